Context: an optimization exercise on an open-source flow, tuned for small area and a short achievable clock period. The choices shown serve that exercise and are no tape-out recipe.
RTL that was checked went through simulation tests only; none was proved equivalent to the original.
Order is by start time. A run may have started before the one above it ended, and the first run may already hold edits.
Not every run is shown, and edits may drop behaviour that the tests do not exercise.
Function not checked in runs 3 to 5, 7, 8, 11 and 12: the RTL went through the layout flow alone.
Power is estimated from default activity; no workload was simulated.

==> flow/constraint.sdc <==
create_clock -name core_clock -period 28.0 [get_ports {clk}]
set_input_delay 5.6000 -clock core_clock [delete_from_list [all_inputs] [get_ports {clk}]]
set_output_delay 5.6000 -clock core_clock [all_outputs]
set_load 0.01 [all_outputs]
==> flow/run.sh <==
#!/bin/bash
# synth_recipe.tcl (not shown) runs the flow's synth.tcl, then flattens the netlist and writes it again
# the make line also repeats each setting of config.mk as NAME=value (left out here)
make -C /OpenROAD-flow-scripts/flow DESIGN_CONFIG=/design/flow/config.mk WORK_HOME=/design/flow/orfs CLKGATE_MAP_FILE= SYNTH_SCRIPT=/design/flow/synth_recipe.tcl finish
==> flow/design.v <==
`timescale 1ns / 1ps
module judge(
	input [63:0]num,
	output [15:0] judge
    );
assign judge[0] = (num[3:0]==4'b0000)?1'b0:1'b1;	
assign judge[1] = (num[7:4]==4'b0000)?1'b0:1'b1;
assign judge[2] = (num[11:8]==4'b0000)?1'b0:1'b1;
assign judge[3] = (num[15:12]==4'b0000)?1'b0:1'b1;
assign judge[4] = (num[19:16]==4'b0000)?1'b0:1'b1;
assign judge[5] = (num[23:20]==4'b0000)?1'b0:1'b1;
assign judge[6] = (num[27:24]==4'b0000)?1'b0:1'b1;
assign judge[7] = (num[31:28]==4'b0000)?1'b0:1'b1;
assign judge[8] = (num[35:32]==4'b0000)?1'b0:1'b1;
assign judge[9] = (num[39:36]==4'b0000)?1'b0:1'b1;
assign judge[10] = (num[43:40]==4'b0000)?1'b0:1'b1;
assign judge[11] = (num[47:44]==4'b0000)?1'b0:1'b1;
assign judge[12] = (num[51:48]==4'b0000)?1'b0:1'b1;
assign judge[13] = (num[55:52]==4'b0000)?1'b0:1'b1;
assign judge[14] = (num[59:56]==4'b0000)?1'b0:1'b1;
assign judge[15] = (num[63:60]==4'b0000)?1'b0:1'b1;
endmodule
`timescale 1ns / 1ps
module GameModeEazy(
input wire clk,
input wire rst,
input wire load,
input wire [63:0] load_board,
input wire [3:0]btn,
input wire [3:0]mode,
output wire [63:0] num,
output wire [15:0] judge
    );
reg [63:0] num_reg; 
reg [63:0] num_reg_last;
reg [3:0]position_reg;
reg [1:0]count;
assign num = num_reg;
judge m0(.num(num),.judge(judge));
always @ (posedge clk)
if (rst) begin
	num_reg = 64'b0001000000000000000000000000000000000000000000000000000000010000;
	count = 2'b00;
end
else if (load) begin
	num_reg = load_board;
end
else if (mode==4'b0011) begin
	if (count==2'b11) count=2'b00; else count=count+1'b1;
	num_reg_last=num_reg;
		if (btn[0]==1)
		begin		
			if (num_reg[3:0]==4'b0000)
				begin
					num_reg[3:0]=num_reg[19:16];
					num_reg[19:16]=4'b0000;
				end
			if (num_reg[7:4]==4'b0000)
				begin
					num_reg[7:4]=num_reg[23:20];
					num_reg[23:20]=4'b0000;
				end	
			if (num_reg[11:8]==4'b0000)
				begin
					num_reg[11:8]=num_reg[27:24];
					num_reg[27:24]=4'b0000;
				end	
			if (num_reg[15:12]==4'b0000)
				begin
					num_reg[15:12]=num_reg[31:28];
					num_reg[31:28]=4'b0000;
				end	
			if (num_reg[19:16]==4'b0000)
				begin
					num_reg[19:16]=num_reg[35:32];
					num_reg[35:32]=4'b0000;
				end
			if (num_reg[23:20]==4'b0000)
				begin
					num_reg[23:20]=num_reg[39:36];
					num_reg[39:36]=4'b0000;
				end	
			if (num_reg[27:24]==4'b0000)
				begin
					num_reg[27:24]=num_reg[43:40];
					num_reg[43:40]=4'b0000;
				end	
			if (num_reg[31:28]==4'b0000)
				begin
					num_reg[31:28]=num_reg[47:44];
					num_reg[47:44]=4'b0000;
				end	
			if (num_reg[3:0]==4'b0000)
				begin
					num_reg[3:0]=num_reg[19:16];
					num_reg[19:16]=4'b0000;
				end
			if (num_reg[7:4]==4'b0000)
				begin
					num_reg[7:4]=num_reg[23:20];
					num_reg[23:20]=4'b0000;
				end	
			if (num_reg[11:8]==4'b0000)
				begin
					num_reg[11:8]=num_reg[27:24];
					num_reg[27:24]=4'b0000;
				end	
			if (num_reg[15:12]==4'b0000)
				begin
					num_reg[15:12]=num_reg[31:28];
					num_reg[31:28]=4'b0000;
				end	
			if (num_reg[35:32]==4'b0000)
				begin
					num_reg[35:32]=num_reg[51:48];
					num_reg[51:48]=4'b0000;
				end
			if (num_reg[39:36]==4'b0000)
				begin
					num_reg[39:36]=num_reg[55:52];
					num_reg[55:52]=4'b0000;
				end	
			if (num_reg[43:40]==4'b0000)
				begin
					num_reg[43:40]=num_reg[59:56];
					num_reg[59:56]=4'b0000;
				end	
			if (num_reg[47:44]==4'b0000)
				begin
					num_reg[47:44]=num_reg[63:60];
					num_reg[63:60]=4'b0000;
				end		
			if (num_reg[19:16]==4'b0000)
				begin
					num_reg[19:16]=num_reg[35:32];
					num_reg[35:32]=4'b0000;
				end
			if (num_reg[23:20]==4'b0000)
				begin
					num_reg[23:20]=num_reg[39:36];
					num_reg[39:36]=4'b0000;
				end	
			if (num_reg[27:24]==4'b0000)
				begin
					num_reg[27:24]=num_reg[43:40];
					num_reg[43:40]=4'b0000;
				end	
			if (num_reg[31:28]==4'b0000)
				begin
					num_reg[31:28]=num_reg[47:44];
					num_reg[47:44]=4'b0000;
				end	
			if (num_reg[3:0]==4'b0000)
				begin
					num_reg[3:0]=num_reg[19:16];
					num_reg[19:16]=4'b0000;
				end
			if (num_reg[7:4]==4'b0000)
				begin
					num_reg[7:4]=num_reg[23:20];
					num_reg[23:20]=4'b0000;
				end	
			if (num_reg[11:8]==4'b0000)
				begin
					num_reg[11:8]=num_reg[27:24];
					num_reg[27:24]=4'b0000;
				end	
			if (num_reg[15:12]==4'b0000)
				begin
					num_reg[15:12]=num_reg[31:28];
					num_reg[31:28]=4'b0000;
				end	
			if (num_reg[3:0]==num_reg[19:16] && num_reg[3:0]!=4'b0000)
				begin
					num_reg[3:0]=num_reg[3:0]+1'b1;
					num_reg[19:16]=4'b0000;
				end
			if (num_reg[7:4]==num_reg[23:20] && num_reg[7:4]!=4'b0000)
				begin
					num_reg[7:4]=num_reg[7:4]+1'b1;
					num_reg[23:20]=4'b0000;
				end	
			if (num_reg[11:8]==num_reg[27:24] && num_reg[11:8]!=4'b0000)
				begin
					num_reg[11:8]=num_reg[11:8]+1'b1;
					num_reg[27:24]=4'b0000;
				end	
			if (num_reg[15:12]==num_reg[31:28] && num_reg[15:12]!=4'b0000)
				begin
					num_reg[15:12]=num_reg[15:12]+1'b1;
					num_reg[31:28]=4'b0000;
				end	
			if (num_reg[35:32]==num_reg[19:16] && num_reg[35:32]!=4'b0000)
				begin
					num_reg[19:16]=num_reg[19:16]+1'b1;
					num_reg[35:32]=4'b0000;
				end
			if (num_reg[23:20]==num_reg[39:36] && num_reg[23:20]!=4'b000)
				begin
					num_reg[23:20]=num_reg[23:20]+1'b1;
					num_reg[39:36]=4'b0000;
				end	
			if (num_reg[43:40]==num_reg[27:24] && num_reg[43:40]!=4'b0000)
				begin
					num_reg[27:24]=num_reg[27:24]+1'b1;
					num_reg[43:40]=4'b0000;
				end	
			if (num_reg[47:44]==num_reg[31:28] && num_reg[47:44]!=4'b0000)
				begin
					num_reg[31:28]=num_reg[31:28]+1'b1;
					num_reg[47:44]=4'b0000;
				end	
			if (num_reg[35:32]==num_reg[51:48] && num_reg[35:32]!=4'b0000)
				begin
					num_reg[35:32]=num_reg[35:32]+1'b1;
					num_reg[51:48]=4'b0000;
				end
			if (num_reg[55:52]==num_reg[39:36] && num_reg[55:52]!=4'b0000) 
				begin
					num_reg[39:36]=num_reg[39:36]+1'b1;
					num_reg[55:52]=4'b0000;
				end	
			if (num_reg[43:40]==num_reg[59:56] && num_reg[43:40]!=4'b0000)
				begin
					num_reg[43:40]=num_reg[43:40]+1'b1;
					num_reg[59:56]=4'b0000;
				end	
			if (num_reg[47:44]==num_reg[63:60] && num_reg[47:44]!=4'b0000)
				begin
					num_reg[47:44]=num_reg[47:44]+1'b1;
					num_reg[63:60]=4'b0000;
				end		
			if (num_reg[3:0]==4'b0000)
				begin
					num_reg[3:0]=num_reg[19:16];
					num_reg[19:16]=4'b0000;
				end
			if (num_reg[7:4]==4'b0000)
				begin
					num_reg[7:4]=num_reg[23:20];
					num_reg[23:20]=4'b0000;
				end	
			if (num_reg[11:8]==4'b0000)
				begin
					num_reg[11:8]=num_reg[27:24];
					num_reg[27:24]=4'b0000;
				end	
			if (num_reg[15:12]==4'b0000)
				begin
					num_reg[15:12]=num_reg[31:28];
					num_reg[31:28]=4'b0000;
				end	
			if (num_reg[19:16]==4'b0000)
				begin
					num_reg[19:16]=num_reg[35:32];
					num_reg[35:32]=4'b0000;
				end
			if (num_reg[23:20]==4'b0000)
				begin
					num_reg[23:20]=num_reg[39:36];
					num_reg[39:36]=4'b0000;
				end	
			if (num_reg[27:24]==4'b0000)
				begin
					num_reg[27:24]=num_reg[43:40];
					num_reg[43:40]=4'b0000;
				end	
			if (num_reg[31:28]==4'b0000)
				begin
					num_reg[31:28]=num_reg[47:44];
					num_reg[47:44]=4'b0000;
				end	
			if (num_reg[3:0]==4'b0000)
				begin
					num_reg[3:0]=num_reg[19:16];
					num_reg[19:16]=4'b0000;
				end
			if (num_reg[7:4]==4'b0000)
				begin
					num_reg[7:4]=num_reg[23:20];
					num_reg[23:20]=4'b0000;
				end	
			if (num_reg[11:8]==4'b0000)
				begin
					num_reg[11:8]=num_reg[27:24];
					num_reg[27:24]=4'b0000;
				end	
			if (num_reg[15:12]==4'b0000)
				begin
					num_reg[15:12]=num_reg[31:28];
					num_reg[31:28]=4'b0000;
				end	
			if (num_reg[35:32]==4'b0000)
				begin
					num_reg[35:32]=num_reg[51:48];
					num_reg[51:48]=4'b0000;
				end
			if (num_reg[39:36]==4'b0000)
				begin
					num_reg[39:36]=num_reg[55:52];
					num_reg[55:52]=4'b0000;
				end	
			if (num_reg[43:40]==4'b0000)
				begin
					num_reg[43:40]=num_reg[59:56];
					num_reg[59:56]=4'b0000;
				end	
			if (num_reg[47:44]==4'b0000)
				begin
					num_reg[47:44]=num_reg[63:60];
					num_reg[63:60]=4'b0000;
				end		
			if (num_reg[19:16]==4'b0000)
				begin
					num_reg[19:16]=num_reg[35:32];
					num_reg[35:32]=4'b0000;
				end
			if (num_reg[23:20]==4'b0000)
				begin
					num_reg[23:20]=num_reg[39:36];
					num_reg[39:36]=4'b0000;
				end	
			if (num_reg[27:24]==4'b0000)
				begin
					num_reg[27:24]=num_reg[43:40];
					num_reg[43:40]=4'b0000;
				end	
			if (num_reg[31:28]==4'b0000)
				begin
					num_reg[31:28]=num_reg[47:44];
					num_reg[47:44]=4'b0000;
				end	
			if (num_reg[3:0]==4'b0000)
				begin
					num_reg[3:0]=num_reg[19:16];
					num_reg[19:16]=4'b0000;
				end
			if (num_reg[7:4]==4'b0000)
				begin
					num_reg[7:4]=num_reg[23:20];
					num_reg[23:20]=4'b0000;
				end	
			if (num_reg[11:8]==4'b0000)
				begin
					num_reg[11:8]=num_reg[27:24];
					num_reg[27:24]=4'b0000;
				end	
			if (num_reg[15:12]==4'b0000)
				begin
					num_reg[15:12]=num_reg[31:28];
					num_reg[31:28]=4'b0000;
				end	
			end		
	else if (btn[1]==1)
		begin	
			if (num_reg[51:48]==4'b0000)
				begin
					num_reg[51:48]=num_reg[35:32];
					num_reg[35:32]=4'b0000;
				end
			if (num_reg[55:52]==4'b0000)
				begin
					num_reg[55:52]=num_reg[39:36];
					num_reg[39:36]=4'b0000;
				end	
			if (num_reg[59:56]==4'b0000)
				begin
					num_reg[59:56]=num_reg[43:40];
					num_reg[43:40]=4'b0000;
				end	
			if (num_reg[63:60]==4'b0000)
				begin
					num_reg[63:60]=num_reg[47:44];
					num_reg[47:44]=4'b0000;
				end	
			if (num_reg[35:32]==4'b0000)
				begin
					num_reg[35:32]=num_reg[19:16];
					num_reg[19:16]=4'b0000;
				end
			if (num_reg[39:36]==4'b0000)
				begin
					num_reg[39:36]=num_reg[23:20];
					num_reg[23:20]=4'b0000;
				end	
			if (num_reg[43:40]==4'b0000)
				begin
					num_reg[43:40]=num_reg[27:24];
					num_reg[27:24]=4'b0000;
				end	
			if (num_reg[47:44]==4'b0000)
				begin
					num_reg[47:44]=num_reg[31:28];
					num_reg[31:28]=4'b0000;
				end	
			if (num_reg[51:48]==4'b0000)
				begin
					num_reg[51:48]=num_reg[35:32];
					num_reg[35:32]=4'b0000;
				end
			if (num_reg[55:52]==4'b0000)
				begin
					num_reg[55:52]=num_reg[39:36];
					num_reg[39:36]=4'b0000;
				end	
			if (num_reg[59:56]==4'b0000)
				begin
					num_reg[59:56]=num_reg[43:40];
					num_reg[43:40]=4'b0000;
				end	
			if (num_reg[63:60]==4'b0000)
				begin
					num_reg[63:60]=num_reg[47:44];
					num_reg[47:44]=4'b0000;
				end	
			if (num_reg[19:16]==4'b0000)
				begin
					num_reg[19:16]=num_reg[3:0];
					num_reg[3:0]=4'b0000;
				end
			if (num_reg[23:20]==4'b0000)
				begin
					num_reg[23:20]=num_reg[7:4];
					num_reg[7:4]=4'b0000;
				end	
			if (num_reg[27:24]==4'b0000)
				begin
					num_reg[27:24]=num_reg[11:8];
					num_reg[11:8]=4'b0000;
				end	
			if (num_reg[31:28]==4'b0000)
				begin
					num_reg[31:28]=num_reg[15:12];
					num_reg[15:12]=4'b0000;
				end		
			if (num_reg[35:32]==4'b0000)
				begin
					num_reg[35:32]=num_reg[19:16];
					num_reg[19:16]=4'b0000;
				end
			if (num_reg[39:36]==4'b0000)
				begin
					num_reg[39:36]=num_reg[23:20];
					num_reg[23:20]=4'b0000;
				end	
			if (num_reg[43:40]==4'b0000)
				begin
					num_reg[43:40]=num_reg[27:24];
					num_reg[27:24]=4'b0000;
				end	
			if (num_reg[47:44]==4'b0000)
				begin
					num_reg[47:44]=num_reg[31:28];
					num_reg[31:28]=4'b0000;
				end	
			if (num_reg[51:48]==4'b0000)
				begin
					num_reg[51:48]=num_reg[35:32];
					num_reg[35:32]=4'b0000;
				end
			if (num_reg[55:52]==4'b0000)
				begin
					num_reg[55:52]=num_reg[39:36];
					num_reg[39:36]=4'b0000;
				end	
			if (num_reg[59:56]==4'b0000)
				begin
					num_reg[59:56]=num_reg[43:40];
					num_reg[43:40]=4'b0000;
				end	
			if (num_reg[63:60]==4'b0000)
				begin
					num_reg[63:60]=num_reg[47:44];
					num_reg[47:44]=4'b0000;
				end	
			if (num_reg[51:48]==num_reg[35:32] && num_reg[51:48]!=4'b0000)
				begin
					num_reg[51:48]=num_reg[51:48]+1'b1;
					num_reg[35:32]=4'b0000;
				end
			if (num_reg[55:52]==num_reg[39:36] && num_reg[55:52]!=4'b0000)
				begin
					num_reg[55:52]=num_reg[55:52]+1'b1;
					num_reg[39:36]=4'b0000;
				end	
			if (num_reg[59:56]==num_reg[43:40] && num_reg[59:56]!=4'b0000)
				begin
					num_reg[59:56]=num_reg[59:56]+1'b1;
					num_reg[43:40]=4'b0000;
				end	
			if (num_reg[63:60]==num_reg[47:44] && num_reg[63:60]!=4'b0000)
				begin
					num_reg[63:60]=num_reg[63:60]+1'b1;
					num_reg[47:44]=4'b0000;
				end	
			if (num_reg[35:32]==num_reg[19:16] && num_reg[35:32]!=4'b0000)
				begin
					num_reg[35:32]=num_reg[35:32]+1'b1;
					num_reg[19:16]=4'b0000;
				end
			if (num_reg[39:36]==num_reg[23:20] && num_reg[39:36]!=4'b0000)
				begin
					num_reg[39:36]=num_reg[39:36]+1'b1;
					num_reg[23:20]=4'b0000;
				end	
			if (num_reg[43:40]==num_reg[27:24] && num_reg[43:40]!=4'b0000)
				begin
					num_reg[43:40]=num_reg[43:40]+1'b1;
					num_reg[27:24]=4'b0000;
				end	
			if (num_reg[47:44]==num_reg[31:28] && num_reg[47:44]!=4'b0000)
				begin
					num_reg[47:44]=num_reg[47:44]+1'b1;
					num_reg[31:28]=4'b0000;
				end	
			if (num_reg[19:16]==num_reg[3:0] && num_reg[19:16]!=4'b0000)
				begin
					num_reg[19:16]=num_reg[19:16]+1'b1;
					num_reg[3:0]=4'b0000;
				end
			if (num_reg[23:20]==num_reg[7:4] && num_reg[23:20]!=4'b0000)
				begin
					num_reg[23:20]=num_reg[23:20]+1'b1;
					num_reg[7:4]=4'b0000;
				end	
			if (num_reg[27:24]==num_reg[11:8] && num_reg[27:24]!=4'b0000)
				begin
					num_reg[27:24]=num_reg[27:24]+1'b1;
					num_reg[11:8]=4'b0000;
				end	
			if (num_reg[31:28]==num_reg[15:12] && num_reg[31:28]!=4'b0000)
				begin
					num_reg[31:28]=num_reg[31:28]+1'b1;
					num_reg[15:12]=4'b0000;
				end		
			if (num_reg[51:48]==4'b0000)
				begin
					num_reg[51:48]=num_reg[35:32];
					num_reg[35:32]=4'b0000;
				end
			if (num_reg[55:52]==4'b0000)
				begin
					num_reg[55:52]=num_reg[39:36];
					num_reg[39:36]=4'b0000;
				end	
			if (num_reg[59:56]==4'b0000)
				begin
					num_reg[59:56]=num_reg[43:40];
					num_reg[43:40]=4'b0000;
				end	
			if (num_reg[63:60]==4'b0000)
				begin
					num_reg[63:60]=num_reg[47:44];
					num_reg[47:44]=4'b0000;
				end	
			if (num_reg[35:32]==4'b0000)
				begin
					num_reg[35:32]=num_reg[19:16];
					num_reg[19:16]=4'b0000;
				end
			if (num_reg[39:36]==4'b0000)
				begin
					num_reg[39:36]=num_reg[23:20];
					num_reg[23:20]=4'b0000;
				end	
			if (num_reg[43:40]==4'b0000)
				begin
					num_reg[43:40]=num_reg[27:24];
					num_reg[27:24]=4'b0000;
				end	
			if (num_reg[47:44]==4'b0000)
				begin
					num_reg[47:44]=num_reg[31:28];
					num_reg[31:28]=4'b0000;
				end	
			if (num_reg[51:48]==4'b0000)
				begin
					num_reg[51:48]=num_reg[35:32];
					num_reg[35:32]=4'b0000;
				end
			if (num_reg[55:52]==4'b0000)
				begin
					num_reg[55:52]=num_reg[39:36];
					num_reg[39:36]=4'b0000;
				end	
			if (num_reg[59:56]==4'b0000)
				begin
					num_reg[59:56]=num_reg[43:40];
					num_reg[43:40]=4'b0000;
				end	
			if (num_reg[63:60]==4'b0000)
				begin
					num_reg[63:60]=num_reg[47:44];
					num_reg[47:44]=4'b0000;
				end	
			if (num_reg[19:16]==4'b0000)
				begin
					num_reg[19:16]=num_reg[3:0];
					num_reg[3:0]=4'b0000;
				end
			if (num_reg[23:20]==4'b0000)
				begin
					num_reg[23:20]=num_reg[7:4];
					num_reg[7:4]=4'b0000;
				end	
			if (num_reg[27:24]==4'b0000)
				begin
					num_reg[27:24]=num_reg[11:8];
					num_reg[11:8]=4'b0000;
				end	
			if (num_reg[31:28]==4'b0000)
				begin
					num_reg[31:28]=num_reg[15:12];
					num_reg[15:12]=4'b0000;
				end		
			if (num_reg[35:32]==4'b0000)
				begin
					num_reg[35:32]=num_reg[19:16];
					num_reg[19:16]=4'b0000;
				end
			if (num_reg[39:36]==4'b0000)
				begin
					num_reg[39:36]=num_reg[23:20];
					num_reg[23:20]=4'b0000;
				end	
			if (num_reg[43:40]==4'b0000)
				begin
					num_reg[43:40]=num_reg[27:24];
					num_reg[27:24]=4'b0000;
				end	
			if (num_reg[47:44]==4'b0000)
				begin
					num_reg[47:44]=num_reg[31:28];
					num_reg[31:28]=4'b0000;
				end	
			if (num_reg[51:48]==4'b0000)
				begin
					num_reg[51:48]=num_reg[35:32];
					num_reg[35:32]=4'b0000;
				end
			if (num_reg[55:52]==4'b0000)
				begin
					num_reg[55:52]=num_reg[39:36];
					num_reg[39:36]=4'b0000;
				end	
			if (num_reg[59:56]==4'b0000)
				begin
					num_reg[59:56]=num_reg[43:40];
					num_reg[43:40]=4'b0000;
				end	
			if (num_reg[63:60]==4'b0000)
				begin
					num_reg[63:60]=num_reg[47:44];
					num_reg[47:44]=4'b0000;
				end	
			end	
	else if(btn[2]==1)
	begin
			if (num_reg[3:0]==4'b0000)
				begin
					num_reg[3:0]=num_reg[7:4];
					num_reg[7:4]=4'b0000;
				end
			if (num_reg[19:16]==4'b0000)
				begin
					num_reg[19:16]=num_reg[23:20];
					num_reg[23:20]=4'b0000;
				end	
			if (num_reg[35:32]==4'b0000)
				begin
					num_reg[35:32]=num_reg[39:36];
					num_reg[39:36]=4'b0000;
				end	
			if (num_reg[51:48]==4'b0000)
				begin
					num_reg[51:48]=num_reg[55:52];
					num_reg[55:52]=4'b0000;
				end	
			if (num_reg[7:4]==4'b0000)
				begin
					num_reg[7:4]=num_reg[11:8];
					num_reg[11:8]=4'b0000;
				end
			if (num_reg[23:20]==4'b0000)
				begin
					num_reg[23:20]=num_reg[27:24];
					num_reg[27:24]=4'b0000;
				end	
			if (num_reg[39:36]==4'b0000)
				begin
					num_reg[39:36]=num_reg[43:40];
					num_reg[43:40]=4'b0000;
				end	
			if (num_reg[55:52]==4'b0000)
				begin
					num_reg[55:52]=num_reg[59:56];
					num_reg[59:56]=4'b0000;
				end	
			if (num_reg[3:0]==4'b0000)
				begin
					num_reg[3:0]=num_reg[7:4];
					num_reg[7:4]=4'b0000;
				end
			if (num_reg[19:16]==4'b0000)
				begin
					num_reg[19:16]=num_reg[23:20];
					num_reg[23:20]=4'b0000;
				end	
			if (num_reg[35:32]==4'b0000)
				begin
					num_reg[35:32]=num_reg[39:36];
					num_reg[39:36]=4'b0000;
				end	
			if (num_reg[51:48]==4'b0000)
				begin
					num_reg[51:48]=num_reg[55:52];
					num_reg[55:52]=4'b0000;
				end	
			if (num_reg[11:8]==4'b0000)
				begin
					num_reg[11:8]=num_reg[15:12];
					num_reg[15:12]=4'b0000;
				end
			if (num_reg[27:24]==4'b0000)
				begin
					num_reg[27:24]=num_reg[31:28];
					num_reg[31:28]=4'b0000;
				end	
			if (num_reg[43:40]==4'b0000)
				begin
					num_reg[43:40]=num_reg[47:44];
					num_reg[47:44]=4'b0000;
				end	
			if (num_reg[59:56]==4'b0000)
				begin
					num_reg[59:56]=num_reg[63:60];
					num_reg[63:60]=4'b0000;
				end		
			if (num_reg[7:4]==4'b0000)
				begin
					num_reg[7:4]=num_reg[11:8];
					num_reg[11:8]=4'b0000;
				end
			if (num_reg[23:20]==4'b0000)
				begin
					num_reg[23:20]=num_reg[27:24];
					num_reg[27:24]=4'b0000;
				end	
			if (num_reg[39:36]==4'b0000)
				begin
					num_reg[39:36]=num_reg[43:40];
					num_reg[43:40]=4'b0000;
				end	
			if (num_reg[55:52]==4'b0000)
				begin
					num_reg[55:52]=num_reg[59:56];
					num_reg[59:56]=4'b0000;
				end	
			if (num_reg[3:0]==4'b0000)
				begin
					num_reg[3:0]=num_reg[7:4];
					num_reg[7:4]=4'b0000;
				end
			if (num_reg[19:16]==4'b0000)
				begin
					num_reg[19:16]=num_reg[23:20];
					num_reg[23:20]=4'b0000;
				end	
			if (num_reg[35:32]==4'b0000)
				begin
					num_reg[35:32]=num_reg[39:36];
					num_reg[39:36]=4'b0000;
				end	
			if (num_reg[51:48]==4'b0000)
				begin
					num_reg[51:48]=num_reg[55:52];
					num_reg[55:52]=4'b0000;
				end	
			if (num_reg[3:0]==num_reg[7:4] && num_reg[3:0]!=4'b0000)
				begin
					num_reg[3:0]=num_reg[3:0]+1'b1;
					num_reg[7:4]=4'b0000;
				end
			if (num_reg[19:16]==num_reg[23:20] && num_reg[19:16]!=4'b0000)
				begin
					num_reg[19:16]=num_reg[19:16]+1'b1;
					num_reg[23:20]=4'b0000;
				end	
			if (num_reg[35:32]==num_reg[39:36] && num_reg[35:32]!=4'b0000)
				begin
					num_reg[35:32]=num_reg[35:32]+1'b1;
					num_reg[39:36]=4'b0000;
				end	
			if (num_reg[51:48]==num_reg[55:52] && num_reg[51:48]!=4'b0000)
				begin
					num_reg[51:48]=num_reg[51:48]+1'b1;
					num_reg[55:52]=4'b0000;
				end	
			if (num_reg[7:4]==num_reg[11:8] && num_reg[7:4]!=4'b0000)
				begin
					num_reg[7:4]=num_reg[7:4]+1'b1;
					num_reg[11:8]=4'b0000;
				end
			if (num_reg[23:20]==num_reg[27:24] && num_reg[23:20]!=4'b0000)
				begin
					num_reg[23:20]=num_reg[23:20]+1'b1;
					num_reg[27:24]=4'b0000;
				end	
			if (num_reg[39:36]==num_reg[43:40] && num_reg[39:36]!=4'b0000)
				begin
					num_reg[39:36]=num_reg[39:36]+1'b1;
					num_reg[43:40]=4'b0000;
				end	
			if (num_reg[55:52]==num_reg[59:56] && num_reg[55:52]!=4'b0000)
				begin
					num_reg[55:52]=num_reg[55:52]+1'b1;
					num_reg[59:56]=4'b0000;
				end	
			if (num_reg[11:8]==num_reg[15:12] && num_reg[11:8]!=4'b0000)
				begin
					num_reg[11:8]=num_reg[11:8]+1'b1;
					num_reg[15:12]=4'b0000;
				end
			if (num_reg[27:24]==num_reg[31:28] && num_reg[27:24]!=4'b0000)
				begin
					num_reg[27:24]=num_reg[27:24]+1'b1;
					num_reg[31:28]=4'b0000;
				end	
			if (num_reg[43:40]==num_reg[47:44] && num_reg[43:40]!=4'b0000)
				begin
					num_reg[43:40]=num_reg[43:40]+1'b1;
					num_reg[47:44]=4'b0000;
				end	
			if (num_reg[59:56]==num_reg[63:60] && num_reg[59:56]!=4'b0000)
				begin
					num_reg[59:56]=num_reg[59:56]+1'b1;
					num_reg[63:60]=4'b0000;
				end		
			if (num_reg[3:0]==4'b0000)
				begin
					num_reg[3:0]=num_reg[7:4];
					num_reg[7:4]=4'b0000;
				end
			if (num_reg[19:16]==4'b0000)
				begin
					num_reg[19:16]=num_reg[23:20];
					num_reg[23:20]=4'b0000;
				end	
			if (num_reg[35:32]==4'b0000)
				begin
					num_reg[35:32]=num_reg[39:36];
					num_reg[39:36]=4'b0000;
				end	
			if (num_reg[51:48]==4'b0000)
				begin
					num_reg[51:48]=num_reg[55:52];
					num_reg[55:52]=4'b0000;
				end	
			if (num_reg[7:4]==4'b0000)
				begin
					num_reg[7:4]=num_reg[11:8];
					num_reg[11:8]=4'b0000;
				end
			if (num_reg[23:20]==4'b0000)
				begin
					num_reg[23:20]=num_reg[27:24];
					num_reg[27:24]=4'b0000;
				end	
			if (num_reg[39:36]==4'b0000)
				begin
					num_reg[39:36]=num_reg[43:40];
					num_reg[43:40]=4'b0000;
				end	
			if (num_reg[55:52]==4'b0000)
				begin
					num_reg[55:52]=num_reg[59:56];
					num_reg[59:56]=4'b0000;
				end	
			if (num_reg[3:0]==4'b0000)
				begin
					num_reg[3:0]=num_reg[7:4];
					num_reg[7:4]=4'b0000;
				end
			if (num_reg[19:16]==4'b0000)
				begin
					num_reg[19:16]=num_reg[23:20];
					num_reg[23:20]=4'b0000;
				end	
			if (num_reg[35:32]==4'b0000)
				begin
					num_reg[35:32]=num_reg[39:36];
					num_reg[39:36]=4'b0000;
				end	
			if (num_reg[51:48]==4'b0000)
				begin
					num_reg[51:48]=num_reg[55:52];
					num_reg[55:52]=4'b0000;
				end	
			if (num_reg[11:8]==4'b0000)
				begin
					num_reg[11:8]=num_reg[15:12];
					num_reg[15:12]=4'b0000;
				end
			if (num_reg[27:24]==4'b0000)
				begin
					num_reg[27:24]=num_reg[31:28];
					num_reg[31:28]=4'b0000;
				end	
			if (num_reg[43:40]==4'b0000)
				begin
					num_reg[43:40]=num_reg[47:44];
					num_reg[47:44]=4'b0000;
				end	
			if (num_reg[59:56]==4'b0000)
				begin
					num_reg[59:56]=num_reg[63:60];
					num_reg[63:60]=4'b0000;
				end		
			if (num_reg[7:4]==4'b0000)
				begin
					num_reg[7:4]=num_reg[11:8];
					num_reg[11:8]=4'b0000;
				end
			if (num_reg[23:20]==4'b0000)
				begin
					num_reg[23:20]=num_reg[27:24];
					num_reg[27:24]=4'b0000;
				end	
			if (num_reg[39:36]==4'b0000)
				begin
					num_reg[39:36]=num_reg[43:40];
					num_reg[43:40]=4'b0000;
				end	
			if (num_reg[55:52]==4'b0000)
				begin
					num_reg[55:52]=num_reg[59:56];
					num_reg[59:56]=4'b0000;
				end	
			if (num_reg[3:0]==4'b0000)
				begin
					num_reg[3:0]=num_reg[7:4];
					num_reg[7:4]=4'b0000;
				end
			if (num_reg[19:16]==4'b0000)
				begin
					num_reg[19:16]=num_reg[23:20];
					num_reg[23:20]=4'b0000;
				end	
			if (num_reg[35:32]==4'b0000)
				begin
					num_reg[35:32]=num_reg[39:36];
					num_reg[39:36]=4'b0000;
				end	
			if (num_reg[51:48]==4'b0000)
				begin
					num_reg[51:48]=num_reg[55:52];
					num_reg[55:52]=4'b0000;
				end	
		end	
	else if(btn[3]==1)
	begin		
			if (num_reg[15:12]==4'b0000)
				begin
					num_reg[15:12]=num_reg[11:8];
					num_reg[11:8]=4'b0000;
				end
			if (num_reg[31:28]==4'b0000)
				begin
					num_reg[31:28]=num_reg[27:24];
					num_reg[27:24]=4'b0000;
				end	
			if (num_reg[47:44]==4'b0000)
				begin
					num_reg[47:44]=num_reg[43:40];
					num_reg[43:40]=4'b0000;
				end	
			if (num_reg[63:60]==4'b0000)
				begin
					num_reg[63:60]=num_reg[59:56];
					num_reg[59:56]=4'b0000;
				end	
			if (num_reg[11:8]==4'b0000)
				begin
					num_reg[11:8]=num_reg[7:4];
					num_reg[7:4]=4'b0000;
				end
			if (num_reg[27:24]==4'b0000)
				begin
					num_reg[27:24]=num_reg[23:20];
					num_reg[23:20]=4'b0000;
				end	
			if (num_reg[43:40]==4'b0000)
				begin
					num_reg[43:40]=num_reg[39:36];
					num_reg[39:36]=4'b0000;
				end	
			if (num_reg[59:56]==4'b0000)
				begin
					num_reg[59:56]=num_reg[55:52];
					num_reg[55:52]=4'b0000;
				end	
			if (num_reg[15:12]==4'b0000)
				begin
					num_reg[15:12]=num_reg[11:8];
					num_reg[11:8]=4'b0000;
				end
			if (num_reg[31:28]==4'b0000)
				begin
					num_reg[31:28]=num_reg[27:24];
					num_reg[27:24]=4'b0000;
				end	
			if (num_reg[47:44]==4'b0000)
				begin
					num_reg[47:44]=num_reg[43:40];
					num_reg[43:40]=4'b0000;
				end	
			if (num_reg[63:60]==4'b0000)
				begin
					num_reg[63:60]=num_reg[59:56];
					num_reg[59:56]=4'b0000;
				end	
			if (num_reg[7:4]==4'b0000)
				begin
					num_reg[7:4]=num_reg[3:0];
					num_reg[3:0]=4'b0000;
				end
			if (num_reg[23:20]==4'b0000)
				begin
					num_reg[23:20]=num_reg[19:16];
					num_reg[19:16]=4'b0000;
				end	
			if (num_reg[39:36]==4'b0000)
				begin
					num_reg[39:36]=num_reg[35:32];
					num_reg[35:32]=4'b0000;
				end	
			if (num_reg[55:52]==4'b0000)
				begin
					num_reg[55:52]=num_reg[51:48];
					num_reg[51:48]=4'b0000;
				end		
			if (num_reg[11:8]==4'b0000)
				begin
					num_reg[11:8]=num_reg[7:4];
					num_reg[7:4]=4'b0000;
				end
			if (num_reg[27:24]==4'b0000)
				begin
					num_reg[27:24]=num_reg[23:20];
					num_reg[23:20]=4'b0000;
				end	
			if (num_reg[43:40]==4'b0000)
				begin
					num_reg[43:40]=num_reg[39:36];
					num_reg[39:36]=4'b0000;
				end	
			if (num_reg[59:56]==4'b0000)
				begin
					num_reg[59:56]=num_reg[55:52];
					num_reg[55:52]=4'b0000;
				end	
			if (num_reg[15:12]==4'b0000)
				begin
					num_reg[15:12]=num_reg[11:8];
					num_reg[11:8]=4'b0000;
				end
			if (num_reg[31:28]==4'b0000)
				begin
					num_reg[31:28]=num_reg[27:24];
					num_reg[27:24]=4'b0000;
				end	
			if (num_reg[47:44]==4'b0000)
				begin
					num_reg[47:44]=num_reg[43:40];
					num_reg[43:40]=4'b0000;
				end	
			if (num_reg[63:60]==4'b0000)
				begin
					num_reg[63:60]=num_reg[59:56];
					num_reg[59:56]=4'b0000;
				end	
			if (num_reg[15:12]==num_reg[11:8] && num_reg[15:12]!=4'b0000)
				begin
					num_reg[15:12]=num_reg[15:12]+1'b1;
					num_reg[11:8]=4'b0000;
				end
			if (num_reg[31:28]==num_reg[27:24] && num_reg[31:28]!=4'b0000)
				begin
					num_reg[31:28]=num_reg[31:28]+1'b1;
					num_reg[27:24]=4'b0000;
				end	
			if (num_reg[47:44]==num_reg[43:40] && num_reg[47:44]!=4'b0000)
				begin
					num_reg[47:44]=num_reg[47:44]+1'b1;
					num_reg[43:40]=4'b0000;
				end	
			if (num_reg[63:60]==num_reg[59:56] && num_reg[63:60]!=4'b0000)
				begin
					num_reg[63:60]=num_reg[63:60]+1'b1;
					num_reg[59:56]=4'b0000;
				end	
			if (num_reg[11:8]==num_reg[7:4] && num_reg[11:8]!=4'b0000)
				begin
					num_reg[11:8]=num_reg[11:8]+1'b1;
					num_reg[7:4]=4'b0000;
				end
			if (num_reg[27:24]==num_reg[23:20] && num_reg[27:24]!=4'b0000)
				begin
					num_reg[27:24]=num_reg[27:24]+1'b1;
					num_reg[23:20]=4'b0000;
				end	
			if (num_reg[43:40]==num_reg[39:36] && num_reg[43:40]!=4'b0000)
				begin
					num_reg[43:40]=num_reg[43:40]+1'b1;
					num_reg[39:36]=4'b0000;
				end	
			if (num_reg[59:56]==num_reg[55:52] && num_reg[59:56]!=4'b0000)
				begin
					num_reg[59:56]=num_reg[59:56]+1'b1;
					num_reg[55:52]=4'b0000;
				end	
			if (num_reg[7:4]==num_reg[3:0] && num_reg[7:4]!=4'b0000)
				begin
					num_reg[7:4]=num_reg[7:4]+1'b1;
					num_reg[3:0]=4'b0000;
				end
			if (num_reg[23:20]==num_reg[19:16] && num_reg[23:20]!=4'b0000)
				begin
					num_reg[23:20]=num_reg[23:20]+1'b1;
					num_reg[19:16]=4'b0000;
				end	
			if (num_reg[39:36]==num_reg[35:32] && num_reg[39:36]!=4'b0000)
				begin
					num_reg[39:36]=num_reg[39:36]+1'b1;
					num_reg[35:32]=4'b0000;
				end	
			if (num_reg[55:52]==num_reg[51:48] && num_reg[55:52]!=4'b0000)
				begin
					num_reg[55:52]=num_reg[55:52]+1'b1;
					num_reg[51:48]=4'b0000;
				end		
			if (num_reg[15:12]==4'b0000)
				begin
					num_reg[15:12]=num_reg[11:8];
					num_reg[11:8]=4'b0000;
				end
			if (num_reg[31:28]==4'b0000)
				begin
					num_reg[31:28]=num_reg[27:24];
					num_reg[27:24]=4'b0000;
				end	
			if (num_reg[47:44]==4'b0000)
				begin
					num_reg[47:44]=num_reg[43:40];
					num_reg[43:40]=4'b0000;
				end	
			if (num_reg[63:60]==4'b0000)
				begin
					num_reg[63:60]=num_reg[59:56];
					num_reg[59:56]=4'b0000;
				end	
			if (num_reg[11:8]==4'b0000)
				begin
					num_reg[11:8]=num_reg[7:4];
					num_reg[7:4]=4'b0000;
				end
			if (num_reg[27:24]==4'b0000)
				begin
					num_reg[27:24]=num_reg[23:20];
					num_reg[23:20]=4'b0000;
				end	
			if (num_reg[43:40]==4'b0000)
				begin
					num_reg[43:40]=num_reg[39:36];
					num_reg[39:36]=4'b0000;
				end	
			if (num_reg[59:56]==4'b0000)
				begin
					num_reg[59:56]=num_reg[55:52];
					num_reg[55:52]=4'b0000;
				end	
			if (num_reg[15:12]==4'b0000)
				begin
					num_reg[15:12]=num_reg[11:8];
					num_reg[11:8]=4'b0000;
				end
			if (num_reg[31:28]==4'b0000)
				begin
					num_reg[31:28]=num_reg[27:24];
					num_reg[27:24]=4'b0000;
				end	
			if (num_reg[47:44]==4'b0000)
				begin
					num_reg[47:44]=num_reg[43:40];
					num_reg[43:40]=4'b0000;
				end	
			if (num_reg[63:60]==4'b0000)
				begin
					num_reg[63:60]=num_reg[59:56];
					num_reg[59:56]=4'b0000;
				end	
			if (num_reg[7:4]==4'b0000)
				begin
					num_reg[7:4]=num_reg[3:0];
					num_reg[3:0]=4'b0000;
				end
			if (num_reg[23:20]==4'b0000)
				begin
					num_reg[23:20]=num_reg[19:16];
					num_reg[19:16]=4'b0000;
				end	
			if (num_reg[39:36]==4'b0000)
				begin
					num_reg[39:36]=num_reg[35:32];
					num_reg[35:32]=4'b0000;
				end	
			if (num_reg[55:52]==4'b0000)
				begin
					num_reg[55:52]=num_reg[51:48];
					num_reg[51:48]=4'b0000;
				end		
			if (num_reg[11:8]==4'b0000)
				begin
					num_reg[11:8]=num_reg[7:4];
					num_reg[7:4]=4'b0000;
				end
			if (num_reg[27:24]==4'b0000)
				begin
					num_reg[27:24]=num_reg[23:20];
					num_reg[23:20]=4'b0000;
				end	
			if (num_reg[43:40]==4'b0000)
				begin
					num_reg[43:40]=num_reg[39:36];
					num_reg[39:36]=4'b0000;
				end	
			if (num_reg[59:56]==4'b0000)
				begin
					num_reg[59:56]=num_reg[55:52];
					num_reg[55:52]=4'b0000;
				end	
			if (num_reg[15:12]==4'b0000)
				begin
					num_reg[15:12]=num_reg[11:8];
					num_reg[11:8]=4'b0000;
				end
			if (num_reg[31:28]==4'b0000)
				begin
					num_reg[31:28]=num_reg[27:24];
					num_reg[27:24]=4'b0000;
				end	
			if (num_reg[47:44]==4'b0000)
				begin
					num_reg[47:44]=num_reg[43:40];
					num_reg[43:40]=4'b0000;
				end	
			if (num_reg[63:60]==4'b0000)
				begin
					num_reg[63:60]=num_reg[59:56];
					num_reg[59:56]=4'b0000;
				end	
		end	
		if (num_reg !=num_reg_last) begin
		if (count==2'b00) position_reg=4'b0000;
		if (count==2'b01) position_reg=4'b0101;
		if (count==2'b10) position_reg=4'b1010;
		if (count==2'b11) position_reg=4'b1111;
		if (num_reg[4*position_reg+3]!=0 || num_reg[4*position_reg+2]!=0 || num_reg[4*position_reg+1]!=0 ||num_reg[4*position_reg]!=0) position_reg=(position_reg==4'b1111)?4'b0000:position_reg+1'b1;
		if (num_reg[4*position_reg+3]!=0 || num_reg[4*position_reg+2]!=0 || num_reg[4*position_reg+1]!=0 ||num_reg[4*position_reg]!=0) position_reg=(position_reg==4'b1111)?4'b0000:position_reg+1'b1;
		if (num_reg[4*position_reg+3]!=0 || num_reg[4*position_reg+2]!=0 || num_reg[4*position_reg+1]!=0 ||num_reg[4*position_reg]!=0) position_reg=(position_reg==4'b1111)?4'b0000:position_reg+1'b1;
		if (num_reg[4*position_reg+3]!=0 || num_reg[4*position_reg+2]!=0 || num_reg[4*position_reg+1]!=0 ||num_reg[4*position_reg]!=0) position_reg=(position_reg==4'b1111)?4'b0000:position_reg+1'b1;
		if (num_reg[4*position_reg+3]!=0 || num_reg[4*position_reg+2]!=0 || num_reg[4*position_reg+1]!=0 ||num_reg[4*position_reg]!=0) position_reg=(position_reg==4'b1111)?4'b0000:position_reg+1'b1;
		if (num_reg[4*position_reg+3]!=0 || num_reg[4*position_reg+2]!=0 || num_reg[4*position_reg+1]!=0 ||num_reg[4*position_reg]!=0) position_reg=(position_reg==4'b1111)?4'b0000:position_reg+1'b1;
		if (num_reg[4*position_reg+3]!=0 || num_reg[4*position_reg+2]!=0 || num_reg[4*position_reg+1]!=0 ||num_reg[4*position_reg]!=0) position_reg=(position_reg==4'b1111)?4'b0000:position_reg+1'b1;
		if (num_reg[4*position_reg+3]!=0 || num_reg[4*position_reg+2]!=0 || num_reg[4*position_reg+1]!=0 ||num_reg[4*position_reg]!=0) position_reg=(position_reg==4'b1111)?4'b0000:position_reg+1'b1;
		if (num_reg[4*position_reg+3]!=0 || num_reg[4*position_reg+2]!=0 || num_reg[4*position_reg+1]!=0 ||num_reg[4*position_reg]!=0) position_reg=(position_reg==4'b1111)?4'b0000:position_reg+1'b1;
		if (num_reg[4*position_reg+3]!=0 || num_reg[4*position_reg+2]!=0 || num_reg[4*position_reg+1]!=0 ||num_reg[4*position_reg]!=0) position_reg=(position_reg==4'b1111)?4'b0000:position_reg+1'b1;
		if (num_reg[4*position_reg+3]!=0 || num_reg[4*position_reg+2]!=0 || num_reg[4*position_reg+1]!=0 ||num_reg[4*position_reg]!=0) position_reg=(position_reg==4'b1111)?4'b0000:position_reg+1'b1;
		if (num_reg[4*position_reg+3]!=0 || num_reg[4*position_reg+2]!=0 || num_reg[4*position_reg+1]!=0 ||num_reg[4*position_reg]!=0) position_reg=(position_reg==4'b1111)?4'b0000:position_reg+1'b1;
		if (num_reg[4*position_reg+3]!=0 || num_reg[4*position_reg+2]!=0 || num_reg[4*position_reg+1]!=0 ||num_reg[4*position_reg]!=0) position_reg=(position_reg==4'b1111)?4'b0000:position_reg+1'b1;
		if (num_reg[4*position_reg+3]!=0 || num_reg[4*position_reg+2]!=0 || num_reg[4*position_reg+1]!=0 ||num_reg[4*position_reg]!=0) position_reg=(position_reg==4'b1111)?4'b0000:position_reg+1'b1;
		if (num_reg[4*position_reg+3]!=0 || num_reg[4*position_reg+2]!=0 || num_reg[4*position_reg+1]!=0 ||num_reg[4*position_reg]!=0) position_reg=(position_reg==4'b1111)?4'b0000:position_reg+1'b1;
		if (num_reg[4*position_reg+3]!=0 || num_reg[4*position_reg+2]!=0 || num_reg[4*position_reg+1]!=0 ||num_reg[4*position_reg]!=0) position_reg=(position_reg==4'b1111)?4'b0000:position_reg+1'b1;
		if (num_reg[3:0]>4'b0111 || num_reg[7:4]>4'b0111 || num_reg[11:8]>4'b0111 || num_reg[15:12]>4'b0111 || 
			 num_reg[19:16]>4'b0111 || num_reg[23:20]>4'b0111 || num_reg[27:24]>4'b0111 || num_reg[31:28]>4'b0111 ||
			 num_reg[35:32]>4'b0111 || num_reg[39:36]>4'b0111 || num_reg[43:40]>4'b0111 || num_reg[47:44]>4'b0111 ||
			 num_reg[51:48]>4'b0111 || num_reg[55:52]>4'b0111 || num_reg[59:56]>4'b0111 || num_reg[63:60]>4'b0111)
		num_reg[4*position_reg +: 4]=4'b0010;
		else
		num_reg[4*position_reg +: 4]=4'b0001;
	end	
end	
endmodule
==> flow/config.mk <==
export PLATFORM = sky130hd
export DESIGN_NAME = GameModeEazy
export DESIGN_NICKNAME = GameModeEazy
export VERILOG_FILES = /design/flow/design.v
export SDC_FILE = /design/flow/constraint.sdc
export NUM_CORES = 4
export LEC_CHECK = 0
export CAP_MARGIN = 20
export CORE_MARGIN = 2
export CORE_UTILIZATION = 30
export GPL_ROUTABILITY_DRIVEN = 1
export SLEW_MARGIN = 20
==> reports/results.md, run 1 <==
| Metric | Value | Unit |
|:---|:---|:---|
| Outcome | no timing/DRC/antenna violations | - |
| Core outline area | 0.1494 | mm² |
| Gate count of the mapped netlist | 6829 | - |
| Post-synthesis sequential area ratio | 3.137 | % |
| Critical Path Most Common Cell | buf_4 | - |
| I/O pin total | 155 | - |
| Die H | 391.3 | µm |
| Arrival time reported for the critical path endpoint | 27.26 | ns |
| Reg2reg setup slack | 1.04 | ns |
| Global-route wire length before repair | 409.6 | mm |
| Fraction of the mapped netlist area in compound gates | 44.26 | % |
| Share of flip-flops with an asynchronous set or reset after synthesis | 0 | % |
| Detailed-router iteration count before antenna repair | 8 | - |
| Count of pins over their slew limit | 0 | - |
| CP bufs+invs | 24 | - |
| Count of antenna-violating nets left after detailed routing | 0 | - |
| Mux share of post-synthesis cell area | 8.139 | % |
| Finished Core Util | 35.77 | % |
| H-tree Lvls | 3 | - |
| Synthesized cell area | 0.04500 | mm² |
| Antenna violations before repair | 23 | - |
| Flop and latch count out of synthesis | 69 | - |
| Largest net degree at the start of global routing | 68 | - |
| Final setup violating endpoints | 0 | - |
| Clock latency on the worst-skew pair | 0.42 | ns |
| Final worst-path cycle share | 96.27 | % |
| Share of final-layout standard cells stronger than drive strength 1 | 17.17 | % |
| Number of flops mapped to enable cells by yosys | 3 | - |
| Accumulated negative setup slack | 0 | ns |
| Core Rows | 142 | - |
| Clock tree from TritonCTS | done | - |
| Post-synthesis to final-layout area growth | 18.77 | % |
| Min Tclk post-route | 26.96 | ns |
| Vias in the first global route | 57452 | - |
| Most common flop cell mapped by yosys | dfxtp_1 | - |
| Filler cells | 16193 | - |
| Setup Crit Path Kind | reg2reg | - |
| Mean cell area of the mapped netlist | 6.589 | µm² |
| Nets@finish | 7383 | - |
| Number of violations reported at the end of detailed-routing iteration 0 | 9609 | - |
| Clock tree root driver cell | clkbuf_16 | - |
| Start point of the worst min-delay path | count[1]$_SDFFE_PP0P_ | - |
| Slowest cell on crit path | mux4_2 | - |
| Worst hold path stage count | 2 | - |
| Port Buf Inserts | 154 | - |
| Detailed-route DRC error count | 0 | - |
| Post-DR wirelength/cell | 31.33 | µm |
| Skew final | 0.02213 | ns |
| Mean number of vias per cell | 6.834 | - |
| Effective utilization at floorplan | 30.11 | % |
| CTS sink cnt | 69 | - |
| Final weighted congestion of routability-driven global placement | 1.105 | - |
| Remaining max-slew budget at the tightest pin | 13.27 | % |
| Max cap viols | 0 | - |
| Type of destination of the critical path | register | - |
| Global routing usage summed across all routing layers | 35.78 | % |
| Critical path data required time | 28.31 | ns |
| Clock edge transition at the registers on the reported setup and hold paths | 0.08 | ns |
| Netlist cell types | 149 | - |
| Kind of cell adding the most delay to the critical path | compound AO/OA/AOI/OAI gates | - |
| Critical Path Fanout Max | 17 | - |
| Flip-flop count of the largest register after layout | 64 | - |
| GRT overflow | 0 | - |
| Hold Crit Class | reg2reg | - |
| Post-Synth XOR/XNOR Area | 6.206 | % |
| Simple-gate share of the synthesized area | 28.18 | % |
| Worst setup SP type | register | - |
| Die area | 0.1531 | mm² |
| Reg-to-reg startpoint | num_reg[21]$_SDFFE_PP0P_ | - |
| Warnings from Yosys | 1 | - |
| Hold Violations, Final | 0 | - |
| Half-perimeter wire length of the detailed placement result | 228.8 | mm |
| Die X-Extent | 391.3 | µm |
| Least-Margin Pin Slew | 1.298 | ns |
| Sink of the worst hold path | count[1]$_SDFFE_PP0P_ | - |
| FF-to-FF End | num_reg[44]$_SDFFE_PP0P_ | - |
| Bufs on Longest Clock Path | 2 | - |
| Biggest cell delay along the critical path | 0.58 | ns |
| Adder-Cell Fraction of Synth Area | 3.203 | % |
| Worst R2R Path Depth | 115 | - |
| Num CTS Buffers | 9 | - |
| Highest clock rate | 37.10 | MHz |
| Via total after detailed routing | 63072 | - |
| Aggregate routed wire length | 289.2 | mm |
| Main combinational cell family by area after synthesis | compound AO/OA/AOI/OAI gates | - |
## stage by stage
stage	instances	instance area [µm²]	hold WS (ns)	setup slack [ns]
floorplan	6829	45000	0.5268	0.1379
global placement	9170	51900	0.5477	0.3410
detailed placement	9171	51930	0.5576	0.2924
CTS	9186	52220	0.5682	0.1403
global route	9219	53420	0.5901	-0.1105
finish	9229	53440	0.5714	1.045
## kinds of logic after synthesis
group,after synthesis
AO/OA/AOI/OAI,2807
adder cells (fa/ha/maj),116
buffers and inverters,740
AND/OR/NAND/NOR,2504
flip-flops,69
multiplexers,287
XOR/XNOR,306
## layout by cell type (no fill, tap or decap), types with 95 or more instances in the layout
cell / n
o31ai_1: 106
nand3_1: 262
o21ai_0: 360
ha_1: 111
a211oi_1: 106
a21o_1: 102
nor2_1: 591
nor3_1: 272
a21oi_1: 608
a31oi_1: 112
nand2_1: 589
o211ai_1: 103
xnor2_1: 228
mux2i_1: 156
buf_4: 648
clkdlybuf4s50_1: 148
o21ai_1: 101
inv_1: 230
and2_1: 95
## area by class of cell
type / instances / area, µm² / share of cell area (%)
antenna: 13 / 32.53 / 0.06087
clock buffer: 11 / 242.7 / 0.4542
clock inverter: 4 / 50.05 / 0.09365
inverter: 277 / 1050 / 1.964
multi-input combinational: 6020 / 41520 / 77.69
sequential: 69 / 1423 / 2.662
tap: 2016 / 2522 / 4.720
timing repair buffer: 819 / 6601 / 12.35
## routing by layer
layer / wire length [µm] / GRT usage, % / share of wire (%) / up-vias
met5: 110 / 0 / 0.038 / -
met4: 17810 / 17.57 / 6.2 / 14
met3: 36590 / 9.971 / 13 / 872
met2: 117300 / 52.51 / 41 / 4408
met1: 117300 / 47.67 / 41 / 30408
li1: - / - / - / 27370
## Yosys cell counts (102+ instances only)
master,n,area (µm²)
o21ai_0,368,1842
a31oi_1,119,744.5
xnor2_1,236,2067
o31ai_1,109,818.3
mux2i_1,164,1642
inv_1,231,867.1
nor2_1,602,2260
nand3_1,267,1336
nor3_1,287,1436
a21oi_1,620,3103
a21o_1,102,765.7
o211ai_1,103,773.2
nand2_1,592,2222
a211oi_1,120,900.9
ha_1,112,1401
clkbuf_1,288,1081
## repair_timing
action | in CTS | in global routing
setup endpoints to repair | 0 | 66
setup buffers | 0 | 29
hold buffers | 0 | 0
hold endpoints to repair | 0 | 0
gates resized for setup | 0 | 195
## tightest hold or removal path, stage by stage, from the launching register on
cell and delay [ns]:
dfxtp_1 0.36, nor2_1 0.12, a211oi_1 0.05
## worst max-delay path by stage
stage,startpoint,end,slack (ns),cells after the start
floorplan,num_reg[2]$_SDFFE_PP0P_,num_reg[1]$_SDFFE_PP0P_,0.14,118
global placement,num_reg[36]$_SDFFE_PP0P_,num_reg[1]$_SDFFE_PP0P_,0.34,108
detailed placement,num_reg[36]$_SDFFE_PP0P_,num_reg[1]$_SDFFE_PP0P_,0.29,106
CTS,num_reg[36]$_SDFFE_PP0P_,num_reg[1]$_SDFFE_PP0P_,0.14,106
global route,num_reg[21]$_SDFFE_PP0P_,num_reg[1]$_SDFFE_PP0P_,-0.11,117
finish,num_reg[21]$_SDFFE_PP0P_,num_reg[44]$_SDFFE_PP0P_,1.04,115
Power of run 1 is left out: the tool's default activity adds up to more than one toggle a clock period on the data nets, which glitch-free logic cannot reach.
==> run 2, diff against run 1 <==
==> flow/design.v (replaced) <==
`timescale 1ns / 1ps
module judge(
	input [63:0]num,
	output [15:0] judge
    );
assign judge[0] = (num[3:0]==4'b0000)?1'b0:1'b1;	
assign judge[1] = (num[7:4]==4'b0000)?1'b0:1'b1;
assign judge[2] = (num[11:8]==4'b0000)?1'b0:1'b1;
assign judge[3] = (num[15:12]==4'b0000)?1'b0:1'b1;
assign judge[4] = (num[19:16]==4'b0000)?1'b0:1'b1;
assign judge[5] = (num[23:20]==4'b0000)?1'b0:1'b1;
assign judge[6] = (num[27:24]==4'b0000)?1'b0:1'b1;
assign judge[7] = (num[31:28]==4'b0000)?1'b0:1'b1;
assign judge[8] = (num[35:32]==4'b0000)?1'b0:1'b1;
assign judge[9] = (num[39:36]==4'b0000)?1'b0:1'b1;
assign judge[10] = (num[43:40]==4'b0000)?1'b0:1'b1;
assign judge[11] = (num[47:44]==4'b0000)?1'b0:1'b1;
assign judge[12] = (num[51:48]==4'b0000)?1'b0:1'b1;
assign judge[13] = (num[55:52]==4'b0000)?1'b0:1'b1;
assign judge[14] = (num[59:56]==4'b0000)?1'b0:1'b1;
assign judge[15] = (num[63:60]==4'b0000)?1'b0:1'b1;
endmodule
module line4(
	input  wire [15:0] in,    
	input  wire        hold,
	output wire [15:0] out,
	output wire        chg
);
	wire [3:0] e0 = in[3:0], e1 = in[7:4], e2 = in[11:8], e3 = in[15:12];
	wire n0 = |e0, n1 = |e1, n2 = |e2, n3 = |e3;
	wire [3:0] x0 = e1 | (e2 & {4{~n1}}) | (e3 & {4{~n1 & ~n2}});
	wire [3:0] x1 = e2 | (e3 & {4{~n2}});
	wire q0 = n0 & (e0 == x0);
	wire q1 = n1 & (e1 == x1);
	wire q2 = n2 & (e2 == e3);
	wire h0 = q0;
	wire t1 = h0;
	wire h1 = q1 & ~t1;
	wire t2 = n1 ? h1 : t1;
	wire h2 = q2 & ~t2;
	wire t3 = n2 ? h2 : t2;
	wire s0 = hold | (n0 & ~(h0 & (&e0)));
	wire s1 = hold | (n1 & ~t1 & ~(h1 & (&e1)));
	wire s2 = hold | (n2 & ~t2 & ~(h2 & (&e2)));
	wire s3 = hold | (n3 & ~t3);
	wire i0 = h0 & ~hold, i1 = h1 & ~hold, i2 = h2 & ~hold;
	wire p00 = s0, p01 = ~s0 & s1, p02 = ~s0 & ~s1 & s2, p03 = ~s0 & ~s1 & ~s2 & s3;
	wire p11 = s0 & s1, p12 = (s0 ^ s1) & s2, p13 = ((s0 ^ s1) ^ s2) & ~(s0 & s1 & s2) & s3;
	wire p22 = s0 & s1 & s2, p23 = ((s0 & s1 & ~s2) | (s0 & ~s1 & s2) | (~s0 & s1 & s2)) & s3;
	wire p33 = s0 & s1 & s2 & s3;
	wire [3:0] v0 = (e0 & {4{p00}}) | (e1 & {4{p01}}) | (e2 & {4{p02}}) | (e3 & {4{p03}});
	wire [3:0] v1 = (e1 & {4{p11}}) | (e2 & {4{p12}}) | (e3 & {4{p13}});
	wire [3:0] v2 = (e2 & {4{p22}}) | (e3 & {4{p23}});
	wire [3:0] v3 = e3 & {4{p33}};
	wire c0 = (p00 & i0) | (p01 & i1) | (p02 & i2);
	wire c1 = (p11 & i1) | (p12 & i2);
	wire c2 = p22 & i2;
	assign out[3:0]   = v0 + {3'b000, c0};
	assign out[7:4]   = v1 + {3'b000, c1};
	assign out[11:8]  = v2 + {3'b000, c2};
	assign out[15:12] = v3;
	wire gap = (~n0 & (n1 | n2 | n3)) | (~n1 & (n2 | n3)) | (~n2 & n3);
	assign chg = gap | h0 | h1 | h2;
endmodule
module GameModeEazy(
input wire clk,
input wire rst,
input wire load,
input wire [63:0] load_board,
input wire [3:0]btn,
input wire [3:0]mode,
output wire [63:0] num,
output wire [15:0] judge
    );
reg [63:0] num_reg;
reg [1:0] count;
assign num = num_reg;
judge m0(.num(num),.judge(judge));
wire move = (mode == 4'b0011) & (|btn);
wire d0 = btn[0] | ~(|btn);
wire d1 = ~btn[0] & btn[1];
wire d2 = ~btn[0] & ~btn[1] & btn[2];
wire d3 = ~btn[0] & ~btn[1] & ~btn[2] & btn[3];
wire [63:0] moved;
wire [3:0] ch;
genvar l, p;
generate
for (l = 0; l < 4; l = l + 1) begin : ln
	wire [15:0] lin, lout;
	for (p = 0; p < 4; p = p + 1) begin : pos
		localparam integer C0 = l + 4*p;
		localparam integer C1 = l + 4*(3-p);
		localparam integer C2 = 4*l + p;
		localparam integer C3 = 4*l + 3 - p;
		assign lin[4*p +: 4] = (num_reg[4*C0 +: 4] & {4{d0}}) | (num_reg[4*C1 +: 4] & {4{d1}}) |
		                       (num_reg[4*C2 +: 4] & {4{d2}}) | (num_reg[4*C3 +: 4] & {4{d3}});
	end
	line4 u(.in(lin), .hold(~move), .out(lout), .chg(ch[l]));
end
endgenerate
genvar i;
generate
for (i = 0; i < 16; i = i + 1) begin : sc
	assign moved[4*i +: 4] = (ln[i%4].lout[4*(i/4) +: 4] & {4{d0}}) |
	                         (ln[i%4].lout[4*(3-i/4) +: 4] & {4{d1}}) |
	                         (ln[i/4].lout[4*(i%4) +: 4] & {4{d2}}) |
	                         (ln[i/4].lout[4*(3-i%4) +: 4] & {4{d3}});
end
endgenerate
wire changed = move & (|ch);
wire [1:0] cnt_n = count + 2'd1;
wire [15:0] em;
generate
for (i = 0; i < 16; i = i + 1) begin : emp
	assign em[i] = ~(|moved[4*i +: 4]);
end
endgenerate
wire big = moved[3] | moved[7] | moved[11] | moved[15] | moved[19] | moved[23] | moved[27] | moved[31] |
           moved[35] | moved[39] | moved[43] | moved[47] | moved[51] | moved[55] | moved[59] | moved[63];
wire f0 = ~(|em[4:0]);
wire f1 = ~(|em[9:5]);
wire f2 = ~(|em[14:10]);
wire f3 = ~em[15];
wire c0 = cnt_n == 2'd0, c1 = cnt_n == 2'd1, c2 = cnt_n == 2'd2, c3 = cnt_n == 2'd3;
wire g0 = changed & (c0 | (c1 & f1 & f2 & f3) | (c2 & f2 & f3) | (c3 & f3));
wire g1 = changed & (c1 | (c2 & f2 & f3 & f0) | (c3 & f3 & f0) | (c0 & f0));
wire g2 = changed & (c2 | (c3 & f3 & f0 & f1) | (c0 & f0 & f1) | (c1 & f1));
wire g3 = changed & (c3 | (c0 & f0 & f1 & f2) | (c1 & f1 & f2) | (c2 & f2));
wire [15:0] sel;
assign sel[0]  = g0 & em[0];
assign sel[1]  = g0 & ~em[0] & em[1];
assign sel[2]  = g0 & ~em[0] & ~em[1] & em[2];
assign sel[3]  = g0 & ~em[0] & ~em[1] & ~em[2] & em[3];
assign sel[4]  = g0 & ~em[0] & ~em[1] & ~em[2] & ~em[3] & em[4];
assign sel[5]  = g1 & em[5];
assign sel[6]  = g1 & ~em[5] & em[6];
assign sel[7]  = g1 & ~em[5] & ~em[6] & em[7];
assign sel[8]  = g1 & ~em[5] & ~em[6] & ~em[7] & em[8];
assign sel[9]  = g1 & ~em[5] & ~em[6] & ~em[7] & ~em[8] & em[9];
assign sel[10] = g2 & em[10];
assign sel[11] = g2 & ~em[10] & em[11];
assign sel[12] = g2 & ~em[10] & ~em[11] & em[12];
assign sel[13] = g2 & ~em[10] & ~em[11] & ~em[12] & em[13];
assign sel[14] = g2 & ~em[10] & ~em[11] & ~em[12] & ~em[13] & em[14];
assign sel[15] = g3 & em[15];
wire [63:0] spawned;
generate
for (i = 0; i < 16; i = i + 1) begin : sp
	assign spawned[4*i +: 4] = moved[4*i +: 4] | {2'b00, sel[i] & big, sel[i] & ~big};
end
endgenerate
always @(posedge clk)
	if (rst) begin
		num_reg <= 64'h1000_0000_0000_0010;
		count <= 2'b00;
	end
	else if (load) begin
		num_reg <= load_board;
	end
	else begin
		if (mode == 4'b0011) count <= cnt_n;
		num_reg <= spawned;
	end
endmodule
==> run 2 against run 1 <==
Highest routed layer is now met4. Final area decreased by 72%. Global-route usage is 5.8 points lower. Worst hold slack lost 0.018 ns.
==> reports/results.md, run 2 <==
| Metric | Value | Unit |
|:---|:---|:---|
| Outcome | no timing/DRC/antenna violations | - |
| Maximum ir drop on the vdd rail | 0.00003659 | V |
| Mean cell area of the mapped netlist | 7.090 | µm² |
| Synth top area cells | dfxtp_1, nand2_1, a21oi_1 | - |
| Biggest cell delay along the critical path | 1.18 | ns |
| Critical path data required time | 28.28 | ns |
| # resized after CTS | 0 | - |
| Hold Violations, Final | 0 | - |
| Post-Place Worst Slack | 12.44 | ns |
| GRT overflow | 0 | - |
| CTS sink cnt | 66 | - |
| Clock latency on the worst-skew pair | 0.37 | ns |
| FF-to-FF End | num_reg[12]$_SDFF_PP0_ | - |
| Final Non-Filler Cells | 2392 | - |
| Flop and latch count out of synthesis | 66 | - |
| Die X-Extent | 209.7 | µm |
| Skew final | 0.01867 | ns |
| Gate count of the mapped netlist | 1791 | - |
| Core outline area | 0.04185 | mm² |
| Total power density per cell area | 43.88 | mW/mm² |
| Worst hold path stage count | 2 | - |
| Leakage | 5.161 | nW |
| Count of hold-fix buffers inserted at cts | 0 | - |
| Max cap viols | 0 | - |
| Most instantiated cells after synthesis | nand2_1, nor2_1, a21oi_1 | - |
| Detailed-route DRC error count | 0 | - |
| Number of cells after detailed placement | 2375 | - |
| Flip-flop count of the largest register after layout | 64 | - |
| Critical Path Fanout Max | 40 | - |
| Num CTS Buffers | 9 | - |
| Clock edge transition at the registers on the reported setup and hold paths | 0.06 | ns |
| Global-route wire length before repair | 100.2 | mm |
| I/O pin total | 155 | - |
| Final setup violating endpoints | 0 | - |
| Min Tclk post-route | 15.62 | ns |
| Netlist cell types | 118 | - |
| Least-Margin Pin Slew | 1.145 | ns |
| Antenna violations before repair | 0 | - |
| Count of pins over their slew limit | 0 | - |
| Final weighted congestion of routability-driven global placement | 1.085 | - |
| Sink of the worst hold path | count[1]$_SDFFE_PP0P_ | - |
| Number of antenna cells inserted | 0 | - |
| Port Buf Inserts | 154 | - |
| Type of destination of the critical path | register | - |
| Arrival time reported for the critical path endpoint | 15.90 | ns |
| Half-perimeter wire length of the detailed placement result | 53.39 | mm |
| Synthesized cell area | 0.01270 | mm² |
| Most common cell after layout, fill and taps aside | nand2_1 | - |
| Setup Crit Path Kind | in2reg | - |
| Aggregate routed wire length | 69.20 | mm |
| Most frequently used cell type in the post-synthesis netlist | nand2_1 | - |
| Share of flip-flops with an asynchronous set or reset after synthesis | 0 | % |
| Post-DR wirelength/cell | 28.93 | µm |
| Remaining max-slew budget at the tightest pin | 23.50 | % |
| Vias in the first global route | 15228 | - |
| RSZ-0062 raised after global routing | false | - |
| Bufs on Longest Clock Path | 2 | - |
| Post-synthesis sequential area ratio | 10.40 | % |
| Number of flops mapped to enable cells by yosys | 0 | - |
| Global routing usage summed across all routing layers | 30.02 | % |
| Effective utilization at floorplan | 30.34 | % |
| Worst-case hold slack | 0.5539 | ns |
| Warnings from Yosys | 1 | - |
| Final worst-path cycle share | 55.80 | % |
| Reg2reg setup slack | 19.19 | ns |
| Hold Crit Class | reg2reg | - |
| Share of the synthesized area in the top cell type | 10.40 | % |
| Via total after detailed routing | 16686 | - |
| Accumulated negative setup slack | 0 | ns |
| Worst setup SP type | input port | - |
| Placed cell area | 0.01438 | mm² |
| Core Rows | 75 | - |
| Clock tree from TritonCTS | done | - |
| Share of final-layout standard cells stronger than drive strength 1 | 7.609 | % |
| Start point of the worst min-delay path | count[1]$_SDFFE_PP0P_ | - |
| Most frequent cells in the layout | nand2_1, nor2_1, clkdlybuf4s50_1, a21oi_1, nand3_1 | - |
| Clock tree root driver cell | clkbuf_16 | - |
| Slowest cell on crit path | clkdlybuf4s50_1 | - |
| Nets@finish | 1971 | - |
| Detailed-router iteration count before antenna repair | 8 | - |
| Number of violations reported at the end of detailed-routing iteration 0 | 2794 | - |
| Die H | 209.7 | µm |
| Reg-to-reg startpoint | num_reg[12]$_SDFF_PP0_ | - |
| Most common flop cell mapped by yosys | dfxtp_1 | - |
| Post-synth top area cell | dfxtp_1 | - |
| Mean number of vias per cell | 6.976 | - |
| Post-synthesis to final-layout area growth | 16.18 | % |
| H-tree Lvls | 3 | - |
| Count of antenna-violating nets left after detailed routing | 0 | - |
| Setup repair bufs after CTS | 0 | - |
| Die area | 0.04399 | mm² |
| Slack of the critical path | 12.38 | ns |
| Filler cells | 4474 | - |
| Worst R2R Path Depth | 27 | - |
| Largest net degree at the start of global routing | 79 | - |
| Post-route standard cell area excluding fillers | 0.01475 | mm² |
| Highest clock rate | 64.01 | MHz |
==> run 2: cell types whose count changed after synthesis, sizes merged, moves of 148 or more <==
cell,before,now
inv,265,40
nor3,293,50
xnor2,244,39
nor2,609,159
o21ai,475,78
a21oi,624,147
nand2,594,198
mux2i,169,21
clkbuf,289,60
nand3,268,80
==> run 2: how the worst max path moves through the flow <==
| stage | startpoint | endpoint | depth (start not counted) |
|---|---|---|---|
| after floorplan | btn[2] | num_reg[12]$_SDFF_PP0_ | 31 |
| after global placement | btn[3] | num_reg[12]$_SDFF_PP0_ | 30 |
| after detailed placement | btn[3] | num_reg[12]$_SDFF_PP0_ | 30 |
| after CTS | btn[3] | num_reg[12]$_SDFF_PP0_ | 30 |
| after global routing | btn[3] | num_reg[12]$_SDFF_PP0_ | 31 |
| final | btn[3] | num_reg[12]$_SDFF_PP0_ | 30 |
==> run 2: logic make-up after synthesis <==
logic type                 Yosys count  share of synthesized area, %
AOI/OAI and AO/OA                  680                         41.73
DFF                                 66                         10.40
adders and majority gates           48                         4.730
buffers and inverters              173                         6.838
and+or+nand+nor                    749                         30.76
xor gates and xnor gates            52                         3.705
muxes                               23                         1.833
==> run 2: layout make-up <==
type                    instances  area [µm²]  share of cell area, %
multi-input cells            1552       10540                  71.47
repair buffers                177        1712                  11.60
clock inverters                 6       115.1                 0.7803
inverters                      42       157.7                  1.069
clock buffers                  10       229.0                  1.552
well taps                     539       674.4                  4.571
flip-flops and latches         66        1321                  8.956
==> run 2: metrics by stage <==
| step | util [%] | total power [mW] |
|---|---|---|
| 3_5_place_dp | 34.36 | 0.4891 |
| 2_1_floorplan | - | 0.3535 |
| 3_3_place_gp | 34.35 | 0.4888 |
| 4_1_cts | 35.18 | 0.6298 |
| 5_1_grt | 35.25 | 0.6691 |
| 6_report | 35.25 | 0.6474 |
==> run 2: power by group <==
group,internal (mW),total [mW],switching (mW)
logic,0.133,0.376,0.243
registers,0.101,0.131,0.0296
clock network,0.0874,0.141,0.0534
==> run 2: metal layers <==
| metal | track usage [%] | wire length [µm] | share of wire (%) | vias to the layer above |
|---|---|---|---|---|
| li1 | - | - | - | 7251 |
| met1 | 40.79 | 28190 | 41 | 7920 |
| met2 | 43.24 | 27640 | 40 | 1301 |
| met3 | 9.217 | 10030 | 14 | 214 |
| met4 | 13.52 | 3338 | 4.8 | 0 |
| met5 | 0 | 0 | 0 | - |
==> run 2: critical path: cells and delay by family <==
kind | cells | cell delay, ns
buffers and inverters | 3 | 1.86
multiplexers | 1 | 0.48
adder cells (fa/ha/maj) | 3 | 0.80
AO/OA/AOI/OAI | 13 | 3.71
AND/OR/NAND/NOR | 9 | 3.33
XOR/XNOR | 1 | 0.09
==> run 3, diff against run 2 <==
==> flow/design.v (replaced) <==
`timescale 1ns / 1ps
module judge(
	input [63:0]num,
	output [15:0] judge
    );
assign judge[0] = (num[3:0]==4'b0000)?1'b0:1'b1;	
assign judge[1] = (num[7:4]==4'b0000)?1'b0:1'b1;
assign judge[2] = (num[11:8]==4'b0000)?1'b0:1'b1;
assign judge[3] = (num[15:12]==4'b0000)?1'b0:1'b1;
assign judge[4] = (num[19:16]==4'b0000)?1'b0:1'b1;
assign judge[5] = (num[23:20]==4'b0000)?1'b0:1'b1;
assign judge[6] = (num[27:24]==4'b0000)?1'b0:1'b1;
assign judge[7] = (num[31:28]==4'b0000)?1'b0:1'b1;
assign judge[8] = (num[35:32]==4'b0000)?1'b0:1'b1;
assign judge[9] = (num[39:36]==4'b0000)?1'b0:1'b1;
assign judge[10] = (num[43:40]==4'b0000)?1'b0:1'b1;
assign judge[11] = (num[47:44]==4'b0000)?1'b0:1'b1;
assign judge[12] = (num[51:48]==4'b0000)?1'b0:1'b1;
assign judge[13] = (num[55:52]==4'b0000)?1'b0:1'b1;
assign judge[14] = (num[59:56]==4'b0000)?1'b0:1'b1;
assign judge[15] = (num[63:60]==4'b0000)?1'b0:1'b1;
endmodule
module dline(
	input  wire [15:0] e,      
	input  wire [11:0] ei,     
	input  wire [3:0]  n,      
	input  wire [2:0]  q,      
	input  wire [2:0]  f,      
	output wire [15:0] out,
	output wire [3:0]  occ,    
	output wire        chg
);
	wire h0 = q[0];
	wire t1 = h0;
	wire h1 = q[1] & ~t1;
	wire t2 = n[1] ? h1 : t1;
	wire h2 = q[2] & ~t2;
	wire t3 = n[2] ? h2 : t2;
	wire s0 = n[0] & ~(h0 & f[0]);
	wire s1 = n[1] & ~t1 & ~(h1 & f[1]);
	wire s2 = n[2] & ~t2 & ~(h2 & f[2]);
	wire s3 = n[3] & ~t3;
	wire p00 = s0, p01 = ~s0 & s1, p02 = ~s0 & ~s1 & s2, p03 = ~s0 & ~s1 & ~s2 & s3;
	wire p11 = s0 & s1, p12 = (s0 ^ s1) & s2, p13 = ((s0 ^ s1) ^ s2) & ~(s0 & s1 & s2) & s3;
	wire p22 = s0 & s1 & s2, p23 = ((s0 & s1 & ~s2) | (s0 & ~s1 & s2) | (~s0 & s1 & s2)) & s3;
	wire p33 = s0 & s1 & s2 & s3;
	wire [3:0] e0 = e[3:0], e1 = e[7:4], e2 = e[11:8], e3 = e[15:12];
	wire [3:0] i0 = ei[3:0], i1 = ei[7:4], i2 = ei[11:8];
	assign out[3:0]   = (e0 & {4{p00 & ~h0}}) | (i0 & {4{p00 & h0}}) |
	                    (e1 & {4{p01 & ~h1}}) | (i1 & {4{p01 & h1}}) |
	                    (e2 & {4{p02 & ~h2}}) | (i2 & {4{p02 & h2}}) |
	                    (e3 & {4{p03}});
	assign out[7:4]   = (e1 & {4{p11 & ~h1}}) | (i1 & {4{p11 & h1}}) |
	                    (e2 & {4{p12 & ~h2}}) | (i2 & {4{p12 & h2}}) |
	                    (e3 & {4{p13}});
	assign out[11:8]  = (e2 & {4{p22 & ~h2}}) | (i2 & {4{p22 & h2}}) |
	                    (e3 & {4{p23}});
	assign out[15:12] = e3 & {4{p33}};
	assign occ = {p33, p22 | p23, p11 | p12 | p13, s0 | s1 | s2 | s3};
	wire gap = (~n[0] & (n[1] | n[2] | n[3])) | (~n[1] & (n[2] | n[3])) | (~n[2] & n[3]);
	assign chg = gap | h0 | h1 | h2;
endmodule
module spawn(
	input  wire [15:0] em,
	input  wire [3:0]  c,       
	input  wire        changed,
	output wire [15:0] sel
);
	wire f0 = ~(|em[4:0]);
	wire f1 = ~(|em[9:5]);
	wire f2 = ~(|em[14:10]);
	wire f3 = ~em[15];
	wire g0 = changed & (c[0] | (c[1] & f1 & f2 & f3) | (c[2] & f2 & f3) | (c[3] & f3));
	wire g1 = changed & (c[1] | (c[2] & f2 & f3 & f0) | (c[3] & f3 & f0) | (c[0] & f0));
	wire g2 = changed & (c[2] | (c[3] & f3 & f0 & f1) | (c[0] & f0 & f1) | (c[1] & f1));
	wire g3 = changed & (c[3] | (c[0] & f0 & f1 & f2) | (c[1] & f1 & f2) | (c[2] & f2));
	assign sel[0]  = g0 & em[0];
	assign sel[1]  = g0 & ~em[0] & em[1];
	assign sel[2]  = g0 & ~em[0] & ~em[1] & em[2];
	assign sel[3]  = g0 & ~em[0] & ~em[1] & ~em[2] & em[3];
	assign sel[4]  = g0 & ~em[0] & ~em[1] & ~em[2] & ~em[3] & em[4];
	assign sel[5]  = g1 & em[5];
	assign sel[6]  = g1 & ~em[5] & em[6];
	assign sel[7]  = g1 & ~em[5] & ~em[6] & em[7];
	assign sel[8]  = g1 & ~em[5] & ~em[6] & ~em[7] & em[8];
	assign sel[9]  = g1 & ~em[5] & ~em[6] & ~em[7] & ~em[8] & em[9];
	assign sel[10] = g2 & em[10];
	assign sel[11] = g2 & ~em[10] & em[11];
	assign sel[12] = g2 & ~em[10] & ~em[11] & em[12];
	assign sel[13] = g2 & ~em[10] & ~em[11] & ~em[12] & em[13];
	assign sel[14] = g2 & ~em[10] & ~em[11] & ~em[12] & ~em[13] & em[14];
	assign sel[15] = g3 & em[15];
endmodule
module GameModeEazy(
input wire clk,
input wire rst,
input wire load,
input wire [63:0] load_board,
input wire [3:0]btn,
input wire [3:0]mode,
output wire [63:0] num,
output wire [15:0] judge
    );
reg [63:0] num_reg;
reg [1:0] count;
assign num = num_reg;
judge m0(.num(num),.judge(judge));
wire [1:0] cnt_n = count + 2'd1;
wire [3:0] c1h = {cnt_n == 2'd3, cnt_n == 2'd2, cnt_n == 2'd1, cnt_n == 2'd0};
wire [15:0] nz, f15;
wire [63:0] inc;
genvar i, l, p, d;
generate
for (i = 0; i < 16; i = i + 1) begin : cl
	assign nz[i]  = |num_reg[4*i +: 4];
	assign f15[i] = &num_reg[4*i +: 4];
	assign inc[4*i +: 4] = num_reg[4*i +: 4] + 4'd1;
end
endgenerate
wire [63:0] mv [0:3];
wire [15:0] oc [0:3];
wire [3:0]  ch [0:3];
generate
for (l = 0; l < 8; l = l + 1) begin : pl
	localparam integer B = (l < 4) ? l : 4*(l-4);
	localparam integer S = (l < 4) ? 4 : 1;
	wire [3:0] c0 = num_reg[4*(B)     +: 4];
	wire [3:0] c1 = num_reg[4*(B+S)   +: 4];
	wire [3:0] c2 = num_reg[4*(B+2*S) +: 4];
	wire [3:0] c3 = num_reg[4*(B+3*S) +: 4];
	wire [3:0] n = {nz[B+3*S], nz[B+2*S], nz[B+S], nz[B]};
	wire [3:0] fl = {f15[B+3*S], f15[B+2*S], f15[B+S], f15[B]};
	wire [3:0] x0 = c1 | (c2 & {4{~n[1]}}) | (c3 & {4{~n[1] & ~n[2]}});
	wire [3:0] x1 = c2 | (c3 & {4{~n[2]}});
	wire E0 = n[0] & (c0 == x0);
	wire E1 = n[1] & (c1 == x1);
	wire E2 = n[2] & (c2 == c3);
	wire [2:0] qf = {E2, E1, E0};
	wire [2:0] qb = {n[1] & E0, n[2] & (n[1] ? E1 : E0), n[2] ? E2 : (n[1] ? E1 : E0)};
	wire [15:0] fo, bo;
	wire [3:0] fc, bc;
	wire fch, bch;
	dline fw(.e({c3, c2, c1, c0}),
	         .ei({inc[4*(B+2*S) +: 4], inc[4*(B+S) +: 4], inc[4*B +: 4]}),
	         .n(n), .q(qf), .f(fl[2:0]), .out(fo), .occ(fc), .chg(fch));
	dline bw(.e({c0, c1, c2, c3}),
	         .ei({inc[4*(B+S) +: 4], inc[4*(B+2*S) +: 4], inc[4*(B+3*S) +: 4]}),
	         .n({n[0], n[1], n[2], n[3]}), .q(qb), .f({fl[1], fl[2], fl[3]}),
	         .out(bo), .occ(bc), .chg(bch));
	localparam integer DF = (l < 4) ? 0 : 2;
	localparam integer LI = (l < 4) ? l : l - 4;
	for (p = 0; p < 4; p = p + 1) begin : pos
		assign mv[DF][4*(B+p*S) +: 4]     = fo[4*p +: 4];
		assign mv[DF+1][4*(B+p*S) +: 4]   = bo[4*(3-p) +: 4];
		assign oc[DF][B+p*S]   = fc[p];
		assign oc[DF+1][B+p*S] = bc[3-p];
	end
	assign ch[DF][LI]   = fch;
	assign ch[DF+1][LI] = bch;
end
endgenerate
wire [63:0] nb [0:3];
generate
for (d = 0; d < 4; d = d + 1) begin : dir
	wire changed = |ch[d];
	wire [15:0] sel;
	wire big = mv[d][3] | mv[d][7] | mv[d][11] | mv[d][15] | mv[d][19] | mv[d][23] | mv[d][27] | mv[d][31] |
	           mv[d][35] | mv[d][39] | mv[d][43] | mv[d][47] | mv[d][51] | mv[d][55] | mv[d][59] | mv[d][63];
	spawn sp(.em(~oc[d]), .c(c1h), .changed(changed), .sel(sel));
	for (i = 0; i < 16; i = i + 1) begin : c
		assign nb[d][4*i +: 4] = mv[d][4*i +: 4] | {2'b00, sel[i] & big, sel[i] & ~big};
	end
end
endgenerate
wire m3 = (mode == 4'b0011);
wire s0 = m3 & btn[0];
wire s1 = m3 & ~btn[0] & btn[1];
wire s2 = m3 & ~btn[0] & ~btn[1] & btn[2];
wire s3 = m3 & ~btn[0] & ~btn[1] & ~btn[2] & btn[3];
wire sh = ~(m3 & (|btn));
wire [63:0] nxt = (nb[0] & {64{s0}}) | (nb[1] & {64{s1}}) | (nb[2] & {64{s2}}) |
                  (nb[3] & {64{s3}}) | (num_reg & {64{sh}});
always @(posedge clk)
	if (rst) begin
		num_reg <= 64'h1000_0000_0000_0010;
		count <= 2'b00;
	end
	else if (load) begin
		num_reg <= load_board;
	end
	else begin
		if (m3) count <= cnt_n;
		num_reg <= nxt;
	end
endmodule
==> run 3 against run 2 <==
Final area is 68% higher. Critical path type is now reg2out. Largest cell class unchanged. Register-to-register slack improved by 0.33 ns. Combinational power rose to 2.6 times the previous value. Sequential share of layout area down 3.6 points. Area after synthesis grew 70%. Clock-buffer cell count grew 1.
==> reports/results.md, run 3 <==
| Metric | Value | Unit |
|:---|:---|:---|
| Warnings from Yosys | 1 | - |
| Count of pins over their slew limit | 0 | - |
| Nets@finish | 3585 | - |
| Count of antenna-violating nets left after detailed routing | 0 | - |
| Final weighted congestion of routability-driven global placement | 1.077 | - |
| Leakage | 8.952 | nW |
| Most frequently used cell type in the post-synthesis netlist | nand2_1 | - |
| H-tree Lvls | 3 | - |
| Post-DR wirelength/cell | 38.79 | µm |
| Number of flops mapped to enable cells by yosys | 0 | - |
| I/O pin total | 155 | - |
| Outcome | no timing/DRC/antenna violations | - |
| Critical Path Most Common Cell | buf_4 | - |
| Post-synthesis to final-layout area growth | 15.07 | % |
| Clock tree root driver cell | clkbuf_16 | - |
| Global routing usage summed across all routing layers | 43.73 | % |
| Least-Margin Pin Slew | 1.248 | ns |
| Kind of cell adding the most delay to the critical path | buffers and inverters | - |
| Number of violations reported at the end of detailed-routing iteration 0 | 4988 | - |
| Via total after detailed routing | 30306 | - |
| Detailed-router iteration count before antenna repair | 9 | - |
| Max cap viols | 0 | - |
| Hold Crit Class | reg2reg | - |
| Half-perimeter wire length of the detailed placement result | 133.3 | mm |
| Largest net degree at the start of global routing | 67 | - |
| Clock tree from TritonCTS | done | - |
| Mean number of vias per cell | 6.965 | - |
| CTS sink cnt | 66 | - |
| Most common flop cell mapped by yosys | dfxtp_1 | - |
| Clock edge transition at the registers on the reported setup and hold paths | 0.09 | ns |
| Setup repair bufs after CTS | 0 | - |
| Most frequent cells in the layout | nand2_1, nor2_1, a21oi_1, o21ai_0, inv_1 | - |
| # resized after CTS | 0 | - |
| Flop and latch count out of synthesis | 66 | - |
| Die area | 0.07404 | mm² |
| Most instantiated cells after synthesis | nand2_1, nor2_1, a21oi_1 | - |
| Bufs on Longest Clock Path | 2 | - |
| Port Buf Inserts | 154 | - |
| Share of final-layout standard cells stronger than drive strength 1 | 9.573 | % |
| Detailed-route DRC error count | 0 | - |
| Antenna violations before repair | 16 | - |
| Flip-flop count of the largest register after layout | 64 | - |
| Core Rows | 98 | - |
| Min Tclk post-route | 8.968 | ns |
| Num CTS Buffers | 9 | - |
| Number of cells after detailed placement | 4329 | - |
| Type of destination of the critical path | primary output | - |
| Final Non-Filler Cells | 4351 | - |
| Mean cell area of the mapped netlist | 6.495 | µm² |
| Global-route wire length before repair | 228.0 | mm |
| Skew final | 0.02366 | ns |
| Synthesized cell area | 0.02156 | mm² |
| Post-synth top area cell | xnor2_1 | - |
| Netlist cell types | 110 | - |
| Slowest cell on crit path | clkdlybuf4s50_1 | - |
| Clock latency on the worst-skew pair | 0.42 | ns |
| Biggest cell delay along the critical path | 0.67 | ns |
| Aggregate routed wire length | 168.8 | mm |
| Vias in the first global route | 27395 | - |
| Final setup violating endpoints | 0 | - |
| Post-synthesis sequential area ratio | 6.127 | % |
| Accumulated negative setup slack | 0 | ns |
| Die X-Extent | 272.1 | µm |
| Count of hold-fix buffers inserted at cts | 0 | - |
| Critical path data required time | 22.40 | ns |
| Highest clock rate | 111.5 | MHz |
| Effective utilization at floorplan | 30.22 | % |
| Gate count of the mapped netlist | 3320 | - |
| Cell breakdown of the critical path | buf_4 > clkinv_1 > ha_1 > nor3b_2 > buf_4 > inv_1 > clkdlybuf4s50_1 | - |
| Die H | 272.1 | µm |
| Maximum ir drop on the vdd rail | 0.00003335 | V |
| Remaining max-slew budget at the tightest pin | 16.51 | % |
| GRT overflow | 0 | - |
| Setup Crit Path Kind | reg2out | - |
| Share of flip-flops with an asynchronous set or reset after synthesis | 0 | % |
| Worst setup SP type | register | - |
| Arrival time reported for the critical path endpoint | 3.37 | ns |
| Hold Violations, Final | 0 | - |
| Most common cell after layout, fill and taps aside | nand2_1 | - |
| RSZ-0062 raised after global routing | false | - |
| CP bufs+invs | 5 | - |
| Synth top area cells | xnor2_1, ha_1, nand2_1 | - |
| Critical Path Fanout Max | 16 | - |
| Core outline area | 0.07136 | mm² |
| Share of the synthesized area in the top cell type | 6.214 | % |
| Final worst-path cycle share | 32.03 | % |
| Total power density per cell area | 48.47 | mW/mm² |
run 3: final timing paths:
kind	from	to	slack (ns)	cells after the start
max	num_reg[24]$_SDFF_PP0_	judge[6]	19.03	7
min reg2reg	count[1]$_SDFFE_PP0P_	count[1]$_SDFFE_PP0P_	0.56	2
max reg2reg	num_reg[41]$_SDFF_PP0_	num_reg[8]$_SDFF_PP0_	19.52	23
min	count[1]$_SDFFE_PP0P_	count[1]$_SDFFE_PP0P_	0.56	2
run 3: routing by layer:
layer,vias to the layer above,GRT usage [%],part of all wire [%]
li1,12597,-,-
met1,14734,56.95,40
met2,2383,63.60,41
met3,582,10.48,11
met4,10,29.57,8.2
met5,-,0,0.044
run 3: cell type report:
| cell class | count | area, µm² |
|---|---|---|
| diodes | 6 | 15.01 |
| clock buffers | 11 | 252.7 |
| clock inverters | 4 | 27.53 |
| fillers | 7941 | 46550 |
| inverters | 189 | 709.4 |
| multi-input cells | 2814 | 18590 |
| flip-flops and latches | 66 | 1321 |
| well taps | 950 | 1189 |
| repair buffers | 311 | 2705 |
run 3: stage by stage:
step	utilization, %	power [mW]	hold WS (ns)	worst slack, ns	instance area, µm²
after floorplan	-	0.6202	0.5136	20.32	21560
after global placement	34.33	1.025	0.5438	19.20	24500
after detailed placement	34.35	1.012	0.5565	19.23	24510
after CTS	34.74	1.148	0.5650	19.09	24790
after global routing	34.75	1.218	0.6157	19.00	24800
final	34.77	1.203	0.5582	19.03	24810
run 3: report_power, final:
part	internal, mW	switching, mW
Clock	0.0647	0.0722
Combinational	0.275	0.684
Sequential	0.101	0.00591
run 3: kinds of logic (layout without fill, tap and decap cells):
kind of cell             Yosys count  in the layout  synth area share [%]
adder cells (fa/ha/maj)          119            119                 7.323
XOR/XNOR                         190            190                 7.717
other                              0              6                     0
flip-flops                        66             66                 6.127
multiplexers                      67             67                 3.302
AO/OA/AOI/OAI                   1107           1107                 35.75
buffers and inverters            440            515                 8.002
AND/OR/NAND/NOR                 1331           1331                 31.78
run 3: worst reg2reg max path: cells and delay by family (launching register included):
| family | cells | cell delay (ns) |
|---|---|---|
| and+or+nand+nor | 11 | 3.84 |
| AOI/OAI and AO/OA | 8 | 2.90 |
| adders and majority gates | 2 | 1.00 |
| buffers and inverters | 2 | 0.37 |
| DFF | 1 | 0.30 |
==> run 4, diff against run 3 <==
--- a/flow/design.v
+++ b/flow/design.v
@@ -1,24 +1,8 @@
-`timescale 1ns / 1ps
 module judge(
-	input [63:0]num,
-	output [15:0] judge
+	input  wire [15:0] nzr,
+	output wire [15:0] judge
     );
-assign judge[0] = (num[3:0]==4'b0000)?1'b0:1'b1;	
-assign judge[1] = (num[7:4]==4'b0000)?1'b0:1'b1;
-assign judge[2] = (num[11:8]==4'b0000)?1'b0:1'b1;
-assign judge[3] = (num[15:12]==4'b0000)?1'b0:1'b1;
-assign judge[4] = (num[19:16]==4'b0000)?1'b0:1'b1;
-assign judge[5] = (num[23:20]==4'b0000)?1'b0:1'b1;
-assign judge[6] = (num[27:24]==4'b0000)?1'b0:1'b1;
-assign judge[7] = (num[31:28]==4'b0000)?1'b0:1'b1;
-assign judge[8] = (num[35:32]==4'b0000)?1'b0:1'b1;
-assign judge[9] = (num[39:36]==4'b0000)?1'b0:1'b1;
-assign judge[10] = (num[43:40]==4'b0000)?1'b0:1'b1;
-assign judge[11] = (num[47:44]==4'b0000)?1'b0:1'b1;
-assign judge[12] = (num[51:48]==4'b0000)?1'b0:1'b1;
-assign judge[13] = (num[55:52]==4'b0000)?1'b0:1'b1;
-assign judge[14] = (num[59:56]==4'b0000)?1'b0:1'b1;
-assign judge[15] = (num[63:60]==4'b0000)?1'b0:1'b1;
+assign judge = nzr;
 endmodule
 module dline(
 	input  wire [15:0] e,      
@@ -27,7 +11,10 @@
 	input  wire [2:0]  q,      
 	input  wire [2:0]  f,      
 	output wire [15:0] out,
+	input  wire [3:0]  b3,     
+	input  wire [2:0]  f7,     
 	output wire [3:0]  occ,    
+	output wire        big,    
 	output wire        chg
 );
 	wire h0 = q[0];
@@ -56,6 +43,8 @@
 	assign out[11:8]  = (e2 & {4{p22 & ~h2}}) | (i2 & {4{p22 & h2}}) |
 	                    (e3 & {4{p23}});
 	assign out[15:12] = e3 & {4{p33}};
+	assign big = (s0 & (b3[0] | (h0 & f7[0]))) | (s1 & (b3[1] | (h1 & f7[1]))) |
+	             (s2 & (b3[2] | (h2 & f7[2]))) | (s3 & b3[3]);
 	assign occ = {p33, p22 | p23, p11 | p12 | p13, s0 | s1 | s2 | s3};
 	wire gap = (~n[0] & (n[1] | n[2] | n[3])) | (~n[1] & (n[2] | n[3])) | (~n[2] & n[3]);
 	assign chg = gap | h0 | h1 | h2;
@@ -102,17 +91,19 @@
 output wire [15:0] judge
     );
 reg [63:0] num_reg;
+reg [15:0] nz;       
 reg [1:0] count;
 assign num = num_reg;
-judge m0(.num(num),.judge(judge));
+judge m0(.nzr(nz),.judge(judge));
 wire [1:0] cnt_n = count + 2'd1;
 wire [3:0] c1h = {cnt_n == 2'd3, cnt_n == 2'd2, cnt_n == 2'd1, cnt_n == 2'd0};
-wire [15:0] nz, f15;
+wire [15:0] f15, f7, b3;
 wire [63:0] inc;
 genvar i, l, p, d;
 generate
 for (i = 0; i < 16; i = i + 1) begin : cl
-	assign nz[i]  = |num_reg[4*i +: 4];
+	assign f7[i]  = num_reg[4*i +: 4] == 4'd7;
+	assign b3[i]  = num_reg[4*i + 3];
 	assign f15[i] = &num_reg[4*i +: 4];
 	assign inc[4*i +: 4] = num_reg[4*i +: 4] + 4'd1;
 end
@@ -120,6 +111,7 @@
 wire [63:0] mv [0:3];
 wire [15:0] oc [0:3];
 wire [3:0]  ch [0:3];
+wire [3:0]  bg [0:3];
 generate
 for (l = 0; l < 8; l = l + 1) begin : pl
 	localparam integer B = (l < 4) ? l : 4*(l-4);
@@ -130,6 +122,8 @@
 	wire [3:0] c3 = num_reg[4*(B+3*S) +: 4];
 	wire [3:0] n = {nz[B+3*S], nz[B+2*S], nz[B+S], nz[B]};
 	wire [3:0] fl = {f15[B+3*S], f15[B+2*S], f15[B+S], f15[B]};
+	wire [3:0] f7l = {f7[B+3*S], f7[B+2*S], f7[B+S], f7[B]};
+	wire [3:0] b3l = {b3[B+3*S], b3[B+2*S], b3[B+S], b3[B]};
 	wire [3:0] x0 = c1 | (c2 & {4{~n[1]}}) | (c3 & {4{~n[1] & ~n[2]}});
 	wire [3:0] x1 = c2 | (c3 & {4{~n[2]}});
 	wire E0 = n[0] & (c0 == x0);
@@ -139,14 +133,16 @@
 	wire [2:0] qb = {n[1] & E0, n[2] & (n[1] ? E1 : E0), n[2] ? E2 : (n[1] ? E1 : E0)};
 	wire [15:0] fo, bo;
 	wire [3:0] fc, bc;
-	wire fch, bch;
+	wire fch, bch, fbig, bbig;
 	dline fw(.e({c3, c2, c1, c0}),
 	         .ei({inc[4*(B+2*S) +: 4], inc[4*(B+S) +: 4], inc[4*B +: 4]}),
-	         .n(n), .q(qf), .f(fl[2:0]), .out(fo), .occ(fc), .chg(fch));
+	         .n(n), .q(qf), .f(fl[2:0]), .b3(b3l), .f7(f7l[2:0]),
+	         .out(fo), .occ(fc), .big(fbig), .chg(fch));
 	dline bw(.e({c0, c1, c2, c3}),
 	         .ei({inc[4*(B+S) +: 4], inc[4*(B+2*S) +: 4], inc[4*(B+3*S) +: 4]}),
 	         .n({n[0], n[1], n[2], n[3]}), .q(qb), .f({fl[1], fl[2], fl[3]}),
-	         .out(bo), .occ(bc), .chg(bch));
+	         .b3({b3l[0], b3l[1], b3l[2], b3l[3]}), .f7({f7l[1], f7l[2], f7l[3]}),
+	         .out(bo), .occ(bc), .big(bbig), .chg(bch));
 	localparam integer DF = (l < 4) ? 0 : 2;
 	localparam integer LI = (l < 4) ? l : l - 4;
 	for (p = 0; p < 4; p = p + 1) begin : pos
@@ -157,15 +153,18 @@
 	end
 	assign ch[DF][LI]   = fch;
 	assign ch[DF+1][LI] = bch;
+	assign bg[DF][LI]   = fbig;
+	assign bg[DF+1][LI] = bbig;
 end
 endgenerate
 wire [63:0] nb [0:3];
+wire [15:0] nn [0:3];
 generate
 for (d = 0; d < 4; d = d + 1) begin : dir
 	wire changed = |ch[d];
 	wire [15:0] sel;
-	wire big = mv[d][3] | mv[d][7] | mv[d][11] | mv[d][15] | mv[d][19] | mv[d][23] | mv[d][27] | mv[d][31] |
-	           mv[d][35] | mv[d][39] | mv[d][43] | mv[d][47] | mv[d][51] | mv[d][55] | mv[d][59] | mv[d][63];
+	wire big = |bg[d];
+	assign nn[d] = oc[d] | sel;
 	spawn sp(.em(~oc[d]), .c(c1h), .changed(changed), .sel(sel));
 	for (i = 0; i < 16; i = i + 1) begin : c
 		assign nb[d][4*i +: 4] = mv[d][4*i +: 4] | {2'b00, sel[i] & big, sel[i] & ~big};
@@ -180,16 +179,27 @@
 wire sh = ~(m3 & (|btn));
 wire [63:0] nxt = (nb[0] & {64{s0}}) | (nb[1] & {64{s1}}) | (nb[2] & {64{s2}}) |
                   (nb[3] & {64{s3}}) | (num_reg & {64{sh}});
+wire [15:0] nzn = (nn[0] & {16{s0}}) | (nn[1] & {16{s1}}) | (nn[2] & {16{s2}}) |
+                  (nn[3] & {16{s3}}) | (nz & {16{sh}});
+wire [15:0] nzl;
+generate
+for (i = 0; i < 16; i = i + 1) begin : ldz
+	assign nzl[i] = |load_board[4*i +: 4];
+end
+endgenerate
 always @(posedge clk)
 	if (rst) begin
 		num_reg <= 64'h1000_0000_0000_0010;
+		nz <= 16'h8002;
 		count <= 2'b00;
 	end
 	else if (load) begin
 		num_reg <= load_board;
+		nz <= nzl;
 	end
 	else begin
 		if (m3) count <= cnt_n;
 		num_reg <= nxt;
-	end
-endmodule
+		nz <= nzn;
+	end
+endmodule
==> flow/flow/run.sh (new file) <==
#!/bin/bash
# The standard layout, with the timing repair steps aiming for a
# setup slack margin well above zero, so that the design is laid out for
# speed rather than only for the (loose) clock period.
set -uo pipefail
bash standard.sh SETUP_SLACK_MARGIN=20 finish > standard.log 2>&1
==> flow/standard.sh (new file) <==
#!/bin/bash
# synth_recipe.tcl (not shown) runs the flow's synth.tcl, then flattens the netlist and writes it again
# the make line also repeats each setting of config.mk as NAME=value (left out here)
make -C /OpenROAD-flow-scripts/flow DESIGN_CONFIG=/design/flow/config.mk WORK_HOME=/design/flow/orfs CLKGATE_MAP_FILE= SYNTH_SCRIPT=/design/flow/synth_recipe.tcl "${@:-finish}"
removed: flow/run.sh
==> run 4 against run 3 <==
Cell count is 3.9% higher. Sequential share of layout area is 0.94 points higher. Largest cell class unchanged. Worst hold slack worse by 0.0019 ns. Largest power group unchanged. Still clean. Critical path depth is 3 higher.
==> reports/results.md, run 4 <==
| Metric | Value | Unit |
|:---|:---|:---|
| Final Non-Filler Cells | 4522 | - |
| Synthesized cell area | 0.02274 | mm² |
| Clock tree root driver cell | clkbuf_16 | - |
| Min Tclk post-route | 8.109 | ns |
| Setup Crit Path Kind | in2reg | - |
| Highest clock rate | 123.3 | MHz |
| Vias in the first global route | 30045 | - |
| Count of pins over their slew limit | 0 | - |
| Most common cell after layout, fill and taps aside | nand2_1 | - |
| Final worst-path cycle share | 28.96 | % |
| Post-synth top area cell | dfxtp_1 | - |
| Share of the synthesized area in the top cell type | 7.218 | % |
| Worst setup SP type | input port | - |
| Worst Setup SP | mode[1] | - |
| Port Buf Inserts | 154 | - |
| Reg-to-reg startpoint | num_reg[1]$_SDFF_PP0_ | - |
| H-tree Lvls | 3 | - |
| Clock tree from TritonCTS | done | - |
| Gate count of the mapped netlist | 3498 | - |
| Most instantiated cells after synthesis | nand2_1, nor2_1, a21oi_1 | - |
| Aggregate routed wire length | 179.1 | mm |
| Remaining max-slew budget at the tightest pin | 17.15 | % |
| Warnings from Yosys | 1 | - |
| Filler cells | 8270 | - |
| Most frequently used cell type in the post-synthesis netlist | nand2_1 | - |
| Number of flops mapped to enable cells by yosys | 0 | - |
| Count of antenna-violating nets left after detailed routing | 0 | - |
| Post-DR wirelength/cell | 39.60 | µm |
| Final weighted congestion of routability-driven global placement | 1.102 | - |
| Count of hold-fix buffers inserted at cts | 0 | - |
| Core Rows | 100 | - |
| Bufs on Longest Clock Path | 2 | - |
| Multi-input combinational cell area | 0.01952 | mm² |
| Kind of cell adding the most delay to the critical path | simple AND/OR/NAND/NOR gates | - |
| Mean number of vias per cell | 7.305 | - |
| Outcome | no timing/DRC/antenna violations | - |
| Post-synthesis sequential area ratio | 7.218 | % |
| Critical Path Fanout Max | 11 | - |
| Total power density per cell area | 33.26 | mW/mm² |
| CP bufs+invs | 3 | - |
| Global routing usage summed across all routing layers | 43.81 | % |
| Leakage | 8.892 | nW |
| Mean cell area of the mapped netlist | 6.502 | µm² |
| Hold Violations, Final | 0 | - |
| Accumulated negative setup slack | 0 | ns |
| Num CTS Buffers | 9 | - |
| GRT overflow | 0 | - |
| Arrival time reported for the critical path endpoint | 8.41 | ns |
| Share of flip-flops with an asynchronous set or reset after synthesis | 0 | % |
| Via total after detailed routing | 33034 | - |
| Biggest cell delay along the critical path | 0.46 | ns |
| Skew final | 0.01847 | ns |
| Critical path data required time | 28.30 | ns |
| RSZ-0062 raised after global routing | true | - |
| Final setup violating endpoints | 0 | - |
| Most common flop cell mapped by yosys | dfxtp_1 | - |
| Effective utilization at floorplan | 30.45 | % |
| Most frequent cells in the layout | nand2_1, nor2_1, a21oi_1, o21ai_0, buf_4 | - |
| Antenna violations before repair | 11 | - |
| Maximum ir drop on the vdd rail | 0.00002437 | V |
| Combined flip-flop and latch cell area | 0.001642 | mm² |
| Detailed-router iteration count before antenna repair | 9 | - |
| Die H | 279.3 | µm |
| Post-synthesis to final-layout area growth | 15.25 | % |
| Type of destination of the critical path | register | - |
| Synth top area cells | dfxtp_1, xnor2_1, nand2_1 | - |
| Max cap viols | 0 | - |
| Largest net degree at the start of global routing | 58 | - |
| Core outline area | 0.07470 | mm² |
| Number of violations reported at the end of detailed-routing iteration 0 | 6028 | - |
| Start point of the worst min-delay path | count[1]$_SDFFE_PP0P_ | - |
| Flip-flop count of the largest register after layout | 64 | - |
| Share of final-layout standard cells stronger than drive strength 1 | 8.794 | % |
| CTS sink cnt | 82 | - |
| Hold Crit Class | reg2reg | - |
| Number of cells after detailed placement | 4492 | - |
| Detailed-route DRC error count | 0 | - |
| Slowest cell on crit path | clkdlybuf4s50_1 | - |
| Half-perimeter wire length of the detailed placement result | 139.0 | mm |
| Netlist cell types | 107 | - |
| Clock latency on the worst-skew pair | 0.41 | ns |
| I/O pin total | 155 | - |
| Least-Margin Pin Slew | 1.238 | ns |
| Nets@finish | 3720 | - |
| Cell breakdown of the critical path | clkdlybuf4s50_1 > nand2_1 > nor3_2 > buf_4 > and3b_1 > buf_4 > nand2_1 > and2b_1 > nand4b_1 > a311oi_1 | - |
| Die X-Extent | 279.3 | µm |
| Clock edge transition at the registers on the reported setup and hold paths | 0.09 | ns |
| Flop and latch count out of synthesis | 82 | - |
| Global-route wire length before repair | 242.7 | mm |
| Die area | 0.07803 | mm² |
run 4: cell count changes after synthesis, sizes merged, moves of 26 or more:
cell	change
clkbuf	+26
inv	-31
nor2b	+31
nor3	+41
o21ai	-43
o22ai	-33
o31ai	+36
run 4: cell families after synthesis:
| logic type | count (synthesis) | synth area share (%) |
|---|---|---|
| mux | 42 | 1.959 |
| flops | 82 | 7.218 |
| fa+ha+maj | 102 | 5.909 |
| buf+inv | 450 | 7.752 |
| simple gates | 1449 | 32.39 |
| xor+xnor | 190 | 7.317 |
| compound gates | 1183 | 37.45 |
run 4: final cells by class:
cell class / instances / area share, %
multi-input combinational: 2966 / 74.45
timing repair buffer: 321 / 11.16
sequential: 82 / 6.263
tap: 969 / 4.626
inverter: 163 / 2.349
clock buffer: 12 / 0.9022
clock inverter: 4 / 0.2005
antenna: 5 / 0.04773
run 4: metal layers:
metal	part of all wire, %	vias up	track usage, %	wire length, µm
met5	0.032	-	0	57
li1	-	13407	-	-
met1	38	15826	56.06	68450
met2	39	3081	61.14	69300
met3	14	712	14.90	25700
met4	8.7	8	30.52	15550
run 4: worst min-delay path, cell delays in order (launching register included):
cell and delay, ns:
dfxtp_1 0.34, mux2i_1 0.13, nor2_1 0.05
run 4: path summary, 6_finish.rpt:
| check | end | cells past startpoint | slack (ns) |
|---|---|---|---|
| worst min-delay path | count[1]$_SDFFE_PP0P_ | 2 | 0.56 |
| worst max register to register | nz[9]$_SDFF_PP0_ | 16 | 20.48 |
| worst min register to register | count[1]$_SDFFE_PP0P_ | 2 | 0.56 |
| worst max-delay path | num_reg[12]$_SDFF_PP0_ | 10 | 19.89 |
run 4: metrics by stage:
step	total power, mW	worst slack [ns]	hold slack, ns	instance area (µm²)	utilization (%)
floorplan	0.4458	20.12	0.5136	22740	-
global placement	0.6927	18.98	0.5432	25580	34.25
detailed placement	0.6875	18.92	0.5520	25580	34.25
CTS	0.8290	19.84	0.5641	25960	34.75
global route	0.8806	19.89	0.6092	26200	35.07
finish	0.8718	19.89	0.5563	26210	35.09
run 4: timing repair:
action	in CTS	in global routing
pin swaps	0	2
endpoints found under the hold margin	0	0
setup endpoints to repair	42	34
setup buffers	0	6
resized for setup	24	39
gates cloned	0	2
run 4: where the power goes:
| part | total (mW) | internal, mW | switching, mW |
|---|---|---|---|
| Sequential | 0.135 | 0.125 | 0.0101 |
| Clock | 0.142 | 0.0696 | 0.0724 |
| Combinational | 0.595 | 0.173 | 0.422 |
==> run 5, diff against run 4 <==
==> flow/design.v (replaced) <==
module judge(
	input  wire [15:0] nzr,
	output wire [15:0] judge
    );
assign judge = nzr;
endmodule
module dctl(
	input  wire [3:0] n,      
	input  wire [2:0] q,      
	input  wire [2:0] f,      
	input  wire [3:0] b3,     
	input  wire [2:0] f7,     
	output wire [9:0] pp,     
	output wire [5:0] pi,     
	output wire [3:0] occ,    
	output wire       big,    
	output wire       chg     
);
	wire h0 = q[0];
	wire t1 = h0;
	wire h1 = q[1] & ~t1;
	wire t2 = n[1] ? h1 : t1;
	wire h2 = q[2] & ~t2;
	wire t3 = n[2] ? h2 : t2;
	wire s0 = n[0] & ~(h0 & f[0]);
	wire s1 = n[1] & ~t1 & ~(h1 & f[1]);
	wire s2 = n[2] & ~t2 & ~(h2 & f[2]);
	wire s3 = n[3] & ~t3;
	wire p00 = s0, p01 = ~s0 & s1, p02 = ~s0 & ~s1 & s2, p03 = ~s0 & ~s1 & ~s2 & s3;
	wire p11 = s0 & s1, p12 = (s0 ^ s1) & s2, p13 = ((s0 ^ s1) ^ s2) & ~(s0 & s1 & s2) & s3;
	wire p22 = s0 & s1 & s2, p23 = ((s0 & s1 & ~s2) | (s0 & ~s1 & s2) | (~s0 & s1 & s2)) & s3;
	wire p33 = s0 & s1 & s2 & s3;
	assign pp = {p33, p23, p22 & ~h2, p13, p12 & ~h2, p11 & ~h1, p03, p02 & ~h2, p01 & ~h1, p00 & ~h0};
	assign pi = {p22 & h2, p12 & h2, p11 & h1, p02 & h2, p01 & h1, p00 & h0};
	assign occ = {p33, p22 | p23, p11 | p12 | p13, s0 | s1 | s2 | s3};
	assign big = (s0 & (b3[0] | (h0 & f7[0]))) | (s1 & (b3[1] | (h1 & f7[1]))) |
	             (s2 & (b3[2] | (h2 & f7[2]))) | (s3 & b3[3]);
	wire gap = (~n[0] & (n[1] | n[2] | n[3])) | (~n[1] & (n[2] | n[3])) | (~n[2] & n[3]);
	assign chg = gap | h0 | h1 | h2;
endmodule
module spawn(
	input  wire [15:0] em,
	input  wire [3:0]  c,       
	input  wire        changed,
	output wire [15:0] sel
);
	wire f0 = ~(|em[4:0]);
	wire f1 = ~(|em[9:5]);
	wire f2 = ~(|em[14:10]);
	wire f3 = ~em[15];
	wire g0 = changed & (c[0] | (c[1] & f1 & f2 & f3) | (c[2] & f2 & f3) | (c[3] & f3));
	wire g1 = changed & (c[1] | (c[2] & f2 & f3 & f0) | (c[3] & f3 & f0) | (c[0] & f0));
	wire g2 = changed & (c[2] | (c[3] & f3 & f0 & f1) | (c[0] & f0 & f1) | (c[1] & f1));
	wire g3 = changed & (c[3] | (c[0] & f0 & f1 & f2) | (c[1] & f1 & f2) | (c[2] & f2));
	assign sel[0]  = g0 & em[0];
	assign sel[1]  = g0 & ~em[0] & em[1];
	assign sel[2]  = g0 & ~em[0] & ~em[1] & em[2];
	assign sel[3]  = g0 & ~em[0] & ~em[1] & ~em[2] & em[3];
	assign sel[4]  = g0 & ~em[0] & ~em[1] & ~em[2] & ~em[3] & em[4];
	assign sel[5]  = g1 & em[5];
	assign sel[6]  = g1 & ~em[5] & em[6];
	assign sel[7]  = g1 & ~em[5] & ~em[6] & em[7];
	assign sel[8]  = g1 & ~em[5] & ~em[6] & ~em[7] & em[8];
	assign sel[9]  = g1 & ~em[5] & ~em[6] & ~em[7] & ~em[8] & em[9];
	assign sel[10] = g2 & em[10];
	assign sel[11] = g2 & ~em[10] & em[11];
	assign sel[12] = g2 & ~em[10] & ~em[11] & em[12];
	assign sel[13] = g2 & ~em[10] & ~em[11] & ~em[12] & em[13];
	assign sel[14] = g2 & ~em[10] & ~em[11] & ~em[12] & ~em[13] & em[14];
	assign sel[15] = g3 & em[15];
endmodule
module GameModeEazy(
input wire clk,
input wire rst,
input wire load,
input wire [63:0] load_board,
input wire [3:0]btn,
input wire [3:0]mode,
output wire [63:0] num,
output wire [15:0] judge
    );
reg [63:0] num_reg;
reg [15:0] nz;       
reg [1:0] count;
assign num = num_reg;
judge m0(.nzr(nz),.judge(judge));
wire [1:0] cnt_n = count + 2'd1;
wire [3:0] c1h = {cnt_n == 2'd3, cnt_n == 2'd2, cnt_n == 2'd1, cnt_n == 2'd0};
wire m3 = (mode == 4'b0011);
wire [3:0] sd;       
assign sd[0] = m3 & btn[0];
assign sd[1] = m3 & ~btn[0] & btn[1];
assign sd[2] = m3 & ~btn[0] & ~btn[1] & btn[2];
assign sd[3] = m3 & ~btn[0] & ~btn[1] & ~btn[2] & btn[3];
wire sh = ~(m3 & (|btn));
wire [15:0] f15, f7, b3;
wire [63:0] inc;
genvar i, l, p, d, j, k;
generate
for (i = 0; i < 16; i = i + 1) begin : cl
	assign f15[i] = &num_reg[4*i +: 4];
	assign f7[i]  = num_reg[4*i +: 4] == 4'd7;
	assign b3[i]  = num_reg[4*i + 3];
	assign inc[4*i +: 4] = num_reg[4*i +: 4] + 4'd1;
end
endgenerate
wire [63:0] tv [0:3];
wire [15:0] oc [0:3];
wire [3:0]  ch [0:3];
wire [3:0]  bg [0:3];
generate
for (l = 0; l < 8; l = l + 1) begin : pl
	localparam integer B = (l < 4) ? l : 4*(l-4);
	localparam integer S = (l < 4) ? 4 : 1;
	localparam integer DF = (l < 4) ? 0 : 2;
	localparam integer LI = (l < 4) ? l : l - 4;
	wire [3:0] c0 = num_reg[4*(B)     +: 4];
	wire [3:0] c1 = num_reg[4*(B+S)   +: 4];
	wire [3:0] c2 = num_reg[4*(B+2*S) +: 4];
	wire [3:0] c3 = num_reg[4*(B+3*S) +: 4];
	wire [3:0] n = {nz[B+3*S], nz[B+2*S], nz[B+S], nz[B]};
	wire [3:0] fl = {f15[B+3*S], f15[B+2*S], f15[B+S], f15[B]};
	wire [3:0] f7l = {f7[B+3*S], f7[B+2*S], f7[B+S], f7[B]};
	wire [3:0] b3l = {b3[B+3*S], b3[B+2*S], b3[B+S], b3[B]};
	wire [3:0] x0 = c1 | (c2 & {4{~n[1]}}) | (c3 & {4{~n[1] & ~n[2]}});
	wire [3:0] x1 = c2 | (c3 & {4{~n[2]}});
	wire E0 = n[0] & (c0 == x0);
	wire E1 = n[1] & (c1 == x1);
	wire E2 = n[2] & (c2 == c3);
	wire [2:0] qf = {E2, E1, E0};
	wire [2:0] qb = {n[1] & E0, n[2] & (n[1] ? E1 : E0), n[2] ? E2 : (n[1] ? E1 : E0)};
	wire [9:0] fpp, bpp;
	wire [5:0] fpi, bpi;
	wire [3:0] fc, bc;
	wire fch, bch, fbig, bbig;
	dctl fw(.n(n), .q(qf), .f(fl[2:0]), .b3(b3l), .f7(f7l[2:0]),
	        .pp(fpp), .pi(fpi), .occ(fc), .big(fbig), .chg(fch));
	dctl bw(.n({n[0], n[1], n[2], n[3]}), .q(qb), .f({fl[1], fl[2], fl[3]}),
	        .b3({b3l[0], b3l[1], b3l[2], b3l[3]}), .f7({f7l[1], f7l[2], f7l[3]}),
	        .pp(bpp), .pi(bpi), .occ(bc), .big(bbig), .chg(bch));
	wire [9:0] gfp = fpp & {10{sd[DF]}},   gbp = bpp & {10{sd[DF+1]}};
	wire [5:0] gfi = fpi & {6{sd[DF]}},    gbi = bpi & {6{sd[DF+1]}};
	wire [3:0] fe0 = c0, fe1 = c1, fe2 = c2, fe3 = c3;
	wire [3:0] fi0 = inc[4*B +: 4], fi1 = inc[4*(B+S) +: 4], fi2 = inc[4*(B+2*S) +: 4];
	wire [3:0] bi0 = inc[4*(B+3*S) +: 4], bi1 = inc[4*(B+2*S) +: 4], bi2 = inc[4*(B+S) +: 4];
	assign tv[DF][4*B +: 4] =
		(c0 & {4{gfp[0]}}) | (c1 & {4{gfp[1]}}) | (c2 & {4{gfp[2]}}) | (c3 & {4{gfp[3]}}) |
		(fi0 & {4{gfi[0]}}) | (fi1 & {4{gfi[1]}}) | (fi2 & {4{gfi[2]}});
	assign tv[DF][4*(B+S) +: 4] =
		(c1 & {4{gfp[4]}}) | (c2 & {4{gfp[5]}}) | (c3 & {4{gfp[6]}}) |
		(fi1 & {4{gfi[3]}}) | (fi2 & {4{gfi[4]}});
	assign tv[DF][4*(B+2*S) +: 4] =
		(c2 & {4{gfp[7]}}) | (c3 & {4{gfp[8]}}) | (fi2 & {4{gfi[5]}});
	assign tv[DF][4*(B+3*S) +: 4] = c3 & {4{gfp[9]}};
	assign tv[DF+1][4*(B+3*S) +: 4] =
		(c3 & {4{gbp[0]}}) | (c2 & {4{gbp[1]}}) | (c1 & {4{gbp[2]}}) | (c0 & {4{gbp[3]}}) |
		(bi0 & {4{gbi[0]}}) | (bi1 & {4{gbi[1]}}) | (bi2 & {4{gbi[2]}});
	assign tv[DF+1][4*(B+2*S) +: 4] =
		(c2 & {4{gbp[4]}}) | (c1 & {4{gbp[5]}}) | (c0 & {4{gbp[6]}}) |
		(bi1 & {4{gbi[3]}}) | (bi2 & {4{gbi[4]}});
	assign tv[DF+1][4*(B+S) +: 4] =
		(c1 & {4{gbp[7]}}) | (c0 & {4{gbp[8]}}) | (bi2 & {4{gbi[5]}});
	assign tv[DF+1][4*B +: 4] = c0 & {4{gbp[9]}};
	for (p = 0; p < 4; p = p + 1) begin : pos
		assign oc[DF][B+p*S]   = fc[p];
		assign oc[DF+1][B+p*S] = bc[3-p];
	end
	assign ch[DF][LI]   = fch;
	assign ch[DF+1][LI] = bch;
	assign bg[DF][LI]   = fbig;
	assign bg[DF+1][LI] = bbig;
end
endgenerate
wire [15:0] sp1 [0:3];
wire [15:0] sp2 [0:3];
wire [15:0] gn [0:3];
generate
for (d = 0; d < 4; d = d + 1) begin : dir
	wire changed = |ch[d];
	wire [15:0] sel;
	wire big = |bg[d];
	spawn sp(.em(~oc[d]), .c(c1h), .changed(changed), .sel(sel));
	assign sp1[d] = sel & {16{sd[d] & ~big}};
	assign sp2[d] = sel & {16{sd[d] & big}};
	assign gn[d] = (oc[d] | sel) & {16{sd[d]}};
end
endgenerate
wire [63:0] nxt;
wire [15:0] nzn = gn[0] | gn[1] | gn[2] | gn[3] | (nz & {16{sh}});
wire [15:0] nzl;
generate
for (i = 0; i < 16; i = i + 1) begin : nx
	assign nxt[4*i +: 4] = tv[0][4*i +: 4] | tv[1][4*i +: 4] | tv[2][4*i +: 4] | tv[3][4*i +: 4] |
	                       (num_reg[4*i +: 4] & {4{sh}}) |
	                       {2'b00, sp2[0][i] | sp2[1][i] | sp2[2][i] | sp2[3][i],
	                               sp1[0][i] | sp1[1][i] | sp1[2][i] | sp1[3][i]};
	assign nzl[i] = |load_board[4*i +: 4];
end
endgenerate
always @(posedge clk)
	if (rst) begin
		num_reg <= 64'h1000_0000_0000_0010;
		nz <= 16'h8002;
		count <= 2'b00;
	end
	else if (load) begin
		num_reg <= load_board;
		nz <= nzl;
	end
	else begin
		if (m3) count <= cnt_n;
		num_reg <= nxt;
		nz <= nzn;
	end
endmodule
==> flow/run.sh (new file) <==
#!/bin/bash
# synth_recipe.tcl (not shown) runs the flow's synth.tcl, then flattens the netlist and writes it again
# the make line also repeats each setting of config.mk as NAME=value (left out here)
make -C /OpenROAD-flow-scripts/flow DESIGN_CONFIG=/design/flow/config.mk WORK_HOME=/design/flow/orfs CLKGATE_MAP_FILE= SYNTH_SCRIPT=/design/flow/synth_recipe.tcl finish
removed: flow/flow/run.sh
removed: flow/standard.sh
==> run 5 against run 4 <==
Global-route usage is 5.2 points higher. Synthesized cell count is 6.5% lower. Combinational power is 13% lower. Clock power is 4% higher. Final area is 4.0% lower. Maximum frequency is 14% lower. Non-clock buffer count is 20 higher. Critical endpoint is now num_reg[17]$_SDFF_PP0_.
==> reports/results.md, run 5 <==
| Metric | Value | Unit |
|:---|:---|:---|
| Min Tclk post-route | 9.386 | ns |
| Effective utilization at floorplan | 30.21 | % |
| Aggregate routed wire length | 188.9 | mm |
| Outcome | no timing/DRC/antenna violations | - |
| Switching power total | 0.4674 | mW |
| Most instantiated cells after synthesis | nand2_1, nor2_1, inv_1 | - |
| Comb power frac | 64.0 | % |
| Setup Crit Path Kind | in2reg | - |
| Global routing usage summed across all routing layers | 49.02 | % |
| Antenna violations before repair | 10 | - |
| Global-route wire length before repair | 252.1 | mm |
| Slowest cell on crit path | nor3_1 | - |
| Combined flip-flop and latch cell area | 0.001643 | mm² |
| Share of the synthesized area in the top cell type | 7.616 | % |
| Finished Core Util | 35.25 | % |
| Final setup violating endpoints | 0 | - |
| Critical path data required time | 28.33 | ns |
| Leakage | 8.677 | nW |
| Clock tree from TritonCTS | done | - |
| Total power density per cell area | 32.21 | mW/mm² |
| RSZ-0062 raised after global routing | false | - |
| Most frequent cells in the layout | nand2_1, nor2_1, buf_4, inv_1, o21ai_0 | - |
| Count of hold-fix buffers inserted at cts | 0 | - |
| Post-synth top area cell | dfxtp_1 | - |
| Maximum ir drop on the vdd rail | 0.00002697 | V |
| Synth top area cells | dfxtp_1, ha_1, nand2_1 | - |
| Critical Path Most Common Cell | nor3_1 | - |
| Flip-flop count of the largest register after layout | 64 | - |
| Hold Violations, Final | 0 | - |
| Worst setup SP type | input port | - |
| Synthesized cell area | 0.02156 | mm² |
| Die X-Extent | 272.1 | µm |
| Share of power burned in the clock network | 18.2 | % |
| GRT overflow | 0 | - |
| Switching fraction of total power | 57.69 | % |
| Via total after detailed routing | 32505 | - |
| Remaining max-slew budget at the tightest pin | 13.98 | % |
| Cell breakdown of the critical path | clkdlybuf4s50_1 > nor2_1 > and4b_2 > buf_4 > nand2_1 > nor3_1 > nor3_1 > o2111ai_1 > a41oi_1 > nand3_1 > a21oi_1 > a311oi_1 | - |
| Warnings from Yosys | 1 | - |
| Post-synthesis sequential area ratio | 7.616 | % |
| Filler cells | 7916 | - |
| Half-perimeter wire length of the detailed placement result | 147.0 | mm |
| Final weighted congestion of routability-driven global placement | 1.120 | - |
| Accumulated negative setup slack | 0 | ns |
| Die area | 0.07401 | mm² |
| Internal power component | 0.3427 | mW |
| Critical Path Fanout Max | 22 | - |
| Largest net degree at the start of global routing | 43 | - |
| Detailed-router iteration count before antenna repair | 7 | - |
| Bufs on Longest Clock Path | 2 | - |
| Flop and latch count out of synthesis | 82 | - |
| Nets@finish | 3573 | - |
| Most frequently used cell type in the post-synthesis netlist | nand2_1 | - |
| Post-synthesis to final-layout area growth | 16.69 | % |
| Arrival time reported for the critical path endpoint | 9.71 | ns |
| Skew final | 0.01324 | ns |
| Share of flip-flops with an asynchronous set or reset after synthesis | 0 | % |
| Count of antenna-violating nets left after detailed routing | 0 | - |
| Share of final-layout standard cells stronger than drive strength 1 | 9.056 | % |
| Core Rows | 98 | - |
| Multi-input combinational cell area | 0.01839 | mm² |
| Setup repair bufs after CTS | 0 | - |
| Clock tree root driver cell | clkbuf_16 | - |
| Number of violations reported at the end of detailed-routing iteration 0 | 6089 | - |
| Num CTS Buffers | 9 | - |
| H-tree Lvls | 3 | - |
| Port Buf Inserts | 154 | - |
| I/O pin total | 155 | - |
| Mean number of vias per cell | 7.481 | - |
| Die H | 272.1 | µm |
| Clock latency on the worst-skew pair | 0.42 | ns |
| Count of pins over their slew limit | 0 | - |
| Least-Margin Pin Slew | 1.286 | ns |
| Final worst-path cycle share | 33.52 | % |
| Most common cell after layout, fill and taps aside | nand2_1 | - |
| Gate count of the mapped netlist | 3269 | - |
| Post-DR wirelength/cell | 43.48 | µm |
| Sequential share of power | 17.8 | % |
| Most common flop cell mapped by yosys | dfxtp_1 | - |
| Vias in the first global route | 29408 | - |
| CTS sink cnt | 82 | - |
| Clock edge transition at the registers on the reported setup and hold paths | 0.08 | ns |
| Type of destination of the critical path | register | - |
| # resized after CTS | 0 | - |
| Mean cell area of the mapped netlist | 6.594 | µm² |
| Highest clock rate | 106.5 | MHz |
| Number of flops mapped to enable cells by yosys | 0 | - |
| Hold Crit Class | reg2reg | - |
| Max cap viols | 0 | - |
| Detailed-route DRC error count | 0 | - |
| Core outline area | 0.07136 | mm² |
| Biggest cell delay along the critical path | 0.81 | ns |
| Netlist cell types | 107 | - |
## run 5: kinds of logic after synthesis
logic type	Yosys count	synth area share, %
AOI/OAI and AO/OA	1106	37.13
xor gates and xnor gates	154	6.257
adders and majority gates	113	7.082
buffers and inverters	418	7.714
DFF	82	7.615
muxes	39	1.834
and+or+nand+nor	1357	32.37
## run 5: metal layers
layer	share of wire (%)	GRT usage, %
met1	37	60.38
met2	39	68.31
met3	14	16.37
met4	11	41.34
met5	0.013	0.06418
## run 5: power groups by stage
stage / sequential, mW / clock, mW / combinational [mW]
4_1_cts: 0.142 / 0.146 / 0.483
6_report: 0.144 / 0.148 / 0.518
2_1_floorplan: 0.140 / 0 / 0.251
5_1_grt: 0.144 / 0.149 / 0.521
3_5_place_dp: 0.145 / 0 / 0.481
3_3_place_gp: 0.145 / 0 / 0.485
## run 5: final timing paths
kind	start	endpoint	slack, ns	cells after the start
max	btn[0]	num_reg[17]$_SDFF_PP0_	18.61	12
min	count[1]$_SDFFE_PP0P_	count[1]$_SDFFE_PP0P_	0.55	2
max reg2reg	num_reg[24]$_SDFF_PP0_	nz[3]$_SDFF_PP0_	19.40	19
min reg2reg	count[1]$_SDFFE_PP0P_	count[1]$_SDFFE_PP0P_	0.55	2
## run 5: metrics by stage
| step | cell area (µm²) | setup WS [ns] | power [mW] | hold slack [ns] | cells |
|---|---|---|---|---|---|
| 2_1_floorplan | 21560 | 20.03 | 0.3907 | 0.4867 | 3269 |
| 3_3_place_gp | 24820 | 18.46 | 0.6300 | 0.5310 | 4324 |
| 3_5_place_dp | 24830 | 18.40 | 0.6259 | 0.5374 | 4324 |
| 4_1_cts | 25130 | 18.81 | 0.7717 | 0.5491 | 4340 |
| 5_1_grt | 25140 | 18.53 | 0.8139 | 0.5745 | 4340 |
| 6_report | 25150 | 18.61 | 0.8101 | 0.5522 | 4345 |
## run 5: layout make-up
cell class	count	share of cell area, %
tap	950	4.725
timing repair buffer	341	11.69
clock buffer	12	0.9799
multi-input combinational	2769	73.10
antenna	5	0.04974
inverter	182	2.726
sequential	82	6.531
clock inverter	4	0.2039
## run 5: worst max-delay path, delay by kind of cell
kind                   cells  cell delay [ns]
buffers and inverters      2             1.00
AO/OA/AOI/OAI              4             0.63
AND/OR/NAND/NOR            6             2.42
==> run 6, diff against run 5 <==
--- a/flow/design.v
+++ b/flow/design.v
@@ -87,12 +87,14 @@
 wire [1:0] cnt_n = count + 2'd1;
 wire [3:0] c1h = {cnt_n == 2'd3, cnt_n == 2'd2, cnt_n == 2'd1, cnt_n == 2'd0};
 wire m3 = (mode == 4'b0011);
-wire [3:0] sd;       
-assign sd[0] = m3 & btn[0];
-assign sd[1] = m3 & ~btn[0] & btn[1];
-assign sd[2] = m3 & ~btn[0] & ~btn[1] & btn[2];
-assign sd[3] = m3 & ~btn[0] & ~btn[1] & ~btn[2] & btn[3];
-wire sh = ~(m3 & (|btn));
+wire go = ~rst & ~load & m3;
+wire [3:0] sd;
+assign sd[0] = go & btn[0];
+assign sd[1] = go & ~btn[0] & btn[1];
+assign sd[2] = go & ~btn[0] & ~btn[1] & btn[2];
+assign sd[3] = go & ~btn[0] & ~btn[1] & ~btn[2] & btn[3];
+wire sh = ~rst & ~load & ~(m3 & (|btn));
+wire sl = ~rst & load;
 wire [15:0] f15, f7, b3;
 wire [63:0] inc;
 genvar i, l, p, d, j, k;
@@ -171,45 +173,33 @@
 	assign bg[DF+1][LI] = bbig;
 end
 endgenerate
-wire [15:0] sp1 [0:3];
-wire [15:0] sp2 [0:3];
-wire [15:0] gn [0:3];
+wire [15:0] sp_sel [0:3];
+wire [3:0] bgd;
 generate
 for (d = 0; d < 4; d = d + 1) begin : dir
-	wire changed = |ch[d];
-	wire [15:0] sel;
-	wire big = |bg[d];
-	spawn sp(.em(~oc[d]), .c(c1h), .changed(changed), .sel(sel));
-	assign sp1[d] = sel & {16{sd[d] & ~big}};
-	assign sp2[d] = sel & {16{sd[d] & big}};
-	assign gn[d] = (oc[d] | sel) & {16{sd[d]}};
-end
-endgenerate
+	spawn sp(.em(~oc[d]), .c(c1h), .changed(|ch[d]), .sel(sp_sel[d]));
+	assign bgd[d] = |bg[d];
+end
+endgenerate
+wire [15:0] sel = (sp_sel[0] & {16{sd[0]}}) | (sp_sel[1] & {16{sd[1]}}) | (sp_sel[2] & {16{sd[2]}}) | (sp_sel[3] & {16{sd[3]}});
+wire big = |(bgd & sd);
 wire [63:0] nxt;
-wire [15:0] nzn = gn[0] | gn[1] | gn[2] | gn[3] | (nz & {16{sh}});
 wire [15:0] nzl;
+wire [15:0] nzn = (oc[0] & {16{sd[0]}}) | (oc[1] & {16{sd[1]}}) | (oc[2] & {16{sd[2]}}) | (oc[3] & {16{sd[3]}}) |
+                  sel | (nz & {16{sh}}) | (nzl & {16{sl}}) | ({16{rst}} & 16'h8002);
 generate
 for (i = 0; i < 16; i = i + 1) begin : nx
 	assign nxt[4*i +: 4] = tv[0][4*i +: 4] | tv[1][4*i +: 4] | tv[2][4*i +: 4] | tv[3][4*i +: 4] |
-	                       (num_reg[4*i +: 4] & {4{sh}}) |
-	                       {2'b00, sp2[0][i] | sp2[1][i] | sp2[2][i] | sp2[3][i],
-	                               sp1[0][i] | sp1[1][i] | sp1[2][i] | sp1[3][i]};
+	                       (num_reg[4*i +: 4] & {4{sh}}) | (load_board[4*i +: 4] & {4{sl}}) |
+	                       {2'b00, sel[i] & big, sel[i] & ~big} |
+	                       {3'b000, rst & (i == 1 || i == 15)};
 	assign nzl[i] = |load_board[4*i +: 4];
 end
 endgenerate
-always @(posedge clk)
-	if (rst) begin
-		num_reg <= 64'h1000_0000_0000_0010;
-		nz <= 16'h8002;
-		count <= 2'b00;
-	end
-	else if (load) begin
-		num_reg <= load_board;
-		nz <= nzl;
-	end
-	else begin
-		if (m3) count <= cnt_n;
-		num_reg <= nxt;
-		nz <= nzn;
-	end
-endmodule
+always @(posedge clk) begin
+	num_reg <= nxt;
+	nz <= nzn;
+	if (rst) count <= 2'b00;
+	else if (~load & m3) count <= cnt_n;
+end
+endmodule
==> flow/flow/run.sh (new file) <==
#!/bin/bash
# The standard layout (standard.sh, unchanged synthesis), with two
# settings changed:
#  - the timing repair steps aim for a setup slack margin well above zero,
#    so the layout is optimised for speed rather than only for the loose
#    clock period;
#  - the port buffers that every input and output gets are buf_2 cells
#    rather than the resizer's default pick (a slow delay buffer).
# The full tool output goes to standard.log in this folder.
set -uo pipefail
bash standard.sh SETUP_SLACK_MARGIN=20 "BUFFER_PORTS_ARGS=-buffer_cell sky130_fd_sc_hd__buf_2" finish > standard.log 2>&1
==> flow/standard.sh (new file) <==
#!/bin/bash
# synth_recipe.tcl (not shown) runs the flow's synth.tcl, then flattens the netlist and writes it again
# the make line also repeats each setting of config.mk as NAME=value (left out here)
make -C /OpenROAD-flow-scripts/flow DESIGN_CONFIG=/design/flow/config.mk WORK_HOME=/design/flow/orfs CLKGATE_MAP_FILE= SYNTH_SCRIPT=/design/flow/synth_recipe.tcl "${@:-finish}"
removed: flow/run.sh
==> run 6 against run 5 <==
Flip-flop and latch count is the same. Combinational power grew 2%. Worst hold slack lost 0.022 ns. Synthesized cell count shrank 9.7%. Final area shrank 12%. Global-route usage shrank 5.2 points. Critical path type unchanged. Largest cell class unchanged. Largest power group unchanged.
==> reports/results.md, run 6 <==
| Metric | Value | Unit |
|:---|:---|:---|
| Count of pins over their slew limit | 0 | - |
| Max cap viols | 0 | - |
| Synth top area cells | dfxtp_1, ha_1, nand2_1 | - |
| Type of destination of the critical path | register | - |
| Internal power component | 0.3402 | mW |
| Post-Place Worst Slack | 19.01 | ns |
| Clock tree root driver cell | clkbuf_16 | - |
| Sequential share of power | 17.4 | % |
| Via total after detailed routing | 27785 | - |
| Comb power frac | 64.8 | % |
| Flop and latch count out of synthesis | 82 | - |
| Clock latency on the worst-skew pair | 0.42 | ns |
| Largest net degree at the start of global routing | 46 | - |
| Clock edge transition at the registers on the reported setup and hold paths | 0.08 | ns |
| Min Tclk post-route | 8.093 | ns |
| Count of hold-fix buffers inserted at cts | 0 | - |
| RSZ-0062 raised after global routing | true | - |
| Num CTS Buffers | 9 | - |
| Final worst-path cycle share | 28.90 | % |
| Nets@finish | 3227 | - |
| Final weighted congestion of routability-driven global placement | 1.111 | - |
| Global-route wire length before repair | 206.2 | mm |
| Total power density per cell area | 36.67 | mW/mm² |
| Netlist cell types | 96 | - |
| Detailed-router iteration count before antenna repair | 10 | - |
| Share of power burned in the clock network | 17.8 | % |
| Final Non-Filler Cells | 3910 | - |
| Switching fraction of total power | 58.18 | % |
| Synthesized cell area | 0.01953 | mm² |
| CTS sink cnt | 82 | - |
| Hold Violations, Final | 0 | - |
| Mean cell area of the mapped netlist | 6.613 | µm² |
| Post-synthesis to final-layout area growth | 13.60 | % |
| Most common flop cell mapped by yosys | dfxtp_1 | - |
| Bufs on Longest Clock Path | 2 | - |
| Arrival time reported for the critical path endpoint | 8.33 | ns |
| Share of the synthesized area in the top cell type | 8.406 | % |
| Slack of the critical path | 19.91 | ns |
| Share of final-layout standard cells stronger than drive strength 1 | 13.75 | % |
| Number of cells after detailed placement | 3875 | - |
| Mean number of vias per cell | 7.106 | - |
| Post-DR wirelength/cell | 38.89 | µm |
| Most common cell after layout, fill and taps aside | nand2_1 | - |
| Post-route standard cell area excluding fillers | 0.02219 | mm² |
| Vias in the first global route | 25400 | - |
| Switching power total | 0.4734 | mW |
| Hold Crit Class | reg2reg | - |
| GRT overflow | 0 | - |
| Placed cell area | 0.02151 | mm² |
| Number of violations reported at the end of detailed-routing iteration 0 | 4744 | - |
| Detailed-route DRC error count | 0 | - |
| Critical path data required time | 28.24 | ns |
| Aggregate routed wire length | 152.0 | mm |
| Outcome | no timing/DRC/antenna violations | - |
| Most instantiated cells after synthesis | nand2_1, nor2_1, o21ai_0 | - |
| Filler cells | 7222 | - |
| Port Buf Inserts | 154 | - |
| Flip-flop count of the largest register after layout | 64 | - |
| I/O pin total | 155 | - |
| Critical Path Fanout Max | 29 | - |
| Number of flops mapped to enable cells by yosys | 0 | - |
| Die area | 0.06715 | mm² |
| Post-synthesis sequential area ratio | 8.406 | % |
| Highest clock rate | 123.6 | MHz |
| Effective utilization at floorplan | 30.29 | % |
| Least-Margin Pin Slew | 1.192 | ns |
| Clock tree from TritonCTS | done | - |
| Final setup violating endpoints | 0 | - |
| Remaining max-slew budget at the tightest pin | 19.85 | % |
| Warnings from Yosys | 1 | - |
| Accumulated negative setup slack | 0 | ns |
| Global routing usage summed across all routing layers | 43.79 | % |
| Worst setup SP type | input port | - |
| Antenna violations before repair | 14 | - |
| Count of antenna-violating nets left after detailed routing | 0 | - |
| Maximum ir drop on the vdd rail | 0.00003384 | V |
| Leakage | 8.017 | nW |
| Core Rows | 93 | - |
| Most frequently used cell type in the post-synthesis netlist | nand2_1 | - |
| Gate count of the mapped netlist | 2953 | - |
| Half-perimeter wire length of the detailed placement result | 119.3 | mm |
| Skew final | 0.02043 | ns |
| H-tree Lvls | 3 | - |
| Core outline area | 0.06446 | mm² |
| Finished Core Util | 34.41 | % |
| Post-synth top area cell | dfxtp_1 | - |
| Share of flip-flops with an asynchronous set or reset after synthesis | 0 | % |
| Die X-Extent | 259.1 | µm |
| Setup Crit Path Kind | in2reg | - |
| Die H | 259.1 | µm |
| Most frequent cells in the layout | nand2_1, nor2_1, o21ai_0, buf_2 | - |
==> run 6: power groups by stage <==
stage | Combinational, mW | Clock, mW | Sequential [mW]
floorplan | 0.273 | 0 | 0.143
global placement | 0.495 | 0 | 0.144
detailed placement | 0.491 | 0 | 0.144
CTS | 0.493 | 0.145 | 0.141
global route | 0.538 | 0.146 | 0.142
finish | 0.527 | 0.145 | 0.142
==> run 6: final timing paths <==
kind / from / endpoint / slack, ns / depth (start not counted)
hold / removal: count[1]$_SDFFE_PP0P_ / count[1]$_SDFFE_PP0P_ / 0.53 / 2
setup reg to reg: nz[10]$_DFF_P_ / num_reg[60]$_DFF_P_ / 21.06 / 18
setup / recovery: load / nz[9]$_DFF_P_ / 19.91 / 8
hold reg to reg: count[1]$_SDFFE_PP0P_ / count[1]$_SDFFE_PP0P_ / 0.53 / 2
==> run 6: timing repair <==
item,4_1_cts,5_1_grt
hold endpoints to repair,0,0
cloned,1,0
gates resized for setup,28,34
setup buffers,1,3
endpoints found under the setup margin,74,59
pin swaps,3,3
==> run 6: routing by layer <==
layer	wire length [µm]	vias up	track usage (%)	part of all wire [%]
li1	-	11402	-	-
met1	56710	13317	53.99	37
met2	61050	2453	63.38	40
met3	19520	609	13.20	13
met4	14740	4	34.00	9.7
met5	30	-	0	0.020
==> run 6: cells by family after synthesis <==
logic type                 count (synthesis)  synth area share [%]
DFF                                       82                 8.406
xor gates and xnor gates                 161                 7.221
and+or+nand+nor                         1230                 31.45
adders and majority gates                116                 8.047
muxes                                     41                 2.146
AOI/OAI and AO/OA                        958                 35.43
buffers and inverters                    365                 7.298
==> run 6: stage by stage <==
stage / power, mW / hold WS (ns)
final: 0.8136 / 0.5301
after global routing: 0.8260 / 0.6024
after CTS: 0.7788 / 0.5310
after detailed placement: 0.6341 / 0.5168
after global placement: 0.6394 / 0.5277
after floorplan: 0.4162 / 0.4867
==> run 6: area by class of cell <==
type                            instances  area [µm²]  area share (%)
Antenna cell                           14       35.03          0.1579
Clock buffer                            9       225.2           1.015
Clock inverter                          7       77.57          0.3497
Inverter                              147       554.3           2.498
Multi-Input combinational cell       2506       16700           75.29
Sequential cell                        82        1642           7.399
Tap cell                              855        1070           4.822
Timing Repair Buffer                  290        1879           8.471
==> run 6: worst max-delay path: stages <==
cell and delay [ns]:
buf_2 0.23, nor3_4 0.11, nand3_1 0.09, buf_4 0.49, nor2_1 0.19, a22o_1 0.35
a211oi_1 1.01, nand3_1 0.23
==> run 7, diff against run 6 <==
--- a/flow/design.v
+++ b/flow/design.v
@@ -1,8 +1,24 @@
+`timescale 1ns / 1ps
 module judge(
-	input  wire [15:0] nzr,
-	output wire [15:0] judge
+	input [63:0]num,
+	output [15:0] judge
     );
-assign judge = nzr;
+assign judge[0] = (num[3:0]==4'b0000)?1'b0:1'b1;	
+assign judge[1] = (num[7:4]==4'b0000)?1'b0:1'b1;
+assign judge[2] = (num[11:8]==4'b0000)?1'b0:1'b1;
+assign judge[3] = (num[15:12]==4'b0000)?1'b0:1'b1;
+assign judge[4] = (num[19:16]==4'b0000)?1'b0:1'b1;
+assign judge[5] = (num[23:20]==4'b0000)?1'b0:1'b1;
+assign judge[6] = (num[27:24]==4'b0000)?1'b0:1'b1;
+assign judge[7] = (num[31:28]==4'b0000)?1'b0:1'b1;
+assign judge[8] = (num[35:32]==4'b0000)?1'b0:1'b1;
+assign judge[9] = (num[39:36]==4'b0000)?1'b0:1'b1;
+assign judge[10] = (num[43:40]==4'b0000)?1'b0:1'b1;
+assign judge[11] = (num[47:44]==4'b0000)?1'b0:1'b1;
+assign judge[12] = (num[51:48]==4'b0000)?1'b0:1'b1;
+assign judge[13] = (num[55:52]==4'b0000)?1'b0:1'b1;
+assign judge[14] = (num[59:56]==4'b0000)?1'b0:1'b1;
+assign judge[15] = (num[63:60]==4'b0000)?1'b0:1'b1;
 endmodule
 module dctl(
 	input  wire [3:0] n,      
@@ -27,7 +43,8 @@
 	wire s2 = n[2] & ~t2 & ~(h2 & f[2]);
 	wire s3 = n[3] & ~t3;
 	wire p00 = s0, p01 = ~s0 & s1, p02 = ~s0 & ~s1 & s2, p03 = ~s0 & ~s1 & ~s2 & s3;
-	wire p11 = s0 & s1, p12 = (s0 ^ s1) & s2, p13 = ((s0 ^ s1) ^ s2) & ~(s0 & s1 & s2) & s3;
+	wire p11 = s0 & s1, p12 = ((s0 & ~s1) | (~s0 & s1)) & s2;
+	wire p13 = ((s0 & ~s1 & ~s2) | (~s0 & s1 & ~s2) | (~s0 & ~s1 & s2)) & s3;
 	wire p22 = s0 & s1 & s2, p23 = ((s0 & s1 & ~s2) | (s0 & ~s1 & s2) | (~s0 & s1 & s2)) & s3;
 	wire p33 = s0 & s1 & s2 & s3;
 	assign pp = {p33, p23, p22 & ~h2, p13, p12 & ~h2, p11 & ~h1, p03, p02 & ~h2, p01 & ~h1, p00 & ~h0};
@@ -80,10 +97,11 @@
 output wire [15:0] judge
     );
 reg [63:0] num_reg;
-reg [15:0] nz;       
+wire [15:0] nz;      
 reg [1:0] count;
 assign num = num_reg;
-judge m0(.nzr(nz),.judge(judge));
+judge m0(.num(num),.judge(judge));
+assign nz = judge;
 wire [1:0] cnt_n = count + 2'd1;
 wire [3:0] c1h = {cnt_n == 2'd3, cnt_n == 2'd2, cnt_n == 2'd1, cnt_n == 2'd0};
 wire m3 = (mode == 4'b0011);
@@ -167,10 +185,11 @@
 		assign oc[DF][B+p*S]   = fc[p];
 		assign oc[DF+1][B+p*S] = bc[3-p];
 	end
-	assign ch[DF][LI]   = fch;
-	assign ch[DF+1][LI] = bch;
+	wire mg = E0 | E1 | E2;
+	assign ch[DF][LI]   = mg | (~n[0] & (n[1] | n[2] | n[3])) | (~n[1] & (n[2] | n[3])) | (~n[2] & n[3]);
+	assign ch[DF+1][LI] = mg | (~n[3] & (n[2] | n[1] | n[0])) | (~n[2] & (n[1] | n[0])) | (~n[1] & n[0]);
 	assign bg[DF][LI]   = fbig;
-	assign bg[DF+1][LI] = bbig;
+	assign bg[DF+1][LI] = fbig;
 end
 endgenerate
 wire [15:0] sp_sel [0:3];
@@ -185,8 +204,6 @@
 wire big = |(bgd & sd);
 wire [63:0] nxt;
 wire [15:0] nzl;
-wire [15:0] nzn = (oc[0] & {16{sd[0]}}) | (oc[1] & {16{sd[1]}}) | (oc[2] & {16{sd[2]}}) | (oc[3] & {16{sd[3]}}) |
-                  sel | (nz & {16{sh}}) | (nzl & {16{sl}}) | ({16{rst}} & 16'h8002);
 generate
 for (i = 0; i < 16; i = i + 1) begin : nx
 	assign nxt[4*i +: 4] = tv[0][4*i +: 4] | tv[1][4*i +: 4] | tv[2][4*i +: 4] | tv[3][4*i +: 4] |
@@ -198,7 +215,6 @@
 endgenerate
 always @(posedge clk) begin
 	num_reg <= nxt;
-	nz <= nzn;
 	if (rst) count <= 2'b00;
 	else if (~load & m3) count <= cnt_n;
 end
==> run 7 against run 6 <==
Setup slack lost 0.038 ns. Sequential power is 23% lower. Via count down 4.5%. Area after synthesis shrank 4.7%. First-iteration DRC count fell by 4.7%. Clock power decreased by 15%. Clock skew down 0.0012 ns.
==> reports/results.md, run 7 <==
| Metric | Value | Unit |
|:---|:---|:---|
| Global routing usage summed across all routing layers | 41.16 | % |
| Mean cell area of the mapped netlist | 6.488 | µm² |
| Die area | 0.06403 | mm² |
| Setup Crit Path Kind | reg2out | - |
| Highest clock rate | 123.0 | MHz |
| Die H | 253.1 | µm |
| Effective utilization at floorplan | 30.26 | % |
| Count of pins over their slew limit | 0 | - |
| Share of the synthesized area in the top cell type | 7.101 | % |
| Type of destination of the critical path | primary output | - |
| Final worst-path cycle share | 29.04 | % |
| Final Non-Filler Cells | 3772 | - |
| Accumulated negative setup slack | 0 | ns |
| Number of cells after detailed placement | 3730 | - |
| Worst setup SP type | register | - |
| Min Tclk post-route | 8.131 | ns |
| Finished Core Util | 34.57 | % |
| CTS sink cnt | 66 | - |
| Num CTS Buffers | 9 | - |
| Aggregate routed wire length | 136.9 | mm |
| Number of violations reported at the end of detailed-routing iteration 0 | 4519 | - |
| Hold Crit Class | reg2reg | - |
| Global-route wire length before repair | 187.1 | mm |
| Total power density per cell area | 51.93 | mW/mm² |
| Final weighted congestion of routability-driven global placement | 1.087 | - |
| Clock tree root driver cell | clkbuf_16 | - |
| Placed cell area | 0.02046 | mm² |
| Vias in the first global route | 24029 | - |
| Clock latency on the worst-skew pair | 0.42 | ns |
| Core Rows | 91 | - |
| Bufs on Longest Clock Path | 2 | - |
| Warnings from Yosys | 1 | - |
| Clock tree from TritonCTS | done | - |
| Count of antenna-violating nets left after detailed routing | 0 | - |
| I/O pin total | 155 | - |
| Arrival time reported for the critical path endpoint | 2.53 | ns |
| Synthesized cell area | 0.01861 | mm² |
| Flop and latch count out of synthesis | 66 | - |
| Leakage | 7.813 | nW |
| Netlist cell types | 125 | - |
| Nets@finish | 3140 | - |
| Flip-flop count of the largest register after layout | 64 | - |
| Die X-Extent | 253.1 | µm |
| Post-synth top area cell | dfxtp_1 | - |
| Most common flop cell mapped by yosys | dfxtp_1 | - |
| Half-perimeter wire length of the detailed placement result | 105.8 | mm |
| Share of final-layout standard cells stronger than drive strength 1 | 16.48 | % |
| Detailed-router iteration count before antenna repair | 9 | - |
| Clock edge transition at the registers on the reported setup and hold paths | 0.06 | ns |
| Most instantiated cells after synthesis | nand2_1, nor2_1, a21oi_1 | - |
| Critical path data required time | 22.40 | ns |
| Share of flip-flops with an asynchronous set or reset after synthesis | 0 | % |
| Skew final | 0.01927 | ns |
| Max cap viols | 0 | - |
| Most frequently used cell type in the post-synthesis netlist | nand2_1 | - |
| RSZ-0062 raised after global routing | true | - |
| Outcome | no timing/DRC/antenna violations | - |
| Post-DR wirelength/cell | 36.29 | µm |
| Maximum ir drop on the vdd rail | 0.00003374 | V |
| Core outline area | 0.06148 | mm² |
| Final setup violating endpoints | 0 | - |
| Port Buf Inserts | 154 | - |
| Post-route standard cell area excluding fillers | 0.02125 | mm² |
| Most common cell after layout, fill and taps aside | nand2_1 | - |
| Critical Path Fanout Max | 22 | - |
| Mean number of vias per cell | 7.037 | - |
| H-tree Lvls | 3 | - |
| Remaining max-slew budget at the tightest pin | 23.00 | % |
| Gate count of the mapped netlist | 2868 | - |
| GRT overflow | 0 | - |
| Antenna violations before repair | 8 | - |
| Hold Violations, Final | 0 | - |
| Post-Place Worst Slack | 18.92 | ns |
| Least-Margin Pin Slew | 1.147 | ns |
| Slack of the critical path | 19.87 | ns |
| Most frequent cells in the layout | nand2_1, nor2_1, a21oi_1, o21ai_0, buf_2 | - |
| Largest net degree at the start of global routing | 53 | - |
| Number of flops mapped to enable cells by yosys | 0 | - |
| Via total after detailed routing | 26542 | - |
| Post-synthesis sequential area ratio | 7.101 | % |
| Synth top area cells | dfxtp_1, nand2_1, nor2_1 | - |
| Detailed-route DRC error count | 0 | - |
| Post-synthesis to final-layout area growth | 14.22 | % |
-- run 7: cell types whose count changed after synthesis, moves of 18 or more --
cell,change
a211oi_1,+21
a21oi_1,+21
clkbuf_1,-34
inv_1,-18
nor2_1,+48
nor2b_1,-39
nor3b_1,-25
nor4_1,-35
o21ai_1,+21
or4_1,-18
-- run 7: metrics by stage --
stage | power, mW | hold WS [ns]
after floorplan | 0.6001 | 0.4806
after global routing | 1.125 | 0.5581
after global placement | 0.9318 | 0.5116
after detailed placement | 0.9219 | 0.5211
final | 1.104 | 0.5352
after CTS | 1.049 | 0.5288
-- run 7: what timing repair did --
action,CTS,global route
hold buffers,0,0
resized for setup,42,33
setup buffers,9,15
pin swaps,2,6
setup endpoints to repair,64,43
gates cloned,1,0
-- run 7: kinds of logic after synthesis --
| kind of cell | synth area share (%) |
|---|---|
| DFF | 7.101 |
| adders and majority gates | 5.917 |
| muxes | 2.293 |
| xor gates and xnor gates | 7.813 |
| AOI/OAI and AO/OA | 34.94 |
| and+or+nand+nor | 34.64 |
| buffers and inverters | 7.302 |
-- run 7: final cells by class --
| cell class | count | area, µm² |
|---|---|---|
| multi-input combinational | 2469 | 16170 |
| antenna | 2 | 5.005 |
| clock buffer | 11 | 242.7 |
| sequential | 66 | 1328 |
| timing repair buffer | 302 | 1989 |
| tap | 790 | 988.4 |
| fill | 6843 | 40230 |
| clock inverter | 3 | 17.52 |
| inverter | 129 | 515.5 |
-- run 7: report_power, final --
part / internal (mW) / switching [mW] / leakage, nW
combinational: 0.241 / 0.630 / 7.14
clock: 0.0613 / 0.0621 / 0.127
sequential: 0.103 / 0.00608 / 0.547
-- run 7: critical path, stage by stage (launching register included) --
cell and delay, ns:
dfxtp_2 0.44, inv_4 0.20, ha_2 0.40, nor3b_2 0.22, buf_4 0.36, inv_2 0.25, buf_2 0.21
-- run 7: final timing paths --
| kind | start | endpoint | depth (start not counted) | slack, ns |
|---|---|---|---|---|
| max | num_reg[41]$_DFF_P_ | judge[10] | 6 | 19.87 |
| max reg2reg | num_reg[21]$_DFF_P_ | num_reg[0]$_DFF_P_ | 22 | 20.97 |
| min | count[1]$_SDFFE_PP0P_ | count[1]$_SDFFE_PP0P_ | 2 | 0.54 |
| min reg2reg | count[1]$_SDFFE_PP0P_ | count[1]$_SDFFE_PP0P_ | 2 | 0.54 |
-- run 7: layer usage --
metal,up-vias,routed length [µm],global-route usage [%]
li1,11009,-,-
met1,12602,51560,52.37
met2,2315,53980,58.90
met3,610,18500,11.71
met4,6,12790,30.01
met5,-,49,0
==> run 8, diff against run 7 <==
--- a/flow/flow/run.sh
+++ b/flow/flow/run.sh
@@ -8,4 +8,4 @@
 #    rather than the resizer's default pick (a slow delay buffer).
 # The full tool output goes to standard.log in this folder.
 set -uo pipefail
-bash standard.sh SETUP_SLACK_MARGIN=20 "BUFFER_PORTS_ARGS=-buffer_cell sky130_fd_sc_hd__buf_2" finish > standard.log 2>&1
+bash standard.sh SETUP_SLACK_MARGIN=20 CORE_UTILIZATION=42 "BUFFER_PORTS_ARGS=-buffer_cell sky130_fd_sc_hd__buf_2" finish > standard.log 2>&1
==> run 8 against run 7 <==
Still clean. Worst hold slack improved by 0.044 ns. Critical path depth increased by 4. Cell count decreased by 5.7%. Area after synthesis unchanged. Clock power increased by 11%. Via count increased by 2.9%. Sequential share of layout area increased by 0.10 points. Synthesized cell count unchanged. Non-clock buffer count decreased by 23. Maximum frequency decreased by 0.66%. Highest routed layer unchanged.
==> reports/results.md, run 8 <==
| Metric | Value | Unit |
|:---|:---|:---|
| Detailed-router iteration count before antenna repair | 10 | - |
| Effective utilization at floorplan | 42.36 | % |
| Synthesized cell area | 0.01861 | mm² |
| Final worst-path cycle share | 29.23 | % |
| Worst setup SP type | input port | - |
| Max cap viols | 0 | - |
| CP bufs+invs | 2 | - |
| Gate count of the mapped netlist | 2868 | - |
| Switching fraction of total power | 63.00 | % |
| Die area | 0.04600 | mm² |
| Count of antenna-violating nets left after detailed routing | 0 | - |
| Global-route wire length before repair | 179.1 | mm |
| Warnings from Yosys | 1 | - |
| GRT overflow | 0 | - |
| Post-synth top area cell | dfxtp_1 | - |
| Critical path data required time | 28.28 | ns |
| Vias in the first global route | 24491 | - |
| Port Buf Inserts | 154 | - |
| Post-DR wirelength/cell | 36.51 | µm |
| Clock edge transition at the registers on the reported setup and hold paths | 0.07 | ns |
| Number of violations reported at the end of detailed-routing iteration 0 | 5490 | - |
| Finished Core Util | 47.67 | % |
| Global routing usage summed across all routing layers | 53.52 | % |
| Type of destination of the critical path | register | - |
| Share of power burned in the clock network | 12.3 | % |
| Share of flip-flops with an asynchronous set or reset after synthesis | 0 | % |
| Mean cell area of the mapped netlist | 6.488 | µm² |
| Highest clock rate | 122.2 | MHz |
| Synth top area cells | dfxtp_1, nand2_1, nor2_1 | - |
| Core Rows | 77 | - |
| Number of flops mapped to enable cells by yosys | 0 | - |
| Clock latency on the worst-skew pair | 0.42 | ns |
| Hold Violations, Final | 0 | - |
| Aggregate routed wire length | 129.9 | mm |
| Remaining max-slew budget at the tightest pin | 7.455 | % |
| Num CTS Buffers | 9 | - |
| Final setup violating endpoints | 0 | - |
| I/O pin total | 155 | - |
| Bufs on Longest Clock Path | 2 | - |
| Slowest cell on crit path | a222oi_1 | - |
| Post-synthesis to final-layout area growth | 12.55 | % |
| Accumulated negative setup slack | 0 | ns |
| Most common cell after layout, fill and taps aside | nand2_1 | - |
| H-tree Lvls | 3 | - |
| Total power density per cell area | 52.82 | mW/mm² |
| Setup Crit Path Kind | in2reg | - |
| Netlist cell types | 125 | - |
| Detailed-route DRC error count | 0 | - |
| Switching power total | 0.6970 | mW |
| Core outline area | 0.04393 | mm² |
| Nets@finish | 3117 | - |
| Most frequently used cell type in the post-synthesis netlist | nand2_1 | - |
| Share of final-layout standard cells stronger than drive strength 1 | 15.99 | % |
| Flop and latch count out of synthesis | 66 | - |
| Hold Crit Class | reg2reg | - |
| Post-route standard cell area excluding fillers | 0.02094 | mm² |
| CTS sink cnt | 66 | - |
| Most frequent cells in the layout | nand2_1, nor2_1, a21oi_1, o21ai_0, buf_2 | - |
| Most common flop cell mapped by yosys | dfxtp_1 | - |
| Skew final | 0.02231 | ns |
| Share of the synthesized area in the top cell type | 7.101 | % |
| Die H | 214.5 | µm |
| Arrival time reported for the critical path endpoint | 8.46 | ns |
| Clock tree root driver cell | clkbuf_16 | - |
| Final weighted congestion of routability-driven global placement | 1.157 | - |
| Internal power component | 0.4094 | mW |
| Via total after detailed routing | 27308 | - |
| Antenna violations before repair | 7 | - |
| RSZ-0062 raised after global routing | true | - |
| Outcome | no timing/DRC/antenna violations | - |
| Comb power frac | 77.8 | % |
| Sequential share of power | 9.9 | % |
| Clock tree from TritonCTS | done | - |
| Die X-Extent | 214.5 | µm |
| Min Tclk post-route | 8.185 | ns |
| Biggest cell delay along the critical path | 1.17 | ns |
| Half-perimeter wire length of the detailed placement result | 98.79 | mm |
| Least-Margin Pin Slew | 1.388 | ns |
| Critical Path Fanout Max | 12 | - |
| Post-synthesis sequential area ratio | 7.101 | % |
| Count of hold-fix buffers inserted at cts | 0 | - |
| Most instantiated cells after synthesis | nand2_1, nor2_1, a21oi_1 | - |
| Leakage | 7.716 | nW |
| Count of pins over their slew limit | 0 | - |
| Flip-flop count of the largest register after layout | 64 | - |
| Maximum ir drop on the vdd rail | 0.00004462 | V |
| Kind of cell adding the most delay to the critical path | compound AO/OA/AOI/OAI gates | - |
| Mean number of vias per cell | 7.677 | - |
| Cell breakdown of the critical path | buf_2 > nor3_2 > and3_4 > buf_12 > nand3_4 > nor2_4 > a222oi_1 > o211ai_1 > a2111oi_2 > o2111ai_1 | - |
| Largest net degree at the start of global routing | 63 | - |
| Placed cell area | 0.02008 | mm² |
[run 8: cell types whose count changed in the layout (fill, tap and decap cells not counted), sizes merged]
| cell | before | now |
|---|---|---|
| buf | 300 | 277 |
| diode | 2 | 6 |
| inv | 118 | 120 |
| bufinv | 0 | 1 |
| clkinv | 6 | 7 |
| clkinvlp | 8 | 7 |
| dlymetal6s2s | 1 | 0 |
[run 8: kinds of logic (layout without fill, tap and decap cells)]
group / after synthesis / after routing / synth area share, %
mux: 40 / 40 / 2.293
other cells: 0 / 6 / 0
flops: 66 / 66 / 7.101
xor+xnor: 166 / 166 / 7.813
compound gates: 921 / 921 / 34.94
buf+inv: 333 / 424 / 7.302
simple gates: 1254 / 1254 / 34.64
fa+ha+maj: 88 / 88 / 5.917
[run 8: power groups by stage]
stage               Combinational (mW)  Clock [mW]  Sequential, mW
floorplan                        0.482           0           0.118
global placement                 0.776           0           0.111
detailed placement               0.782           0           0.111
CTS                              0.791       0.134           0.109
global route                     0.873       0.138           0.110
finish                           0.861       0.137           0.109
[run 8: path summary, 6_finish.rpt]
check	from	endpoint	slack (ns)	depth (start not counted)
min	count[1]$_SDFFE_PP0P_	count[1]$_SDFFE_PP0P_	0.58	2
min reg2reg	count[1]$_SDFFE_PP0P_	count[1]$_SDFFE_PP0P_	0.58	2
max reg2reg	num_reg[41]$_DFF_P_	num_reg[0]$_DFF_P_	20.92	23
max	btn[0]	num_reg[62]$_DFF_P_	19.82	10
[run 8: tightest hold or removal path, cell delays in order (launching register included)]
cell and delay (ns):
dfxtp_1 0.36, o21ai_0 0.11, a21oi_1 0.07
[run 8: metal layers]
layer,vias to the layer above,wire length (µm),GRT usage [%]
met4,6,13560,41.78
met2,2835,48610,73.13
met1,12656,45520,64.84
met5,-,65,0
met3,856,22110,23.70
li1,10955,-,-
[run 8: through the flow]
step | power, mW | hold slack, ns | setup WS (ns) | cells
floorplan | 0.6001 | 0.4806 | 20.03 | 2868
global placement | 0.8865 | 0.5318 | 18.84 | 3510
detailed placement | 0.8931 | 0.5469 | 18.79 | 3511
CTS | 1.034 | 0.5558 | 19.64 | 3535
global route | 1.120 | 0.5964 | 19.93 | 3551
finish | 1.106 | 0.5790 | 19.82 | 3557
[run 8: cell type report]
class / count / area (µm²)
Clock buffer: 10 / 239.0
Antenna cell: 6 / 15.01
Inverter: 129 / 511.7
Clock inverter: 6 / 65.06
Fill cell: 4641 / 22990
Timing Repair Buffer: 279 / 1804
Sequential cell: 66 / 1330
Multi-Input combinational cell: 2469 / 16240
Tap cell: 592 / 740.7
[run 8: what timing repair did]
action | 4_1_cts | 5_1_grt
endpoints found under the setup margin | 69 | 51
pin swaps | 8 | 9
gates resized for setup | 44 | 35
cloned | 1 | 1
setup buffers | 7 | 15
==> run 9, diff against run 8 <==
--- a/flow/design.v
+++ b/flow/design.v
@@ -158,8 +158,8 @@
 	dctl bw(.n({n[0], n[1], n[2], n[3]}), .q(qb), .f({fl[1], fl[2], fl[3]}),
 	        .b3({b3l[0], b3l[1], b3l[2], b3l[3]}), .f7({f7l[1], f7l[2], f7l[3]}),
 	        .pp(bpp), .pi(bpi), .occ(bc), .big(bbig), .chg(bch));
-	wire [9:0] gfp = fpp & {10{sd[DF]}},   gbp = bpp & {10{sd[DF+1]}};
-	wire [5:0] gfi = fpi & {6{sd[DF]}},    gbi = bpi & {6{sd[DF+1]}};
+	wire [9:0] gfp = fpp,   gbp = bpp;
+	wire [5:0] gfi = fpi,   gbi = bpi;
 	wire [3:0] fe0 = c0, fe1 = c1, fe2 = c2, fe3 = c3;
 	wire [3:0] fi0 = inc[4*B +: 4], fi1 = inc[4*(B+S) +: 4], fi2 = inc[4*(B+2*S) +: 4];
 	wire [3:0] bi0 = inc[4*(B+3*S) +: 4], bi1 = inc[4*(B+2*S) +: 4], bi2 = inc[4*(B+S) +: 4];
@@ -206,7 +206,8 @@
 wire [15:0] nzl;
 generate
 for (i = 0; i < 16; i = i + 1) begin : nx
-	assign nxt[4*i +: 4] = tv[0][4*i +: 4] | tv[1][4*i +: 4] | tv[2][4*i +: 4] | tv[3][4*i +: 4] |
+	assign nxt[4*i +: 4] = (tv[0][4*i +: 4] & {4{sd[0]}}) | (tv[1][4*i +: 4] & {4{sd[1]}}) |
+	                       (tv[2][4*i +: 4] & {4{sd[2]}}) | (tv[3][4*i +: 4] & {4{sd[3]}}) |
 	                       (num_reg[4*i +: 4] & {4{sh}}) | (load_board[4*i +: 4] & {4{sl}}) |
 	                       {2'b00, sel[i] & big, sel[i] & ~big} |
 	                       {3'b000, rst & (i == 1 || i == 15)};
--- a/flow/flow/run.sh
+++ b/flow/flow/run.sh
@@ -8,4 +8,4 @@
 #    rather than the resizer's default pick (a slow delay buffer).
 # The full tool output goes to standard.log in this folder.
 set -uo pipefail
-bash standard.sh SETUP_SLACK_MARGIN=20 CORE_UTILIZATION=42 "BUFFER_PORTS_ARGS=-buffer_cell sky130_fd_sc_hd__buf_2" finish > standard.log 2>&1
+bash standard.sh SETUP_SLACK_MARGIN=20 "BUFFER_PORTS_ARGS=-buffer_cell sky130_fd_sc_hd__buf_2" finish > standard.log 2>&1
==> run 9 against run 8 <==
Setup slack better by 0.18 ns. Sequential share of layout area about the same. Via count fell by 7.0%. Register-to-register slack gained 0.37 ns. Combinational power is 14% lower. Critical path type is now reg2out. Sequential power is 4% lower. Area after synthesis barely moved. Critical endpoint is now judge[6]. Global-route usage fell by 18 points. Die area grew 39%.
==> reports/results.md, run 9 <==
| Metric | Value | Unit |
|:---|:---|:---|
| Total power after layout | 0.9669 | mW |
| Count of pins over their slew limit | 0 | - |
| Effective utilization at floorplan | 30.25 | % |
| Critical Path Fanout Max | 21 | - |
| Reg-to-reg startpoint | num_reg[32]$_DFF_P_ | - |
| RSZ-0062 raised after global routing | false | - |
| Cell breakdown of the critical path | inv_1 > ha_2 > nor3b_2 > buf_6 > clkinv_2 > buf_2 | - |
| CTS sink cnt | 66 | - |
| Hold Violations, Final | 0 | - |
| GRT overflow | 0 | - |
| Clock tree root driver cell | clkbuf_16 | - |
| Arrival time reported for the critical path endpoint | 2.40 | ns |
| Start point of the worst min-delay path | count[1]$_SDFFE_PP0P_ | - |
| Remaining max-slew budget at the tightest pin | 13.86 | % |
| Critical path data required time | 22.40 | ns |
| Leakage | 7.787 | nW |
| Number of violations reported at the end of detailed-routing iteration 0 | 4528 | - |
| Max cap viols | 0 | - |
| Global routing usage summed across all routing layers | 35.89 | % |
| Sink of the worst hold path | count[1]$_SDFFE_PP0P_ | - |
| Most frequent cells in the layout | nand2_1, nor2_1, o21ai_0, a21oi_1, buf_2 | - |
| Switching fraction of total power | 60.02 | % |
| Flip-flop count of the largest register after layout | 64 | - |
| Setup Crit Path Kind | reg2out | - |
| Comb power frac | 76.4 | % |
| Bufs on Longest Clock Path | 2 | - |
| Kind of cell adding the most delay to the critical path | buffers and inverters | - |
| Maximum ir drop on the vdd rail | 0.00003568 | V |
| Most common cell after layout, fill and taps aside | nand2_1 | - |
| Filler cells | 6828 | - |
| Share of final-layout standard cells stronger than drive strength 1 | 15.38 | % |
| Most frequently used cell type in the post-synthesis netlist | nand2_1 | - |
| Accumulated negative setup slack | 0 | ns |
| Core Rows | 91 | - |
| Number of flops mapped to enable cells by yosys | 0 | - |
| Biggest cell delay along the critical path | 0.52 | ns |
| Half-perimeter wire length of the detailed placement result | 91.82 | mm |
| Share of flip-flops with an asynchronous set or reset after synthesis | 0 | % |
| Aggregate routed wire length | 119.0 | mm |
| Most instantiated cells after synthesis | nand2_1, nor2_1, o21ai_0 | - |
| Most common flop cell mapped by yosys | dfxtp_1 | - |
| Slowest cell on crit path | dfxtp_1 | - |
| Final Non-Filler Cells | 3692 | - |
| Highest clock rate | 124.9 | MHz |
| Sequential share of power | 10.9 | % |
| Worst setup SP type | register | - |
| Detailed-router iteration count before antenna repair | 10 | - |
| Gate count of the mapped netlist | 2833 | - |
| Final weighted congestion of routability-driven global placement | 1.059 | - |
| Netlist cell types | 107 | - |
| Die X-Extent | 253 | µm |
| Antenna violations before repair | 5 | - |
| Clock tree from TritonCTS | done | - |
| Post-synthesis to final-layout area growth | 12.14 | % |
| Clock edge transition at the registers on the reported setup and hold paths | 0.06 | ns |
| Internal power component | 0.3865 | mW |
| Core outline area | 0.06148 | mm² |
| Synth top area cells | dfxtp_1, ha_1, nand2_1 | - |
| Nets@finish | 3061 | - |
| Number of cells after detailed placement | 3660 | - |
| Via total after detailed routing | 25383 | - |
| H-tree Lvls | 3 | - |
| FF-to-FF End | num_reg[13]$_DFF_P_ | - |
| Vias in the first global route | 23068 | - |
| Flop and latch count out of synthesis | 66 | - |
| Final worst-path cycle share | 28.59 | % |
| Post-synth top area cell | dfxtp_1 | - |
| Hold Crit Class | reg2reg | - |
| Count of hold-fix buffers inserted at cts | 0 | - |
| Final setup violating endpoints | 0 | - |
| Mean cell area of the mapped netlist | 6.566 | µm² |
| Worst R2R Path Depth | 18 | - |
| Warnings from Yosys | 1 | - |
| Largest net degree at the start of global routing | 41 | - |
| Clock latency on the worst-skew pair | 0.40 | ns |
| Min Tclk post-route | 8.005 | ns |
| Least-Margin Pin Slew | 1.259 | ns |
| Share of power burned in the clock network | 12.7 | % |
| Die area | 0.06401 | mm² |
| I/O pin total | 155 | - |
| Mean number of vias per cell | 6.875 | - |
| Detailed-route DRC error count | 0 | - |
| Worst hold path stage count | 2 | - |
| Reg2reg setup slack | 21.29 | ns |
| Die H | 253 | µm |
| Post-DR wirelength/cell | 32.24 | µm |
| Skew final | 0.01320 | ns |
| Synthesized cell area | 0.01860 | mm² |
| CP bufs+invs | 4 | - |
| Type of destination of the critical path | primary output | - |
| Outcome | no timing/DRC/antenna violations | - |
| Port Buf Inserts | 154 | - |
| Post-synthesis sequential area ratio | 7.103 | % |
| Share of the synthesized area in the top cell type | 7.103 | % |
| Switching power total | 0.5803 | mW |
| Total power density per cell area | 46.36 | mW/mm² |
| Global-route wire length before repair | 166.9 | mm |
| Count of antenna-violating nets left after detailed routing | 0 | - |
| Num CTS Buffers | 9 | - |
==> run 9: cells by family (layout without fill, tap and decap cells) <==
group	after synthesis	in the layout	synth area share, %
other	0	3	0
adders and majority gates	92	92	6.189
AOI/OAI and AO/OA	982	982	37.58
and+or+nand+nor	1101	1101	30.22
DFF	66	66	7.103
buffers and inverters	362	428	7.716
muxes	43	43	2.395
xor gates and xnor gates	187	187	8.805
==> run 9: cell type report <==
type / instances / area [µm²] / area share, %
Antenna cell: 3 / 7.507 / 0.03599
Clock buffer: 14 / 274.0 / 1.314
Multi-Input combinational cell: 2405 / 15970 / 76.59
Clock inverter: 2 / 10.01 / 0.04799
Inverter: 129 / 523.0 / 2.508
Sequential cell: 66 / 1323 / 6.341
Timing Repair Buffer: 283 / 1758 / 8.428
Tap cell: 790 / 988.4 / 4.739
==> run 9: power groups by stage <==
stage / Clock (mW) / Combinational (mW) / Sequential [mW]
finish: 0.123 / 0.738 / 0.105
global route: 0.126 / 0.771 / 0.106
CTS: 0.122 / 0.696 / 0.105
detailed placement: 0 / 0.691 / 0.107
global placement: 0 / 0.697 / 0.107
floorplan: 0 / 0.437 / 0.111
==> run 9: repair_timing <==
action	in CTS	in global routing
resized for setup	12	22
buffers inserted	4	9
pin swaps	1	1
setup endpoints to repair	13	40
==> run 9: worst reg2reg max path, delay by kind of cell, from the launching register on <==
| family | cells | cell delay, ns |
|---|---|---|
| compound gates | 6 | 2.27 |
| flops | 1 | 0.30 |
| xor+xnor | 1 | 0.43 |
| fa+ha+maj | 2 | 0.78 |
| simple gates | 6 | 2.36 |
| buf+inv | 3 | 0.51 |
==> run 9: metal layers <==
metal | vias to the layer above | wire [µm] | GRT usage [%]
met5 | - | 10 | 0
met4 | 2 | 9017 | 22.74
met3 | 466 | 15310 | 7.823
met2 | 2128 | 49290 | 53.05
met1 | 11896 | 45410 | 47.01
li1 | 10891 | - | -
==> run 9: worst max path at each step <==
stage / depth (start not counted) / end / start
finish: 6 / judge[6] / num_reg[25]$_DFF_P_
global route: 6 / judge[6] / num_reg[25]$_DFF_P_
CTS: 7 / judge[10] / num_reg[40]$_DFF_P_
detailed placement: 12 / num_reg[49]$_DFF_P_ / mode[3]
global placement: 12 / num_reg[49]$_DFF_P_ / mode[3]
floorplan: 10 / num_reg[48]$_DFF_P_ / mode[3]
==> run 9: through the flow <==
step	hold slack (ns)	cell area, µm²	setup WS (ns)	util [%]
floorplan	0.4806	18610	20.15	-
global placement	0.5461	20330	19.35	33.07
detailed placement	0.5436	20340	19.31	33.07
CTS	0.5519	20690	19.84	33.65
global route	0.5870	20850	20.01	33.91
finish	0.5508	20860	20.00	33.92
==> run 10, diff against run 9 <==
--- a/flow/flow/run.sh
+++ b/flow/flow/run.sh
@@ -8,4 +8,4 @@
 #    rather than the resizer's default pick (a slow delay buffer).
 # The full tool output goes to standard.log in this folder.
 set -uo pipefail
-bash standard.sh SETUP_SLACK_MARGIN=20 "BUFFER_PORTS_ARGS=-buffer_cell sky130_fd_sc_hd__buf_2" finish > standard.log 2>&1
+bash standard.sh SETUP_SLACK_MARGIN=20 CORE_UTILIZATION=42 "BUFFER_PORTS_ARGS=-buffer_cell sky130_fd_sc_hd__buf_2" finish > standard.log 2>&1
==> run 10 against run 9 <==
Sequential power barely moved. Maximum frequency barely moved. Largest cell class unchanged. Worst hold slack lost 0.023 ns. Final area down 1.8%. Critical endpoint unchanged.
==> reports/results.md, run 10 <==
| Metric | Value | Unit |
|:---|:---|:---|
| Min Tclk post-route | 8.009 | ns |
| Arrival time reported for the critical path endpoint | 2.41 | ns |
| Sink of the worst hold path | count[1]$_SDFFE_PP0P_ | - |
| Maximum ir drop on the vdd rail | 0.00002786 | V |
| Biggest cell delay along the critical path | 0.43 | ns |
| Flop and latch count out of synthesis | 66 | - |
| CTS sink cnt | 66 | - |
| Share of the synthesized area in the top cell type | 7.103 | % |
| Bufs on Longest Clock Path | 2 | - |
| Mean number of vias per cell | 7.463 | - |
| Synthesized cell area | 0.01860 | mm² |
| Number of flops mapped to enable cells by yosys | 0 | - |
| Vias in the first global route | 23798 | - |
| Final setup violating endpoints | 0 | - |
| Die area | 0.04599 | mm² |
| Worst setup SP type | register | - |
| Internal power component | 0.3806 | mW |
| Aggregate routed wire length | 119.7 | mm |
| Hold Crit Class | reg2reg | - |
| Share of power burned in the clock network | 12.8 | % |
| Least-Margin Pin Slew | 1.168 | ns |
| Warnings from Yosys | 1 | - |
| Comb power frac | 76.1 | % |
| Highest clock rate | 124.9 | MHz |
| H-tree Lvls | 3 | - |
| Port Buf Inserts | 154 | - |
| Post-synthesis sequential area ratio | 7.103 | % |
| Clock latency on the worst-skew pair | 0.40 | ns |
| Gate count of the mapped netlist | 2833 | - |
| Count of antenna-violating nets left after detailed routing | 0 | - |
| Global routing usage summed across all routing layers | 49.81 | % |
| Switching power total | 0.5850 | mW |
| Clock tree from TritonCTS | done | - |
| Post-route standard cell area excluding fillers | 0.02047 | mm² |
| Post-synth top area cell | dfxtp_1 | - |
| Combined flip-flop and latch cell area | 0.001330 | mm² |
| FF-to-FF End | num_reg[13]$_DFF_P_ | - |
| Multi-input combinational cell area | 0.01599 | mm² |
| Count of pins over their slew limit | 0 | - |
| Hold Violations, Final | 0 | - |
| Core outline area | 0.04393 | mm² |
| Core Rows | 77 | - |
| Total power after layout | 0.9656 | mW |
| Critical Path Fanout Max | 21 | - |
| Clock edge transition at the registers on the reported setup and hold paths | 0.06 | ns |
| Most common flop cell mapped by yosys | dfxtp_1 | - |
| Number of violations reported at the end of detailed-routing iteration 0 | 4787 | - |
| Slowest cell on crit path | dfxtp_2 | - |
| Detailed-router iteration count before antenna repair | 13 | - |
| Type of destination of the critical path | primary output | - |
| Die X-Extent | 214.4 | µm |
| Final weighted congestion of routability-driven global placement | 1.110 | - |
| Final worst-path cycle share | 28.60 | % |
| Placed cell area | 0.02003 | mm² |
| Accumulated negative setup slack | 0 | ns |
| RSZ-0062 raised after global routing | false | - |
| Leakage | 7.766 | nW |
| Worst hold path stage count | 2 | - |
| Most frequent cells in the layout | nand2_1, nor2_1, o21ai_0, a21oi_1, buf_2 | - |
| Worst R2R Path Depth | 18 | - |
| Setup Crit Path Kind | reg2out | - |
| GRT overflow | 0 | - |
| Synth top area cells | dfxtp_1, ha_1, nand2_1 | - |
| Clock tree root driver cell | clkbuf_16 | - |
| Cell breakdown of the critical path | clkinv_1 > ha_2 > nor3b_2 > buf_4 > clkinv_2 > buf_2 | - |
| Num CTS Buffers | 9 | - |
| Switching fraction of total power | 60.58 | % |
| Share of flip-flops with an asynchronous set or reset after synthesis | 0 | % |
| Sequential share of power | 11.1 | % |
| Post-synthesis to final-layout area growth | 10.06 | % |
| Remaining max-slew budget at the tightest pin | 19.87 | % |
| Total power density per cell area | 47.17 | mW/mm² |
| I/O pin total | 155 | - |
| Half-perimeter wire length of the detailed placement result | 91.66 | mm |
| Skew final | 0.01419 | ns |
| Largest net degree at the start of global routing | 40 | - |
| Die H | 214.4 | µm |
| Global-route wire length before repair | 168.0 | mm |
| Start point of the worst min-delay path | count[1]$_SDFFE_PP0P_ | - |
| Post-DR wirelength/cell | 34.44 | µm |
| Filler cells | 4697 | - |
| Via total after detailed routing | 25943 | - |
| Nets@finish | 3045 | - |
| Effective utilization at floorplan | 42.34 | % |
| Netlist cell types | 107 | - |
| Reg2reg setup slack | 21.13 | ns |
| Reg-to-reg startpoint | num_reg[32]$_DFF_P_ | - |
| Detailed-route DRC error count | 0 | - |
| Max cap viols | 0 | - |
| Flip-flop count of the largest register after layout | 64 | - |
| Share of final-layout standard cells stronger than drive strength 1 | 15.02 | % |
| Outcome | no timing/DRC/antenna violations | - |
| Most instantiated cells after synthesis | nand2_1, nor2_1, o21ai_0 | - |
| Antenna violations before repair | 6 | - |
| Most frequently used cell type in the post-synthesis netlist | nand2_1 | - |
| Most common cell after layout, fill and taps aside | nand2_1 | - |
| Mean cell area of the mapped netlist | 6.566 | µm² |
| Critical path data required time | 22.40 | ns |
## run 10: metal layers
| layer | vias up | GRT usage, % | wire [µm] |
|---|---|---|---|
| li1 | 10860 | - | - |
| met1 | 12195 | 62.07 | 44660 |
| met2 | 2312 | 69.87 | 46720 |
| met3 | 568 | 18.13 | 17600 |
| met4 | 8 | 36.74 | 10670 |
| met5 | - | 0 | 46 |
## run 10: logic make-up (layout without fill, tap and decap cells)
group	after synthesis	after routing	synth area share [%]
AO/OA/AOI/OAI	982	982	37.58
XOR/XNOR	187	187	8.805
adder cells (fa/ha/maj)	92	92	6.189
buffers and inverters	362	412	7.716
flip-flops	66	66	7.103
multiplexers	43	43	2.395
other	0	1	0
AND/OR/NAND/NOR	1101	1101	30.22
## run 10: stage by stage
step / utilization, % / setup WS [ns] / hold slack, ns / cells
final: 46.60 / 19.99 / 0.5282 / 3476
after global routing: 46.59 / 20.00 / 0.6008 / 3475
after CTS: 46.41 / 20.00 / 0.5315 / 3472
after detailed placement: 45.59 / 19.02 / 0.5233 / 3453
after global placement: 45.59 / 19.16 / 0.5273 / 3453
after floorplan: - / 20.15 / 0.4806 / 2833
## run 10: power by group through the flow
stage                     Combinational, mW  Clock, mW  Sequential (mW)
after floorplan                       0.437          0            0.111
after global placement                0.679          0            0.109
after detailed placement              0.681          0            0.109
after CTS                             0.685      0.123            0.107
after global routing                  0.760      0.126            0.108
final                                 0.735      0.124            0.108
## run 10: layout make-up
cell class / count / area share, %
Multi-Input combinational cell: 2405 / 78.09
Clock inverter: 2 / 0.04889
Clock buffer: 14 / 1.338
Tap cell: 592 / 3.618
Timing Repair Buffer: 267 / 7.945
Sequential cell: 66 / 6.497
Antenna cell: 1 / 0.01222
Inverter: 129 / 2.451
## run 10: worst max-delay path by stage
stage / start / slack (ns) / cells past startpoint / to
global route: num_reg[24]$_DFF_P_ / 20.00 / 6 / judge[6]
detailed placement: mode[3] / 19.02 / 11 / num_reg[48]$_DFF_P_
CTS: num_reg[37]$_DFF_P_ / 20.00 / 6 / judge[9]
global placement: mode[3] / 19.16 / 11 / num_reg[48]$_DFF_P_
finish: num_reg[24]$_DFF_P_ / 19.99 / 6 / judge[6]
floorplan: mode[3] / 20.15 / 10 / num_reg[48]$_DFF_P_
## run 10: critical path: cells and delay by family, from the launching register on
| family | cells | cell delay, ns |
|---|---|---|
| flip-flops | 1 | 0.43 |
| buffers and inverters | 4 | 0.97 |
| AND/OR/NAND/NOR | 1 | 0.22 |
| adder cells (fa/ha/maj) | 1 | 0.38 |
## run 10: what timing repair did
| item | 4_1_cts | 5_1_grt |
|---|---|---|
| cloned | 0 | 0 |
| setup endpoints to repair | 20 | 18 |
| hold buffers | 0 | 0 |
| setup buffers | 3 | 3 |
| resized for setup | 22 | 13 |
| pin swaps | 2 | 0 |
==> run 11, diff against run 10 <==
--- a/flow/design.v
+++ b/flow/design.v
@@ -20,71 +20,24 @@
 assign judge[14] = (num[59:56]==4'b0000)?1'b0:1'b1;
 assign judge[15] = (num[63:60]==4'b0000)?1'b0:1'b1;
 endmodule
-module dctl(
-	input  wire [3:0] n,      
-	input  wire [2:0] q,      
-	input  wire [2:0] f,      
-	input  wire [3:0] b3,     
-	input  wire [2:0] f7,     
-	output wire [9:0] pp,     
-	output wire [5:0] pi,     
-	output wire [3:0] occ,    
-	output wire       big,    
-	output wire       chg     
+module pick(
+	input  wire       rst,
+	input  wire       load,
+	input  wire [3:0] btn,
+	input  wire [3:0] mode,
+	output wire [3:0] sd,
+	output wire       sh,
+	output wire       sl,
+	output wire       go
 );
-	wire h0 = q[0];
-	wire t1 = h0;
-	wire h1 = q[1] & ~t1;
-	wire t2 = n[1] ? h1 : t1;
-	wire h2 = q[2] & ~t2;
-	wire t3 = n[2] ? h2 : t2;
-	wire s0 = n[0] & ~(h0 & f[0]);
-	wire s1 = n[1] & ~t1 & ~(h1 & f[1]);
-	wire s2 = n[2] & ~t2 & ~(h2 & f[2]);
-	wire s3 = n[3] & ~t3;
-	wire p00 = s0, p01 = ~s0 & s1, p02 = ~s0 & ~s1 & s2, p03 = ~s0 & ~s1 & ~s2 & s3;
-	wire p11 = s0 & s1, p12 = ((s0 & ~s1) | (~s0 & s1)) & s2;
-	wire p13 = ((s0 & ~s1 & ~s2) | (~s0 & s1 & ~s2) | (~s0 & ~s1 & s2)) & s3;
-	wire p22 = s0 & s1 & s2, p23 = ((s0 & s1 & ~s2) | (s0 & ~s1 & s2) | (~s0 & s1 & s2)) & s3;
-	wire p33 = s0 & s1 & s2 & s3;
-	assign pp = {p33, p23, p22 & ~h2, p13, p12 & ~h2, p11 & ~h1, p03, p02 & ~h2, p01 & ~h1, p00 & ~h0};
-	assign pi = {p22 & h2, p12 & h2, p11 & h1, p02 & h2, p01 & h1, p00 & h0};
-	assign occ = {p33, p22 | p23, p11 | p12 | p13, s0 | s1 | s2 | s3};
-	assign big = (s0 & (b3[0] | (h0 & f7[0]))) | (s1 & (b3[1] | (h1 & f7[1]))) |
-	             (s2 & (b3[2] | (h2 & f7[2]))) | (s3 & b3[3]);
-	wire gap = (~n[0] & (n[1] | n[2] | n[3])) | (~n[1] & (n[2] | n[3])) | (~n[2] & n[3]);
-	assign chg = gap | h0 | h1 | h2;
-endmodule
-module spawn(
-	input  wire [15:0] em,
-	input  wire [3:0]  c,       
-	input  wire        changed,
-	output wire [15:0] sel
-);
-	wire f0 = ~(|em[4:0]);
-	wire f1 = ~(|em[9:5]);
-	wire f2 = ~(|em[14:10]);
-	wire f3 = ~em[15];
-	wire g0 = changed & (c[0] | (c[1] & f1 & f2 & f3) | (c[2] & f2 & f3) | (c[3] & f3));
-	wire g1 = changed & (c[1] | (c[2] & f2 & f3 & f0) | (c[3] & f3 & f0) | (c[0] & f0));
-	wire g2 = changed & (c[2] | (c[3] & f3 & f0 & f1) | (c[0] & f0 & f1) | (c[1] & f1));
-	wire g3 = changed & (c[3] | (c[0] & f0 & f1 & f2) | (c[1] & f1 & f2) | (c[2] & f2));
-	assign sel[0]  = g0 & em[0];
-	assign sel[1]  = g0 & ~em[0] & em[1];
-	assign sel[2]  = g0 & ~em[0] & ~em[1] & em[2];
-	assign sel[3]  = g0 & ~em[0] & ~em[1] & ~em[2] & em[3];
-	assign sel[4]  = g0 & ~em[0] & ~em[1] & ~em[2] & ~em[3] & em[4];
-	assign sel[5]  = g1 & em[5];
-	assign sel[6]  = g1 & ~em[5] & em[6];
-	assign sel[7]  = g1 & ~em[5] & ~em[6] & em[7];
-	assign sel[8]  = g1 & ~em[5] & ~em[6] & ~em[7] & em[8];
-	assign sel[9]  = g1 & ~em[5] & ~em[6] & ~em[7] & ~em[8] & em[9];
-	assign sel[10] = g2 & em[10];
-	assign sel[11] = g2 & ~em[10] & em[11];
-	assign sel[12] = g2 & ~em[10] & ~em[11] & em[12];
-	assign sel[13] = g2 & ~em[10] & ~em[11] & ~em[12] & em[13];
-	assign sel[14] = g2 & ~em[10] & ~em[11] & ~em[12] & ~em[13] & em[14];
-	assign sel[15] = g3 & em[15];
+	wire m3 = (mode == 4'b0011);
+	assign go = ~rst & ~load & m3;
+	assign sd[0] = go & btn[0];
+	assign sd[1] = go & ~btn[0] & btn[1];
+	assign sd[2] = go & ~btn[0] & ~btn[1] & btn[2];
+	assign sd[3] = go & ~btn[0] & ~btn[1] & ~btn[2] & btn[3];
+	assign sh = ~rst & ~load & ~(m3 & (|btn));
+	assign sl = ~rst & load;
 endmodule
 module GameModeEazy(
 input wire clk,
@@ -101,23 +54,80 @@
 reg [1:0] count;
 assign num = num_reg;
 judge m0(.num(num),.judge(judge));
-assign nz = judge;
 wire [1:0] cnt_n = count + 2'd1;
 wire [3:0] c1h = {cnt_n == 2'd3, cnt_n == 2'd2, cnt_n == 2'd1, cnt_n == 2'd0};
-wire m3 = (mode == 4'b0011);
-wire go = ~rst & ~load & m3;
 wire [3:0] sd;
-assign sd[0] = go & btn[0];
-assign sd[1] = go & ~btn[0] & btn[1];
-assign sd[2] = go & ~btn[0] & ~btn[1] & btn[2];
-assign sd[3] = go & ~btn[0] & ~btn[1] & ~btn[2] & btn[3];
-wire sh = ~rst & ~load & ~(m3 & (|btn));
-wire sl = ~rst & load;
+wire sh, sl, go;
+pick m1(.rst(rst), .load(load), .btn(btn), .mode(mode), .sd(sd), .sh(sh), .sl(sl), .go(go));
+	function [20:0] dctl;
+		input [3:0] n;      
+		input [2:0] q;      
+		input [2:0] f;      
+		input [3:0] b3;     
+		input [2:0] f7;     
+		reg h0, t1, h1, t2, h2, t3, s0, s1, s2, s3;
+		reg p00, p01, p02, p03, p11, p12, p13, p22, p23, p33;
+		begin
+			h0 = q[0];
+			t1 = h0;
+			h1 = q[1] & ~t1;
+			t2 = n[1] ? h1 : t1;
+			h2 = q[2] & ~t2;
+			t3 = n[2] ? h2 : t2;
+			s0 = n[0] & ~(h0 & f[0]);
+			s1 = n[1] & ~t1 & ~(h1 & f[1]);
+			s2 = n[2] & ~t2 & ~(h2 & f[2]);
+			s3 = n[3] & ~t3;
+			p00 = s0; p01 = ~s0 & s1; p02 = ~s0 & ~s1 & s2; p03 = ~s0 & ~s1 & ~s2 & s3;
+			p11 = s0 & s1; p12 = ((s0 & ~s1) | (~s0 & s1)) & s2;
+			p13 = ((s0 & ~s1 & ~s2) | (~s0 & s1 & ~s2) | (~s0 & ~s1 & s2)) & s3;
+			p22 = s0 & s1 & s2; p23 = ((s0 & s1 & ~s2) | (s0 & ~s1 & s2) | (~s0 & s1 & s2)) & s3;
+			p33 = s0 & s1 & s2 & s3;
+			dctl = {(s0 & (b3[0] | (h0 & f7[0]))) | (s1 & (b3[1] | (h1 & f7[1]))) |
+			        (s2 & (b3[2] | (h2 & f7[2]))) | (s3 & b3[3]),
+			        p33, p22 | p23, p11 | p12 | p13, s0 | s1 | s2 | s3,
+			        p22 & h2, p12 & h2, p11 & h1, p02 & h2, p01 & h1, p00 & h0,
+			        p33, p23, p22 & ~h2, p13, p12 & ~h2, p11 & ~h1, p03, p02 & ~h2, p01 & ~h1, p00 & ~h0};
+		end
+	endfunction
+	function [15:0] spawn;
+		input [15:0] em;
+		input [3:0]  c;       
+		input        changed;
+		reg f0, f1, f2, f3, g0, g1, g2, g3;
+		begin
+			f0 = ~(|em[4:0]);
+			f1 = ~(|em[9:5]);
+			f2 = ~(|em[14:10]);
+			f3 = ~em[15];
+			g0 = changed & (c[0] | (c[1] & f1 & f2 & f3) | (c[2] & f2 & f3) | (c[3] & f3));
+			g1 = changed & (c[1] | (c[2] & f2 & f3 & f0) | (c[3] & f3 & f0) | (c[0] & f0));
+			g2 = changed & (c[2] | (c[3] & f3 & f0 & f1) | (c[0] & f0 & f1) | (c[1] & f1));
+			g3 = changed & (c[3] | (c[0] & f0 & f1 & f2) | (c[1] & f1 & f2) | (c[2] & f2));
+			spawn[0]  = g0 & em[0];
+			spawn[1]  = g0 & ~em[0] & em[1];
+			spawn[2]  = g0 & ~em[0] & ~em[1] & em[2];
+			spawn[3]  = g0 & ~em[0] & ~em[1] & ~em[2] & em[3];
+			spawn[4]  = g0 & ~em[0] & ~em[1] & ~em[2] & ~em[3] & em[4];
+			spawn[5]  = g1 & em[5];
+			spawn[6]  = g1 & ~em[5] & em[6];
+			spawn[7]  = g1 & ~em[5] & ~em[6] & em[7];
+			spawn[8]  = g1 & ~em[5] & ~em[6] & ~em[7] & em[8];
+			spawn[9]  = g1 & ~em[5] & ~em[6] & ~em[7] & ~em[8] & em[9];
+			spawn[10] = g2 & em[10];
+			spawn[11] = g2 & ~em[10] & em[11];
+			spawn[12] = g2 & ~em[10] & ~em[11] & em[12];
+			spawn[13] = g2 & ~em[10] & ~em[11] & ~em[12] & em[13];
+			spawn[14] = g2 & ~em[10] & ~em[11] & ~em[12] & ~em[13] & em[14];
+			spawn[15] = g3 & em[15];
+		end
+	endfunction
 wire [15:0] f15, f7, b3;
 wire [63:0] inc;
 genvar i, l, p, d, j, k;
 generate
 for (i = 0; i < 16; i = i + 1) begin : cl
+	assign nz[i]  = |num_reg[4*i +: 4];
 	assign f15[i] = &num_reg[4*i +: 4];
 	assign f7[i]  = num_reg[4*i +: 4] == 4'd7;
 	assign b3[i]  = num_reg[4*i + 3];
@@ -152,12 +162,10 @@
 	wire [9:0] fpp, bpp;
 	wire [5:0] fpi, bpi;
 	wire [3:0] fc, bc;
-	wire fch, bch, fbig, bbig;
-	dctl fw(.n(n), .q(qf), .f(fl[2:0]), .b3(b3l), .f7(f7l[2:0]),
-	        .pp(fpp), .pi(fpi), .occ(fc), .big(fbig), .chg(fch));
-	dctl bw(.n({n[0], n[1], n[2], n[3]}), .q(qb), .f({fl[1], fl[2], fl[3]}),
-	        .b3({b3l[0], b3l[1], b3l[2], b3l[3]}), .f7({f7l[1], f7l[2], f7l[3]}),
-	        .pp(bpp), .pi(bpi), .occ(bc), .big(bbig), .chg(bch));
+	wire fbig, bbig;
+	assign {fbig, fc, fpi, fpp} = dctl(n, qf, fl[2:0], b3l, f7l[2:0]);
+	assign {bbig, bc, bpi, bpp} = dctl({n[0], n[1], n[2], n[3]}, qb, {fl[1], fl[2], fl[3]},
+	                                   {b3l[0], b3l[1], b3l[2], b3l[3]}, {f7l[1], f7l[2], f7l[3]});
 	wire [9:0] gfp = fpp,   gbp = bpp;
 	wire [5:0] gfi = fpi,   gbi = bpi;
 	wire [3:0] fe0 = c0, fe1 = c1, fe2 = c2, fe3 = c3;
@@ -196,7 +204,7 @@
 wire [3:0] bgd;
 generate
 for (d = 0; d < 4; d = d + 1) begin : dir
-	spawn sp(.em(~oc[d]), .c(c1h), .changed(|ch[d]), .sel(sp_sel[d]));
+	assign sp_sel[d] = spawn(~oc[d], c1h, |ch[d]);
 	assign bgd[d] = |bg[d];
 end
 endgenerate
@@ -217,6 +225,6 @@
 always @(posedge clk) begin
 	num_reg <= nxt;
 	if (rst) count <= 2'b00;
-	else if (~load & m3) count <= cnt_n;
+	else if (go) count <= cnt_n;
 end
 endmodule
--- a/flow/flow/run.sh
+++ b/flow/flow/run.sh
@@ -8,4 +8,4 @@
 #    rather than the resizer's default pick (a slow delay buffer).
 # The full tool output goes to standard.log in this folder.
 set -uo pipefail
-bash standard.sh SETUP_SLACK_MARGIN=20 CORE_UTILIZATION=42 "BUFFER_PORTS_ARGS=-buffer_cell sky130_fd_sc_hd__buf_2" finish > standard.log 2>&1
+bash standard.sh SETUP_SLACK_MARGIN=20 "BUFFER_PORTS_ARGS=-buffer_cell sky130_fd_sc_hd__buf_2" finish > standard.log 2>&1
--- a/flow/config.mk
+++ b/flow/config.mk
@@ -10,3 +10,5 @@
 export CORE_UTILIZATION = 30
 export GPL_ROUTABILITY_DRIVEN = 1
 export SLEW_MARGIN = 20
+export SYNTH_HIERARCHICAL = 1
+export SYNTH_MINIMUM_KEEP_SIZE = 0
==> run 11 against run 10 <==
Core utilization is 13 points lower. Total power is 5.5% lower. Critical path type is now in2reg. Maximum frequency is 0.90% higher. Critical endpoint is now num_reg[1]$_DFF_P_. Still clean. Clock-buffer cell count stayed put. Largest cell class unchanged. Routed wire length is 1.0% lower.
==> reports/results.md, run 11 <==
| Metric | Value | Unit |
|:---|:---|:---|
| Outcome | no timing/DRC/antenna violations | - |
| Critical path data required time | 28.23 | ns |
| Core Rows | 92 | - |
| Core outline area | 0.06308 | mm² |
| Worst-case hold slack | 0.6071 | ns |
| Least-Margin Pin Slew | 1.151 | ns |
| Most frequently used cell type in the post-synthesis netlist | nand2_1 | - |
| Share of final-layout standard cells stronger than drive strength 1 | 16.13 | % |
| Hold Violations, Final | 0 | - |
| Post-synthesis to final-layout area growth | 11.84 | % |
| Maximum ir drop on the vdd rail | 0.00003446 | V |
| Max cap viols | 0 | - |
| Count of pins over their slew limit | 0 | - |
| Detailed-route DRC error count | 0 | - |
| Finished Core Util | 33.95 | % |
| Accumulated negative setup slack | 0 | ns |
| Start point of the worst min-delay path | count[1]$_SDFFE_PP0P_ | - |
| Number of flops mapped to enable cells by yosys | 0 | - |
| Effective utilization at floorplan | 30.36 | % |
| Netlist cell types | 121 | - |
| CTS sink cnt | 66 | - |
| Global-route wire length before repair | 166.9 | mm |
| Post-synthesis sequential area ratio | 6.900 | % |
| Clock latency on the worst-skew pair | 0.39 | ns |
| Bufs on Longest Clock Path | 2 | - |
| Most instantiated cells after synthesis | nand2_1, nor2_1, o21ai_0 | - |
| Count of antenna-violating nets left after detailed routing | 0 | - |
| FF-to-FF End | num_reg[0]$_DFF_P_ | - |
| Min Tclk post-route | 7.937 | ns |
| Skew final | 0.01028 | ns |
| Sink of the worst hold path | count[1]$_SDFFE_PP0P_ | - |
| Reg2reg setup slack | 20.73 | ns |
| Remaining max-slew budget at the tightest pin | 23.04 | % |
| Largest net degree at the start of global routing | 64 | - |
| Final weighted congestion of routability-driven global placement | 1.072 | - |
| Die area | 0.06587 | mm² |
| Share of flip-flops with an asynchronous set or reset after synthesis | 0 | % |
| Detailed-router iteration count before antenna repair | 7 | - |
| Final setup violating endpoints | 0 | - |
| Final worst-path cycle share | 28.35 | % |
| Num CTS Buffers | 9 | - |
| Aggregate routed wire length | 118.5 | mm |
| Total power density per cell area | 42.61 | mW/mm² |
| H-tree Lvls | 3 | - |
| Flop and latch count out of synthesis | 66 | - |
| Post-DR wirelength/cell | 31.40 | µm |
| Vias in the first global route | 23276 | - |
| Port Buf Inserts | 154 | - |
| Most common flop cell mapped by yosys | dfxtp_1 | - |
| Mean cell area of the mapped netlist | 6.684 | µm² |
| Reg-to-reg startpoint | num_reg[24]$_DFF_P_ | - |
| Critical Path Most Common Cell | buf_4 | - |
| Die H | 256.7 | µm |
| I/O pin total | 155 | - |
| Number of violations reported at the end of detailed-routing iteration 0 | 5100 | - |
| Global routing usage summed across all routing layers | 34.09 | % |
| Setup Crit Path Kind | in2reg | - |
| Antenna violations before repair | 1 | - |
| CP bufs+invs | 4 | - |
| Worst setup SP type | input port | - |
| Slowest cell on crit path | nor2_2 | - |
| Nets@finish | 3088 | - |
| Hold Crit Class | reg2reg | - |
| Type of destination of the critical path | register | - |
| Highest clock rate | 126.0 | MHz |
| Critical Path Fanout Max | 16 | - |
| Leakage | 7.844 | nW |
| Worst hold path stage count | 2 | - |
| Most frequent cells in the layout | nand2_1, nor2_1, o21ai_0, a21oi_1, buf_2 | - |
| Synth top area cells | dfxtp_1, xnor2_1, ha_1 | - |
| Clock edge transition at the registers on the reported setup and hold paths | 0.07 | ns |
| Gate count of the mapped netlist | 2865 | - |
| Final Non-Filler Cells | 3773 | - |
| Post-synth top area cell | dfxtp_1 | - |
| Cell breakdown of the critical path | buf_2 > nor4_4 > buf_4 > inv_1 > buf_4 > a32oi_1 > nor2_2 > o221ai_1 | - |
| GRT overflow | 0 | - |
| Share of the synthesized area in the top cell type | 6.900 | % |
| Die X-Extent | 256.7 | µm |
| RSZ-0062 raised after global routing | false | - |
| Biggest cell delay along the critical path | 0.88 | ns |
| Flip-flop count of the largest register after layout | 64 | - |
| Mean number of vias per cell | 6.871 | - |
| Warnings from Yosys | 7 | - |
| Total power after layout | 0.9125 | mW |
| Synthesized cell area | 0.01915 | mm² |
| Clock tree root driver cell | clkbuf_16 | - |
| Number of cells after detailed placement | 3751 | - |
| Kind of cell adding the most delay to the critical path | buffers and inverters | - |
| Via total after detailed routing | 25925 | - |
| Half-perimeter wire length of the detailed placement result | 89.56 | mm |
| Most common cell after layout, fill and taps aside | nand2_1 | - |
| Worst R2R Path Depth | 21 | - |
| Clock tree from TritonCTS | done | - |
| Arrival time reported for the critical path endpoint | 8.16 | ns |
run 11: cell count changes after synthesis, sizes merged, moves of 10 or more:
cell    change
o22ai      -15
nand3      -12
or4        +18
and2       -16
a221oi     -10
a221o      +18
or2        +12
clkbuf     -10
or3b       +11
xnor2      +24
o21ai      +26
xor2       -26
a22oi      -11
run 11: routing by layer:
layer | wire (µm) | global-route usage, % | up-vias
met3 | 15340 | 5.813 | 470
li1 | - | - | 11029
met4 | 8862 | 21.11 | 2
met2 | 49310 | 51.23 | 2210
met1 | 44960 | 45.16 | 12214
met5 | 14 | 0 | -
run 11: logic make-up after synthesis:
family | Yosys count | synth area share (%)
multiplexers | 47 | 2.587
buffers and inverters | 350 | 7.344
adder cells (fa/ha/maj) | 92 | 6.011
XOR/XNOR | 185 | 8.461
AND/OR/NAND/NOR | 1131 | 31.36
flip-flops | 66 | 6.900
AO/OA/AOI/OAI | 994 | 37.34
run 11: cell type report:
cell class	count	area, µm²
fillers	7050	41660
multi-input cells	2449	16570
repair buffers	273	1725
flip-flops and latches	66	1321
well taps	846	1059
inverters	122	457.9
clock buffers	14	274.0
clock inverters	2	10.01
diodes	1	2.502
run 11: worst max path at each step:
stage,to,startpoint,cells after the start,slack (ns)
2_1_floorplan,num_reg[12]$_DFF_P_,mode[2],9,20.16
3_3_place_gp,num_reg[12]$_DFF_P_,mode[2],11,19.31
3_5_place_dp,num_reg[12]$_DFF_P_,mode[2],11,19.24
4_1_cts,num_reg[17]$_DFF_P_,mode[2],9,20.00
6_report,num_reg[1]$_DFF_P_,rst,8,20.06
5_1_grt,num_reg[28]$_DFF_P_,btn[0],11,20.00
run 11: stage by stage:
step,worst slack (ns),area [µm²]
final,20.06,21420
after global routing,20.00,21410
after CTS,20.00,21280
after detailed placement,19.24,20940
after global placement,19.31,20940
after floorplan,20.16,19150
run 11: report_power, final:
group / switching, mW / total [mW] / internal [mW] / leakage (nW)
clock network: 0.0576 / 0.125 / 0.0671 / 0.143
logic: 0.479 / 0.682 / 0.203 / 7.16
registers: 0.00599 / 0.106 / 0.0997 / 0.545
run 11: repair_timing:
item                                    in CTS  in global routing
hold buffers                                 0                  0
endpoints found under the setup margin      29                 31
gates cloned                                 0                  2
gates resized for setup                      8                 19
pin swaps                                    0                  2
buffers inserted                             0                  3
run 11: worst min-delay path, stage by stage, from the launching register on:
cell,delay (ns)
dfxtp_1,0.37
mux2i_1,0.15
nor2_1,0.05
run 11: Yosys stat by module, one instance, submodules excluded:
module        flip-flops and latches  times used  cell area [µm²]
pick                               0           1            98.84
GameModeEazy                      66           1            18930
judge                              0           1            120.1
==> run 12, diff against run 11 <==
--- a/flow/design.v
+++ b/flow/design.v
@@ -56,9 +56,15 @@
 judge m0(.num(num),.judge(judge));
 wire [1:0] cnt_n = count + 2'd1;
 wire [3:0] c1h = {cnt_n == 2'd3, cnt_n == 2'd2, cnt_n == 2'd1, cnt_n == 2'd0};
-wire [3:0] sd;
-wire sh, sl, go;
-pick m1(.rst(rst), .load(load), .btn(btn), .mode(mode), .sd(sd), .sh(sh), .sl(sl), .go(go));
+wire [3:0] sdr [0:3];
+wire [3:0] shr, slr, gor;
+genvar g;
+generate
+for (g = 0; g < 4; g = g + 1) begin : pk
+	pick m(.rst(rst), .load(load), .btn(btn), .mode(mode), .sd(sdr[g]), .sh(shr[g]), .sl(slr[g]), .go(gor[g]));
+end
+endgenerate
+wire go = gor[0];
 	function [20:0] dctl;
 		input [3:0] n;      
 		input [2:0] q;      
@@ -208,16 +214,18 @@
 	assign bgd[d] = |bg[d];
 end
 endgenerate
-wire [15:0] sel = (sp_sel[0] & {16{sd[0]}}) | (sp_sel[1] & {16{sd[1]}}) | (sp_sel[2] & {16{sd[2]}}) | (sp_sel[3] & {16{sd[3]}});
-wire big = |(bgd & sd);
 wire [63:0] nxt;
 wire [15:0] nzl;
 generate
 for (i = 0; i < 16; i = i + 1) begin : nx
+	wire [3:0] sd = sdr[i/4];
+	wire sh = shr[i/4], sl = slr[i/4];
+	wire sel = (sp_sel[0][i] & sd[0]) | (sp_sel[1][i] & sd[1]) | (sp_sel[2][i] & sd[2]) | (sp_sel[3][i] & sd[3]);
+	wire big = |(bgd & sd);
 	assign nxt[4*i +: 4] = (tv[0][4*i +: 4] & {4{sd[0]}}) | (tv[1][4*i +: 4] & {4{sd[1]}}) |
 	                       (tv[2][4*i +: 4] & {4{sd[2]}}) | (tv[3][4*i +: 4] & {4{sd[3]}}) |
 	                       (num_reg[4*i +: 4] & {4{sh}}) | (load_board[4*i +: 4] & {4{sl}}) |
-	                       {2'b00, sel[i] & big, sel[i] & ~big} |
+	                       {2'b00, sel & big, sel & ~big} |
 	                       {3'b000, rst & (i == 1 || i == 15)};
 	assign nzl[i] = |load_board[4*i +: 4];
 end
==> run 12 against run 11 <==
Still clean on timing, DRC and antenna. Non-clock buffer count decreased by 11. Worst hold slack got worse by 0.053 ns. Setup slack got worse by 0.066 ns. Via count grew 0.16%. Sequential power about the same. Routed wire length increased by 1.1%. Register-to-register slack better by 0.05 ns. Clock power fell by 9.6%. Critical path depth unchanged. Flip-flop and latch count unchanged. Synthesized cell count is 2.3% higher. Largest cell class unchanged. Largest power group unchanged. Highest routed layer unchanged.
==> reports/results.md, run 12 <==
| Metric | Value | Unit |
|:---|:---|:---|
| Warnings from Yosys | 7 | - |
| Worst setup SP type | input port | - |
| Post-Place Worst Slack | 19.74 | ns |
| Max cap viols | 0 | - |
| Most common cell after layout, fill and taps aside | nand2_1 | - |
| Die X-Extent | 258.7 | µm |
| Post-synthesis to final-layout area growth | 10.62 | % |
| Half-perimeter wire length of the detailed placement result | 95.59 | mm |
| Total power density per cell area | 43.85 | mW/mm² |
| Arrival time reported for the critical path endpoint | 8.25 | ns |
| Gate count of the mapped netlist | 2931 | - |
| Via total after detailed routing | 25966 | - |
| Num CTS Buffers | 9 | - |
| Maximum ir drop on the vdd rail | 0.00003701 | V |
| Flip-flop count of the largest register after layout | 64 | - |
| Setup Crit Path Kind | in2reg | - |
| Start point of the worst min-delay path | num_reg[7]$_DFF_P_ | - |
| Effective utilization at floorplan | 30.24 | % |
| Placed cell area | 0.02124 | mm² |
| GRT overflow | 0 | - |
| RSZ-0062 raised after global routing | false | - |
| Number of violations reported at the end of detailed-routing iteration 0 | 4157 | - |
| Hold Violations, Final | 0 | - |
| Slack of the critical path | 20.00 | ns |
| Nets@finish | 3144 | - |
| Share of final-layout standard cells stronger than drive strength 1 | 14.22 | % |
| Final worst-path cycle share | 28.58 | % |
| Global-route wire length before repair | 168.9 | mm |
| Accumulated negative setup slack | 0 | ns |
| Critical Path Fanout Max | 25 | - |
| Largest net degree at the start of global routing | 30 | - |
| Antenna violations before repair | 2 | - |
| H-tree Lvls | 3 | - |
| Final setup violating endpoints | 0 | - |
| I/O pin total | 155 | - |
| Reg2reg setup slack | 20.78 | ns |
| Min Tclk post-route | 8.003 | ns |
| FF-to-FF End | num_reg[33]$_DFF_P_ | - |
| Die H | 258.7 | µm |
| Reg-to-reg startpoint | num_reg[21]$_DFF_P_ | - |
| Post-DR wirelength/cell | 31.21 | µm |
| Post-route standard cell area excluding fillers | 0.02153 | mm² |
| Detailed-route DRC error count | 0 | - |
| Core outline area | 0.06435 | mm² |
| Worst R2R Path Depth | 16 | - |
| Number of antenna cells inserted | 0 | - |
| Hold Crit Class | reg2reg | - |
| Mean cell area of the mapped netlist | 6.639 | µm² |
| Die area | 0.06692 | mm² |
| Detailed-router iteration count before antenna repair | 10 | - |
| Global routing usage summed across all routing layers | 34.23 | % |
| CTS sink cnt | 66 | - |
| Sink of the worst hold path | num_reg[7]$_DFF_P_ | - |
| Outcome | no timing/DRC/antenna violations | - |
| # resized after CTS | 0 | - |
| Count of pins over their slew limit | 0 | - |
| Type of destination of the critical path | register | - |
| Synthesized cell area | 0.01946 | mm² |
| Clock edge transition at the registers on the reported setup and hold paths | 0.06 | ns |
| Highest clock rate | 125.0 | MHz |
| Remaining max-slew budget at the tightest pin | 19.02 | % |
| Count of antenna-violating nets left after detailed routing | 0 | - |
| Skew final | 0.009581 | ns |
| Aggregate routed wire length | 119.8 | mm |
| Port Buf Inserts | 154 | - |
| Least-Margin Pin Slew | 1.205 | ns |
| Critical path data required time | 28.25 | ns |
| Setup repair bufs after CTS | 0 | - |
| Bufs on Longest Clock Path | 2 | - |
| Leakage | 8.046 | nW |
| Clock tree from TritonCTS | done | - |
| Clock latency on the worst-skew pair | 0.39 | ns |
| Final weighted congestion of routability-driven global placement | 1.057 | - |
| Most frequent cells in the layout | nand2_1, nor2_1, o21ai_0, xnor2_1, buf_2 | - |
| Worst hold path stage count | 2 | - |
| Core Rows | 93 | - |
| Count of hold-fix buffers inserted at cts | 0 | - |
| Mean number of vias per cell | 6.767 | - |
| Clock tree root driver cell | clkbuf_16 | - |
| Vias in the first global route | 23259 | - |
==> run 12: stage by stage <==
step | hold WS [ns] | utilization [%] | total power, mW | std cells
6_report | 0.5542 | 33.45 | 0.9439 | 3837
5_1_grt | 0.5803 | 33.45 | 0.9806 | 3837
4_1_cts | 0.5564 | 33.42 | 0.9115 | 3835
3_5_place_dp | 0.5390 | 33.01 | 0.7964 | 3819
3_3_place_gp | 0.5225 | 33.01 | 0.8033 | 3819
2_1_floorplan | 0.5136 | - | 0.5531 | 2931
==> run 12: how the worst max path moves through the flow <==
stage | slack (ns) | from | cells past startpoint | to
2_1_floorplan | 20.30 | mode[2] | 7 | num_reg[49]$_DFF_P_
3_3_place_gp | 19.74 | btn[0] | 9 | num_reg[52]$_DFF_P_
3_5_place_dp | 19.74 | btn[0] | 9 | num_reg[52]$_DFF_P_
4_1_cts | 20.14 | btn[0] | 9 | num_reg[52]$_DFF_P_
5_1_grt | 20.07 | rst | 8 | num_reg[19]$_DFF_P_
6_report | 20.00 | rst | 8 | num_reg[19]$_DFF_P_
==> run 12: per-layer routing <==
layer	GRT usage, %	vias up	share of wire [%]
li1	-	11241	-
met3	7.473	366	12
met4	19.16	4	6.7
met2	51.87	2041	42
met5	0	-	0.023
met1	44.80	12314	39
==> run 12: final cells by class <==
type                    count  area, µm²
repair buffers            262       1588
clock buffers              10      229.0
well taps                 855       1070
inverters                 132      495.5
flip-flops and latches     66       1321
multi-input cells        2506      16790
fillers                  7086      42820
clock inverters             6      33.78
==> run 12: power breakdown <==
part | switching, mW | internal, mW | leakage, nW
clock network | 0.0542 | 0.0592 | 0.136
registers | 0.00749 | 0.100 | 0.545
logic | 0.506 | 0.216 | 7.37
total | 0.568 | 0.376 | 8.05
==> run 12: critical path, cell delays in order <==
cell and delay [ns]:
buf_2 0.56, nor2_1 0.14, and4bb_2 0.45, inv_1 0.38, nor2_1 0.09, a221o_1 0.37
a222oi_1 0.43, o221ai_1 0.18
==> run 13, diff against run 12 <==
==> flow/design.v: back to that of run 9 <==
--- a/flow/flow/run.sh
+++ b/flow/flow/run.sh
@@ -8,4 +8,4 @@
 #    rather than the resizer's default pick (a slow delay buffer).
 # The full tool output goes to standard.log in this folder.
 set -uo pipefail
-bash standard.sh SETUP_SLACK_MARGIN=20 "BUFFER_PORTS_ARGS=-buffer_cell sky130_fd_sc_hd__buf_2" finish > standard.log 2>&1
+bash standard.sh SETUP_SLACK_MARGIN=20 CORE_UTILIZATION=42 PLACE_DENSITY=0.75 "BUFFER_PORTS_ARGS=-buffer_cell sky130_fd_sc_hd__buf_2" finish > standard.log 2>&1
--- a/flow/config.mk
+++ b/flow/config.mk
@@ -10,5 +10,3 @@
 export CORE_UTILIZATION = 30
 export GPL_ROUTABILITY_DRIVEN = 1
 export SLEW_MARGIN = 20
-export SYNTH_HIERARCHICAL = 1
-export SYNTH_MINIMUM_KEEP_SIZE = 0
==> run 13 against run 12 <==
First-iteration DRC count up 13%. Setup slack worse by 0.032 ns. Clock skew is 0.0086 ns higher. Area after synthesis down 4.4%. Worst hold slack got worse by 0.0035 ns. Via count is 0.47% lower. Die area fell by 31%. Sequential power hardly changed. Critical endpoint is now judge[7]. Largest cell class unchanged.
==> reports/results.md, run 13 <==
| Metric | Value | Unit |
|:---|:---|:---|
| Finished Core Util | 46.86 | % |
| Least-Margin Pin Slew | 1.230 | ns |
| Number of violations reported at the end of detailed-routing iteration 0 | 4679 | - |
| Post-Synth XOR/XNOR Area | 8.805 | % |
| Mux share of post-synthesis cell area | 2.395 | % |
| Mean number of vias per cell | 7.410 | - |
| I/O pin total | 155 | - |
| Outcome | no timing/DRC/antenna violations | - |
| Warnings from Yosys | 1 | - |
| Num CTS Buffers | 9 | - |
| Die area | 0.04599 | mm² |
| Sink of the worst hold path | count[1]$_SDFFE_PP0P_ | - |
| H-tree Lvls | 3 | - |
| Global routing usage summed across all routing layers | 49.79 | % |
| Count of pins over their slew limit | 0 | - |
| Most frequently used cell type in the post-synthesis netlist | nand2_1 | - |
| Share of the synthesized area in the top cell type | 7.103 | % |
| Nets@finish | 3056 | - |
| Vias in the first global route | 23160 | - |
| Simple-gate share of the synthesized area | 30.22 | % |
| Adder-Cell Fraction of Synth Area | 6.189 | % |
| Post-synthesis sequential area ratio | 7.103 | % |
| Bufs on Longest Clock Path | 2 | - |
| Fraction of the mapped netlist area in compound gates | 37.58 | % |
| Main combinational cell family by area after synthesis | compound AO/OA/AOI/OAI gates | - |
| Reg2reg setup slack | 21.29 | ns |
| Post-DR wirelength/cell | 34.50 | µm |
| Max cap viols | 0 | - |
| Highest clock rate | 124.5 | MHz |
| Skew final | 0.01818 | ns |
| Gate count of the mapped netlist | 2833 | - |
| Critical Path Fanout Max | 12 | - |
| Die H | 214.4 | µm |
| Worst hold path stage count | 2 | - |
| Setup Crit Path Kind | reg2out | - |
| Worst setup SP type | register | - |
| FF-to-FF End | num_reg[12]$_DFF_P_ | - |
| Post-synthesis to final-layout area growth | 10.68 | % |
| Critical path data required time | 22.40 | ns |
| Detailed-route DRC error count | 0 | - |
| Final weighted congestion of routability-driven global placement | 1.096 | - |
| Die X-Extent | 214.4 | µm |
| Synth top area cells | dfxtp_1, ha_1, nand2_1 | - |
| Accumulated negative setup slack | 0 | ns |
| Mean cell area of the mapped netlist | 6.566 | µm² |
| Number of cells after detailed placement | 3463 | - |
| Aggregate routed wire length | 120.3 | mm |
| Min Tclk post-route | 8.034 | ns |
| Port Buf Inserts | 154 | - |
| Filler cells | 4755 | - |
| Leakage | 7.824 | nW |
| Clock edge transition at the registers on the reported setup and hold paths | 0.07 | ns |
| Hold Violations, Final | 0 | - |
| Most frequent cells in the layout | nand2_1, nor2_1, o21ai_0, a21oi_1, buf_2 | - |
| Type of destination of the critical path | primary output | - |
| Post-synth top area cell | dfxtp_1 | - |
| Number of flops mapped to enable cells by yosys | 0 | - |
| Effective utilization at floorplan | 42.34 | % |
| Synthesized cell area | 0.01860 | mm² |
| Flip-flop count of the largest register after layout | 64 | - |
| Count of antenna-violating nets left after detailed routing | 0 | - |
| Final Non-Filler Cells | 3488 | - |
| Most common flop cell mapped by yosys | dfxtp_1 | - |
| Share of flip-flops with an asynchronous set or reset after synthesis | 0 | % |
| CTS sink cnt | 66 | - |
| Antenna violations before repair | 6 | - |
| GRT overflow | 0 | - |
| Final worst-path cycle share | 28.69 | % |
| Final setup violating endpoints | 0 | - |
| Half-perimeter wire length of the detailed placement result | 91.13 | mm |
| Arrival time reported for the critical path endpoint | 2.43 | ns |
| Total power density per cell area | 47.66 | mW/mm² |
| Maximum ir drop on the vdd rail | 0.00002822 | V |
| Worst R2R Path Depth | 18 | - |
| RSZ-0062 raised after global routing | true | - |
| Core outline area | 0.04393 | mm² |
| Most instantiated cells after synthesis | nand2_1, nor2_1, o21ai_0 | - |
| Core Rows | 77 | - |
| Most common cell after layout, fill and taps aside | nand2_1 | - |
| Hold Crit Class | reg2reg | - |
| Remaining max-slew budget at the tightest pin | 17.12 | % |
| Start point of the worst min-delay path | count[1]$_SDFFE_PP0P_ | - |
| Flop and latch count out of synthesis | 66 | - |
| Clock latency on the worst-skew pair | 0.40 | ns |
| Via total after detailed routing | 25845 | - |
| Reg-to-reg startpoint | num_reg[16]$_DFF_P_ | - |
| Worst-case hold slack | 0.5506 | ns |
| Netlist cell types | 107 | - |
| Share of final-layout standard cells stronger than drive strength 1 | 15.03 | % |
| Clock tree root driver cell | clkbuf_16 | - |
| Global-route wire length before repair | 167.8 | mm |
| Detailed-router iteration count before antenna repair | 11 | - |
| Clock tree from TritonCTS | done | - |
| Largest net degree at the start of global routing | 63 | - |
[run 13: final cells by class]
cell class / instances / area, µm² / area share [%]
sequential: 66 / 1329 / 6.455
multi-input combinational: 2405 / 15970 / 77.58
inverter: 129 / 495.5 / 2.407
tap: 592 / 740.7 / 3.598
clock inverter: 2 / 35.03 / 0.1702
clock buffer: 14 / 264.0 / 1.282
timing repair buffer: 278 / 1747 / 8.485
antenna: 2 / 5.005 / 0.02431
[run 13: kinds of logic after synthesis]
group | count (synthesis)
and+or+nand+nor | 1101
xor gates and xnor gates | 187
muxes | 43
adders and majority gates | 92
AOI/OAI and AO/OA | 982
DFF | 66
buffers and inverters | 362
[run 13: routing by layer]
layer	track usage, %	share of wire [%]
met4	31.92	8.0
met1	62.39	37
met3	15.90	14
met5	0	0.061
met2	73.34	41
[run 13: worst max path at each step]
stage / from / end / slack [ns] / cells past startpoint
global placement: mode[3] / num_reg[17]$_DFF_P_ / 19.40 / 10
floorplan: mode[3] / num_reg[48]$_DFF_P_ / 20.15 / 10
finish: num_reg[28]$_DFF_P_ / judge[7] / 19.97 / 7
global route: mode[3] / num_reg[49]$_DFF_P_ / 19.99 / 11
CTS: num_reg[36]$_DFF_P_ / judge[9] / 19.97 / 7
detailed placement: mode[3] / num_reg[17]$_DFF_P_ / 19.35 / 10
[run 13: power by group]
part	internal (mW)	switching (mW)	total (mW)
sequential	0.100	0.00790	0.108
combinational	0.216	0.524	0.740
clock	0.0740	0.0592	0.133
[run 13: timing repair]
item                                   CTS  global route
hold buffers                             0             0
pin swaps                                1             2
setup buffers                            2             4
endpoints found under the hold margin    0             0
setup endpoints to repair               14            29
resized for setup                       13            12
[run 13: critical path, stage by stage, from the launching register on]
cell	delay, ns
dfxtp_1	0.31
buf_4	0.25
clkinv_2	0.28
ha_1	0.32
nor3b_2	0.16
buf_4	0.20
inv_2	0.30
buf_2	0.20
[run 13: per-stage QoR]
stage | cell area [µm²] | worst slack [ns] | power (mW)
floorplan | 18610 | 20.15 | 0.5478
global placement | 20100 | 19.40 | 0.8053
detailed placement | 20100 | 19.35 | 0.7974
CTS | 20460 | 19.97 | 0.9308
global route | 20580 | 19.99 | 1.003
finish | 20590 | 19.97 | 0.9812
==> run 14, diff against run 13 <==
--- a/flow/flow/run.sh
+++ b/flow/flow/run.sh
@@ -8,4 +8,4 @@
 #    rather than the resizer's default pick (a slow delay buffer).
 # The full tool output goes to standard.log in this folder.
 set -uo pipefail
-bash standard.sh SETUP_SLACK_MARGIN=20 CORE_UTILIZATION=42 PLACE_DENSITY=0.75 "BUFFER_PORTS_ARGS=-buffer_cell sky130_fd_sc_hd__buf_2" finish > standard.log 2>&1
+bash standard.sh SETUP_SLACK_MARGIN=20 CORE_UTILIZATION=42 GPL_ROUTABILITY_DRIVEN=0 "BUFFER_PORTS_ARGS=-buffer_cell sky130_fd_sc_hd__buf_2" finish > standard.log 2>&1
==> run 14 against run 13 <==
Sequential share of layout area is 0.064 points higher. Largest cell class unchanged. Highest routed layer unchanged. First-iteration DRC count is 16% higher. Setup slack got worse by 0.025 ns. Clock skew decreased by 0.0038 ns. Total power is 4.6% lower.
==> reports/results.md, run 14 <==
| Metric | Value | Unit |
|:---|:---|:---|
| Filler cells | 4616 | - |
| Most common cell after layout, fill and taps aside | nand2_1 | - |
| Core Rows | 77 | - |
| Max cap viols | 0 | - |
| Mean number of vias per cell | 7.487 | - |
| Detailed-router iteration count before antenna repair | 14 | - |
| Flop and latch count out of synthesis | 66 | - |
| Least-Margin Pin Slew | 1.151 | ns |
| Leakage | 7.728 | nW |
| Outcome | no timing/DRC/antenna violations | - |
| Post-DR wirelength/cell | 30.79 | µm |
| Synthesized cell area | 0.01860 | mm² |
| Via total after detailed routing | 25994 | - |
| Post-route standard cell area excluding fillers | 0.02046 | mm² |
| Core outline area | 0.04393 | mm² |
| Highest clock rate | 124.1 | MHz |
| Warnings from Yosys | 1 | - |
| Clock latency on the worst-skew pair | 0.40 | ns |
| Mean cell area of the mapped netlist | 6.566 | µm² |
| Effective utilization at floorplan | 42.34 | % |
| Comb power frac | 74.7 | % |
| Die X-Extent | 214.4 | µm |
| Total power density per cell area | 45.73 | mW/mm² |
| Most utilized layer in the global route result | met2 | - |
| Nets@finish | 3041 | - |
| Skew final | 0.01438 | ns |
| Die area | 0.04599 | mm² |
| Most common flop cell mapped by yosys | dfxtp_1 | - |
| Arrival time reported for the critical path endpoint | 2.46 | ns |
| Flip-flop count of the largest register after layout | 64 | - |
| Synth top area cells | dfxtp_1, ha_1, nand2_1 | - |
| GRT overflow | 0 | - |
| Number of cells after detailed placement | 3438 | - |
| Share of flip-flops with an asynchronous set or reset after synthesis | 0 | % |
| Final setup violating endpoints | 0 | - |
| Met3 layer usage reported by global route | 18.28 | % |
| Maximum ir drop on the vdd rail | 0.00003071 | V |
| Worst setup SP type | register | - |
| Aggregate routed wire length | 106.9 | mm |
| Share of power burned in the clock network | 13.5 | % |
| Half-perimeter wire length of the detailed placement result | 78.64 | mm |
| Worst-case hold slack | 0.5351 | ns |
| Global routing usage summed across all routing layers | 43.92 | % |
| Clock edge transition at the registers on the reported setup and hold paths | 0.07 | ns |
| Internal power component | 0.3805 | mW |
| Number of flops mapped to enable cells by yosys | 0 | - |
| Accumulated negative setup slack | 0 | ns |
| Most instantiated cells after synthesis | nand2_1, nor2_1, o21ai_0 | - |
| Hold Violations, Final | 0 | - |
| Clock tree root driver cell | clkbuf_16 | - |
| Count of antenna-violating nets left after detailed routing | 0 | - |
| I/O pin total | 155 | - |
| Count of pins over their slew limit | 0 | - |
| Most frequent cells in the layout | nand2_1, nor2_1, o21ai_0, a21oi_1, buf_2 | - |
| Detailed-route DRC error count | 0 | - |
| Share of the synthesized area in the top cell type | 7.103 | % |
| Min Tclk post-route | 8.059 | ns |
| Largest net degree at the start of global routing | 63 | - |
| Die H | 214.4 | µm |
| Placed cell area | 0.01991 | mm² |
| Sequential share of power | 11.7 | % |
| Remaining max-slew budget at the tightest pin | 22.94 | % |
| Gate count of the mapped netlist | 2833 | - |
| Critical path data required time | 22.40 | ns |
| Count of hold-fix buffers inserted at cts | 0 | - |
| Global-route wire length before repair | 152.8 | mm |
| GR Layer Usage met2 | 62.40 | % |
| Post-synthesis sequential area ratio | 7.103 | % |
| Num CTS Buffers | 9 | - |
| Hold Crit Class | reg2reg | - |
| Share of final-layout standard cells stronger than drive strength 1 | 14.97 | % |
| Final worst-path cycle share | 28.78 | % |
| Post-synthesis to final-layout area growth | 10.00 | % |
| RSZ-0062 raised after global routing | true | - |
| Met1 Usage GRT | 53.13 | % |
| Number of violations reported at the end of detailed-routing iteration 0 | 5421 | - |
| Vias in the first global route | 23646 | - |
| Type of destination of the critical path | primary output | - |
| Critical Path Fanout Max | 13 | - |
| Port Buf Inserts | 154 | - |
| Most frequently used cell type in the post-synthesis netlist | nand2_1 | - |
| Setup Crit Path Kind | reg2out | - |
| Switching power total | 0.5551 | mW |
| Clock tree from TritonCTS | done | - |
| Bufs on Longest Clock Path | 2 | - |
| CTS sink cnt | 66 | - |
| Switching fraction of total power | 59.33 | % |
| Antenna violations before repair | 0 | - |
| Final Non-Filler Cells | 3472 | - |
| Post-synth top area cell | dfxtp_1 | - |
| H-tree Lvls | 3 | - |
| Netlist cell types | 107 | - |
==> run 14: cell counts after synthesis <==
No cell type changed its count.
==> run 14: what timing repair did <==
item	4_1_cts	5_1_grt
gates cloned	0	1
pin swaps	2	1
resized for setup	22	16
endpoints found under the setup margin	17	29
setup buffers	6	8
==> run 14: final cells by class <==
type | count | area [µm²] | area share, %
diodes | 1 | 2.502 | 0.01223
clock buffers | 13 | 240.2 | 1.174
clock inverters | 3 | 40.04 | 0.1957
inverters | 129 | 513.0 | 2.507
multi-input cells | 2405 | 16010 | 78.22
flip-flops and latches | 66 | 1334 | 6.519
well taps | 592 | 740.7 | 3.620
repair buffers | 262 | 1580 | 7.723
repair inverters | 1 | 5.005 | 0.02446
==> run 14: kinds of logic after synthesis <==
kind of cell / share of synthesized area (%)
compound gates: 37.58
xor+xnor: 8.805
fa+ha+maj: 6.189
buf+inv: 7.716
flops: 7.103
mux: 2.395
simple gates: 30.22
==> run 14: critical path, stage by stage (launching register included) <==
cell and delay [ns]:
dfxtp_1 0.54, inv_1 0.30, ha_1 0.21, nor3b_2 0.50, clkinvlp_4 0.31, buf_2 0.20
==> run 14: path summary, 6_finish.rpt <==
check	slack [ns]	cells after the start	to	from
min	0.54	2	count[1]$_SDFFE_PP0P_	count[1]$_SDFFE_PP0P_
min reg2reg	0.54	2	count[1]$_SDFFE_PP0P_	count[1]$_SDFFE_PP0P_
max reg2reg	21.08	21	num_reg[48]$_DFF_P_	num_reg[20]$_DFF_P_
max	19.94	5	judge[1]	num_reg[5]$_DFF_P_
==> run 14: power groups by stage <==
| stage | clock, mW | combinational, mW | sequential (mW) |
|---|---|---|---|
| after detailed placement | 0 | 0.640 | 0.111 |
| final | 0.127 | 0.699 | 0.110 |
| after global routing | 0.129 | 0.725 | 0.110 |
| after CTS | 0.126 | 0.645 | 0.109 |
| after global placement | 0 | 0.632 | 0.111 |
| after floorplan | 0 | 0.437 | 0.111 |
==> run 14: routing by layer <==
| metal | vias up | share of wire, % |
|---|---|---|
| li1 | 10833 | - |
| met1 | 11799 | 35 |
| met2 | 2682 | 39 |
| met3 | 678 | 17 |
| met4 | 2 | 9.2 |
| met5 | - | 0.064 |
==> run 14: metrics by stage <==
| stage | power [mW] | utilization (%) | setup slack, ns |
|---|---|---|---|
| 6_report | 0.9356 | 46.57 | 19.94 |
| 5_1_grt | 0.9644 | 46.57 | 19.95 |
| 4_1_cts | 0.8797 | 46.23 | 20.00 |
| 3_5_place_dp | 0.7511 | 45.31 | 19.07 |
| 3_3_place_gp | 0.7426 | 45.31 | 19.18 |
| 2_1_floorplan | 0.5478 | - | 20.15 |
==> run 15, diff against run 14 <==
==> flow/flow/run.sh (replaced) <==
#!/bin/bash
# The standard layout (standard.sh, unchanged synthesis), with two
# settings changed:
#  - the timing repair steps aim for a setup slack margin well above zero,
#    so the layout is optimised for speed rather than only for the loose
#    clock period;
#  - the port buffers that every input and output gets are buf_1 cells
#    rather than the resizer's default pick (a slow delay buffer).
# The full tool output goes to standard.log in this folder.
set -uo pipefail
bash standard.sh SETUP_SLACK_MARGIN=20 CORE_UTILIZATION=42 "BUFFER_PORTS_ARGS=-buffer_cell sky130_fd_sc_hd__buf_1" finish > standard.log 2>&1
==> run 15 against run 14 <==
Global-route usage rose by 6.1 points. Non-clock buffer count rose by 10. Largest power group unchanged. Die area did not move. Largest cell class unchanged. Cell count rose by 0.26%. Routed wire length rose by 13%. Sequential share of layout area barely moved. Combinational power rose by 4.9%.
==> reports/results.md, run 15 <==
| Metric | Value | Unit |
|:---|:---|:---|
| Vias in the first global route | 23986 | - |
| Flip-flop count of the largest register after layout | 64 | - |
| Remaining max-slew budget at the tightest pin | 21.21 | % |
| Finished Core Util | 46.34 | % |
| Netlist cell types | 107 | - |
| Share of final-layout standard cells stronger than drive strength 1 | 9.972 | % |
| Total power density per cell area | 47.82 | mW/mm² |
| Hold Crit Class | reg2reg | - |
| Most common cell after layout, fill and taps aside | nand2_1 | - |
| Max cap viols | 0 | - |
| Count of pins over their slew limit | 0 | - |
| Filler cells | 4757 | - |
| Final setup violating endpoints | 0 | - |
| Most frequent cells in the layout | nand2_1, nor2_1, o21ai_0, a21oi_1, buf_1 | - |
| Half-perimeter wire length of the detailed placement result | 92.21 | mm |
| Flop and latch count out of synthesis | 66 | - |
| Largest net degree at the start of global routing | 40 | - |
| H-tree Lvls | 3 | - |
| Type of destination of the critical path | primary output | - |
| Post-synthesis sequential area ratio | 7.103 | % |
| Effective utilization at floorplan | 42.34 | % |
| Critical Path Fanout Max | 22 | - |
| Nets@finish | 3050 | - |
| Clock tree root driver cell | clkbuf_16 | - |
| Most frequently used cell type in the post-synthesis netlist | nand2_1 | - |
| Number of flops mapped to enable cells by yosys | 0 | - |
| Global-route wire length before repair | 168.6 | mm |
| Global routing usage summed across all routing layers | 49.97 | % |
| Worst setup SP type | register | - |
| RSZ-0062 raised after global routing | true | - |
| Die H | 214.4 | µm |
| Clock latency on the worst-skew pair | 0.41 | ns |
| Antenna violations before repair | 2 | - |
| Post-synthesis to final-layout area growth | 9.444 | % |
| Hold Violations, Final | 0 | - |
| Post-synth top area cell | dfxtp_1 | - |
| Maximum ir drop on the vdd rail | 0.00002628 | V |
| Multi-input combinational cell area | 0.01599 | mm² |
| Least-Margin Pin Slew | 1.180 | ns |
| Bufs on Longest Clock Path | 2 | - |
| Skew final | 0.01125 | ns |
| Highest clock rate | 124.7 | MHz |
| Gate count of the mapped netlist | 2833 | - |
| Detailed-router iteration count before antenna repair | 8 | - |
| Via total after detailed routing | 25898 | - |
| Synth top area cells | dfxtp_1, ha_1, nand2_1 | - |
| Clock tree from TritonCTS | done | - |
| Leakage | 7.300 | nW |
| Setup Crit Path Kind | reg2out | - |
| Aggregate routed wire length | 120.5 | mm |
| Final worst-path cycle share | 28.64 | % |
| Number of cells after detailed placement | 3459 | - |
| Outcome | no timing/DRC/antenna violations | - |
| Mean number of vias per cell | 7.440 | - |
| Share of flip-flops with an asynchronous set or reset after synthesis | 0 | % |
| Post-DR wirelength/cell | 34.62 | µm |
| CTS sink cnt | 66 | - |
| Most instantiated cells after synthesis | nand2_1, nor2_1, o21ai_0 | - |
| Detailed-route DRC error count | 0 | - |
| Final weighted congestion of routability-driven global placement | 1.099 | - |
| Synthesized cell area | 0.01860 | mm² |
| Most common flop cell mapped by yosys | dfxtp_1 | - |
| Core outline area | 0.04393 | mm² |
| Total power after layout | 0.9734 | mW |
| Arrival time reported for the critical path endpoint | 2.42 | ns |
| Die X-Extent | 214.4 | µm |
| GRT overflow | 0 | - |
| I/O pin total | 155 | - |
| Count of antenna-violating nets left after detailed routing | 0 | - |
| Critical path data required time | 22.40 | ns |
| Port Buf Inserts | 154 | - |
| Num CTS Buffers | 9 | - |
| Final Non-Filler Cells | 3481 | - |
| Warnings from Yosys | 1 | - |
| Share of the synthesized area in the top cell type | 7.103 | % |
| Accumulated negative setup slack | 0 | ns |
| Number of violations reported at the end of detailed-routing iteration 0 | 4658 | - |
| Combined flip-flop and latch cell area | 0.001331 | mm² |
| Clock edge transition at the registers on the reported setup and hold paths | 0.07 | ns |
| Mean cell area of the mapped netlist | 6.566 | µm² |
| Die area | 0.04599 | mm² |
| Min Tclk post-route | 8.020 | ns |
| Core Rows | 77 | - |
[run 15: cell counts after synthesis]
No cell type changed its count.
[run 15: kinds of logic (layout without fill, tap and decap cells)]
| kind of cell | count (synthesis) | in the layout | share of synthesized area, % |
|---|---|---|---|
| xor gates and xnor gates | 187 | 187 | 8.805 |
| buffers and inverters | 362 | 417 | 7.716 |
| DFF | 66 | 66 | 7.103 |
| and+or+nand+nor | 1101 | 1101 | 30.22 |
| adders and majority gates | 92 | 92 | 6.189 |
| muxes | 43 | 43 | 2.395 |
| other | 0 | 1 | 0 |
| AOI/OAI and AO/OA | 982 | 982 | 37.58 |
[run 15: layer usage]
layer / vias to the layer above / part of all wire [%] / GRT usage, % / wire length, µm
li1: 10856 / - / - / -
met1: 12212 / 37 / 62.52 / 44790
met2: 2339 / 40 / 71.57 / 47980
met3: 489 / 15 / 17.43 / 17880
met4: 2 / 8.2 / 34.31 / 9864
met5: - / 0.0066 / 0 / 8
[run 15: power by group]
part / internal, mW / switching (mW) / leakage [nW]
registers: 0.100 / 0.00836 / 0.548
clock network: 0.0720 / 0.0595 / 0.152
logic: 0.212 / 0.521 / 6.60
[run 15: layout make-up]
type                       count  area share, %
antenna                        1        0.01229
clock buffer                  15          1.463
clock inverter                 1        0.02459
inverter                     129          2.520
multi-input combinational   2405          78.56
sequential                    66          6.540
tap                          592          3.639
timing repair buffer         272          7.246
[run 15: worst paths after layout]
kind | startpoint | endpoint | slack (ns) | cells after the start
hold reg to reg | count[1]$_SDFFE_PP0P_ | count[1]$_SDFFE_PP0P_ | 0.57 | 2
setup reg to reg | num_reg[52]$_DFF_P_ | num_reg[61]$_DFF_P_ | 21.23 | 20
hold / removal | count[1]$_SDFFE_PP0P_ | count[1]$_SDFFE_PP0P_ | 0.57 | 2
setup / recovery | num_reg[41]$_DFF_P_ | judge[10] | 19.98 | 6
[run 15: per-stage QoR]
step / worst slack (ns) / hold WS [ns] / area, µm²
after global routing: 19.94 / 0.6071 / 20350
final: 19.98 / 0.5678 / 20360
after CTS: 19.75 / 0.5589 / 20240
after detailed placement: 19.46 / 0.5508 / 19880
after global placement: 19.51 / 0.5305 / 19880
after floorplan: 20.15 / 0.4806 / 18610
[run 15: timing repair]
item,CTS,global route
pin swaps,0,1
setup buffers,1,4
gates resized for setup,17,21
endpoints found under the setup margin,16,19
hold buffers,0,0
[run 15: critical path: stages, from the launching register on]
cell        delay, ns
dfxtp_2          0.44
inv_2            0.18
ha_2             0.36
nor3b_2          0.21
buf_4            0.32
clkinvlp_4       0.28
buf_1            0.21
==> run 16, diff against run 15 <==
==> flow/flow/run.sh (replaced) <==
#!/bin/bash
# The standard layout (standard.sh: the standard synthesis and ORFS
# flow, unchanged), with these flow settings changed:
#  - SETUP_SLACK_MARGIN=20: the timing repair steps aim for a setup slack
#    margin well above zero, so the layout is optimised for speed rather
#    than only for the (loose) clock period; the SDC is the design's own;
#  - CORE_UTILIZATION=42: a smaller core, for shorter wires;
#  - every input and output port still gets a buffer, but a buf_1 cell
#    rather than the resizer's default pick (a slow delay buffer); the
#    timing repair may upsize it.
# The full tool output goes to standard.log in this folder.
set -uo pipefail
bash standard.sh SETUP_SLACK_MARGIN=20 CORE_UTILIZATION=42 \
  "BUFFER_PORTS_ARGS=-buffer_cell sky130_fd_sc_hd__buf_1" finish > standard.log 2>&1
==> run 16 against run 15 <==
Critical endpoint unchanged. Synthesized cell count is the same. Cell count is the same. Setup slack is the same. Sequential power is essentially flat. Area after synthesis is the same.
==> reports/results.md, run 16 <==
| Metric | Value | Unit |
|:---|:---|:---|
| Vias in the first global route | 23986 | - |
| Clock tree root driver cell | clkbuf_16 | - |
| Total power density per cell area | 47.82 | mW/mm² |
| Mean number of vias per cell | 7.440 | - |
| Count of antenna-violating nets left after detailed routing | 0 | - |
| Core outline area | 0.04393 | mm² |
| I/O pin total | 155 | - |
| Synthesized cell area | 0.01860 | mm² |
| Flop and latch count out of synthesis | 66 | - |
| Core Rows | 77 | - |
| Sink of the worst hold path | count[1]$_SDFFE_PP0P_ | - |
| GRT overflow | 0 | - |
| Share of final-layout standard cells stronger than drive strength 1 | 9.972 | % |
| Maximum ir drop on the vdd rail | 0.00002628 | V |
| Switching fraction of total power | 60.54 | % |
| Finished Core Util | 46.34 | % |
| Reg2reg setup slack | 21.23 | ns |
| Netlist cell types | 107 | - |
| Comb power frac | 75.3 | % |
| CTS sink cnt | 66 | - |
| Accumulated negative setup slack | 0 | ns |
| Clock edge transition at the registers on the reported setup and hold paths | 0.07 | ns |
| Start point of the worst min-delay path | count[1]$_SDFFE_PP0P_ | - |
| Worst R2R Path Depth | 20 | - |
| Slack of the critical path | 19.98 | ns |
| Warnings from Yosys | 1 | - |
| Count of hold-fix buffers inserted at cts | 0 | - |
| Share of power burned in the clock network | 13.5 | % |
| Post-synthesis to final-layout area growth | 9.444 | % |
| Final worst-path cycle share | 28.64 | % |
| Setup Crit Path Kind | reg2out | - |
| Remaining max-slew budget at the tightest pin | 21.21 | % |
| Mean cell area of the mapped netlist | 6.566 | µm² |
| Nets@finish | 3050 | - |
| Most common flop cell mapped by yosys | dfxtp_1 | - |
| Hold Violations, Final | 0 | - |
| Most frequently used cell type in the post-synthesis netlist | nand2_1 | - |
| Arrival time reported for the critical path endpoint | 2.42 | ns |
| Reg-to-reg startpoint | num_reg[52]$_DFF_P_ | - |
| Type of destination of the critical path | primary output | - |
| Most frequent cells in the layout | nand2_1, nor2_1, o21ai_0, a21oi_1, buf_1 | - |
| Post-DR wirelength/cell | 34.62 | µm |
| Worst-case hold slack | 0.5678 | ns |
| Worst Setup SP | num_reg[41]$_DFF_P_ | - |
| Synth top area cells | dfxtp_1, ha_1, nand2_1 | - |
| RSZ-0062 raised after global routing | true | - |
| Via total after detailed routing | 25898 | - |
| Aggregate routed wire length | 120.5 | mm |
| Share of flip-flops with an asynchronous set or reset after synthesis | 0 | % |
| Die area | 0.04599 | mm² |
| Outcome | no timing/DRC/antenna violations | - |
| Share of the synthesized area in the top cell type | 7.103 | % |
| Critical path data required time | 22.40 | ns |
| Detailed-route DRC error count | 0 | - |
| Final Non-Filler Cells | 3481 | - |
| Final setup violating endpoints | 0 | - |
| Final weighted congestion of routability-driven global placement | 1.099 | - |
| Post-synth top area cell | dfxtp_1 | - |
| Antenna violations before repair | 2 | - |
| Post-Place Worst Slack | 19.46 | ns |
| FF-to-FF End | num_reg[61]$_DFF_P_ | - |
| Half-perimeter wire length of the detailed placement result | 92.21 | mm |
| Flip-flop count of the largest register after layout | 64 | - |
| Most instantiated cells after synthesis | nand2_1, nor2_1, o21ai_0 | - |
| Bufs on Longest Clock Path | 2 | - |
| Detailed-router iteration count before antenna repair | 8 | - |
| Number of cells after detailed placement | 3459 | - |
| Most common cell after layout, fill and taps aside | nand2_1 | - |
| Global-route wire length before repair | 168.6 | mm |
| Clock tree from TritonCTS | done | - |
| Count of pins over their slew limit | 0 | - |
| Critical Path Fanout Max | 22 | - |
| Highest clock rate | 124.7 | MHz |
| Worst hold path stage count | 2 | - |
| Hold Crit Class | reg2reg | - |
| Post-synthesis sequential area ratio | 7.103 | % |
| Die H | 214.4 | µm |
| Leakage | 7.300 | nW |
| Min Tclk post-route | 8.020 | ns |
| Number of flops mapped to enable cells by yosys | 0 | - |
| Internal power component | 0.3841 | mW |
| Number of violations reported at the end of detailed-routing iteration 0 | 4658 | - |
| Switching power total | 0.5893 | mW |
| Num CTS Buffers | 9 | - |
| Global routing usage summed across all routing layers | 49.97 | % |
| Die X-Extent | 214.4 | µm |
| Clock latency on the worst-skew pair | 0.41 | ns |
| Skew final | 0.01125 | ns |
| Least-Margin Pin Slew | 1.180 | ns |
| Effective utilization at floorplan | 42.34 | % |
| H-tree Lvls | 3 | - |
| Largest net degree at the start of global routing | 40 | - |
| Gate count of the mapped netlist | 2833 | - |
| Sequential share of power | 11.2 | % |
| Port Buf Inserts | 154 | - |
| Max cap viols | 0 | - |
| Worst setup SP type | register | - |
-- run 16: area by class of cell --
| class | count | area, µm² |
|---|---|---|
| timing repair buffer | 272 | 1475 |
| clock buffer | 15 | 297.8 |
| multi-input combinational | 2405 | 15990 |
| sequential | 66 | 1331 |
| clock inverter | 1 | 5.005 |
| tap | 592 | 740.7 |
| inverter | 129 | 513.0 |
| antenna | 1 | 2.502 |
| fill | 4757 | 23580 |
-- run 16: per-layer routing --
layer	GRT usage [%]	vias to the layer above	wire length (µm)
li1	-	10856	-
met4	34.31	2	9864
met3	17.43	489	17880
met2	71.57	2339	47980
met1	62.52	12212	44790
met5	0	-	8
-- run 16: timing repair --
item,CTS,global route
endpoints found under the setup margin,16,19
pin swaps,0,1
setup buffers,1,4
gates resized for setup,17,21
-- run 16: worst max path at each step --
stage	endpoint	slack, ns	depth (start not counted)
floorplan	num_reg[48]$_DFF_P_	20.15	10
finish	judge[10]	19.98	6
CTS	judge[10]	19.75	6
global route	judge[10]	19.94	6
detailed placement	num_reg[17]$_DFF_P_	19.46	10
global placement	num_reg[17]$_DFF_P_	19.51	10
-- run 16: logic make-up after synthesis --
group	Yosys count	share of synthesized area, %
flops	66	7.103
mux	43	2.395
compound gates	982	37.58
buf+inv	362	7.716
xor+xnor	187	8.805
simple gates	1101	30.22
fa+ha+maj	92	6.189
-- run 16: power groups by stage --
| stage | clock network [mW] | logic, mW | registers, mW |
|---|---|---|---|
| 3_3_place_gp | 0 | 0.678 | 0.110 |
| 5_1_grt | 0.133 | 0.758 | 0.109 |
| 2_1_floorplan | 0 | 0.437 | 0.111 |
| 4_1_cts | 0.129 | 0.684 | 0.108 |
| 3_5_place_dp | 0 | 0.680 | 0.110 |
| 6_report | 0.132 | 0.733 | 0.109 |
-- run 16: metrics by stage --
stage	power [mW]	instance area, µm²
6_report	0.9734	20360
2_1_floorplan	0.5478	18610
3_5_place_dp	0.7895	19880
4_1_cts	0.9209	20240
5_1_grt	0.9999	20350
3_3_place_gp	0.7874	19880
-- run 16: worst max-delay path: stages (launching register included) --
cell        delay (ns)
dfxtp_2           0.44
inv_2             0.18
ha_2              0.36
nor3b_2           0.21
buf_4             0.32
clkinvlp_4        0.28
buf_1             0.21
==> run 17, diff against run 16 <==
--- a/flow/flow/run.sh
+++ b/flow/flow/run.sh
@@ -10,5 +10,5 @@
 #    timing repair may upsize it.
 # The full tool output goes to standard.log in this folder.
 set -uo pipefail
-bash standard.sh SETUP_SLACK_MARGIN=20 CORE_UTILIZATION=42 \
+bash standard.sh SETUP_SLACK_MARGIN=20 CORE_UTILIZATION=42 REMOVE_ABC_BUFFERS=1 \
   "BUFFER_PORTS_ARGS=-buffer_cell sky130_fd_sc_hd__buf_1" finish > standard.log 2>&1
==> run 17 against run 16 <==
Via count increased by 1.2%. Global-route usage increased by 0.090 points. Die area unchanged. Non-clock buffer count decreased by 1. Total power increased by 0.59%. Cell count about the same. Sequential share of layout area about the same. Flip-flop and latch count unchanged. Worst hold slack got worse by 0.035 ns. Clock power about the same. Clock skew increased by 0.0036 ns. Final area decreased by 0.17%. Critical path type unchanged.
==> reports/results.md, run 17 <==
| Metric | Value | Unit |
|:---|:---|:---|
| Core outline area | 0.04393 | mm² |
| Share of flip-flops with an asynchronous set or reset after synthesis | 0 | % |
| H-tree Lvls | 3 | - |
| Num CTS Buffers | 9 | - |
| Largest net degree at the start of global routing | 63 | - |
| Multi-input combinational cell area | 0.01598 | mm² |
| Combined flip-flop and latch cell area | 0.001323 | mm² |
| Least-Margin Pin Slew | 1.178 | ns |
| Critical path data required time | 22.40 | ns |
| Fraction of the mapped netlist area in compound gates | 37.58 | % |
| CTS sink cnt | 66 | - |
| Mean cell area of the mapped netlist | 6.566 | µm² |
| Flip-flop count of the largest register after layout | 64 | - |
| Sink of the worst hold path | count[1]$_SDFFE_PP0P_ | - |
| Number of flops mapped to enable cells by yosys | 0 | - |
| Type of destination of the critical path | primary output | - |
| Hold Crit Class | reg2reg | - |
| Port Buf Inserts | 154 | - |
| Count of hold-fix buffers inserted at cts | 0 | - |
| Share of final-layout standard cells stronger than drive strength 1 | 9.598 | % |
| Netlist cell types | 107 | - |
| Simple-gate share of the synthesized area | 30.22 | % |
| Effective utilization at floorplan | 42.34 | % |
| Remaining max-slew budget at the tightest pin | 21.28 | % |
| Post-DR wirelength/cell | 34.72 | µm |
| Accumulated negative setup slack | 0 | ns |
| Clock edge transition at the registers on the reported setup and hold paths | 0.06 | ns |
| Arrival time reported for the critical path endpoint | 2.42 | ns |
| Vias in the first global route | 23884 | - |
| Share of the synthesized area in the top cell type | 7.103 | % |
| Most common cell after layout, fill and taps aside | nand2_1 | - |
| Nets@finish | 3049 | - |
| Half-perimeter wire length of the detailed placement result | 92.62 | mm |
| Clock latency on the worst-skew pair | 0.41 | ns |
| Worst R2R Path Depth | 19 | - |
| Outcome | no timing/DRC/antenna violations | - |
| Comb power frac | 75.6 | % |
| Hold Violations, Final | 0 | - |
| Count of pins over their slew limit | 0 | - |
| Post-synthesis to final-layout area growth | 9.263 | % |
| Reg-to-reg startpoint | num_reg[20]$_DFF_P_ | - |
| I/O pin total | 155 | - |
| Worst hold path stage count | 2 | - |
| Skew final | 0.01480 | ns |
| Mux share of post-synthesis cell area | 2.395 | % |
| Antenna violations before repair | 4 | - |
| Max cap viols | 0 | - |
| Global-route wire length before repair | 169.1 | mm |
| Post-synthesis sequential area ratio | 7.103 | % |
| Core Rows | 77 | - |
| Highest clock rate | 124.7 | MHz |
| Detailed-route DRC error count | 0 | - |
| Reg2reg setup slack | 21.00 | ns |
| Maximum ir drop on the vdd rail | 0.00003066 | V |
| Final setup violating endpoints | 0 | - |
| Gate count of the mapped netlist | 2833 | - |
| Internal power component | 0.3874 | mW |
| Detailed-router iteration count before antenna repair | 9 | - |
| Sequential share of power | 10.7 | % |
| Post-Place Worst Slack | 19.18 | ns |
| Start point of the worst min-delay path | count[1]$_SDFFE_PP0P_ | - |
| Most frequent cells in the layout | nand2_1, nor2_1, o21ai_0, a21oi_1, buf_1 | - |
| Aggregate routed wire length | 120.8 | mm |
| Total power after layout | 0.9791 | mW |
| Number of violations reported at the end of detailed-routing iteration 0 | 4800 | - |
| Most common flop cell mapped by yosys | dfxtp_1 | - |
| Post-synth top area cell | dfxtp_1 | - |
| Global routing usage summed across all routing layers | 50.06 | % |
| Post-Synth XOR/XNOR Area | 8.805 | % |
| Total power density per cell area | 48.18 | mW/mm² |
| GRT overflow | 0 | - |
| Switching fraction of total power | 60.43 | % |
| Adder-Cell Fraction of Synth Area | 6.189 | % |
| Synthesized cell area | 0.01860 | mm² |
| Filler cells | 4727 | - |
| Clock tree root driver cell | clkbuf_16 | - |
| Finished Core Util | 46.26 | % |
| Worst setup SP type | register | - |
| Die area | 0.04599 | mm² |
| Warnings from Yosys | 1 | - |
| Synth top area cells | dfxtp_1, ha_1, nand2_1 | - |
| Most frequently used cell type in the post-synthesis netlist | nand2_1 | - |
| Setup Crit Path Kind | reg2out | - |
| Number of cells after detailed placement | 3460 | - |
| Flop and latch count out of synthesis | 66 | - |
| Main combinational cell family by area after synthesis | compound AO/OA/AOI/OAI gates | - |
| Clock tree from TritonCTS | done | - |
| Switching power total | 0.5917 | mW |
| Slack of the critical path | 19.98 | ns |
| Most instantiated cells after synthesis | nand2_1, nor2_1, o21ai_0 | - |
| Final worst-path cycle share | 28.63 | % |
| Count of antenna-violating nets left after detailed routing | 0 | - |
| Final weighted congestion of routability-driven global placement | 1.092 | - |
| Die H | 214.4 | µm |
| FF-to-FF End | num_reg[49]$_DFF_P_ | - |
| Bufs on Longest Clock Path | 2 | - |
| RSZ-0062 raised after global routing | false | - |
| Via total after detailed routing | 26197 | - |
| Leakage | 7.273 | nW |
| Share of power burned in the clock network | 13.7 | % |
| Min Tclk post-route | 8.016 | ns |
| Mean number of vias per cell | 7.528 | - |
| Die X-Extent | 214.4 | µm |
| Critical Path Fanout Max | 16 | - |
| Final Non-Filler Cells | 3480 | - |
## run 17: worst max-delay path, cell delays in order, from the launching register on
cell and delay (ns):
dfxtp_1 0.31, buf_4 0.30, inv_1 0.21, ha_1 0.24, and2_1 0.13, buf_4 0.21
inv_1 0.41, buf_1 0.20
## run 17: cell families (layout without fill, tap and decap cells)
family | after synthesis | count (layout)
compound gates | 982 | 982
other cells | 0 | 2
buf+inv | 362 | 415
flops | 66 | 66
xor+xnor | 187 | 187
mux | 43 | 43
simple gates | 1101 | 1101
fa+ha+maj | 92 | 92
## run 17: layout make-up
class                           count  share of cell area, %
Clock buffer                       13                  1.330
Clock inverter                      2                 0.1724
Inverter                          129                  2.493
Timing Repair Buffer              271                  7.203
Tap cell                          592                  3.645
Antenna cell                        2                0.02463
Multi-Input combinational cell   2405                  78.62
Sequential cell                    66                  6.507
## run 17: metrics by stage
| step | hold WS (ns) | cell area, µm² |
|---|---|---|
| after detailed placement | 0.5196 | 19880 |
| after CTS | 0.5322 | 20250 |
| final | 0.5325 | 20320 |
| after global routing | 0.5898 | 20320 |
| after global placement | 0.5116 | 19870 |
| after floorplan | 0.4806 | 17650 |
## run 17: what timing repair did
item | in CTS | in global routing
gates resized for setup | 14 | 13
pin swaps | 0 | 1
setup endpoints to repair | 38 | 16
buffers inserted | 2 | 1
## run 17: routing by layer
metal,vias to the layer above,share of wire [%],global-route usage (%)
met5,-,0.011,0
met4,2,7.5,31.06
met2,2443,40,72.36
met3,565,15,21.74
li1,10855,-,-
met1,12332,37,60.73
## run 17: power by group through the flow
| stage | registers (mW) | clock network [mW] | logic (mW) |
|---|---|---|---|
| 3_5_place_dp | 0.107 | 0 | 0.684 |
| 2_1_floorplan | 0.127 | 0 | 0.404 |
| 5_1_grt | 0.106 | 0.136 | 0.765 |
| 4_1_cts | 0.105 | 0.132 | 0.689 |
| 3_3_place_gp | 0.107 | 0 | 0.683 |
| 6_report | 0.105 | 0.134 | 0.740 |
## run 17: worst max path at each step
stage                   startpoint             endpoint  slack [ns]  depth (start not counted)
2_1_floorplan              mode[3]  num_reg[48]$_DFF_P_       19.14                         10
4_1_cts        num_reg[24]$_DFF_P_             judge[6]       20.01                          7
3_5_place_dp               mode[3]  num_reg[13]$_DFF_P_       19.18                         10
5_1_grt        num_reg[60]$_DFF_P_            judge[15]       20.00                          7
3_3_place_gp               mode[3]  num_reg[12]$_DFF_P_       19.23                         10
6_report       num_reg[60]$_DFF_P_            judge[15]       19.98                          7
==> run 18, diff against run 17 <==
--- a/flow/flow/run.sh
+++ b/flow/flow/run.sh
@@ -10,5 +10,5 @@
 #    timing repair may upsize it.
 # The full tool output goes to standard.log in this folder.
 set -uo pipefail
-bash standard.sh SETUP_SLACK_MARGIN=20 CORE_UTILIZATION=42 REMOVE_ABC_BUFFERS=1 \
+bash standard.sh SETUP_SLACK_MARGIN=0 CORE_UTILIZATION=42 \
   "BUFFER_PORTS_ARGS=-buffer_cell sky130_fd_sc_hd__buf_1" finish > standard.log 2>&1
==> run 18 against run 17 <==
Global-route usage increased by 0.20 points. First-iteration DRC count decreased by 6.3%. Die area unchanged. Sequential power about the same. Clock power about the same. Register-to-register slack got worse by 0.19 ns. Final area decreased by 0.66%. Clock-buffer cell count unchanged. Total power decreased by 1.2%. Synthesized cell count unchanged. Largest cell class unchanged.
==> reports/results.md, run 18 <==
| Metric | Value | Unit |
|:---|:---|:---|
| Worst hold path stage count | 2 | - |
| Port Buf Inserts | 154 | - |
| Share of final-layout standard cells stronger than drive strength 1 | 8.819 | % |
| Max cap viols | 0 | - |
| Skew final | 0.01472 | ns |
| Clock tree root driver cell | clkbuf_16 | - |
| Warnings from Yosys | 1 | - |
| Critical Path Fanout Max | 26 | - |
| Maximum ir drop on the vdd rail | 0.00002487 | V |
| Most instantiated cells after synthesis | nand2_1, nor2_1, o21ai_0 | - |
| Bufs on Longest Clock Path | 2 | - |
| Mean cell area of the mapped netlist | 6.566 | µm² |
| Die area | 0.04599 | mm² |
| Critical path data required time | 28.29 | ns |
| Post-synth top area cell | dfxtp_1 | - |
| Flip-flop count of the largest register after layout | 64 | - |
| Combined flip-flop and latch cell area | 0.001321 | mm² |
| Effective utilization at floorplan | 42.34 | % |
| Synth top area cells | dfxtp_1, ha_1, nand2_1 | - |
| Global routing usage summed across all routing layers | 50.26 | % |
| Die X-Extent | 214.4 | µm |
| Clock edge transition at the registers on the reported setup and hold paths | 0.06 | ns |
| Final setup violating endpoints | 0 | - |
| Post-DR wirelength/cell | 34.74 | µm |
| Clock tree from TritonCTS | done | - |
| I/O pin total | 155 | - |
| Leakage | 7.236 | nW |
| Most common cell after layout, fill and taps aside | nand2_1 | - |
| Share of the synthesized area in the top cell type | 7.103 | % |
| Core outline area | 0.04393 | mm² |
| Core Rows | 77 | - |
| # resized after CTS | 0 | - |
| Outcome | no timing/DRC/antenna violations | - |
| Global-route wire length before repair | 169.6 | mm |
| Detailed-router iteration count before antenna repair | 10 | - |
| Nets@finish | 3043 | - |
| Setup repair bufs after CTS | 0 | - |
| Die H | 214.4 | µm |
| Clock latency on the worst-skew pair | 0.39 | ns |
| Hold Crit Class | reg2reg | - |
| Hold Violations, Final | 0 | - |
| Critical Path Most Common Cell | o221ai_1 | - |
| Most frequent cells in the layout | nand2_1, nor2_1, o21ai_0, a21oi_1, buf_1 | - |
| Final worst-path cycle share | 30.54 | % |
| Half-perimeter wire length of the detailed placement result | 92.74 | mm |
| H-tree Lvls | 3 | - |
| Biggest cell delay along the critical path | 0.69 | ns |
| Flop and latch count out of synthesis | 66 | - |
| Vias in the first global route | 23792 | - |
| Slowest cell on crit path | or4b_2 | - |
| Worst R2R Path Depth | 17 | - |
| Min Tclk post-route | 8.552 | ns |
| Gate count of the mapped netlist | 2833 | - |
| Antenna violations before repair | 3 | - |
| Largest net degree at the start of global routing | 63 | - |
| Count of antenna-violating nets left after detailed routing | 0 | - |
| Number of violations reported at the end of detailed-routing iteration 0 | 4496 | - |
| Final weighted congestion of routability-driven global placement | 1.101 | - |
| Count of hold-fix buffers inserted at cts | 0 | - |
| Multi-input combinational cell area | 0.01592 | mm² |
| RSZ-0062 raised after global routing | false | - |
| Remaining max-slew budget at the tightest pin | 23.04 | % |
| Filler cells | 4719 | - |
| Most frequently used cell type in the post-synthesis netlist | nand2_1 | - |
| Least-Margin Pin Slew | 1.142 | ns |
| GRT overflow | 0 | - |
| Highest clock rate | 116.9 | MHz |
| Finished Core Util | 45.96 | % |
| Cell breakdown of the critical path | buf_1 > nor2_1 > nand3_1 > nor3_1 > nand3_2 > buf_4 > a31oi_1 > o221ai_1 > or4b_2 > o31a_1 > and3_1 > o221ai_1 | - |
| Total power density per cell area | 47.90 | mW/mm² |
| Num CTS Buffers | 9 | - |
| Total power after layout | 0.9671 | mW |
| Number of flops mapped to enable cells by yosys | 0 | - |
| Aggregate routed wire length | 120.7 | mm |
| Via total after detailed routing | 26095 | - |
| Type of destination of the critical path | register | - |
| Mean number of vias per cell | 7.507 | - |
| Synthesized cell area | 0.01860 | mm² |
| Arrival time reported for the critical path endpoint | 8.85 | ns |
| Accumulated negative setup slack | 0 | ns |
| Worst setup SP type | input port | - |
| Netlist cell types | 107 | - |
| Setup Crit Path Kind | in2reg | - |
| Most common flop cell mapped by yosys | dfxtp_1 | - |
| Detailed-route DRC error count | 0 | - |
| Count of pins over their slew limit | 0 | - |
| Worst-case hold slack | 0.5492 | ns |
| Post-synthesis to final-layout area growth | 8.543 | % |
| Share of flip-flops with an asynchronous set or reset after synthesis | 0 | % |
| CTS sink cnt | 66 | - |
| Post-synthesis sequential area ratio | 7.103 | % |
-- run 18: cell counts after synthesis --
Identical to the previous run, type by type.
-- run 18: per-stage QoR --
stage | cell area [µm²] | setup WS, ns | std cells
floorplan | 18600 | 19.97 | 2833
global placement | 19850 | 19.29 | 3457
detailed placement | 19860 | 19.16 | 3457
CTS | 20170 | 19.57 | 3472
global route | 20180 | 19.13 | 3472
finish | 20190 | 19.45 | 3476
-- run 18: area by class of cell --
cell class,count,share of cell area (%)
clock inverters,2,0.1735
repair buffers,265,6.991
multi-input cells,2405,78.84
inverters,129,2.398
flip-flops and latches,66,6.544
clock buffers,13,1.339
well taps,592,3.669
diodes,4,0.04958
-- run 18: worst paths after layout --
kind | startpoint | endpoint | slack (ns)
setup / recovery | mode[3] | num_reg[48]$_DFF_P_ | 19.45
hold / removal | count[1]$_SDFFE_PP0P_ | count[1]$_SDFFE_PP0P_ | 0.55
setup reg to reg | num_reg[16]$_DFF_P_ | num_reg[12]$_DFF_P_ | 20.81
hold reg to reg | count[1]$_SDFFE_PP0P_ | count[1]$_SDFFE_PP0P_ | 0.55
-- run 18: critical path: cells and delay by family --
kind	cells	cell delay [ns]
buf+inv	2	0.37
compound gates	4	0.96
simple gates	6	1.89
-- run 18: kinds of logic after synthesis --
group | share of synthesized area (%)
muxes | 2.395
AOI/OAI and AO/OA | 37.58
and+or+nand+nor | 30.22
DFF | 7.103
adders and majority gates | 6.189
buffers and inverters | 7.716
xor gates and xnor gates | 8.805
-- run 18: power by group --
part / internal (mW) / switching, mW
clock: 0.0757 / 0.0549
combinational: 0.209 / 0.521
sequential: 0.100 / 0.00634
-- run 18: layer usage --
| layer | global-route usage (%) | share of wire, % |
|---|---|---|
| met5 | 0 | 0.014 |
| met4 | 33.40 | 8.3 |
| met3 | 16.67 | 15 |
| met2 | 73.38 | 40 |
| met1 | 62.69 | 37 |
==> run 19, diff against run 18 <==
--- a/flow/flow/run.sh
+++ b/flow/flow/run.sh
@@ -10,5 +10,5 @@
 #    timing repair may upsize it.
 # The full tool output goes to standard.log in this folder.
 set -uo pipefail
-bash standard.sh SETUP_SLACK_MARGIN=0 CORE_UTILIZATION=42 \
+bash standard.sh SETUP_SLACK_MARGIN=20 CORE_UTILIZATION=48 REMOVE_ABC_BUFFERS=1 \
   "BUFFER_PORTS_ARGS=-buffer_cell sky130_fd_sc_hd__buf_1" finish > standard.log 2>&1
==> run 19 against run 18 <==
Highest routed layer unchanged. Non-clock buffer count grew 13. Cell count shrank 1.8%. Still clean. Setup slack better by 0.51 ns.
==> reports/results.md, run 19 <==
| Metric | Value | Unit |
|:---|:---|:---|
| Most frequently used cell type in the post-synthesis netlist | nand2_1 | - |
| Count of antenna-violating nets left after detailed routing | 0 | - |
| Most common cell after layout, fill and taps aside | nand2_1 | - |
| Core outline area | 0.03847 | mm² |
| Number of violations reported at the end of detailed-routing iteration 0 | 5660 | - |
| Combined flip-flop and latch cell area | 0.001326 | mm² |
| Post-synth top area cell | dfxtp_1 | - |
| Antenna violations before repair | 6 | - |
| Half-perimeter wire length of the detailed placement result | 86.37 | mm |
| Die area | 0.04034 | mm² |
| Type of destination of the critical path | primary output | - |
| Count of pins over their slew limit | 0 | - |
| Flip-flop count of the largest register after layout | 64 | - |
| Share of the synthesized area in the top cell type | 7.103 | % |
| Vias in the first global route | 24302 | - |
| Largest net degree at the start of global routing | 63 | - |
| Comb power frac | 75.5 | % |
| Least-Margin Pin Slew | 1.314 | ns |
| Bufs on Longest Clock Path | 2 | - |
| Nets@finish | 3057 | - |
| Synth top area cells | dfxtp_1, ha_1, nand2_1 | - |
| Synthesized cell area | 0.01860 | mm² |
| Switching power total | 0.5839 | mW |
| Accumulated negative setup slack | 0 | ns |
| Worst setup SP type | register | - |
| Netlist cell types | 107 | - |
| Total power density per cell area | 47.57 | mW/mm² |
| Detailed-router iteration count before antenna repair | 12 | - |
| Skew final | 0.01446 | ns |
| Global routing usage summed across all routing layers | 54.52 | % |
| Slack of the critical path | 19.96 | ns |
| Mean number of vias per cell | 7.757 | - |
| Share of power burned in the clock network | 13.6 | % |
| Post-synthesis to final-layout area growth | 9.465 | % |
| Flop and latch count out of synthesis | 66 | - |
| Maximum ir drop on the vdd rail | 0.00003866 | V |
| Gate count of the mapped netlist | 2833 | - |
| Post-DR wirelength/cell | 33.80 | µm |
| Filler cells | 4009 | - |
| Biggest cell delay along the critical path | 0.60 | ns |
| Global-route wire length before repair | 163.2 | mm |
| Critical path data required time | 22.40 | ns |
| Switching fraction of total power | 60.28 | % |
| Max cap viols | 0 | - |
| Clock tree root driver cell | clkbuf_16 | - |
| Final weighted congestion of routability-driven global placement | 1.137 | - |
| Critical Path Fanout Max | 21 | - |
| Arrival time reported for the critical path endpoint | 2.44 | ns |
| Most frequent cells in the layout | nand2_1, nor2_1, o21ai_0, a21oi_1, buf_1 | - |
| Die H | 200.9 | µm |
| Clock tree from TritonCTS | done | - |
| Share of final-layout standard cells stronger than drive strength 1 | 10.16 | % |
| Hold Crit Class | reg2reg | - |
| CP bufs+invs | 4 | - |
| Cell breakdown of the critical path | clkinvlp_4 > ha_2 > nor3b_2 > buf_6 > clkinv_2 > buf_1 | - |
| Count of hold-fix buffers inserted at cts | 0 | - |
| Detailed-route DRC error count | 0 | - |
| Post-Place Worst Slack | 18.75 | ns |
| Final worst-path cycle share | 28.72 | % |
| Remaining max-slew budget at the tightest pin | 12.41 | % |
| Kind of cell adding the most delay to the critical path | buffers and inverters | - |
| Port Buf Inserts | 154 | - |
| Aggregate routed wire length | 115.4 | mm |
| Via total after detailed routing | 26491 | - |
| Highest clock rate | 124.3 | MHz |
| Slowest cell on crit path | dfxtp_2 | - |
| GRT overflow | 0 | - |
| Die X-Extent | 200.9 | µm |
| Final setup violating endpoints | 0 | - |
| Post-synthesis sequential area ratio | 7.103 | % |
| Clock latency on the worst-skew pair | 0.41 | ns |
| RSZ-0062 raised after global routing | false | - |
| CTS sink cnt | 66 | - |
| Number of flops mapped to enable cells by yosys | 0 | - |
| H-tree Lvls | 3 | - |
| Setup Crit Path Kind | reg2out | - |
| Multi-input combinational cell area | 0.01603 | mm² |
| Most instantiated cells after synthesis | nand2_1, nor2_1, o21ai_0 | - |
| Clock edge transition at the registers on the reported setup and hold paths | 0.06 | ns |
| Warnings from Yosys | 1 | - |
| Sequential share of power | 10.9 | % |
| Outcome | no timing/DRC/antenna violations | - |
| Leakage | 7.347 | nW |
| Effective utilization at floorplan | 48.35 | % |
| I/O pin total | 155 | - |
| Internal power component | 0.3847 | mW |
| Hold Violations, Final | 0 | - |
| Share of flip-flops with an asynchronous set or reset after synthesis | 0 | % |
| Min Tclk post-route | 8.043 | ns |
| Mean cell area of the mapped netlist | 6.566 | µm² |
| Core Rows | 72 | - |
| Num CTS Buffers | 9 | - |
| Most common flop cell mapped by yosys | dfxtp_1 | - |
-- run 19: cell count changes in the layout (fill, tap and decap cells not counted), sizes merged --
cell,delta
buf,+13
bufinv,-1
clkbuf,+2
clkinv,-2
clkinvlp,+5
diode,-2
inv,-3
nand3,+1
-- run 19: final timing paths --
check	start	endpoint	cells after the start	slack [ns]
min	count[1]$_SDFFE_PP0P_	count[1]$_SDFFE_PP0P_	2	0.54
min reg2reg	count[1]$_SDFFE_PP0P_	count[1]$_SDFFE_PP0P_	2	0.54
max	num_reg[24]$_DFF_P_	judge[6]	6	19.96
max reg2reg	num_reg[32]$_DFF_P_	num_reg[13]$_DFF_P_	18	21.22
-- run 19: routing by layer --
metal	vias up	routed length [µm]	GRT usage, %
li1	10885	-	-
met5	-	69	0.2381
met4	10	10350	38.89
met3	731	20010	26.59
met1	12198	39760	64.36
met2	2667	45260	76.51
-- run 19: timing repair --
action / 4_1_cts / 5_1_grt
gates resized for setup: 23 / 14
pin swaps: 2 / 1
gates cloned: 1 / 0
buffers inserted: 3 / 14
endpoints found under the setup margin: 39 / 28
-- run 19: cell type report --
type                            instances  area share, %
Multi-Input combinational cell       2406          78.73
Clock inverter                          1        0.02458
Clock buffer                           15          1.463
Antenna cell                            2        0.02458
Tap cell                              518          3.183
Sequential cell                        66          6.514
Inverter                              129          2.495
Timing Repair Buffer                  278          7.565
-- run 19: power groups by stage --
stage	combinational (mW)	sequential [mW]	clock, mW
CTS	0.672	0.105	0.128
global placement	0.657	0.107	0
finish	0.731	0.106	0.132
detailed placement	0.665	0.107	0
global route	0.753	0.106	0.132
floorplan	0.404	0.127	0
-- run 19: worst reg2reg max path, stage by stage (launching register included) --
cell	delay (ns)
dfxtp_1	0.31
buf_4	0.32
inv_1	0.14
ha_2	0.29
and3b_1	0.26
o221a_2	0.26
o211ai_1	0.51
or4_1	0.52
o211ai_1	0.28
inv_1	0.14
ha_1	0.44
nand2_1	0.09
a211oi_1	0.85
nand4_1	0.50
o41ai_1	0.67
nand3_1	0.21
or4b_1	0.59
o311ai_2	0.14
a211o_1	0.19
-- run 19: metrics by stage --
stage	util [%]	std cells	hold slack [ns]	cell area (µm²)	power (mW)
after floorplan	-	2600	0.4806	17650	0.5305
after global placement	51.27	3378	0.5202	19720	0.7644
after detailed placement	51.36	3379	0.5216	19760	0.7727
after CTS	52.47	3399	0.5323	20180	0.9050
after global routing	52.92	3413	0.5692	20360	0.9906
final	52.93	3415	0.5374	20360	0.9686
-- run 19: cell families (layout without fill, tap and decap cells) --
kind of cell	after synthesis	in the layout	share of synthesized area (%)
mux	43	43	2.395
compound gates	982	982	37.58
xor+xnor	187	187	8.805
buf+inv	362	423	7.716
fa+ha+maj	92	92	6.189
other cells	0	2	0
simple gates	1101	1102	30.22
flops	66	66	7.103
==> run 20, diff against run 19 <==
--- a/flow/flow/run.sh
+++ b/flow/flow/run.sh
@@ -10,5 +10,5 @@
 #    timing repair may upsize it.
 # The full tool output goes to standard.log in this folder.
 set -uo pipefail
-bash standard.sh SETUP_SLACK_MARGIN=20 CORE_UTILIZATION=48 REMOVE_ABC_BUFFERS=1 \
+bash standard.sh SETUP_SLACK_MARGIN=21 CORE_UTILIZATION=42 REMOVE_ABC_BUFFERS=1 \
   "BUFFER_PORTS_ARGS=-buffer_cell sky130_fd_sc_hd__buf_1" finish > standard.log 2>&1
==> run 20 against run 19 <==
Sequential share of layout area fell by 0.77 points. Critical path type is now in2reg. Critical endpoint is now num_reg[5]$_DFF_P_. Cell count rose by 7.6%. Core utilization rose by 1.3 points. Still clean. Clock power barely moved. Routed wire length rose by 13%. Global-route usage fell by 1.3 points. Via count rose by 4.4%.
==> reports/results.md, run 20 <==
| Metric | Value | Unit |
|:---|:---|:---|
| Detailed-router iteration count before antenna repair | 10 | - |
| Port Buf Inserts | 154 | - |
| Post-synth top area cell | dfxtp_1 | - |
| Flop and latch count out of synthesis | 66 | - |
| Post-route standard cell area excluding fillers | 0.02383 | mm² |
| Min Tclk post-route | 7.438 | ns |
| Die area | 0.04599 | mm² |
| H-tree Lvls | 3 | - |
| Final Non-Filler Cells | 3676 | - |
| Number of violations reported at the end of detailed-routing iteration 0 | 5505 | - |
| Finished Core Util | 54.24 | % |
| Most common cell after layout, fill and taps aside | nand2_1 | - |
| Biggest cell delay along the critical path | 0.45 | ns |
| Post-DR wirelength/cell | 35.59 | µm |
| Flip-flop count of the largest register after layout | 64 | - |
| Cell breakdown of the critical path | buf_1 > nor2_1 > nand3_2 > buf_4 > buf_6 > o21ai_2 > buf_6 > buf_12 > o21ai_4 > a222oi_1 > o21ai_0 > a211o_1 | - |
| Worst-case hold slack | 0.5297 | ns |
| Share of flip-flops with an asynchronous set or reset after synthesis | 0 | % |
| Reg-to-reg startpoint | num_reg[33]$_DFF_P_ | - |
| Least-Margin Pin Slew | 1.220 | ns |
| Core Rows | 77 | - |
| Setup Crit Path Kind | in2reg | - |
| Synth top area cells | dfxtp_1, ha_1, nand2_1 | - |
| CTS sink cnt | 66 | - |
| Start point of the worst min-delay path | count[1]$_SDFFE_PP0P_ | - |
| Critical path data required time | 28.29 | ns |
| Mean cell area of the mapped netlist | 6.566 | µm² |
| Arrival time reported for the critical path endpoint | 7.72 | ns |
| Most frequently used cell type in the post-synthesis netlist | nand2_1 | - |
| Kind of cell adding the most delay to the critical path | compound AO/OA/AOI/OAI gates | - |
| Aggregate routed wire length | 130.8 | mm |
| Vias in the first global route | 25122 | - |
| Total power density per cell area | 44.68 | mW/mm² |
| Die X-Extent | 214.4 | µm |
| Mean number of vias per cell | 7.521 | - |
| RSZ-0062 raised after global routing | true | - |
| Most frequent cells in the layout | nand2_1, nor2_1, buf_4, o21ai_0, a21oi_1 | - |
| Clock tree root driver cell | clkbuf_16 | - |
| Bufs on Longest Clock Path | 2 | - |
| Share of final-layout standard cells stronger than drive strength 1 | 21.27 | % |
| Accumulated negative setup slack | 0 | ns |
| Remaining max-slew budget at the tightest pin | 18.18 | % |
| Count of antenna-violating nets left after detailed routing | 0 | - |
| Count of pins over their slew limit | 0 | - |
| Detailed-route DRC error count | 0 | - |
| Gate count of the mapped netlist | 2833 | - |
| Slowest cell on crit path | a222oi_1 | - |
| Nets@finish | 3243 | - |
| Critical Path Fanout Max | 8 | - |
| Via total after detailed routing | 27649 | - |
| CP bufs+invs | 5 | - |
| Max cap viols | 0 | - |
| Type of destination of the critical path | register | - |
| Largest net degree at the start of global routing | 63 | - |
| Num CTS Buffers | 9 | - |
| Worst Setup SP | mode[2] | - |
| Post-synthesis to final-layout area growth | 28.10 | % |
| Global-route wire length before repair | 179.4 | mm |
| Half-perimeter wire length of the detailed placement result | 92.62 | mm |
| I/O pin total | 155 | - |
| Final worst-path cycle share | 26.56 | % |
| Die H | 214.4 | µm |
| Final setup violating endpoints | 0 | - |
| Number of cells after detailed placement | 3460 | - |
| Core outline area | 0.04393 | mm² |
| Outcome | no timing/DRC/antenna violations | - |
| Maximum ir drop on the vdd rail | 0.00002831 | V |
| GRT overflow | 0 | - |
| Global routing usage summed across all routing layers | 53.25 | % |
| Skew final | 0.01179 | ns |
| Hold Crit Class | reg2reg | - |
| Most common flop cell mapped by yosys | dfxtp_1 | - |
| Netlist cell types | 107 | - |
| Number of flops mapped to enable cells by yosys | 0 | - |
| Clock edge transition at the registers on the reported setup and hold paths | 0.07 | ns |
| Worst setup SP type | input port | - |
| Post-synthesis sequential area ratio | 7.103 | % |
| Most instantiated cells after synthesis | nand2_1, nor2_1, o21ai_0 | - |
| Critical Path Most Common Cell | buf_6 | - |
| Leakage | 8.809 | nW |
| Share of the synthesized area in the top cell type | 7.103 | % |
| Final weighted congestion of routability-driven global placement | 1.092 | - |
| Highest clock rate | 134.5 | MHz |
| Synthesized cell area | 0.01860 | mm² |
| Hold Violations, Final | 0 | - |
| Warnings from Yosys | 1 | - |
| Clock tree from TritonCTS | done | - |
| Placed cell area | 0.01988 | mm² |
| Antenna violations before repair | 6 | - |
| Clock latency on the worst-skew pair | 0.40 | ns |
| Effective utilization at floorplan | 42.34 | % |
==> run 20: worst reg2reg max path, cell delays in order (launching register included) <==
cell      delay, ns
dfxtp_1        0.32
buf_8          0.13
inv_1          0.13
ha_4           0.16
buf_4          0.15
nor4bb_1       0.47
o22ai_1        0.19
xnor2_1        0.44
or4_1          0.60
o211ai_1       0.27
inv_1          0.14
ha_1           0.49
nand2_1        0.10
a211oi_1       0.86
nand4_1        0.48
o41ai_1        0.88
nand3_4        0.13
or4b_4         0.57
o311ai_4       0.10
a211o_1        0.18
==> run 20: logic make-up after synthesis <==
kind of cell / count (synthesis) / share of synthesized area (%)
muxes: 43 / 2.395
buffers and inverters: 362 / 7.716
AOI/OAI and AO/OA: 982 / 37.58
adders and majority gates: 92 / 6.189
DFF: 66 / 7.103
and+or+nand+nor: 1101 / 30.22
xor gates and xnor gates: 187 / 8.805
==> run 20: final timing paths <==
check	to	slack [ns]	cells past startpoint
max	num_reg[5]$_DFF_P_	20.56	12
min	count[1]$_SDFFE_PP0P_	0.53	2
max reg2reg	num_reg[13]$_DFF_P_	21.16	19
min reg2reg	count[1]$_SDFFE_PP0P_	0.53	2
==> run 20: through the flow <==
| step | power (mW) | worst slack, ns |
|---|---|---|
| CTS | 0.9918 | 20.65 |
| global route | 1.087 | 20.51 |
| detailed placement | 0.7905 | 19.18 |
| floorplan | 0.5305 | 19.14 |
| global placement | 0.7898 | 19.23 |
| finish | 1.065 | 20.56 |
==> run 20: where the power goes <==
part / total (mW) / internal [mW] / switching [mW]
Combinational: 0.824 / 0.257 / 0.567
Clock: 0.134 / 0.0757 / 0.0583
Sequential: 0.107 / 0.100 / 0.00617
Total: 1.06 / 0.434 / 0.631
==> run 20: repair_timing <==
item	in CTS	in global routing
buffers inserted	136	46
gates cloned	10	5
pin swaps	60	45
resized for setup	416	86
hold buffers	0	0
endpoints found under the setup margin	81	81
==> run 20: metal layers <==
| layer | routed length, µm | vias to the layer above | GRT usage, % |
|---|---|---|---|
| met2 | 51060 | 2734 | 75.64 |
| met1 | 46090 | 12889 | 63.90 |
| met4 | 11840 | 4 | 35.09 |
| li1 | - | 11253 | - |
| met5 | 107 | - | 0 |
| met3 | 21730 | 769 | 24.75 |
==> run 20: area by class of cell <==
cell class	instances	area, µm²
fill	4417	20110
timing repair buffer	463	3802
sequential	66	1369
inverter	129	693.2
multi-input combinational	2407	16910
tap	592	740.7
antenna	4	10.01
clock buffer	13	270.3
clock inverter	2	35.03
==> run 21, diff against run 20 <==
--- a/flow/flow/run.sh
+++ b/flow/flow/run.sh
@@ -10,5 +10,5 @@
 #    timing repair may upsize it.
 # The full tool output goes to standard.log in this folder.
 set -uo pipefail
-bash standard.sh SETUP_SLACK_MARGIN=21 CORE_UTILIZATION=42 REMOVE_ABC_BUFFERS=1 \
+bash standard.sh SETUP_SLACK_MARGIN=20.3 CORE_UTILIZATION=42 REMOVE_ABC_BUFFERS=1 \
   "BUFFER_PORTS_ARGS=-buffer_cell sky130_fd_sc_hd__buf_1" finish > standard.log 2>&1
==> run 21 against run 20 <==
Final area is 13% lower. Critical path depth is 5 lower. Clock-buffer cell count stayed put. Via count is 4.4% lower. Register-to-register slack worse by 0.05 ns. Still clean on timing, DRC and antenna. Worst hold slack better by 0.0028 ns. Global-route usage is 3.1 points lower. Cell count is 4.8% lower. Largest power group unchanged. Clock power hardly changed. Non-clock buffer count is 174 lower. Maximum frequency is 3.6% lower. Largest cell class unchanged.
==> reports/results.md, run 21 <==
| Metric | Value | Unit |
|:---|:---|:---|
| Outcome | no timing/DRC/antenna violations | - |
| Via total after detailed routing | 26437 | - |
| Die X-Extent | 214.4 | µm |
| Sink of the worst hold path | count[1]$_SDFFE_PP0P_ | - |
| Start point of the worst min-delay path | count[1]$_SDFFE_PP0P_ | - |
| Most common flop cell mapped by yosys | dfxtp_1 | - |
| Worst-case hold slack | 0.5325 | ns |
| Critical Path Fanout Max | 12 | - |
| Netlist cell types | 107 | - |
| Vias in the first global route | 23948 | - |
| Clock edge transition at the registers on the reported setup and hold paths | 0.07 | ns |
| Port Buf Inserts | 154 | - |
| Core Rows | 77 | - |
| Largest net degree at the start of global routing | 63 | - |
| Highest clock rate | 129.6 | MHz |
| Final setup violating endpoints | 0 | - |
| Most common cell after layout, fill and taps aside | nand2_1 | - |
| Num CTS Buffers | 9 | - |
| Post-synthesis to final-layout area growth | 11.41 | % |
| Min Tclk post-route | 7.717 | ns |
| Hold Violations, Final | 0 | - |
| Critical path data required time | 22.40 | ns |
| Die area | 0.04599 | mm² |
| Gate count of the mapped netlist | 2833 | - |
| Post-synth top area cell | dfxtp_1 | - |
| Hold Crit Class | reg2reg | - |
| Final weighted congestion of routability-driven global placement | 1.092 | - |
| Count of antenna-violating nets left after detailed routing | 0 | - |
| Remaining max-slew budget at the tightest pin | 17.94 | % |
| Synth top area cells | dfxtp_1, ha_1, nand2_1 | - |
| Total power density per cell area | 47.86 | mW/mm² |
| Global routing usage summed across all routing layers | 50.16 | % |
| RSZ-0062 raised after global routing | true | - |
| Skew final | 0.01532 | ns |
| CTS sink cnt | 66 | - |
| Half-perimeter wire length of the detailed placement result | 92.62 | mm |
| Flip-flop count of the largest register after layout | 64 | - |
| Worst R2R Path Depth | 20 | - |
| Worst setup SP type | register | - |
| Arrival time reported for the critical path endpoint | 2.12 | ns |
| Antenna violations before repair | 3 | - |
| Post-synthesis sequential area ratio | 7.103 | % |
| Share of the synthesized area in the top cell type | 7.103 | % |
| Global-route wire length before repair | 169.5 | mm |
| Filler cells | 4707 | - |
| Share of final-layout standard cells stronger than drive strength 1 | 10.88 | % |
| Warnings from Yosys | 1 | - |
| Reg2reg setup slack | 21.11 | ns |
| Detailed-route DRC error count | 0 | - |
| Count of pins over their slew limit | 0 | - |
| FF-to-FF End | num_reg[13]$_DFF_P_ | - |
| Least-Margin Pin Slew | 1.223 | ns |
| Clock tree root driver cell | clkbuf_16 | - |
| Most frequent cells in the layout | nand2_1, nor2_1, o21ai_0, a21oi_1, buf_1 | - |
| Mean number of vias per cell | 7.551 | - |
| Mean cell area of the mapped netlist | 6.566 | µm² |
| Number of flops mapped to enable cells by yosys | 0 | - |
| Most frequently used cell type in the post-synthesis netlist | nand2_1 | - |
| Number of violations reported at the end of detailed-routing iteration 0 | 4773 | - |
| Aggregate routed wire length | 121.3 | mm |
| Worst hold path stage count | 2 | - |
| Detailed-router iteration count before antenna repair | 9 | - |
| Max cap viols | 0 | - |
| Effective utilization at floorplan | 42.34 | % |
| Share of flip-flops with an asynchronous set or reset after synthesis | 0 | % |
| Reg-to-reg startpoint | num_reg[17]$_DFF_P_ | - |
| H-tree Lvls | 3 | - |
| Post-DR wirelength/cell | 34.66 | µm |
| Nets@finish | 3067 | - |
| Most instantiated cells after synthesis | nand2_1, nor2_1, o21ai_0 | - |
| GRT overflow | 0 | - |
| Accumulated negative setup slack | 0 | ns |
| Clock tree from TritonCTS | done | - |
| Setup Crit Path Kind | reg2out | - |
| Core outline area | 0.04393 | mm² |
| Synthesized cell area | 0.01860 | mm² |
| Bufs on Longest Clock Path | 2 | - |
| I/O pin total | 155 | - |
| Type of destination of the critical path | primary output | - |
| Die H | 214.4 | µm |
| Flop and latch count out of synthesis | 66 | - |
| Leakage | 7.448 | nW |
| Final worst-path cycle share | 27.56 | % |
| Clock latency on the worst-skew pair | 0.41 | ns |
| Maximum ir drop on the vdd rail | 0.00002812 | V |
## run 21: cell counts after synthesis
Identical to the previous run, type by type.
## run 21: layout make-up
cell class / instances / area (µm²) / share of cell area (%)
multi-input cells: 2405 / 16120 / 77.81
flip-flops and latches: 66 / 1325 / 6.394
well taps: 592 / 740.7 / 3.574
clock inverters: 2 / 35.03 / 0.1691
inverters: 129 / 536.8 / 2.590
clock buffers: 13 / 270.3 / 1.304
repair buffers: 289 / 1678 / 8.097
diodes: 5 / 12.51 / 0.06038
## run 21: worst max-delay path, stage by stage (launching register included)
cell,delay (ns)
dfxtp_1,0.29
buf_4,0.21
inv_1,0.16
ha_4,0.28
nor3b_4,0.25
buf_6,0.22
clkinv_4,0.15
buf_1,0.16
## run 21: what timing repair did
action                                  in CTS  in global routing
setup buffers                                9                 10
pin swaps                                    2                  5
hold buffers                                 0                  0
gates cloned                                 0                  2
resized for setup                           62                 28
endpoints found under the setup margin      59                 37
## run 21: layer usage
layer  global-route usage (%)  vias up  share of wire (%)
li1                         -    10902                  -
met1                    60.97    12363                 36
met2                    72.20     2535                 40
met3                    21.55      635                 15
met4                    31.83        2                8.1
met5                        0        -              0.011
## run 21: power breakdown
part | internal, mW | switching (mW)
combinational | 0.219 | 0.534
clock | 0.0757 | 0.0582
sequential | 0.100 | 0.00533
## run 21: logic make-up after synthesis
kind of cell	after synthesis	share of synthesized area, %
compound gates	982	37.58
xor+xnor	187	8.805
fa+ha+maj	92	6.189
buf+inv	362	7.716
flops	66	7.103
mux	43	2.395
simple gates	1101	30.22
## run 21: how the worst max path moves through the flow
stage / start / endpoint / depth (start not counted)
after floorplan: mode[3] / num_reg[48]$_DFF_P_ / 10
after global placement: mode[3] / num_reg[12]$_DFF_P_ / 10
after detailed placement: mode[3] / num_reg[13]$_DFF_P_ / 10
after CTS: num_reg[24]$_DFF_P_ / judge[6] / 7
after global routing: mode[3] / num_reg[53]$_DFF_P_ / 11
final: num_reg[25]$_DFF_P_ / judge[6] / 7
## run 21: through the flow
stage / instances / worst slack (ns) / total power [mW] / util [%] / instance area [µm²]
4_1_cts: 3484 / 20.30 / 0.9330 / 46.66 / 20500
5_1_grt: 3496 / 20.23 / 1.018 / 47.14 / 20710
3_5_place_dp: 3460 / 19.18 / 0.7905 / 45.25 / 19880
3_3_place_gp: 3460 / 19.23 / 0.7898 / 45.24 / 19870
6_report: 3501 / 20.28 / 0.9919 / 47.17 / 20720
2_1_floorplan: 2600 / 19.14 / 0.5305 / - / 17650
==> run 22, diff against run 21 <==
--- a/flow/flow/run.sh
+++ b/flow/flow/run.sh
@@ -10,5 +10,5 @@
 #    timing repair may upsize it.
 # The full tool output goes to standard.log in this folder.
 set -uo pipefail
-bash standard.sh SETUP_SLACK_MARGIN=20.3 CORE_UTILIZATION=42 REMOVE_ABC_BUFFERS=1 \
+bash standard.sh SETUP_SLACK_MARGIN=20.6 CORE_UTILIZATION=42 REMOVE_ABC_BUFFERS=1 \
   "BUFFER_PORTS_ARGS=-buffer_cell sky130_fd_sc_hd__buf_1" finish > standard.log 2>&1
==> run 22 against run 21 <==
Critical path depth grew 3. Final area grew 4.4%. Routed wire length grew 1.6%. Flip-flop and latch count is the same. Combinational power grew 2.9%. Sequential share of layout area shrank 0.22 points. Via count grew 0.76%. Core utilization grew 2.1 points. Global-route usage grew 0.81 points. Sequential power is essentially flat. Largest cell class unchanged.
==> reports/results.md, run 22 <==
| Metric | Value | Unit |
|:---|:---|:---|
| Outcome | no timing/DRC/antenna violations | - |
| Synth top area cells | dfxtp_1, ha_1, nand2_1 | - |
| Cell breakdown of the critical path | buf_2 > nor3_4 > buf_4 > and3b_1 > buf_12 > buf_12 > a221o_1 > a222oi_1 > o21ai_0 > a21o_1 | - |
| Post-route standard cell area excluding fillers | 0.02163 | mm² |
| Simple-gate share of the synthesized area | 30.22 | % |
| Detailed-router iteration count before antenna repair | 9 | - |
| Effective utilization at floorplan | 42.34 | % |
| Most instantiated cells after synthesis | nand2_1, nor2_1, o21ai_0 | - |
| Global routing usage summed across all routing layers | 50.96 | % |
| Max cap viols | 0 | - |
| Kind of cell adding the most delay to the critical path | compound AO/OA/AOI/OAI gates | - |
| Worst path depth | 10 | - |
| Accumulated negative setup slack | 0 | ns |
| Count of pins over their slew limit | 0 | - |
| Placed cell area | 0.01988 | mm² |
| Main combinational cell family by area after synthesis | compound AO/OA/AOI/OAI gates | - |
| Share of the synthesized area in the top cell type | 7.103 | % |
| Most common cell after layout, fill and taps aside | nand2_1 | - |
| Share of final-layout standard cells stronger than drive strength 1 | 14.23 | % |
| Final weighted congestion of routability-driven global placement | 1.092 | - |
| Port Buf Inserts | 154 | - |
| CTS sink cnt | 66 | - |
| Bufs on Longest Clock Path | 2 | - |
| Final worst-path cycle share | 26.45 | % |
| Largest net degree at the start of global routing | 63 | - |
| CP bufs+invs | 4 | - |
| Worst-case hold slack | 0.5316 | ns |
| Maximum ir drop on the vdd rail | 0.00003057 | V |
| Post-synthesis to final-layout area growth | 16.27 | % |
| Aggregate routed wire length | 123.3 | mm |
| Count of antenna-violating nets left after detailed routing | 0 | - |
| Filler cells | 4648 | - |
| Die X-Extent | 214.4 | µm |
| Clock tree root driver cell | clkbuf_16 | - |
| Flip-flop count of the largest register after layout | 64 | - |
| Core outline area | 0.04393 | mm² |
| Mean number of vias per cell | 7.499 | - |
| Setup Crit Path Kind | in2reg | - |
| Total power density per cell area | 47.00 | mW/mm² |
| Biggest cell delay along the critical path | 0.43 | ns |
| Hold Crit Class | reg2reg | - |
| Half-perimeter wire length of the detailed placement result | 92.62 | mm |
| Combined flip-flop and latch cell area | 0.001335 | mm² |
| Post-DR wirelength/cell | 34.71 | µm |
| Min Tclk post-route | 7.406 | ns |
| Clock tree from TritonCTS | done | - |
| Hold Violations, Final | 0 | - |
| Gate count of the mapped netlist | 2833 | - |
| Share of flip-flops with an asynchronous set or reset after synthesis | 0 | % |
| Mux share of post-synthesis cell area | 2.395 | % |
| Worst R2R Path Depth | 20 | - |
| Count of hold-fix buffers inserted at cts | 0 | - |
| Switching power total | 0.6082 | mW |
| Netlist cell types | 107 | - |
| Warnings from Yosys | 1 | - |
| Post-synth top area cell | dfxtp_1 | - |
| Arrival time reported for the critical path endpoint | 7.70 | ns |
| Most frequent cells in the layout | nand2_1, nor2_1, o21ai_0, a21oi_1, buf_4 | - |
| Number of cells after detailed placement | 3460 | - |
| Num CTS Buffers | 9 | - |
| Flop and latch count out of synthesis | 66 | - |
| Critical Path Most Common Cell | buf_12 | - |
| Post-Synth XOR/XNOR Area | 8.805 | % |
| Core Rows | 77 | - |
| Post-synthesis sequential area ratio | 7.103 | % |
| Clock edge transition at the registers on the reported setup and hold paths | 0.07 | ns |
| Global-route wire length before repair | 172.4 | mm |
| Most common flop cell mapped by yosys | dfxtp_1 | - |
| Worst setup SP type | input port | - |
| Final setup violating endpoints | 0 | - |
| Adder-Cell Fraction of Synth Area | 6.189 | % |
| Final Non-Filler Cells | 3552 | - |
| Die area | 0.04599 | mm² |
| RSZ-0062 raised after global routing | true | - |
| Internal power component | 0.4082 | mW |
| Sequential share of power | 10.4 | % |
| Worst hold path stage count | 2 | - |
| Via total after detailed routing | 26637 | - |
| Antenna violations before repair | 3 | - |
| Type of destination of the critical path | register | - |
| Die H | 214.4 | µm |
| Skew final | 0.01664 | ns |
| Slowest cell on crit path | a221o_1 | - |
| Number of flops mapped to enable cells by yosys | 0 | - |
| Fraction of the mapped netlist area in compound gates | 37.58 | % |
| H-tree Lvls | 3 | - |
| Number of violations reported at the end of detailed-routing iteration 0 | 4848 | - |
| Clock latency on the worst-skew pair | 0.41 | ns |
| Share of power burned in the clock network | 13.3 | % |
| Switching fraction of total power | 59.84 | % |
| Nets@finish | 3121 | - |
| Synthesized cell area | 0.01860 | mm² |
| Highest clock rate | 135.0 | MHz |
| Multi-input combinational cell area | 0.01634 | mm² |
| Least-Margin Pin Slew | 1.234 | ns |
| I/O pin total | 155 | - |
| GRT overflow | 0 | - |
| Critical path data required time | 28.29 | ns |
| Critical Path Fanout Max | 8 | - |
| Vias in the first global route | 24407 | - |
| Detailed-route DRC error count | 0 | - |
| Leakage | 7.835 | nW |
| Most frequently used cell type in the post-synthesis netlist | nand2_1 | - |
| Comb power frac | 76.3 | % |
| Remaining max-slew budget at the tightest pin | 17.54 | % |
| Mean cell area of the mapped netlist | 6.566 | µm² |
## run 22: cell counts after synthesis
Identical to the previous run, type by type.
## run 22: layer usage
layer / wire length (µm) / part of all wire, % / GRT usage [%] / vias up
met2: 49690 / 40 / 73.81 / 2484
met1: 44950 / 36 / 62.35 / 12545
li1: - / - / - / 11019
met5: 12 / 0.0097 / 0 / -
met3: 19300 / 16 / 21.13 / 587
met4: 9350 / 7.6 / 31.53 / 2
## run 22: cell type report
cell class                      count  share of cell area, %
Antenna cell                        2                0.02314
Clock buffer                       13                  1.250
Clock inverter                      2                 0.1620
Inverter                          129                  2.777
Multi-Input combinational cell   2405                  75.55
Sequential cell                    66                  6.173
Tap cell                          592                  3.425
Timing Repair Buffer              343                  10.64
## run 22: worst min-delay path, stage by stage, from the launching register on
cell	delay (ns)
dfxtp_1	0.34
o21ai_0	0.08
a21oi_1	0.06
## run 22: final timing paths
path	end	startpoint	slack [ns]
setup / recovery	num_reg[1]$_DFF_P_	rst	20.59
hold / removal	count[1]$_SDFFE_PP0P_	count[1]$_SDFFE_PP0P_	0.53
setup reg to reg	num_reg[13]$_DFF_P_	num_reg[17]$_DFF_P_	21.17
hold reg to reg	count[1]$_SDFFE_PP0P_	count[1]$_SDFFE_PP0P_	0.53
## run 22: cells by family after synthesis
logic type / Yosys count
simple gates: 1101
compound gates: 982
buf+inv: 362
xor+xnor: 187
fa+ha+maj: 92
flops: 66
mux: 43
## run 22: timing repair
item | in CTS | in global routing
hold endpoints to repair | 0 | 0
buffers inserted | 41 | 30
endpoints found under the setup margin | 77 | 55
pin swaps | 14 | 11
resized for setup | 168 | 46
gates cloned | 4 | 0
## run 22: metrics by stage
step | total power [mW] | setup slack (ns) | utilization (%)
after floorplan | 0.5305 | 19.14 | -
after global routing | 1.041 | 20.54 | 49.21
after detailed placement | 0.7905 | 19.18 | 45.25
after CTS | 0.9513 | 20.60 | 48.25
final | 1.016 | 20.59 | 49.23
after global placement | 0.7898 | 19.23 | 45.24
## run 22: power by group through the flow
stage | sequential (mW) | combinational (mW) | clock (mW)
global route | 0.106 | 0.798 | 0.136
floorplan | 0.127 | 0.404 | 0
global placement | 0.107 | 0.683 | 0
detailed placement | 0.107 | 0.684 | 0
finish | 0.106 | 0.775 | 0.135
CTS | 0.105 | 0.714 | 0.132
==> run 23, diff against run 22 <==
--- a/flow/flow/run.sh
+++ b/flow/flow/run.sh
@@ -10,5 +10,5 @@
 #    timing repair may upsize it.
 # The full tool output goes to standard.log in this folder.
 set -uo pipefail
-bash standard.sh SETUP_SLACK_MARGIN=20.6 CORE_UTILIZATION=42 REMOVE_ABC_BUFFERS=1 \
+bash standard.sh SETUP_SLACK_MARGIN=20.4 CORE_UTILIZATION=42 REMOVE_ABC_BUFFERS=1 \
   "BUFFER_PORTS_ARGS=-buffer_cell sky130_fd_sc_hd__buf_1" finish > standard.log 2>&1
==> run 23 against run 22 <==
Area after synthesis stayed put. First-iteration DRC count is 0.62% higher. Flip-flop and latch count stayed put. Combinational power is 2% lower. Sequential power hardly changed. Sequential share of layout area is 0.12 points higher. Setup slack worse by 0.21 ns. Die area stayed put. Cell count is 0.99% lower. Critical endpoint is now judge[3].
==> reports/results.md, run 23 <==
| Metric | Value | Unit |
|:---|:---|:---|
| Highest clock rate | 131.4 | MHz |
| Mean cell area of the mapped netlist | 6.566 | µm² |
| Number of violations reported at the end of detailed-routing iteration 0 | 4878 | - |
| Share of flip-flops with an asynchronous set or reset after synthesis | 0 | % |
| Die area | 0.04599 | mm² |
| Synthesized cell area | 0.01860 | mm² |
| I/O pin total | 155 | - |
| Maximum ir drop on the vdd rail | 0.00003248 | V |
| Met3 layer usage reported by global route | 21.69 | % |
| Most common flop cell mapped by yosys | dfxtp_1 | - |
| Post-route standard cell area excluding fillers | 0.02106 | mm² |
| Total power after layout | 0.9981 | mW |
| Warnings from Yosys | 1 | - |
| Most common cell after layout, fill and taps aside | nand2_1 | - |
| Share of final-layout standard cells stronger than drive strength 1 | 12.29 | % |
| Core Rows | 77 | - |
| Worst hold path stage count | 2 | - |
| Num CTS Buffers | 9 | - |
| Via total after detailed routing | 26553 | - |
| Count of pins over their slew limit | 0 | - |
| Gate count of the mapped netlist | 2833 | - |
| Placed cell area | 0.01988 | mm² |
| Critical path data required time | 22.40 | ns |
| Most frequently used cell type in the post-synthesis netlist | nand2_1 | - |
| Flip-flop count of the largest register after layout | 64 | - |
| Filler cells | 4685 | - |
| Most instantiated cells after synthesis | nand2_1, nor2_1, o21ai_0 | - |
| Cell breakdown of the critical path | inv_1 > ha_1 > and2_0 > buf_4 > inv_1 > buf_8 > buf_1 | - |
| Post-synthesis sequential area ratio | 7.103 | % |
| Met1 Usage GRT | 61.14 | % |
| Critical Path Fanout Max | 13 | - |
| Detailed-router iteration count before antenna repair | 11 | - |
| Leakage | 7.578 | nW |
| Synth top area cells | dfxtp_1, ha_1, nand2_1 | - |
| Outcome | no timing/DRC/antenna violations | - |
| Post-DR wirelength/cell | 34.75 | µm |
| Half-perimeter wire length of the detailed placement result | 92.62 | mm |
| Biggest cell delay along the critical path | 0.37 | ns |
| Worst setup SP type | register | - |
| Post-synth top area cell | dfxtp_1 | - |
| Global routing usage summed across all routing layers | 50.50 | % |
| Setup Crit Path Kind | reg2out | - |
| RSZ-0062 raised after global routing | false | - |
| Total power density per cell area | 47.40 | mW/mm² |
| Flop and latch count out of synthesis | 66 | - |
| Largest net degree at the start of global routing | 63 | - |
| FF-to-FF End | num_reg[13]$_DFF_P_ | - |
| Final weighted congestion of routability-driven global placement | 1.092 | - |
| Hold Crit Class | reg2reg | - |
| Detailed-route DRC error count | 0 | - |
| Max cap viols | 0 | - |
| Die H | 214.4 | µm |
| Final worst-path cycle share | 27.19 | % |
| Effective utilization at floorplan | 42.34 | % |
| Global-route wire length before repair | 170.6 | mm |
| Share of the synthesized area in the top cell type | 7.103 | % |
| Clock tree root driver cell | clkbuf_16 | - |
| Mean number of vias per cell | 7.550 | - |
| Reg2reg setup slack | 21.36 | ns |
| Netlist cell types | 107 | - |
| Final setup violating endpoints | 0 | - |
| Number of flops mapped to enable cells by yosys | 0 | - |
| Worst Setup SP | num_reg[12]$_DFF_P_ | - |
| Worst R2R Path Depth | 20 | - |
| Arrival time reported for the critical path endpoint | 2.01 | ns |
| Slowest cell on crit path | dfxtp_1 | - |
| Critical Path Most Common Cell | inv_1 | - |
| Bufs on Longest Clock Path | 2 | - |
| Count of antenna-violating nets left after detailed routing | 0 | - |
| CTS sink cnt | 66 | - |
| GRT overflow | 0 | - |
| Min Tclk post-route | 7.613 | ns |
| Nets@finish | 3085 | - |
| Clock tree from TritonCTS | done | - |
| Port Buf Inserts | 154 | - |
| Most frequent cells in the layout | nand2_1, nor2_1, o21ai_0, a21oi_1, buf_1 | - |
| Most utilized layer in the global route result | met2 | - |
| Accumulated negative setup slack | 0 | ns |
| Skew final | 0.01403 | ns |
| Reg-to-reg startpoint | num_reg[17]$_DFF_P_ | - |
| Timing endpoint of the critical path | judge[3] | - |
| Clock edge transition at the registers on the reported setup and hold paths | 0.07 | ns |
| Clock latency on the worst-skew pair | 0.41 | ns |
| Type of destination of the critical path | primary output | - |
| Core outline area | 0.04393 | mm² |
| Count of hold-fix buffers inserted at cts | 0 | - |
| GR Layer Usage met2 | 73.28 | % |
| Post-synthesis to final-layout area growth | 13.22 | % |
| H-tree Lvls | 3 | - |
| Remaining max-slew budget at the tightest pin | 15.63 | % |
| Least-Margin Pin Slew | 1.262 | ns |
| Hold Violations, Final | 0 | - |
| Aggregate routed wire length | 122.2 | mm |
| Die X-Extent | 214.4 | µm |
| Vias in the first global route | 24140 | - |
| Antenna violations before repair | 4 | - |
-- run 23: how the worst min path moves through the flow --
stage                     startpoint               endpoint  slack, ns
6_report       count[1]$_SDFFE_PP0P_  count[1]$_SDFFE_PP0P_       0.54
2_1_floorplan  count[1]$_SDFFE_PP0P_  count[1]$_SDFFE_PP0P_       0.48
5_1_grt        count[1]$_SDFFE_PP0P_  count[1]$_SDFFE_PP0P_       0.59
3_5_place_dp   count[1]$_SDFFE_PP0P_  count[1]$_SDFFE_PP0P_       0.52
4_1_cts        count[1]$_SDFFE_PP0P_  count[1]$_SDFFE_PP0P_       0.53
3_3_place_gp   count[1]$_SDFFE_PP0P_  count[1]$_SDFFE_PP0P_       0.51
-- run 23: per-stage QoR --
| step | setup slack (ns) | hold slack (ns) | util [%] | cells |
|---|---|---|---|---|
| 6_report | 20.39 | 0.5383 | 47.94 | 3517 |
| 5_1_grt | 20.40 | 0.5898 | 47.92 | 3515 |
| 4_1_cts | 20.40 | 0.5322 | 47.10 | 3495 |
| 3_5_place_dp | 19.18 | 0.5196 | 45.25 | 3460 |
| 3_3_place_gp | 19.23 | 0.5116 | 45.24 | 3460 |
| 2_1_floorplan | 19.14 | 0.4806 | - | 2600 |
-- run 23: layout make-up --
type	count	area (µm²)	share of cell area, %
Inverter	129	558.0	2.650
Multi-Input combinational cell	2405	16240	77.11
Timing Repair Buffer	307	1883	8.942
Clock inverter	2	35.03	0.1664
Clock buffer	13	270.3	1.283
Antenna cell	3	7.507	0.03565
Sequential cell	66	1325	6.292
Tap cell	592	740.7	3.517
-- run 23: what timing repair did --
action	4_1_cts	5_1_grt
setup endpoints to repair	63	43
endpoints found under the hold margin	0	0
pin swaps	6	14
buffers inserted	18	19
resized for setup	90	47
cloned	2	0
-- run 23: report_power, final --
group | internal [mW] | total [mW] | switching (mW)
Combinational | 0.221 | 0.758 | 0.537
Sequential | 0.100 | 0.105 | 0.00538
Clock | 0.0757 | 0.135 | 0.0591
-- run 23: routing by layer --
metal  up-vias  wire length [µm]
met5         -                58
met3       586             18700
met1     12465             44760
met2      2559             49610
li1      10939                 -
met4         4              9069
-- run 23: kinds of logic after synthesis --
family | share of synthesized area, %
adder cells (fa/ha/maj) | 6.189
AO/OA/AOI/OAI | 37.58
buffers and inverters | 7.716
multiplexers | 2.395
AND/OR/NAND/NOR | 30.22
flip-flops | 7.103
XOR/XNOR | 8.805
-- run 23: worst max-delay path: cells and delay by family, from the launching register on --
kind                       cells  cell delay, ns
buffers and inverters          5            0.87
DFF                            1            0.37
adders and majority gates      1            0.22
and+or+nand+nor                1            0.13
==> run 24, diff against run 23 <==
--- a/flow/flow/run.sh
+++ b/flow/flow/run.sh
@@ -10,5 +10,5 @@
 #    timing repair may upsize it.
 # The full tool output goes to standard.log in this folder.
 set -uo pipefail
-bash standard.sh SETUP_SLACK_MARGIN=20.4 CORE_UTILIZATION=42 REMOVE_ABC_BUFFERS=1 \
+bash standard.sh SETUP_SLACK_MARGIN=20.5 CORE_UTILIZATION=42 REMOVE_ABC_BUFFERS=1 \
   "BUFFER_PORTS_ARGS=-buffer_cell sky130_fd_sc_hd__buf_1" finish > standard.log 2>&1
==> run 24 against run 23 <==
Still clean. Sequential share of layout area fell by 0.062 points. Clock-buffer cell count did not move. Sequential power barely moved. Synthesized cell count did not move. Clock power barely moved. First-iteration DRC count fell by 1.2%. Setup slack improved by 0.10 ns. Global-route usage rose by 0.14 points. Clock skew rose by 0.00067 ns. Flip-flop and latch count did not move. Critical path depth did not move. Routed wire length rose by 0.19%. Critical path type unchanged. Highest routed layer is now met4.
==> reports/results.md, run 24 <==
| Metric | Value | Unit |
|:---|:---|:---|
| Outcome | no timing/DRC/antenna violations | - |
| Start point of the worst min-delay path | count[1]$_SDFFE_PP0P_ | - |
| Total power density per cell area | 47.19 | mW/mm² |
| Most common cell after layout, fill and taps aside | nand2_1 | - |
| CTS sink cnt | 66 | - |
| Gate count of the mapped netlist | 2833 | - |
| H-tree Lvls | 3 | - |
| Fraction of the mapped netlist area in compound gates | 37.58 | % |
| Clock edge transition at the registers on the reported setup and hold paths | 0.07 | ns |
| Filler cells | 4655 | - |
| Post-synthesis sequential area ratio | 7.103 | % |
| Core outline area | 0.04393 | mm² |
| Effective utilization at floorplan | 42.34 | % |
| Die area | 0.04599 | mm² |
| Global routing usage summed across all routing layers | 50.64 | % |
| Min Tclk post-route | 7.510 | ns |
| Skew final | 0.01470 | ns |
| Simple-gate share of the synthesized area | 30.22 | % |
| Critical path data required time | 22.40 | ns |
| Clock latency on the worst-skew pair | 0.41 | ns |
| Mean cell area of the mapped netlist | 6.566 | µm² |
| Port Buf Inserts | 154 | - |
| Count of hold-fix buffers inserted at cts | 0 | - |
| Aggregate routed wire length | 122.4 | mm |
| Count of antenna-violating nets left after detailed routing | 0 | - |
| Post-Synth XOR/XNOR Area | 8.805 | % |
| Mean number of vias per cell | 7.476 | - |
| Type of destination of the critical path | primary output | - |
| Most common flop cell mapped by yosys | dfxtp_1 | - |
| Finished Core Util | 48.60 | % |
| Netlist cell types | 107 | - |
| Clock tree root driver cell | clkbuf_16 | - |
| Post-synthesis to final-layout area growth | 14.78 | % |
| Highest clock rate | 133.2 | MHz |
| Flop and latch count out of synthesis | 66 | - |
| Final worst-path cycle share | 26.82 | % |
| Sink of the worst hold path | count[1]$_SDFFE_PP0P_ | - |
| Detailed-router iteration count before antenna repair | 14 | - |
| Biggest cell delay along the critical path | 0.37 | ns |
| Mux share of post-synthesis cell area | 2.395 | % |
| Largest net degree at the start of global routing | 63 | - |
| Synth top area cells | dfxtp_1, ha_1, nand2_1 | - |
| Share of the synthesized area in the top cell type | 7.103 | % |
| Number of violations reported at the end of detailed-routing iteration 0 | 4819 | - |
| Worst setup SP type | register | - |
| Hold Violations, Final | 0 | - |
| Bufs on Longest Clock Path | 2 | - |
| Clock tree from TritonCTS | done | - |
| Setup Crit Path Kind | reg2out | - |
| Worst R2R Path Depth | 20 | - |
| Die H | 214.4 | µm |
| Most frequently used cell type in the post-synthesis netlist | nand2_1 | - |
| Nets@finish | 3097 | - |
| Max cap viols | 0 | - |
| I/O pin total | 155 | - |
| Via total after detailed routing | 26374 | - |
| RSZ-0062 raised after global routing | true | - |
| Most frequent cells in the layout | nand2_1, nor2_1, o21ai_0, a21oi_1, buf_1 | - |
| Critical Path Fanout Max | 13 | - |
| GRT overflow | 0 | - |
| Final setup violating endpoints | 0 | - |
| Post-synth top area cell | dfxtp_1 | - |
| Main combinational cell family by area after synthesis | compound AO/OA/AOI/OAI gates | - |
| Slowest cell on crit path | dfxtp_1 | - |
| Accumulated negative setup slack | 0 | ns |
| Number of flops mapped to enable cells by yosys | 0 | - |
| Flip-flop count of the largest register after layout | 64 | - |
| Adder-Cell Fraction of Synth Area | 6.189 | % |
| Synthesized cell area | 0.01860 | mm² |
| Least-Margin Pin Slew | 1.324 | ns |
| Reg-to-reg startpoint | num_reg[16]$_DFF_P_ | - |
| Global-route wire length before repair | 171.2 | mm |
| Share of final-layout standard cells stronger than drive strength 1 | 13.19 | % |
| Count of pins over their slew limit | 0 | - |
| Num CTS Buffers | 9 | - |
| Leakage | 7.692 | nW |
| Most instantiated cells after synthesis | nand2_1, nor2_1, o21ai_0 | - |
| Vias in the first global route | 24125 | - |
| Reg2reg setup slack | 21.21 | ns |
| Cell breakdown of the critical path | inv_1 > ha_1 > and2_0 > buf_4 > inv_2 > buf_12 > buf_2 | - |
| Maximum ir drop on the vdd rail | 0.00003173 | V |
| Share of flip-flops with an asynchronous set or reset after synthesis | 0 | % |
| Die X-Extent | 214.4 | µm |
| Hold Crit Class | reg2reg | - |
| Antenna violations before repair | 3 | - |
| Core Rows | 77 | - |
| Total power after layout | 1.007 | mW |
| Detailed-route DRC error count | 0 | - |
| Final weighted congestion of routability-driven global placement | 1.092 | - |
| FF-to-FF End | num_reg[13]$_DFF_P_ | - |
| Post-DR wirelength/cell | 34.70 | µm |
| Warnings from Yosys | 1 | - |
| Remaining max-slew budget at the tightest pin | 11.49 | % |
| Half-perimeter wire length of the detailed placement result | 92.62 | mm |
| Worst hold path stage count | 2 | - |
| Arrival time reported for the critical path endpoint | 1.91 | ns |
## run 24: cell counts after synthesis
No cell type changed its count.
## run 24: where the power goes
part,internal [mW],switching [mW],total [mW]
Clock,0.0757,0.0594,0.135
Combinational,0.226,0.540,0.767
Sequential,0.100,0.00579,0.106
## run 24: metrics by stage
stage               worst slack [ns]  cells  hold WS (ns)  cell area, µm²
finish                         20.49   3528        0.5344           21350
global route                   20.44   3527        0.5897           21350
CTS                            20.50   3503        0.5322           20880
detailed placement             19.18   3460        0.5196           19880
global placement               19.23   3460        0.5116           19870
floorplan                      19.14   2600        0.4806           17650
## run 24: cell families (layout without fill, tap and decap cells)
family | count (synthesis) | after routing
fa+ha+maj | 92 | 92
compound gates | 982 | 982
simple gates | 1101 | 1101
mux | 43 | 43
other cells | 0 | 2
xor+xnor | 187 | 187
flops | 66 | 66
buf+inv | 362 | 463
## run 24: metal layers
layer,global-route usage (%),vias to the layer above,share of wire (%)
met3,20.85,559,15
li1,-,10974,-
met5,0,-,0
met1,61.78,12373,37
met4,31.69,0,7.5
met2,73.51,2468,41
## run 24: worst max-delay path, delay by kind of cell, from the launching register on
family | cells | cell delay, ns
buffers and inverters | 5 | 0.78
and+or+nand+nor | 1 | 0.13
DFF | 1 | 0.37
adders and majority gates | 1 | 0.22
## run 24: final cells by class
cell class	count	area, µm²	share of cell area (%)
Sequential cell	66	1330	6.230
Clock inverter	2	35.03	0.1641
Antenna cell	2	5.005	0.02344
Tap cell	592	740.7	3.469
Multi-Input combinational cell	2405	16340	76.52
Clock buffer	13	270.3	1.266
Timing Repair Buffer	319	2052	9.611
Inverter	129	579.3	2.713
## run 24: what timing repair did
| item | 4_1_cts | 5_1_grt |
|---|---|---|
| gates cloned | 2 | 1 |
| pin swaps | 10 | 14 |
| endpoints found under the setup margin | 75 | 50 |
| resized for setup | 124 | 61 |
| setup buffers | 26 | 22 |
## run 24: how the worst max path moves through the flow
stage                        start                  end  slack (ns)
6_report       num_reg[12]$_DFF_P_             judge[3]       20.49
4_1_cts        num_reg[12]$_DFF_P_             judge[3]       20.50
5_1_grt                    mode[2]  num_reg[48]$_DFF_P_       20.44
2_1_floorplan              mode[3]  num_reg[48]$_DFF_P_       19.14
3_5_place_dp               mode[3]  num_reg[13]$_DFF_P_       19.18
3_3_place_gp               mode[3]  num_reg[12]$_DFF_P_       19.23
==> run 25, diff against run 24 <==
==> flow/flow/run.sh (replaced) <==
#!/bin/bash
# The standard layout (standard.sh: the standard synthesis and ORFS
# flow, unchanged), with these flow settings changed:
#  - SETUP_SLACK_MARGIN: the timing repair steps aim for a setup slack
#    margin well above zero, so the layout is optimised for speed rather
#    than only for the (loose) clock period; the SDC is the design's own;
#  - CORE_UTILIZATION=42: a smaller core, for shorter wires;
#  - REMOVE_ABC_BUFFERS=1: the buffers from synthesis are removed at
#    floorplan and the resizer buffers the netlist afresh;
#  - every input and output port still gets a buffer, but a buf_1 cell
#    rather than the resizer's default pick (a slow delay buffer); the
#    timing repair may upsize it.
# The full tool output goes to standard.log in this folder.
set -uo pipefail
bash standard.sh SETUP_SLACK_MARGIN=20.3 CORE_UTILIZATION=42 REMOVE_ABC_BUFFERS=1 \
  "BUFFER_PORTS_ARGS=-buffer_cell sky130_fd_sc_hd__buf_1" finish > standard.log 2>&1
==> run 25 against run 24 <==
Still clean. Maximum frequency fell by 2.7%. Clock skew is 0.00062 ns higher. Clock power barely moved. Sequential power is essentially flat. Critical endpoint is now judge[6]. Largest cell class unchanged. Highest routed layer is now met5.
==> reports/results.md, run 25 <==
| Metric | Value | Unit |
|:---|:---|:---|
| Outcome | no timing/DRC/antenna violations | - |
| Number of flops mapped to enable cells by yosys | 0 | - |
| Most common cell after layout, fill and taps aside | nand2_1 | - |
| Hold Violations, Final | 0 | - |
| Combined flip-flop and latch cell area | 0.001325 | mm² |
| Detailed-router iteration count before antenna repair | 9 | - |
| GRT overflow | 0 | - |
| Least-Margin Pin Slew | 1.223 | ns |
| Synthesized cell area | 0.01860 | mm² |
| Netlist cell types | 107 | - |
| Arrival time reported for the critical path endpoint | 2.12 | ns |
| Most frequently used cell type in the post-synthesis netlist | nand2_1 | - |
| Most common flop cell mapped by yosys | dfxtp_1 | - |
| Maximum ir drop on the vdd rail | 0.00002812 | V |
| Max cap viols | 0 | - |
| Highest clock rate | 129.6 | MHz |
| Critical Path Fanout Max | 12 | - |
| Clock tree from TritonCTS | done | - |
| Count of pins over their slew limit | 0 | - |
| Gate count of the mapped netlist | 2833 | - |
| Leakage | 7.448 | nW |
| Post-synth top area cell | dfxtp_1 | - |
| RSZ-0062 raised after global routing | true | - |
| Count of hold-fix buffers inserted at cts | 0 | - |
| Multi-input combinational cell area | 0.01612 | mm² |
| Count of antenna-violating nets left after detailed routing | 0 | - |
| Die H | 214.4 | µm |
| Core outline area | 0.04393 | mm² |
| Clock latency on the worst-skew pair | 0.41 | ns |
| Synth top area cells | dfxtp_1, ha_1, nand2_1 | - |
| Internal power component | 0.3945 | mW |
| Effective utilization at floorplan | 42.34 | % |
| Final setup violating endpoints | 0 | - |
| Half-perimeter wire length of the detailed placement result | 92.62 | mm |
| Post-synthesis to final-layout area growth | 11.41 | % |
| Remaining max-slew budget at the tightest pin | 17.94 | % |
| Share of power burned in the clock network | 13.5 | % |
| Comb power frac | 75.9 | % |
| Most frequent cells in the layout | nand2_1, nor2_1, o21ai_0, a21oi_1, buf_1 | - |
| Bufs on Longest Clock Path | 2 | - |
| Final worst-path cycle share | 27.56 | % |
| Largest net degree at the start of global routing | 63 | - |
| Accumulated negative setup slack | 0 | ns |
| Total power density per cell area | 47.86 | mW/mm² |
| Core Rows | 77 | - |
| I/O pin total | 155 | - |
| Final weighted congestion of routability-driven global placement | 1.092 | - |
| Sequential share of power | 10.6 | % |
| Via total after detailed routing | 26437 | - |
| Total power after layout | 0.9919 | mW |
| Die area | 0.04599 | mm² |
| Switching power total | 0.5974 | mW |
| Post-synthesis sequential area ratio | 7.103 | % |
| Number of cells after detailed placement | 3460 | - |
| Num CTS Buffers | 9 | - |
| Finished Core Util | 47.17 | % |
| Worst hold path stage count | 2 | - |
| Critical path data required time | 22.40 | ns |
| Switching fraction of total power | 60.23 | % |
| Port Buf Inserts | 154 | - |
| Antenna violations before repair | 3 | - |
| Mean cell area of the mapped netlist | 6.566 | µm² |
| Mean number of vias per cell | 7.551 | - |
| Post-DR wirelength/cell | 34.66 | µm |
| Warnings from Yosys | 1 | - |
| Clock edge transition at the registers on the reported setup and hold paths | 0.07 | ns |
| Share of flip-flops with an asynchronous set or reset after synthesis | 0 | % |
| Final Non-Filler Cells | 3501 | - |
| Skew final | 0.01532 | ns |
| Clock tree root driver cell | clkbuf_16 | - |
| Share of final-layout standard cells stronger than drive strength 1 | 10.88 | % |
| Flip-flop count of the largest register after layout | 64 | - |
| Hold Crit Class | reg2reg | - |
| Vias in the first global route | 23948 | - |
| Aggregate routed wire length | 121.3 | mm |
| Min Tclk post-route | 7.717 | ns |
| Detailed-route DRC error count | 0 | - |
| Worst setup SP type | register | - |
| Number of violations reported at the end of detailed-routing iteration 0 | 4773 | - |
| Setup Crit Path Kind | reg2out | - |
| Worst R2R Path Depth | 20 | - |
| Flop and latch count out of synthesis | 66 | - |
| Nets@finish | 3067 | - |
| Share of the synthesized area in the top cell type | 7.103 | % |
| H-tree Lvls | 3 | - |
| Global routing usage summed across all routing layers | 50.16 | % |
| CTS sink cnt | 66 | - |
| Most instantiated cells after synthesis | nand2_1, nor2_1, o21ai_0 | - |
| Global-route wire length before repair | 169.5 | mm |
| Die X-Extent | 214.4 | µm |
| Filler cells | 4707 | - |
| Type of destination of the critical path | primary output | - |
[run 25: repair_timing]
action / in CTS / in global routing
gates cloned: 0 / 2
resized for setup: 62 / 28
setup endpoints to repair: 59 / 37
pin swaps: 2 / 5
buffers inserted: 9 / 10
[run 25: cell families after synthesis]
| logic type | after synthesis | share of synthesized area, % |
|---|---|---|
| adder cells (fa/ha/maj) | 92 | 6.189 |
| XOR/XNOR | 187 | 8.805 |
| flip-flops | 66 | 7.103 |
| buffers and inverters | 362 | 7.716 |
| multiplexers | 43 | 2.395 |
| AO/OA/AOI/OAI | 982 | 37.58 |
| AND/OR/NAND/NOR | 1101 | 30.22 |
[run 25: worst paths after layout]
kind,slack (ns),endpoint,start
worst max-delay path,20.28,judge[6],num_reg[25]$_DFF_P_
worst min-delay path,0.53,count[1]$_SDFFE_PP0P_,count[1]$_SDFFE_PP0P_
worst max register to register,21.11,num_reg[13]$_DFF_P_,num_reg[17]$_DFF_P_
worst min register to register,0.53,count[1]$_SDFFE_PP0P_,count[1]$_SDFFE_PP0P_
[run 25: area by class of cell]
class | instances | area share, %
Inverter | 129 | 2.590
Antenna cell | 5 | 0.06038
Clock inverter | 2 | 0.1691
Multi-Input combinational cell | 2405 | 77.81
Tap cell | 592 | 3.574
Sequential cell | 66 | 6.394
Timing Repair Buffer | 289 | 8.097
Clock buffer | 13 | 1.304
[run 25: routing by layer]
layer  up-vias  GRT usage [%]  wire (µm)
met5         -              0         13
met4         2          31.83       9794
met3       635          21.55      18810
met2      2535          72.20      48460
met1     12363          60.97      44270
li1      10902              -          -
[run 25: worst max-delay path, cell delays in order (launching register included)]
cell and delay [ns]:
dfxtp_1 0.29, buf_4 0.21, inv_1 0.16, ha_4 0.28, nor3b_4 0.25, buf_6 0.22, clkinv_4 0.15, buf_1 0.16
[run 25: per-stage QoR]
stage	instance area, µm²	hold WS [ns]	setup WS [ns]
finish	20720	0.5325	20.28
global route	20710	0.5897	20.23
CTS	20500	0.5322	20.30
detailed placement	19880	0.5196	19.18
global placement	19870	0.5116	19.23
floorplan	17650	0.4806	19.14
[run 25: power by group through the flow]
| stage | Combinational (mW) | Sequential, mW | Clock, mW |
|---|---|---|---|
| 2_1_floorplan | 0.404 | 0.127 | 0 |
| 3_3_place_gp | 0.683 | 0.107 | 0 |
| 3_5_place_dp | 0.684 | 0.107 | 0 |
| 4_1_cts | 0.696 | 0.105 | 0.132 |
| 5_1_grt | 0.776 | 0.106 | 0.136 |
| 6_report | 0.753 | 0.105 | 0.134 |
==> run 26, diff against run 25 <==
==> flow/flow/run.sh (replaced) <==
#!/bin/bash
# The standard layout (standard.sh: the standard synthesis and ORFS
# flow, unchanged), with these flow settings changed:
#  - SETUP_SLACK_MARGIN=20: the timing repair steps aim for a setup slack
#    margin well above zero, so the layout is optimised for speed rather
#    than only for the (loose) clock period; the SDC is the design's own;
#  - CORE_UTILIZATION=42: a smaller core, for shorter wires;
#  - every input and output port still gets a buffer, but a buf_1 cell
#    rather than the resizer's default pick (a slow delay buffer); the
#    timing repair may upsize it.
# The full tool output goes to standard.log in this folder.
set -uo pipefail
bash standard.sh SETUP_SLACK_MARGIN=20.3 CORE_UTILIZATION=42 \
  "BUFFER_PORTS_ARGS=-buffer_cell sky130_fd_sc_hd__buf_1" finish > standard.log 2>&1
==> run 26 against run 25 <==
First-iteration DRC count up 5.4%. Routed wire length down 1.6%. Cell count about the same. Non-clock buffer count up 5. Setup slack worse by 0.0031 ns. Synthesized cell count unchanged. Register-to-register slack better by 0.32 ns. Core utilization up 0.26 points. Via count down 0.78%. Clock power down 12%. Largest power group unchanged.
==> reports/results.md, run 26 <==
| Metric | Value | Unit |
|:---|:---|:---|
| Outcome | no timing/DRC/antenna violations | - |
| Synth top area cells | dfxtp_1, ha_1, nand2_1 | - |
| Total power density per cell area | 46.48 | mW/mm² |
| Port Buf Inserts | 154 | - |
| Kind of cell adding the most delay to the critical path | simple AND/OR/NAND/NOR gates | - |
| Share of final-layout standard cells stronger than drive strength 1 | 11.58 | % |
| Flop and latch count out of synthesis | 66 | - |
| Clock latency on the worst-skew pair | 0.39 | ns |
| Mean cell area of the mapped netlist | 6.566 | µm² |
| Type of destination of the critical path | register | - |
| Netlist cell types | 107 | - |
| Switching fraction of total power | 60.45 | % |
| Global routing usage summed across all routing layers | 49.26 | % |
| Max cap viols | 0 | - |
| Via total after detailed routing | 26231 | - |
| CP bufs+invs | 2 | - |
| Detailed-route DRC error count | 0 | - |
| Num CTS Buffers | 9 | - |
| Final weighted congestion of routability-driven global placement | 1.100 | - |
| Maximum ir drop on the vdd rail | 0.00002754 | V |
| Bufs on Longest Clock Path | 2 | - |
| Post-synthesis sequential area ratio | 7.103 | % |
| Min Tclk post-route | 7.720 | ns |
| Clock tree root driver cell | clkbuf_16 | - |
| Share of the synthesized area in the top cell type | 7.103 | % |
| Post-synthesis to final-layout area growth | 12.01 | % |
| Final setup violating endpoints | 0 | - |
| Skew final | 0.01628 | ns |
| GRT overflow | 0 | - |
| Die X-Extent | 214.4 | µm |
| Gate count of the mapped netlist | 2833 | - |
| Count of pins over their slew limit | 0 | - |
| Most common cell after layout, fill and taps aside | nand2_1 | - |
| Effective utilization at floorplan | 42.34 | % |
| Most frequently used cell type in the post-synthesis netlist | nand2_1 | - |
| Clock edge transition at the registers on the reported setup and hold paths | 0.06 | ns |
| Highest clock rate | 129.5 | MHz |
| Final worst-path cycle share | 27.57 | % |
| Filler cells | 4656 | - |
| Hold Crit Class | reg2reg | - |
| Die H | 214.4 | µm |
| CTS sink cnt | 66 | - |
| Post-route standard cell area excluding fillers | 0.02084 | mm² |
| Biggest cell delay along the critical path | 0.37 | ns |
| Slowest cell on crit path | a2111oi_4 | - |
| Core Rows | 77 | - |
| Comb power frac | 76.7 | % |
| Accumulated negative setup slack | 0 | ns |
| Post-synth top area cell | dfxtp_1 | - |
| Worst setup SP type | input port | - |
| Critical path data required time | 28.31 | ns |
| Flip-flop count of the largest register after layout | 64 | - |
| H-tree Lvls | 3 | - |
| Warnings from Yosys | 1 | - |
| Post-DR wirelength/cell | 34.08 | µm |
| Antenna violations before repair | 3 | - |
| Number of flops mapped to enable cells by yosys | 0 | - |
| Leakage | 7.481 | nW |
| Cell breakdown of the critical path | buf_1 > nor2_1 > nand3_2 > nor3_4 > and3_1 > buf_12 > and2_1 > nand3_1 > a2111oi_4 > a311oi_1 > o21ai_1 | - |
| Vias in the first global route | 23854 | - |
| Placed cell area | 0.01986 | mm² |
| Most frequent cells in the layout | nand2_1, nor2_1, o21ai_0, a21oi_1, buf_1 | - |
| Share of power burned in the clock network | 12.2 | % |
| Largest net degree at the start of global routing | 63 | - |
| Die area | 0.04599 | mm² |
| Most common flop cell mapped by yosys | dfxtp_1 | - |
| Clock tree from TritonCTS | done | - |
| Arrival time reported for the critical path endpoint | 8.03 | ns |
| Critical Path Fanout Max | 18 | - |
| Finished Core Util | 47.43 | % |
| Detailed-router iteration count before antenna repair | 10 | - |
| I/O pin total | 155 | - |
| Switching power total | 0.5854 | mW |
| Synthesized cell area | 0.01860 | mm² |
| Count of antenna-violating nets left after detailed routing | 0 | - |
| Global-route wire length before repair | 167.7 | mm |
| Setup Crit Path Kind | in2reg | - |
| Count of hold-fix buffers inserted at cts | 0 | - |
| Core outline area | 0.04393 | mm² |
| Nets@finish | 3072 | - |
| Hold Violations, Final | 0 | - |
| RSZ-0062 raised after global routing | true | - |
| Sequential share of power | 11.1 | % |
| Remaining max-slew budget at the tightest pin | 16.09 | % |
| Aggregate routed wire length | 119.4 | mm |
| Half-perimeter wire length of the detailed placement result | 90.43 | mm |
| Share of flip-flops with an asynchronous set or reset after synthesis | 0 | % |
| Least-Margin Pin Slew | 1.255 | ns |
| Mean number of vias per cell | 7.486 | - |
| Internal power component | 0.3829 | mW |
| Most instantiated cells after synthesis | nand2_1, nor2_1, o21ai_0 | - |
| Number of violations reported at the end of detailed-routing iteration 0 | 5029 | - |
[run 26: cell counts after synthesis]
Identical to the previous run, type by type.
[run 26: cell families (layout without fill, tap and decap cells)]
family | Yosys count | in the layout | synth area share (%)
AND/OR/NAND/NOR | 1101 | 1101 | 30.22
AO/OA/AOI/OAI | 982 | 982 | 37.58
buffers and inverters | 362 | 438 | 7.716
XOR/XNOR | 187 | 187 | 8.805
adder cells (fa/ha/maj) | 92 | 92 | 6.189
flip-flops | 66 | 66 | 7.103
multiplexers | 43 | 43 | 2.395
other | 0 | 3 | 0
[run 26: area by class of cell]
type	instances	area (µm²)	area share (%)
Tap cell	592	740.7	3.555
Inverter	129	535.5	2.570
Timing Repair Buffer	294	1758	8.437
Sequential cell	66	1338	6.420
Antenna cell	3	7.507	0.03603
Clock inverter	2	12.51	0.06005
Multi-Input combinational cell	2405	16180	77.67
Clock buffer	13	260.3	1.249
[run 26: path summary, 6_finish.rpt]
check	start	slack [ns]	end	cells past startpoint
hold reg to reg	count[1]$_SDFFE_PP0P_	0.53	count[1]$_SDFFE_PP0P_	2
setup reg to reg	num_reg[32]$_DFF_P_	21.43	num_reg[12]$_DFF_P_	18
hold / removal	count[1]$_SDFFE_PP0P_	0.53	count[1]$_SDFFE_PP0P_	2
setup / recovery	mode[2]	20.28	num_reg[53]$_DFF_P_	11
[run 26: worst reg2reg max path: stages, from the launching register on]
cell and delay [ns]:
dfxtp_1 0.31, buf_4 0.30, inv_1 0.16, ha_4 0.23, and3b_1 0.23, o221a_2 0.25, o211ai_1 0.54, or4_1 0.57
o211ai_1 0.26, inv_1 0.13, ha_1 0.44, nand2_1 0.10, a211oi_1 0.76, nand4_1 0.41, o41ai_1 0.71, nand3_1 0.23
or4b_4 0.60, o311ai_4 0.11, a211o_1 0.18
[run 26: what timing repair did]
| action | in CTS | in global routing |
|---|---|---|
| gates resized for setup | 62 | 51 |
| setup buffers | 12 | 19 |
| gates cloned | 0 | 2 |
| pin swaps | 2 | 5 |
| setup endpoints to repair | 37 | 47 |
[run 26: per-layer routing]
layer  vias up  part of all wire, %  track usage (%)
met1     12383                   37            61.61
met4         0                  8.7            33.75
li1      10922                    -                -
met3       585                   14            15.97
met5         -                    0           0.6250
met2      2341                   40            71.47
[run 26: power by group through the flow]
stage                     Combinational (mW)  Sequential, mW  Clock [mW]
after floorplan                        0.438           0.111           0
after global placement                 0.673           0.109           0
after detailed placement               0.675           0.109           0
after CTS                              0.687           0.107       0.118
after global routing                   0.765           0.108       0.120
final                                  0.742           0.108       0.118
[run 26: stage by stage]
step,setup WS [ns],total power [mW],std cells,hold slack [ns]
final,20.28,0.9683,3504,0.5284
after detailed placement,19.54,0.7843,3453,0.5172
after global placement,19.58,0.7820,3453,0.5252
after CTS,20.19,0.9124,3480,0.5262
after floorplan,20.30,0.5484,2833,0.4806
after global routing,20.23,0.9931,3502,0.5806
==> run 27, diff against run 26 <==
==> flow/flow/run.sh (replaced) <==
#!/bin/bash
# The standard layout (standard.sh: the standard synthesis and ORFS
# flow, unchanged), with these flow settings changed:
#  - SETUP_SLACK_MARGIN: the timing repair steps aim for a setup slack
#    margin well above zero, so the layout is optimised for speed rather
#    than only for the (loose) clock period; the SDC is the design's own;
#  - CORE_UTILIZATION=42: a smaller core, for shorter wires;
#  - REMOVE_ABC_BUFFERS=1: the buffers from synthesis are removed at
#    floorplan and the resizer buffers the netlist afresh;
#  - every input and output port still gets a buffer, but a buf_1 cell
#    rather than the resizer's default pick (a slow delay buffer); the
#    timing repair may upsize it.
# The full tool output goes to standard.log in this folder.
set -uo pipefail
bash standard.sh SETUP_SLACK_MARGIN=20.3 CORE_UTILIZATION=42 REMOVE_ABC_BUFFERS=1 PLACE_DENSITY=0.7 \
  "BUFFER_PORTS_ARGS=-buffer_cell sky130_fd_sc_hd__buf_1" finish > standard.log 2>&1
==> run 27 against run 26 <==
Register-to-register slack worse by 0.17 ns. Die area stayed put. Sequential share of layout area hardly changed. Clock skew is 0.0057 ns lower. Maximum frequency is 0.13% lower. Clock power is 12% higher. Critical endpoint is now num_reg[1]$_DFF_P_. Highest routed layer is now met5.
==> reports/results.md, run 27 <==
| Metric | Value | Unit |
|:---|:---|:---|
| Largest net degree at the start of global routing | 63 | - |
| Count of antenna-violating nets left after detailed routing | 0 | - |
| Share of final-layout standard cells stronger than drive strength 1 | 10.59 | % |
| Final setup violating endpoints | 0 | - |
| Most common cell after layout, fill and taps aside | nand2_1 | - |
| Finished Core Util | 46.88 | % |
| Die area | 0.04599 | mm² |
| Placed cell area | 0.01985 | mm² |
| Critical Path Fanout Max | 17 | - |
| Outcome | no timing/DRC/antenna violations | - |
| Number of antenna cells inserted | 0 | - |
| Share of flip-flops with an asynchronous set or reset after synthesis | 0 | % |
| Share of the synthesized area in the top cell type | 7.103 | % |
| Aggregate routed wire length | 112.8 | mm |
| Total power density per cell area | 46.82 | mW/mm² |
| Final weighted congestion of routability-driven global placement | 1.081 | - |
| Slack of the critical path | 20.27 | ns |
| Synth top area cells | dfxtp_1, ha_1, nand2_1 | - |
| Accumulated negative setup slack | 0 | ns |
| Port Buf Inserts | 154 | - |
| Bufs on Longest Clock Path | 2 | - |
| Min Tclk post-route | 7.729 | ns |
| Die X-Extent | 214.4 | µm |
| Post-synthesis to final-layout area growth | 10.72 | % |
| Worst setup SP type | input port | - |
| Global routing usage summed across all routing layers | 46.82 | % |
| Post-synth top area cell | dfxtp_1 | - |
| Global-route wire length before repair | 159.9 | mm |
| Core outline area | 0.04393 | mm² |
| Gate count of the mapped netlist | 2833 | - |
| Mean cell area of the mapped netlist | 6.566 | µm² |
| Most frequently used cell type in the post-synthesis netlist | nand2_1 | - |
| Switching power total | 0.5735 | mW |
| Number of flops mapped to enable cells by yosys | 0 | - |
| Filler cells | 4708 | - |
| Post-Place Worst Slack | 18.87 | ns |
| Nets@finish | 3063 | - |
| Hold Crit Class | reg2reg | - |
| Final worst-path cycle share | 27.60 | % |
| CTS sink cnt | 66 | - |
| Leakage | 7.418 | nW |
| Vias in the first global route | 23158 | - |
| Die H | 214.4 | µm |
| Least-Margin Pin Slew | 1.264 | ns |
| Flop and latch count out of synthesis | 66 | - |
| Arrival time reported for the critical path endpoint | 8.02 | ns |
| Clock tree from TritonCTS | done | - |
| Netlist cell types | 107 | - |
| Half-perimeter wire length of the detailed placement result | 86.48 | mm |
| Most instantiated cells after synthesis | nand2_1, nor2_1, o21ai_0 | - |
| Share of power burned in the clock network | 13.7 | % |
| Synthesized cell area | 0.01860 | mm² |
| Type of destination of the critical path | register | - |
| Internal power component | 0.3907 | mW |
| Max cap viols | 0 | - |
| Setup Crit Path Kind | in2reg | - |
| Biggest cell delay along the critical path | 0.67 | ns |
| Detailed-route DRC error count | 0 | - |
| Count of pins over their slew limit | 0 | - |
| Clock tree root driver cell | clkbuf_16 | - |
| Slowest cell on crit path | o21a_1 | - |
| Worst-case hold slack | 0.5485 | ns |
| Clock edge transition at the registers on the reported setup and hold paths | 0.06 | ns |
| Most common flop cell mapped by yosys | dfxtp_1 | - |
| Critical path data required time | 28.29 | ns |
| Kind of cell adding the most delay to the critical path | compound AO/OA/AOI/OAI gates | - |
| Remaining max-slew budget at the tightest pin | 15.74 | % |
| Warnings from Yosys | 1 | - |
| Sequential share of power | 10.9 | % |
| Comb power frac | 75.4 | % |
| I/O pin total | 155 | - |
| Mean number of vias per cell | 7.312 | - |
| Via total after detailed routing | 25534 | - |
| Hold Violations, Final | 0 | - |
| Flip-flop count of the largest register after layout | 64 | - |
| Multi-input combinational cell area | 0.01607 | mm² |
| Skew final | 0.01054 | ns |
| Post-route standard cell area excluding fillers | 0.02059 | mm² |
| Clock latency on the worst-skew pair | 0.40 | ns |
| Core Rows | 77 | - |
| Switching fraction of total power | 59.48 | % |
| Post-synthesis sequential area ratio | 7.103 | % |
| Number of violations reported at the end of detailed-routing iteration 0 | 5229 | - |
| GRT overflow | 0 | - |
| Post-DR wirelength/cell | 32.31 | µm |
| CP bufs+invs | 1 | - |
| Effective utilization at floorplan | 42.34 | % |
| Detailed-router iteration count before antenna repair | 8 | - |
| Maximum ir drop on the vdd rail | 0.00002991 | V |
| Highest clock rate | 129.4 | MHz |
| H-tree Lvls | 3 | - |
| Num CTS Buffers | 9 | - |
| Most frequent cells in the layout | nand2_1, nor2_1, o21ai_0, a21oi_1, buf_1 | - |
| RSZ-0062 raised after global routing | false | - |
| Cell breakdown of the critical path | buf_1 > nor2_1 > nand3_2 > o21a_1 > a221o_1 > a222oi_1 > o21ai_0 > a21o_1 | - |
| Antenna violations before repair | 2 | - |
| Combined flip-flop and latch cell area | 0.001329 | mm² |
run 27: cell types whose count changed in the layout (fill, tap and decap cells not counted), moves of 4 or more:
cell	previous run	this run
buf_6	16	8
dfxtp_1	59	64
inv_2	3	7
dfxtp_2	4	0
run 27: power groups by stage:
stage	Clock [mW]	Combinational (mW)	Sequential [mW]
CTS	0.131	0.679	0.105
global route	0.134	0.757	0.105
floorplan	0	0.404	0.127
finish	0.132	0.727	0.105
detailed placement	0	0.668	0.107
global placement	0	0.674	0.107
run 27: what timing repair did:
item / in CTS / in global routing
pin swaps: 4 / 4
buffers inserted: 9 / 10
cloned: 1 / 1
gates resized for setup: 49 / 25
hold buffers: 0 / 0
setup endpoints to repair: 54 / 41
run 27: per-stage QoR:
step	power, mW	std cells
floorplan	0.5305	2600
global placement	0.7807	3456
detailed placement	0.7742	3456
CTS	0.9147	3481
global route	0.9959	3492
finish	0.9643	3492
run 27: cells by family after synthesis:
family                   count (synthesis)  synth area share, %
flip-flops                              66                7.103
buffers and inverters                  362                7.716
XOR/XNOR                               187                8.805
AO/OA/AOI/OAI                          982                37.58
adder cells (fa/ha/maj)                 92                6.189
multiplexers                            43                2.395
AND/OR/NAND/NOR                       1101                30.22
run 27: per-layer routing:
metal	vias to the layer above	share of wire [%]	global-route usage, %
met1	11851	37	58.65
met2	2260	40	67.15
li1	10887	-	-
met3	534	15	17.82
met4	2	7.9	29.35
met5	-	0.012	0
run 27: final timing paths:
check                   startpoint                    end  slack [ns]  cells after the start
max                        mode[3]     num_reg[1]$_DFF_P_       20.27                      8
min          count[1]$_SDFFE_PP0P_  count[1]$_SDFFE_PP0P_        0.55                      2
max reg2reg    num_reg[16]$_DFF_P_    num_reg[13]$_DFF_P_       21.26                     20
min reg2reg  count[1]$_SDFFE_PP0P_  count[1]$_SDFFE_PP0P_        0.55                      2
run 27: final cells by class:
cell class / instances / area share (%)
flip-flops and latches: 66 / 6.452
inverters: 129 / 2.558
well taps: 592 / 3.597
multi-input cells: 2405 / 78.04
clock inverters: 2 / 0.1701
repair buffers: 285 / 7.874
clock buffers: 13 / 1.312
run 27: worst register-to-register path: cells and delay by family (launching register included):
family / cells / cell delay (ns)
AND/OR/NAND/NOR: 6 / 2.15
AO/OA/AOI/OAI: 6 / 2.09
buffers and inverters: 5 / 0.97
adder cells (fa/ha/maj): 2 / 0.71
XOR/XNOR: 1 / 0.44
flip-flops: 1 / 0.30
==> run 28, diff against run 27 <==
--- a/flow/flow/run.sh
+++ b/flow/flow/run.sh
@@ -12,5 +12,5 @@
 #    timing repair may upsize it.
 # The full tool output goes to standard.log in this folder.
 set -uo pipefail
-bash standard.sh SETUP_SLACK_MARGIN=20.3 CORE_UTILIZATION=42 REMOVE_ABC_BUFFERS=1 PLACE_DENSITY=0.7 \
+bash standard.sh SETUP_SLACK_MARGIN=20.3 CORE_UTILIZATION=36 REMOVE_ABC_BUFFERS=1 \
   "BUFFER_PORTS_ARGS=-buffer_cell sky130_fd_sc_hd__buf_1" finish > standard.log 2>&1
==> run 28 against run 27 <==
Still clean on timing, DRC and antenna. Final area grew 1.1%. Core utilization shrank 6.2 points. Routed wire length grew 3.0%. Flip-flop and latch count is the same. First-iteration DRC count shrank 11%. Sequential power is essentially flat. Die area grew 16%. Total power is essentially flat. Combinational power grew 1%. Sequential share of layout area is essentially flat. Setup slack gained 0.055 ns. Clock power shrank 5%. Largest power group unchanged.
==> reports/results.md, run 28 <==
| Metric | Value | Unit |
|:---|:---|:---|
| Outcome | no timing/DRC/antenna violations | - |
| Clock edge transition at the registers on the reported setup and hold paths | 0.07 | ns |
| Post-synth top area cell | dfxtp_1 | - |
| Arrival time reported for the critical path endpoint | 2.07 | ns |
| Final weighted congestion of routability-driven global placement | 1.063 | - |
| Most instantiated cells after synthesis | nand2_1, nor2_1, o21ai_0 | - |
| Synthesized cell area | 0.01860 | mm² |
| Share of the synthesized area in the top cell type | 7.103 | % |
| Warnings from Yosys | 1 | - |
| Die area | 0.05350 | mm² |
| Total power density per cell area | 46.33 | mW/mm² |
| Core Rows | 83 | - |
| GRT overflow | 0 | - |
| Via total after detailed routing | 25665 | - |
| Count of pins over their slew limit | 0 | - |
| Clock tree from TritonCTS | done | - |
| Clock latency on the worst-skew pair | 0.40 | ns |
| Min Tclk post-route | 7.675 | ns |
| Num CTS Buffers | 9 | - |
| Maximum ir drop on the vdd rail | 0.00002468 | V |
| Slowest cell on crit path | dfxtp_2 | - |
| Largest net degree at the start of global routing | 40 | - |
| Final worst-path cycle share | 27.41 | % |
| Global routing usage summed across all routing layers | 41.64 | % |
| Port Buf Inserts | 154 | - |
| Gate count of the mapped netlist | 2833 | - |
| CTS sink cnt | 66 | - |
| Vias in the first global route | 22905 | - |
| Post-DR wirelength/cell | 32.34 | µm |
| Die H | 231.3 | µm |
| Global-route wire length before repair | 164.0 | mm |
| Mean cell area of the mapped netlist | 6.566 | µm² |
| Clock tree root driver cell | clkbuf_16 | - |
| Most common flop cell mapped by yosys | dfxtp_1 | - |
| Flop and latch count out of synthesis | 66 | - |
| Synth top area cells | dfxtp_1, ha_1, nand2_1 | - |
| Post-Place Worst Slack | 18.78 | ns |
| Max cap viols | 0 | - |
| Nets@finish | 3075 | - |
| Hold Violations, Final | 0 | - |
| Detailed-route DRC error count | 0 | - |
| Aggregate routed wire length | 116.3 | mm |
| Mean number of vias per cell | 7.139 | - |
| Critical Path Fanout Max | 12 | - |
| CP bufs+invs | 4 | - |
| Share of final-layout standard cells stronger than drive strength 1 | 11.36 | % |
| Cell breakdown of the critical path | inv_1 > ha_4 > nor3b_4 > buf_6 > clkinv_4 > buf_1 | - |
| Total power after layout | 0.9651 | mW |
| Final setup violating endpoints | 0 | - |
| Post-synthesis sequential area ratio | 7.103 | % |
| Highest clock rate | 130.3 | MHz |
| Most frequently used cell type in the post-synthesis netlist | nand2_1 | - |
| Netlist cell types | 107 | - |
| Flip-flop count of the largest register after layout | 64 | - |
| RSZ-0062 raised after global routing | true | - |
| Number of violations reported at the end of detailed-routing iteration 0 | 4639 | - |
| H-tree Lvls | 3 | - |
| Hold Crit Class | reg2reg | - |
| Most frequent cells in the layout | nand2_1, nor2_1, o21ai_0, a21oi_1, buf_1 | - |
| Die X-Extent | 231.3 | µm |
| Worst setup SP type | register | - |
| Number of flops mapped to enable cells by yosys | 0 | - |
| Setup Crit Path Kind | reg2out | - |
| Accumulated negative setup slack | 0 | ns |
| Kind of cell adding the most delay to the critical path | buffers and inverters | - |
| Antenna violations before repair | 3 | - |
| Remaining max-slew budget at the tightest pin | 23.62 | % |
| Count of antenna-violating nets left after detailed routing | 0 | - |
| Leakage | 7.447 | nW |
| Critical path data required time | 22.40 | ns |
| Biggest cell delay along the critical path | 0.42 | ns |
| Bufs on Longest Clock Path | 2 | - |
| Least-Margin Pin Slew | 1.139 | ns |
| Post-synthesis to final-layout area growth | 11.99 | % |
| Detailed-router iteration count before antenna repair | 12 | - |
| Core outline area | 0.05120 | mm² |
| Type of destination of the critical path | primary output | - |
| Effective utilization at floorplan | 36.33 | % |
| Most common cell after layout, fill and taps aside | nand2_1 | - |
| Half-perimeter wire length of the detailed placement result | 88.59 | mm |
| Skew final | 0.01102 | ns |
| I/O pin total | 155 | - |
| Slack of the critical path | 20.33 | ns |
| Share of flip-flops with an asynchronous set or reset after synthesis | 0 | % |
## run 28: cell counts after synthesis
No cell type changed its count.
## run 28: metal layers
metal  share of wire [%]  wire, µm  vias to the layer above  global-route usage, %
li1                    -         -                    10911                      -
met2                  40     46560                     2284                  60.66
met1                  38     44510                    11981                  55.00
met5               0.033        38                        -                      0
met3                  14     16430                      485                  11.25
met4                 7.5      8716                        4                  23.53
## run 28: tightest hold or removal path, stage by stage (launching register included)
cell and delay, ns:
dfxtp_1 0.35, xnor2_1 0.16, nor2_1 0.04
## run 28: layout make-up
type	count	area, µm²
Antenna cell	2	5.005
Multi-Input combinational cell	2405	16090
Inverter	129	535.5
Tap cell	680	850.8
Fill cell	5613	30370
Sequential cell	66	1334
Clock inverter	6	57.56
Clock buffer	10	229.0
Timing Repair Buffer	297	1727
## run 28: kinds of logic after synthesis
family / after synthesis / share of synthesized area [%]
and+or+nand+nor: 1101 / 30.22
AOI/OAI and AO/OA: 982 / 37.58
buffers and inverters: 362 / 7.716
xor gates and xnor gates: 187 / 8.805
adders and majority gates: 92 / 6.189
DFF: 66 / 7.103
muxes: 43 / 2.395
## run 28: worst paths after layout
check / slack (ns) / to / cells after the start / startpoint
max: 20.33 / judge[6] / 6 / num_reg[25]$_DFF_P_
min: 0.59 / count[0]$_SDFFE_PP0P_ / 2 / count[0]$_SDFFE_PP0P_
max reg2reg: 21.14 / num_reg[13]$_DFF_P_ / 20 / num_reg[16]$_DFF_P_
min reg2reg: 0.59 / count[0]$_SDFFE_PP0P_ / 2 / count[0]$_SDFFE_PP0P_
## run 28: timing repair
action / CTS / global route
cloned: 0 / 3
endpoints found under the setup margin: 68 / 31
hold buffers: 0 / 0
pin swaps: 3 / 2
buffers inserted: 14 / 11
gates resized for setup: 61 / 37
## run 28: metrics by stage
step	cells	instance area, µm²	hold slack [ns]	utilization [%]
finish	3595	20830	0.5876	40.69
global route	3593	20830	0.6411	40.68
CTS	3579	20590	0.5356	40.23
detailed placement	3549	19990	0.5256	39.05
global placement	3549	19990	0.5228	39.05
floorplan	2600	17650	0.4806	-
## run 28: power breakdown
part	switching, mW	internal [mW]	leakage [nW]
logic	0.516	0.219	6.76
registers	0.00486	0.100	0.547
clock network	0.0576	0.0683	0.142
==> run 29, diff against run 28 <==
--- a/flow/flow/run.sh
+++ b/flow/flow/run.sh
@@ -4,7 +4,7 @@
 #  - SETUP_SLACK_MARGIN: the timing repair steps aim for a setup slack
 #    margin well above zero, so the layout is optimised for speed rather
 #    than only for the (loose) clock period; the SDC is the design's own;
-#  - CORE_UTILIZATION=42: a smaller core, for shorter wires;
+#  - CORE_UTILIZATION=36: a smaller core, for shorter wires;
 #  - REMOVE_ABC_BUFFERS=1: the buffers from synthesis are removed at
 #    floorplan and the resizer buffers the netlist afresh;
 #  - every input and output port still gets a buffer, but a buf_1 cell
==> run 29 against run 28 <==
Total power did not move. Largest power group unchanged. Synthesized cell count unchanged. Global-route usage did not move. Critical endpoint unchanged. Combinational power barely moved. Highest routed layer unchanged.
==> reports/results.md, run 29 <==
| Metric | Value | Unit |
|:---|:---|:---|
| Total power after layout | 0.9651 | mW |
| Post-synth top area cell | dfxtp_1 | - |
| Slack of the critical path | 20.33 | ns |
| Kind of cell adding the most delay to the critical path | buffers and inverters | - |
| Antenna violations before repair | 3 | - |
| Worst path depth | 6 | - |
| Worst setup SP type | register | - |
| Most instantiated cells after synthesis | nand2_1, nor2_1, o21ai_0 | - |
| Mean number of vias per cell | 7.139 | - |
| Max cap viols | 0 | - |
| Vias in the first global route | 22905 | - |
| CP bufs+invs | 4 | - |
| Clock tree from TritonCTS | done | - |
| Critical path data required time | 22.40 | ns |
| Mean cell area of the mapped netlist | 6.566 | µm² |
| Die area | 0.05350 | mm² |
| Largest net degree at the start of global routing | 40 | - |
| Clock tree root driver cell | clkbuf_16 | - |
| Cell breakdown of the critical path | inv_1 > ha_4 > nor3b_4 > buf_6 > clkinv_4 > buf_1 | - |
| Setup Crit Path Kind | reg2out | - |
| Most frequent cells in the layout | nand2_1, nor2_1, o21ai_0, a21oi_1, buf_1 | - |
| Global routing usage summed across all routing layers | 41.64 | % |
| Synthesized cell area | 0.01860 | mm² |
| Port Buf Inserts | 154 | - |
| Post-synthesis sequential area ratio | 7.103 | % |
| Final weighted congestion of routability-driven global placement | 1.063 | - |
| Effective utilization at floorplan | 36.33 | % |
| Die X-Extent | 231.3 | µm |
| Least-Margin Pin Slew | 1.139 | ns |
| Arrival time reported for the critical path endpoint | 2.07 | ns |
| Flop and latch count out of synthesis | 66 | - |
| Worst-case hold slack | 0.5876 | ns |
| Core Rows | 83 | - |
| Biggest cell delay along the critical path | 0.42 | ns |
| Finished Core Util | 40.69 | % |
| Gate count of the mapped netlist | 2833 | - |
| Final worst-path cycle share | 27.41 | % |
| Number of cells after detailed placement | 3549 | - |
| Most frequently used cell type in the post-synthesis netlist | nand2_1 | - |
| Hold Violations, Final | 0 | - |
| Count of antenna-violating nets left after detailed routing | 0 | - |
| Start point of the worst min-delay path | count[0]$_SDFFE_PP0P_ | - |
| Detailed-route DRC error count | 0 | - |
| Highest clock rate | 130.3 | MHz |
| I/O pin total | 155 | - |
| RSZ-0062 raised after global routing | true | - |
| FF-to-FF End | num_reg[13]$_DFF_P_ | - |
| Half-perimeter wire length of the detailed placement result | 88.59 | mm |
| Outcome | no timing/DRC/antenna violations | - |
| Worst Setup SP | num_reg[25]$_DFF_P_ | - |
| Share of flip-flops with an asynchronous set or reset after synthesis | 0 | % |
| Share of final-layout standard cells stronger than drive strength 1 | 11.36 | % |
| Bufs on Longest Clock Path | 2 | - |
| Critical Path Fanout Max | 12 | - |
| Placed cell area | 0.01999 | mm² |
| H-tree Lvls | 3 | - |
| Synth top area cells | dfxtp_1, ha_1, nand2_1 | - |
| Die H | 231.3 | µm |
| Worst hold path stage count | 2 | - |
| Post-route standard cell area excluding fillers | 0.02083 | mm² |
| Worst R2R Path Depth | 20 | - |
| Accumulated negative setup slack | 0 | ns |
| Post-DR wirelength/cell | 32.34 | µm |
| Total power density per cell area | 46.33 | mW/mm² |
| Clock edge transition at the registers on the reported setup and hold paths | 0.07 | ns |
| Flip-flop count of the largest register after layout | 64 | - |
| Netlist cell types | 107 | - |
| Remaining max-slew budget at the tightest pin | 23.62 | % |
| Number of flops mapped to enable cells by yosys | 0 | - |
| Aggregate routed wire length | 116.3 | mm |
| Most common flop cell mapped by yosys | dfxtp_1 | - |
| Reg2reg setup slack | 21.14 | ns |
| Clock latency on the worst-skew pair | 0.40 | ns |
| Via total after detailed routing | 25665 | - |
| Most common cell after layout, fill and taps aside | nand2_1 | - |
| Reg-to-reg startpoint | num_reg[16]$_DFF_P_ | - |
| Nets@finish | 3075 | - |
| Post-synthesis to final-layout area growth | 11.99 | % |
| Leakage | 7.447 | nW |
| Min Tclk post-route | 7.675 | ns |
| Sink of the worst hold path | count[0]$_SDFFE_PP0P_ | - |
| Number of violations reported at the end of detailed-routing iteration 0 | 4639 | - |
| Global-route wire length before repair | 164.0 | mm |
| Share of the synthesized area in the top cell type | 7.103 | % |
| Type of destination of the critical path | primary output | - |
| Count of pins over their slew limit | 0 | - |
| Num CTS Buffers | 9 | - |
| Final Non-Filler Cells | 3595 | - |
| Maximum ir drop on the vdd rail | 0.00002468 | V |
| CTS sink cnt | 66 | - |
| Post-Place Worst Slack | 18.78 | ns |
| Core outline area | 0.05120 | mm² |
| GRT overflow | 0 | - |
| Final setup violating endpoints | 0 | - |
| Warnings from Yosys | 1 | - |
| Skew final | 0.01102 | ns |
| Detailed-router iteration count before antenna repair | 12 | - |
| Slowest cell on crit path | dfxtp_2 | - |
| Hold Crit Class | reg2reg | - |
-- run 29: area by class of cell --
cell class | instances | area, µm²
Clock buffer | 10 | 229.0
Multi-Input combinational cell | 2405 | 16090
Sequential cell | 66 | 1334
Antenna cell | 2 | 5.005
Inverter | 129 | 535.5
Fill cell | 5613 | 30370
Timing Repair Buffer | 297 | 1727
Tap cell | 680 | 850.8
Clock inverter | 6 | 57.56
-- run 29: worst reg2reg max path, cell delays in order (launching register included) --
cell and delay (ns):
dfxtp_1 0.30, buf_4 0.20, inv_1 0.17, ha_2 0.26, nor3b_2 0.20, buf_6 0.14
buf_4 0.29, o22ai_1 0.15, xnor2_1 0.43, or4_1 0.55, o211ai_1 0.26, inv_1 0.13
ha_1 0.43, nand2_1 0.09, a211oi_1 0.92, nand4_1 0.49, o41ai_1 0.67, nand3_1 0.24
or4b_4 0.58, o311ai_2 0.13, a211o_1 0.19
-- run 29: repair_timing --
item,4_1_cts,5_1_grt
resized for setup,61,37
gates cloned,0,3
hold buffers,0,0
setup endpoints to repair,68,31
buffers inserted,14,11
pin swaps,3,2
-- run 29: cells by family (layout without fill, tap and decap cells) --
logic type,Yosys count,after routing,share of synthesized area (%)
compound gates,982,982,37.58
xor+xnor,187,187,8.805
fa+ha+maj,92,92,6.189
buf+inv,362,442,7.716
flops,66,66,7.103
mux,43,43,2.395
other cells,0,2,0
simple gates,1101,1101,30.22
-- run 29: per-layer routing --
layer | global-route usage (%) | part of all wire (%) | vias to the layer above
met5 | 0 | 0.033 | -
met3 | 11.25 | 14 | 485
met4 | 23.53 | 7.5 | 4
met1 | 55.00 | 38 | 11981
li1 | - | - | 10911
met2 | 60.66 | 40 | 2284
-- run 29: how the worst max path moves through the flow --
stage	slack, ns	to
global route	20.28	judge[13]
global placement	18.92	num_reg[49]$_DFF_P_
detailed placement	18.78	num_reg[49]$_DFF_P_
floorplan	19.14	num_reg[48]$_DFF_P_
finish	20.33	judge[6]
CTS	20.30	judge[0]
-- run 29: report_power, final --
part	leakage [nW]	switching (mW)	total, mW	internal, mW
Sequential	0.547	0.00486	0.105	0.100
Clock	0.142	0.0576	0.126	0.0683
Combinational	6.76	0.516	0.734	0.219

-- separate check: timing with driven ports --
The results above use ideal ports. As a check the final layouts listed here were re-extracted and re-timed, cells and wires unchanged.
Step 1, drivers: a clkbuf_16 drives clk and a buf_2 each remaining input, both assumed.
Step 2 adds t to the input delays and takes it off the output delays; t is the mean of the earliest and latest rising clock arrival at the registers after step 1. Input paths then give back, and output paths get back, about the clock's delay inside the block.
Slacks: ideal ports / drivers / drivers and shift; pairs: ideal ports / drivers.
| run | shift t [ns] | setup slack, ns | worst setup path at the end | clock arrival spread, ns | cell pins on the clock port's net |
|---|---|---|---|---|---|
| run 1 | 0.467 | 1.045 / 1.045 / 0.736 | input to register | 0.022 / 0.022 | 1 |
| run 2 | 0.405 | 12.377 / 12.388 / 11.982 | input to register | 0.019 / 0.019 | 1 |
| run 3 | 0.481 | 19.032 / 18.960 / 19.112 | input to register | 0.024 / 0.024 | 1 |
| run 4 | 0.464 | 19.891 / 19.923 / 19.459 | input to register | 0.018 / 0.019 | 1 |
| run 5 | 0.484 | 18.614 / 18.654 / 18.170 | input to register | 0.013 / 0.013 | 1 |
| run 6 | 0.479 | 19.907 / 19.951 / 19.472 | input to register | 0.020 / 0.020 | 1 |
| run 7 | 0.468 | 19.869 / 19.807 / 19.526 | input to register | 0.019 / 0.019 | 1 |
| run 8 | 0.466 | 19.815 / 19.839 / 19.373 | input to register | 0.023 / 0.022 | 1 |
| run 9 | 0.457 | 19.995 / 19.930 / 19.711 | input to register | 0.013 / 0.013 | 1 |
| run 10 | 0.446 | 19.991 / 19.935 / 19.687 | input to register | 0.014 / 0.015 | 1 |
| run 11 | 0.456 | 20.063 / 20.108 / 19.653 | input to register | 0.011 / 0.011 | 1 |
| run 12 | 0.443 | 19.997 / 20.030 / 19.588 | input to register | 0.010 / 0.009 | 1 |
| run 13 | 0.452 | 19.966 / 19.906 / 19.677 | input to register | 0.019 / 0.018 | 1 |
| run 14 | 0.451 | 19.941 / 19.887 / 19.601 | input to register | 0.014 / 0.014 | 1 |
| run 15 | 0.464 | 19.980 / 19.923 / 19.575 | input to register | 0.011 / 0.011 | 1 |
| run 16 | 0.464 | 19.980 / 19.923 / 19.575 | input to register | 0.011 / 0.011 | 1 |
| run 17 | 0.455 | 19.984 / 19.928 / 19.696 | input to register | 0.015 / 0.015 | 1 |
| run 18 | 0.445 | 19.448 / 19.424 / 19.039 | input to register | 0.014 / 0.015 | 1 |
| run 19 | 0.461 | 19.957 / 19.902 / 19.619 | input to register | 0.015 / 0.015 | 1 |
| run 20 | 0.457 | 20.562 / 20.599 / 20.142 | input to register | 0.011 / 0.012 | 1 |
| run 21 | 0.456 | 20.283 / 20.226 / 19.935 | input to register | 0.015 / 0.015 | 1 |
| run 22 | 0.458 | 20.594 / 20.558 / 20.168 | input to register | 0.017 / 0.017 | 1 |
| run 23 | 0.461 | 20.387 / 20.328 / 20.030 | input to register | 0.015 / 0.014 | 1 |
| run 24 | 0.454 | 20.490 / 20.436 / 20.092 | input to register | 0.015 / 0.014 | 1 |
| run 25 | 0.456 | 20.283 / 20.226 / 19.935 | input to register | 0.015 / 0.015 | 1 |
| run 26 | 0.436 | 20.280 / 20.241 / 19.867 | input to register | 0.016 / 0.016 | 1 |
| run 27 | 0.448 | 20.271 / 20.240 / 19.855 | input to register | 0.011 / 0.010 | 1 |
| run 28 | 0.449 | 20.325 / 20.272 / 19.937 | input to register | 0.011 / 0.011 | 1 |
| run 29 | 0.449 | 20.325 / 20.272 / 19.937 | input to register | 0.011 / 0.011 | 1 |
After both steps every run listed still meets setup and hold. The setup slack of run 5, which loses most, moves by +0.040 ns with the drivers and by -0.444 ns with both steps.
